What follows belongs to an exercise in optimizing a design on an open flow for small area; a production flow would make more cautious choices. RTL that was checked went through simulation tests only; none was proved equivalent to the original. Runs are listed by start time; runs that overlapped did not see each other's results, and the first one shown may already differ from the original design. Not every run is shown, and edits may drop behaviour that the tests do not exercise. The RTL of runs 2 to 7, 15 to 18, 22, 24, 25 and 34 was laid out without a check of its function. No driver is modelled on the clock port, so clocking that relies on it looks cheaper here than on a real chip.

==> design.v <==
module FIR_low_pass_filter(
	input clk,
	input rst,
	input [7:0]FIR_IN,
	output reg [16:0]FIR_OUT
);
reg[7:0] delay_pipeline1;
reg[7:0] delay_pipeline2;
reg[7:0] delay_pipeline3;
reg[7:0] delay_pipeline4;
reg[7:0] delay_pipeline5;
reg[7:0] delay_pipeline6;
reg[7:0] delay_pipeline7;
reg[7:0] delay_pipeline8;
reg[7:0] delay_pipeline9;
wire[7:0] coeff1 = 8'd7;	 
wire[7:0] coeff2 = 8'd5;
wire[7:0] coeff3 = 8'd51;
wire[7:0] coeff4 = 8'd135;
wire[7:0] coeff5 = 8'd179;
wire[7:0] coeff6 = 8'd135;
wire[7:0] coeff7 = 8'd51;
wire[7:0] coeff8 = 8'd5;
wire[7:0] coeff9 = 8'd7;
reg signed [16:0] multi_data1 ; 
reg signed [16:0] multi_data2 ;
reg signed [16:0] multi_data3 ;
reg signed [16:0] multi_data4 ;
reg signed [16:0] multi_data5 ;
reg signed [16:0] multi_data6 ;
reg signed [16:0] multi_data7 ;
reg signed [16:0] multi_data8 ;
reg signed [16:0] multi_data9 ;
always@(posedge clk or negedge rst)
if(!rst)
begin
	delay_pipeline1 <= 8'b0 ;
	delay_pipeline2 <= 8'b0 ;
	delay_pipeline3 <= 8'b0 ;
	delay_pipeline4 <= 8'b0 ;
	delay_pipeline5 <= 8'b0 ;
	delay_pipeline6 <= 8'b0 ;
	delay_pipeline7 <= 8'b0 ;
	delay_pipeline8 <= 8'b0 ;
	delay_pipeline9 <= 8'b0 ;
end
else
begin
	delay_pipeline1 <= FIR_IN;
	delay_pipeline2 <= delay_pipeline1 ;
	delay_pipeline3 <= delay_pipeline2 ;
	delay_pipeline4 <= delay_pipeline3 ;
	delay_pipeline5 <= delay_pipeline4 ;
	delay_pipeline6 <= delay_pipeline5 ;
	delay_pipeline7 <= delay_pipeline6 ;
	delay_pipeline8 <= delay_pipeline7 ;
	delay_pipeline9 <= delay_pipeline8 ;
end
always@(posedge clk or negedge rst)  
	if(!rst)
		multi_data1 <= 17'b0 ;
	else
		multi_data1 <= delay_pipeline1*coeff1 ;
always@(posedge clk or negedge rst)  
	if(!rst)
		multi_data2 <= 17'b0 ;
	else
		multi_data2 <= delay_pipeline2*coeff2 ;
always@(posedge clk or negedge rst)  
	if(!rst)
		multi_data3 <= 17'b0 ;
	else
		multi_data3 <= delay_pipeline3*coeff3 ;
always@(posedge clk or negedge rst)  
	if(!rst)
		multi_data4 <= 17'b0 ;
	else
		multi_data4 <= delay_pipeline4*coeff4 ;
always@(posedge clk or negedge rst)  
	if(!rst)
		multi_data5 <= 17'b0 ;
	else
		multi_data5 <= delay_pipeline5*coeff5 ;
always@(posedge clk or negedge rst)  
	if(!rst)
		multi_data6 <= 17'b0 ;
	else
		multi_data6 <= delay_pipeline6*coeff6 ;
always@(posedge clk or negedge rst)  
	if(!rst)
		multi_data7 <= 17'b0 ;
	else
		multi_data7 <= delay_pipeline7*coeff7 ;
always@(posedge clk or negedge rst)  
	if(!rst)
		multi_data8 <= 17'b0 ;
	else
		multi_data8 <= delay_pipeline8*coeff8 ;
always@(posedge clk or negedge rst)  
	if(!rst)
		multi_data9 <= 17'b0 ;
	else
		multi_data9 <= delay_pipeline9*coeff9 ;
always@(posedge clk or negedge rst)
	if(!rst)
		FIR_OUT <= 16'b0 ;
	else
		FIR_OUT <= multi_data1 + multi_data2 + multi_data3 + multi_data4 +multi_data5 + multi_data6 + multi_data7 + multi_data8 + multi_data9 ;
endmodule
==> run.sh <==
#!/bin/bash
# synth_recipe.tcl (not shown) runs the flow's synth.tcl, then flattens the netlist and writes it again
# the make line also repeats each setting of config.mk as NAME=value (left out here)
make -C /OpenROAD-flow-scripts/flow DESIGN_CONFIG=/design/flow/config.mk WORK_HOME=/design/flow/orfs CLKGATE_MAP_FILE= SYNTH_SCRIPT=/design/flow/synth_recipe.tcl finish
==> config.mk <==
export PLATFORM = sky130hd
export DESIGN_NAME = FIR_low_pass_filter
export DESIGN_NICKNAME = FIR_low_pass_filter
export VERILOG_FILES = /design/flow/design.v
export SDC_FILE = /design/flow/constraint.sdc
export NUM_CORES = 4
export LEC_CHECK = 0
export CAP_MARGIN = 20
export CORE_MARGIN = 2
export CORE_UTILIZATION = 40
export SLEW_MARGIN = 20
==> constraint.sdc <==
create_clock -name core_clock -period 7.0 [get_ports {clk}]
set_input_delay 1.4000 -clock core_clock [delete_from_list [all_inputs] [get_ports {clk}]]
set_output_delay 1.4000 -clock core_clock [all_outputs]
set_load 0.01 [all_outputs]
==> flow_summary_export.csv, run 1 <==
group,metric,value,unit
clock_network,numCtsBuffers,17,
run_status,outcome,"complete, no violations",
floorplanning,io-pin-count,27,
yosys,synth_edf_count,0,
clock_network,cts.clk_slew.worst_paths,0.07,ns
worst_setup_path,cp-end-kind,"register",
min_path,hold_path_end,"delay_pipeline9[1]",
cells_and_area,mostFrequentLayoutCells,"inv_1 (308), ha_1 (239), dfrtp_1 (199), fa_1 (150), xnor2_1 (64)",
sta,period_share,64.5,%
detailed_routing,drcViolationCount,0,
worst_setup_path,slowest_delay,0.55,ns
global_route,antenna_found_initial,0,
clock_network,cts-resized-gates,0,
floorplanning,initial_core_util,40.7,%
yosys,ys_async_sr_fraction,100,%
clock_network,clock_latency,0.45,ns
clock_network,postCtsSetupBuffers,0,
floorplanning,dieWidth,195,um
sta,rsz0062_at_grt,"no",
worst_setup_path,crit_arrival,4.83,ns
detailed_routing,wirelength,28500,um
min_path,hp-class,"reg2reg",
detailed_routing,drt_iter0_markers,342,
worst_setup_path,required,7.32,ns
global_route,grt_pass1_wl,47800,um
worst_setup_path,reg2regPathDepth,17,
yosys,synthesis.instances,1265,
yosys,synth.largest_area_cell,"dfrtp_1",
yosys,ys.flop_type,"dfrtp_1",
worst_setup_path,crit_slowest_cell,"fa_1",
sta,finalSetupViolCount,0,
detailed_routing,ant_nets,0,
global_route,overflow,0,
yosys,synth_nets,1664,
cells_and_area,fillers,3338,
yosys,yosysWarnings,1,
cells_and_area,syn_to_final_growth,9.87,%
yosys,synth_seq_cells,199,
floorplanning,fp.dieH,195,um
sta,finalSetupTns,0,ns
worst_setup_path,worst-path-max-fanout,4,
sta,clock.fmax,0.222,GHz
clock_network,htree_num_levels,4,
placement,place_area,0.0154,mm^2
sta,fin_crit,4.51,ns
clock_network,cts_tree,"built",
cells_and_area,final_common_cell,"inv_1",
worst_setup_path,crit_chain,"inv_1, fa_1, inv_1, fa_1, fa_1, inv_1, fa_1, inv_1, ha_1, inv_1, fa_1, nor2b_4, o31a_1, o41ai_4, or2_4, a41o_1, xnor2_1",
clock_network,cts_root_buf,"clkbuf_16",
detailed_routing,wl_per_cell,16.0,um
detailed_routing,viasPerCell,4.71,
placement,dp_hpwl,23500,um
flow_run,max_cap_viol_count,0,
global_route,grt_max_degree,76,
yosys,ys_types,48,
yosys,ys_seq_area_share,34.3,%
clock_network,cts_buffer_depth,2,
detailed_routing,dr.pass1.iters,5,
yosys,syn_area,0.0145,mm^2
placement,gp_congestion,0.869,
sta,holdWs,0.388,ns
cells_and_area,drive_gt1_share,2.95,%
worst_setup_path,r2r-start,"multi_data1[2]",
worst_setup_path,critical_path_class,"reg2reg",
sta,worst_clock_skew,0.0130,ns
global_route,grt_pass1_vias,9130,
worst_setup_path,critical_path.top_delay_family,"adder cells",
sta,slew_violations,0,
sta,relSlewSlack,40.5,%
min_path,hold-path-cell-count,0,
sta,finalHoldViolCount,0,
yosys,synth_top_area_share,34.3,%
floorplanning,rows,69,
cells_and_area,stdcell_area,0.0160,mm^2
placement,io_buffers,26,
worst_setup_path,crit_buf_inv,5,
cells_and_area,nets,1710,
worst_setup_path,rrSetupSlack,2.49,ns
worst_setup_path,crit_cells,17,
yosys,syn_avg_cell_area,11.5,um^2
detailed_routing,vias,8402,
clock_network,cts_hold_buf,0,
yosys,synth_area_leaders,"dfrtp_1 (34%), fa_1 (21%), ha_1 (21%)",
sta,worstMarginPinSlew,0.892,ns
cells_and_area,antenna_cells,0,
min_path,min_from,"delay_pipeline8[1]",
worst_setup_path,r2r-end,"FIR_OUT[16]",
floorplanning,die_area,0.0378,mm^2
clock_network,cts_sinks,199,
worst_setup_path,worst_setup_path_start_kind,"register",
global_route,track_usage,16.4,%
floorplanning,fp.coreArea,0.0357,mm^2
cell usage after synthesis, types with 2 or more instances:
master / count
a21boi_1: 2
o21bai_1: 13
nand3_1: 4
nand4_1: 3
nor2b_1: 10
o31a_1: 2
xnor2_1: 64
a211oi_1: 6
and2_1: 2
o311ai_0: 2
fa_1: 150
o31ai_1: 3
xor2_1: 19
inv_1: 308
a21oi_1: 59
dfrtp_1: 199
ha_1: 239
or3_1: 3
nor3_1: 7
o41ai_1: 3
o21a_1: 10
nand2_1: 28
o21ai_0: 31
nor2_1: 40
nand2b_1: 7
a31o_1: 2
o21ai_1: 7
a21o_1: 22
sequential cells by signal, summed over array words and instances, names as in the netlist, 9 cells and up:
name,cells
multi_data2,9
multi_data4,15
multi_data5,15
multi_data7,13
multi_data9,11
multi_data1,10
multi_data6,15
multi_data3,13
multi_data8,9
FIR_OUT,17
worst max-delay path by stage:
| stage | startpoint | end |
|---|---|---|
| final | multi_data1[2] | FIR_OUT[16] |
| after global routing | delay_pipeline3[1] | FIR_OUT[16] |
| after CTS | multi_data1[2] | FIR_OUT[16] |
| after detailed placement | multi_data1[2] | FIR_OUT[16] |
| after global placement | multi_data1[2] | FIR_OUT[16] |
| after floorplan | multi_data1[2] | FIR_OUT[16] |
cell families after synthesis:
family                     synth area share [%]
xor gates and xnor gates                   5.01
muxes                                    0.0689
adders and majority gates                  41.3
and+or+nand+nor                            3.60
buffers and inverters                      7.99
DFF                                        34.3
AOI/OAI and AO/OA                          7.77
per-layer routing:
layer | GRT usage [%] | wire [um] | vias up
met5 | 0 | 0 | -
met4 | 4.33 | 406 | 0
met3 | 2.34 | 767 | 29
met2 | 26.8 | 13300 | 91
met1 | 23.1 | 14000 | 4200
li1 | - | - | 4082
cell type report:
| cell class | count | area [um^2] | area share (%) |
|---|---|---|---|
| Multi-Input combinational cell | 757 | 8380 | 52.5 |
| Clock inverter | 11 | 151 | 0.949 |
| Tap cell | 461 | 577 | 3.62 |
| Inverter | 308 | 1160 | 7.25 |
| Timing Repair Buffer | 28 | 279 | 1.75 |
| Clock buffer | 18 | 429 | 2.69 |
| Sequential cell | 199 | 4980 | 31.2 |
metrics by stage:
stage               worst slack, ns  utilization, %  cells
global route                   2.25            44.7   1782
detailed placement             2.49            43.1   1753
CTS                            2.48            44.7   1782
finish                         2.49            44.7   1782
global placement               2.53            43.1   1753
floorplan                      2.71               -   1265
Power of run 1 is not shown: default switching activity piles up to over one toggle a cycle in this logic, so the estimate is an artifact.
==> run 2: changes to the inputs <==
==> design.v (replaced) <==
module FIR_low_pass_filter(
	input clk,
	input rst,
	input [7:0]FIR_IN,
	output reg [16:0]FIR_OUT
);
reg [7:0] d0;
reg [7:0] d1;
reg [7:0] d2;
reg [7:0] d3;
reg [7:0] d4;
reg [7:0] d5;
reg [7:0] d6;
reg [7:0] d7;
reg [7:0] d8;
reg [7:0] d9;
always @(posedge clk or negedge rst)
	if (!rst) begin
		d0 <= 8'b0;
		d1 <= 8'b0;
		d2 <= 8'b0;
		d3 <= 8'b0;
		d4 <= 8'b0;
		d5 <= 8'b0;
		d6 <= 8'b0;
		d7 <= 8'b0;
		d8 <= 8'b0;
		d9 <= 8'b0;
	end else begin
		d0 <= FIR_IN;
		d1 <= d0;
		d2 <= d1;
		d3 <= d2;
		d4 <= d3;
		d5 <= d4;
		d6 <= d5;
		d7 <= d6;
		d8 <= d7;
		d9 <= d8;
	end
wire w1;
wire w2;
wire w4;
wire w5;
wire w7;
wire w9;
wire w11;
wire w13;
wire w15;
wire w17;
wire w19;
wire w20;
wire w22;
wire w24;
wire w26;
wire w28;
wire w30;
wire w32;
wire w34;
wire w35;
wire w37;
wire w39;
wire w41;
wire w43;
wire w45;
wire w47;
wire w49;
wire w50;
wire w52;
wire w54;
wire w56;
wire w58;
wire w59;
wire w61;
wire w62;
wire w64;
wire w66;
wire w68;
wire w70;
wire w72;
wire w74;
wire w76;
wire w77;
wire w79;
wire w81;
wire w83;
wire w85;
wire w87;
wire w89;
wire w91;
wire w92;
wire w94;
wire w96;
wire w98;
wire w100;
wire w102;
wire w104;
wire w106;
wire w107;
wire w109;
wire w111;
wire w113;
wire w115;
wire w116;
wire w118;
wire w119;
wire w121;
wire w123;
wire w125;
wire w127;
wire w129;
wire w131;
wire w133;
wire w134;
wire w136;
wire w138;
wire w140;
wire w142;
wire w144;
wire w146;
wire w148;
wire w149;
wire w151;
wire w153;
wire w155;
wire w157;
wire w159;
wire w161;
wire w163;
wire w164;
wire w166;
wire w168;
wire w170;
wire w172;
wire w173;
wire w175;
wire w176;
wire w178;
wire w180;
wire w182;
wire w184;
wire w186;
wire w188;
wire w190;
wire w191;
wire w193;
wire w195;
wire w197;
wire w199;
wire w201;
wire w203;
wire w205;
wire w206;
wire w208;
wire w210;
wire w212;
wire w214;
wire w216;
wire w218;
wire w220;
wire w221;
wire w223;
wire w225;
wire w227;
wire w229;
wire w230;
wire w232;
wire w233;
wire w235;
wire w237;
wire w239;
wire w241;
wire w243;
wire w245;
wire w247;
wire w248;
wire w250;
wire w252;
wire w254;
wire w256;
wire w258;
wire w260;
wire w262;
wire w263;
wire w265;
wire w267;
wire w269;
wire w271;
wire w273;
wire w275;
wire w277;
wire w278;
wire w280;
wire w282;
wire w284;
wire w286;
wire w288;
wire w290;
wire w292;
wire w293;
wire w295;
wire w296;
wire w298;
wire w300;
wire w302;
wire w304;
wire w306;
wire w308;
wire w310;
wire w311;
wire w313;
wire w315;
wire w317;
wire w319;
wire w321;
wire w323;
wire w325;
wire w326;
wire w328;
wire w330;
wire w332;
wire w334;
wire w336;
wire w338;
wire w340;
wire w341;
wire w343;
wire w345;
wire w347;
wire w349;
wire w351;
wire w352;
wire w354;
wire w355;
wire w357;
wire w359;
wire w361;
wire w363;
wire w365;
wire w367;
wire w369;
wire w370;
wire w372;
wire w374;
wire w376;
wire w378;
wire w380;
wire w382;
wire w384;
wire w385;
wire w387;
wire w389;
wire w391;
wire w393;
wire w395;
wire w397;
wire w399;
wire w400;
wire w402;
wire w404;
wire w406;
wire w408;
wire w410;
wire w412;
wire w414;
wire w416;
wire w418;
wire w420;
wire w421;
wire w423;
wire w424;
wire w426;
wire w427;
wire w429;
wire w430;
wire w432;
wire w433;
wire w435;
wire w436;
wire w438;
wire w439;
wire w441;
wire w442;
wire w444;
wire w445;
wire w447;
wire w448;
wire w450;
wire w451;
wire w453;
wire w454;
wire w456;
wire w457;
wire w459;
wire w460;
wire w462;
wire w463;
wire w465;
wire w466;
wire w468;
wire w469;
wire w471;
wire w472;
wire w474;
wire w475;
wire w477;
wire w478;
wire w480;
wire w481;
wire w483;
wire w484;
wire w486;
wire w487;
wire w489;
wire w490;
wire w492;
wire w493;
wire w495;
wire w496;
wire w498;
wire w499;
wire w501;
wire w502;
wire w504;
wire w505;
wire w507;
wire w508;
wire w510;
wire w511;
wire w513;
wire w514;
wire w516;
wire w517;
wire w519;
wire w520;
wire w522;
wire w523;
wire w525;
wire w526;
wire w528;
wire w529;
wire w531;
wire w532;
wire w534;
wire w535;
wire w537;
wire w538;
wire w540;
wire w541;
wire w543;
wire w544;
wire w546;
wire w547;
wire w549;
wire w550;
wire w552;
wire w553;
wire w555;
wire w556;
wire w558;
wire w559;
wire w561;
wire w562;
wire w564;
wire w565;
wire w567;
wire w568;
wire w570;
wire w571;
wire w573;
wire w574;
wire w576;
wire w577;
wire w579;
wire w580;
wire w582;
wire w583;
wire w585;
wire w586;
wire w588;
wire w589;
wire w591;
wire w592;
wire w594;
wire w595;
wire w597;
wire w598;
wire w600;
wire w601;
wire w603;
wire w604;
wire w606;
wire w607;
wire w609;
wire w610;
wire w612;
wire w613;
wire w615;
wire w617;
wire w619;
wire w621;
wire w623;
wire w624;
wire w626;
wire w628;
wire w630;
wire w632;
wire w634;
wire w636;
wire w638;
wire w639;
wire w641;
wire w643;
wire w645;
wire w647;
wire w649;
wire w651;
wire w653;
wire w655;
wire w657;
wire w659;
wire w661;
wire w663;
wire w665;
wire w667;
wire w669;
wire w671;
wire w673;
wire w674;
wire w676;
wire w678;
wire w680;
wire w682;
wire w684;
wire w685;
wire w687;
wire w689;
wire w691;
fir_ha u3 (.a(d1[0]), .b(d9[0]), .y(w1), .z(w2));
fir_ha u6 (.a(d1[1]), .b(d9[1]), .y(w4), .z(w5));
fir_xr u8 (.a(w4), .b(w2), .y(w7));
fir_aoi u10 (.a(w4), .b(w2), .c(w5), .y(w9));
fir_xn u12 (.a(d1[2]), .b(d9[2]), .y(w11));
fir_xr u14 (.a(w11), .b(w9), .y(w13));
fir_nd u16 (.a(d1[2]), .b(d9[2]), .y(w15));
fir_oai u18 (.a(w11), .b(w9), .c(w15), .y(w17));
fir_ha u21 (.a(d1[3]), .b(d9[3]), .y(w19), .z(w20));
fir_xr u23 (.a(w19), .b(w17), .y(w22));
fir_aoi u25 (.a(w19), .b(w17), .c(w20), .y(w24));
fir_xn u27 (.a(d1[4]), .b(d9[4]), .y(w26));
fir_xr u29 (.a(w26), .b(w24), .y(w28));
fir_nd u31 (.a(d1[4]), .b(d9[4]), .y(w30));
fir_oai u33 (.a(w26), .b(w24), .c(w30), .y(w32));
fir_ha u36 (.a(d1[5]), .b(d9[5]), .y(w34), .z(w35));
fir_xr u38 (.a(w34), .b(w32), .y(w37));
fir_aoi u40 (.a(w34), .b(w32), .c(w35), .y(w39));
fir_xn u42 (.a(d1[6]), .b(d9[6]), .y(w41));
fir_xr u44 (.a(w41), .b(w39), .y(w43));
fir_nd u46 (.a(d1[6]), .b(d9[6]), .y(w45));
fir_oai u48 (.a(w41), .b(w39), .c(w45), .y(w47));
fir_ha u51 (.a(d1[7]), .b(d9[7]), .y(w49), .z(w50));
fir_xr u53 (.a(w49), .b(w47), .y(w52));
fir_aoi u55 (.a(w49), .b(w47), .c(w50), .y(w54));
fir_iv u57 (.a(w54), .y(w56));
fir_ha u60 (.a(d2[0]), .b(d8[0]), .y(w58), .z(w59));
fir_ha u63 (.a(d2[1]), .b(d8[1]), .y(w61), .z(w62));
fir_xr u65 (.a(w61), .b(w59), .y(w64));
fir_aoi u67 (.a(w61), .b(w59), .c(w62), .y(w66));
fir_xn u69 (.a(d2[2]), .b(d8[2]), .y(w68));
fir_xr u71 (.a(w68), .b(w66), .y(w70));
fir_nd u73 (.a(d2[2]), .b(d8[2]), .y(w72));
fir_oai u75 (.a(w68), .b(w66), .c(w72), .y(w74));
fir_ha u78 (.a(d2[3]), .b(d8[3]), .y(w76), .z(w77));
fir_xr u80 (.a(w76), .b(w74), .y(w79));
fir_aoi u82 (.a(w76), .b(w74), .c(w77), .y(w81));
fir_xn u84 (.a(d2[4]), .b(d8[4]), .y(w83));
fir_xr u86 (.a(w83), .b(w81), .y(w85));
fir_nd u88 (.a(d2[4]), .b(d8[4]), .y(w87));
fir_oai u90 (.a(w83), .b(w81), .c(w87), .y(w89));
fir_ha u93 (.a(d2[5]), .b(d8[5]), .y(w91), .z(w92));
fir_xr u95 (.a(w91), .b(w89), .y(w94));
fir_aoi u97 (.a(w91), .b(w89), .c(w92), .y(w96));
fir_xn u99 (.a(d2[6]), .b(d8[6]), .y(w98));
fir_xr u101 (.a(w98), .b(w96), .y(w100));
fir_nd u103 (.a(d2[6]), .b(d8[6]), .y(w102));
fir_oai u105 (.a(w98), .b(w96), .c(w102), .y(w104));
fir_ha u108 (.a(d2[7]), .b(d8[7]), .y(w106), .z(w107));
fir_xr u110 (.a(w106), .b(w104), .y(w109));
fir_aoi u112 (.a(w106), .b(w104), .c(w107), .y(w111));
fir_iv u114 (.a(w111), .y(w113));
fir_ha u117 (.a(d3[0]), .b(d7[0]), .y(w115), .z(w116));
fir_ha u120 (.a(d3[1]), .b(d7[1]), .y(w118), .z(w119));
fir_xr u122 (.a(w118), .b(w116), .y(w121));
fir_aoi u124 (.a(w118), .b(w116), .c(w119), .y(w123));
fir_xn u126 (.a(d3[2]), .b(d7[2]), .y(w125));
fir_xr u128 (.a(w125), .b(w123), .y(w127));
fir_nd u130 (.a(d3[2]), .b(d7[2]), .y(w129));
fir_oai u132 (.a(w125), .b(w123), .c(w129), .y(w131));
fir_ha u135 (.a(d3[3]), .b(d7[3]), .y(w133), .z(w134));
fir_xr u137 (.a(w133), .b(w131), .y(w136));
fir_aoi u139 (.a(w133), .b(w131), .c(w134), .y(w138));
fir_xn u141 (.a(d3[4]), .b(d7[4]), .y(w140));
fir_xr u143 (.a(w140), .b(w138), .y(w142));
fir_nd u145 (.a(d3[4]), .b(d7[4]), .y(w144));
fir_oai u147 (.a(w140), .b(w138), .c(w144), .y(w146));
fir_ha u150 (.a(d3[5]), .b(d7[5]), .y(w148), .z(w149));
fir_xr u152 (.a(w148), .b(w146), .y(w151));
fir_aoi u154 (.a(w148), .b(w146), .c(w149), .y(w153));
fir_xn u156 (.a(d3[6]), .b(d7[6]), .y(w155));
fir_xr u158 (.a(w155), .b(w153), .y(w157));
fir_nd u160 (.a(d3[6]), .b(d7[6]), .y(w159));
fir_oai u162 (.a(w155), .b(w153), .c(w159), .y(w161));
fir_ha u165 (.a(d3[7]), .b(d7[7]), .y(w163), .z(w164));
fir_xr u167 (.a(w163), .b(w161), .y(w166));
fir_aoi u169 (.a(w163), .b(w161), .c(w164), .y(w168));
fir_iv u171 (.a(w168), .y(w170));
fir_ha u174 (.a(d4[0]), .b(d6[0]), .y(w172), .z(w173));
fir_ha u177 (.a(d4[1]), .b(d6[1]), .y(w175), .z(w176));
fir_xr u179 (.a(w175), .b(w173), .y(w178));
fir_aoi u181 (.a(w175), .b(w173), .c(w176), .y(w180));
fir_xn u183 (.a(d4[2]), .b(d6[2]), .y(w182));
fir_xr u185 (.a(w182), .b(w180), .y(w184));
fir_nd u187 (.a(d4[2]), .b(d6[2]), .y(w186));
fir_oai u189 (.a(w182), .b(w180), .c(w186), .y(w188));
fir_ha u192 (.a(d4[3]), .b(d6[3]), .y(w190), .z(w191));
fir_xr u194 (.a(w190), .b(w188), .y(w193));
fir_aoi u196 (.a(w190), .b(w188), .c(w191), .y(w195));
fir_xn u198 (.a(d4[4]), .b(d6[4]), .y(w197));
fir_xr u200 (.a(w197), .b(w195), .y(w199));
fir_nd u202 (.a(d4[4]), .b(d6[4]), .y(w201));
fir_oai u204 (.a(w197), .b(w195), .c(w201), .y(w203));
fir_ha u207 (.a(d4[5]), .b(d6[5]), .y(w205), .z(w206));
fir_xr u209 (.a(w205), .b(w203), .y(w208));
fir_aoi u211 (.a(w205), .b(w203), .c(w206), .y(w210));
fir_xn u213 (.a(d4[6]), .b(d6[6]), .y(w212));
fir_xr u215 (.a(w212), .b(w210), .y(w214));
fir_nd u217 (.a(d4[6]), .b(d6[6]), .y(w216));
fir_oai u219 (.a(w212), .b(w210), .c(w216), .y(w218));
fir_ha u222 (.a(d4[7]), .b(d6[7]), .y(w220), .z(w221));
fir_xr u224 (.a(w220), .b(w218), .y(w223));
fir_aoi u226 (.a(w220), .b(w218), .c(w221), .y(w225));
fir_iv u228 (.a(w225), .y(w227));
fir_ha u231 (.a(w1), .b(w172), .y(w229), .z(w230));
fir_ha u234 (.a(w7), .b(w178), .y(w232), .z(w233));
fir_xr u236 (.a(w232), .b(w230), .y(w235));
fir_aoi u238 (.a(w232), .b(w230), .c(w233), .y(w237));
fir_xn u240 (.a(w13), .b(w184), .y(w239));
fir_xr u242 (.a(w239), .b(w237), .y(w241));
fir_nd u244 (.a(w13), .b(w184), .y(w243));
fir_oai u246 (.a(w239), .b(w237), .c(w243), .y(w245));
fir_ha u249 (.a(w22), .b(w193), .y(w247), .z(w248));
fir_xr u251 (.a(w247), .b(w245), .y(w250));
fir_aoi u253 (.a(w247), .b(w245), .c(w248), .y(w252));
fir_xn u255 (.a(w28), .b(w199), .y(w254));
fir_xr u257 (.a(w254), .b(w252), .y(w256));
fir_nd u259 (.a(w28), .b(w199), .y(w258));
fir_oai u261 (.a(w254), .b(w252), .c(w258), .y(w260));
fir_ha u264 (.a(w37), .b(w208), .y(w262), .z(w263));
fir_xr u266 (.a(w262), .b(w260), .y(w265));
fir_aoi u268 (.a(w262), .b(w260), .c(w263), .y(w267));
fir_xn u270 (.a(w43), .b(w214), .y(w269));
fir_xr u272 (.a(w269), .b(w267), .y(w271));
fir_nd u274 (.a(w43), .b(w214), .y(w273));
fir_oai u276 (.a(w269), .b(w267), .c(w273), .y(w275));
fir_ha u279 (.a(w52), .b(w223), .y(w277), .z(w278));
fir_xr u281 (.a(w277), .b(w275), .y(w280));
fir_aoi u283 (.a(w277), .b(w275), .c(w278), .y(w282));
fir_xn u285 (.a(w56), .b(w227), .y(w284));
fir_xr u287 (.a(w284), .b(w282), .y(w286));
fir_nd u289 (.a(w56), .b(w227), .y(w288));
fir_oai u291 (.a(w284), .b(w282), .c(w288), .y(w290));
fir_ha u294 (.a(d5[0]), .b(w115), .y(w292), .z(w293));
fir_ha u297 (.a(d5[1]), .b(w121), .y(w295), .z(w296));
fir_xr u299 (.a(w295), .b(w293), .y(w298));
fir_aoi u301 (.a(w295), .b(w293), .c(w296), .y(w300));
fir_xn u303 (.a(w127), .b(d5[2]), .y(w302));
fir_xr u305 (.a(w302), .b(w300), .y(w304));
fir_nd u307 (.a(w127), .b(d5[2]), .y(w306));
fir_oai u309 (.a(w302), .b(w300), .c(w306), .y(w308));
fir_ha u312 (.a(d5[3]), .b(w136), .y(w310), .z(w311));
fir_xr u314 (.a(w310), .b(w308), .y(w313));
fir_aoi u316 (.a(w310), .b(w308), .c(w311), .y(w315));
fir_xn u318 (.a(w142), .b(d5[4]), .y(w317));
fir_xr u320 (.a(w317), .b(w315), .y(w319));
fir_nd u322 (.a(w142), .b(d5[4]), .y(w321));
fir_oai u324 (.a(w317), .b(w315), .c(w321), .y(w323));
fir_ha u327 (.a(d5[5]), .b(w151), .y(w325), .z(w326));
fir_xr u329 (.a(w325), .b(w323), .y(w328));
fir_aoi u331 (.a(w325), .b(w323), .c(w326), .y(w330));
fir_xn u333 (.a(w157), .b(d5[6]), .y(w332));
fir_xr u335 (.a(w332), .b(w330), .y(w334));
fir_nd u337 (.a(w157), .b(d5[6]), .y(w336));
fir_oai u339 (.a(w332), .b(w330), .c(w336), .y(w338));
fir_ha u342 (.a(d5[7]), .b(w166), .y(w340), .z(w341));
fir_xr u344 (.a(w340), .b(w338), .y(w343));
fir_aoi u346 (.a(w340), .b(w338), .c(w341), .y(w345));
fir_xn u348 (.a(w170), .b(w345), .y(w347));
fir_anb u350 (.a(w170), .b(w345), .y(w349));
fir_ha u353 (.a(w292), .b(w298), .y(w351), .z(w352));
fir_ha u356 (.a(w298), .b(w304), .y(w354), .z(w355));
fir_xr u358 (.a(w354), .b(w352), .y(w357));
fir_aoi u360 (.a(w354), .b(w352), .c(w355), .y(w359));
fir_xn u362 (.a(w313), .b(w304), .y(w361));
fir_xr u364 (.a(w361), .b(w359), .y(w363));
fir_nd u366 (.a(w313), .b(w304), .y(w365));
fir_oai u368 (.a(w361), .b(w359), .c(w365), .y(w367));
fir_ha u371 (.a(w313), .b(w319), .y(w369), .z(w370));
fir_xr u373 (.a(w369), .b(w367), .y(w372));
fir_aoi u375 (.a(w369), .b(w367), .c(w370), .y(w374));
fir_xn u377 (.a(w328), .b(w319), .y(w376));
fir_xr u379 (.a(w376), .b(w374), .y(w378));
fir_nd u381 (.a(w328), .b(w319), .y(w380));
fir_oai u383 (.a(w376), .b(w374), .c(w380), .y(w382));
fir_ha u386 (.a(w328), .b(w334), .y(w384), .z(w385));
fir_xr u388 (.a(w384), .b(w382), .y(w387));
fir_aoi u390 (.a(w384), .b(w382), .c(w385), .y(w389));
fir_xn u392 (.a(w343), .b(w334), .y(w391));
fir_xr u394 (.a(w391), .b(w389), .y(w393));
fir_nd u396 (.a(w343), .b(w334), .y(w395));
fir_oai u398 (.a(w391), .b(w389), .c(w395), .y(w397));
fir_ha u401 (.a(w343), .b(w347), .y(w399), .z(w400));
fir_xr u403 (.a(w399), .b(w397), .y(w402));
fir_aoi u405 (.a(w399), .b(w397), .c(w400), .y(w404));
fir_xn u407 (.a(w349), .b(w347), .y(w406));
fir_xr u409 (.a(w406), .b(w404), .y(w408));
fir_nd u411 (.a(w349), .b(w347), .y(w410));
fir_oai u413 (.a(w406), .b(w404), .c(w410), .y(w412));
fir_xr u415 (.a(w349), .b(w412), .y(w414));
fir_nd u417 (.a(w349), .b(w412), .y(w416));
fir_iv u419 (.a(w416), .y(w418));
fir_fa u422 (.a(w58), .b(w292), .c(w229), .y(w420), .z(w421));
fir_fa u425 (.a(w64), .b(w229), .c(w421), .y(w423), .z(w424));
fir_fa u428 (.a(w235), .b(w351), .c(w423), .y(w426), .z(w427));
fir_fa u431 (.a(w58), .b(w229), .c(w70), .y(w429), .z(w430));
fir_fa u434 (.a(w235), .b(w429), .c(w241), .y(w432), .z(w433));
fir_fa u437 (.a(w424), .b(w432), .c(w357), .y(w435), .z(w436));
fir_fa u440 (.a(w64), .b(w79), .c(w235), .y(w438), .z(w439));
fir_fa u443 (.a(w430), .b(w241), .c(w250), .y(w441), .z(w442));
fir_fa u446 (.a(w438), .b(w433), .c(w441), .y(w444), .z(w445));
fir_fa u449 (.a(w363), .b(w436), .c(w444), .y(w447), .z(w448));
fir_fa u452 (.a(w292), .b(w70), .c(w85), .y(w450), .z(w451));
fir_fa u455 (.a(w241), .b(w439), .c(w250), .y(w453), .z(w454));
fir_fa u458 (.a(w450), .b(w256), .c(w442), .y(w456), .z(w457));
fir_fa u461 (.a(w453), .b(w372), .c(w445), .y(w459), .z(w460));
fir_fa u464 (.a(w456), .b(w448), .c(w459), .y(w462), .z(w463));
fir_fa u467 (.a(w79), .b(w351), .c(w94), .y(w465), .z(w466));
fir_fa u470 (.a(w250), .b(w451), .c(w256), .y(w468), .z(w469));
fir_fa u473 (.a(w465), .b(w454), .c(w265), .y(w471), .z(w472));
fir_fa u476 (.a(w468), .b(w457), .c(w471), .y(w474), .z(w475));
fir_fa u479 (.a(w378), .b(w460), .c(w474), .y(w477), .z(w478));
fir_fa u482 (.a(w85), .b(w100), .c(w256), .y(w480), .z(w481));
fir_fa u485 (.a(w466), .b(w357), .c(w265), .y(w483), .z(w484));
fir_fa u488 (.a(w469), .b(w271), .c(w480), .y(w486), .z(w487));
fir_fa u491 (.a(w472), .b(w483), .c(w486), .y(w489), .z(w490));
fir_fa u494 (.a(w387), .b(w475), .c(w489), .y(w492), .z(w493));
fir_fa u497 (.a(d5[0]), .b(w172), .c(w94), .y(w495), .z(w496));
fir_fa u500 (.a(w109), .b(w495), .c(w265), .y(w498), .z(w499));
fir_fa u503 (.a(w363), .b(w481), .c(w271), .y(w501), .z(w502));
fir_fa u506 (.a(w484), .b(w280), .c(w498), .y(w504), .z(w505));
fir_fa u509 (.a(w487), .b(w501), .c(w504), .y(w507), .z(w508));
fir_fa u512 (.a(w393), .b(w490), .c(w507), .y(w510), .z(w511));
fir_fa u515 (.a(d5[1]), .b(w178), .c(w100), .y(w513), .z(w514));
fir_fa u518 (.a(w496), .b(w113), .c(w513), .y(w516), .z(w517));
fir_fa u521 (.a(w271), .b(w372), .c(w499), .y(w519), .z(w520));
fir_fa u524 (.a(w280), .b(w516), .c(w502), .y(w522), .z(w523));
fir_fa u527 (.a(w286), .b(w505), .c(w519), .y(w525), .z(w526));
fir_fa u530 (.a(w522), .b(w402), .c(w508), .y(w528), .z(w529));
fir_fa u533 (.a(w525), .b(w511), .c(w528), .y(w531), .z(w532));
fir_fa u536 (.a(d5[2]), .b(w184), .c(w109), .y(w534), .z(w535));
fir_fa u539 (.a(w514), .b(w534), .c(w280), .y(w537), .z(w538));
fir_fa u542 (.a(w378), .b(w517), .c(w290), .y(w540), .z(w541));
fir_fa u545 (.a(w286), .b(w520), .c(w537), .y(w543), .z(w544));
fir_fa u548 (.a(w523), .b(w540), .c(w526), .y(w546), .z(w547));
fir_fa u551 (.a(w543), .b(w408), .c(w529), .y(w549), .z(w550));
fir_fa u554 (.a(w546), .b(w549), .c(w532), .y(w552), .z(w553));
fir_fa u557 (.a(d5[3]), .b(w193), .c(w113), .y(w555), .z(w556));
fir_fa u560 (.a(w535), .b(w555), .c(w290), .y(w558), .z(w559));
fir_fa u563 (.a(w286), .b(w387), .c(w538), .y(w561), .z(w562));
fir_fa u566 (.a(w541), .b(w558), .c(w544), .y(w564), .z(w565));
fir_fa u569 (.a(w561), .b(w414), .c(w547), .y(w567), .z(w568));
fir_fa u572 (.a(w564), .b(w550), .c(w567), .y(w570), .z(w571));
fir_fa u575 (.a(d5[4]), .b(w199), .c(w556), .y(w573), .z(w574));
fir_fa u578 (.a(w290), .b(w573), .c(w393), .y(w576), .z(w577));
fir_fa u581 (.a(w559), .b(w562), .c(w576), .y(w579), .z(w580));
fir_fa u584 (.a(w418), .b(w565), .c(w579), .y(w582), .z(w583));
fir_fa u587 (.a(w568), .b(w582), .c(w571), .y(w585), .z(w586));
fir_fa u590 (.a(d5[5]), .b(w208), .c(w574), .y(w588), .z(w589));
fir_fa u593 (.a(w402), .b(w588), .c(w577), .y(w591), .z(w592));
fir_fa u596 (.a(w580), .b(w591), .c(w583), .y(w594), .z(w595));
fir_fa u599 (.a(d5[6]), .b(w214), .c(w589), .y(w597), .z(w598));
fir_fa u602 (.a(w408), .b(w597), .c(w592), .y(w600), .z(w601));
fir_fa u605 (.a(d5[7]), .b(w223), .c(w598), .y(w603), .z(w604));
fir_fa u608 (.a(w414), .b(w603), .c(w601), .y(w606), .z(w607));
fir_fa u611 (.a(w227), .b(w418), .c(w604), .y(w609), .z(w610));
fir_ha u614 (.a(w427), .b(w435), .y(w612), .z(w613));
fir_xr u616 (.a(w447), .b(w613), .y(w615));
fir_nd u618 (.a(w447), .b(w613), .y(w617));
fir_xn u620 (.a(w462), .b(w617), .y(w619));
fir_anb u622 (.a(w462), .b(w617), .y(w621));
fir_ha u625 (.a(w463), .b(w477), .y(w623), .z(w624));
fir_xr u627 (.a(w623), .b(w621), .y(w626));
fir_aoi u629 (.a(w623), .b(w621), .c(w624), .y(w628));
fir_xn u631 (.a(w478), .b(w492), .y(w630));
fir_xr u633 (.a(w630), .b(w628), .y(w632));
fir_nd u635 (.a(w478), .b(w492), .y(w634));
fir_oai u637 (.a(w630), .b(w628), .c(w634), .y(w636));
fir_ha u640 (.a(w493), .b(w510), .y(w638), .z(w639));
fir_xr u642 (.a(w638), .b(w636), .y(w641));
fir_aoi u644 (.a(w638), .b(w636), .c(w639), .y(w643));
fir_xn u646 (.a(w531), .b(w643), .y(w645));
fir_anb u648 (.a(w531), .b(w643), .y(w647));
fir_xr u650 (.a(w552), .b(w647), .y(w649));
fir_nd u652 (.a(w552), .b(w647), .y(w651));
fir_xn u654 (.a(w553), .b(w570), .y(w653));
fir_xr u656 (.a(w653), .b(w651), .y(w655));
fir_nd u658 (.a(w553), .b(w570), .y(w657));
fir_oai u660 (.a(w653), .b(w651), .c(w657), .y(w659));
fir_xr u662 (.a(w585), .b(w659), .y(w661));
fir_nd u664 (.a(w585), .b(w659), .y(w663));
fir_xn u666 (.a(w586), .b(w594), .y(w665));
fir_xr u668 (.a(w665), .b(w663), .y(w667));
fir_nd u670 (.a(w586), .b(w594), .y(w669));
fir_oai u672 (.a(w665), .b(w663), .c(w669), .y(w671));
fir_ha u675 (.a(w600), .b(w595), .y(w673), .z(w674));
fir_xr u677 (.a(w673), .b(w671), .y(w676));
fir_aoi u679 (.a(w673), .b(w671), .c(w674), .y(w678));
fir_xn u681 (.a(w606), .b(w678), .y(w680));
fir_anb u683 (.a(w606), .b(w678), .y(w682));
fir_ha u686 (.a(w609), .b(w607), .y(w684), .z(w685));
fir_xr u688 (.a(w684), .b(w682), .y(w687));
fir_aoi u690 (.a(w684), .b(w682), .c(w685), .y(w689));
fir_xn u692 (.a(w610), .b(w689), .y(w691));
wire [16:0] y = {w691, w687, w680, w676, w667, w661, w655, w649, w645, w641, w632, w626, w619, w615, w612, w426, w420};
always @(posedge clk or negedge rst)
	if (!rst)
		FIR_OUT <= 17'b0;
	else
		FIR_OUT <= y;
endmodule
module fir_anb(input a, input b, output y);
	assign y = a & ~b;
endmodule
module fir_aoi(input a, input b, input c, output y);
	assign y = ~((a & b) | c);
endmodule
module fir_fa(input a, input b, input c, output y, output z);
	assign y = a ^ b ^ c;
	assign z = (a & b) | (a & c) | (b & c);
endmodule
module fir_ha(input a, input b, output y, output z);
	assign y = a ^ b;
	assign z = a & b;
endmodule
module fir_iv(input a, output y);
	assign y = ~a;
endmodule
module fir_nd(input a, input b, output y);
	assign y = ~(a & b);
endmodule
module fir_oai(input a, input b, input c, output y);
	assign y = ~((a | b) & c);
endmodule
module fir_xn(input a, input b, output y);
	assign y = ~(a ^ b);
endmodule
module fir_xr(input a, input b, output y);
	assign y = a ^ b;
endmodule
--- a/config.mk
+++ b/config.mk
@@ -6,6 +6,9 @@
 export NUM_CORES = 4
 export LEC_CHECK = 0
+export ABC_AREA = 1
 export CAP_MARGIN = 20
 export CORE_MARGIN = 2
 export CORE_UTILIZATION = 40
 export SLEW_MARGIN = 20
+export SYNTH_HIERARCHICAL = 1
+export SYNTH_MINIMUM_KEEP_SIZE = 0
==> run 2 against run 1 <==
Compared with the run above:
- register-to-register slack worse by 1.9 ns
- core utilization up 1.6 points
- synthesized area down 55%
- sequential share of layout area up 1.7 points
- global-route usage down 1.9 points
- first-iteration DRC count down 48%
- design area down 54%
- cell count down 42%
- routed wire length down 61%
- critical path type unchanged
==> flow_summary_export.csv, run 2 <==
group,metric,value,unit
run_status,outcome,"complete, no violations",
worst_setup_path,r2r-end,"FIR_OUT[16]",
sta,period_share,91.0,%
cells_and_area,stdcell_area,0.00738,mm^2
cells_and_area,antenna_cells,0,
cells_and_area,largest_register,"FIR_OUT",
detailed_routing,ant_nets,0,
cells_and_area,drive_gt1_share,6.67,%
detailed_routing,drcViolationCount,0,
flow_run,max_cap_viol_count,0,
clock_network,postCtsSetupBuffers,0,
worst_setup_path,critical_path_class,"reg2reg",
placement,place_area,0.00707,mm^2
clock_network,htree_num_levels,3,
detailed_routing,drt_iter0_markers,177,
clock_network,cts_hold_buf,0,
global_route,grt_max_degree,63,
floorplanning,fp.dieH,132,um
detailed_routing,viasPerCell,4.18,
worst_setup_path,slowest_delay,0.53,ns
worst_setup_path,reg2regPathDepth,27,
sta,relSlewSlack,48.3,%
min_path,hold_path_end,"d1[7]",
detailed_routing,wl_per_cell,10.9,um
global_route,overflow,0,
yosys,syn_avg_cell_area,8.52,um^2
floorplanning,initial_core_util,41.0,%
clock_network,cts_root_buf,"clkbuf_16",
min_path,min_from,"d0[7]",
worst_setup_path,path_common_cell,"nand2_1",
yosys,synth_nets,881,
min_path,hold-path-cell-count,0,
sta,worst_clock_skew,0.0126,ns
min_path,hp-class,"reg2reg",
sta,finalSetupTns,0,ns
worst_setup_path,worst_setup_path_start_kind,"register",
cells_and_area,mostFrequentLayoutCells,"nand2_1 (309), inv_1 (195), dfrtp_1 (97), fa_1 (64), ha_1 (40)",
yosys,synth_seq_cells,97,
worst_setup_path,crit_buf_inv,2,
yosys,synth_edf_count,0,
floorplanning,dieWidth,132,um
yosys,ys_async_sr_fraction,100,%
yosys,synth_common_cells,"nand2_1 (309), inv_1 (195), dfrtp_1 (97), fa_1 (64), ha_1 (40)",
cells_and_area,final_common_cell,"nand2_1",
sta,finalHoldViolCount,0,
floorplanning,die_area,0.0174,mm^2
worst_setup_path,critical_path.top_delay_family,"adder cells",
placement,io_buffers,26,
worst_setup_path,rrSetupSlack,0.63,ns
sta,rsz0062_at_grt,"no",
detailed_routing,vias,4293,
clock_network,cts.clk_slew.worst_paths,0.07,ns
clock_network,cts-resized-gates,0,
clock_network,cts_tree,"built",
yosys,synthesis.instances,767,
clock_network,cts_buffer_depth,2,
placement,dp_hpwl,9090,um
clock_network,clock_latency,0.36,ns
global_route,grt_pass1_wl,19800,um
cells_and_area,final_util,46.3,%
detailed_routing,wirelength,11200,um
yosys,synth.largest_area_cell,"dfrtp_1",
yosys,yosysMostFrequentCell,"nand2_1",
clock_network,cts_sinks,97,
yosys,yosysWarnings,7,
detailed_routing,dr.pass1.iters,4,
sta,finalSetupViolCount,0,
worst_setup_path,cp-end-kind,"register",
yosys,synth_area_leaders,"dfrtp_1 (37%), fa_1 (20%), nand2_1 (18%)",
clock_network,numCtsBuffers,9,
yosys,ys_seq_area_share,37.1,%
global_route,track_usage,14.5,%
yosys,ys_types,8,
yosys,syn_area,0.00654,mm^2
yosys,ys.flop_type,"dfrtp_1",
floorplanning,io-pin-count,27,
sta,worstMarginPinSlew,0.775,ns
sta,fin_crit,6.37,ns
sta,slew_violations,0,
worst_setup_path,crit_slowest_cell,"fa_1",
sta,clock.fmax,0.157,GHz
cells_and_area,syn_to_final_growth,12.9,%
floorplanning,fp.coreArea,0.0159,mm^2
worst_setup_path,required,7.25,ns
yosys,synth_top_area_share,37.1,%
cells_and_area,nets,919,
global_route,grt_pass1_vias,4223,
placement,gp_congestion,0.800,
global_route,antenna_found_initial,0,
floorplanning,rows,46,
cells_and_area,largest_reg_flops,17,
worst_setup_path,crit_arrival,6.62,ns
worst_setup_path,worst-path-max-fanout,3,
worst_setup_path,r2r-start,"d1[1]",
[run 2: cell types whose count changed after synthesis, moves of 19 or more]
cell	previous run	this run
dfrtp_1	199	97
a21o_1	22	0
nor2_1	40	0
o21ai_1	7	26
inv_1	308	195
xnor2_1	64	0
fa_1	150	64
ha_1	239	40
a21oi_1	59	0
o21ai_0	31	0
a21oi_2	0	32
xor2_1	19	0
nand2_1	28	309
[run 2: how the worst max path moves through the flow]
stage | startpoint | endpoint | slack, ns | cells after the start
after global placement | d1[1] | FIR_OUT[16] | 0.68 | 27
after global routing | d3[1] | FIR_OUT[16] | 0.08 | 35
after floorplan | d3[1] | FIR_OUT[16] | 1.11 | 24
after CTS | d1[1] | FIR_OUT[16] | 0.59 | 27
final | d1[1] | FIR_OUT[16] | 0.63 | 27
after detailed placement | d1[1] | FIR_OUT[16] | 0.63 | 27
[run 2: layout make-up]
| cell class | count | area (um^2) |
|---|---|---|
| fillers | 1530 | 8560 |
| multi-input cells | 475 | 3380 |
| flip-flops and latches | 97 | 2430 |
| inverters | 195 | 732 |
| well taps | 216 | 270 |
| repair buffers | 27 | 265 |
| clock buffers | 9 | 225 |
| clock inverters | 7 | 85.1 |
[run 2: through the flow]
step,std cells,hold slack (ns),setup slack (ns)
3_3_place_gp,1010,0.332,0.676
2_1_floorplan,767,0.331,1.11
5_1_grt,1026,0.358,0.0780
3_5_place_dp,1010,0.335,0.632
6_report,1026,0.349,0.631
4_1_cts,1026,0.351,0.586
[run 2: kinds of logic (layout without fill, tap and decap cells)]
logic type	Yosys count	in the layout	share of synthesized area [%]
DFF	97	97	37.1
AOI/OAI and AO/OA	58	58	6.28
and+or+nand+nor	313	313	18.1
adders and majority gates	104	104	27.3
buffers and inverters	195	238	11.2
[run 2: routing by layer]
layer	routed length (um)	GRT usage, %
met1	5670	19.4
met2	5120	23.7
met3	250	3.23
met4	177	4.65
met5	0	0
[run 2: worst reg2reg max path: cells and delay by family (launching register included)]
kind / cells / cell delay, ns
buffers and inverters: 2 / 0.14
AND/OR/NAND/NOR: 9 / 0.84
AO/OA/AOI/OAI: 8 / 1.44
adder cells (fa/ha/maj): 8 / 3.45
flip-flops: 1 / 0.39
[run 2: Yosys stat by module (local to each module, per instance)]
module / flops+latches / cells / copies in the design / area (um^2)
FIR_low_pass_filter: 97 / 97 / 1 / 2430
fir_fa: 0 / 1 / 64 / 20.0
fir_xn: 0 / 5 / 31 / 18.8
fir_xr: 0 / 5 / 62 / 18.8
fir_ha: 0 / 1 / 40 / 12.5
fir_anb: 0 / 2 / 4 / 10.0
fir_aoi: 0 / 1 / 32 / 8.76
fir_oai: 0 / 1 / 26 / 5.00
fir_iv: 0 / 1 / 5 / 3.75
fir_nd: 0 / 1 / 30 / 3.75
Power of run 2 is left out for the same reason.
==> run 3: changes to the inputs <==
--- a/config.mk
+++ b/config.mk
@@ -6,5 +6,4 @@
 export NUM_CORES = 4
 export LEC_CHECK = 0
-export ABC_AREA = 1
 export CAP_MARGIN = 20
 export CORE_MARGIN = 2
==> run 3 against run 2 <==
Compared with the run above:
- die area shrank 14%
- register-to-register slack got worse by 0.13 ns
- flip-flop and latch count stayed put
- first-iteration DRC count decreased by 47%
- fmax decreased by 2.0%
- worst setup slack lost 0.13 ns
- routed wire length fell by 19%
- global-route usage fell by 0.19 points
- highest routed layer unchanged
- critical path depth decreased by 5
==> flow_summary_export.csv, run 3 <==
group,metric,value,unit
detailed_routing,viasPerCell,4.63,
worst_setup_path,startpoint,"d4[1]",
yosys,synth.largest_area_cell,"dfrtp_1",
global_route,grt_pass1_wl,16000,um
min_path,hold-path-cell-count,0,
worst_setup_path,crit_arrival,6.74,ns
placement,dp_hpwl,7430,um
yosys,ys.flop_type,"dfrtp_1",
global_route,grt_max_degree,80,
yosys,yosysMostFrequentCell,"dfrtp_1",
min_path,hp-class,"reg2reg",
detailed_routing,wl_per_cell,14.9,um
flow_run,max_cap_viol_count,0,
global_route,track_usage,14.4,%
yosys,synthesis.instances,391,
yosys,syn_avg_cell_area,14.4,um^2
worst_setup_path,r2r-start,"d4[1]",
clock_network,cts-resized-gates,0,
clock_network,cts_sinks,97,
worst_setup_path,crit_chain,"ha_1, a21oi_2, xor2_1, xnor2_1, o21ai_1, a21oi_2, o21ai_1, xor2_2, fa_1, fa_1, fa_1, fa_1, fa_1, fa_1, nand2_1, o21ai_1, nand2_1, o21ai_1, a21oi_2, nor2b_4, a21oi_2, xnor2_1",
yosys,synth_area_leaders,"dfrtp_1 (43%), fa_1 (23%), xor2_1 (9.7%)",
yosys,synthMuxAreaShare,0,%
worst_setup_path,slowest_delay,0.53,ns
sta,slew_violations,0,
worst_setup_path,cp-end-kind,"register",
yosys,syn_area,0.00562,mm^2
yosys,yosysWarnings,7,
floorplanning,dieWidth,123,um
detailed_routing,dr.pass1.iters,4,
sta,clock.fmax,0.154,GHz
sta,relSlewSlack,37.5,%
clock_network,cts_buffer_depth,2,
sta,finalHoldViolCount,0,
cells_and_area,final_common_cell,"dfrtp_1",
yosys,synth-compound-area-share,7.30,%
clock_network,cts_root_buf,"clkbuf_16",
yosys,synth_nets,505,
clock_network,postCtsSetupBuffers,0,
worst_setup_path,worst_setup_path_start_kind,"register",
clock_network,clock_latency,0.35,ns
detailed_routing,ant_nets,0,
yosys,synth_top_area_share,43.2,%
yosys,ys_types,10,
floorplanning,io-pin-count,27,
placement,gp_congestion,0.795,
floorplanning,rows,43,
global_route,antenna_found_initial,0,
sta,finalSetupTns,0,ns
placement,io_buffers,26,
floorplanning,initial_core_util,40.6,%
global_route,globalRouteMet2Util,22.8,%
sta,worst_clock_skew,0.00791,ns
worst_setup_path,critical_path_class,"reg2reg",
yosys,synthAdderAreaFrac,31.7,%
cells_and_area,largest_register,"FIR_OUT",
yosys,synth_xor_area_share,14.5,%
yosys,synth_seq_cells,97,
worst_setup_path,crit_slowest_cell,"fa_1",
sta,worstMarginPinSlew,0.937,ns
detailed_routing,vias,2842,
cells_and_area,syn_to_final_growth,14.4,%
clock_network,cts_tree,"built",
yosys,ys_async_sr_fraction,100,%
clock_network,cts_hold_buf,0,
worst_setup_path,reg2regPathDepth,22,
cells_and_area,stdcell_area,0.00643,mm^2
detailed_routing,drt_iter0_markers,93,
detailed_routing,drcViolationCount,0,
cells_and_area,largest_reg_flops,17,
placement,place_area,0.00611,mm^2
global_route,grt_pass1_vias,3261,
global_route,grt_use_met3,3.81,%
global_route,overflow,0,
sta,fin_crit,6.50,ns
clock_network,cts.clk_slew.worst_paths,0.07,ns
clock_network,htree_num_levels,3,
cells_and_area,fillers,1217,
clock_network,numCtsBuffers,9,
cells_and_area,mostFrequentLayoutCells,"dfrtp_1 (97), fa_1 (64), xor2_1 (60), ha_1 (40), a21oi_2 (32)",
yosys,synth-simple-area-share,2.98,%
cells_and_area,final_util,46.5,%
cells_and_area,drive_gt1_share,12.9,%
cells_and_area,nets,543,
cells_and_area,antenna_cells,0,
floorplanning,fp.coreArea,0.0138,mm^2
floorplanning,die_area,0.0150,mm^2
worst_setup_path,worst-path-max-fanout,3,
worst_setup_path,path_common_cell,"fa_1",
worst_setup_path,required,7.24,ns
global_route,grt_use_met1,19.2,%
run_status,outcome,"complete, no violations",
detailed_routing,wirelength,9140,um
cells_and_area,multi_input_area,0.00319,mm^2
floorplanning,fp.dieH,123,um
yosys,synth_edf_count,0,
sta,period_share,92.9,%
global_route,gr-max-usage-layer,"met2",
yosys,ys_seq_area_share,43.2,%
yosys,synth_top_family_by_area,"adder cells",
cells_and_area,ff_latch_area,0.00243,mm^2
sta,rsz0062_at_grt,"no",
yosys,synth_common_cells,"dfrtp_1 (97), fa_1 (64), xor2_1 (62), ha_1 (40), a21oi_2 (32)",
min_path,min_from,"d0[3]",
sta,finalSetupViolCount,0,
[run 3: cell count changes after synthesis, sizes merged]
cell | previous run | this run
nand2 | 309 | 30
inv | 195 | 5
xor2 | 0 | 62
xnor2 | 0 | 31
nor2 | 4 | 0
nor2b | 0 | 4
[run 3: per-layer routing]
metal	vias up	part of all wire [%]
met2	37	47
met5	-	0
met3	11	2.9
li1	1359	-
met4	0	1.6
met1	1435	48
[run 3: final cells by class]
class,count,share of cell area [%]
tap,180,3.50
multi-input combinational,289,49.6
clock buffer,10,3.72
timing repair buffer,27,4.13
sequential,97,37.8
clock inverter,6,1.01
inverter,5,0.292
[run 3: path summary, 6_finish.rpt]
path | end | slack, ns
max in group asynchronous | d9[7] | 4.86
min in group asynchronous | FIR_OUT[10] | 0.92
setup reg to reg | FIR_OUT[16] | 0.50
setup / recovery | FIR_OUT[16] | 0.50
hold reg to reg | d1[3] | 0.35
hold / removal | d1[3] | 0.35
[run 3: Yosys stat by module (local to each module, per instance), a selection]
module               cells  flops+latches  area (um^2)  times used
FIR_low_pass_filter     97             97         2430           1
fir_anb                  1              0         13.8           4
fir_ha                   1              0         12.5          40
fir_aoi                  1              0         8.76          32
fir_xn                   1              0         8.76          31
fir_nd                   1              0         3.75          30
[run 3: cells by family (layout without fill, tap and decap cells)]
group,count (synthesis),count (layout)
AO/OA/AOI/OAI,58,58
XOR/XNOR,93,93
adder cells (fa/ha/maj),104,104
buffers and inverters,5,48
flip-flops,97,97
AND/OR/NAND/NOR,34,34
[run 3: worst max-delay path, delay by kind of cell, from the launching register on]
| kind | cells | cell delay [ns] |
|---|---|---|
| AOI/OAI and AO/OA | 8 | 1.55 |
| xor gates and xnor gates | 4 | 1.00 |
| adders and majority gates | 7 | 3.11 |
| DFF | 1 | 0.39 |
| and+or+nand+nor | 3 | 0.35 |
[run 3: metrics by stage]
stage / setup slack [ns] / hold slack (ns) / std cells
final: 0.499 / 0.348 / 614
after global routing: 0.0376 / 0.356 / 614
after CTS: 0.378 / 0.350 / 614
after detailed placement: 0.395 / 0.335 / 598
after global placement: 0.429 / 0.333 / 598
after floorplan: 1.04 / 0.331 / 391
Power of run 3 is left out for the same reason.
==> run 4: changes to the inputs <==
--- a/config.mk
+++ b/config.mk
@@ -9,4 +9,5 @@
 export CORE_MARGIN = 2
 export CORE_UTILIZATION = 40
+export CTS_BUF_LIST = sky130_fd_sc_hd__clkbuf_8
 export SLEW_MARGIN = 20
 export SYNTH_HIERARCHICAL = 1
==> run 4 against run 3 <==
Compared with the run above:
- highest routed layer unchanged
- flip-flop and latch count unchanged
- still clean on timing, DRC and antenna
- via count down 0.14%
- cell count is the same
- count of clock-buffer cells in the layout is the same
- worst setup slack lost 0.0025 ns
- critical path depth unchanged
- sequential share of layout area rose by 0.60 points
- die area stayed put
- critical path type unchanged
- global-route usage grew 0.060 points
==> flow_summary_export.csv, run 4 <==
group,metric,value,unit
run_status,outcome,"complete, no violations",
placement,gp_congestion,0.795,
detailed_routing,wirelength,9110,um
global_route,grt_pass1_vias,3263,
sta,rsz0062_at_grt,"no",
yosys,syn_area,0.00562,mm^2
sta,finalSetupViolCount,0,
cells_and_area,final_common_cell,"dfrtp_1",
yosys,synth.largest_area_cell,"dfrtp_1",
detailed_routing,vias,2838,
floorplanning,initial_core_util,40.6,%
yosys,synth_area_leaders,"dfrtp_1 (43%), fa_1 (23%), xor2_1 (9.7%)",
yosys,synth_nets,505,
worst_setup_path,crit_slowest_cell,"fa_1",
global_route,globalRouteMet2Util,22.5,%
sta,clock.fmax,0.154,GHz
cells_and_area,fillers,1225,
cells_and_area,drive_gt1_share,12.9,%
cells_and_area,largest_reg_flops,17,
floorplanning,rows,43,
yosys,synthMuxAreaShare,0,%
cells_and_area,largest_register,"FIR_OUT",
yosys,ys_seq_area_share,43.2,%
detailed_routing,drcViolationCount,0,
min_path,hold-path-cell-count,0,
cells_and_area,multi_input_area,0.00319,mm^2
cells_and_area,mostFrequentLayoutCells,"dfrtp_1 (97), fa_1 (64), xor2_1 (60), ha_1 (40), a21oi_2 (32)",
global_route,track_usage,14.4,%
clock_network,cts.clk_slew.worst_paths,0.09,ns
floorplanning,fp.coreArea,0.0138,mm^2
yosys,synth_top_area_share,43.2,%
global_route,overflow,0,
clock_network,cts_tree,"built",
yosys,syn_avg_cell_area,14.4,um^2
clock_network,cts_root_buf,"clkbuf_8",
cells_and_area,final_util,45.8,%
detailed_routing,viasPerCell,4.62,
yosys,synthAdderAreaFrac,31.7,%
yosys,yosysMostFrequentCell,"dfrtp_1",
sta,fin_crit,6.50,ns
min_path,hp-class,"reg2reg",
clock_network,clock_latency,0.39,ns
detailed_routing,ant_nets,0,
placement,io_buffers,26,
worst_setup_path,crit_arrival,6.78,ns
yosys,synth_seq_cells,97,
cells_and_area,antenna_cells,0,
yosys,synth_common_cells,"dfrtp_1 (97), fa_1 (64), xor2_1 (62), ha_1 (40), a21oi_2 (32)",
sta,relSlewSlack,37.8,%
cells_and_area,ff_latch_area,0.00243,mm^2
global_route,grt_pass1_wl,16000,um
worst_setup_path,critical_path.top_delay_family,"adder cells",
worst_setup_path,worst-path-max-fanout,3,
clock_network,cts_buffer_depth,2,
worst_setup_path,slowest_delay,0.55,ns
global_route,grt_use_met3,4.51,%
sta,worstMarginPinSlew,0.934,ns
detailed_routing,dr.pass1.iters,4,
worst_setup_path,worst_setup_path_start_kind,"register",
worst_setup_path,reg2regPathDepth,22,
yosys,ys_types,10,
placement,dp_hpwl,7430,um
clock_network,numCtsBuffers,9,
yosys,synth_xor_area_share,14.5,%
sta,worst_clock_skew,0.0211,ns
floorplanning,fp.dieH,123,um
worst_setup_path,cp-end-kind,"register",
worst_setup_path,critical_path_class,"reg2reg",
yosys,synth-simple-area-share,2.98,%
clock_network,htree_num_levels,3,
flow_run,max_cap_viol_count,0,
worst_setup_path,crit_buf_inv,0,
floorplanning,io-pin-count,27,
yosys,yosysWarnings,7,
sta,period_share,92.9,%
worst_setup_path,required,7.27,ns
cells_and_area,syn_to_final_growth,12.6,%
sta,finalHoldViolCount,0,
floorplanning,die_area,0.0150,mm^2
clock_network,cts_hold_buf,0,
yosys,ys.flop_type,"dfrtp_1",
yosys,synth-compound-area-share,7.30,%
yosys,synthesis.instances,391,
yosys,ys_async_sr_fraction,100,%
yosys,synth_edf_count,0,
yosys,synth_top_family_by_area,"adder cells",
global_route,grt_use_met1,19.2,%
sta,slew_violations,0,
floorplanning,dieWidth,123,um
detailed_routing,wl_per_cell,14.8,um
worst_setup_path,crit_chain,"ha_1, a21oi_2, xor2_1, xnor2_1, o21ai_1, a21oi_2, o21ai_1, xor2_2, fa_1, fa_1, fa_1, fa_1, fa_1, fa_1, nand2_1, o21ai_1, nand2_1, o21ai_1, a21oi_2, nor2b_4, a21oi_2, xnor2_1",
detailed_routing,drt_iter0_markers,82,
global_route,gr-max-usage-layer,"met2",
sta,finalSetupTns,0,ns
worst_setup_path,crit_cells,22,
worst_setup_path,path_common_cell,"fa_1",
clock_network,cts_sinks,97,
cells_and_area,nets,543,
global_route,grt_max_degree,80,
global_route,antenna_found_initial,0,
[run 4: cell count changes in the layout (fill, tap and decap cells not counted)]
cell       change
clkbuf_8       +9
clkbuf_16      -9
[run 4: cell families (layout without fill, tap and decap cells)]
family	after synthesis	count (layout)
compound gates	58	58
xor+xnor	93	93
fa+ha+maj	104	104
buf+inv	5	48
flops	97	97
simple gates	34	34
[run 4: worst register-to-register path: stages, from the launching register on]
cell     delay [ns]
dfrtp_1        0.39
ha_1           0.34
a21oi_2        0.22
xor2_1         0.39
xnor2_1        0.18
o21ai_1        0.27
a21oi_2        0.12
o21ai_1        0.30
xor2_2         0.31
fa_1           0.49
fa_1           0.45
fa_1           0.39
fa_1           0.40
fa_1           0.47
fa_1           0.56
nand2_1        0.09
o21ai_1        0.22
nand2_1        0.12
o21ai_1        0.24
a21oi_2        0.12
nor2b_4        0.14
a21oi_2        0.07
xnor2_1        0.12
[run 4: what timing repair did]
action,4_1_cts,5_1_grt
gates resized for setup,0,2
setup buffers,0,0
endpoints found under the setup margin,0,1
endpoints found under the hold margin,0,0
[run 4: final timing paths]
path,slack [ns],to,start
worst max-delay path,0.50,FIR_OUT[16],d4[1]
worst min register to register,0.35,d1[3],d0[3]
worst max register to register,0.50,FIR_OUT[16],d4[1]
worst min-delay path,0.35,d1[3],d0[3]
max in group asynchronous,4.90,d9[7],rst
min in group asynchronous,0.87,FIR_OUT[10],rst
[run 4: cell type report]
cell class	instances	area share (%)
clock buffer	10	2.17
clock inverter	6	1.03
inverter	5	0.297
multi-input combinational	289	50.4
sequential	97	38.4
tap	180	3.56
timing repair buffer	27	4.19
[run 4: Yosys stat by module (local to each module, per instance)]
module	cell area [um^2]	flops+latches
fir_iv	3.75	0
fir_anb	13.8	0
fir_xn	8.76	0
fir_ha	12.5	0
FIR_low_pass_filter	2430	97
fir_fa	20.0	0
fir_nd	3.75	0
fir_xr	8.76	0
fir_oai	5.00	0
fir_aoi	8.76	0
[run 4: layer usage]
layer	share of wire [%]	wire, um
met5	0	0
met4	1.5	140
met3	3.4	308
met2	47	4310
met1	48	4350
[run 4: metrics by stage]
step | std cells | setup slack [ns] | hold slack (ns) | area, um^2
6_report | 614 | 0.496 | 0.353 | 6330
5_1_grt | 614 | 0.0335 | 0.363 | 6330
4_1_cts | 614 | 0.381 | 0.356 | 6310
3_5_place_dp | 598 | 0.395 | 0.335 | 6110
3_3_place_gp | 598 | 0.429 | 0.333 | 6110
2_1_floorplan | 391 | 1.04 | 0.331 | 5620
Power of run 4 is left out for the same reason.
==> run 5: changes to the inputs <==
--- a/config.mk
+++ b/config.mk
@@ -10,4 +10,6 @@
 export CORE_UTILIZATION = 40
 export CTS_BUF_LIST = sky130_fd_sc_hd__clkbuf_8
+export CTS_CLUSTER_DIAMETER = 100
+export CTS_CLUSTER_SIZE = 20
 export SLEW_MARGIN = 20
 export SYNTH_HIERARCHICAL = 1
==> run 5 against run 4 <==
Compared with the run above:
- sequential share of layout area unchanged
- hold slack unchanged
- synthesized cell count unchanged
- first-iteration DRC count unchanged
- count of clock-buffer cells in the layout unchanged
- non-clock buffer count unchanged
- synthesized area unchanged
- critical endpoint unchanged
==> flow_summary_export.csv, run 5 <==
group,metric,value,unit
cells_and_area,nets,543,
yosys,ys_async_sr_fraction,100,%
global_route,overflow,0,
clock_network,numCtsBuffers,9,
worst_setup_path,slowest_delay,0.55,ns
yosys,synth.largest_area_cell,"dfrtp_1",
detailed_routing,routed-wl-met3,308,um
floorplanning,rows,43,
clock_network,clock_latency,0.39,ns
floorplanning,dieWidth,123,um
clock_network,cts_sinks,97,
cells_and_area,multi_input_area,0.00319,mm^2
floorplanning,io-pin-count,27,
clock_network,cts.clk_slew.worst_paths,0.09,ns
min_path,hp-class,"reg2reg",
placement,dp_hpwl,7430,um
worst_setup_path,critical_path.top_delay_family,"adder cells",
cells_and_area,syn_to_final_growth,12.6,%
detailed_routing,viasPerCell,4.62,
sta,finalHoldViolCount,0,
worst_setup_path,required,7.27,ns
cells_and_area,drive_gt1_share,12.9,%
yosys,synth_seq_cells,97,
cells_and_area,fillers,1225,
cells_and_area,mostFrequentLayoutCells,"dfrtp_1 (97), fa_1 (64), xor2_1 (60), ha_1 (40), a21oi_2 (32)",
clock_network,cts_hold_buf,0,
sta,slew_violations,0,
detailed_routing,top_layer,"met4",
global_route,grt_pass1_vias,3263,
detailed_routing,dr.pass1.iters,4,
cells_and_area,antenna_cells,0,
worst_setup_path,worst-path-max-fanout,3,
global_route,track_usage,14.4,%
cells_and_area,largest_register,"FIR_OUT",
worst_setup_path,critical_path_class,"reg2reg",
global_route,grt_pass1_wl,16000,um
yosys,yosysWarnings,7,
clock_network,cts_buffer_depth,2,
floorplanning,fp.coreArea,0.0138,mm^2
flow_run,max_cap_viol_count,0,
clock_network,htree_num_levels,3,
detailed_routing,met1_length,4350,um
clock_network,cts_tree,"built",
yosys,synth_edf_count,0,
floorplanning,fp.dieH,123,um
detailed_routing,drt_iter0_markers,82,
worst_setup_path,cp-end-kind,"register",
clock_network,cts_root_buf,"clkbuf_8",
sta,worstMarginPinSlew,0.934,ns
yosys,synth_top_area_share,43.2,%
yosys,syn_avg_cell_area,14.4,um^2
yosys,yosysMostFrequentCell,"dfrtp_1",
yosys,synthesis.instances,391,
run_status,outcome,"complete, no violations",
detailed_routing,wl_per_cell,14.8,um
sta,fin_crit,6.50,ns
yosys,synth_area_leaders,"dfrtp_1 (43%), fa_1 (23%), xor2_1 (9.7%)",
floorplanning,die_area,0.0150,mm^2
cells_and_area,ff_latch_area,0.00243,mm^2
yosys,ys_types,10,
sta,worst_clock_skew,0.0211,ns
global_route,grt_max_degree,80,
detailed_routing,route.met2.wl,4310,um
sta,relSlewSlack,37.8,%
yosys,ys.flop_type,"dfrtp_1",
sta,period_share,92.9,%
worst_setup_path,crit_slowest_cell,"fa_1",
placement,gp_congestion,0.795,
detailed_routing,wirelength,9110,um
cells_and_area,largest_reg_flops,17,
yosys,synth_nets,505,
sta,finalSetupViolCount,0,
worst_setup_path,worst_setup_path_start_kind,"register",
sta,clock.fmax,0.154,GHz
sta,rsz0062_at_grt,"no",
yosys,ys_seq_area_share,43.2,%
floorplanning,initial_core_util,40.6,%
global_route,antenna_found_initial,0,
worst_setup_path,path_common_cell,"fa_1",
cells_and_area,final_common_cell,"dfrtp_1",
placement,io_buffers,26,
detailed_routing,ant_nets,0,
yosys,synth_common_cells,"dfrtp_1 (97), fa_1 (64), xor2_1 (62), ha_1 (40), a21oi_2 (32)",
worst_setup_path,crit_arrival,6.78,ns
yosys,syn_area,0.00562,mm^2
sta,finalSetupTns,0,ns
detailed_routing,drcViolationCount,0,
worst_setup_path,crit_buf_inv,0,
worst_setup_path,crit_chain,"ha_1, a21oi_2, xor2_1, xnor2_1, o21ai_1, a21oi_2, o21ai_1, xor2_2, fa_1, fa_1, fa_1, fa_1, fa_1, fa_1, nand2_1, o21ai_1, nand2_1, o21ai_1, a21oi_2, nor2b_4, a21oi_2, xnor2_1",
detailed_routing,vias,2838,
## run 5: Yosys stat by module (local to each module, per instance), a selection
module	cell area [um^2]	flops+latches
fir_xn	8.76	0
fir_fa	20.0	0
fir_nd	3.75	0
fir_aoi	8.76	0
fir_anb	13.8	0
fir_iv	3.75	0
fir_ha	12.5	0
fir_xr	8.76	0
## run 5: final timing paths
kind | to | depth (start not counted) | slack, ns | startpoint
max | FIR_OUT[16] | 22 | 0.50 | d4[1]
min | d1[3] | 0 | 0.35 | d0[3]
max reg2reg | FIR_OUT[16] | 22 | 0.50 | d4[1]
min reg2reg | d1[3] | 0 | 0.35 | d0[3]
max in group asynchronous | d9[7] | 2 | 4.90 | rst
min in group asynchronous | FIR_OUT[10] | 1 | 0.87 | rst
## run 5: layout make-up
type | instances | share of cell area, %
repair buffers | 27 | 4.19
well taps | 180 | 3.56
clock inverters | 6 | 1.03
clock buffers | 10 | 2.17
flip-flops and latches | 97 | 38.4
inverters | 5 | 0.297
multi-input cells | 289 | 50.4
## run 5: kinds of logic after synthesis
group | synth area share [%]
adders and majority gates | 31.7
xor gates and xnor gates | 14.5
AOI/OAI and AO/OA | 7.30
buffers and inverters | 0.334
DFF | 43.2
and+or+nand+nor | 2.98
## run 5: repair_timing
| action | 4_1_cts | 5_1_grt |
|---|---|---|
| setup buffers | 0 | 0 |
| resized for setup | 0 | 2 |
| endpoints found under the setup margin | 0 | 1 |
## run 5: metrics by stage
stage / worst slack (ns) / instances / instance area [um^2] / hold WS (ns) / utilization, %
after floorplan: 1.04 / 391 / 5620 / 0.331 / -
after global placement: 0.429 / 598 / 6110 / 0.333 / 44.2
after detailed placement: 0.395 / 598 / 6110 / 0.335 / 44.2
after CTS: 0.381 / 614 / 6310 / 0.356 / 45.7
after global routing: 0.0335 / 614 / 6330 / 0.363 / 45.8
final: 0.496 / 614 / 6330 / 0.353 / 45.8
## run 5: metal layers
metal | vias up | track usage [%]
li1 | 1357 | -
met1 | 1429 | 19.2
met2 | 41 | 22.5
met3 | 11 | 4.51
met4 | 0 | 4.74
met5 | - | 0
Power of run 5 is left out for the same reason.
==> run 6: changes to the inputs <==
--- a/config.mk
+++ b/config.mk
@@ -9,7 +9,5 @@
 export CORE_MARGIN = 2
 export CORE_UTILIZATION = 40
-export CTS_BUF_LIST = sky130_fd_sc_hd__clkbuf_8
-export CTS_CLUSTER_DIAMETER = 100
-export CTS_CLUSTER_SIZE = 20
+export CTS_BUF_LIST = sky130_fd_sc_hd__clkbuf_2 sky130_fd_sc_hd__clkbuf_4 sky130_fd_sc_hd__clkbuf_8
 export SLEW_MARGIN = 20
 export SYNTH_HIERARCHICAL = 1
==> run 6 against run 5 <==
Compared with the run above:
- sequential share of layout area unchanged
- flip-flop and latch count unchanged
- highest routed layer unchanged
- register-to-register slack about the same
- worst setup slack unchanged
- fmax unchanged
- global-route usage unchanged
==> flow_summary_export.csv, run 6 <==
group,metric,value,unit
run_status,outcome,"complete, no violations",
worst_setup_path,worst_setup_path_start_kind,"register",
global_route,track_usage,14.4,%
worst_setup_path,crit_chain,"ha_1, a21oi_2, xor2_1, xnor2_1, o21ai_1, a21oi_2, o21ai_1, xor2_2, fa_1, fa_1, fa_1, fa_1, fa_1, fa_1, nand2_1, o21ai_1, nand2_1, o21ai_1, a21oi_2, nor2b_4, a21oi_2, xnor2_1",
floorplanning,rows,43,
global_route,antenna_found_initial,0,
floorplanning,initial_core_util,40.6,%
sta,finalSetupTns,0,ns
global_route,grt_max_degree,80,
cells_and_area,largest_reg_flops,17,
clock_network,postCtsSetupBuffers,0,
yosys,synth_top_area_share,43.2,%
cells_and_area,syn_to_final_growth,12.6,%
worst_setup_path,critical_path_class,"reg2reg",
floorplanning,dieWidth,123,um
detailed_routing,wl_per_cell,14.8,um
yosys,synthMuxAreaShare,0,%
worst_setup_path,slowest_delay,0.55,ns
clock_network,numCtsBuffers,9,
yosys,ys.flop_type,"dfrtp_1",
cells_and_area,mostFrequentLayoutCells,"dfrtp_1 (97), fa_1 (64), xor2_1 (60), ha_1 (40), a21oi_2 (32)",
detailed_routing,drt_iter0_markers,82,
placement,io_buffers,26,
clock_network,clock_latency,0.39,ns
detailed_routing,vias,2838,
sta,finalSetupViolCount,0,
clock_network,cts_root_buf,"clkbuf_8",
yosys,synthesis.instances,391,
yosys,ys_async_sr_fraction,100,%
yosys,synth_seq_cells,97,
detailed_routing,viasPerCell,4.62,
flow_run,max_cap_viol_count,0,
clock_network,htree_num_levels,3,
sta,finalHoldViolCount,0,
worst_setup_path,cp-end-kind,"register",
cells_and_area,final_util,45.8,%
global_route,overflow,0,
yosys,syn_area,0.00562,mm^2
global_route,grt_pass1_vias,3263,
global_route,grt_pass1_wl,16000,um
floorplanning,fp.coreArea,0.0138,mm^2
worst_setup_path,crit_slowest_cell,"fa_1",
clock_network,cts_hold_buf,0,
yosys,synth_nets,505,
clock_network,cts_tree,"built",
yosys,synth_area_leaders,"dfrtp_1 (43%), fa_1 (23%), xor2_1 (9.7%)",
detailed_routing,wirelength,9110,um
yosys,synth_xor_area_share,14.5,%
yosys,yosysWarnings,7,
clock_network,cts_buffer_depth,2,
yosys,ys_types,10,
detailed_routing,dr.pass1.iters,4,
yosys,synth_edf_count,0,
sta,period_share,92.9,%
worst_setup_path,required,7.27,ns
yosys,synth-simple-area-share,2.98,%
cells_and_area,largest_register,"FIR_OUT",
sta,clock.fmax,0.154,GHz
detailed_routing,ant_nets,0,
placement,dp_hpwl,7430,um
cells_and_area,nets,543,
clock_network,cts.clk_slew.worst_paths,0.09,ns
floorplanning,fp.dieH,123,um
worst_setup_path,worst-path-max-fanout,3,
floorplanning,io-pin-count,27,
yosys,synth.largest_area_cell,"dfrtp_1",
worst_setup_path,crit_arrival,6.78,ns
min_path,hp-class,"reg2reg",
placement,gp_congestion,0.795,
yosys,synth-compound-area-share,7.30,%
detailed_routing,drcViolationCount,0,
yosys,syn_avg_cell_area,14.4,um^2
yosys,synthAdderAreaFrac,31.7,%
cells_and_area,antenna_cells,0,
sta,slew_violations,0,
cells_and_area,fillers,1225,
sta,worstMarginPinSlew,0.934,ns
sta,relSlewSlack,37.8,%
floorplanning,die_area,0.0150,mm^2
cells_and_area,drive_gt1_share,12.9,%
yosys,synth_top_family_by_area,"adder cells",
sta,worst_clock_skew,0.0211,ns
sta,fin_crit,6.50,ns
sta,rsz0062_at_grt,"no",
yosys,synth_common_cells,"dfrtp_1 (97), fa_1 (64), xor2_1 (62), ha_1 (40), a21oi_2 (32)",
worst_setup_path,path_common_cell,"fa_1",
yosys,yosysMostFrequentCell,"dfrtp_1",
cells_and_area,final_common_cell,"dfrtp_1",
yosys,ys_seq_area_share,43.2,%
clock_network,cts_sinks,97,
==> run 6: cell counts after synthesis <==
No cell type changed its count.
==> run 6: layout make-up <==
type	instances	area [um^2]	area share, %
repair buffers	27	265	4.19
clock buffers	10	138	2.17
well taps	180	225	3.56
clock inverters	6	65.1	1.03
multi-input cells	289	3190	50.4
inverters	5	18.8	0.297
flip-flops and latches	97	2430	38.4
==> run 6: repair_timing <==
action,4_1_cts,5_1_grt
endpoints found under the setup margin,0,1
resized for setup,0,2
hold endpoints to repair,0,0
==> run 6: worst max-delay path: cells and delay by family (launching register included) <==
family                   cells  cell delay [ns]
flip-flops                   1             0.39
AND/OR/NAND/NOR              3             0.35
XOR/XNOR                     4             1.00
adder cells (fa/ha/maj)      7             3.09
AO/OA/AOI/OAI                8             1.55
==> run 6: worst paths after layout <==
path	from	to	slack [ns]	cells after the start
max in group asynchronous	rst	d9[7]	4.90	2
worst min register to register	d0[3]	d1[3]	0.35	0
min in group asynchronous	rst	FIR_OUT[10]	0.87	1
worst max-delay path	d4[1]	FIR_OUT[16]	0.50	22
worst max register to register	d4[1]	FIR_OUT[16]	0.50	22
worst min-delay path	d0[3]	d1[3]	0.35	0
==> run 6: per-module statistics from Yosys (local to each module, per instance), a selection <==
| module | flops+latches | times used | cells | area, um^2 |
|---|---|---|---|---|
| fir_xr | 0 | 62 | 1 | 8.76 |
| fir_anb | 0 | 4 | 1 | 13.8 |
| fir_xn | 0 | 31 | 1 | 8.76 |
| fir_iv | 0 | 5 | 1 | 3.75 |
| fir_aoi | 0 | 32 | 1 | 8.76 |
| fir_fa | 0 | 64 | 1 | 20.0 |
| fir_oai | 0 | 26 | 1 | 5.00 |
==> run 6: through the flow <==
step / cells / worst slack, ns / hold WS, ns / instance area (um^2)
2_1_floorplan: 391 / 1.04 / 0.331 / 5620
3_3_place_gp: 598 / 0.429 / 0.333 / 6110
3_5_place_dp: 598 / 0.395 / 0.335 / 6110
4_1_cts: 614 / 0.381 / 0.356 / 6310
5_1_grt: 614 / 0.0335 / 0.363 / 6330
6_report: 614 / 0.496 / 0.353 / 6330
==> run 6: metal layers <==
metal  routed length [um]  part of all wire (%)  GRT usage, %  vias to the layer above
met5                    0                     0             0                        -
met4                  140                   1.5          4.74                        0
met2                 4310                    47          22.5                       41
met3                  308                   3.4          4.51                       11
met1                 4350                    48          19.2                     1429
li1                     -                     -             -                     1357
==> run 6: cells by family after synthesis <==
group,count (synthesis)
flip-flops,97
XOR/XNOR,93
adder cells (fa/ha/maj),104
AO/OA/AOI/OAI,58
AND/OR/NAND/NOR,34
buffers and inverters,5
Power of run 6 is left out for the same reason.
==> run 7: too many edits to list; what changed since run 6 <==
design.v: 768 -> 685 lines; modules unchanged: 8
  FIR_low_pass_filter: edited, 739 -> 656 lines, shown in part
  fir_nab: new, 3 lines
  removed: fir_anb
==> module FIR_low_pass_filter, changes in run 7, first 145 of 960 lines <==
@@ -75,10 +75,11 @@
 wire w62;
 wire w64;
-wire w66;
+wire w65;
+wire w67;
 wire w68;
 wire w70;
-wire w72;
-wire w74;
-wire w76;
+wire w71;
+wire w73;
+wire w75;
 wire w77;
 wire w79;
@@ -86,7 +87,7 @@
 wire w83;
 wire w85;
-wire w87;
-wire w89;
-wire w91;
+wire w86;
+wire w88;
+wire w90;
 wire w92;
 wire w94;
@@ -94,10 +95,12 @@
 wire w98;
 wire w100;
-wire w102;
+wire w101;
+wire w103;
 wire w104;
 wire w106;
 wire w107;
 wire w109;
-wire w111;
+wire w110;
+wire w112;
 wire w113;
 wire w115;
@@ -106,8 +109,9 @@
 wire w119;
 wire w121;
-wire w123;
-wire w125;
-wire w127;
-wire w129;
+wire w122;
+wire w124;
+wire w126;
+wire w128;
+wire w130;
 wire w131;
 wire w133;
@@ -133,17 +137,18 @@
 wire w170;
 wire w172;
-wire w173;
-wire w175;
+wire w174;
 wire w176;
 wire w178;
-wire w180;
-wire w182;
-wire w184;
-wire w186;
+wire w179;
+wire w181;
+wire w183;
+wire w185;
+wire w187;
 wire w188;
 wire w190;
 wire w191;
 wire w193;
-wire w195;
+wire w194;
+wire w196;
 wire w197;
 wire w199;
@@ -151,7 +156,7 @@
 wire w203;
 wire w205;
-wire w206;
-wire w208;
-wire w210;
+wire w207;
+wire w209;
+wire w211;
 wire w212;
 wire w214;
@@ -159,11 +164,10 @@
 wire w218;
 wire w220;
-wire w221;
-wire w223;
-wire w225;
+wire w222;
+wire w224;
+wire w226;
 wire w227;
 wire w229;
-wire w230;
-wire w232;
+wire w231;
 wire w233;
 wire w235;
@@ -171,13 +175,16 @@
 wire w239;
 wire w241;
-wire w243;
+wire w242;
+wire w244;
 wire w245;
 wire w247;
 wire w248;
 wire w250;
-wire w252;
+wire w251;
+wire w253;
 wire w254;
 wire w256;
-wire w258;
+wire w257;
+wire w259;
 wire w260;
 wire w262;
@@ -189,17 +196,18 @@
 wire w273;
 wire w275;
-wire w277;
+wire w276;
 wire w278;
-wire w280;
+wire w279;
+wire w281;
 wire w282;
 wire w284;
-wire w286;
-wire w288;
-wire w290;
-wire w292;
+wire w285;
==> module fir_nab as of run 7 <==
module fir_nab(input a, input b, output y);
	assign y = ~(~a & b);
endmodule
--- a/config.mk
+++ b/config.mk
@@ -9,5 +9,5 @@
 export CORE_MARGIN = 2
 export CORE_UTILIZATION = 40
-export CTS_BUF_LIST = sky130_fd_sc_hd__clkbuf_2 sky130_fd_sc_hd__clkbuf_4 sky130_fd_sc_hd__clkbuf_8
+export CTS_BUF_LIST = sky130_fd_sc_hd__clkbuf_8
 export SLEW_MARGIN = 20
 export SYNTH_HIERARCHICAL = 1
==> run 7 against run 6 <==
Compared with the run above:
- still clean on timing, DRC and antenna
- cell count decreased by 5.0%
- synthesized area is 5.4% lower
- die area is 5.2% lower
- sequential share of layout area grew 0.22 points
- routed wire length fell by 3.5%
- synthesized cell count decreased by 11%
- hold slack gained 0.0010 ns
- core utilization rose by 2.1 points
==> flow_summary_export.csv, run 7 <==
group,metric,value,unit
run_status,outcome,"complete, no violations",
yosys,synth_common_cells,"dfrtp_1 (97), fa_1 (70), xor2_1 (49), ha_1 (35), nand2_1 (25)",
detailed_routing,wirelength,8790,um
sta,period_share,96.1,%
yosys,ys_types,10,
clock_network,clock_latency,0.37,ns
yosys,synth_top_area_share,45.6,%
worst_setup_path,required,7.27,ns
cells_and_area,stdcell_area,0.00629,mm^2
global_route,globalRouteMet2Util,22.7,%
floorplanning,rows,42,
cells_and_area,nets,517,
clock_network,cts_buffer_depth,2,
global_route,grt_use_met1,19.1,%
yosys,yosysMostFrequentCell,"dfrtp_1",
floorplanning,die_area,0.0142,mm^2
flow_run,max_cap_viol_count,0,
worst_setup_path,crit_slowest_cell,"fa_1",
clock_network,cts_hold_buf,0,
placement,gp_congestion,0.748,
worst_setup_path,critical_path_class,"reg2reg",
floorplanning,dieWidth,119,um
global_route,overflow,0,
clock_network,cts_sinks,97,
yosys,ys_async_sr_fraction,100,%
cells_and_area,largest_reg_flops,17,
yosys,syn_area,0.00532,mm^2
yosys,ys_seq_area_share,45.6,%
detailed_routing,dr.pass1.iters,4,
detailed_routing,drcViolationCount,0,
sta,fin_crit,6.72,ns
cells_and_area,mostFrequentLayoutCells,"dfrtp_1 (97), fa_1 (68), xor2_1 (37), ha_1 (34)",
yosys,synthesis.instances,349,
worst_setup_path,crit_chain,"ha_1, fa_1, fa_1, fa_1, fa_1, fa_1, fa_1, fa_1, ha_2, a21oi_4, o21ai_2, a21oi_2, o21ai_2, xor2_2, fa_1, ha_1, a21oi_2, o21ai_2, a21oi_2, o21ai_2, nand2_1, o21ai_1, xor2_1",
yosys,yosysWarnings,7,
clock_network,cts_root_buf,"clkbuf_8",
yosys,synth_area_leaders,"dfrtp_1 (46%), fa_1 (26%), ha_1 (8.2%)",
global_route,grt_use_met3,4.26,%
detailed_routing,ant_nets,0,
sta,worstMarginPinSlew,0.703,ns
worst_setup_path,reg2regPathDepth,23,
worst_setup_path,crit_arrival,6.99,ns
placement,dp_hpwl,7040,um
global_route,track_usage,14.3,%
worst_setup_path,startpoint,"d7[0]",
placement,place_area,0.00587,mm^2
yosys,ys.flop_type,"dfrtp_1",
floorplanning,fp.dieH,119,um
cells_and_area,largest_register,"FIR_OUT",
sta,finalHoldViolCount,0,
clock_network,cts_tree,"built",
clock_network,numCtsBuffers,9,
floorplanning,initial_core_util,40.5,%
detailed_routing,wl_per_cell,15.1,um
clock_network,cts.clk_slew.worst_paths,0.10,ns
global_route,grt_max_degree,58,
cells_and_area,syn_to_final_growth,18.3,%
worst_setup_path,endpoint,"FIR_OUT[16]",
cells_and_area,final_util,47.9,%
worst_setup_path,slowest_delay,0.52,ns
sta,holdWs,0.354,ns
placement,place_inst,561,
global_route,grt_pass1_wl,15100,um
detailed_routing,viasPerCell,4.51,
sta,clock.fmax,0.149,GHz
worst_setup_path,rrSetupSlack,0.28,ns
sta,slew_violations,0,
clock_network,htree_num_levels,3,
cells_and_area,final_common_cell,"dfrtp_1",
floorplanning,fp.coreArea,0.0131,mm^2
placement,io_buffers,26,
detailed_routing,vias,2627,
yosys,synth_seq_cells,97,
worst_setup_path,cp-end-kind,"register",
yosys,synth_nets,464,
detailed_routing,drt_iter0_markers,79,
floorplanning,io-pin-count,27,
global_route,gr-max-usage-layer,"met2",
global_route,grt_pass1_vias,2989,
min_path,hp-class,"reg2reg",
sta,worst_clock_skew,0.00957,ns
min_path,hold-path-cell-count,0,
yosys,synth.largest_area_cell,"dfrtp_1",
global_route,antenna_found_initial,0,
cells_and_area,antenna_cells,0,
yosys,syn_avg_cell_area,15.2,um^2
worst_setup_path,worst_setup_path_start_kind,"register",
worst_setup_path,r2r-end,"FIR_OUT[16]",
worst_setup_path,worst-path-max-fanout,3,
sta,finalSetupViolCount,0,
worst_setup_path,path_common_cell,"fa_1",
cells_and_area,drive_gt1_share,19.7,%
yosys,synth_edf_count,0,
cells_and_area,fin_cells,583,
worst_setup_path,r2r-start,"d7[0]",
sta,relSlewSlack,53.1,%
## run 7: changes by cell type in the layout (fill, tap and decap cells not counted), sizes merged, moves of 2 or more
cell / before / now
xnor2: 31 / 22
nor2b: 4 / 0
fa: 64 / 70
nand2: 30 / 25
clkinv: 3 / 1
a21oi: 32 / 23
ha: 40 / 35
xor2: 62 / 49
o21ai: 26 / 21
buf: 2 / 17
## run 7: how the worst min path moves through the flow
stage                from  endpoint  slack, ns
floorplan           d0[0]     d1[0]       0.33
global route        d0[4]     d1[4]       0.36
global placement    d0[4]     d1[4]       0.33
detailed placement  d0[4]     d1[4]       0.33
finish              d0[0]     d1[0]       0.35
CTS                 d0[4]     d1[4]       0.36
## run 7: kinds of logic after synthesis
logic type	Yosys count	synth area share, %
xor+xnor	71	11.7
buf+inv	6	0.423
simple gates	26	1.88
compound gates	44	5.76
fa+ha+maj	105	34.6
flops	97	45.6
## run 7: stage by stage
step           setup TNS [ns]  setup WS (ns)
6_report                    0          0.276
5_1_grt               -0.0363        -0.0363
4_1_cts                     0       0.000212
3_5_place_dp                0         0.0215
3_3_place_gp                0         0.0615
2_1_floorplan               0          0.558
## run 7: layout make-up
cell class	instances	area [um^2]
multi-input combinational	246	3020
timing repair buffer	42	378
inverter	6	22.5
clock buffer	10	138
tap	176	220
clock inverter	6	88.8
sequential	97	2430
fill	1158	6850
## run 7: critical path: cells and delay by family (launching register included)
family | cells | cell delay [ns]
AOI/OAI and AO/OA | 9 | 1.27
and+or+nand+nor | 1 | 0.09
xor gates and xnor gates | 2 | 0.43
DFF | 1 | 0.41
adders and majority gates | 11 | 4.42
## run 7: metal layers
| layer | vias up | part of all wire, % | wire (um) |
|---|---|---|---|
| met5 | - | 0 | 0 |
| met4 | 0 | 1.3 | 113 |
| met3 | 8 | 2.8 | 248 |
| met2 | 29 | 49 | 4320 |
| met1 | 1361 | 47 | 4110 |
| li1 | 1229 | - | - |
## run 7: what timing repair did
action	CTS	global route
setup buffers	0	6
setup endpoints to repair	0	3
gates resized for setup	0	25
## run 7: Yosys stat by module, one instance, submodules excluded
module	times used	cell area (um^2)	flops+latches
FIR_low_pass_filter	1	2430	97
fir_fa	70	20.0	0
fir_ha	35	12.5	0
fir_aoi	23	8.76	0
fir_xn	22	8.76	0
fir_xr	49	8.76	0
fir_nab	1	6.26	0
fir_oai	21	5.00	0
fir_iv	6	3.75	0
fir_nd	25	3.75	0
Power of run 7 is left out for the same reason.
==> run 8: too many edits to list; what changed since run 7 <==
design.v: 685 -> 746 lines; modules unchanged: 9
  FIR_low_pass_filter: edited, 656 -> 717 lines, shown in part
==> module FIR_low_pass_filter, changes in run 8, first 147 of 935 lines <==
@@ -81,16 +81,17 @@
 wire w71;
 wire w73;
-wire w75;
-wire w77;
-wire w79;
-wire w81;
-wire w83;
-wire w85;
+wire w74;
+wire w76;
+wire w78;
+wire w80;
+wire w82;
+wire w84;
 wire w86;
 wire w88;
-wire w90;
-wire w92;
-wire w94;
-wire w96;
+wire w89;
+wire w91;
+wire w93;
+wire w95;
+wire w97;
 wire w98;
 wire w100;
@@ -101,10 +102,8 @@
 wire w107;
 wire w109;
-wire w110;
-wire w112;
+wire w111;
 wire w113;
 wire w115;
-wire w116;
-wire w118;
+wire w117;
 wire w119;
 wire w121;
@@ -114,12 +113,12 @@
 wire w128;
 wire w130;
-wire w131;
-wire w133;
+wire w132;
 wire w134;
 wire w136;
-wire w138;
-wire w140;
-wire w142;
-wire w144;
+wire w137;
+wire w139;
+wire w141;
+wire w143;
+wire w145;
 wire w146;
 wire w148;
@@ -145,18 +144,17 @@
 wire w185;
 wire w187;
-wire w188;
-wire w190;
+wire w189;
 wire w191;
 wire w193;
 wire w194;
 wire w196;
-wire w197;
-wire w199;
-wire w201;
+wire w198;
+wire w200;
+wire w202;
 wire w203;
 wire w205;
-wire w207;
-wire w209;
-wire w211;
+wire w206;
+wire w208;
+wire w210;
 wire w212;
 wire w214;
@@ -164,7 +162,7 @@
 wire w218;
 wire w220;
-wire w222;
-wire w224;
-wire w226;
+wire w221;
+wire w223;
+wire w225;
 wire w227;
 wire w229;
@@ -172,56 +170,55 @@
 wire w233;
 wire w235;
-wire w237;
-wire w239;
-wire w241;
+wire w236;
+wire w238;
+wire w240;
 wire w242;
 wire w244;
-wire w245;
-wire w247;
+wire w246;
 wire w248;
 wire w250;
 wire w251;
 wire w253;
-wire w254;
-wire w256;
+wire w255;
 wire w257;
 wire w259;
-wire w260;
-wire w262;
+wire w261;
 wire w263;
 wire w265;
-wire w267;
+wire w266;
+wire w268;
 wire w269;
 wire w271;
-wire w273;
+wire w272;
+wire w274;
 wire w275;
-wire w276;
-wire w278;
+wire w277;
 wire w279;
 wire w281;
-wire w282;
-wire w284;
+wire w283;
 wire w285;
 wire w287;
 wire w289;
-wire w291;
-wire w293;
==> run 8 against run 7 <==
Compared with the run above:
- hold slack about the same
- highest routed layer unchanged
- synthesized cell count increased by 9.7%
- still clean on timing, DRC and antenna
- register-to-register slack improved by 0.18 ns
- die area increased by 2.1%
- core utilization decreased by 1.6 points
- sequential share of layout area increased by 1.0 points
- design area decreased by 2.6%
- critical path depth unchanged
- worst setup slack improved by 0.18 ns
- synthesized area increased by 2.1%
==> flow_summary_export.csv, run 8 <==
group,metric,value,unit
sta,finalSetupTns,0,ns
worst_setup_path,r2r-start,"d2[0]",
detailed_routing,viasPerCell,4.49,
floorplanning,rows,42,
yosys,ys.flop_type,"dfrtp_1",
clock_network,cts_buffer_depth,2,
sta,slew_violations,0,
sta,period_share,93.5,%
sta,worstMarginPinSlew,0.750,ns
min_path,hold_path_end,"d1[2]",
yosys,yosysWarnings,7,
cells_and_area,mostFrequentLayoutCells,"dfrtp_1 (97), xor2_1 (59), fa_1 (57), ha_1 (41), nand2_1 (31)",
sta,finalSetupViolCount,0,
detailed_routing,wirelength,8870,um
yosys,synth_edf_count,0,
cells_and_area,antenna_cells,0,
min_path,hp-class,"reg2reg",
worst_setup_path,crit_arrival,6.85,ns
clock_network,cts_root_buf,"clkbuf_8",
placement,dp_hpwl,7170,um
worst_setup_path,worst_setup_path_start_kind,"register",
worst_setup_path,reg2regPathDepth,23,
clock_network,cts_hold_buf,0,
worst_setup_path,critical_path_class,"reg2reg",
floorplanning,fp.coreArea,0.0132,mm^2
clock_network,numCtsBuffers,9,
clock_network,clock_latency,0.38,ns
yosys,synth_top_area_share,44.7,%
global_route,antenna_found_initial,0,
worst_setup_path,cp-end-kind,"register",
sta,fin_crit,6.55,ns
cells_and_area,final_common_cell,"dfrtp_1",
sta,worst_clock_skew,0.00850,ns
sta,clock.fmax,0.153,GHz
floorplanning,die_area,0.0145,mm^2
yosys,yosysMostFrequentCell,"dfrtp_1",
run_status,outcome,"complete, no violations",
global_route,grt_pass1_wl,15400,um
cells_and_area,nets,530,
yosys,synth_seq_cells,97,
cells_and_area,largest_reg_flops,17,
yosys,synthesis.instances,383,
yosys,ys_seq_area_share,44.7,%
yosys,ys_async_sr_fraction,100,%
cells_and_area,syn_to_final_growth,12.9,%
floorplanning,io-pin-count,27,
worst_setup_path,rrSetupSlack,0.45,ns
floorplanning,fp.dieH,121,um
cells_and_area,drive_gt1_share,12.0,%
global_route,track_usage,14.3,%
sta,finalHoldViolCount,0,
global_route,overflow,0,
sta,rsz0062_at_grt,"no",
global_route,grt_pass1_vias,3065,
yosys,ys_types,10,
floorplanning,initial_core_util,41.0,%
detailed_routing,wl_per_cell,14.7,um
clock_network,cts_tree,"built",
worst_setup_path,required,7.30,ns
worst_setup_path,r2r-end,"FIR_OUT[16]",
floorplanning,dieWidth,121,um
detailed_routing,vias,2701,
yosys,syn_area,0.00543,mm^2
yosys,synth_nets,491,
detailed_routing,drt_iter0_markers,67,
worst_setup_path,worst-path-max-fanout,2,
clock_network,htree_num_levels,3,
clock_network,cts_sinks,97,
yosys,syn_avg_cell_area,14.2,um^2
global_route,grt_max_degree,63,
placement,io_buffers,26,
yosys,synth.largest_area_cell,"dfrtp_1",
placement,gp_congestion,0.751,
sta,relSlewSlack,50.0,%
yosys,synth_common_cells,"dfrtp_1 (97), xor2_1 (62), fa_1 (57), ha_1 (41), nand2_1 (31)",
min_path,hold-path-cell-count,0,
flow_run,max_cap_viol_count,0,
detailed_routing,ant_nets,0,
cells_and_area,largest_register,"FIR_OUT",
clock_network,cts.clk_slew.worst_paths,0.09,ns
yosys,synth_area_leaders,"dfrtp_1 (45%), fa_1 (21%), xor2_1 (10%)",
min_path,min_from,"d0[2]",
detailed_routing,dr.pass1.iters,4,
detailed_routing,drcViolationCount,0,
[run 8: layout make-up]
| class | instances | area, um^2 |
|---|---|---|
| Clock inverter | 4 | 27.5 |
| Clock buffer | 11 | 151 |
| Tap cell | 176 | 220 |
| Inverter | 7 | 26.3 |
| Timing Repair Buffer | 28 | 273 |
| Multi-Input combinational cell | 279 | 3000 |
| Sequential cell | 97 | 2430 |
| Fill cell | 1195 | 7110 |
[run 8: cell families after synthesis]
kind of cell | synth area share (%)
fa+ha+maj | 30.5
simple gates | 2.37
flops | 44.7
xor+xnor | 14.7
buf+inv | 0.484
compound gates | 7.33
[run 8: per-stage QoR]
stage | setup WS (ns) | cell area, um^2 | util, % | cells | hold WS [ns]
after detailed placement | 0.350 | 5920 | 44.7 | 587 | 0.335
after CTS | 0.329 | 6100 | 46.1 | 602 | 0.356
after global routing | 0.0169 | 6130 | 46.3 | 602 | 0.362
final | 0.452 | 6130 | 46.3 | 602 | 0.354
after global placement | 0.406 | 5920 | 44.7 | 587 | 0.332
after floorplan | 0.956 | 5430 | - | 383 | 0.331
[run 8: how the worst max path moves through the flow]
stage,from,to,slack (ns),cells past startpoint
after floorplan,d2[0],FIR_OUT[16],0.96,21
final,d2[0],FIR_OUT[16],0.45,23
after detailed placement,d2[0],FIR_OUT[16],0.35,22
after global placement,d2[0],FIR_OUT[16],0.41,22
after CTS,d2[0],FIR_OUT[16],0.33,22
after global routing,d3[0],FIR_OUT[16],0.02,25
[run 8: critical path, cell delays in order, from the launching register on]
cell,delay [ns]
dfrtp_1,0.39
ha_1,0.21
fa_1,0.39
fa_1,0.43
fa_1,0.41
fa_1,0.44
a21oi_2,0.22
o21ai_1,0.14
xor2_1,0.27
ha_1,0.33
a21oi_2,0.19
o21ai_1,0.11
xor2_1,0.20
fa_1,0.42
fa_1,0.51
fa_1,0.41
ha_1,0.33
a21oi_2,0.08
o21ai_1,0.24
a21oi_2,0.10
o21ai_1,0.20
nand2_1,0.11
o21ai_1,0.17
xor2_1,0.16
[run 8: per-layer routing]
metal	track usage, %	wire, um	vias to the layer above
met5	0	0	-
met1	19.5	4280	1337
met4	5.67	153	0
met2	22.4	4190	29
li1	-	-	1325
met3	3.11	250	10
[run 8: modules after synthesis (local to each module, per instance)]
module / copies in the design / flip-flops and latches / cells inside / area [um^2]
fir_xn: 29 / 0 / 1 / 8.76
fir_aoi: 30 / 0 / 1 / 8.76
fir_oai: 27 / 0 / 1 / 5.00
FIR_low_pass_filter: 1 / 97 / 97 / 2430
fir_nd: 31 / 0 / 1 / 3.75
fir_fa: 57 / 0 / 1 / 20.0
fir_iv: 7 / 0 / 1 / 3.75
fir_ha: 41 / 0 / 1 / 12.5
fir_nab: 2 / 0 / 1 / 6.26
fir_xr: 62 / 0 / 1 / 8.76
[run 8: what timing repair did]
action | CTS | global route
buffers inserted | 0 | 0
setup endpoints to repair | 0 | 1
gates resized for setup | 0 | 4
Power of run 8 is left out for the same reason.
==> run 9: changes to the inputs <==
==> flow/run.sh (new file) <==
#!/bin/bash
# Own layout flow: the standard flow with three changes after synthesis:
#  - ports are buffered with sky130_fd_sc_hd__buf_1 instead of the default buffer,
#  - CTS inserts no dummy loads (buffers still clkbuf_8 as in config.mk),
#  - logic cells that synthesis upsized start from drive strength 1 (downsize.tcl);
#    the usual repair steps upsize them again where timing needs it.
# Each step's full output goes to its own log file here.
set -euo pipefail
HERE=$(pwd)
bash standard.sh synth > synth.log 2>&1
bash standard.sh \
  BUFFER_PORTS_ARGS="-buffer_cell sky130_fd_sc_hd__buf_1" \
  CTS_ARGS="-sink_clustering_enable -repair_clock_nets -buf_list sky130_fd_sc_hd__clkbuf_8 -dont_use_dummy_load" \
  POST_FLOORPLAN_TCL="$HERE/flow/downsize.tcl" \
  finish > layout.log 2>&1
==> flow/downsize.tcl (new file) <==
# Runs after floorplan (before placement): put every logic cell that synthesis
# upsized back to its smallest drive strength. Later repair steps upsize again
# wherever timing needs it. Registers are not touched.
set n 0
foreach inst [get_cells *] {
  set ref [get_property $inst ref_name]
  if { [regexp {^(sky130_fd_sc_hd__(?:a21oi|o21ai|xor2|xnor2|nand2|nor2|nor2b|nand2b|inv|ha|fa))_[2-9]$} $ref -> base] } {
    set small [get_lib_cells */${base}_1]
    if { [llength $small] > 0 } {
      replace_cell $inst [lindex $small 0]
      incr n
    }
  }
}
puts "downsize.tcl: $n cells set to drive strength 1"
==> standard.sh (new file) <==
#!/bin/bash
# synth_recipe.tcl (not shown) runs the flow's synth.tcl, then flattens the netlist and writes it again
# the make line also repeats each setting of config.mk as NAME=value (left out here)
make -C /OpenROAD-flow-scripts/flow DESIGN_CONFIG=/design/flow/config.mk WORK_HOME=/design/flow/orfs CLKGATE_MAP_FILE= SYNTH_SCRIPT=/design/flow/synth_recipe.tcl "${@:-finish}"
removed: run.sh
==> run 9 against run 8 <==
Compared with the run above:
- routed wire length increased by 0.26%
- critical path depth increased by 2
- die area is the same
- still clean on timing, DRC and antenna
- largest cell class unchanged
- register-to-register slack worse by 0.07 ns
==> flow_summary_export.csv, run 9 <==
group,metric,value,unit
run_status,outcome,"complete, no violations",
cells_and_area,syn_to_final_growth,9.79,%
worst_setup_path,crit_arrival,6.87,ns
clock_network,cts_tree,"built",
placement,gp_congestion,0.778,
yosys,ys_types,10,
sta,finalHoldViolCount,0,
yosys,yosysMostFrequentCell,"dfrtp_1",
cells_and_area,final_common_cell,"dfrtp_1",
sta,clock.fmax,0.151,GHz
clock_network,postCtsSetupBuffers,0,
detailed_routing,ant_nets,0,
worst_setup_path,crit_slowest_cell,"fa_1",
yosys,synth_top_area_share,44.7,%
yosys,synthesis.instances,383,
clock_network,cts_sinks,97,
sta,finalSetupTns,0,ns
flow_run,max_cap_viol_count,0,
clock_network,clock_latency,0.37,ns
floorplanning,initial_core_util,41.0,%
global_route,grt_max_degree,66,
yosys,syn_area,0.00543,mm^2
worst_setup_path,worst-path-max-fanout,3,
global_route,grt_pass1_vias,3063,
worst_setup_path,required,7.25,ns
clock_network,cts.clk_slew.worst_paths,0.09,ns
floorplanning,fp.dieH,121,um
sta,worst_clock_skew,0.0179,ns
yosys,yosysWarnings,7,
detailed_routing,wl_per_cell,14.9,um
global_route,grt_pass1_wl,15300,um
yosys,synth_edf_count,0,
cells_and_area,antenna_cells,0,
floorplanning,rows,42,
worst_setup_path,worst_setup_path_start_kind,"register",
cells_and_area,nets,529,
detailed_routing,viasPerCell,4.61,
floorplanning,fp.coreArea,0.0132,mm^2
floorplanning,io-pin-count,27,
cells_and_area,stdcell_area,0.00596,mm^2
cells_and_area,largest_register,"FIR_OUT",
worst_setup_path,slowest_delay,0.47,ns
sta,worstMarginPinSlew,0.770,ns
clock_network,cts_root_buf,"clkbuf_8",
worst_setup_path,crit_buf_inv,0,
yosys,synth_common_cells,"dfrtp_1 (97), xor2_1 (62), fa_1 (57), ha_1 (41), nand2_1 (31)",
placement,place_area,0.00565,mm^2
cells_and_area,drive_gt1_share,10.7,%
clock_network,cts_hold_buf,0,
sta,setup_slack,0.386,ns
global_route,overflow,0,
yosys,ys_async_sr_fraction,100,%
yosys,synth.largest_area_cell,"dfrtp_1",
sta,slew_violations,0,
sta,period_share,94.5,%
placement,dp_hpwl,7110,um
clock_network,htree_num_levels,3,
yosys,synthMuxAreaShare,0,%
detailed_routing,drcViolationCount,0,
yosys,synth-simple-area-share,2.37,%
yosys,synthAdderAreaFrac,30.5,%
yosys,ys.flop_type,"dfrtp_1",
yosys,synth_top_family_by_area,"adder cells",
sta,finalSetupViolCount,0,
yosys,ys_seq_area_share,44.7,%
cells_and_area,mostFrequentLayoutCells,"dfrtp_1 (97), fa_1 (57), xor2_1 (46), ha_1 (41), nand2_1 (31)",
detailed_routing,wirelength,8890,um
yosys,synth_seq_cells,97,
yosys,synth_nets,491,
global_route,track_usage,14.0,%
sta,relSlewSlack,48.7,%
worst_setup_path,path_common_cell,"o21ai_1",
yosys,syn_avg_cell_area,14.2,um^2
yosys,synth_xor_area_share,14.7,%
min_path,hp-class,"reg2reg",
placement,io_buffers,26,
yosys,synth-compound-area-share,7.33,%
yosys,synth_area_leaders,"dfrtp_1 (45%), fa_1 (21%), xor2_1 (10%)",
floorplanning,dieWidth,121,um
placement,pre_cts_slack,0.335,ns
worst_setup_path,critical_path_class,"reg2reg",
detailed_routing,vias,2745,
cells_and_area,largest_reg_flops,17,
detailed_routing,dr.pass1.iters,4,
sta,fin_crit,6.61,ns
floorplanning,die_area,0.0145,mm^2
clock_network,numCtsBuffers,9,
clock_network,cts_buffer_depth,2,
detailed_routing,drt_iter0_markers,118,
worst_setup_path,critical_path.top_delay_family,"adder cells",
global_route,antenna_found_initial,0,
worst_setup_path,cp-end-kind,"register",
[run 9: cell counts after synthesis]
Identical to the previous run, type by type.
[run 9: metal layers]
layer / vias to the layer above / global-route usage [%] / share of wire [%]
met2: 29 / 22.1 / 49
met4: 0 / 5.45 / 1.9
met5: - / 0 / 0
met1: 1392 / 18.7 / 47
met3: 14 / 3.49 / 2.8
li1: 1310 / - / -
[run 9: layout make-up]
cell class                      count  area, um^2
Sequential cell                    97        2430
Inverter                            7        26.3
Fill cell                        1216        7280
Tap cell                          176         220
Timing Repair Buffer               27         109
Clock buffer                        9         124
Multi-Input combinational cell    279        3060
[run 9: worst reg2reg max path, stage by stage, from the launching register on]
cell and delay, ns:
dfrtp_1 0.41, ha_1 0.21, fa_1 0.39, fa_1 0.44
xor2_1 0.20, ha_1 0.34, a21oi_2 0.22, o21ai_1 0.14
a21oi_1 0.26, o21ai_1 0.15, xor2_1 0.28, ha_1 0.32
a21oi_1 0.24, o21ai_1 0.18, a21oi_2 0.23, xnor2_2 0.18
fa_1 0.47, fa_1 0.44, ha_1 0.31, a21oi_1 0.22
o21ai_1 0.13, a21oi_1 0.22, o21ai_1 0.14, nand2_1 0.11
o21ai_1 0.09, xor2_1 0.16
[run 9: Yosys stat by module (local to each module, per instance)]
module / area (um^2) / times used / flip-flops and latches
fir_oai: 5.00 / 27 / 0
fir_xr: 8.76 / 62 / 0
fir_nab: 6.26 / 2 / 0
fir_nd: 3.75 / 31 / 0
fir_ha: 12.5 / 41 / 0
fir_iv: 3.75 / 7 / 0
fir_fa: 20.0 / 57 / 0
FIR_low_pass_filter: 2430 / 1 / 97
fir_aoi: 8.76 / 30 / 0
fir_xn: 8.76 / 29 / 0
[run 9: final timing paths]
path,startpoint,to,slack (ns),cells after the start
worst max register to register,d7[0],FIR_OUT[16],0.39,25
worst max-delay path,d7[0],FIR_OUT[16],0.39,25
worst min register to register,d0[5],d1[5],0.35,0
min in group asynchronous,rst,d0[4],1.00,1
max in group asynchronous,rst,FIR_OUT[7],4.86,2
worst min-delay path,d0[5],d1[5],0.35,0
[run 9: repair_timing]
item,in CTS,in global routing
endpoints found under the hold margin,0,0
resized for setup,0,34
endpoints found under the setup margin,0,2
[run 9: metrics by stage]
stage                     hold WS, ns  std cells  util, %
after floorplan                 0.331        383        -
after global placement          0.335        586     42.6
after detailed placement        0.335        586     42.6
after CTS                       0.353        595     43.6
after global routing            0.359        595     45.0
final                           0.352        595     45.0
[run 9: cells by family (layout without fill, tap and decap cells)]
logic type	count (synthesis)	count (layout)
compound gates	57	57
xor+xnor	91	91
fa+ha+maj	98	98
buf+inv	7	43
flops	97	97
simple gates	33	33
Power of run 9 is left out for the same reason.
==> run 10: changes to the inputs <==
==> run.sh (new file) <==
#!/bin/bash
# synth_recipe.tcl (not shown) runs the flow's synth.tcl, then flattens the netlist and writes it again
# the make line also repeats each setting of config.mk as NAME=value (left out here)
make -C /OpenROAD-flow-scripts/flow DESIGN_CONFIG=/design/flow/config.mk WORK_HOME=/design/flow/orfs CLKGATE_MAP_FILE= SYNTH_SCRIPT=/design/flow/synth_recipe.tcl finish
--- a/config.mk
+++ b/config.mk
@@ -8,6 +8,7 @@
 export CAP_MARGIN = 20
 export CORE_MARGIN = 2
-export CORE_UTILIZATION = 40
+export CORE_UTILIZATION = 55
 export CTS_BUF_LIST = sky130_fd_sc_hd__clkbuf_8
+export PLACE_DENSITY = 0.65
 export SLEW_MARGIN = 20
 export SYNTH_HIERARCHICAL = 1
removed: flow/run.sh
removed: flow/downsize.tcl
removed: standard.sh
==> run 10 against run 9 <==
Compared with the run above:
- critical path depth shrank 2
- routed wire length shrank 3.2%
- global-route usage grew 5.1 points
- sequential share of layout area shrank 1.3 points
- critical endpoint unchanged
- core utilization grew 19 points
- design area grew 3.2%
- still clean
- critical path type unchanged
- fmax grew 1.4%
- die area shrank 26%
- first-iteration DRC count shrank 42%
==> flow_summary_export.csv, run 10 <==
group,metric,value,unit
detailed_routing,ant_nets,0,
detailed_routing,drt_iter0_markers,69,
yosys,synth_common_cells,"dfrtp_1 (97), xor2_1 (62), fa_1 (57), ha_1 (41), nand2_1 (31)",
worst_setup_path,critical_path.top_delay_family,"adder cells",
cells_and_area,multi_input_area,0.00306,mm^2
sta,slew_violations,0,
floorplanning,die_area,0.0107,mm^2
min_path,hold-path-cell-count,0,
detailed_routing,wirelength,8610,um
clock_network,cts_tree,"built",
clock_network,clock_latency,0.38,ns
floorplanning,dieWidth,103,um
cells_and_area,mostFrequentLayoutCells,"dfrtp_1 (97), fa_1 (57), xor2_1 (54), ha_1 (41), nand2_1 (31)",
worst_setup_path,worst_setup_path_start_kind,"register",
sta,finalHoldViolCount,0,
yosys,synth_edf_count,0,
yosys,ys_seq_area_share,44.7,%
detailed_routing,wl_per_cell,15.4,um
worst_setup_path,worst-path-max-fanout,2,
yosys,synthesis.instances,383,
worst_setup_path,path_common_cell,"fa_1",
detailed_routing,drcViolationCount,0,
yosys,ys_types,10,
clock_network,cts.clk_slew.worst_paths,0.09,ns
yosys,yosysMostFrequentCell,"dfrtp_1",
clock_network,htree_num_levels,3,
min_path,min_from,"d0[3]",
global_route,track_usage,19.1,%
clock_network,cts_sinks,97,
global_route,overflow,0,
worst_setup_path,critical_path_class,"reg2reg",
cells_and_area,ff_latch_area,0.00243,mm^2
worst_setup_path,slowest_delay,0.51,ns
worst_setup_path,r2r-start,"d2[0]",
global_route,grt_pass1_wl,14700,um
worst_setup_path,cp-end-kind,"register",
flow_run,max_cap_viol_count,0,
sta,period_share,93.2,%
floorplanning,io-pin-count,27,
global_route,antenna_found_initial,0,
sta,worstMarginPinSlew,0.722,ns
sta,finalSetupViolCount,0,
yosys,synth_nets,491,
yosys,syn_avg_cell_area,14.2,um^2
detailed_routing,vias,2735,
worst_setup_path,crit_chain,"ha_1, fa_1, fa_1, fa_1, fa_1, a21oi_2, o21ai_1, xor2_1, ha_1, a21oi_2, o21ai_1, xor2_1, fa_1, fa_1, fa_1, ha_1, a21oi_2, o21ai_1, a21oi_2, o21ai_1, nand2_1, o21ai_1, xor2_1",
worst_setup_path,crit_slowest_cell,"fa_1",
cells_and_area,final_common_cell,"dfrtp_1",
global_route,grt_max_degree,62,
min_path,hold_path_end,"d1[3]",
sta,fin_crit,6.52,ns
min_path,hp-class,"reg2reg",
yosys,syn_area,0.00543,mm^2
detailed_routing,dr.pass1.iters,4,
yosys,synth_area_leaders,"dfrtp_1 (45%), fa_1 (21%), xor2_1 (10%)",
clock_network,cts_root_buf,"clkbuf_8",
yosys,ys_async_sr_fraction,100,%
global_route,grt_pass1_vias,2990,
cells_and_area,antenna_cells,0,
yosys,synth.largest_area_cell,"dfrtp_1",
sta,holdWs,0.351,ns
worst_setup_path,crit_buf_inv,0,
placement,gp_congestion,0.811,
sta,relSlewSlack,51.8,%
floorplanning,fp.dieH,103,um
yosys,synth_seq_cells,97,
cells_and_area,largest_register,"FIR_OUT",
worst_setup_path,r2r-end,"FIR_OUT[16]",
sta,worst_clock_skew,0.0159,ns
worst_setup_path,crit_arrival,6.82,ns
floorplanning,fp.coreArea,0.00968,mm^2
sta,clock.fmax,0.153,GHz
clock_network,numCtsBuffers,9,
worst_setup_path,reg2regPathDepth,23,
cells_and_area,largest_reg_flops,17,
worst_setup_path,required,7.30,ns
detailed_routing,viasPerCell,4.88,
placement,dp_hpwl,6950,um
cells_and_area,fillers,763,
cells_and_area,syn_to_final_growth,13.3,%
clock_network,cts_buffer_depth,2,
floorplanning,initial_core_util,56.1,%
clock_network,cts_hold_buf,0,
yosys,ys.flop_type,"dfrtp_1",
run_status,outcome,"complete, no violations",
yosys,synth_top_area_share,44.7,%
yosys,yosysWarnings,7,
floorplanning,rows,36,
cells_and_area,drive_gt1_share,14.3,%
cells_and_area,nets,530,
worst_setup_path,rrSetupSlack,0.48,ns
placement,io_buffers,26,
run 10: cell counts after synthesis:
No cell type changed its count.
run 10: worst max-delay path by stage:
stage                     startpoint           to  slack (ns)  depth (start not counted)
after CTS                      d2[0]  FIR_OUT[16]        0.36                         22
after detailed placement       d2[0]  FIR_OUT[16]        0.44                         22
after floorplan                d2[0]  FIR_OUT[16]        0.96                         21
final                          d2[0]  FIR_OUT[16]        0.48                         23
after global placement         d3[0]  FIR_OUT[16]        0.43                         21
after global routing           d3[0]  FIR_OUT[16]       -0.02                         24
run 10: kinds of logic (layout without fill, tap and decap cells):
kind of cell	Yosys count	count (layout)	synth area share (%)
DFF	97	97	44.7
xor gates and xnor gates	91	91	14.7
buffers and inverters	7	51	0.484
and+or+nand+nor	33	33	2.37
adders and majority gates	98	98	30.5
AOI/OAI and AO/OA	57	57	7.33
run 10: per-layer routing:
layer | share of wire [%] | global-route usage [%] | wire [um] | vias up
met3 | 2.8 | 5.65 | 245 | 9
met4 | 1.2 | 4.86 | 103 | 0
met1 | 48 | 26.1 | 4150 | 1370
li1 | - | - | - | 1327
met5 | 0 | 0 | 0 | -
met2 | 48 | 30.5 | 4100 | 29
run 10: what timing repair did:
action,in CTS,in global routing
endpoints found under the setup margin,0,1
setup buffers,0,1
resized for setup,0,14
run 10: worst reg2reg max path, stage by stage (launching register included):
cell and delay (ns):
dfrtp_1 0.39, ha_1 0.23, fa_1 0.40, fa_1 0.43, fa_1 0.40, fa_1 0.44, a21oi_2 0.23, o21ai_1 0.14
xor2_1 0.24, ha_1 0.32, a21oi_2 0.20, o21ai_1 0.12, xor2_1 0.22, fa_1 0.41, fa_1 0.51, fa_1 0.41
ha_1 0.33, a21oi_2 0.08, o21ai_1 0.23, a21oi_2 0.10, o21ai_1 0.21, nand2_1 0.11, o21ai_1 0.17, xor2_1 0.15
run 10: Yosys stat by module, one instance, submodules excluded:
module	copies in the design	cell area, um^2	cells inside	flops+latches
fir_nd	31	3.75	1	0
fir_fa	57	20.0	1	0
fir_xr	62	8.76	1	0
fir_iv	7	3.75	1	0
FIR_low_pass_filter	1	2430	97	97
fir_xn	29	8.76	1	0
fir_nab	2	6.26	1	0
fir_aoi	30	8.76	1	0
fir_oai	27	5.00	1	0
fir_ha	41	12.5	1	0
run 10: cell type report:
cell class | instances | share of cell area [%]
Clock buffer | 10 | 2.24
Clock inverter | 6 | 0.956
Inverter | 7 | 0.427
Multi-Input combinational cell | 279 | 49.8
Sequential cell | 97 | 39.4
Tap cell | 133 | 2.70
Timing Repair Buffer | 28 | 4.43
run 10: through the flow:
stage                     util [%]  area (um^2)  std cells  setup WS [ns]  TNS (ns)
final                         63.5         6150        560          0.479         0
after global routing          63.5         6150        560        -0.0151   -0.0151
after CTS                     62.6         6060        559          0.362         0
after detailed placement      60.5         5860        543          0.439         0
after global placement        60.5         5860        543          0.429         0
after floorplan                  -         5430        383          0.956         0
Power of run 10 is left out for the same reason.
==> run 11: changes to the inputs <==
--- a/config.mk
+++ b/config.mk
@@ -8,7 +8,7 @@
 export CAP_MARGIN = 20
 export CORE_MARGIN = 2
-export CORE_UTILIZATION = 55
+export CORE_UTILIZATION = 65
 export CTS_BUF_LIST = sky130_fd_sc_hd__clkbuf_8
-export PLACE_DENSITY = 0.65
+export PLACE_DENSITY = 0.75
 export SLEW_MARGIN = 20
 export SYNTH_HIERARCHICAL = 1
==> run 11 against run 10 <==
Compared with the run above:
- via count increased by 2.4%
- synthesized area stayed put
- global-route usage is 3.9 points higher
- worst setup slack worse by 0.12 ns
- first-iteration DRC count is 43% higher
- clock skew increased by 0.0013 ns
- sequential share of layout area grew 0.66 points
- non-clock buffer count fell by 1
- design area fell by 1.6%
- fmax is 1.8% lower
- register-to-register slack worse by 0.12 ns
==> flow_summary_export.csv, run 11 <==
group,metric,value,unit
run_status,outcome,"complete, no violations",
yosys,syn_area,0.00543,mm^2
sta,rsz0062_at_grt,"no",
global_route,globalRouteMet2Util,37.7,%
yosys,synth_top_area_share,44.7,%
cells_and_area,mostFrequentLayoutCells,"dfrtp_1 (97), xor2_1 (60), fa_1 (57), ha_1 (41), nand2_1 (31)",
yosys,yosysWarnings,7,
worst_setup_path,rrSetupSlack,0.36,ns
clock_network,cts.clk_slew.worst_paths,0.11,ns
worst_setup_path,required,7.30,ns
worst_setup_path,worst-path-max-fanout,2,
floorplanning,io-pin-count,27,
detailed_routing,drt_iter0_markers,99,
sta,slew_violations,0,
global_route,grt_use_met1,31.6,%
cells_and_area,largest_register,"FIR_OUT",
clock_network,cts_root_buf,"clkbuf_8",
sta,worst_clock_skew,0.0172,ns
detailed_routing,vias,2801,
floorplanning,rows,33,
worst_setup_path,crit_arrival,6.94,ns
clock_network,cts_tree,"built",
clock_network,postCtsSetupBuffers,0,
sta,finalHoldViolCount,0,
worst_setup_path,critical_path_class,"reg2reg",
cells_and_area,largest_reg_flops,17,
detailed_routing,wl_per_cell,17.1,um
clock_network,cts_buffer_depth,2,
global_route,grt_use_met3,4.35,%
cells_and_area,syn_to_final_growth,11.4,%
worst_setup_path,r2r-start,"d2[0]",
placement,dp_hpwl,7270,um
yosys,synthesis.instances,383,
clock_network,cts_sinks,97,
sta,clock.fmax,0.151,GHz
yosys,yosysMostFrequentCell,"dfrtp_1",
yosys,ys_seq_area_share,44.7,%
cells_and_area,nets,529,
min_path,hp-class,"reg2reg",
detailed_routing,drcViolationCount,0,
clock_network,htree_num_levels,3,
global_route,antenna_found_initial,0,
cells_and_area,final_common_cell,"dfrtp_1",
placement,io_buffers,26,
sta,period_share,94.9,%
floorplanning,dieWidth,95.4,um
worst_setup_path,crit_slowest_cell,"fa_1",
global_route,grt_pass1_vias,3120,
yosys,synth_seq_cells,97,
sta,relSlewSlack,38.4,%
sta,finalSetupViolCount,0,
worst_setup_path,crit_chain,"ha_1, fa_1, fa_1, fa_1, fa_1, xor2_1, ha_1, xor2_1, fa_1, fa_1, fa_1, fa_1, nand2_1, o21ai_1, a21oi_2, o21ai_2, a21oi_2, o21ai_1, nand2_1, o21ai_1, xor2_1",
detailed_routing,viasPerCell,5.27,
yosys,syn_avg_cell_area,14.2,um^2
floorplanning,fp.dieH,95.4,um
floorplanning,die_area,0.00910,mm^2
global_route,grt_max_degree,78,
detailed_routing,wirelength,9060,um
worst_setup_path,reg2regPathDepth,21,
worst_setup_path,slowest_delay,0.55,ns
yosys,synth_common_cells,"dfrtp_1 (97), xor2_1 (62), fa_1 (57), ha_1 (41), nand2_1 (31)",
yosys,ys.flop_type,"dfrtp_1",
global_route,overflow,0,
sta,worstMarginPinSlew,0.924,ns
detailed_routing,ant_nets,0,
clock_network,clock_latency,0.37,ns
min_path,hold_path_end,"d1[6]",
global_route,track_usage,23.1,%
yosys,ys_async_sr_fraction,100,%
floorplanning,fp.coreArea,0.00818,mm^2
cells_and_area,antenna_cells,0,
yosys,synth.largest_area_cell,"dfrtp_1",
placement,gp_congestion,0.815,
yosys,ys_types,10,
sta,fin_crit,6.64,ns
yosys,synth_area_leaders,"dfrtp_1 (45%), fa_1 (21%), xor2_1 (10%)",
yosys,synth_edf_count,0,
yosys,synth_nets,491,
clock_network,numCtsBuffers,9,
global_route,grt_pass1_wl,15200,um
global_route,gr-max-usage-layer,"met2",
sta,finalSetupTns,0,ns
floorplanning,initial_core_util,66.4,%
detailed_routing,dr.pass1.iters,4,
worst_setup_path,worst_setup_path_start_kind,"register",
cells_and_area,drive_gt1_share,12.0,%
min_path,hold-path-cell-count,0,
worst_setup_path,cp-end-kind,"register",
flow_run,max_cap_viol_count,0,
min_path,min_from,"d0[6]",
worst_setup_path,path_common_cell,"fa_1",
worst_setup_path,r2r-end,"FIR_OUT[16]",
## run 11: cell counts after synthesis
No cell type changed its count.
## run 11: worst max path at each step
stage / startpoint / end / slack [ns] / cells past startpoint
5_1_grt: d2[0] / FIR_OUT[16] / 0.04 / 23
4_1_cts: d2[0] / FIR_OUT[16] / 0.32 / 21
2_1_floorplan: d2[0] / FIR_OUT[16] / 0.96 / 21
3_3_place_gp: d3[0] / FIR_OUT[16] / 0.47 / 21
3_5_place_dp: d3[0] / FIR_OUT[16] / 0.34 / 21
6_report: d2[0] / FIR_OUT[16] / 0.36 / 21
## run 11: cells by family (layout without fill, tap and decap cells)
family                     Yosys count  in the layout  synth area share (%)
and+or+nand+nor                     33             33                  2.37
adders and majority gates           98             98                  30.5
AOI/OAI and AO/OA                   57             57                  7.33
buffers and inverters                7             50                 0.484
DFF                                 97             97                  44.7
xor gates and xnor gates            91             91                  14.7
## run 11: per-module statistics from Yosys (local to each module, per instance), a selection
module / area (um^2) / cells inside / times used / flops+latches
FIR_low_pass_filter: 2430 / 97 / 1 / 97
fir_aoi: 8.76 / 1 / 30 / 0
fir_fa: 20.0 / 1 / 57 / 0
fir_ha: 12.5 / 1 / 41 / 0
fir_iv: 3.75 / 1 / 7 / 0
fir_nd: 3.75 / 1 / 31 / 0
fir_oai: 5.00 / 1 / 27 / 0
fir_xn: 8.76 / 1 / 29 / 0
fir_xr: 8.76 / 1 / 62 / 0
## run 11: cell type report
cell class / instances / area (um^2)
repair buffers: 27 / 265
flip-flops and latches: 97 / 2430
inverters: 7 / 26.3
clock buffers: 9 / 124
well taps: 105 / 131
fillers: 575 / 2120
clock inverters: 7 / 81.3
multi-input cells: 279 / 3000
## run 11: metrics by stage
step	cell area, um^2	hold WS, ns	cells	utilization [%]	setup slack, ns
2_1_floorplan	5430	0.331	383	-	0.956
3_3_place_gp	5830	0.333	515	71.3	0.474
3_5_place_dp	5830	0.335	515	71.3	0.340
4_1_cts	6030	0.359	531	73.8	0.319
5_1_grt	6050	0.368	531	74.0	0.0364
6_report	6050	0.357	531	74.0	0.358
## run 11: worst max-delay path: cells and delay by family (launching register included)
kind / cells / cell delay (ns)
compound gates: 6 / 1.01
xor+xnor: 3 / 0.78
fa+ha+maj: 10 / 4.16
flops: 1 / 0.41
simple gates: 2 / 0.20
## run 11: timing repair
action / 4_1_cts / 5_1_grt
hold buffers: 0 / 0
endpoints found under the setup margin: 0 / 1
resized for setup: 0 / 3
endpoints found under the hold margin: 0 / 0
## run 11: metal layers
layer	part of all wire [%]	routed length (um)	vias to the layer above
met1	46	4150	1414
met3	2.6	233	15
met5	0	0	-
met4	2.0	177	0
met2	50	4500	44
li1	-	-	1328
Power of run 11 is left out for the same reason.
==> run 12: changes to the inputs <==
==> flow/run.sh (new file) <==
#!/bin/bash
# Own layout flow: the standard flow (standard.sh), synthesis unchanged, with
# these layout settings changed:
#  - ports are buffered with sky130_fd_sc_hd__buf_1 instead of the default buffer,
#  - CTS inserts no dummy loads (clock buffers clkbuf_8 as in config.mk),
#  - after global-route timing repair, non-critical cells are downsized
#    (ORFS RECOVER_POWER).
# Each step's full output goes to its own log file in this folder.
set -euo pipefail
bash standard.sh synth > synth.log 2>&1
bash standard.sh \
  BUFFER_PORTS_ARGS="-buffer_cell sky130_fd_sc_hd__buf_1" \
  CTS_ARGS="-sink_clustering_enable -repair_clock_nets -buf_list sky130_fd_sc_hd__clkbuf_8 -dont_use_dummy_load" \
  RECOVER_POWER=100 \
  finish > layout.log 2>&1
==> standard.sh (new file) <==
#!/bin/bash
# synth_recipe.tcl (not shown) runs the flow's synth.tcl, then flattens the netlist and writes it again
# the make line also repeats each setting of config.mk as NAME=value (left out here)
make -C /OpenROAD-flow-scripts/flow DESIGN_CONFIG=/design/flow/config.mk WORK_HOME=/design/flow/orfs CLKGATE_MAP_FILE= SYNTH_SCRIPT=/design/flow/synth_recipe.tcl "${@:-finish}"
--- a/config.mk
+++ b/config.mk
@@ -8,7 +8,6 @@
 export CAP_MARGIN = 20
 export CORE_MARGIN = 2
-export CORE_UTILIZATION = 65
+export CORE_UTILIZATION = 40
 export CTS_BUF_LIST = sky130_fd_sc_hd__clkbuf_8
-export PLACE_DENSITY = 0.75
 export SLEW_MARGIN = 20
 export SYNTH_HIERARCHICAL = 1
removed: run.sh
==> run 12 against run 11 <==
Compared with the run above:
- count of clock-buffer cells in the layout unchanged
- register-to-register slack about the same
- critical path type unchanged
- critical path depth increased by 1
- critical endpoint unchanged
- flip-flop and latch count unchanged
- clock skew increased by 0.0049 ns
- non-clock buffer count increased by 1
- core utilization decreased by 29 points
- fmax about the same
- cell count increased by 12%
- now fails the layout checks on max-capacitance violations, max-slew violations
- highest routed layer unchanged
- sequential share of layout area increased by 0.88 points
- routed wire length decreased by 3.0%
- first-iteration DRC count decreased by 41%
- largest cell class unchanged
==> flow_summary_export.csv, run 12 <==
group,metric,value,unit
run_status,outcome,"failed layout checks",
run_status,so_faults,"max-capacitance violations, max-slew violations",
yosys,synth_common_cells,"dfrtp_1 (97), xor2_1 (62), fa_1 (57), ha_1 (41), nand2_1 (31)",
yosys,synth.largest_area_cell,"dfrtp_1",
yosys,syn_area,0.00543,mm^2
yosys,synth_top_area_share,44.7,%
cells_and_area,fillers,1209,
yosys,synthesis.instances,383,
placement,io_buffers,26,
global_route,overflow,0,
cells_and_area,ff_latch_area,0.00243,mm^2
yosys,synth_edf_count,0,
placement,gp_congestion,0.764,
sta,worst_clock_skew,0.0221,ns
detailed_routing,wl_per_cell,14.8,um
cells_and_area,syn_to_final_growth,9.03,%
sta,slew_violations,100,
cells_and_area,final_util,44.7,%
global_route,grt_pass1_vias,3092,
clock_network,cts_sinks,97,
global_route,grt_max_degree,68,
floorplanning,rows,42,
clock_network,cts_tree,"built",
yosys,syn_avg_cell_area,14.2,um^2
detailed_routing,vias,2712,
cells_and_area,nets,530,
worst_setup_path,worst_setup_path_start_kind,"register",
clock_network,clock_latency,0.38,ns
yosys,ys_async_sr_fraction,100,%
clock_network,cts_buffer_depth,2,
clock_network,htree_num_levels,3,
sta,clock.fmax,0.151,GHz
placement,pre_cts_slack,0.355,ns
worst_setup_path,cp-end-kind,"register",
detailed_routing,wirelength,8790,um
floorplanning,fp.dieH,121,um
sta,period_share,94.8,%
yosys,synth_seq_cells,97,
global_route,grt_pass1_wl,15400,um
clock_network,cts.clk_slew.worst_paths,0.09,ns
cells_and_area,largest_register,"FIR_OUT",
worst_setup_path,worst-path-max-fanout,2,
placement,place_inst,587,
yosys,ys_types,10,
yosys,yosysMostFrequentCell,"dfrtp_1",
clock_network,numCtsBuffers,9,
floorplanning,io-pin-count,27,
cells_and_area,fin_cells,596,
flow_run,max_cap_viol_count,2,
sta,rsz0062_at_grt,"no",
detailed_routing,drcViolationCount,0,
floorplanning,die_area,0.0145,mm^2
cells_and_area,antenna_cells,0,
clock_network,cts_root_buf,"clkbuf_8",
cells_and_area,drive_gt1_share,10.7,%
yosys,synth_nets,491,
clock_network,cts_hold_buf,0,
cells_and_area,final_common_cell,"dfrtp_1",
cells_and_area,mostFrequentLayoutCells,"dfrtp_1 (97), xor2_1 (58), fa_1 (57), ha_1 (41), nand2_1 (31)",
sta,worstMarginPinSlew,3.44,ns
sta,setup_slack,0.361,ns
worst_setup_path,required,7.29,ns
yosys,ys.flop_type,"dfrtp_1",
worst_setup_path,crit_arrival,6.93,ns
sta,relSlewSlack,-129,%
cells_and_area,largest_reg_flops,17,
cells_and_area,multi_input_area,0.00302,mm^2
floorplanning,dieWidth,121,um
detailed_routing,ant_nets,0,
sta,finalSetupViolCount,0,
yosys,yosysWarnings,7,
placement,dp_hpwl,7100,um
global_route,antenna_found_initial,0,
yosys,synth_area_leaders,"dfrtp_1 (45%), fa_1 (21%), xor2_1 (10%)",
sta,finalSetupTns,0,ns
floorplanning,initial_core_util,41.0,%
global_route,track_usage,14.2,%
yosys,ys_seq_area_share,44.7,%
sta,fin_crit,6.64,ns
detailed_routing,viasPerCell,4.55,
floorplanning,fp.coreArea,0.0132,mm^2
min_path,hp-class,"reg2reg",
worst_setup_path,critical_path_class,"reg2reg",
sta,finalHoldViolCount,0,
detailed_routing,dr.pass1.iters,5,
detailed_routing,drt_iter0_markers,58,
[run 12: per-layer routing]
layer,vias up,part of all wire (%),track usage [%]
li1,1327,-,-
met1,1345,49,19.0
met2,28,46,22.8
met3,12,2.5,3.40
met4,0,1.6,5.01
met5,-,0,0
[run 12: cell families after synthesis]
kind of cell,count (synthesis),share of synthesized area [%]
adders and majority gates,98,30.5
DFF,97,44.7
xor gates and xnor gates,91,14.7
AOI/OAI and AO/OA,57,7.33
and+or+nand+nor,33,2.37
buffers and inverters,7,0.484
[run 12: per-module statistics from Yosys, one instance, submodules excluded, a selection]
module               cells  copies in the design  flip-flops and latches  cell area (um^2)
fir_nd                   1                    31                       0              3.75
FIR_low_pass_filter     97                     1                      97              2430
fir_xn                   1                    29                       0              8.76
fir_ha                   1                    41                       0              12.5
fir_aoi                  1                    30                       0              8.76
fir_fa                   1                    57                       0              20.0
fir_nab                  1                     2                       0              6.26
[run 12: path summary, 6_finish.rpt]
check	endpoint	cells past startpoint	slack, ns	startpoint
worst max register to register	FIR_OUT[16]	22	0.36	d2[0]
worst min-delay path	d1[2]	0	0.35	d0[2]
min in group asynchronous	d0[5]	1	1.48	rst
worst min register to register	d1[2]	0	0.35	d0[2]
worst max-delay path	FIR_OUT[16]	22	0.36	d2[0]
max in group asynchronous	d6[5]	2	1.49	rst
[run 12: worst max-delay path, cell delays in order, from the launching register on]
cell	delay [ns]
dfrtp_1	0.40
ha_1	0.21
fa_1	0.39
fa_1	0.42
fa_1	0.42
fa_1	0.44
a21oi_2	0.23
o21ai_1	0.14
xor2_1	0.25
ha_1	0.31
xor2_1	0.32
fa_1	0.51
fa_1	0.56
fa_1	0.44
xnor2_1	0.17
o21ai_1	0.23
a21oi_2	0.10
o21ai_1	0.24
a21oi_2	0.10
o21ai_1	0.20
nand2_1	0.11
o21ai_1	0.20
xor2_1	0.15
[run 12: timing repair]
item	in CTS	in global routing
endpoints found under the setup margin	0	1
hold endpoints to repair	0	0
gates resized for setup	0	5
setup buffers	0	0
[run 12: final cells by class]
class	count	area share, %
multi-input combinational	279	50.9
sequential	97	41.0
tap	176	3.72
clock buffer	9	2.09
timing repair buffer	28	1.84
inverter	7	0.444
[run 12: metrics by stage]
stage          hold WS [ns]  cell area (um^2)
2_1_floorplan         0.331              5430
3_3_place_gp          0.334              5770
3_5_place_dp          0.336              5770
4_1_cts               0.353              5890
5_1_grt               0.360              5920
6_report              0.349              5920
Power of run 12 is left out for the same reason.
==> run 13: changes to the inputs <==
==> flow/run.sh (replaced) <==
#!/bin/bash
# Own layout flow: the standard flow (standard.sh) with synthesis unchanged and
# these layout settings changed: ports buffered with sky130_fd_sc_hd__buf_1, and
# CTS without dummy loads (-buf_list sky130_fd_sc_hd__clkbuf_8).
# Each step's full output goes to its own log file in this folder.
set -euo pipefail
bash standard.sh synth > synth.log 2>&1
bash standard.sh \
  BUFFER_PORTS_ARGS="-buffer_cell sky130_fd_sc_hd__buf_1" \
  CTS_ARGS="-sink_clustering_enable -repair_clock_nets -dont_use_dummy_load -buf_list sky130_fd_sc_hd__clkbuf_8" \
  finish > layout.log 2>&1
==> run 13 against run 12 <==
Compared with the run above:
- now clean on timing, DRC and antenna
- first-iteration DRC count unchanged
- sequential share of layout area down 0.052 points
- global-route usage unchanged
- fmax stayed put
- non-clock buffer count stayed put
- register-to-register slack hardly changed
- core utilization grew 0.057 points
- hold slack barely moved
- clock skew hardly changed
- critical path depth stayed put
- synthesized cell count did not move
- die area unchanged
- highest routed layer unchanged
==> flow_summary_export.csv, run 13 <==
group,metric,value,unit
floorplanning,initial_core_util,41.0,%
clock_network,cts_buffer_depth,2,
clock_network,cts_tree,"built",
global_route,track_usage,14.2,%
detailed_routing,drcViolationCount,0,
sta,relSlewSlack,45.9,%
detailed_routing,wirelength,8800,um
yosys,yosysMostFrequentCell,"dfrtp_1",
yosys,synth_seq_cells,97,
clock_network,clock_latency,0.38,ns
detailed_routing,dr.pass1.iters,5,
sta,fin_crit,6.64,ns
clock_network,postCtsSetupBuffers,0,
worst_setup_path,cp-end-kind,"register",
clock_network,cts.clk_slew.worst_paths,0.09,ns
yosys,synth_top_area_share,44.7,%
detailed_routing,ant_nets,0,
worst_setup_path,critical_path.top_delay_family,"adder cells",
cells_and_area,final_common_cell,"dfrtp_1",
yosys,syn_avg_cell_area,14.2,um^2
floorplanning,rows,42,
yosys,ys_types,10,
placement,io_buffers,26,
yosys,synth_edf_count,0,
min_path,hp-class,"reg2reg",
cells_and_area,syn_to_final_growth,9.17,%
worst_setup_path,crit_slowest_cell,"fa_1",
floorplanning,io-pin-count,27,
clock_network,cts_root_buf,"clkbuf_8",
clock_network,cts_hold_buf,0,
cells_and_area,largest_reg_flops,17,
yosys,synthesis.instances,383,
cells_and_area,mostFrequentLayoutCells,"dfrtp_1 (97), xor2_1 (58), fa_1 (57), ha_1 (41), nand2_1 (31)",
worst_setup_path,slowest_delay,0.56,ns
sta,worstMarginPinSlew,0.812,ns
cells_and_area,drive_gt1_share,11.2,%
global_route,overflow,0,
yosys,ys_seq_area_share,44.7,%
clock_network,cts-resized-gates,0,
detailed_routing,viasPerCell,4.56,
flow_run,max_cap_viol_count,0,
clock_network,numCtsBuffers,9,
cells_and_area,antenna_cells,0,
floorplanning,dieWidth,121,um
floorplanning,fp.coreArea,0.0132,mm^2
placement,dp_hpwl,7100,um
yosys,synth.largest_area_cell,"dfrtp_1",
global_route,grt_pass1_wl,15400,um
floorplanning,fp.dieH,121,um
clock_network,htree_num_levels,3,
worst_setup_path,crit_chain,"ha_1, fa_1, fa_1, fa_1, fa_1, a21oi_2, o21ai_1, xor2_1, ha_1, xor2_1, fa_1, fa_1, fa_1, xnor2_1, o21ai_1, a21oi_2, o21ai_1, a21oi_2, o21ai_1, nand2_1, o21ai_1, xor2_1",
sta,finalHoldViolCount,0,
clock_network,cts_sinks,97,
detailed_routing,vias,2720,
sta,finalSetupViolCount,0,
floorplanning,die_area,0.0145,mm^2
worst_setup_path,required,7.29,ns
global_route,grt_max_degree,68,
detailed_routing,wl_per_cell,14.8,um
detailed_routing,drt_iter0_markers,58,
sta,period_share,94.8,%
sta,rsz0062_at_grt,"no",
worst_setup_path,crit_buf_inv,0,
yosys,synth_nets,491,
placement,gp_congestion,0.764,
cells_and_area,final_util,44.8,%
worst_setup_path,worst-path-max-fanout,2,
yosys,syn_area,0.00543,mm^2
yosys,synth_common_cells,"dfrtp_1 (97), xor2_1 (62), fa_1 (57), ha_1 (41), nand2_1 (31)",
worst_setup_path,path_common_cell,"fa_1",
yosys,synth_area_leaders,"dfrtp_1 (45%), fa_1 (21%), xor2_1 (10%)",
sta,finalSetupTns,0,ns
global_route,grt_pass1_vias,3092,
sta,holdWs,0.349,ns
worst_setup_path,worst_setup_path_start_kind,"register",
run_status,outcome,"complete, no violations",
sta,clock.fmax,0.151,GHz
yosys,ys_async_sr_fraction,100,%
global_route,antenna_found_initial,0,
worst_setup_path,crit_arrival,6.93,ns
sta,worst_clock_skew,0.0221,ns
yosys,ys.flop_type,"dfrtp_1",
cells_and_area,largest_register,"FIR_OUT",
worst_setup_path,critical_path_class,"reg2reg",
sta,slew_violations,0,
yosys,yosysWarnings,7,
cells_and_area,nets,530,
==> run 13: metrics by stage <==
| step | setup slack [ns] | area [um^2] | std cells |
|---|---|---|---|
| 6_report | 0.361 | 5930 | 596 |
| 2_1_floorplan | 0.956 | 5430 | 383 |
| 4_1_cts | 0.305 | 5890 | 596 |
| 5_1_grt | 0.00166 | 5930 | 596 |
| 3_5_place_dp | 0.355 | 5770 | 587 |
| 3_3_place_gp | 0.407 | 5770 | 587 |
==> run 13: cell type report <==
class / count / area (um^2)
tap: 176 / 220
inverter: 7 / 26.3
clock buffer: 9 / 124
timing repair buffer: 28 / 116
fill: 1207 / 7310
sequential: 97 / 2430
multi-input combinational: 279 / 3020
==> run 13: final timing paths <==
path,start,to,slack (ns),cells after the start
setup / recovery,d2[0],FIR_OUT[16],0.36,22
hold / removal,d0[2],d1[2],0.35,0
setup reg to reg,d2[0],FIR_OUT[16],0.36,22
hold reg to reg,d0[2],d1[2],0.35,0
max in group asynchronous,rst,d6[5],4.82,2
min in group asynchronous,rst,d0[5],0.99,1
==> run 13: metal layers <==
layer / wire, um / track usage, %
met4: 142 / 5.01
met2: 4090 / 22.8
met1: 4340 / 19.0
met5: 0 / 0
met3: 230 / 3.40
==> run 13: logic make-up after synthesis <==
group	count (synthesis)	share of synthesized area (%)
adder cells (fa/ha/maj)	98	30.5
AO/OA/AOI/OAI	57	7.33
XOR/XNOR	91	14.7
buffers and inverters	7	0.484
AND/OR/NAND/NOR	33	2.37
flip-flops	97	44.7
==> run 13: per-module statistics from Yosys (local to each module, per instance) <==
module / cells inside / copies in the design / flops+latches
fir_oai: 1 / 27 / 0
fir_nd: 1 / 31 / 0
fir_aoi: 1 / 30 / 0
fir_fa: 1 / 57 / 0
fir_iv: 1 / 7 / 0
fir_xr: 1 / 62 / 0
fir_xn: 1 / 29 / 0
fir_ha: 1 / 41 / 0
fir_nab: 1 / 2 / 0
FIR_low_pass_filter: 97 / 1 / 97
Power of run 13 is left out for the same reason.
==> run 14: changes to the inputs <==
==> flow/run.sh (replaced) <==
#!/bin/bash
# Own layout flow: the standard flow (standard.sh) with synthesis unchanged and
# these layout settings changed: ports buffered with sky130_fd_sc_hd__buf_1, and
# CTS without dummy loads (-buf_list sky130_fd_sc_hd__clkbuf_4 -root_buf sky130_fd_sc_hd__clkbuf_8).
# Each step's full output goes to its own log file in this folder.
set -euo pipefail
bash standard.sh synth > synth.log 2>&1
bash standard.sh \
  BUFFER_PORTS_ARGS="-buffer_cell sky130_fd_sc_hd__buf_1" \
  CTS_ARGS="-sink_clustering_enable -repair_clock_nets -dont_use_dummy_load -buf_list sky130_fd_sc_hd__clkbuf_4 -root_buf sky130_fd_sc_hd__clkbuf_8" \
  finish > layout.log 2>&1
==> run 14 against run 13 <==
Compared with the run above:
- worst setup slack did not move
- synthesized area did not move
- synthesized cell count did not move
- sequential share of layout area did not move
==> flow_summary_export.csv, run 14 <==
group,metric,value,unit
run_status,outcome,"complete, no violations",
sta,slew_violations,0,
floorplanning,initial_core_util,41.0,%
clock_network,htree_num_levels,3,
sta,period_share,94.8,%
yosys,syn_area,0.00543,mm^2
min_path,hp-class,"reg2reg",
cells_and_area,stdcell_area,0.00593,mm^2
floorplanning,fp.coreArea,0.0132,mm^2
detailed_routing,viasPerCell,4.56,
worst_setup_path,worst-path-max-fanout,2,
sta,setup_slack,0.361,ns
floorplanning,io-pin-count,27,
yosys,ys.flop_type,"dfrtp_1",
yosys,ys_types,10,
sta,fin_crit,6.64,ns
worst_setup_path,slowest_delay,0.56,ns
sta,clock.fmax,0.151,GHz
global_route,overflow,0,
yosys,synth.largest_area_cell,"dfrtp_1",
sta,relSlewSlack,45.9,%
yosys,synth_area_leaders,"dfrtp_1 (45%), fa_1 (21%), xor2_1 (10%)",
global_route,grt_pass1_vias,3092,
global_route,grt_pass1_wl,15400,um
global_route,grt_max_degree,68,
clock_network,cts_sinks,97,
cells_and_area,largest_reg_flops,17,
placement,dp_hpwl,7100,um
clock_network,postCtsSetupBuffers,0,
yosys,synth_common_cells,"dfrtp_1 (97), xor2_1 (62), fa_1 (57), ha_1 (41), nand2_1 (31)",
yosys,ys_seq_area_share,44.7,%
floorplanning,rows,42,
cells_and_area,antenna_cells,0,
global_route,track_usage,14.2,%
cells_and_area,syn_to_final_growth,9.17,%
floorplanning,die_area,0.0145,mm^2
clock_network,cts_buffer_depth,2,
clock_network,numCtsBuffers,9,
worst_setup_path,worst_setup_path_start_kind,"register",
cells_and_area,final_common_cell,"dfrtp_1",
worst_setup_path,crit_arrival,6.93,ns
placement,pre_cts_slack,0.355,ns
detailed_routing,drcViolationCount,0,
worst_setup_path,crit_buf_inv,0,
sta,worst_clock_skew,0.0221,ns
sta,rsz0062_at_grt,"no",
yosys,yosysWarnings,7,
placement,gp_congestion,0.764,
detailed_routing,drt_iter0_markers,58,
flow_run,max_cap_viol_count,0,
yosys,synth_edf_count,0,
placement,io_buffers,26,
cells_and_area,mostFrequentLayoutCells,"dfrtp_1 (97), xor2_1 (58), fa_1 (57), ha_1 (41), nand2_1 (31)",
clock_network,clock_latency,0.38,ns
yosys,yosysMostFrequentCell,"dfrtp_1",
clock_network,cts_root_buf,"clkbuf_8",
worst_setup_path,crit_chain,"ha_1, fa_1, fa_1, fa_1, fa_1, a21oi_2, o21ai_1, xor2_1, ha_1, xor2_1, fa_1, fa_1, fa_1, xnor2_1, o21ai_1, a21oi_2, o21ai_1, a21oi_2, o21ai_1, nand2_1, o21ai_1, xor2_1",
clock_network,cts.clk_slew.worst_paths,0.09,ns
sta,worstMarginPinSlew,0.812,ns
detailed_routing,wl_per_cell,14.8,um
worst_setup_path,required,7.29,ns
worst_setup_path,critical_path_class,"reg2reg",
detailed_routing,dr.pass1.iters,5,
cells_and_area,largest_register,"FIR_OUT",
worst_setup_path,crit_slowest_cell,"fa_1",
yosys,syn_avg_cell_area,14.2,um^2
placement,place_area,0.00577,mm^2
sta,finalSetupViolCount,0,
worst_setup_path,path_common_cell,"fa_1",
floorplanning,dieWidth,121,um
floorplanning,fp.dieH,121,um
detailed_routing,wirelength,8800,um
yosys,synthesis.instances,383,
cells_and_area,final_util,44.8,%
worst_setup_path,critical_path.top_delay_family,"adder cells",
clock_network,cts_tree,"built",
yosys,synth_nets,491,
detailed_routing,ant_nets,0,
yosys,ys_async_sr_fraction,100,%
yosys,synth_top_area_share,44.7,%
worst_setup_path,rrSetupSlack,0.36,ns
global_route,antenna_found_initial,0,
sta,finalHoldViolCount,0,
worst_setup_path,cp-end-kind,"register",
cells_and_area,drive_gt1_share,11.2,%
yosys,synth_seq_cells,97,
cells_and_area,nets,530,
sta,finalSetupTns,0,ns
detailed_routing,vias,2720,
## run 14: area by class of cell
cell class / count / area (um^2)
Fill cell: 1207 / 7310
Multi-Input combinational cell: 279 / 3020
Sequential cell: 97 / 2430
Tap cell: 176 / 220
Clock buffer: 9 / 124
Timing Repair Buffer: 28 / 116
Inverter: 7 / 26.3
## run 14: cells by family after synthesis
logic type,after synthesis,synth area share [%]
adders and majority gates,98,30.5
DFF,97,44.7
xor gates and xnor gates,91,14.7
AOI/OAI and AO/OA,57,7.33
and+or+nand+nor,33,2.37
buffers and inverters,7,0.484
## run 14: per-stage QoR
stage          instances  hold slack [ns]
2_1_floorplan        383            0.331
3_3_place_gp         587            0.334
3_5_place_dp         587            0.336
4_1_cts              596            0.353
5_1_grt              596            0.360
6_report             596            0.349
## run 14: repair_timing
action	4_1_cts	5_1_grt
resized for setup	0	5
endpoints found under the setup margin	0	1
hold buffers	0	0
## run 14: layer usage
layer	global-route usage, %	up-vias	part of all wire [%]
li1	-	1327	-
met1	19.0	1349	49
met2	22.8	32	46
met3	3.40	12	2.6
met4	5.01	0	1.6
met5	0	-	0
## run 14: modules after synthesis (local to each module, per instance), excerpt
module	area (um^2)	copies in the design	cells	flip-flops and latches
FIR_low_pass_filter	2430	1	97	97
fir_fa	20.0	57	1	0
fir_ha	12.5	41	1	0
fir_iv	3.75	7	1	0
fir_nab	6.26	2	1	0
fir_xr	8.76	62	1	0
## run 14: worst paths after layout
path | to | cells past startpoint | start
max in group asynchronous | d6[5] | 2 | rst
max | FIR_OUT[16] | 22 | d2[0]
min | d1[2] | 0 | d0[2]
max reg2reg | FIR_OUT[16] | 22 | d2[0]
min reg2reg | d1[2] | 0 | d0[2]
min in group asynchronous | d0[5] | 1 | rst
Power of run 14 is left out for the same reason.
==> run 15: too many edits to list; what changed since run 14 <==
design.v: 746 -> 725 lines; modules unchanged: 9
  FIR_low_pass_filter: edited, 717 -> 696 lines, shown in part
==> module FIR_low_pass_filter, changes in run 15, first 145 of 1058 lines <==
@@ -14,5 +14,6 @@
 reg [7:0] d7;
 reg [7:0] d8;
-reg [7:0] d9;
+reg [8:0] r;
+wire [8:0] r_next;
 always @(posedge clk or negedge rst)
 	if (!rst) begin
@@ -26,5 +27,5 @@
 		d7 <= 8'b0;
 		d8 <= 8'b0;
-		d9 <= 8'b0;
+		r <= 9'b0;
 	end else begin
 		d0 <= FIR_IN;
@@ -37,5 +38,5 @@
 		d7 <= d6;
 		d8 <= d7;
-		d9 <= d8;
+		r <= r_next;
 	end
 wire w1;
@@ -44,35 +45,38 @@
 wire w5;
 wire w7;
-wire w9;
+wire w8;
+wire w10;
 wire w11;
 wire w13;
-wire w15;
+wire w14;
+wire w16;
 wire w17;
 wire w19;
 wire w20;
 wire w22;
-wire w24;
+wire w23;
+wire w25;
 wire w26;
 wire w28;
-wire w30;
+wire w29;
+wire w31;
 wire w32;
 wire w34;
 wire w35;
 wire w37;
-wire w39;
-wire w41;
-wire w43;
-wire w45;
-wire w47;
-wire w49;
+wire w38;
+wire w40;
+wire w42;
+wire w44;
+wire w46;
+wire w48;
 wire w50;
 wire w52;
-wire w54;
-wire w56;
-wire w58;
+wire w53;
+wire w55;
+wire w57;
 wire w59;
 wire w61;
-wire w62;
-wire w64;
+wire w63;
 wire w65;
 wire w67;
@@ -94,16 +98,15 @@
 wire w95;
 wire w97;
-wire w98;
-wire w100;
+wire w99;
 wire w101;
 wire w103;
 wire w104;
 wire w106;
-wire w107;
-wire w109;
-wire w111;
-wire w113;
-wire w115;
-wire w117;
+wire w108;
+wire w110;
+wire w112;
+wire w114;
+wire w116;
+wire w118;
 wire w119;
 wire w121;
@@ -121,40 +124,40 @@
 wire w143;
 wire w145;
-wire w146;
-wire w148;
+wire w147;
 wire w149;
 wire w151;
-wire w153;
-wire w155;
-wire w157;
-wire w159;
-wire w161;
-wire w163;
+wire w152;
+wire w154;
+wire w156;
+wire w158;
+wire w160;
+wire w162;
 wire w164;
 wire w166;
-wire w168;
-wire w170;
-wire w172;
-wire w174;
+wire w167;
+wire w169;
+wire w171;
+wire w173;
+wire w175;
 wire w176;
 wire w178;
 wire w179;
 wire w181;
-wire w183;
-wire w185;
-wire w187;
-wire w189;
-wire w191;
-wire w193;
+wire w182;
+wire w184;
+wire w186;
+wire w188;
==> flow/run.sh (replaced) <==
#!/bin/bash
# Own layout flow: the standard flow (standard.sh) with synthesis unchanged and
# two layout settings changed: the ports are buffered with sky130_fd_sc_hd__buf_1
# instead of the default buffer, and CTS inserts no dummy loads (clock buffers
# clkbuf_8 as in config.mk). Each step's full output goes to its own log file here.
set -euo pipefail
bash standard.sh synth > synth.log 2>&1
bash standard.sh \
  BUFFER_PORTS_ARGS="-buffer_cell sky130_fd_sc_hd__buf_1" \
  CTS_ARGS="-sink_clustering_enable -repair_clock_nets -dont_use_dummy_load -buf_list sky130_fd_sc_hd__clkbuf_8" \
  finish > layout.log 2>&1
==> run 15 against run 14 <==
Compared with the run above:
- hold slack lost 0.0041 ns
- register-to-register slack gained 0.09 ns
- count of clock-buffer cells in the layout unchanged
- still clean
- highest routed layer unchanged
- synthesized area down 0.23%
- clock skew grew 0.0059 ns
- design area hardly changed
- flip-flop and latch count is 1 higher
- largest cell class unchanged
- sequential share of layout area is 0.43 points higher
- core utilization is essentially flat
- worst setup slack better by 0.091 ns
- routed wire length rose by 5.4%
==> flow_summary_export.csv, run 15 <==
group,metric,value,unit
yosys,synth_top_area_share,45.3,%
sta,worst_clock_skew,0.0281,ns
worst_setup_path,crit_arrival,6.85,ns
cells_and_area,antenna_cells,0,
floorplanning,dieWidth,120,um
yosys,ys_async_sr_fraction,100,%
worst_setup_path,critical_path_class,"reg2reg",
detailed_routing,wl_per_cell,15.9,um
run_status,outcome,"complete, no violations",
cells_and_area,drive_gt1_share,11.5,%
detailed_routing,viasPerCell,4.66,
floorplanning,rows,42,
worst_setup_path,crit_chain,"ha_1, xor2_1, fa_1, a21oi_2, o21ai_1, a21oi_2, o21ai_1, a21oi_2, o21ai_1, xor2_1, ha_1, xor2_1, fa_1, fa_1, fa_1, xnor2_1, o21ai_1, a21oi_2, o21ai_1, a21oi_2, o21ai_1, nand2_1, o21ai_1, xor2_1",
clock_network,numCtsBuffers,9,
clock_network,clock_latency,0.37,ns
sta,relSlewSlack,53.6,%
placement,dp_hpwl,7410,um
cells_and_area,nets,520,
global_route,grt_max_degree,58,
yosys,ys.flop_type,"dfrtp_1",
yosys,synth_nets,482,
floorplanning,initial_core_util,40.9,%
yosys,synth_edf_count,0,
worst_setup_path,worst-path-max-fanout,2,
cells_and_area,largest_register,"FIR_OUT",
placement,gp_congestion,0.773,
detailed_routing,dr.pass1.iters,4,
yosys,syn_area,0.00542,mm^2
worst_setup_path,cp-end-kind,"register",
clock_network,cts_buffer_depth,2,
cells_and_area,mostFrequentLayoutCells,"dfrtp_1 (98), fa_1 (61), xor2_1 (49), ha_1 (40)",
detailed_routing,ant_nets,0,
worst_setup_path,worst_setup_path_start_kind,"register",
cells_and_area,syn_to_final_growth,9.40,%
yosys,yosysWarnings,7,
worst_setup_path,crit_slowest_cell,"fa_1",
clock_network,cts_hold_buf,0,
detailed_routing,drt_iter0_markers,107,
cells_and_area,final_common_cell,"dfrtp_1",
sta,worstMarginPinSlew,0.696,ns
sta,finalSetupViolCount,0,
flow_run,max_cap_viol_count,0,
floorplanning,io-pin-count,27,
placement,io_buffers,26,
yosys,synth.largest_area_cell,"dfrtp_1",
worst_setup_path,slowest_delay,0.51,ns
yosys,synthesis.instances,371,
global_route,overflow,0,
global_route,antenna_found_initial,0,
sta,fin_crit,6.55,ns
detailed_routing,wirelength,9270,um
clock_network,htree_num_levels,3,
floorplanning,die_area,0.0145,mm^2
sta,clock.fmax,0.153,GHz
clock_network,cts_sinks,98,
global_route,track_usage,14.8,%
cells_and_area,fin_cells,583,
floorplanning,fp.coreArea,0.0132,mm^2
yosys,synth_seq_cells,98,
clock_network,cts-resized-gates,0,
global_route,grt_pass1_wl,15900,um
worst_setup_path,crit_buf_inv,0,
placement,place_inst,574,
cells_and_area,reg_top3,"FIR_OUT (17), r (9)",
worst_setup_path,path_common_cell,"o21ai_1",
worst_setup_path,required,7.31,ns
yosys,yosysMostFrequentCell,"dfrtp_1",
yosys,ys_types,10,
worst_setup_path,critical_path.top_delay_family,"adder cells",
clock_network,cts.clk_slew.worst_paths,0.10,ns
yosys,synth_area_leaders,"dfrtp_1 (45%), fa_1 (23%), ha_1 (9.2%)",
sta,finalHoldViolCount,0,
sta,finalSetupTns,0,ns
sta,slew_violations,0,
yosys,synth_common_cells,"dfrtp_1 (98), fa_1 (61), xor2_1 (56), ha_1 (40)",
global_route,grt_pass1_vias,3122,
min_path,hp-class,"reg2reg",
detailed_routing,drcViolationCount,0,
detailed_routing,vias,2717,
sta,rsz0062_at_grt,"no",
clock_network,cts_root_buf,"clkbuf_8",
clock_network,postCtsSetupBuffers,0,
floorplanning,fp.dieH,120,um
clock_network,cts_tree,"built",
cells_and_area,largest_reg_flops,17,
sta,period_share,93.5,%
yosys,ys_seq_area_share,45.3,%
yosys,syn_avg_cell_area,14.6,um^2
[run 15: layout make-up]
cell class              count  area [um^2]
fillers                  1225         7310
multi-input cells         268         3000
flip-flops and latches     98         2450
well taps                 176          220
clock buffers               9          124
repair buffers             27          109
inverters                   5         18.8
[run 15: worst reg2reg max path, cell delays in order (launching register included)]
cell and delay [ns]:
dfrtp_1 0.39, ha_1 0.33, xor2_1 0.45, fa_1 0.36, a21oi_2 0.09, o21ai_1 0.31
a21oi_2 0.12, o21ai_1 0.32, a21oi_2 0.14, o21ai_1 0.25, xor2_1 0.29, ha_1 0.33
xor2_1 0.21, fa_1 0.42, fa_1 0.51, fa_1 0.44, xnor2_1 0.17, o21ai_1 0.23
a21oi_2 0.11, o21ai_1 0.25, a21oi_2 0.11, o21ai_1 0.21, nand2_1 0.12, o21ai_1 0.18
xor2_1 0.14
[run 15: final timing paths]
| check | cells past startpoint | startpoint | slack [ns] | end |
|---|---|---|---|---|
| max in group asynchronous | 2 | rst | 4.82 | d8[3] |
| max | 24 | d4[1] | 0.45 | FIR_OUT[16] |
| min | 0 | d1[2] | 0.34 | d2[2] |
| max reg2reg | 24 | d4[1] | 0.45 | FIR_OUT[16] |
| min in group asynchronous | 1 | rst | 1.06 | d6[1] |
| min reg2reg | 0 | d1[2] | 0.34 | d2[2] |
[run 15: logic make-up (layout without fill, tap and decap cells)]
family | Yosys count | in the layout | synth area share (%)
simple gates | 30 | 30 | 2.22
buf+inv | 5 | 41 | 0.346
compound gates | 53 | 53 | 6.83
fa+ha+maj | 101 | 101 | 31.8
flops | 98 | 98 | 45.3
xor+xnor | 84 | 84 | 13.6
[run 15: per-stage QoR]
step | util (%) | hold WS, ns | worst slack (ns) | area (um^2)
6_report | 44.8 | 0.345 | 0.452 | 5930
5_1_grt | 44.8 | 0.353 | 0.00589 | 5930
4_1_cts | 44.3 | 0.353 | 0.375 | 5870
3_5_place_dp | 43.4 | 0.336 | 0.423 | 5750
3_3_place_gp | 43.4 | 0.332 | 0.487 | 5750
2_1_floorplan | - | 0.331 | 1.18 | 5420
[run 15: layer usage]
metal | track usage (%) | share of wire [%] | vias up
met4 | 4.80 | 1.2 | 0
met2 | 23.8 | 48 | 30
met1 | 20.1 | 48 | 1402
li1 | - | - | 1277
met5 | 0 | 0 | -
met3 | 3.25 | 2.5 | 8
[run 15: Yosys stat by module, one instance, submodules excluded]
module	flops+latches	cells inside	times used	area (um^2)
FIR_low_pass_filter	98	98	1	2450
fir_fa	0	1	61	20.0
fir_ha	0	1	40	12.5
fir_aoi	0	1	28	8.76
fir_xn	0	1	28	8.76
fir_xr	0	1	56	8.76
fir_nab	0	1	3	6.26
fir_oai	0	1	25	5.00
fir_iv	0	1	5	3.75
fir_nd	0	1	27	3.75
Power of run 15 is left out for the same reason.
==> run 16: too many edits to list; what changed since run 15 <==
design.v: 725 -> 756 lines; modules unchanged: 9
  FIR_low_pass_filter: edited, 696 -> 727 lines, shown in part
==> module FIR_low_pass_filter, changes in run 16, first 147 of 1030 lines <==
@@ -14,6 +14,5 @@
 reg [7:0] d7;
 reg [7:0] d8;
-reg [8:0] r;
-wire [8:0] r_next;
+reg [7:0] d9;
 always @(posedge clk or negedge rst)
 	if (!rst) begin
@@ -27,5 +26,5 @@
 		d7 <= 8'b0;
 		d8 <= 8'b0;
-		r <= 9'b0;
+		d9 <= 8'b0;
 	end else begin
 		d0 <= FIR_IN;
@@ -38,5 +37,5 @@
 		d7 <= d6;
 		d8 <= d7;
-		r <= r_next;
+		d9 <= d8;
 	end
 wire w1;
@@ -45,38 +44,35 @@
 wire w5;
 wire w7;
-wire w8;
-wire w10;
+wire w9;
 wire w11;
 wire w13;
-wire w14;
-wire w16;
+wire w15;
 wire w17;
 wire w19;
 wire w20;
 wire w22;
-wire w23;
-wire w25;
+wire w24;
 wire w26;
 wire w28;
-wire w29;
-wire w31;
+wire w30;
 wire w32;
 wire w34;
 wire w35;
 wire w37;
-wire w38;
-wire w40;
-wire w42;
-wire w44;
-wire w46;
-wire w48;
+wire w39;
+wire w41;
+wire w43;
+wire w45;
+wire w47;
+wire w49;
 wire w50;
 wire w52;
-wire w53;
-wire w55;
-wire w57;
+wire w54;
+wire w56;
+wire w58;
 wire w59;
 wire w61;
-wire w63;
+wire w62;
+wire w64;
 wire w65;
 wire w67;
@@ -85,28 +81,28 @@
 wire w71;
 wire w73;
-wire w74;
-wire w76;
-wire w78;
-wire w80;
-wire w82;
-wire w84;
+wire w75;
+wire w77;
+wire w79;
+wire w81;
+wire w83;
+wire w85;
 wire w86;
 wire w88;
-wire w89;
-wire w91;
-wire w93;
-wire w95;
-wire w97;
-wire w99;
+wire w90;
+wire w92;
+wire w94;
+wire w96;
+wire w98;
+wire w100;
 wire w101;
 wire w103;
 wire w104;
 wire w106;
-wire w108;
-wire w110;
-wire w112;
-wire w114;
-wire w116;
-wire w118;
+wire w107;
+wire w109;
+wire w111;
+wire w113;
+wire w115;
+wire w117;
 wire w119;
 wire w121;
@@ -129,53 +125,53 @@
 wire w152;
 wire w154;
-wire w156;
-wire w158;
-wire w160;
-wire w162;
-wire w164;
-wire w166;
+wire w155;
+wire w157;
+wire w159;
+wire w161;
+wire w163;
+wire w165;
 wire w167;
 wire w169;
-wire w171;
-wire w173;
-wire w175;
+wire w170;
+wire w172;
+wire w174;
 wire w176;
==> run 16 against run 15 <==
Compared with the run above:
- count of clock-buffer cells in the layout stayed put
- sequential share of layout area is 0.34 points lower
- core utilization is 0.26 points lower
- synthesized area is 0.69% higher
- register-to-register slack better by 0.04 ns
- clock skew is 0.0045 ns lower
- critical path depth stayed put
- worst setup slack better by 0.045 ns
- largest cell class unchanged
==> flow_summary_export.csv, run 16 <==
group,metric,value,unit
run_status,outcome,"complete, no violations",
cells_and_area,antenna_cells,0,
worst_setup_path,crit_chain,"ha_1, a21oi_2, xor2_1, ha_1, a21oi_2, o21ai_1, a21oi_2, o21ai_1, xor2_1, ha_1, a21oi_2, xor2_1, fa_1, fa_1, fa_1, xnor2_1, o21ai_1, a21oi_2, o21ai_1, a21oi_2, o21ai_1, nand2_1, o21ai_1, xor2_1",
yosys,synth.largest_area_cell,"dfrtp_1",
yosys,ys_seq_area_share,44.5,%
worst_setup_path,worst-path-max-fanout,2,
worst_setup_path,crit_arrival,6.80,ns
yosys,ys_types,10,
cells_and_area,syn_to_final_growth,8.44,%
sta,setup_slack,0.497,ns
worst_setup_path,crit_buf_inv,0,
detailed_routing,wl_per_cell,15.1,um
detailed_routing,drcViolationCount,0,
sta,fin_crit,6.50,ns
global_route,antenna_found_initial,0,
yosys,yosysWarnings,7,
worst_setup_path,worst_setup_path_start_kind,"register",
clock_network,cts_sinks,97,
cells_and_area,largest_reg_flops,17,
placement,dp_hpwl,7310,um
detailed_routing,vias,2748,
worst_setup_path,critical_path_class,"reg2reg",
floorplanning,fp.coreArea,0.0133,mm^2
yosys,yosysMostFrequentCell,"dfrtp_1",
sta,finalHoldViolCount,0,
clock_network,htree_num_levels,3,
yosys,synthesis.instances,388,
worst_setup_path,slowest_delay,0.57,ns
sta,holdWs,0.350,ns
sta,relSlewSlack,54.1,%
yosys,synth_area_leaders,"dfrtp_1 (44%), fa_1 (20%), xor2_1 (10%)",
clock_network,numCtsBuffers,9,
yosys,synth_nets,496,
clock_network,cts_hold_buf,0,
yosys,ys_async_sr_fraction,100,%
placement,gp_congestion,0.764,
clock_network,cts_tree,"built",
yosys,synth_top_area_share,44.5,%
sta,period_share,92.9,%
detailed_routing,drt_iter0_markers,85,
clock_network,cts_buffer_depth,2,
cells_and_area,drive_gt1_share,10.4,%
detailed_routing,wirelength,9080,um
floorplanning,io-pin-count,27,
placement,io_buffers,26,
detailed_routing,viasPerCell,4.58,
floorplanning,dieWidth,121,um
worst_setup_path,crit_slowest_cell,"fa_1",
global_route,grt_pass1_vias,3100,
sta,slew_violations,0,
yosys,syn_area,0.00546,mm^2
sta,worstMarginPinSlew,0.689,ns
clock_network,cts_root_buf,"clkbuf_8",
yosys,syn_avg_cell_area,14.1,um^2
detailed_routing,dr.pass1.iters,4,
placement,pre_cts_slack,0.459,ns
worst_setup_path,cp-end-kind,"register",
cells_and_area,largest_register,"FIR_OUT",
floorplanning,rows,42,
flow_run,max_cap_viol_count,0,
global_route,grt_pass1_wl,15500,um
global_route,track_usage,14.4,%
min_path,hp-class,"reg2reg",
worst_setup_path,critical_path.top_delay_family,"adder cells",
sta,rsz0062_at_grt,"no",
clock_network,cts.clk_slew.worst_paths,0.09,ns
sta,finalSetupViolCount,0,
worst_setup_path,rrSetupSlack,0.50,ns
yosys,synth_edf_count,0,
cells_and_area,fillers,1212,
cells_and_area,nets,534,
global_route,overflow,0,
detailed_routing,ant_nets,0,
cells_and_area,mostFrequentLayoutCells,"dfrtp_1 (97), xor2_1 (62), fa_1 (54), ha_1 (44), a21oi_2 (32)",
sta,clock.fmax,0.154,GHz
yosys,ys.flop_type,"dfrtp_1",
yosys,synth_common_cells,"dfrtp_1 (97), xor2_1 (63), fa_1 (54), ha_1 (44), a21oi_2 (32)",
cells_and_area,final_common_cell,"dfrtp_1",
sta,worst_clock_skew,0.0236,ns
clock_network,clock_latency,0.37,ns
worst_setup_path,required,7.30,ns
yosys,synth_seq_cells,97,
floorplanning,die_area,0.0146,mm^2
floorplanning,fp.dieH,121,um
floorplanning,initial_core_util,41.0,%
global_route,grt_max_degree,50,
sta,finalSetupTns,0,ns
-- run 16: cell families after synthesis --
| logic type | count (synthesis) | share of synthesized area, % |
|---|---|---|
| AO/OA/AOI/OAI | 60 | 7.70 |
| XOR/XNOR | 94 | 15.1 |
| adder cells (fa/ha/maj) | 98 | 29.9 |
| buffers and inverters | 6 | 0.413 |
| flip-flops | 97 | 44.5 |
| AND/OR/NAND/NOR | 33 | 2.41 |
-- run 16: repair_timing --
item                                    4_1_cts  5_1_grt
resized for setup                             0        1
setup buffers                                 0        0
endpoints found under the setup margin        0        1
-- run 16: final timing paths --
check | from | to | depth (start not counted)
min in group asynchronous | rst | d0[3] | 1
hold reg to reg | d0[3] | d1[3] | 0
hold / removal | d0[3] | d1[3] | 0
setup / recovery | d4[1] | FIR_OUT[16] | 24
max in group asynchronous | rst | d8[3] | 2
setup reg to reg | d4[1] | FIR_OUT[16] | 24
-- run 16: metrics by stage --
step	area (um^2)	util [%]	std cells
after floorplan	5460	-	388
after global placement	5790	43.5	591
after detailed placement	5790	43.5	591
after CTS	5910	44.4	600
after global routing	5920	44.5	600
final	5920	44.5	600
-- run 16: metal layers --
| metal | routed length, um | share of wire (%) | vias to the layer above | global-route usage (%) |
|---|---|---|---|---|
| li1 | - | - | 1346 | - |
| met1 | 4400 | 48 | 1361 | 19.4 |
| met2 | 4300 | 47 | 33 | 22.9 |
| met3 | 243 | 2.7 | 8 | 3.54 |
| met4 | 136 | 1.5 | 0 | 4.80 |
| met5 | 0 | 0 | - | 0 |
-- run 16: layout make-up --
| class | count | area (um^2) | area share [%] |
|---|---|---|---|
| tap | 176 | 220 | 3.72 |
| clock buffer | 9 | 124 | 2.09 |
| inverter | 6 | 22.5 | 0.381 |
| sequential | 97 | 2430 | 41.0 |
| multi-input combinational | 285 | 3010 | 50.9 |
| timing repair buffer | 27 | 109 | 1.84 |
-- run 16: per-module statistics from Yosys (local to each module, per instance), a selection --
module	flops+latches	times used
fir_fa	0	54
fir_oai	0	28
FIR_low_pass_filter	97	1
fir_xn	0	31
fir_nab	0	3
fir_xr	0	63
fir_nd	0	30
Power of run 16 is left out for the same reason.
==> run 17: changes to the inputs <==
==> design.v (replaced) <==
module FIR_low_pass_filter(
	input clk,
	input rst,
	input [7:0]FIR_IN,
	output reg [16:0]FIR_OUT
);
reg [7:0] d0;
reg [7:0] d1;
reg [7:0] d2;
reg [7:0] d3;
reg [7:0] d4;
reg [7:0] d5;
reg [7:0] d6;
reg [7:0] d7;
reg [7:0] d8;
reg [8:0] r;
wire [8:0] r_next;
always @(posedge clk or negedge rst)
	if (!rst) begin
		d0 <= 8'b0;
		d1 <= 8'b0;
		d2 <= 8'b0;
		d3 <= 8'b0;
		d4 <= 8'b0;
		d5 <= 8'b0;
		d6 <= 8'b0;
		d7 <= 8'b0;
		d8 <= 8'b0;
		r <= 9'b0;
	end else begin
		d0 <= FIR_IN;
		d1 <= d0;
		d2 <= d1;
		d3 <= d2;
		d4 <= d3;
		d5 <= d4;
		d6 <= d5;
		d7 <= d6;
		d8 <= d7;
		r <= r_next;
	end
wire w1;
wire w2;
wire w4;
wire w5;
wire w7;
wire w8;
wire w10;
wire w11;
wire w13;
wire w14;
wire w16;
wire w17;
wire w19;
wire w20;
wire w22;
wire w23;
wire w25;
wire w26;
wire w28;
wire w29;
wire w31;
wire w32;
wire w34;
wire w35;
wire w37;
wire w38;
wire w40;
wire w41;
wire w43;
wire w45;
wire w47;
wire w49;
wire w51;
wire w53;
wire w55;
wire w56;
wire w58;
wire w60;
wire w62;
wire w64;
wire w65;
wire w67;
wire w68;
wire w70;
wire w71;
wire w73;
wire w74;
wire w76;
wire w77;
wire w79;
wire w81;
wire w83;
wire w85;
wire w87;
wire w89;
wire w91;
wire w92;
wire w94;
wire w96;
wire w98;
wire w100;
wire w102;
wire w104;
wire w106;
wire w107;
wire w109;
wire w110;
wire w112;
wire w113;
wire w115;
wire w117;
wire w119;
wire w121;
wire w123;
wire w125;
wire w127;
wire w128;
wire w130;
wire w132;
wire w134;
wire w136;
wire w138;
wire w140;
wire w142;
wire w143;
wire w145;
wire w147;
wire w149;
wire w151;
wire w153;
wire w155;
wire w157;
wire w158;
wire w160;
wire w161;
wire w163;
wire w164;
wire w166;
wire w168;
wire w170;
wire w172;
wire w174;
wire w176;
wire w178;
wire w179;
wire w181;
wire w183;
wire w185;
wire w187;
wire w189;
wire w191;
wire w193;
wire w194;
wire w196;
wire w198;
wire w200;
wire w202;
wire w204;
wire w206;
wire w208;
wire w209;
wire w211;
wire w213;
wire w215;
wire w217;
wire w218;
wire w220;
wire w221;
wire w223;
wire w224;
wire w226;
wire w227;
wire w229;
wire w230;
wire w232;
wire w234;
wire w236;
wire w238;
wire w240;
wire w242;
wire w244;
wire w245;
wire w247;
wire w249;
wire w251;
wire w253;
wire w255;
wire w257;
wire w259;
wire w261;
wire w263;
wire w265;
wire w266;
wire w268;
wire w269;
wire w271;
wire w272;
wire w274;
wire w275;
wire w277;
wire w279;
wire w281;
wire w283;
wire w285;
wire w287;
wire w289;
wire w290;
wire w292;
wire w294;
wire w296;
wire w298;
wire w300;
wire w302;
wire w304;
wire w305;
wire w307;
wire w309;
wire w311;
wire w313;
wire w315;
wire w317;
wire w319;
wire w321;
wire w323;
wire w325;
wire w326;
wire w328;
wire w329;
wire w331;
wire w332;
wire w334;
wire w335;
wire w337;
wire w339;
wire w341;
wire w343;
wire w345;
wire w347;
wire w349;
wire w350;
wire w352;
wire w354;
wire w356;
wire w358;
wire w360;
wire w362;
wire w364;
wire w365;
wire w367;
wire w369;
wire w371;
wire w373;
wire w375;
wire w377;
wire w379;
wire w381;
wire w383;
wire w385;
wire w386;
wire w388;
wire w389;
wire w391;
wire w392;
wire w394;
wire w395;
wire w397;
wire w398;
wire w400;
wire w401;
wire w403;
wire w404;
wire w406;
wire w407;
wire w409;
wire w410;
wire w412;
wire w413;
wire w415;
wire w416;
wire w418;
wire w419;
wire w421;
wire w422;
wire w424;
wire w425;
wire w427;
wire w428;
wire w430;
wire w431;
wire w433;
wire w434;
wire w436;
wire w437;
wire w439;
wire w440;
wire w442;
wire w443;
wire w445;
wire w446;
wire w448;
wire w449;
wire w451;
wire w452;
wire w454;
wire w455;
wire w457;
wire w458;
wire w460;
wire w461;
wire w463;
wire w464;
wire w466;
wire w467;
wire w469;
wire w470;
wire w472;
wire w473;
wire w475;
wire w476;
wire w478;
wire w479;
wire w481;
wire w482;
wire w484;
wire w485;
wire w487;
wire w488;
wire w490;
wire w491;
wire w493;
wire w494;
wire w496;
wire w497;
wire w499;
wire w500;
wire w502;
wire w503;
wire w505;
wire w506;
wire w508;
wire w509;
wire w511;
wire w512;
wire w514;
wire w515;
wire w517;
wire w518;
wire w520;
wire w521;
wire w523;
wire w524;
wire w526;
wire w527;
wire w529;
wire w530;
wire w532;
wire w533;
wire w535;
wire w536;
wire w538;
wire w539;
wire w541;
wire w543;
wire w545;
wire w547;
wire w549;
wire w551;
wire w553;
wire w555;
wire w557;
wire w559;
wire w561;
wire w563;
wire w565;
wire w566;
wire w568;
wire w570;
wire w572;
wire w574;
wire w576;
wire w578;
wire w580;
wire w581;
wire w583;
wire w585;
wire w587;
wire w589;
wire w591;
wire w593;
wire w595;
wire w597;
wire w599;
wire w601;
wire w603;
wire w605;
wire w607;
fir_ha u3 (.a(d0[0]), .b(d8[0]), .y(w1), .z(w2));
fir_fa u6 (.a(d0[1]), .b(d8[1]), .c(w2), .y(w4), .z(w5));
fir_fa u9 (.a(d0[2]), .b(d8[2]), .c(w5), .y(w7), .z(w8));
fir_fa u12 (.a(d0[3]), .b(d8[3]), .c(w8), .y(w10), .z(w11));
fir_fa u15 (.a(d0[4]), .b(d8[4]), .c(w11), .y(w13), .z(w14));
fir_fa u18 (.a(d0[5]), .b(d8[5]), .c(w14), .y(w16), .z(w17));
fir_fa u21 (.a(d0[6]), .b(d8[6]), .c(w17), .y(w19), .z(w20));
fir_fa u24 (.a(d0[7]), .b(d8[7]), .c(w20), .y(w22), .z(w23));
fir_ha u27 (.a(d2[0]), .b(d8[0]), .y(w25), .z(w26));
fir_fa u30 (.a(d2[1]), .b(d8[1]), .c(w26), .y(w28), .z(w29));
fir_fa u33 (.a(d2[2]), .b(d8[2]), .c(w29), .y(w31), .z(w32));
fir_fa u36 (.a(d2[3]), .b(d8[3]), .c(w32), .y(w34), .z(w35));
fir_fa u39 (.a(d2[4]), .b(d8[4]), .c(w35), .y(w37), .z(w38));
fir_ha u42 (.a(d2[5]), .b(d8[5]), .y(w40), .z(w41));
fir_xr u44 (.a(w40), .b(w38), .y(w43));
fir_aoi u46 (.a(w40), .b(w38), .c(w41), .y(w45));
fir_xn u48 (.a(d2[6]), .b(d8[6]), .y(w47));
fir_xr u50 (.a(w47), .b(w45), .y(w49));
fir_nd u52 (.a(d2[6]), .b(d8[6]), .y(w51));
fir_oai u54 (.a(w47), .b(w45), .c(w51), .y(w53));
fir_ha u57 (.a(d2[7]), .b(d8[7]), .y(w55), .z(w56));
fir_xr u59 (.a(w55), .b(w53), .y(w58));
fir_aoi u61 (.a(w55), .b(w53), .c(w56), .y(w60));
fir_iv u63 (.a(w60), .y(w62));
fir_ha u66 (.a(d3[0]), .b(d7[0]), .y(w64), .z(w65));
fir_fa u69 (.a(d3[1]), .b(d7[1]), .c(w65), .y(w67), .z(w68));
fir_fa u72 (.a(d3[2]), .b(d7[2]), .c(w68), .y(w70), .z(w71));
fir_fa u75 (.a(d3[3]), .b(d7[3]), .c(w71), .y(w73), .z(w74));
fir_ha u78 (.a(d3[4]), .b(d7[4]), .y(w76), .z(w77));
fir_xr u80 (.a(w76), .b(w74), .y(w79));
fir_aoi u82 (.a(w76), .b(w74), .c(w77), .y(w81));
fir_xn u84 (.a(d3[5]), .b(d7[5]), .y(w83));
fir_xr u86 (.a(w83), .b(w81), .y(w85));
fir_nd u88 (.a(d3[5]), .b(d7[5]), .y(w87));
fir_oai u90 (.a(w83), .b(w81), .c(w87), .y(w89));
fir_ha u93 (.a(d3[6]), .b(d7[6]), .y(w91), .z(w92));
fir_xr u95 (.a(w91), .b(w89), .y(w94));
fir_aoi u97 (.a(w91), .b(w89), .c(w92), .y(w96));
fir_xn u99 (.a(d3[7]), .b(d7[7]), .y(w98));
fir_xr u101 (.a(w98), .b(w96), .y(w100));
fir_nd u103 (.a(d3[7]), .b(d7[7]), .y(w102));
fir_oai u105 (.a(w98), .b(w96), .c(w102), .y(w104));
fir_ha u108 (.a(d4[0]), .b(d6[0]), .y(w106), .z(w107));
fir_fa u111 (.a(d4[1]), .b(d6[1]), .c(w107), .y(w109), .z(w110));
fir_ha u114 (.a(d4[2]), .b(d6[2]), .y(w112), .z(w113));
fir_xr u116 (.a(w112), .b(w110), .y(w115));
fir_aoi u118 (.a(w112), .b(w110), .c(w113), .y(w117));
fir_xn u120 (.a(d4[3]), .b(d6[3]), .y(w119));
fir_xr u122 (.a(w119), .b(w117), .y(w121));
fir_nd u124 (.a(d4[3]), .b(d6[3]), .y(w123));
fir_oai u126 (.a(w119), .b(w117), .c(w123), .y(w125));
fir_ha u129 (.a(d4[4]), .b(d6[4]), .y(w127), .z(w128));
fir_xr u131 (.a(w127), .b(w125), .y(w130));
fir_aoi u133 (.a(w127), .b(w125), .c(w128), .y(w132));
fir_xn u135 (.a(d4[5]), .b(d6[5]), .y(w134));
fir_xr u137 (.a(w134), .b(w132), .y(w136));
fir_nd u139 (.a(d4[5]), .b(d6[5]), .y(w138));
fir_oai u141 (.a(w134), .b(w132), .c(w138), .y(w140));
fir_ha u144 (.a(d4[6]), .b(d6[6]), .y(w142), .z(w143));
fir_xr u146 (.a(w142), .b(w140), .y(w145));
fir_aoi u148 (.a(w142), .b(w140), .c(w143), .y(w147));
fir_xn u150 (.a(d4[7]), .b(d6[7]), .y(w149));
fir_xr u152 (.a(w149), .b(w147), .y(w151));
fir_nd u154 (.a(d4[7]), .b(d6[7]), .y(w153));
fir_oai u156 (.a(w149), .b(w147), .c(w153), .y(w155));
fir_ha u159 (.a(r[0]), .b(w106), .y(w157), .z(w158));
fir_fa u162 (.a(r[1]), .b(w158), .c(w109), .y(w160), .z(w161));
fir_ha u165 (.a(r[2]), .b(w115), .y(w163), .z(w164));
fir_xr u167 (.a(w163), .b(w161), .y(w166));
fir_aoi u169 (.a(w163), .b(w161), .c(w164), .y(w168));
fir_xn u171 (.a(r[3]), .b(w121), .y(w170));
fir_xr u173 (.a(w170), .b(w168), .y(w172));
fir_nd u175 (.a(r[3]), .b(w121), .y(w174));
fir_oai u177 (.a(w170), .b(w168), .c(w174), .y(w176));
fir_ha u180 (.a(r[4]), .b(w130), .y(w178), .z(w179));
fir_xr u182 (.a(w178), .b(w176), .y(w181));
fir_aoi u184 (.a(w178), .b(w176), .c(w179), .y(w183));
fir_xn u186 (.a(r[5]), .b(w136), .y(w185));
fir_xr u188 (.a(w185), .b(w183), .y(w187));
fir_nd u190 (.a(r[5]), .b(w136), .y(w189));
fir_oai u192 (.a(w185), .b(w183), .c(w189), .y(w191));
fir_ha u195 (.a(r[6]), .b(w145), .y(w193), .z(w194));
fir_xr u197 (.a(w193), .b(w191), .y(w196));
fir_aoi u199 (.a(w193), .b(w191), .c(w194), .y(w198));
fir_xn u201 (.a(r[7]), .b(w151), .y(w200));
fir_xr u203 (.a(w200), .b(w198), .y(w202));
fir_nd u205 (.a(r[7]), .b(w151), .y(w204));
fir_oai u207 (.a(w200), .b(w198), .c(w204), .y(w206));
fir_ha u210 (.a(r[8]), .b(w155), .y(w208), .z(w209));
fir_xr u212 (.a(w208), .b(w206), .y(w211));
fir_aoi u214 (.a(w208), .b(w206), .c(w209), .y(w213));
fir_iv u216 (.a(w213), .y(w215));
fir_ha u219 (.a(d5[0]), .b(w64), .y(w217), .z(w218));
fir_fa u222 (.a(d5[1]), .b(w218), .c(w67), .y(w220), .z(w221));
fir_fa u225 (.a(d5[2]), .b(w70), .c(w221), .y(w223), .z(w224));
fir_fa u228 (.a(d5[3]), .b(w73), .c(w224), .y(w226), .z(w227));
fir_ha u231 (.a(d5[4]), .b(w79), .y(w229), .z(w230));
fir_xr u233 (.a(w229), .b(w227), .y(w232));
fir_aoi u235 (.a(w229), .b(w227), .c(w230), .y(w234));
fir_xn u237 (.a(w85), .b(d5[5]), .y(w236));
fir_xr u239 (.a(w236), .b(w234), .y(w238));
fir_nd u241 (.a(w85), .b(d5[5]), .y(w240));
fir_oai u243 (.a(w236), .b(w234), .c(w240), .y(w242));
fir_ha u246 (.a(d5[6]), .b(w94), .y(w244), .z(w245));
fir_xr u248 (.a(w244), .b(w242), .y(w247));
fir_aoi u250 (.a(w244), .b(w242), .c(w245), .y(w249));
fir_xn u252 (.a(w100), .b(d5[7]), .y(w251));
fir_xr u254 (.a(w251), .b(w249), .y(w253));
fir_nd u256 (.a(w100), .b(d5[7]), .y(w255));
fir_oai u258 (.a(w251), .b(w249), .c(w255), .y(w257));
fir_xr u260 (.a(w104), .b(w257), .y(w259));
fir_nd u262 (.a(w104), .b(w257), .y(w261));
fir_iv u264 (.a(w261), .y(w263));
fir_ha u267 (.a(w25), .b(w157), .y(w265), .z(w266));
fir_fa u270 (.a(w28), .b(w266), .c(w160), .y(w268), .z(w269));
fir_fa u273 (.a(w31), .b(w166), .c(w269), .y(w271), .z(w272));
fir_ha u276 (.a(w34), .b(w172), .y(w274), .z(w275));
fir_xr u278 (.a(w274), .b(w272), .y(w277));
fir_aoi u280 (.a(w274), .b(w272), .c(w275), .y(w279));
fir_xn u282 (.a(w181), .b(w37), .y(w281));
fir_xr u284 (.a(w281), .b(w279), .y(w283));
fir_nd u286 (.a(w181), .b(w37), .y(w285));
fir_oai u288 (.a(w281), .b(w279), .c(w285), .y(w287));
fir_ha u291 (.a(w187), .b(w43), .y(w289), .z(w290));
fir_xr u293 (.a(w289), .b(w287), .y(w292));
fir_aoi u295 (.a(w289), .b(w287), .c(w290), .y(w294));
fir_xn u297 (.a(w196), .b(w49), .y(w296));
fir_xr u299 (.a(w296), .b(w294), .y(w298));
fir_nd u301 (.a(w196), .b(w49), .y(w300));
fir_oai u303 (.a(w296), .b(w294), .c(w300), .y(w302));
fir_ha u306 (.a(w202), .b(w58), .y(w304), .z(w305));
fir_xr u308 (.a(w304), .b(w302), .y(w307));
fir_aoi u310 (.a(w304), .b(w302), .c(w305), .y(w309));
fir_xn u312 (.a(w211), .b(w62), .y(w311));
fir_xr u314 (.a(w311), .b(w309), .y(w313));
fir_nd u316 (.a(w211), .b(w62), .y(w315));
fir_oai u318 (.a(w311), .b(w309), .c(w315), .y(w317));
fir_xr u320 (.a(w215), .b(w317), .y(w319));
fir_nd u322 (.a(w215), .b(w317), .y(w321));
fir_iv u324 (.a(w321), .y(w323));
fir_ha u327 (.a(w217), .b(w220), .y(w325), .z(w326));
fir_fa u330 (.a(w220), .b(w326), .c(w223), .y(w328), .z(w329));
fir_fa u333 (.a(w223), .b(w226), .c(w329), .y(w331), .z(w332));
fir_ha u336 (.a(w226), .b(w232), .y(w334), .z(w335));
fir_xr u338 (.a(w334), .b(w332), .y(w337));
fir_aoi u340 (.a(w334), .b(w332), .c(w335), .y(w339));
fir_xn u342 (.a(w238), .b(w232), .y(w341));
fir_xr u344 (.a(w341), .b(w339), .y(w343));
fir_nd u346 (.a(w238), .b(w232), .y(w345));
fir_oai u348 (.a(w341), .b(w339), .c(w345), .y(w347));
fir_ha u351 (.a(w238), .b(w247), .y(w349), .z(w350));
fir_xr u353 (.a(w349), .b(w347), .y(w352));
fir_aoi u355 (.a(w349), .b(w347), .c(w350), .y(w354));
fir_xn u357 (.a(w253), .b(w247), .y(w356));
fir_xr u359 (.a(w356), .b(w354), .y(w358));
fir_nd u361 (.a(w253), .b(w247), .y(w360));
fir_oai u363 (.a(w356), .b(w354), .c(w360), .y(w362));
fir_ha u366 (.a(w253), .b(w259), .y(w364), .z(w365));
fir_xr u368 (.a(w364), .b(w362), .y(w367));
fir_aoi u370 (.a(w364), .b(w362), .c(w365), .y(w369));
fir_xn u372 (.a(w263), .b(w259), .y(w371));
fir_xr u374 (.a(w371), .b(w369), .y(w373));
fir_nd u376 (.a(w263), .b(w259), .y(w375));
fir_oai u378 (.a(w371), .b(w369), .c(w375), .y(w377));
fir_xr u380 (.a(w263), .b(w377), .y(w379));
fir_nd u382 (.a(w263), .b(w377), .y(w381));
fir_iv u384 (.a(w381), .y(w383));
fir_ha u387 (.a(w217), .b(w265), .y(w385), .z(w386));
fir_fa u390 (.a(w157), .b(w386), .c(w325), .y(w388), .z(w389));
fir_ha u393 (.a(w268), .b(w388), .y(w391), .z(w392));
fir_fa u396 (.a(w265), .b(w160), .c(w389), .y(w394), .z(w395));
fir_fa u399 (.a(w271), .b(w328), .c(w392), .y(w397), .z(w398));
fir_ha u402 (.a(w394), .b(w397), .y(w400), .z(w401));
fir_fa u405 (.a(w166), .b(w268), .c(w277), .y(w403), .z(w404));
fir_fa u408 (.a(w395), .b(w331), .c(w398), .y(w406), .z(w407));
fir_fa u411 (.a(w403), .b(w401), .c(w406), .y(w409), .z(w410));
fir_fa u414 (.a(w217), .b(w172), .c(w271), .y(w412), .z(w413));
fir_fa u417 (.a(w283), .b(w412), .c(w404), .y(w415), .z(w416));
fir_fa u420 (.a(w337), .b(w407), .c(w415), .y(w418), .z(w419));
fir_ha u423 (.a(w410), .b(w418), .y(w421), .z(w422));
fir_fa u426 (.a(w325), .b(w181), .c(w277), .y(w424), .z(w425));
fir_fa u429 (.a(w413), .b(w292), .c(w424), .y(w427), .z(w428));
fir_fa u432 (.a(w343), .b(w416), .c(w427), .y(w430), .z(w431));
fir_fa u435 (.a(w419), .b(w430), .c(w422), .y(w433), .z(w434));
fir_fa u438 (.a(w328), .b(w187), .c(w283), .y(w436), .z(w437));
fir_fa u441 (.a(w425), .b(w298), .c(w436), .y(w439), .z(w440));
fir_fa u444 (.a(w428), .b(w352), .c(w439), .y(w442), .z(w443));
fir_fa u447 (.a(d5[0]), .b(w106), .c(w196), .y(w445), .z(w446));
fir_fa u450 (.a(w331), .b(w292), .c(w445), .y(w448), .z(w449));
fir_fa u453 (.a(w437), .b(w307), .c(w448), .y(w451), .z(w452));
fir_fa u456 (.a(w440), .b(w358), .c(w451), .y(w454), .z(w455));
fir_fa u459 (.a(d5[1]), .b(w109), .c(w202), .y(w457), .z(w458));
fir_fa u462 (.a(w446), .b(w337), .c(w298), .y(w460), .z(w461));
fir_fa u465 (.a(w457), .b(w449), .c(w313), .y(w463), .z(w464));
fir_fa u468 (.a(w460), .b(w452), .c(w367), .y(w466), .z(w467));
fir_fa u471 (.a(w463), .b(w455), .c(w466), .y(w469), .z(w470));
fir_fa u474 (.a(d5[2]), .b(w115), .c(w211), .y(w472), .z(w473));
fir_fa u477 (.a(w458), .b(w343), .c(w307), .y(w475), .z(w476));
fir_fa u480 (.a(w472), .b(w461), .c(w319), .y(w478), .z(w479));
fir_fa u483 (.a(w475), .b(w464), .c(w373), .y(w481), .z(w482));
fir_fa u486 (.a(w478), .b(w467), .c(w481), .y(w484), .z(w485));
fir_fa u489 (.a(d5[3]), .b(w121), .c(w215), .y(w487), .z(w488));
fir_fa u492 (.a(w473), .b(w352), .c(w487), .y(w490), .z(w491));
fir_fa u495 (.a(w313), .b(w323), .c(w476), .y(w493), .z(w494));
fir_fa u498 (.a(w490), .b(w479), .c(w493), .y(w496), .z(w497));
fir_fa u501 (.a(w379), .b(w482), .c(w496), .y(w499), .z(w500));
fir_fa u504 (.a(d5[4]), .b(w130), .c(w488), .y(w502), .z(w503));
fir_fa u507 (.a(w358), .b(w319), .c(w491), .y(w505), .z(w506));
fir_fa u510 (.a(w502), .b(w494), .c(w383), .y(w508), .z(w509));
fir_fa u513 (.a(w505), .b(w497), .c(w508), .y(w511), .z(w512));
fir_fa u516 (.a(d5[5]), .b(w136), .c(w323), .y(w514), .z(w515));
fir_fa u519 (.a(w503), .b(w367), .c(w514), .y(w517), .z(w518));
fir_fa u522 (.a(w506), .b(w517), .c(w509), .y(w520), .z(w521));
fir_fa u525 (.a(d5[6]), .b(w145), .c(w373), .y(w523), .z(w524));
fir_fa u528 (.a(w515), .b(w523), .c(w518), .y(w526), .z(w527));
fir_fa u531 (.a(d5[7]), .b(w151), .c(w379), .y(w529), .z(w530));
fir_fa u534 (.a(w524), .b(w529), .c(w527), .y(w532), .z(w533));
fir_fa u537 (.a(w155), .b(w383), .c(w530), .y(w535), .z(w536));
fir_ha u540 (.a(w431), .b(w442), .y(w538), .z(w539));
fir_xr u542 (.a(w538), .b(w434), .y(w541));
fir_aoi u544 (.a(w538), .b(w434), .c(w539), .y(w543));
fir_xn u546 (.a(w443), .b(w454), .y(w545));
fir_xr u548 (.a(w545), .b(w543), .y(w547));
fir_nd u550 (.a(w443), .b(w454), .y(w549));
fir_oai u552 (.a(w545), .b(w543), .c(w549), .y(w551));
fir_xr u554 (.a(w469), .b(w551), .y(w553));
fir_nd u556 (.a(w469), .b(w551), .y(w555));
fir_xn u558 (.a(w470), .b(w484), .y(w557));
fir_xr u560 (.a(w557), .b(w555), .y(w559));
fir_nd u562 (.a(w470), .b(w484), .y(w561));
fir_oai u564 (.a(w557), .b(w555), .c(w561), .y(w563));
fir_ha u567 (.a(w485), .b(w499), .y(w565), .z(w566));
fir_xr u569 (.a(w565), .b(w563), .y(w568));
fir_aoi u571 (.a(w565), .b(w563), .c(w566), .y(w570));
fir_xn u573 (.a(w500), .b(w511), .y(w572));
fir_xr u575 (.a(w572), .b(w570), .y(w574));
fir_nd u577 (.a(w500), .b(w511), .y(w576));
fir_oai u579 (.a(w572), .b(w570), .c(w576), .y(w578));
fir_ha u582 (.a(w512), .b(w520), .y(w580), .z(w581));
fir_xr u584 (.a(w580), .b(w578), .y(w583));
fir_aoi u586 (.a(w580), .b(w578), .c(w581), .y(w585));
fir_xn u588 (.a(w521), .b(w526), .y(w587));
fir_xr u590 (.a(w587), .b(w585), .y(w589));
fir_nd u592 (.a(w521), .b(w526), .y(w591));
fir_oai u594 (.a(w587), .b(w585), .c(w591), .y(w593));
fir_xr u596 (.a(w532), .b(w593), .y(w595));
fir_nd u598 (.a(w532), .b(w593), .y(w597));
fir_xn u600 (.a(w533), .b(w535), .y(w599));
fir_xr u602 (.a(w599), .b(w597), .y(w601));
fir_nd u604 (.a(w533), .b(w535), .y(w603));
fir_oai u606 (.a(w599), .b(w597), .c(w603), .y(w605));
fir_xr u608 (.a(w536), .b(w605), .y(w607));
assign r_next = {w23, w22, w19, w16, w13, w10, w7, w4, w1};
wire [16:0] y = {w607, w601, w595, w589, w583, w574, w568, w559, w553, w547, w541, w433, w421, w409, w400, w391, w385};
always @(posedge clk or negedge rst)
	if (!rst)
		FIR_OUT <= 17'b0;
	else
		FIR_OUT <= y;
endmodule
module fir_aoi(input a, input b, input c, output y);
	assign y = ~((a & b) | c);
endmodule
module fir_fa(input a, input b, input c, output y, output z);
	assign y = a ^ b ^ c;
	assign z = (a & b) | (a & c) | (b & c);
endmodule
module fir_ha(input a, input b, output y, output z);
	assign y = a ^ b;
	assign z = a & b;
endmodule
module fir_iv(input a, output y);
	assign y = ~a;
endmodule
module fir_nd(input a, input b, output y);
	assign y = ~(a & b);
endmodule
module fir_oai(input a, input b, input c, output y);
	assign y = ~((a | b) & c);
endmodule
module fir_xn(input a, input b, output y);
	assign y = ~(a ^ b);
endmodule
module fir_xr(input a, input b, output y);
	assign y = a ^ b;
endmodule
==> run 17 against run 16 <==
Compared with the run above:
- largest cell class unchanged
- count of clock-buffer cells in the layout did not move
- critical endpoint unchanged
- core utilization rose by 0.95 points
- die area fell by 2.2%
- non-clock buffer count rose by 4
- routed wire length fell by 3.5%
- hold slack barely moved
- flip-flop and latch count rose by 1
==> flow_summary_export.csv, run 17 <==
group,metric,value,unit
cells_and_area,drive_gt1_share,15.1,%
global_route,grt_pass1_wl,15100,um
yosys,ys_async_sr_fraction,100,%
worst_setup_path,worst_setup_path_start_kind,"register",
placement,io_buffers,26,
yosys,synth_area_leaders,"dfrtp_1 (46%), fa_1 (26%), xor2_1 (8.2%)",
yosys,synth_edf_count,0,
worst_setup_path,path_common_cell,"fa_1",
detailed_routing,drcViolationCount,0,
sta,relSlewSlack,55.2,%
global_route,overflow,0,
clock_network,cts_sinks,98,
yosys,synth_nets,464,
global_route,grt_pass1_vias,3020,
cells_and_area,final_common_cell,"dfrtp_1",
floorplanning,fp.dieH,119,um
worst_setup_path,required,7.28,ns
yosys,ys_seq_area_share,46.0,%
cells_and_area,reg_top3,"FIR_OUT (17), r (9)",
floorplanning,io-pin-count,27,
sta,worst_clock_skew,0.0227,ns
worst_setup_path,worst-path-max-fanout,2,
global_route,grt_max_degree,57,
detailed_routing,wirelength,8760,um
placement,dp_hpwl,7110,um
global_route,antenna_found_initial,0,
cells_and_area,final_util,45.5,%
sta,worstMarginPinSlew,0.672,ns
sta,finalSetupViolCount,0,
floorplanning,die_area,0.0143,mm^2
worst_setup_path,crit_slowest_cell,"fa_1",
worst_setup_path,cp-end-kind,"register",
cells_and_area,largest_reg_flops,17,
floorplanning,dieWidth,119,um
floorplanning,rows,42,
yosys,synth_top_area_share,46.0,%
cells_and_area,mostFrequentLayoutCells,"dfrtp_1 (98), fa_1 (69), xor2_1 (34), ha_1 (34), nand2_1 (27)",
sta,clock.fmax,0.151,GHz
yosys,synth_common_cells,"dfrtp_1 (98), fa_1 (70), xor2_1 (50), ha_1 (34), nand2_1 (27)",
placement,gp_congestion,0.798,
yosys,yosysWarnings,7,
clock_network,cts_buffer_depth,2,
detailed_routing,drt_iter0_markers,112,
worst_setup_path,crit_arrival,6.90,ns
worst_setup_path,critical_path_class,"reg2reg",
yosys,synthesis.instances,350,
global_route,track_usage,14.2,%
floorplanning,fp.coreArea,0.0131,mm^2
flow_run,max_cap_viol_count,0,
detailed_routing,viasPerCell,4.57,
yosys,syn_avg_cell_area,15.2,um^2
yosys,ys_types,9,
yosys,ys.flop_type,"dfrtp_1",
sta,finalHoldViolCount,0,
clock_network,cts_tree,"built",
sta,period_share,94.6,%
yosys,syn_area,0.00533,mm^2
yosys,yosysMostFrequentCell,"dfrtp_1",
min_path,hp-class,"reg2reg",
cells_and_area,nets,506,
clock_network,cts_root_buf,"clkbuf_8",
detailed_routing,dr.pass1.iters,4,
yosys,synth.largest_area_cell,"dfrtp_1",
cells_and_area,syn_to_final_growth,12.0,%
detailed_routing,ant_nets,0,
worst_setup_path,slowest_delay,0.59,ns
clock_network,clock_latency,0.36,ns
clock_network,cts_hold_buf,0,
clock_network,numCtsBuffers,9,
worst_setup_path,crit_chain,"ha_1, fa_1, fa_1, fa_1, fa_1, a21oi_2, o21ai_1, a21oi_2, o21ai_1, xor2_1, fa_1, fa_1, fa_1, fa_1, ha_1, a21oi_2, o21ai_2, a21oi_2, o21ai_1, nand2_1, o21ai_1, xor2_1",
yosys,synth_seq_cells,98,
sta,finalSetupTns,0,ns
detailed_routing,vias,2584,
cells_and_area,largest_register,"FIR_OUT",
clock_network,cts.clk_slew.worst_paths,0.09,ns
sta,fin_crit,6.62,ns
sta,slew_violations,0,
floorplanning,initial_core_util,40.6,%
run_status,outcome,"complete, no violations",
detailed_routing,wl_per_cell,15.5,um
cells_and_area,antenna_cells,0,
clock_network,htree_num_levels,3,
run 17: cell count changes after synthesis, sizes merged:
cell / previous run / this run
fa: 54 / 70
xor2: 63 / 50
a21oi: 32 / 22
ha: 44 / 34
xnor2: 31 / 22
o21ai: 28 / 22
nand2: 30 / 27
nand2b: 3 / 0
dfrtp: 97 / 98
inv: 6 / 5
run 17: cell type report:
class / instances / area (um^2)
clock buffers: 9 / 124
fillers: 1216 / 7170
inverters: 5 / 18.8
multi-input cells: 247 / 3020
flip-flops and latches: 98 / 2450
well taps: 176 / 220
repair buffers: 31 / 139
run 17: critical path, delay by kind of cell (launching register included):
family                   cells  cell delay, ns
AND/OR/NAND/NOR              1            0.11
adder cells (fa/ha/maj)     10            4.24
flip-flops                   1            0.40
AO/OA/AOI/OAI                9            1.41
XOR/XNOR                     2            0.38
run 17: path summary, 6_finish.rpt:
path | startpoint | to | slack [ns] | cells after the start
setup / recovery | d4[0] | FIR_OUT[16] | 0.38 | 22
hold / removal | d1[2] | d2[2] | 0.35 | 0
setup reg to reg | d4[0] | FIR_OUT[16] | 0.38 | 22
hold reg to reg | d1[2] | d2[2] | 0.35 | 0
max in group asynchronous | rst | r[3] | 4.83 | 2
min in group asynchronous | rst | d7[1] | 1.07 | 1
run 17: modules after synthesis, one instance, submodules excluded:
| module | cells inside | flip-flops and latches | times used |
|---|---|---|---|
| fir_xr | 1 | 0 | 50 |
| FIR_low_pass_filter | 98 | 98 | 1 |
| fir_iv | 1 | 0 | 5 |
| fir_oai | 1 | 0 | 22 |
| fir_nd | 1 | 0 | 27 |
| fir_xn | 1 | 0 | 22 |
| fir_fa | 1 | 0 | 70 |
| fir_ha | 1 | 0 | 34 |
| fir_aoi | 1 | 0 | 22 |
run 17: repair_timing:
| action | in CTS | in global routing |
|---|---|---|
| resized for setup | 0 | 24 |
| buffers inserted | 0 | 2 |
| endpoints found under the setup margin | 0 | 2 |
run 17: logic make-up after synthesis:
group / count (synthesis) / share of synthesized area [%]
buf+inv: 5 / 0.352
xor+xnor: 72 / 11.8
simple gates: 27 / 1.90
flops: 98 / 46.0
compound gates: 44 / 5.68
fa+ha+maj: 104 / 34.3
run 17: through the flow:
step	std cells	worst slack [ns]	hold slack [ns]	cell area (um^2)
final	566	0.376	0.349	5970
after global routing	566	-0.0123	0.362	5970
after CTS	564	0.186	0.353	5800
after detailed placement	555	0.232	0.336	5680
after global placement	555	0.244	0.334	5680
after floorplan	350	0.774	0.331	5330
run 17: per-layer routing:
layer | wire [um] | up-vias | track usage [%]
met1 | 4160 | 1335 | 19.4
met5 | 0 | - | 0
met2 | 4210 | 35 | 22.1
li1 | - | 1203 | -
met3 | 241 | 11 | 3.69
met4 | 144 | 0 | 5.22
Power of run 17 is left out for the same reason.
==> run 18: changes to the inputs <==
==> design.v (replaced) <==
module FIR_low_pass_filter(
	input clk,
	input rst,
	input [7:0]FIR_IN,
	output reg [16:0]FIR_OUT
);
reg [7:0] d0;
reg [7:0] d1;
reg [7:0] d2;
reg [7:0] d3;
reg [7:0] d4;
reg [7:0] d5;
reg [7:0] d6;
reg [7:0] d7;
reg [7:0] d8;
reg [8:0] r;
wire [8:0] r_next;
always @(posedge clk or negedge rst)
	if (!rst) begin
		d0 <= 8'b0;
		d1 <= 8'b0;
		d2 <= 8'b0;
		d3 <= 8'b0;
		d4 <= 8'b0;
		d5 <= 8'b0;
		d6 <= 8'b0;
		d7 <= 8'b0;
		d8 <= 8'b0;
		r <= 9'b0;
	end else begin
		d0 <= FIR_IN;
		d1 <= d0;
		d2 <= d1;
		d3 <= d2;
		d4 <= d3;
		d5 <= d4;
		d6 <= d5;
		d7 <= d6;
		d8 <= d7;
		r <= r_next;
	end
wire w1;
wire w2;
wire w4;
wire w5;
wire w7;
wire w8;
wire w10;
wire w11;
wire w13;
wire w14;
wire w16;
wire w17;
wire w19;
wire w20;
wire w22;
wire w23;
wire w25;
wire w26;
wire w28;
wire w29;
wire w31;
wire w32;
wire w34;
wire w35;
wire w37;
wire w38;
wire w40;
wire w41;
wire w43;
wire w44;
wire w46;
wire w48;
wire w50;
wire w52;
wire w54;
wire w56;
wire w58;
wire w59;
wire w61;
wire w62;
wire w64;
wire w65;
wire w67;
wire w68;
wire w70;
wire w71;
wire w73;
wire w75;
wire w77;
wire w79;
wire w81;
wire w83;
wire w85;
wire w86;
wire w88;
wire w90;
wire w92;
wire w94;
wire w96;
wire w98;
wire w100;
wire w101;
wire w103;
wire w104;
wire w106;
wire w108;
wire w110;
wire w112;
wire w114;
wire w116;
wire w118;
wire w119;
wire w121;
wire w123;
wire w125;
wire w127;
wire w129;
wire w131;
wire w133;
wire w134;
wire w136;
wire w138;
wire w140;
wire w142;
wire w144;
wire w146;
wire w148;
wire w149;
wire w151;
wire w153;
wire w155;
wire w157;
wire w158;
wire w160;
wire w161;
wire w163;
wire w164;
wire w166;
wire w167;
wire w169;
wire w170;
wire w172;
wire w174;
wire w176;
wire w178;
wire w180;
wire w182;
wire w184;
wire w185;
wire w187;
wire w189;
wire w191;
wire w193;
wire w195;
wire w197;
wire w199;
wire w200;
wire w202;
wire w204;
wire w206;
wire w208;
wire w209;
wire w211;
wire w212;
wire w214;
wire w215;
wire w217;
wire w218;
wire w220;
wire w221;
wire w223;
wire w224;
wire w226;
wire w228;
wire w230;
wire w232;
wire w234;
wire w236;
wire w238;
wire w239;
wire w241;
wire w243;
wire w245;
wire w247;
wire w249;
wire w251;
wire w252;
wire w254;
wire w255;
wire w257;
wire w258;
wire w260;
wire w261;
wire w263;
wire w264;
wire w266;
wire w268;
wire w270;
wire w272;
wire w274;
wire w276;
wire w278;
wire w279;
wire w281;
wire w283;
wire w285;
wire w287;
wire w289;
wire w291;
wire w293;
wire w294;
wire w296;
wire w298;
wire w300;
wire w302;
wire w304;
wire w306;
wire w307;
wire w309;
wire w310;
wire w312;
wire w313;
wire w315;
wire w316;
wire w318;
wire w319;
wire w321;
wire w323;
wire w325;
wire w327;
wire w329;
wire w331;
wire w333;
wire w334;
wire w336;
wire w338;
wire w340;
wire w342;
wire w344;
wire w346;
wire w348;
wire w349;
wire w351;
wire w353;
wire w355;
wire w357;
wire w359;
wire w361;
wire w362;
wire w364;
wire w365;
wire w367;
wire w368;
wire w370;
wire w371;
wire w373;
wire w374;
wire w376;
wire w377;
wire w379;
wire w380;
wire w382;
wire w383;
wire w385;
wire w386;
wire w388;
wire w389;
wire w391;
wire w392;
wire w394;
wire w395;
wire w397;
wire w398;
wire w400;
wire w401;
wire w403;
wire w404;
wire w406;
wire w407;
wire w409;
wire w410;
wire w412;
wire w413;
wire w415;
wire w416;
wire w418;
wire w419;
wire w421;
wire w422;
wire w424;
wire w425;
wire w427;
wire w428;
wire w430;
wire w431;
wire w433;
wire w434;
wire w436;
wire w437;
wire w439;
wire w440;
wire w442;
wire w443;
wire w445;
wire w446;
wire w448;
wire w449;
wire w451;
wire w452;
wire w454;
wire w455;
wire w457;
wire w458;
wire w460;
wire w461;
wire w463;
wire w464;
wire w466;
wire w467;
wire w469;
wire w470;
wire w472;
wire w473;
wire w475;
wire w476;
wire w478;
wire w479;
wire w481;
wire w482;
wire w484;
wire w485;
wire w487;
wire w488;
wire w490;
wire w491;
wire w493;
wire w494;
wire w496;
wire w497;
wire w499;
wire w500;
wire w502;
wire w503;
wire w505;
wire w506;
wire w508;
wire w509;
wire w511;
wire w512;
wire w514;
wire w515;
wire w517;
wire w518;
wire w520;
wire w522;
wire w524;
wire w526;
wire w528;
wire w530;
wire w532;
wire w534;
wire w536;
wire w537;
wire w539;
wire w541;
wire w543;
wire w545;
wire w547;
wire w549;
wire w551;
wire w552;
wire w554;
wire w556;
wire w558;
wire w560;
wire w562;
wire w564;
wire w566;
wire w568;
wire w570;
wire w572;
wire w574;
wire w576;
wire w578;
fir_ha u3 (.a(d0[0]), .b(d8[0]), .y(w1), .z(w2));
fir_fa u6 (.a(d0[1]), .b(d8[1]), .c(w2), .y(w4), .z(w5));
fir_fa u9 (.a(d0[2]), .b(d8[2]), .c(w5), .y(w7), .z(w8));
fir_fa u12 (.a(d0[3]), .b(d8[3]), .c(w8), .y(w10), .z(w11));
fir_fa u15 (.a(d0[4]), .b(d8[4]), .c(w11), .y(w13), .z(w14));
fir_fa u18 (.a(d0[5]), .b(d8[5]), .c(w14), .y(w16), .z(w17));
fir_fa u21 (.a(d0[6]), .b(d8[6]), .c(w17), .y(w19), .z(w20));
fir_fa u24 (.a(d0[7]), .b(d8[7]), .c(w20), .y(w22), .z(w23));
fir_ha u27 (.a(d2[0]), .b(d8[0]), .y(w25), .z(w26));
fir_fa u30 (.a(d2[1]), .b(d8[1]), .c(w26), .y(w28), .z(w29));
fir_fa u33 (.a(d2[2]), .b(d8[2]), .c(w29), .y(w31), .z(w32));
fir_fa u36 (.a(d2[3]), .b(d8[3]), .c(w32), .y(w34), .z(w35));
fir_fa u39 (.a(d2[4]), .b(d8[4]), .c(w35), .y(w37), .z(w38));
fir_fa u42 (.a(d2[5]), .b(d8[5]), .c(w38), .y(w40), .z(w41));
fir_ha u45 (.a(d2[6]), .b(d8[6]), .y(w43), .z(w44));
fir_xr u47 (.a(w43), .b(w41), .y(w46));
fir_aoi u49 (.a(w43), .b(w41), .c(w44), .y(w48));
fir_xn u51 (.a(d2[7]), .b(d8[7]), .y(w50));
fir_xr u53 (.a(w50), .b(w48), .y(w52));
fir_nd u55 (.a(d2[7]), .b(d8[7]), .y(w54));
fir_oai u57 (.a(w50), .b(w48), .c(w54), .y(w56));
fir_ha u60 (.a(d3[0]), .b(d7[0]), .y(w58), .z(w59));
fir_fa u63 (.a(d3[1]), .b(d7[1]), .c(w59), .y(w61), .z(w62));
fir_fa u66 (.a(d3[2]), .b(d7[2]), .c(w62), .y(w64), .z(w65));
fir_fa u69 (.a(d3[3]), .b(d7[3]), .c(w65), .y(w67), .z(w68));
fir_ha u72 (.a(d3[4]), .b(d7[4]), .y(w70), .z(w71));
fir_xr u74 (.a(w70), .b(w68), .y(w73));
fir_aoi u76 (.a(w70), .b(w68), .c(w71), .y(w75));
fir_xn u78 (.a(d3[5]), .b(d7[5]), .y(w77));
fir_xr u80 (.a(w77), .b(w75), .y(w79));
fir_nd u82 (.a(d3[5]), .b(d7[5]), .y(w81));
fir_oai u84 (.a(w77), .b(w75), .c(w81), .y(w83));
fir_ha u87 (.a(d3[6]), .b(d7[6]), .y(w85), .z(w86));
fir_xr u89 (.a(w85), .b(w83), .y(w88));
fir_aoi u91 (.a(w85), .b(w83), .c(w86), .y(w90));
fir_xn u93 (.a(d3[7]), .b(d7[7]), .y(w92));
fir_xr u95 (.a(w92), .b(w90), .y(w94));
fir_nd u97 (.a(d3[7]), .b(d7[7]), .y(w96));
fir_oai u99 (.a(w92), .b(w90), .c(w96), .y(w98));
fir_ha u102 (.a(d4[0]), .b(d6[0]), .y(w100), .z(w101));
fir_ha u105 (.a(d4[1]), .b(d6[1]), .y(w103), .z(w104));
fir_xr u107 (.a(w103), .b(w101), .y(w106));
fir_aoi u109 (.a(w103), .b(w101), .c(w104), .y(w108));
fir_xn u111 (.a(d4[2]), .b(d6[2]), .y(w110));
fir_xr u113 (.a(w110), .b(w108), .y(w112));
fir_nd u115 (.a(d4[2]), .b(d6[2]), .y(w114));
fir_oai u117 (.a(w110), .b(w108), .c(w114), .y(w116));
fir_ha u120 (.a(d4[3]), .b(d6[3]), .y(w118), .z(w119));
fir_xr u122 (.a(w118), .b(w116), .y(w121));
fir_aoi u124 (.a(w118), .b(w116), .c(w119), .y(w123));
fir_xn u126 (.a(d4[4]), .b(d6[4]), .y(w125));
fir_xr u128 (.a(w125), .b(w123), .y(w127));
fir_nd u130 (.a(d4[4]), .b(d6[4]), .y(w129));
fir_oai u132 (.a(w125), .b(w123), .c(w129), .y(w131));
fir_ha u135 (.a(d4[5]), .b(d6[5]), .y(w133), .z(w134));
fir_xr u137 (.a(w133), .b(w131), .y(w136));
fir_aoi u139 (.a(w133), .b(w131), .c(w134), .y(w138));
fir_xn u141 (.a(d4[6]), .b(d6[6]), .y(w140));
fir_xr u143 (.a(w140), .b(w138), .y(w142));
fir_nd u145 (.a(d4[6]), .b(d6[6]), .y(w144));
fir_oai u147 (.a(w140), .b(w138), .c(w144), .y(w146));
fir_ha u150 (.a(d4[7]), .b(d6[7]), .y(w148), .z(w149));
fir_xr u152 (.a(w148), .b(w146), .y(w151));
fir_aoi u154 (.a(w148), .b(w146), .c(w149), .y(w153));
fir_iv u156 (.a(w153), .y(w155));
fir_ha u159 (.a(r[0]), .b(w100), .y(w157), .z(w158));
fir_fa u162 (.a(r[1]), .b(w106), .c(w158), .y(w160), .z(w161));
fir_fa u165 (.a(r[2]), .b(w112), .c(w161), .y(w163), .z(w164));
fir_fa u168 (.a(r[3]), .b(w121), .c(w164), .y(w166), .z(w167));
fir_ha u171 (.a(r[4]), .b(w127), .y(w169), .z(w170));
fir_xr u173 (.a(w169), .b(w167), .y(w172));
fir_aoi u175 (.a(w169), .b(w167), .c(w170), .y(w174));
fir_xn u177 (.a(r[5]), .b(w136), .y(w176));
fir_xr u179 (.a(w176), .b(w174), .y(w178));
fir_nd u181 (.a(r[5]), .b(w136), .y(w180));
fir_oai u183 (.a(w176), .b(w174), .c(w180), .y(w182));
fir_ha u186 (.a(r[6]), .b(w142), .y(w184), .z(w185));
fir_xr u188 (.a(w184), .b(w182), .y(w187));
fir_aoi u190 (.a(w184), .b(w182), .c(w185), .y(w189));
fir_xn u192 (.a(r[7]), .b(w151), .y(w191));
fir_xr u194 (.a(w191), .b(w189), .y(w193));
fir_nd u196 (.a(r[7]), .b(w151), .y(w195));
fir_oai u198 (.a(w191), .b(w189), .c(w195), .y(w197));
fir_ha u201 (.a(r[8]), .b(w155), .y(w199), .z(w200));
fir_xr u203 (.a(w199), .b(w197), .y(w202));
fir_aoi u205 (.a(w199), .b(w197), .c(w200), .y(w204));
fir_iv u207 (.a(w204), .y(w206));
fir_ha u210 (.a(d5[0]), .b(w58), .y(w208), .z(w209));
fir_fa u213 (.a(d5[1]), .b(w209), .c(w61), .y(w211), .z(w212));
fir_fa u216 (.a(d5[2]), .b(w64), .c(w212), .y(w214), .z(w215));
fir_fa u219 (.a(d5[3]), .b(w67), .c(w215), .y(w217), .z(w218));
fir_fa u222 (.a(d5[4]), .b(w73), .c(w218), .y(w220), .z(w221));
fir_ha u225 (.a(d5[5]), .b(w79), .y(w223), .z(w224));
fir_xr u227 (.a(w223), .b(w221), .y(w226));
fir_aoi u229 (.a(w223), .b(w221), .c(w224), .y(w228));
fir_xn u231 (.a(w88), .b(d5[6]), .y(w230));
fir_xr u233 (.a(w230), .b(w228), .y(w232));
fir_nd u235 (.a(w88), .b(d5[6]), .y(w234));
fir_oai u237 (.a(w230), .b(w228), .c(w234), .y(w236));
fir_ha u240 (.a(d5[7]), .b(w94), .y(w238), .z(w239));
fir_xr u242 (.a(w238), .b(w236), .y(w241));
fir_aoi u244 (.a(w238), .b(w236), .c(w239), .y(w243));
fir_xn u246 (.a(w98), .b(w243), .y(w245));
fir_nab u248 (.a(w243), .b(w98), .y(w247));
fir_iv u250 (.a(w247), .y(w249));
fir_ha u253 (.a(w25), .b(w157), .y(w251), .z(w252));
fir_fa u256 (.a(w28), .b(w252), .c(w160), .y(w254), .z(w255));
fir_fa u259 (.a(w31), .b(w163), .c(w255), .y(w257), .z(w258));
fir_fa u262 (.a(w34), .b(w166), .c(w258), .y(w260), .z(w261));
fir_ha u265 (.a(w37), .b(w172), .y(w263), .z(w264));
fir_xr u267 (.a(w263), .b(w261), .y(w266));
fir_aoi u269 (.a(w263), .b(w261), .c(w264), .y(w268));
fir_xn u271 (.a(w178), .b(w40), .y(w270));
fir_xr u273 (.a(w270), .b(w268), .y(w272));
fir_nd u275 (.a(w178), .b(w40), .y(w274));
fir_oai u277 (.a(w270), .b(w268), .c(w274), .y(w276));
fir_ha u280 (.a(w187), .b(w46), .y(w278), .z(w279));
fir_xr u282 (.a(w278), .b(w276), .y(w281));
fir_aoi u284 (.a(w278), .b(w276), .c(w279), .y(w283));
fir_xn u286 (.a(w193), .b(w52), .y(w285));
fir_xr u288 (.a(w285), .b(w283), .y(w287));
fir_nd u290 (.a(w193), .b(w52), .y(w289));
fir_oai u292 (.a(w285), .b(w283), .c(w289), .y(w291));
fir_ha u295 (.a(w56), .b(w202), .y(w293), .z(w294));
fir_xr u297 (.a(w293), .b(w291), .y(w296));
fir_aoi u299 (.a(w293), .b(w291), .c(w294), .y(w298));
fir_xn u301 (.a(w206), .b(w298), .y(w300));
fir_nab u303 (.a(w298), .b(w206), .y(w302));
fir_iv u305 (.a(w302), .y(w304));
fir_ha u308 (.a(w208), .b(w211), .y(w306), .z(w307));
fir_fa u311 (.a(w211), .b(w307), .c(w214), .y(w309), .z(w310));
fir_fa u314 (.a(w214), .b(w217), .c(w310), .y(w312), .z(w313));
fir_fa u317 (.a(w217), .b(w220), .c(w313), .y(w315), .z(w316));
fir_ha u320 (.a(w220), .b(w226), .y(w318), .z(w319));
fir_xr u322 (.a(w318), .b(w316), .y(w321));
fir_aoi u324 (.a(w318), .b(w316), .c(w319), .y(w323));
fir_xn u326 (.a(w232), .b(w226), .y(w325));
fir_xr u328 (.a(w325), .b(w323), .y(w327));
fir_nd u330 (.a(w232), .b(w226), .y(w329));
fir_oai u332 (.a(w325), .b(w323), .c(w329), .y(w331));
fir_ha u335 (.a(w232), .b(w241), .y(w333), .z(w334));
fir_xr u337 (.a(w333), .b(w331), .y(w336));
fir_aoi u339 (.a(w333), .b(w331), .c(w334), .y(w338));
fir_xn u341 (.a(w245), .b(w241), .y(w340));
fir_xr u343 (.a(w340), .b(w338), .y(w342));
fir_nd u345 (.a(w245), .b(w241), .y(w344));
fir_oai u347 (.a(w340), .b(w338), .c(w344), .y(w346));
fir_ha u350 (.a(w245), .b(w249), .y(w348), .z(w349));
fir_xr u352 (.a(w348), .b(w346), .y(w351));
fir_aoi u354 (.a(w348), .b(w346), .c(w349), .y(w353));
fir_xn u356 (.a(w249), .b(w353), .y(w355));
fir_nab u358 (.a(w353), .b(w249), .y(w357));
fir_iv u360 (.a(w357), .y(w359));
fir_ha u363 (.a(w208), .b(w251), .y(w361), .z(w362));
fir_fa u366 (.a(w157), .b(w362), .c(w306), .y(w364), .z(w365));
fir_ha u369 (.a(w254), .b(w364), .y(w367), .z(w368));
fir_fa u372 (.a(w251), .b(w160), .c(w365), .y(w370), .z(w371));
fir_fa u375 (.a(w257), .b(w309), .c(w368), .y(w373), .z(w374));
fir_ha u378 (.a(w370), .b(w373), .y(w376), .z(w377));
fir_fa u381 (.a(w163), .b(w254), .c(w371), .y(w379), .z(w380));
fir_fa u384 (.a(w260), .b(w312), .c(w374), .y(w382), .z(w383));
fir_fa u387 (.a(w379), .b(w377), .c(w382), .y(w385), .z(w386));
fir_fa u390 (.a(w208), .b(w166), .c(w257), .y(w388), .z(w389));
fir_fa u393 (.a(w388), .b(w266), .c(w380), .y(w391), .z(w392));
fir_fa u396 (.a(w315), .b(w383), .c(w391), .y(w394), .z(w395));
fir_ha u399 (.a(w386), .b(w394), .y(w397), .z(w398));
fir_fa u402 (.a(w306), .b(w172), .c(w260), .y(w400), .z(w401));
fir_fa u405 (.a(w389), .b(w272), .c(w400), .y(w403), .z(w404));
fir_fa u408 (.a(w392), .b(w321), .c(w403), .y(w406), .z(w407));
fir_fa u411 (.a(w395), .b(w406), .c(w398), .y(w409), .z(w410));
fir_fa u414 (.a(w309), .b(w178), .c(w266), .y(w412), .z(w413));
fir_fa u417 (.a(w401), .b(w412), .c(w281), .y(w415), .z(w416));
fir_fa u420 (.a(w404), .b(w327), .c(w415), .y(w418), .z(w419));
fir_fa u423 (.a(w407), .b(w418), .c(w410), .y(w421), .z(w422));
fir_fa u426 (.a(d5[0]), .b(w100), .c(w187), .y(w424), .z(w425));
fir_fa u429 (.a(w312), .b(w272), .c(w424), .y(w427), .z(w428));
fir_fa u432 (.a(w413), .b(w287), .c(w427), .y(w430), .z(w431));
fir_fa u435 (.a(w416), .b(w336), .c(w430), .y(w433), .z(w434));
fir_fa u438 (.a(d5[1]), .b(w106), .c(w193), .y(w436), .z(w437));
fir_fa u441 (.a(w425), .b(w315), .c(w281), .y(w439), .z(w440));
fir_fa u444 (.a(w436), .b(w428), .c(w296), .y(w442), .z(w443));
fir_fa u447 (.a(w439), .b(w342), .c(w431), .y(w445), .z(w446));
fir_fa u450 (.a(w442), .b(w434), .c(w445), .y(w448), .z(w449));
fir_fa u453 (.a(d5[2]), .b(w112), .c(w202), .y(w451), .z(w452));
fir_fa u456 (.a(w437), .b(w321), .c(w287), .y(w454), .z(w455));
fir_fa u459 (.a(w451), .b(w440), .c(w300), .y(w457), .z(w458));
fir_fa u462 (.a(w454), .b(w443), .c(w351), .y(w460), .z(w461));
fir_fa u465 (.a(w457), .b(w446), .c(w460), .y(w463), .z(w464));
fir_fa u468 (.a(d5[3]), .b(w121), .c(w206), .y(w466), .z(w467));
fir_fa u471 (.a(w452), .b(w327), .c(w466), .y(w469), .z(w470));
fir_fa u474 (.a(w296), .b(w455), .c(w304), .y(w472), .z(w473));
fir_fa u477 (.a(w469), .b(w458), .c(w355), .y(w475), .z(w476));
fir_fa u480 (.a(w472), .b(w461), .c(w475), .y(w478), .z(w479));
fir_fa u483 (.a(d5[4]), .b(w127), .c(w467), .y(w481), .z(w482));
fir_fa u486 (.a(w336), .b(w300), .c(w470), .y(w484), .z(w485));
fir_fa u489 (.a(w481), .b(w473), .c(w484), .y(w487), .z(w488));
fir_fa u492 (.a(w359), .b(w476), .c(w487), .y(w490), .z(w491));
fir_fa u495 (.a(d5[5]), .b(w136), .c(w342), .y(w493), .z(w494));
fir_fa u498 (.a(w482), .b(w304), .c(w493), .y(w496), .z(w497));
fir_fa u501 (.a(w485), .b(w496), .c(w488), .y(w499), .z(w500));
fir_fa u504 (.a(d5[6]), .b(w142), .c(w351), .y(w502), .z(w503));
fir_fa u507 (.a(w494), .b(w502), .c(w497), .y(w505), .z(w506));
fir_fa u510 (.a(d5[7]), .b(w151), .c(w355), .y(w508), .z(w509));
fir_fa u513 (.a(w503), .b(w508), .c(w506), .y(w511), .z(w512));
fir_fa u516 (.a(w155), .b(w359), .c(w509), .y(w514), .z(w515));
fir_ha u519 (.a(w419), .b(w433), .y(w517), .z(w518));
fir_xr u521 (.a(w517), .b(w422), .y(w520));
fir_aoi u523 (.a(w517), .b(w422), .c(w518), .y(w522));
fir_xn u525 (.a(w448), .b(w522), .y(w524));
fir_nab u527 (.a(w522), .b(w448), .y(w526));
fir_xn u529 (.a(w449), .b(w463), .y(w528));
fir_xr u531 (.a(w528), .b(w526), .y(w530));
fir_nd u533 (.a(w449), .b(w463), .y(w532));
fir_oai u535 (.a(w528), .b(w526), .c(w532), .y(w534));
fir_ha u538 (.a(w464), .b(w478), .y(w536), .z(w537));
fir_xr u540 (.a(w536), .b(w534), .y(w539));
fir_aoi u542 (.a(w536), .b(w534), .c(w537), .y(w541));
fir_xn u544 (.a(w479), .b(w490), .y(w543));
fir_xr u546 (.a(w543), .b(w541), .y(w545));
fir_nd u548 (.a(w479), .b(w490), .y(w547));
fir_oai u550 (.a(w543), .b(w541), .c(w547), .y(w549));
fir_ha u553 (.a(w491), .b(w499), .y(w551), .z(w552));
fir_xr u555 (.a(w551), .b(w549), .y(w554));
fir_aoi u557 (.a(w551), .b(w549), .c(w552), .y(w556));
fir_xn u559 (.a(w500), .b(w505), .y(w558));
fir_xr u561 (.a(w558), .b(w556), .y(w560));
fir_nd u563 (.a(w500), .b(w505), .y(w562));
fir_oai u565 (.a(w558), .b(w556), .c(w562), .y(w564));
fir_xr u567 (.a(w511), .b(w564), .y(w566));
fir_nd u569 (.a(w511), .b(w564), .y(w568));
fir_xn u571 (.a(w512), .b(w514), .y(w570));
fir_xr u573 (.a(w570), .b(w568), .y(w572));
fir_nd u575 (.a(w512), .b(w514), .y(w574));
fir_oai u577 (.a(w570), .b(w568), .c(w574), .y(w576));
fir_xr u579 (.a(w515), .b(w576), .y(w578));
assign r_next = {w23, w22, w19, w16, w13, w10, w7, w4, w1};
wire [16:0] y = {w578, w572, w566, w560, w554, w545, w539, w530, w524, w520, w421, w409, w397, w385, w376, w367, w361};
always @(posedge clk or negedge rst)
	if (!rst)
		FIR_OUT <= 17'b0;
	else
		FIR_OUT <= y;
endmodule
module fir_aoi(input a, input b, input c, output y);
	assign y = ~((a & b) | c);
endmodule
module fir_fa(input a, input b, input c, output y, output z);
	assign y = a ^ b ^ c;
	assign z = (a & b) | (a & c) | (b & c);
endmodule
module fir_ha(input a, input b, output y, output z);
	assign y = a ^ b;
	assign z = a & b;
endmodule
module fir_iv(input a, output y);
	assign y = ~a;
endmodule
module fir_nab(input a, input b, output y);
	assign y = ~(~a & b);
endmodule
module fir_nd(input a, input b, output y);
	assign y = ~(a & b);
endmodule
module fir_oai(input a, input b, input c, output y);
	assign y = ~((a | b) & c);
endmodule
module fir_xn(input a, input b, output y);
	assign y = ~(a ^ b);
endmodule
module fir_xr(input a, input b, output y);
	assign y = a ^ b;
endmodule
==> run 18 against run 17 <==
Compared with the run above:
- register-to-register slack got worse by 0.04 ns
- non-clock buffer count grew 3
- synthesized cell count down 4.9%
- critical path depth decreased by 1
- clock skew decreased by 0.0011 ns
- global-route usage is 0.22 points higher
- fmax decreased by 0.61%
- critical endpoint unchanged
==> flow_summary_export.csv, run 18 <==
group,metric,value,unit
cells_and_area,syn_to_final_growth,12.0,%
worst_setup_path,required,7.24,ns
worst_setup_path,r2r-end,"FIR_OUT[16]",
floorplanning,fp.dieH,119,um
detailed_routing,ant_nets,0,
floorplanning,dieWidth,119,um
placement,place_area,0.00566,mm^2
yosys,syn_area,0.00530,mm^2
worst_setup_path,critical_path_class,"reg2reg",
clock_network,htree_num_levels,3,
clock_network,cts_root_buf,"clkbuf_8",
worst_setup_path,rrSetupSlack,0.34,ns
cells_and_area,fillers,1160,
yosys,synth_seq_cells,98,
yosys,synth_common_cells,"dfrtp_1 (98), fa_1 (76), xor2_1 (40), ha_1 (33)",
cells_and_area,stdcell_area,0.00594,mm^2
yosys,synthesis.instances,333,
detailed_routing,dr.pass1.iters,4,
global_route,grt_use_met3,2.92,%
cells_and_area,largest_reg_flops,17,
yosys,synth_nets,452,
worst_setup_path,path_common_cell,"fa_1",
detailed_routing,wl_per_cell,15.9,um
sta,finalSetupTns,0,ns
run_status,outcome,"complete, no violations",
yosys,ys.flop_type,"dfrtp_1",
worst_setup_path,reg2regPathDepth,21,
yosys,synth_edf_count,0,
floorplanning,rows,42,
worst_setup_path,worst-path-max-fanout,2,
global_route,overflow,0,
yosys,syn_avg_cell_area,15.9,um^2
sta,slew_violations,0,
min_path,hold_path_end,"d2[4]",
clock_network,cts_sinks,98,
global_route,grt_pass1_wl,15200,um
detailed_routing,drt_iter0_markers,80,
floorplanning,die_area,0.0142,mm^2
cells_and_area,mostFrequentLayoutCells,"dfrtp_1 (98), fa_1 (73), ha_1 (33), xor2_1 (28), buf_1 (25)",
global_route,track_usage,14.4,%
clock_network,cts_tree,"built",
sta,fin_crit,6.66,ns
sta,finalSetupViolCount,0,
clock_network,numCtsBuffers,9,
min_path,hold-path-cell-count,0,
worst_setup_path,worst_setup_path_start_kind,"register",
worst_setup_path,crit_arrival,6.90,ns
sta,worst_clock_skew,0.0216,ns
worst_setup_path,crit_buf_inv,0,
yosys,ys_types,10,
placement,io_buffers,26,
floorplanning,initial_core_util,40.5,%
worst_setup_path,r2r-start,"d6[0]",
min_path,min_from,"d1[4]",
worst_setup_path,cp-end-kind,"register",
sta,holdWs,0.340,ns
yosys,yosysMostFrequentCell,"dfrtp_1",
cells_and_area,antenna_cells,0,
clock_network,cts_buffer_depth,2,
detailed_routing,drcViolationCount,0,
cells_and_area,drive_gt1_share,16.0,%
global_route,globalRouteMet2Util,22.8,%
placement,pre_cts_slack,0.122,ns
detailed_routing,viasPerCell,4.58,
clock_network,cts.clk_slew.worst_paths,0.09,ns
min_path,hp-class,"reg2reg",
global_route,grt_max_degree,51,
placement,gp_congestion,0.774,
detailed_routing,wirelength,8780,um
worst_setup_path,crit_slowest_cell,"fa_1",
global_route,grt_use_met1,19.3,%
worst_setup_path,slowest_delay,0.56,ns
yosys,synth_top_area_share,46.3,%
yosys,ys_async_sr_fraction,100,%
cells_and_area,reg_top3,"FIR_OUT (17), r (9)",
flow_run,max_cap_viol_count,0,
detailed_routing,vias,2528,
sta,setup_slack,0.335,ns
yosys,yosysWarnings,7,
floorplanning,io-pin-count,27,
worst_setup_path,crit_cells,21,
global_route,gr-max-usage-layer,"met2",
sta,clock.fmax,0.150,GHz
worst_setup_path,crit_chain,"ha_1, ha_1, fa_1, fa_1, fa_1, fa_1, fa_1, fa_1, fa_1, fa_1, fa_1, a21oi_2, nand2b_1, o21ai_2, a21oi_2, o21ai_2, a21oi_2, o21ai_2, nand2_1, o21ai_1, xor2_1",
global_route,grt_pass1_vias,2967,
sta,period_share,95.2,%
worst_setup_path,critical_path.top_delay_family,"adder cells",
yosys,ys_seq_area_share,46.3,%
yosys,synth_area_leaders,"dfrtp_1 (46%), fa_1 (29%), ha_1 (7.8%)",
cells_and_area,largest_register,"FIR_OUT",
sta,worstMarginPinSlew,0.686,ns
sta,finalHoldViolCount,0,
global_route,antenna_found_initial,0,
cells_and_area,nets,497,
sta,relSlewSlack,54.3,%
clock_network,clock_latency,0.37,ns
yosys,synth.largest_area_cell,"dfrtp_1",
cells_and_area,final_common_cell,"dfrtp_1",
floorplanning,fp.coreArea,0.0131,mm^2
placement,dp_hpwl,7260,um
==> run 18: final cells by class <==
cell class	instances	area (um^2)	share of cell area, %
Sequential cell	98	2450	41.3
Multi-Input combinational cell	230	2960	49.9
Clock buffer	9	124	2.09
Timing Repair Buffer	34	161	2.72
Inverter	5	18.8	0.316
Tap cell	176	220	3.71
==> run 18: timing repair <==
item,4_1_cts,5_1_grt
setup endpoints to repair,0,3
hold buffers,0,0
buffers inserted,0,3
gates resized for setup,0,22
==> run 18: worst register-to-register path: stages, from the launching register on <==
cell and delay, ns:
dfrtp_1 0.42, ha_1 0.35, ha_1 0.21, fa_1 0.39, fa_1 0.54, fa_1 0.45
fa_1 0.56, fa_1 0.45, fa_1 0.51, fa_1 0.43, fa_1 0.42, fa_1 0.42
a21oi_2 0.17, nand2b_1 0.18, o21ai_2 0.10, a21oi_2 0.19, o21ai_2 0.10, a21oi_2 0.19
o21ai_2 0.09, nand2_1 0.09, o21ai_1 0.09, xor2_1 0.16
==> run 18: cell families (layout without fill, tap and decap cells) <==
kind of cell	Yosys count	count (layout)	synth area share [%]
adder cells (fa/ha/maj)	109	109	36.5
AO/OA/AOI/OAI	38	38	5.07
XOR/XNOR	61	61	10.1
flip-flops	98	98	46.3
buffers and inverters	5	48	0.354
AND/OR/NAND/NOR	22	22	1.75
==> run 18: worst max path at each step <==
stage          start          end  slack [ns]
2_1_floorplan  d3[0]  FIR_OUT[16]        0.59
3_3_place_gp   d3[0]  FIR_OUT[16]        0.14
3_5_place_dp   d3[0]  FIR_OUT[16]        0.12
4_1_cts        d3[0]  FIR_OUT[16]        0.04
5_1_grt        d3[0]  FIR_OUT[16]      -0.005
6_report       d6[0]  FIR_OUT[16]        0.34
==> run 18: layer usage <==
layer / wire, um / vias to the layer above
li1: - / 1156
met1: 4120 / 1325
met2: 4230 / 35
met3: 241 / 12
met4: 189 / 0
met5: 0 / -
==> run 18: stage by stage <==
stage	instances	util (%)
floorplan	333	-
global placement	540	43.3
detailed placement	540	43.3
CTS	549	44.2
global route	552	45.4
finish	552	45.4
==> run 18: per-module statistics from Yosys (local to each module, per instance) <==
module	flip-flops and latches	area, um^2	cells inside
FIR_low_pass_filter	98	2450	98
fir_fa	0	20.0	1
fir_ha	0	12.5	1
fir_aoi	0	8.76	1
fir_xn	0	8.76	1
fir_xr	0	8.76	1
fir_nab	0	6.26	1
fir_oai	0	5.00	1
fir_iv	0	3.75	1
fir_nd	0	3.75	1
Power of run 18 is left out for the same reason.
## Run 19: large edit since run 18, in outline
design.v: 657 -> 706 lines; modules unchanged: 9
  FIR_low_pass_filter: edited, 628 -> 677 lines, shown in part
==> module FIR_low_pass_filter, changes in run 19, first 150 of 965 lines <==
@@ -69,14 +69,13 @@
 wire w41;
 wire w43;
-wire w44;
-wire w46;
-wire w48;
-wire w50;
-wire w52;
-wire w54;
+wire w45;
+wire w47;
+wire w49;
+wire w51;
+wire w53;
+wire w55;
 wire w56;
 wire w58;
-wire w59;
-wire w61;
+wire w60;
 wire w62;
 wire w64;
@@ -87,18 +86,18 @@
 wire w71;
 wire w73;
-wire w75;
-wire w77;
-wire w79;
-wire w81;
-wire w83;
-wire w85;
+wire w74;
+wire w76;
+wire w78;
+wire w80;
+wire w82;
+wire w84;
 wire w86;
 wire w88;
-wire w90;
-wire w92;
-wire w94;
-wire w96;
-wire w98;
-wire w100;
+wire w89;
+wire w91;
+wire w93;
+wire w95;
+wire w97;
+wire w99;
 wire w101;
 wire w103;
@@ -108,39 +107,39 @@
 wire w110;
 wire w112;
-wire w114;
+wire w113;
+wire w115;
 wire w116;
 wire w118;
-wire w119;
-wire w121;
-wire w123;
-wire w125;
-wire w127;
-wire w129;
+wire w120;
+wire w122;
+wire w124;
+wire w126;
+wire w128;
+wire w130;
 wire w131;
 wire w133;
-wire w134;
-wire w136;
-wire w138;
-wire w140;
-wire w142;
-wire w144;
+wire w135;
+wire w137;
+wire w139;
+wire w141;
+wire w143;
+wire w145;
 wire w146;
 wire w148;
-wire w149;
-wire w151;
-wire w153;
-wire w155;
-wire w157;
+wire w150;
+wire w152;
+wire w154;
+wire w156;
 wire w158;
 wire w160;
 wire w161;
 wire w163;
-wire w164;
-wire w166;
+wire w165;
 wire w167;
 wire w169;
 wire w170;
 wire w172;
-wire w174;
+wire w173;
+wire w175;
 wire w176;
 wire w178;
@@ -148,7 +147,7 @@
 wire w182;
 wire w184;
-wire w185;
-wire w187;
-wire w189;
+wire w186;
+wire w188;
+wire w190;
 wire w191;
 wire w193;
@@ -156,25 +155,24 @@
 wire w197;
 wire w199;
-wire w200;
-wire w202;
-wire w204;
+wire w201;
+wire w203;
+wire w205;
 wire w206;
 wire w208;
-wire w209;
-wire w211;
+wire w210;
 wire w212;
 wire w214;
-wire w215;
-wire w217;
+wire w216;
 wire w218;
 wire w220;
 wire w221;
 wire w223;
-wire w224;
-wire w226;
==> run 19 against run 18 <==
Compared with the run above:
- still clean on timing, DRC and antenna
- design area is 0.93% lower
- synthesized area is 1.6% higher
- count of clock-buffer cells in the layout stayed put
- global-route usage hardly changed
- non-clock buffer count is 7 lower
- critical path depth is 2 higher
- critical endpoint unchanged
- largest cell class unchanged
- highest routed layer unchanged
==> flow_summary_export.csv, run 19 <==
group,metric,value,unit
run_status,outcome,"complete, no violations",
yosys,yosysWarnings,7,
yosys,yosysMostFrequentCell,"dfrtp_1",
detailed_routing,met1_length,4190,um
yosys,synth-compound-area-share,6.27,%
sta,slew_violations,0,
yosys,ys_types,10,
worst_setup_path,worst_setup_path_start_kind,"register",
sta,clock.fmax,0.151,GHz
floorplanning,dieWidth,120,um
yosys,ys_seq_area_share,45.5,%
worst_setup_path,critical_path_class,"reg2reg",
detailed_routing,dr.pass1.iters,4,
clock_network,clock_latency,0.38,ns
yosys,ys_async_sr_fraction,100,%
global_route,grt_pass1_wl,15300,um
cells_and_area,mostFrequentLayoutCells,"dfrtp_1 (98), fa_1 (66), xor2_1 (47), ha_1 (38), a21oi_2 (26)",
placement,gp_congestion,0.810,
yosys,synth-simple-area-share,1.97,%
clock_network,cts_root_buf,"clkbuf_8",
clock_network,cts-resized-gates,0,
yosys,synth_top_area_share,45.5,%
placement,io_buffers,26,
yosys,synthesis.instances,360,
cells_and_area,largest_register,"FIR_OUT",
cells_and_area,antenna_cells,0,
placement,dp_hpwl,7250,um
detailed_routing,route.met2.wl,4320,um
worst_setup_path,cp-end-kind,"register",
cells_and_area,syn_to_final_growth,9.25,%
worst_setup_path,required,7.28,ns
detailed_routing,ant_nets,0,
detailed_routing,wl_per_cell,15.6,um
yosys,synth_seq_cells,98,
worst_setup_path,r2r-start,"d2[0]",
sta,worstMarginPinSlew,0.714,ns
sta,worst_clock_skew,0.0207,ns
yosys,synthMuxAreaShare,0,%
worst_setup_path,crit_arrival,6.90,ns
global_route,grt_max_degree,52,
min_path,hold-path-cell-count,0,
sta,period_share,94.5,%
cells_and_area,reg_top3,"FIR_OUT (17), r (9)",
cells_and_area,final_common_cell,"dfrtp_1",
floorplanning,rows,42,
sta,rsz0062_at_grt,"no",
worst_setup_path,r2r-end,"FIR_OUT[16]",
min_path,hold_path_end,"d2[3]",
clock_network,htree_num_levels,3,
global_route,antenna_found_initial,0,
clock_network,cts_tree,"built",
yosys,synth_common_cells,"dfrtp_1 (98), fa_1 (66), xor2_1 (52), ha_1 (38), a21oi_2 (26)",
detailed_routing,wirelength,8920,um
detailed_routing,top_layer,"met4",
clock_network,postCtsSetupBuffers,0,
yosys,synth_xor_area_share,12.4,%
sta,fin_crit,6.62,ns
global_route,track_usage,14.4,%
cells_and_area,drive_gt1_share,10.9,%
floorplanning,initial_core_util,40.8,%
sta,finalSetupViolCount,0,
detailed_routing,drcViolationCount,0,
sta,finalSetupTns,0,ns
yosys,synth_nets,474,
yosys,synthAdderAreaFrac,33.4,%
floorplanning,fp.coreArea,0.0132,mm^2
detailed_routing,routed-wl-met3,255,um
yosys,synth_edf_count,0,
detailed_routing,viasPerCell,4.60,
global_route,overflow,0,
min_path,hp-class,"reg2reg",
floorplanning,fp.dieH,120,um
worst_setup_path,startpoint,"d2[0]",
cells_and_area,nets,512,
yosys,ys.flop_type,"dfrtp_1",
worst_setup_path,worst-path-max-fanout,2,
detailed_routing,drt_iter0_markers,65,
flow_run,max_cap_viol_count,0,
detailed_routing,vias,2631,
clock_network,cts_sinks,98,
clock_network,numCtsBuffers,9,
cells_and_area,largest_reg_flops,17,
yosys,syn_avg_cell_area,15.0,um^2
clock_network,cts_buffer_depth,2,
yosys,synth_top_family_by_area,"adder cells",
floorplanning,die_area,0.0144,mm^2
yosys,syn_area,0.00539,mm^2
clock_network,cts_hold_buf,0,
sta,finalHoldViolCount,0,
clock_network,cts.clk_slew.worst_paths,0.09,ns
sta,relSlewSlack,52.4,%
min_path,min_from,"d1[3]",
worst_setup_path,rrSetupSlack,0.38,ns
yosys,synth_area_leaders,"dfrtp_1 (46%), fa_1 (25%), ha_1 (8.8%)",
worst_setup_path,reg2regPathDepth,23,
yosys,synth.largest_area_cell,"dfrtp_1",
floorplanning,io-pin-count,27,
global_route,grt_pass1_vias,3010,
run 19: changes by cell type after synthesis, sizes merged:
cell / before / now
xor2: 40 / 52
fa: 76 / 66
nand2: 18 / 25
a21oi: 21 / 26
ha: 33 / 38
o21ai: 17 / 22
xnor2: 21 / 24
inv: 5 / 7
nand2b: 4 / 2
run 19: how the worst max path moves through the flow:
stage,slack (ns),to
4_1_cts,0.30,FIR_OUT[16]
2_1_floorplan,0.96,FIR_OUT[16]
3_5_place_dp,0.37,FIR_OUT[16]
6_report,0.38,FIR_OUT[16]
3_3_place_gp,0.40,FIR_OUT[16]
5_1_grt,0.01,FIR_OUT[16]
run 19: per-layer routing:
layer | up-vias | global-route usage, %
li1 | 1238 | -
met1 | 1357 | 19.2
met2 | 26 | 22.9
met3 | 10 | 3.61
met4 | 0 | 5.51
met5 | - | 0
run 19: stage by stage:
step | worst slack (ns) | hold slack, ns | utilization [%] | instances | area [um^2]
3_5_place_dp | 0.366 | 0.336 | 43.3 | 563 | 5710
4_1_cts | 0.303 | 0.354 | 44.3 | 572 | 5840
6_report | 0.384 | 0.354 | 44.6 | 572 | 5880
5_1_grt | 0.0125 | 0.361 | 44.6 | 572 | 5880
2_1_floorplan | 0.956 | 0.331 | - | 360 | 5390
3_3_place_gp | 0.404 | 0.332 | 43.3 | 563 | 5710
run 19: cell families (layout without fill, tap and decap cells):
group,Yosys count,in the layout
compound gates,48,48
xor+xnor,76,76
fa+ha+maj,104,104
buf+inv,7,43
flops,98,98
simple gates,27,27
run 19: per-module statistics from Yosys (local to each module, per instance):
module | times used | cells | area, um^2 | flip-flops and latches
fir_nd | 25 | 1 | 3.75 | 0
fir_xr | 52 | 1 | 8.76 | 0
fir_oai | 22 | 1 | 5.00 | 0
fir_iv | 7 | 1 | 3.75 | 0
fir_fa | 66 | 1 | 20.0 | 0
fir_nab | 2 | 1 | 6.26 | 0
fir_xn | 24 | 1 | 8.76 | 0
fir_ha | 38 | 1 | 12.5 | 0
fir_aoi | 26 | 1 | 8.76 | 0
FIR_low_pass_filter | 1 | 98 | 2450 | 98
run 19: area by class of cell:
type,count,area (um^2)
flip-flops and latches,98,2450
fillers,1195,7310
multi-input cells,255,2950
clock buffers,9,124
well taps,176,220
inverters,7,26.3
repair buffers,27,109
run 19: critical path, cell delays in order, from the launching register on:
cell	delay (ns)
dfrtp_1	0.40
ha_1	0.22
fa_1	0.41
fa_1	0.41
fa_1	0.40
fa_1	0.43
a21oi_2	0.23
o21ai_1	0.15
xor2_1	0.29
ha_1	0.33
a21oi_2	0.20
o21ai_1	0.12
xor2_1	0.21
fa_1	0.40
fa_1	0.51
fa_1	0.41
ha_1	0.33
a21oi_2	0.08
o21ai_1	0.24
a21oi_2	0.10
o21ai_1	0.20
nand2_1	0.12
o21ai_1	0.17
xor2_1	0.16
Power of run 19 is left out for the same reason.
==> run 20: changes to the inputs <==
==> flow/run.sh (replaced) <==
#!/bin/bash
set -euo pipefail
HERE=$(pwd)
bash standard.sh synth > synth.log 2>&1
bash standard.sh \
  BUFFER_PORTS_ARGS="-buffer_cell sky130_fd_sc_hd__buf_1" \
  PRE_CTS_TCL="$HERE/flow/pre_cts.tcl" \
  CTS_ARGS="-sink_clustering_enable -repair_clock_nets -dont_use_dummy_load -buf_list sky130_fd_sc_hd__clkbuf_16" \
  finish > layout.log 2>&1
==> flow/pre_cts.tcl (new file) <==
set_max_fanout 49 [current_design]
==> run 20 against run 19 <==
Compared with the run above:
- still clean on timing, DRC and antenna
- routed wire length grew 2.0%
- die area is the same
- synthesized area is the same
- critical path depth is the same
- design area grew 2.5%
- cell count grew 0.70%
- synthesized cell count is the same
- via count grew 1.6%
- flip-flop and latch count is the same
- sequential share of layout area shrank 1.0 points
- non-clock buffer count grew 4
==> flow_summary_export.csv, run 20 <==
group,metric,value,unit
sta,finalSetupTns,0,ns
worst_setup_path,crit_cells,23,
worst_setup_path,crit_chain,"ha_1, fa_1, fa_1, fa_1, fa_1, xor2_1, ha_1, a21oi_2, o21ai_1, a21oi_2, o21ai_1, xor2_1, fa_1, fa_1, fa_1, ha_1, a21oi_2, o21ai_1, a21oi_2, o21ai_1, nand2_1, o21ai_1, xor2_1",
floorplanning,dieWidth,120,um
worst_setup_path,slowest_delay,0.51,ns
worst_setup_path,endpoint,"FIR_OUT[16]",
floorplanning,fp.dieH,120,um
global_route,grt_pass1_wl,15300,um
yosys,yosysWarnings,7,
worst_setup_path,cp-end-kind,"register",
cells_and_area,final_util,45.7,%
detailed_routing,viasPerCell,4.64,
worst_setup_path,crit_arrival,6.88,ns
sta,rsz0062_at_grt,"no",
worst_setup_path,critical_path.top_delay_family,"adder cells",
detailed_routing,wirelength,9100,um
clock_network,clock_latency,0.35,ns
worst_setup_path,startpoint,"d2[0]",
cells_and_area,nets,516,
yosys,synthesis.instances,360,
sta,holdWs,0.350,ns
cells_and_area,fillers,1175,
global_route,overflow,0,
yosys,ys_types,10,
global_route,grt_max_degree,52,
yosys,ys_seq_area_share,45.5,%
min_path,hp-class,"reg2reg",
flow_run,max_cap_viol_count,0,
cells_and_area,syn_to_final_growth,12.0,%
sta,slew_violations,0,
yosys,ys_async_sr_fraction,100,%
yosys,synth_area_leaders,"dfrtp_1 (46%), fa_1 (25%), ha_1 (8.8%)",
cells_and_area,largest_reg_flops,17,
floorplanning,die_area,0.0144,mm^2
yosys,synth_nets,474,
yosys,ys.flop_type,"dfrtp_1",
sta,worst_clock_skew,0.0119,ns
floorplanning,fp.coreArea,0.0132,mm^2
clock_network,cts.clk_slew.worst_paths,0.06,ns
worst_setup_path,worst-path-max-fanout,2,
clock_network,numCtsBuffers,9,
worst_setup_path,crit_buf_inv,0,
sta,period_share,94.6,%
detailed_routing,dr.pass1.iters,2,
sta,finalHoldViolCount,0,
detailed_routing,drt_iter0_markers,78,
sta,worstMarginPinSlew,0.595,ns
cells_and_area,final_common_cell,"dfrtp_1",
yosys,synth_common_cells,"dfrtp_1 (98), fa_1 (66), xor2_1 (52), ha_1 (38), a21oi_2 (26)",
sta,finalSetupViolCount,0,
cells_and_area,reg_top3,"FIR_OUT (17), r (9)",
yosys,yosysMostFrequentCell,"dfrtp_1",
clock_network,cts_tree,"built",
yosys,syn_avg_cell_area,15.0,um^2
detailed_routing,drcViolationCount,0,
floorplanning,io-pin-count,27,
detailed_routing,ant_nets,0,
run_status,outcome,"complete, no violations",
worst_setup_path,path_common_cell,"fa_1",
yosys,synth_top_area_share,45.5,%
yosys,syn_area,0.00539,mm^2
sta,clock.fmax,0.151,GHz
global_route,track_usage,14.4,%
worst_setup_path,crit_slowest_cell,"fa_1",
worst_setup_path,rrSetupSlack,0.38,ns
placement,dp_hpwl,7250,um
worst_setup_path,r2r-start,"d2[0]",
detailed_routing,vias,2673,
sta,fin_crit,6.62,ns
worst_setup_path,critical_path_class,"reg2reg",
global_route,antenna_found_initial,0,
cells_and_area,antenna_cells,0,
cells_and_area,drive_gt1_share,11.3,%
clock_network,cts_sinks,98,
floorplanning,rows,42,
worst_setup_path,required,7.26,ns
floorplanning,initial_core_util,40.8,%
worst_setup_path,reg2regPathDepth,23,
worst_setup_path,r2r-end,"FIR_OUT[16]",
sta,relSlewSlack,60.3,%
yosys,synth_seq_cells,98,
placement,io_buffers,26,
cells_and_area,stdcell_area,0.00603,mm^2
cells_and_area,largest_register,"FIR_OUT",
global_route,grt_pass1_vias,3019,
cells_and_area,mostFrequentLayoutCells,"dfrtp_1 (98), fa_1 (66), xor2_1 (48), ha_1 (38), a21oi_2 (26)",
yosys,synth.largest_area_cell,"dfrtp_1",
worst_setup_path,worst_setup_path_start_kind,"register",
placement,gp_congestion,0.810,
yosys,synth_edf_count,0,
placement,place_area,0.00571,mm^2
detailed_routing,wl_per_cell,15.8,um
## run 20: worst reg2reg max path, cell delays in order (launching register included)
cell,delay (ns)
dfrtp_1,0.39
ha_1,0.22
fa_1,0.43
fa_1,0.41
fa_1,0.40
fa_1,0.43
xor2_1,0.34
ha_1,0.35
a21oi_2,0.19
o21ai_1,0.16
a21oi_2,0.20
o21ai_1,0.12
xor2_1,0.21
fa_1,0.40
fa_1,0.51
fa_1,0.41
ha_1,0.33
a21oi_2,0.08
o21ai_1,0.24
a21oi_2,0.10
o21ai_1,0.20
nand2_1,0.11
o21ai_1,0.17
xor2_1,0.16
## run 20: per-stage QoR
stage	worst slack (ns)	cells
floorplan	0.956	360
global placement	0.404	563
detailed placement	0.366	563
CTS	0.319	572
finish	0.375	576
global route	0.0248	576
## run 20: what timing repair did
action	CTS	global route
hold buffers	0	0
setup endpoints to repair	0	1
resized for setup	0	5
hold endpoints to repair	0	0
buffers inserted	0	0
## run 20: cells by family (layout without fill, tap and decap cells)
kind of cell	after synthesis	in the layout	share of synthesized area (%)
buf+inv	7	47	0.488
xor+xnor	76	76	12.4
fa+ha+maj	104	104	33.4
simple gates	27	27	1.97
flops	98	98	45.5
compound gates	48	48	6.27
## run 20: cell type report
cell class | instances | area, um^2 | area share [%]
Clock buffer | 9 | 225 | 3.73
Multi-Input combinational cell | 255 | 2940 | 48.8
Tap cell | 176 | 220 | 3.65
Sequential cell | 98 | 2450 | 40.7
Inverter | 7 | 26.3 | 0.436
Timing Repair Buffer | 31 | 164 | 2.72
## run 20: worst min path at each step
stage / startpoint / endpoint / slack (ns) / cells past startpoint
after floorplan: d1[0] / d2[0] / 0.33 / 0
after global placement: d1[6] / d2[6] / 0.33 / 0
after detailed placement: d1[3] / d2[3] / 0.34 / 0
after CTS: d1[3] / d2[3] / 0.35 / 0
after global routing: d1[4] / d2[4] / 0.35 / 0
final: d1[3] / d2[3] / 0.35 / 0
## run 20: per-layer routing
metal,track usage [%],wire [um]
met3,3.61,230
met4,4.85,132
met1,19.2,4280
met5,0,0
met2,23.2,4450
## run 20: Yosys stat by module, one instance, submodules excluded
module / cell area [um^2] / times used / flops+latches
FIR_low_pass_filter: 2450 / 1 / 98
fir_fa: 20.0 / 66 / 0
fir_ha: 12.5 / 38 / 0
fir_aoi: 8.76 / 26 / 0
fir_xn: 8.76 / 24 / 0
fir_xr: 8.76 / 52 / 0
fir_nab: 6.26 / 2 / 0
fir_oai: 5.00 / 22 / 0
fir_iv: 3.75 / 7 / 0
fir_nd: 3.75 / 25 / 0
Power of run 20 is left out for the same reason.
==> run 21: changes to the inputs <==
==> flow/run.sh (replaced) <==
#!/bin/bash
set -euo pipefail
HERE=$(pwd)
bash standard.sh synth > synth.log 2>&1
bash standard.sh \
  BUFFER_PORTS_ARGS="-buffer_cell sky130_fd_sc_hd__buf_1" \
  PRE_CTS_TCL="$HERE/flow/pre_cts.tcl" \
  CTS_ARGS="-sink_clustering_enable -repair_clock_nets -dont_use_dummy_load -buf_list sky130_fd_sc_hd__clkbuf_8" \
  finish > layout.log 2>&1
==> run 21 against run 20 <==
Compared with the run above:
- still clean
- first-iteration DRC count fell by 14%
- non-clock buffer count did not move
- hold slack improved by 0.0046 ns
- via count fell by 0.15%
- cell count did not move
- synthesized cell count did not move
- flip-flop and latch count did not move
- clock skew rose by 0.0087 ns
- largest cell class unchanged
==> flow_summary_export.csv, run 21 <==
group,metric,value,unit
sta,worst_clock_skew,0.0205,ns
yosys,synthesis.instances,360,
yosys,synth.largest_area_cell,"dfrtp_1",
yosys,synthAdderAreaFrac,33.4,%
sta,finalSetupTns,0,ns
yosys,synthMuxAreaShare,0,%
detailed_routing,wl_per_cell,15.7,um
cells_and_area,syn_to_final_growth,10.3,%
placement,io_buffers,26,
cells_and_area,nets,516,
global_route,track_usage,14.4,%
floorplanning,fp.coreArea,0.0132,mm^2
floorplanning,die_area,0.0144,mm^2
flow_run,max_cap_viol_count,0,
detailed_routing,drcViolationCount,0,
sta,relSlewSlack,60.3,%
min_path,hold-path-cell-count,0,
worst_setup_path,worst-path-max-fanout,2,
yosys,yosysWarnings,7,
yosys,ys_types,10,
global_route,grt_max_degree,52,
floorplanning,rows,42,
global_route,overflow,0,
clock_network,clock_latency,0.38,ns
cells_and_area,ff_latch_area,0.00245,mm^2
min_path,hp-class,"reg2reg",
yosys,synth_xor_area_share,12.4,%
yosys,synth_nets,474,
floorplanning,fp.dieH,120,um
yosys,synth_common_cells,"dfrtp_1 (98), fa_1 (66), xor2_1 (52), ha_1 (38), a21oi_2 (26)",
yosys,ys_seq_area_share,45.5,%
detailed_routing,dr.pass1.iters,4,
clock_network,cts_hold_buf,0,
cells_and_area,mostFrequentLayoutCells,"dfrtp_1 (98), fa_1 (66), xor2_1 (47), ha_1 (38), a21oi_2 (26)",
sta,rsz0062_at_grt,"no",
clock_network,cts_sinks,98,
run_status,outcome,"complete, no violations",
worst_setup_path,crit_arrival,6.91,ns
global_route,grt_pass1_vias,3010,
placement,gp_congestion,0.810,
sta,clock.fmax,0.151,GHz
cells_and_area,reg_top3,"FIR_OUT (17), r (9)",
global_route,antenna_found_initial,0,
yosys,synth-compound-area-share,6.27,%
yosys,synth-simple-area-share,1.97,%
global_route,grt_pass1_wl,15300,um
floorplanning,io-pin-count,27,
yosys,syn_avg_cell_area,15.0,um^2
yosys,ys_async_sr_fraction,100,%
detailed_routing,viasPerCell,4.63,
cells_and_area,multi_input_area,0.00295,mm^2
worst_setup_path,critical_path_class,"reg2reg",
sta,worstMarginPinSlew,0.595,ns
cells_and_area,drive_gt1_share,11.5,%
yosys,yosysMostFrequentCell,"dfrtp_1",
sta,finalHoldViolCount,0,
cells_and_area,largest_register,"FIR_OUT",
yosys,synth_area_leaders,"dfrtp_1 (46%), fa_1 (25%), ha_1 (8.8%)",
yosys,syn_area,0.00539,mm^2
worst_setup_path,cp-end-kind,"register",
detailed_routing,ant_nets,0,
yosys,synth_seq_cells,98,
worst_setup_path,reg2regPathDepth,23,
cells_and_area,antenna_cells,0,
placement,dp_hpwl,7250,um
worst_setup_path,required,7.28,ns
worst_setup_path,worst_setup_path_start_kind,"register",
clock_network,numCtsBuffers,9,
sta,finalSetupViolCount,0,
cells_and_area,final_common_cell,"dfrtp_1",
detailed_routing,wirelength,9050,um
sta,period_share,94.6,%
yosys,synth_edf_count,0,
clock_network,cts_tree,"built",
clock_network,cts.clk_slew.worst_paths,0.09,ns
sta,fin_crit,6.63,ns
yosys,synth_top_family_by_area,"adder cells",
sta,holdWs,0.354,ns
sta,slew_violations,0,
floorplanning,dieWidth,120,um
yosys,ys.flop_type,"dfrtp_1",
detailed_routing,vias,2669,
cells_and_area,largest_reg_flops,17,
floorplanning,initial_core_util,40.8,%
yosys,synth_top_area_share,45.5,%
cells_and_area,fillers,1192,
detailed_routing,drt_iter0_markers,67,
==> run 21: cell counts after synthesis <==
No cell type changed its count.
==> run 21: worst paths after layout <==
check,startpoint,slack (ns),endpoint
max in group asynchronous,rst,4.73,d5[5]
min in group asynchronous,rst,0.84,FIR_OUT[0]
worst max-delay path,d2[0],0.37,FIR_OUT[16]
worst min-delay path,d1[3],0.35,d2[3]
worst min register to register,d1[3],0.35,d2[3]
worst max register to register,d2[0],0.37,FIR_OUT[16]
==> run 21: worst max-delay path, stage by stage, from the launching register on <==
cell	delay, ns
dfrtp_1	0.40
ha_1	0.23
fa_1	0.41
fa_1	0.41
fa_1	0.40
fa_1	0.43
a21oi_2	0.23
o21ai_1	0.15
xor2_1	0.29
ha_1	0.33
a21oi_2	0.20
o21ai_1	0.12
xor2_1	0.21
fa_1	0.40
fa_1	0.51
fa_1	0.41
ha_1	0.33
a21oi_2	0.08
o21ai_1	0.24
a21oi_2	0.10
o21ai_1	0.20
nand2_1	0.11
o21ai_1	0.17
xor2_1	0.16
==> run 21: cell families (layout without fill, tap and decap cells) <==
group,after synthesis,count (layout)
adders and majority gates,104,104
and+or+nand+nor,27,27
xor gates and xnor gates,76,76
buffers and inverters,7,47
DFF,98,98
AOI/OAI and AO/OA,48,48
==> run 21: layout make-up <==
class                           instances  share of cell area, %
Clock buffer                            9                   2.09
Inverter                                7                  0.442
Multi-Input combinational cell        255                   49.7
Sequential cell                        98                   41.3
Tap cell                              176                   3.71
Timing Repair Buffer                   31                   2.76
==> run 21: per-layer routing <==
layer	wire length (um)	share of wire, %	GRT usage, %	vias to the layer above
li1	-	-	-	1247
met1	4280	47	19.2	1384
met2	4360	48	22.9	28
met3	259	2.9	3.61	10
met4	153	1.7	5.51	0
met5	0	0	0	-
==> run 21: what timing repair did <==
item / in CTS / in global routing
gates resized for setup: 0 / 6
setup buffers: 0 / 0
setup endpoints to repair: 0 / 1
==> run 21: modules after synthesis, one instance, submodules excluded <==
module               times used  flip-flops and latches
FIR_low_pass_filter           1                      98
fir_aoi                      26                       0
fir_fa                       66                       0
fir_ha                       38                       0
fir_iv                        7                       0
fir_nab                       2                       0
fir_nd                       25                       0
fir_oai                      22                       0
fir_xn                       24                       0
fir_xr                       52                       0
==> run 21: metrics by stage <==
step	setup WS, ns	instance area (um^2)	std cells	utilization [%]
3_5_place_dp	0.366	5710	563	43.3
2_1_floorplan	0.956	5390	360	-
5_1_grt	0.0125	5940	576	45.0
4_1_cts	0.303	5840	572	44.3
3_3_place_gp	0.404	5710	563	43.3
6_report	0.375	5940	576	45.0
Power of run 21 is left out for the same reason.
==> run 22: changes to the inputs <==
==> design.v: back to that of run 17 <==
==> flow/run.sh (replaced) <==
#!/bin/bash
# Own layout flow: the standard flow (standard.sh) with synthesis unchanged and
# two layout settings changed: the ports are buffered with sky130_fd_sc_hd__buf_1
# instead of the default buffer, and CTS inserts no dummy loads (clock buffers
# clkbuf_8 as in config.mk). Each step's full output goes to its own log file here.
set -euo pipefail
bash standard.sh synth > synth.log 2>&1
bash standard.sh \
  BUFFER_PORTS_ARGS="-buffer_cell sky130_fd_sc_hd__buf_1" \
  CTS_ARGS="-sink_clustering_enable -repair_clock_nets -dont_use_dummy_load -buf_list sky130_fd_sc_hd__clkbuf_8" \
  finish > layout.log 2>&1
--- a/config.mk
+++ b/config.mk
@@ -10,4 +10,5 @@
 export CORE_UTILIZATION = 40
 export CTS_BUF_LIST = sky130_fd_sc_hd__clkbuf_8
+export SETUP_SLACK_MARGIN = -0.25
 export SLEW_MARGIN = 20
 export SYNTH_HIERARCHICAL = 1
removed: flow/pre_cts.tcl
==> run 22 against run 21 <==
Compared with the run above:
- still clean on timing, DRC and antenna
- register-to-register slack got worse by 0.15 ns
- non-clock buffer count decreased by 2
- cell count decreased by 2.1%
- critical path depth decreased by 2
- fmax decreased by 2.2%
- count of clock-buffer cells in the layout unchanged
- routed wire length decreased by 3.4%
==> flow_summary_export.csv, run 22 <==
group,metric,value,unit
detailed_routing,drt_iter0_markers,136,
worst_setup_path,critical_path_class,"reg2reg",
flow_run,max_cap_viol_count,0,
floorplanning,initial_core_util,40.6,%
cells_and_area,reg_top3,"FIR_OUT (17), r (9)",
detailed_routing,ant_nets,0,
floorplanning,dieWidth,119,um
yosys,ys_async_sr_fraction,100,%
global_route,antenna_found_initial,0,
yosys,syn_area,0.00533,mm^2
cells_and_area,ff_latch_area,0.00245,mm^2
detailed_routing,wirelength,8740,um
worst_setup_path,worst-path-max-fanout,3,
yosys,ys.flop_type,"dfrtp_1",
detailed_routing,met1_length,4190,um
worst_setup_path,slowest_delay,0.57,ns
sta,slew_violations,0,
cells_and_area,drive_gt1_share,9.02,%
cells_and_area,antenna_cells,0,
sta,worst_clock_skew,0.0224,ns
clock_network,cts_buffer_depth,2,
detailed_routing,top_layer,"met4",
detailed_routing,route.met2.wl,4150,um
floorplanning,fp.dieH,119,um
yosys,synth_edf_count,0,
worst_setup_path,crit_chain,"ha_1, fa_1, fa_1, fa_1, fa_1, xor2_1, ha_1, a21oi_2, o21ai_1, xor2_1, fa_1, fa_1, fa_1, ha_1, a21oi_2, o21ai_1, a21oi_2, o21ai_1, nand2_1, o21ai_1, xor2_1",
global_route,grt_pass1_wl,15100,um
yosys,synth_area_leaders,"dfrtp_1 (46%), fa_1 (26%), xor2_1 (8.2%)",
yosys,synthesis.instances,350,
floorplanning,io-pin-count,27,
yosys,ys_seq_area_share,46.0,%
clock_network,cts_hold_buf,0,
yosys,synth_common_cells,"dfrtp_1 (98), fa_1 (70), xor2_1 (50), ha_1 (34), nand2_1 (27)",
placement,io_buffers,26,
placement,place_inst,555,
clock_network,cts.clk_slew.worst_paths,0.09,ns
cells_and_area,syn_to_final_growth,8.78,%
floorplanning,die_area,0.0143,mm^2
yosys,syn_avg_cell_area,15.2,um^2
worst_setup_path,cp-end-kind,"register",
worst_setup_path,critical_path.top_delay_family,"adder cells",
global_route,track_usage,14.2,%
detailed_routing,routed-wl-met3,262,um
yosys,ys_types,9,
yosys,yosysWarnings,7,
sta,fin_crit,6.77,ns
sta,clock.fmax,0.148,GHz
yosys,synth_nets,464,
cells_and_area,nets,504,
cells_and_area,multi_input_area,0.00286,mm^2
sta,holdWs,0.350,ns
cells_and_area,final_common_cell,"dfrtp_1",
floorplanning,rows,42,
sta,finalSetupViolCount,0,
worst_setup_path,path_common_cell,"fa_1",
placement,dp_hpwl,7110,um
clock_network,htree_num_levels,3,
worst_setup_path,crit_arrival,7.05,ns
cells_and_area,fillers,1223,
yosys,synth.largest_area_cell,"dfrtp_1",
cells_and_area,largest_reg_flops,17,
detailed_routing,dr.pass1.iters,4,
worst_setup_path,crit_buf_inv,0,
cells_and_area,mostFrequentLayoutCells,"dfrtp_1 (98), fa_1 (70), xor2_1 (50), ha_1 (34), nand2_1 (27)",
detailed_routing,wl_per_cell,15.5,um
clock_network,cts_sinks,98,
global_route,overflow,0,
detailed_routing,drcViolationCount,0,
sta,worstMarginPinSlew,0.676,ns
min_path,hp-class,"reg2reg",
sta,finalHoldViolCount,0,
detailed_routing,viasPerCell,4.59,
clock_network,clock_latency,0.36,ns
cells_and_area,fin_cells,564,
clock_network,cts-resized-gates,0,
yosys,yosysMostFrequentCell,"dfrtp_1",
sta,finalSetupTns,0,ns
worst_setup_path,required,7.28,ns
sta,relSlewSlack,54.9,%
run_status,outcome,"complete, no violations",
detailed_routing,vias,2589,
placement,gp_congestion,0.798,
sta,period_share,96.8,%
yosys,synth_top_area_share,46.0,%
floorplanning,fp.coreArea,0.0131,mm^2
yosys,synth_seq_cells,98,
global_route,grt_pass1_vias,3020,
clock_network,numCtsBuffers,9,
global_route,grt_max_degree,57,
cells_and_area,largest_register,"FIR_OUT",
worst_setup_path,crit_slowest_cell,"fa_1",
clock_network,cts_tree,"built",
clock_network,postCtsSetupBuffers,0,
clock_network,cts_root_buf,"clkbuf_8",
worst_setup_path,worst_setup_path_start_kind,"register",
run 22: final timing paths:
path                        from           to  slack (ns)  cells past startpoint
setup / recovery           d3[0]  FIR_OUT[16]        0.23                     21
hold / removal             d1[2]        d2[2]        0.35                      0
setup reg to reg           d3[0]  FIR_OUT[16]        0.23                     21
hold reg to reg            d1[2]        d2[2]        0.35                      0
max in group asynchronous    rst        d0[4]        4.83                      2
min in group asynchronous    rst        d7[1]        1.07                      1
run 22: cell families after synthesis:
family	synth area share, %
AO/OA/AOI/OAI	5.68
XOR/XNOR	11.8
buffers and inverters	0.352
adder cells (fa/ha/maj)	34.3
flip-flops	46.0
AND/OR/NAND/NOR	1.90
run 22: worst register-to-register path, delay by kind of cell, from the launching register on:
family	cells	cell delay [ns]
fa+ha+maj	10	4.15
flops	1	0.40
simple gates	1	0.11
xor+xnor	3	0.88
compound gates	7	1.14
run 22: per-layer routing:
metal  global-route usage, %  up-vias
met5                       0        -
met4                    5.22        0
met3                    3.69       11
met2                    22.1       30
met1                    19.4     1334
li1                        -     1214
run 22: area by class of cell:
cell class / instances / area share, %
clock buffer: 9 / 2.14
multi-input combinational: 247 / 49.3
timing repair buffer: 29 / 2.14
sequential: 98 / 42.3
inverter: 5 / 0.324
tap: 176 / 3.80
run 22: metrics by stage:
stage / util [%] / instance area (um^2) / worst slack [ns]
floorplan: - / 5330 / 0.774
global placement: 43.2 / 5680 / 0.244
detailed placement: 43.2 / 5680 / 0.232
CTS: 44.2 / 5800 / 0.186
global route: 44.2 / 5800 / -0.231
finish: 44.2 / 5800 / 0.225
run 22: modules after synthesis, one instance, submodules excluded, excerpt:
module	cells	cell area, um^2	copies in the design	flip-flops and latches
fir_ha	1	12.5	34	0
fir_xr	1	8.76	50	0
fir_xn	1	8.76	22	0
FIR_low_pass_filter	98	2450	1	98
fir_iv	1	3.75	5	0
fir_fa	1	20.0	70	0
fir_nd	1	3.75	27	0
fir_aoi	1	8.76	22	0
Power of run 22 is left out for the same reason.
==> run 23: changes to the inputs <==
==> design.v: back to that of run 19 <==
==> run 23 against run 22 <==
Compared with the run above:
- still clean
- design area is 0.65% higher
- first-iteration DRC count fell by 50%
- critical path depth is the same
- non-clock buffer count decreased by 2
- fmax is 1.9% higher
- largest cell class unchanged
==> flow_summary_export.csv, run 23 <==
group,metric,value,unit
sta,finalSetupViolCount,0,
detailed_routing,viasPerCell,4.65,
cells_and_area,multi_input_area,0.00291,mm^2
floorplanning,rows,42,
cells_and_area,antenna_cells,0,
worst_setup_path,cp-end-kind,"register",
detailed_routing,routed-wl-met3,244,um
worst_setup_path,worst_setup_path_start_kind,"register",
detailed_routing,wl_per_cell,15.6,um
cells_and_area,fillers,1201,
detailed_routing,met1_length,4210,um
yosys,ys_seq_area_share,45.5,%
detailed_routing,top_layer,"met4",
global_route,antenna_found_initial,0,
floorplanning,dieWidth,120,um
worst_setup_path,worst-path-max-fanout,2,
worst_setup_path,crit_arrival,6.93,ns
yosys,ys_async_sr_fraction,100,%
detailed_routing,ant_nets,0,
clock_network,htree_num_levels,3,
cells_and_area,ff_latch_area,0.00245,mm^2
placement,gp_congestion,0.810,
clock_network,numCtsBuffers,9,
floorplanning,io-pin-count,27,
yosys,syn_area,0.00539,mm^2
sta,finalSetupTns,0,ns
clock_network,cts_root_buf,"clkbuf_8",
flow_run,max_cap_viol_count,0,
cells_and_area,largest_reg_flops,17,
global_route,grt_max_degree,52,
cells_and_area,final_common_cell,"dfrtp_1",
clock_network,cts-resized-gates,0,
yosys,synth_top_area_share,45.5,%
sta,period_share,94.9,%
sta,slew_violations,0,
yosys,syn_avg_cell_area,15.0,um^2
run_status,outcome,"complete, no violations",
cells_and_area,reg_top3,"FIR_OUT (17), r (9)",
yosys,ys.flop_type,"dfrtp_1",
global_route,track_usage,14.4,%
clock_network,cts_sinks,98,
yosys,synth_common_cells,"dfrtp_1 (98), fa_1 (66), xor2_1 (52), ha_1 (38), a21oi_2 (26)",
yosys,synth_edf_count,0,
worst_setup_path,reg2regPathDepth,21,
clock_network,cts.clk_slew.worst_paths,0.09,ns
detailed_routing,route.met2.wl,4280,um
cells_and_area,largest_register,"FIR_OUT",
yosys,synth.largest_area_cell,"dfrtp_1",
yosys,yosysMostFrequentCell,"dfrtp_1",
cells_and_area,mostFrequentLayoutCells,"dfrtp_1 (98), fa_1 (66), xor2_1 (52), ha_1 (38), a21oi_2 (26)",
yosys,synth_seq_cells,98,
clock_network,cts_hold_buf,0,
detailed_routing,vias,2662,
global_route,grt_pass1_wl,15300,um
sta,worstMarginPinSlew,0.706,ns
sta,relSlewSlack,53.0,%
floorplanning,fp.dieH,120,um
sta,clock.fmax,0.150,GHz
detailed_routing,drcViolationCount,0,
floorplanning,initial_core_util,40.8,%
yosys,synthesis.instances,360,
cells_and_area,nets,512,
worst_setup_path,critical_path_class,"reg2reg",
yosys,synth_nets,474,
detailed_routing,drt_iter0_markers,68,
floorplanning,die_area,0.0144,mm^2
min_path,hold-path-cell-count,0,
clock_network,cts_buffer_depth,2,
cells_and_area,syn_to_final_growth,8.41,%
sta,fin_crit,6.65,ns
yosys,synth_area_leaders,"dfrtp_1 (46%), fa_1 (25%), ha_1 (8.8%)",
worst_setup_path,required,7.28,ns
min_path,hp-class,"reg2reg",
yosys,yosysWarnings,7,
floorplanning,fp.coreArea,0.0132,mm^2
sta,worst_clock_skew,0.0207,ns
detailed_routing,wirelength,8900,um
yosys,ys_types,10,
cells_and_area,final_util,44.3,%
clock_network,postCtsSetupBuffers,0,
clock_network,clock_latency,0.38,ns
placement,dp_hpwl,7250,um
placement,io_buffers,26,
sta,finalHoldViolCount,0,
clock_network,cts_tree,"built",
global_route,grt_pass1_vias,3010,
detailed_routing,dr.pass1.iters,4,
global_route,overflow,0,
cells_and_area,drive_gt1_share,9.34,%
[run 23: stage by stage]
step | cell area, um^2 | instances | setup WS [ns] | hold slack, ns
floorplan | 5390 | 360 | 0.956 | 0.331
finish | 5840 | 572 | 0.354 | 0.354
global route | 5840 | 572 | -0.0848 | 0.361
global placement | 5710 | 563 | 0.404 | 0.332
detailed placement | 5710 | 563 | 0.366 | 0.336
CTS | 5840 | 572 | 0.303 | 0.354
[run 23: layout make-up]
cell class | instances | area share (%)
clock buffer | 9 | 2.12
sequential | 98 | 42.0
inverter | 7 | 0.450
multi-input combinational | 255 | 49.8
timing repair buffer | 27 | 1.86
tap | 176 | 3.77
[run 23: cell families (layout without fill, tap and decap cells)]
| family | Yosys count | in the layout | share of synthesized area (%) |
|---|---|---|---|
| AO/OA/AOI/OAI | 48 | 48 | 6.27 |
| XOR/XNOR | 76 | 76 | 12.4 |
| adder cells (fa/ha/maj) | 104 | 104 | 33.4 |
| buffers and inverters | 7 | 43 | 0.488 |
| flip-flops | 98 | 98 | 45.5 |
| AND/OR/NAND/NOR | 27 | 27 | 1.97 |
[run 23: per-module statistics from Yosys, one instance, submodules excluded]
module | cells inside | flip-flops and latches | times used
fir_xr | 1 | 0 | 52
fir_xn | 1 | 0 | 24
FIR_low_pass_filter | 98 | 98 | 1
fir_ha | 1 | 0 | 38
fir_aoi | 1 | 0 | 26
fir_iv | 1 | 0 | 7
fir_nd | 1 | 0 | 25
fir_oai | 1 | 0 | 22
fir_fa | 1 | 0 | 66
fir_nab | 1 | 0 | 2
[run 23: final timing paths]
path	slack, ns	endpoint	start
max	0.35	FIR_OUT[16]	d2[0]
min	0.35	d2[3]	d1[3]
max reg2reg	0.35	FIR_OUT[16]	d2[0]
min reg2reg	0.35	d2[3]	d1[3]
max in group asynchronous	4.83	d5[5]	rst
min in group asynchronous	1.10	d0[3]	rst
[run 23: critical path: stages (launching register included)]
cell and delay, ns:
dfrtp_1 0.40, ha_1 0.22, fa_1 0.41, fa_1 0.41
fa_1 0.40, fa_1 0.43, xor2_1 0.31, ha_1 0.32
xor2_1 0.30, fa_1 0.48, fa_1 0.47, fa_1 0.41
fa_1 0.55, nand2_1 0.09, o21ai_1 0.26, a21oi_2 0.11
o21ai_1 0.24, a21oi_2 0.10, o21ai_1 0.20, nand2_1 0.11
o21ai_1 0.17, xor2_1 0.16
[run 23: per-layer routing]
metal,up-vias,track usage (%)
met1,1382,19.2
met3,11,3.61
met4,0,5.51
met5,-,0
met2,27,22.9
li1,1242,-
Power of run 23 is left out for the same reason.
==> run 24: changes to the inputs <==
==> design.v: back to that of run 18 <==
--- a/config.mk
+++ b/config.mk
@@ -10,5 +10,5 @@
 export CORE_UTILIZATION = 40
 export CTS_BUF_LIST = sky130_fd_sc_hd__clkbuf_8
-export SETUP_SLACK_MARGIN = -0.25
+export SETUP_SLACK_MARGIN = -0.35
 export SLEW_MARGIN = 20
 export SYNTH_HIERARCHICAL = 1
==> run 24 against run 23 <==
Compared with the run above:
- clock skew is 0.00092 ns higher
- via count is 5.6% lower
- sequential share of layout area is 0.17 points higher
- core utilization is 0.17 points higher
- register-to-register slack worse by 0.21 ns
- fmax is 3.1% lower
- critical endpoint unchanged
- synthesized area is 1.6% lower
- hold slack worse by 0.014 ns
==> flow_summary_export.csv, run 24 <==
group,metric,value,unit
run_status,outcome,"complete, no violations",
clock_network,htree_num_levels,3,
detailed_routing,drt_iter0_markers,83,
worst_setup_path,crit_chain,"ha_1, fa_1, fa_1, fa_1, fa_1, fa_1, xor2_2, ha_1, a21oi_2, o21ai_1, a21oi_2, o21ai_1, a21oi_2, xnor2_2, fa_1, fa_1, ha_1, a21oi_2, o21ai_1, a21oi_2, o21ai_1, nand2_1, o21ai_1, xor2_1",
global_route,antenna_found_initial,0,
sta,clock.fmax,0.146,GHz
floorplanning,fp.coreArea,0.0131,mm^2
clock_network,cts_tree,"built",
floorplanning,die_area,0.0142,mm^2
worst_setup_path,slowest_delay,0.47,ns
yosys,synth_nets,452,
detailed_routing,wirelength,8750,um
clock_network,cts_sinks,98,
yosys,synth_area_leaders,"dfrtp_1 (46%), fa_1 (29%), ha_1 (7.8%)",
yosys,synth_edf_count,0,
cells_and_area,nets,494,
cells_and_area,fillers,1175,
floorplanning,initial_core_util,40.5,%
worst_setup_path,worst_setup_path_start_kind,"register",
cells_and_area,reg_top3,"FIR_OUT (17), r (9)",
yosys,synth_seq_cells,98,
clock_network,cts_root_buf,"clkbuf_8",
global_route,track_usage,14.4,%
detailed_routing,ant_nets,0,
detailed_routing,wl_per_cell,15.9,um
yosys,synth_top_area_share,46.3,%
cells_and_area,final_util,44.4,%
sta,fin_crit,6.86,ns
yosys,synth_common_cells,"dfrtp_1 (98), fa_1 (76), xor2_1 (40), ha_1 (33)",
yosys,synthesis.instances,333,
detailed_routing,vias,2513,
worst_setup_path,required,7.28,ns
clock_network,cts.clk_slew.worst_paths,0.09,ns
sta,worst_clock_skew,0.0217,ns
sta,finalSetupTns,0,ns
yosys,ys_async_sr_fraction,100,%
worst_setup_path,crit_buf_inv,0,
sta,relSlewSlack,54.2,%
yosys,syn_avg_cell_area,15.9,um^2
floorplanning,dieWidth,119,um
cells_and_area,stdcell_area,0.00581,mm^2
cells_and_area,ff_latch_area,0.00245,mm^2
cells_and_area,syn_to_final_growth,9.68,%
cells_and_area,antenna_cells,0,
worst_setup_path,crit_slowest_cell,"fa_1",
yosys,synth.largest_area_cell,"dfrtp_1",
yosys,yosysWarnings,7,
yosys,ys_seq_area_share,46.3,%
floorplanning,fp.dieH,119,um
detailed_routing,viasPerCell,4.58,
cells_and_area,final_common_cell,"dfrtp_1",
detailed_routing,dr.pass1.iters,4,
worst_setup_path,crit_arrival,7.14,ns
placement,dp_hpwl,7260,um
worst_setup_path,cp-end-kind,"register",
placement,place_inst,540,
floorplanning,io-pin-count,27,
clock_network,cts_buffer_depth,2,
worst_setup_path,critical_path_class,"reg2reg",
worst_setup_path,worst-path-max-fanout,3,
detailed_routing,drcViolationCount,0,
min_path,hp-class,"reg2reg",
clock_network,clock_latency,0.37,ns
placement,gp_congestion,0.774,
global_route,grt_pass1_vias,2967,
cells_and_area,mostFrequentLayoutCells,"dfrtp_1 (98), fa_1 (76), xor2_1 (37), ha_1 (33), buf_1 (25)",
global_route,overflow,0,
cells_and_area,fin_cells,549,
cells_and_area,largest_register,"FIR_OUT",
clock_network,numCtsBuffers,9,
sta,worstMarginPinSlew,0.686,ns
yosys,syn_area,0.00530,mm^2
placement,place_area,0.00566,mm^2
cells_and_area,drive_gt1_share,10.7,%
worst_setup_path,path_common_cell,"fa_1",
worst_setup_path,critical_path.top_delay_family,"adder cells",
cells_and_area,largest_reg_flops,17,
yosys,ys_types,10,
yosys,ys.flop_type,"dfrtp_1",
global_route,grt_pass1_wl,15200,um
sta,slew_violations,0,
cells_and_area,multi_input_area,0.00286,mm^2
sta,finalSetupViolCount,0,
floorplanning,rows,42,
placement,io_buffers,26,
flow_run,max_cap_viol_count,0,
yosys,yosysMostFrequentCell,"dfrtp_1",
global_route,grt_max_degree,51,
sta,finalHoldViolCount,0,
sta,period_share,98.0,%
## run 24: cell count changes after synthesis, sizes merged, moves of 5 or more
cell   previous run  this run
a21oi            26        21
xor2             52        40
nand2            25        18
o21ai            22        17
ha               38        33
fa               66        76
## run 24: path summary, 6_finish.rpt
path / from / endpoint / slack, ns / depth (start not counted)
worst max-delay path: d3[0] / FIR_OUT[16] / 0.14 / 24
worst min-delay path: d1[4] / d2[4] / 0.34 / 0
worst max register to register: d3[0] / FIR_OUT[16] / 0.14 / 24
worst min register to register: d1[4] / d2[4] / 0.34 / 0
max in group asynchronous: rst / FIR_OUT[15] / 4.83 / 2
min in group asynchronous: rst / d7[2] / 1.09 / 1
## run 24: cell families after synthesis
| kind of cell | Yosys count | synth area share, % |
|---|---|---|
| AND/OR/NAND/NOR | 22 | 1.75 |
| AO/OA/AOI/OAI | 38 | 5.07 |
| adder cells (fa/ha/maj) | 109 | 36.5 |
| XOR/XNOR | 61 | 10.1 |
| buffers and inverters | 5 | 0.354 |
| flip-flops | 98 | 46.3 |
## run 24: layer usage
layer | vias up | track usage (%) | part of all wire (%)
li1 | 1160 | - | -
met1 | 1302 | 19.3 | 47
met2 | 39 | 22.8 | 48
met3 | 12 | 2.92 | 2.9
met4 | 0 | 6.70 | 2.2
met5 | - | 0 | 0
## run 24: cell type report
class | count | share of cell area [%]
timing repair buffer | 31 | 2.39
inverter | 5 | 0.323
sequential | 98 | 42.2
multi-input combinational | 230 | 49.2
clock buffer | 9 | 2.13
tap | 176 | 3.79
## run 24: Yosys stat by module (local to each module, per instance)
module               flops+latches  times used
fir_ha                           0          33
fir_xn                           0          21
fir_fa                           0          76
FIR_low_pass_filter             98           1
fir_oai                          0          17
fir_xr                           0          40
fir_iv                           0           5
fir_nab                          0           4
fir_nd                           0          18
fir_aoi                          0          21
## run 24: per-stage QoR
stage               hold slack, ns  setup WS (ns)
finish                       0.340          0.139
global placement             0.333          0.139
floorplan                    0.331          0.589
detailed placement           0.336          0.122
CTS                          0.351         0.0420
global route                 0.367         -0.284
## run 24: repair_timing
item / CTS / global route
buffers inserted: 0 / 0
resized for setup: 0 / 4
hold buffers: 0 / 0
endpoints found under the setup margin: 0 / 1
Power of run 24 is left out for the same reason.
==> run 25: too many edits to list; what changed since run 24 <==
design.v: 657 -> 689 lines; modules unchanged: 7
  FIR_low_pass_filter: edited, 628 -> 660 lines, shown in part
  fir_an: new, 3 lines
  fir_ao: new, 3 lines
  removed: fir_iv, fir_nab
==> module FIR_low_pass_filter, changes in run 25, first 130 of 807 lines <==
@@ -71,44 +71,44 @@
 wire w44;
 wire w46;
-wire w48;
-wire w50;
-wire w52;
+wire w47;
+wire w49;
+wire w51;
+wire w53;
 wire w54;
 wire w56;
-wire w58;
+wire w57;
 wire w59;
 wire w61;
-wire w62;
-wire w64;
+wire w63;
 wire w65;
 wire w67;
-wire w68;
-wire w70;
+wire w69;
 wire w71;
-wire w73;
-wire w75;
-wire w77;
-wire w79;
-wire w81;
-wire w83;
-wire w85;
+wire w72;
+wire w74;
+wire w76;
+wire w78;
+wire w80;
+wire w82;
+wire w84;
 wire w86;
-wire w88;
-wire w90;
-wire w92;
-wire w94;
-wire w96;
-wire w98;
-wire w100;
+wire w87;
+wire w89;
+wire w91;
+wire w93;
+wire w95;
+wire w97;
+wire w99;
 wire w101;
-wire w103;
+wire w102;
 wire w104;
 wire w106;
 wire w108;
-wire w110;
+wire w109;
+wire w111;
 wire w112;
 wire w114;
-wire w116;
-wire w118;
+wire w115;
+wire w117;
 wire w119;
 wire w121;
@@ -117,6 +117,6 @@
 wire w127;
 wire w129;
-wire w131;
-wire w133;
+wire w130;
+wire w132;
 wire w134;
 wire w136;
@@ -125,6 +125,6 @@
 wire w142;
 wire w144;
-wire w146;
-wire w148;
+wire w145;
+wire w147;
 wire w149;
 wire w151;
@@ -132,12 +132,11 @@
 wire w155;
 wire w157;
-wire w158;
+wire w159;
 wire w160;
-wire w161;
+wire w162;
 wire w163;
-wire w164;
+wire w165;
 wire w166;
-wire w167;
-wire w169;
+wire w168;
 wire w170;
 wire w172;
@@ -146,6 +145,6 @@
 wire w178;
 wire w180;
-wire w182;
-wire w184;
+wire w181;
+wire w183;
 wire w185;
 wire w187;
@@ -154,6 +153,6 @@
 wire w193;
 wire w195;
-wire w197;
-wire w199;
+wire w196;
+wire w198;
 wire w200;
 wire w202;
@@ -161,8 +160,7 @@
 wire w206;
 wire w208;
-wire w209;
+wire w210;
 wire w211;
==> module fir_an as of run 25 <==
module fir_an(input a, input b, output y);
	assign y = a & b;
endmodule
==> module fir_ao as of run 25 <==
module fir_ao(input a, input b, input c, output y);
	assign y = (a & b) | c;
endmodule
==> flow/run.sh (replaced) <==
#!/bin/bash
# Own layout flow: the standard flow (standard.sh) with synthesis unchanged and
# two layout settings changed: the ports are buffered with sky130_fd_sc_hd__buf_1
# instead of the default buffer, and CTS inserts no dummy loads (clock buffers
# clkbuf_8 as in config.mk). After floorplan, flow/downsize.tcl sets the a21oi_2
# cells that synthesis chose back to a21oi_1.
# Each step's full output goes to its own log file here.
set -euo pipefail
HERE=$(pwd)
bash standard.sh synth > synth.log 2>&1
bash standard.sh \
  BUFFER_PORTS_ARGS="-buffer_cell sky130_fd_sc_hd__buf_1" \
  CTS_ARGS="-sink_clustering_enable -repair_clock_nets -dont_use_dummy_load -buf_list sky130_fd_sc_hd__clkbuf_8" \
  POST_FLOORPLAN_TCL="$HERE/flow/downsize.tcl" \
  finish > layout.log 2>&1
==> flow/downsize.tcl (new file) <==
# Runs after floorplan, before placement: synthesis maps each one-gate a21oi
# module on its own and picks sky130_fd_sc_hd__a21oi_2; put those back to
# a21oi_1 (same function). Later repair steps upsize any that timing needs.
set n 0
set small [lindex [get_lib_cells */sky130_fd_sc_hd__a21oi_1] 0]
foreach inst [get_cells *] {
  if { [get_property $inst ref_name] == "sky130_fd_sc_hd__a21oi_2" } {
    replace_cell $inst $small
    incr n
  }
}
puts "downsize.tcl: $n a21oi_2 cells set to a21oi_1"
--- a/config.mk
+++ b/config.mk
@@ -10,5 +10,5 @@
 export CORE_UTILIZATION = 40
 export CTS_BUF_LIST = sky130_fd_sc_hd__clkbuf_8
-export SETUP_SLACK_MARGIN = -0.35
+export SETUP_SLACK_MARGIN = -0.25
 export SLEW_MARGIN = 20
 export SYNTH_HIERARCHICAL = 1
==> run 25 against run 24 <==
Compared with the run above:
- non-clock buffer count shrank 3
- still clean
- design area fell by 1.0%
- worst setup slack got worse by 0.045 ns
- synthesized cell count up 5.7%
- largest cell class unchanged
==> flow_summary_export.csv, run 25 <==
group,metric,value,unit
placement,gp_congestion,0.797,
placement,io_buffers,26,
yosys,yosysMostFrequentCell,"dfrtp_1",
floorplanning,die_area,0.0143,mm^2
clock_network,cts_sinks,98,
cells_and_area,final_common_cell,"dfrtp_1",
clock_network,clock_latency,0.37,ns
global_route,antenna_found_initial,0,
yosys,synth_top_area_share,45.9,%
placement,place_inst,556,
yosys,ys_types,10,
worst_setup_path,crit_buf_inv,0,
floorplanning,dieWidth,120,um
worst_setup_path,r2r-end,"FIR_OUT[16]",
cells_and_area,drive_gt1_share,4.37,%
sta,finalSetupTns,0,ns
yosys,syn_avg_cell_area,15.2,um^2
worst_setup_path,worst-path-max-fanout,2,
yosys,ys_seq_area_share,45.9,%
global_route,grt_pass1_vias,2966,
detailed_routing,viasPerCell,4.58,
cells_and_area,fillers,1200,
yosys,synth_area_leaders,"dfrtp_1 (46%), fa_1 (25%), xor2_1 (8.7%)",
yosys,synth_nets,465,
clock_network,cts_root_buf,"clkbuf_8",
worst_setup_path,r2r-start,"d2[0]",
global_route,grt_max_degree,68,
cells_and_area,multi_input_area,0.00284,mm^2
worst_setup_path,required,7.29,ns
yosys,yosysWarnings,7,
yosys,ys_async_sr_fraction,100,%
detailed_routing,drcViolationCount,0,
floorplanning,io-pin-count,27,
yosys,synth_edf_count,0,
placement,dp_hpwl,6940,um
sta,period_share,98.7,%
sta,worstMarginPinSlew,0.830,ns
detailed_routing,drt_iter0_markers,87,
worst_setup_path,worst_setup_path_start_kind,"register",
worst_setup_path,crit_chain,"ha_1, fa_1, fa_1, fa_1, fa_1, fa_1, fa_1, xor2_1, ha_1, a21oi_1, o21ai_1, xor2_1, fa_1, fa_1, xnor2_1, o21ai_1, a21oi_1, o21ai_1, a21oi_1, o21ai_1, nand2_1, o21ai_1, xor2_1",
clock_network,cts_buffer_depth,2,
sta,worst_clock_skew,0.0299,ns
floorplanning,rows,42,
clock_network,numCtsBuffers,9,
worst_setup_path,rrSetupSlack,0.09,ns
flow_run,max_cap_viol_count,0,
cells_and_area,ff_latch_area,0.00245,mm^2
clock_network,cts_tree,"built",
min_path,hold-path-cell-count,0,
cells_and_area,fin_cells,565,
run_status,outcome,"complete, no violations",
yosys,synth_seq_cells,98,
min_path,min_from,"d1[6]",
worst_setup_path,reg2regPathDepth,23,
min_path,hp-class,"reg2reg",
floorplanning,fp.coreArea,0.0131,mm^2
global_route,track_usage,13.8,%
sta,clock.fmax,0.145,GHz
sta,finalHoldViolCount,0,
yosys,syn_area,0.00534,mm^2
detailed_routing,ant_nets,0,
cells_and_area,reg_top3,"FIR_OUT (17), r (9)",
yosys,synth.largest_area_cell,"dfrtp_1",
floorplanning,initial_core_util,40.7,%
worst_setup_path,path_common_cell,"fa_1",
global_route,overflow,0,
detailed_routing,wl_per_cell,15.2,um
cells_and_area,nets,504,
sta,relSlewSlack,44.7,%
clock_network,htree_num_levels,3,
worst_setup_path,critical_path.top_delay_family,"adder cells",
clock_network,cts_hold_buf,0,
cells_and_area,largest_reg_flops,17,
sta,fin_crit,6.91,ns
min_path,hold_path_end,"d2[6]",
yosys,synth_common_cells,"dfrtp_1 (98), fa_1 (67), xor2_1 (53), ha_1 (36), nand2_1 (25)",
floorplanning,fp.dieH,120,um
clock_network,postCtsSetupBuffers,0,
global_route,grt_pass1_wl,14800,um
detailed_routing,dr.pass1.iters,4,
worst_setup_path,cp-end-kind,"register",
worst_setup_path,slowest_delay,0.49,ns
cells_and_area,mostFrequentLayoutCells,"dfrtp_1 (98), fa_1 (67), xor2_1 (50), ha_1 (36)",
cells_and_area,syn_to_final_growth,7.70,%
sta,finalSetupViolCount,0,
cells_and_area,antenna_cells,0,
worst_setup_path,critical_path_class,"reg2reg",
yosys,synthesis.instances,352,
clock_network,cts.clk_slew.worst_paths,0.10,ns
detailed_routing,wirelength,8610,um
cells_and_area,largest_register,"FIR_OUT",
sta,holdWs,0.330,ns
clock_network,cts-resized-gates,0,
yosys,ys.flop_type,"dfrtp_1",
sta,slew_violations,0,
worst_setup_path,crit_slowest_cell,"fa_1",
worst_setup_path,crit_arrival,7.20,ns
detailed_routing,vias,2587,
==> run 25: changes by cell type in the layout (fill, tap and decap cells not counted), moves of 4 or more <==
| cell | change |
|---|---|
| o21ai_1 | +6 |
| nand2_1 | +7 |
| a21oi_1 | +19 |
| xor2_1 | +13 |
| inv_1 | -5 |
| a21oi_2 | -19 |
| nand2b_1 | -4 |
| fa_1 | -9 |
==> run 25: cell families after synthesis <==
kind of cell               after synthesis  share of synthesized area, %
DFF                                     98                          45.9
xor gates and xnor gates                76                          12.5
adders and majority gates              103                          33.5
AOI/OAI and AO/OA                       47                          6.02
and+or+nand+nor                         28                          2.11
==> run 25: per-module statistics from Yosys (local to each module, per instance) <==
module | times used | cell area, um^2
fir_an | 3 | 6.26
fir_ha | 36 | 12.5
fir_xn | 23 | 8.76
fir_xr | 53 | 8.76
fir_aoi | 21 | 8.76
fir_fa | 67 | 20.0
fir_oai | 23 | 5.00
FIR_low_pass_filter | 1 | 2450
fir_nd | 25 | 3.75
fir_ao | 3 | 7.51
==> run 25: how the worst max path moves through the flow <==
stage               startpoint          end  slack [ns]  cells past startpoint
floorplan                d2[0]  FIR_OUT[16]        0.79                     23
global placement         d4[0]  FIR_OUT[16]      -0.005                     24
detailed placement       d4[0]  FIR_OUT[16]       -0.05                     24
CTS                      d4[0]  FIR_OUT[16]       -0.08                     24
global route             d4[0]  FIR_OUT[16]       -0.24                     24
finish                   d2[0]  FIR_OUT[16]        0.09                     23
==> run 25: area by class of cell <==
type	instances	share of cell area, %
multi-input combinational	254	49.4
sequential	98	42.6
clock buffer	9	2.15
timing repair buffer	28	2.02
tap	176	3.83
==> run 25: stage by stage <==
step | area (um^2) | utilization [%] | setup slack, ns
2_1_floorplan | 5340 | - | 0.794
3_3_place_gp | 5600 | 42.6 | -0.00485
3_5_place_dp | 5600 | 42.6 | -0.0460
4_1_cts | 5730 | 43.6 | -0.0813
5_1_grt | 5760 | 43.8 | -0.245
6_report | 5760 | 43.8 | 0.0945
==> run 25: layer usage <==
metal,global-route usage (%),share of wire [%]
met5,0,0
met4,4.19,1.3
met3,3.28,2.7
met2,21.6,47
met1,19.4,49
Power of run 25 is left out for the same reason.
==> run 26: changes to the inputs <==
==> design.v (replaced) <==
module FIR_low_pass_filter(
	input clk,
	input rst,
	input [7:0]FIR_IN,
	output reg [16:0]FIR_OUT
);
reg [7:0] d0;
reg [7:0] d1;
reg [7:0] d2;
reg [7:0] d3;
reg [7:0] d4;
reg [7:0] d5;
reg [7:0] d6;
reg [7:0] d7;
reg [7:0] d8;
reg [8:0] r;
wire [8:0] r_next;
always @(posedge clk or negedge rst)
	if (!rst) begin
		d0 <= 8'b0;
		d1 <= 8'b0;
		d2 <= 8'b0;
		d3 <= 8'b0;
		d4 <= 8'b0;
		d5 <= 8'b0;
		d6 <= 8'b0;
		d7 <= 8'b0;
		d8 <= 8'b0;
		r <= 9'b0;
	end else begin
		d0 <= FIR_IN;
		d1 <= d0;
		d2 <= d1;
		d3 <= d2;
		d4 <= d3;
		d5 <= d4;
		d6 <= d5;
		d7 <= d6;
		d8 <= d7;
		r <= r_next;
	end
wire w1;
wire w2;
wire w4;
wire w5;
wire w7;
wire w8;
wire w10;
wire w11;
wire w13;
wire w14;
wire w16;
wire w17;
wire w19;
wire w20;
wire w22;
wire w23;
wire w25;
wire w26;
wire w28;
wire w29;
wire w31;
wire w32;
wire w34;
wire w35;
wire w37;
wire w38;
wire w40;
wire w41;
wire w43;
wire w45;
wire w47;
wire w49;
wire w51;
wire w53;
wire w55;
wire w56;
wire w58;
wire w60;
wire w62;
wire w63;
wire w65;
wire w66;
wire w68;
wire w69;
wire w71;
wire w72;
wire w74;
wire w75;
wire w77;
wire w79;
wire w81;
wire w83;
wire w85;
wire w87;
wire w89;
wire w90;
wire w92;
wire w94;
wire w96;
wire w98;
wire w100;
wire w102;
wire w104;
wire w105;
wire w107;
wire w108;
wire w110;
wire w112;
wire w114;
wire w116;
wire w118;
wire w120;
wire w122;
wire w123;
wire w125;
wire w127;
wire w129;
wire w131;
wire w133;
wire w135;
wire w137;
wire w138;
wire w140;
wire w142;
wire w144;
wire w146;
wire w148;
wire w150;
wire w152;
wire w153;
wire w155;
wire w157;
wire w159;
wire w160;
wire w162;
wire w163;
wire w165;
wire w166;
wire w168;
wire w169;
wire w171;
wire w173;
wire w175;
wire w177;
wire w179;
wire w181;
wire w183;
wire w184;
wire w186;
wire w188;
wire w190;
wire w192;
wire w194;
wire w196;
wire w198;
wire w199;
wire w201;
wire w203;
wire w205;
wire w207;
wire w209;
wire w211;
wire w213;
wire w214;
wire w216;
wire w217;
wire w219;
wire w220;
wire w222;
wire w223;
wire w225;
wire w226;
wire w228;
wire w230;
wire w232;
wire w234;
wire w236;
wire w238;
wire w240;
wire w241;
wire w243;
wire w245;
wire w247;
wire w249;
wire w251;
wire w253;
wire w255;
wire w257;
wire w259;
wire w260;
wire w262;
wire w263;
wire w265;
wire w266;
wire w268;
wire w269;
wire w271;
wire w273;
wire w275;
wire w277;
wire w279;
wire w281;
wire w283;
wire w284;
wire w286;
wire w288;
wire w290;
wire w292;
wire w294;
wire w296;
wire w298;
wire w299;
wire w301;
wire w303;
wire w305;
wire w307;
wire w309;
wire w311;
wire w313;
wire w315;
wire w317;
wire w318;
wire w320;
wire w321;
wire w323;
wire w324;
wire w326;
wire w327;
wire w329;
wire w331;
wire w333;
wire w335;
wire w337;
wire w339;
wire w341;
wire w342;
wire w344;
wire w346;
wire w348;
wire w350;
wire w352;
wire w354;
wire w356;
wire w357;
wire w359;
wire w361;
wire w363;
wire w365;
wire w367;
wire w369;
wire w371;
wire w373;
wire w375;
wire w376;
wire w378;
wire w379;
wire w381;
wire w382;
wire w384;
wire w385;
wire w387;
wire w388;
wire w390;
wire w391;
wire w393;
wire w394;
wire w396;
wire w397;
wire w399;
wire w400;
wire w402;
wire w403;
wire w405;
wire w406;
wire w408;
wire w409;
wire w411;
wire w412;
wire w414;
wire w415;
wire w417;
wire w418;
wire w420;
wire w421;
wire w423;
wire w424;
wire w426;
wire w427;
wire w429;
wire w430;
wire w432;
wire w433;
wire w435;
wire w436;
wire w438;
wire w439;
wire w441;
wire w442;
wire w444;
wire w445;
wire w447;
wire w448;
wire w450;
wire w451;
wire w453;
wire w454;
wire w456;
wire w457;
wire w459;
wire w460;
wire w462;
wire w463;
wire w465;
wire w466;
wire w468;
wire w469;
wire w471;
wire w472;
wire w474;
wire w475;
wire w477;
wire w478;
wire w480;
wire w481;
wire w483;
wire w484;
wire w486;
wire w487;
wire w489;
wire w490;
wire w492;
wire w493;
wire w495;
wire w496;
wire w498;
wire w499;
wire w501;
wire w502;
wire w504;
wire w505;
wire w507;
wire w508;
wire w510;
wire w511;
wire w513;
wire w514;
wire w516;
wire w517;
wire w519;
wire w520;
wire w522;
wire w523;
wire w525;
wire w526;
wire w528;
wire w529;
wire w531;
wire w532;
wire w534;
wire w536;
wire w538;
wire w540;
wire w542;
wire w544;
wire w546;
wire w548;
wire w550;
wire w551;
wire w553;
wire w555;
wire w557;
wire w559;
wire w561;
wire w563;
wire w565;
wire w566;
wire w568;
wire w570;
wire w572;
wire w574;
wire w576;
wire w578;
wire w580;
wire w582;
wire w584;
wire w586;
wire w588;
wire w590;
wire w592;
fir_ha u3 (.a(d0[0]), .b(d8[0]), .y(w1), .z(w2));
fir_fa u6 (.a(d0[1]), .b(d8[1]), .c(w2), .y(w4), .z(w5));
fir_fa u9 (.a(d0[2]), .b(d8[2]), .c(w5), .y(w7), .z(w8));
fir_fa u12 (.a(d0[3]), .b(d8[3]), .c(w8), .y(w10), .z(w11));
fir_fa u15 (.a(d0[4]), .b(d8[4]), .c(w11), .y(w13), .z(w14));
fir_fa u18 (.a(d0[5]), .b(d8[5]), .c(w14), .y(w16), .z(w17));
fir_fa u21 (.a(d0[6]), .b(d8[6]), .c(w17), .y(w19), .z(w20));
fir_fa u24 (.a(d0[7]), .b(d8[7]), .c(w20), .y(w22), .z(w23));
fir_ha u27 (.a(d2[0]), .b(d8[0]), .y(w25), .z(w26));
fir_fa u30 (.a(d2[1]), .b(d8[1]), .c(w26), .y(w28), .z(w29));
fir_fa u33 (.a(d2[2]), .b(d8[2]), .c(w29), .y(w31), .z(w32));
fir_fa u36 (.a(d2[3]), .b(d8[3]), .c(w32), .y(w34), .z(w35));
fir_fa u39 (.a(d2[4]), .b(d8[4]), .c(w35), .y(w37), .z(w38));
fir_ha u42 (.a(d2[5]), .b(d8[5]), .y(w40), .z(w41));
fir_xr u44 (.a(w40), .b(w38), .y(w43));
fir_aoi u46 (.a(w40), .b(w38), .c(w41), .y(w45));
fir_xn u48 (.a(d2[6]), .b(d8[6]), .y(w47));
fir_xr u50 (.a(w47), .b(w45), .y(w49));
fir_nd u52 (.a(d2[6]), .b(d8[6]), .y(w51));
fir_oai u54 (.a(w47), .b(w45), .c(w51), .y(w53));
fir_ha u57 (.a(d2[7]), .b(d8[7]), .y(w55), .z(w56));
fir_xr u59 (.a(w55), .b(w53), .y(w58));
fir_ao u61 (.a(w55), .b(w53), .c(w56), .y(w60));
fir_ha u64 (.a(d3[0]), .b(d7[0]), .y(w62), .z(w63));
fir_fa u67 (.a(d3[1]), .b(d7[1]), .c(w63), .y(w65), .z(w66));
fir_fa u70 (.a(d3[2]), .b(d7[2]), .c(w66), .y(w68), .z(w69));
fir_fa u73 (.a(d3[3]), .b(d7[3]), .c(w69), .y(w71), .z(w72));
fir_ha u76 (.a(d3[4]), .b(d7[4]), .y(w74), .z(w75));
fir_xr u78 (.a(w74), .b(w72), .y(w77));
fir_aoi u80 (.a(w74), .b(w72), .c(w75), .y(w79));
fir_xn u82 (.a(d3[5]), .b(d7[5]), .y(w81));
fir_xr u84 (.a(w81), .b(w79), .y(w83));
fir_nd u86 (.a(d3[5]), .b(d7[5]), .y(w85));
fir_oai u88 (.a(w81), .b(w79), .c(w85), .y(w87));
fir_ha u91 (.a(d3[6]), .b(d7[6]), .y(w89), .z(w90));
fir_xr u93 (.a(w89), .b(w87), .y(w92));
fir_aoi u95 (.a(w89), .b(w87), .c(w90), .y(w94));
fir_xn u97 (.a(d3[7]), .b(d7[7]), .y(w96));
fir_xr u99 (.a(w96), .b(w94), .y(w98));
fir_nd u101 (.a(d3[7]), .b(d7[7]), .y(w100));
fir_oai u103 (.a(w96), .b(w94), .c(w100), .y(w102));
fir_ha u106 (.a(d4[0]), .b(d6[0]), .y(w104), .z(w105));
fir_ha u109 (.a(d4[1]), .b(d6[1]), .y(w107), .z(w108));
fir_xr u111 (.a(w107), .b(w105), .y(w110));
fir_aoi u113 (.a(w107), .b(w105), .c(w108), .y(w112));
fir_xn u115 (.a(d4[2]), .b(d6[2]), .y(w114));
fir_xr u117 (.a(w114), .b(w112), .y(w116));
fir_nd u119 (.a(d4[2]), .b(d6[2]), .y(w118));
fir_oai u121 (.a(w114), .b(w112), .c(w118), .y(w120));
fir_ha u124 (.a(d4[3]), .b(d6[3]), .y(w122), .z(w123));
fir_xr u126 (.a(w122), .b(w120), .y(w125));
fir_aoi u128 (.a(w122), .b(w120), .c(w123), .y(w127));
fir_xn u130 (.a(d4[4]), .b(d6[4]), .y(w129));
fir_xr u132 (.a(w129), .b(w127), .y(w131));
fir_nd u134 (.a(d4[4]), .b(d6[4]), .y(w133));
fir_oai u136 (.a(w129), .b(w127), .c(w133), .y(w135));
fir_ha u139 (.a(d4[5]), .b(d6[5]), .y(w137), .z(w138));
fir_xr u141 (.a(w137), .b(w135), .y(w140));
fir_aoi u143 (.a(w137), .b(w135), .c(w138), .y(w142));
fir_xn u145 (.a(d4[6]), .b(d6[6]), .y(w144));
fir_xr u147 (.a(w144), .b(w142), .y(w146));
fir_nd u149 (.a(d4[6]), .b(d6[6]), .y(w148));
fir_oai u151 (.a(w144), .b(w142), .c(w148), .y(w150));
fir_ha u154 (.a(d4[7]), .b(d6[7]), .y(w152), .z(w153));
fir_xr u156 (.a(w152), .b(w150), .y(w155));
fir_ao u158 (.a(w152), .b(w150), .c(w153), .y(w157));
fir_ha u161 (.a(r[0]), .b(w104), .y(w159), .z(w160));
fir_fa u164 (.a(r[1]), .b(w110), .c(w160), .y(w162), .z(w163));
fir_fa u167 (.a(r[2]), .b(w116), .c(w163), .y(w165), .z(w166));
fir_ha u170 (.a(r[3]), .b(w125), .y(w168), .z(w169));
fir_xr u172 (.a(w168), .b(w166), .y(w171));
fir_aoi u174 (.a(w168), .b(w166), .c(w169), .y(w173));
fir_xn u176 (.a(r[4]), .b(w131), .y(w175));
fir_xr u178 (.a(w175), .b(w173), .y(w177));
fir_nd u180 (.a(r[4]), .b(w131), .y(w179));
fir_oai u182 (.a(w175), .b(w173), .c(w179), .y(w181));
fir_ha u185 (.a(r[5]), .b(w140), .y(w183), .z(w184));
fir_xr u187 (.a(w183), .b(w181), .y(w186));
fir_aoi u189 (.a(w183), .b(w181), .c(w184), .y(w188));
fir_xn u191 (.a(r[6]), .b(w146), .y(w190));
fir_xr u193 (.a(w190), .b(w188), .y(w192));
fir_nd u195 (.a(r[6]), .b(w146), .y(w194));
fir_oai u197 (.a(w190), .b(w188), .c(w194), .y(w196));
fir_ha u200 (.a(r[7]), .b(w155), .y(w198), .z(w199));
fir_xr u202 (.a(w198), .b(w196), .y(w201));
fir_aoi u204 (.a(w198), .b(w196), .c(w199), .y(w203));
fir_xn u206 (.a(r[8]), .b(w157), .y(w205));
fir_xr u208 (.a(w205), .b(w203), .y(w207));
fir_nd u210 (.a(r[8]), .b(w157), .y(w209));
fir_oai u212 (.a(w205), .b(w203), .c(w209), .y(w211));
fir_ha u215 (.a(d5[0]), .b(w62), .y(w213), .z(w214));
fir_fa u218 (.a(d5[1]), .b(w214), .c(w65), .y(w216), .z(w217));
fir_fa u221 (.a(d5[2]), .b(w68), .c(w217), .y(w219), .z(w220));
fir_fa u224 (.a(d5[3]), .b(w71), .c(w220), .y(w222), .z(w223));
fir_ha u227 (.a(d5[4]), .b(w77), .y(w225), .z(w226));
fir_xr u229 (.a(w225), .b(w223), .y(w228));
fir_aoi u231 (.a(w225), .b(w223), .c(w226), .y(w230));
fir_xn u233 (.a(w83), .b(d5[5]), .y(w232));
fir_xr u235 (.a(w232), .b(w230), .y(w234));
fir_nd u237 (.a(w83), .b(d5[5]), .y(w236));
fir_oai u239 (.a(w232), .b(w230), .c(w236), .y(w238));
fir_ha u242 (.a(d5[6]), .b(w92), .y(w240), .z(w241));
fir_xr u244 (.a(w240), .b(w238), .y(w243));
fir_aoi u246 (.a(w240), .b(w238), .c(w241), .y(w245));
fir_xn u248 (.a(w98), .b(d5[7]), .y(w247));
fir_xr u250 (.a(w247), .b(w245), .y(w249));
fir_nd u252 (.a(w98), .b(d5[7]), .y(w251));
fir_oai u254 (.a(w247), .b(w245), .c(w251), .y(w253));
fir_xr u256 (.a(w102), .b(w253), .y(w255));
fir_an u258 (.a(w102), .b(w253), .y(w257));
fir_ha u261 (.a(w25), .b(w159), .y(w259), .z(w260));
fir_fa u264 (.a(w28), .b(w260), .c(w162), .y(w262), .z(w263));
fir_fa u267 (.a(w31), .b(w165), .c(w263), .y(w265), .z(w266));
fir_ha u270 (.a(w34), .b(w171), .y(w268), .z(w269));
fir_xr u272 (.a(w268), .b(w266), .y(w271));
fir_aoi u274 (.a(w268), .b(w266), .c(w269), .y(w273));
fir_xn u276 (.a(w177), .b(w37), .y(w275));
fir_xr u278 (.a(w275), .b(w273), .y(w277));
fir_nd u280 (.a(w177), .b(w37), .y(w279));
fir_oai u282 (.a(w275), .b(w273), .c(w279), .y(w281));
fir_ha u285 (.a(w186), .b(w43), .y(w283), .z(w284));
fir_xr u287 (.a(w283), .b(w281), .y(w286));
fir_aoi u289 (.a(w283), .b(w281), .c(w284), .y(w288));
fir_xn u291 (.a(w192), .b(w49), .y(w290));
fir_xr u293 (.a(w290), .b(w288), .y(w292));
fir_nd u295 (.a(w192), .b(w49), .y(w294));
fir_oai u297 (.a(w290), .b(w288), .c(w294), .y(w296));
fir_ha u300 (.a(w201), .b(w58), .y(w298), .z(w299));
fir_xr u302 (.a(w298), .b(w296), .y(w301));
fir_aoi u304 (.a(w298), .b(w296), .c(w299), .y(w303));
fir_xn u306 (.a(w207), .b(w60), .y(w305));
fir_xr u308 (.a(w305), .b(w303), .y(w307));
fir_nd u310 (.a(w207), .b(w60), .y(w309));
fir_oai u312 (.a(w305), .b(w303), .c(w309), .y(w311));
fir_xr u314 (.a(w211), .b(w311), .y(w313));
fir_an u316 (.a(w211), .b(w311), .y(w315));
fir_ha u319 (.a(w213), .b(w216), .y(w317), .z(w318));
fir_fa u322 (.a(w216), .b(w318), .c(w219), .y(w320), .z(w321));
fir_fa u325 (.a(w219), .b(w222), .c(w321), .y(w323), .z(w324));
fir_ha u328 (.a(w222), .b(w228), .y(w326), .z(w327));
fir_xr u330 (.a(w326), .b(w324), .y(w329));
fir_aoi u332 (.a(w326), .b(w324), .c(w327), .y(w331));
fir_xn u334 (.a(w234), .b(w228), .y(w333));
fir_xr u336 (.a(w333), .b(w331), .y(w335));
fir_nd u338 (.a(w234), .b(w228), .y(w337));
fir_oai u340 (.a(w333), .b(w331), .c(w337), .y(w339));
fir_ha u343 (.a(w234), .b(w243), .y(w341), .z(w342));
fir_xr u345 (.a(w341), .b(w339), .y(w344));
fir_aoi u347 (.a(w341), .b(w339), .c(w342), .y(w346));
fir_xn u349 (.a(w249), .b(w243), .y(w348));
fir_xr u351 (.a(w348), .b(w346), .y(w350));
fir_nd u353 (.a(w249), .b(w243), .y(w352));
fir_oai u355 (.a(w348), .b(w346), .c(w352), .y(w354));
fir_ha u358 (.a(w249), .b(w255), .y(w356), .z(w357));
fir_xr u360 (.a(w356), .b(w354), .y(w359));
fir_aoi u362 (.a(w356), .b(w354), .c(w357), .y(w361));
fir_xn u364 (.a(w257), .b(w255), .y(w363));
fir_xr u366 (.a(w363), .b(w361), .y(w365));
fir_nd u368 (.a(w257), .b(w255), .y(w367));
fir_oai u370 (.a(w363), .b(w361), .c(w367), .y(w369));
fir_xr u372 (.a(w257), .b(w369), .y(w371));
fir_an u374 (.a(w257), .b(w369), .y(w373));
fir_ha u377 (.a(w213), .b(w259), .y(w375), .z(w376));
fir_fa u380 (.a(w159), .b(w376), .c(w317), .y(w378), .z(w379));
fir_ha u383 (.a(w262), .b(w378), .y(w381), .z(w382));
fir_fa u386 (.a(w259), .b(w162), .c(w379), .y(w384), .z(w385));
fir_fa u389 (.a(w265), .b(w320), .c(w382), .y(w387), .z(w388));
fir_ha u392 (.a(w384), .b(w387), .y(w390), .z(w391));
fir_fa u395 (.a(w165), .b(w262), .c(w271), .y(w393), .z(w394));
fir_fa u398 (.a(w385), .b(w323), .c(w388), .y(w396), .z(w397));
fir_fa u401 (.a(w393), .b(w391), .c(w396), .y(w399), .z(w400));
fir_fa u404 (.a(w213), .b(w171), .c(w265), .y(w402), .z(w403));
fir_fa u407 (.a(w277), .b(w402), .c(w394), .y(w405), .z(w406));
fir_fa u410 (.a(w329), .b(w397), .c(w405), .y(w408), .z(w409));
fir_ha u413 (.a(w400), .b(w408), .y(w411), .z(w412));
fir_fa u416 (.a(w317), .b(w177), .c(w271), .y(w414), .z(w415));
fir_fa u419 (.a(w403), .b(w414), .c(w286), .y(w417), .z(w418));
fir_fa u422 (.a(w406), .b(w335), .c(w417), .y(w420), .z(w421));
fir_fa u425 (.a(w409), .b(w420), .c(w412), .y(w423), .z(w424));
fir_fa u428 (.a(w186), .b(w320), .c(w277), .y(w426), .z(w427));
fir_fa u431 (.a(w415), .b(w292), .c(w426), .y(w429), .z(w430));
fir_fa u434 (.a(w418), .b(w344), .c(w429), .y(w432), .z(w433));
fir_fa u437 (.a(w421), .b(w432), .c(w424), .y(w435), .z(w436));
fir_fa u440 (.a(d5[0]), .b(w104), .c(w192), .y(w438), .z(w439));
fir_fa u443 (.a(w323), .b(w286), .c(w438), .y(w441), .z(w442));
fir_fa u446 (.a(w427), .b(w301), .c(w441), .y(w444), .z(w445));
fir_fa u449 (.a(w430), .b(w350), .c(w444), .y(w447), .z(w448));
fir_fa u452 (.a(d5[1]), .b(w110), .c(w201), .y(w450), .z(w451));
fir_fa u455 (.a(w439), .b(w329), .c(w292), .y(w453), .z(w454));
fir_fa u458 (.a(w450), .b(w442), .c(w307), .y(w456), .z(w457));
fir_fa u461 (.a(w453), .b(w445), .c(w359), .y(w459), .z(w460));
fir_fa u464 (.a(w456), .b(w448), .c(w459), .y(w462), .z(w463));
fir_fa u467 (.a(d5[2]), .b(w116), .c(w207), .y(w465), .z(w466));
fir_fa u470 (.a(w451), .b(w335), .c(w301), .y(w468), .z(w469));
fir_fa u473 (.a(w465), .b(w454), .c(w313), .y(w471), .z(w472));
fir_fa u476 (.a(w468), .b(w457), .c(w365), .y(w474), .z(w475));
fir_fa u479 (.a(w471), .b(w460), .c(w474), .y(w477), .z(w478));
fir_fa u482 (.a(d5[3]), .b(w125), .c(w211), .y(w480), .z(w481));
fir_fa u485 (.a(w466), .b(w480), .c(w344), .y(w483), .z(w484));
fir_fa u488 (.a(w307), .b(w469), .c(w315), .y(w486), .z(w487));
fir_fa u491 (.a(w483), .b(w472), .c(w486), .y(w489), .z(w490));
fir_fa u494 (.a(w371), .b(w475), .c(w489), .y(w492), .z(w493));
fir_fa u497 (.a(d5[4]), .b(w131), .c(w481), .y(w495), .z(w496));
fir_fa u500 (.a(w350), .b(w313), .c(w495), .y(w498), .z(w499));
fir_fa u503 (.a(w484), .b(w487), .c(w498), .y(w501), .z(w502));
fir_fa u506 (.a(w373), .b(w490), .c(w501), .y(w504), .z(w505));
fir_fa u509 (.a(d5[5]), .b(w140), .c(w315), .y(w507), .z(w508));
fir_fa u512 (.a(w496), .b(w359), .c(w507), .y(w510), .z(w511));
fir_fa u515 (.a(w499), .b(w510), .c(w502), .y(w513), .z(w514));
fir_fa u518 (.a(d5[6]), .b(w146), .c(w365), .y(w516), .z(w517));
fir_fa u521 (.a(w508), .b(w516), .c(w511), .y(w519), .z(w520));
fir_fa u524 (.a(d5[7]), .b(w155), .c(w371), .y(w522), .z(w523));
fir_fa u527 (.a(w517), .b(w522), .c(w520), .y(w525), .z(w526));
fir_fa u530 (.a(w157), .b(w373), .c(w523), .y(w528), .z(w529));
fir_ha u533 (.a(w433), .b(w447), .y(w531), .z(w532));
fir_xr u535 (.a(w531), .b(w436), .y(w534));
fir_aoi u537 (.a(w531), .b(w436), .c(w532), .y(w536));
fir_xn u539 (.a(w462), .b(w536), .y(w538));
fir_nab u541 (.a(w536), .b(w462), .y(w540));
fir_xn u543 (.a(w463), .b(w477), .y(w542));
fir_xr u545 (.a(w542), .b(w540), .y(w544));
fir_nd u547 (.a(w463), .b(w477), .y(w546));
fir_oai u549 (.a(w542), .b(w540), .c(w546), .y(w548));
fir_ha u552 (.a(w478), .b(w492), .y(w550), .z(w551));
fir_xr u554 (.a(w550), .b(w548), .y(w553));
fir_aoi u556 (.a(w550), .b(w548), .c(w551), .y(w555));
fir_xn u558 (.a(w493), .b(w504), .y(w557));
fir_xr u560 (.a(w557), .b(w555), .y(w559));
fir_nd u562 (.a(w493), .b(w504), .y(w561));
fir_oai u564 (.a(w557), .b(w555), .c(w561), .y(w563));
fir_ha u567 (.a(w505), .b(w513), .y(w565), .z(w566));
fir_xr u569 (.a(w565), .b(w563), .y(w568));
fir_aoi u571 (.a(w565), .b(w563), .c(w566), .y(w570));
fir_xn u573 (.a(w514), .b(w519), .y(w572));
fir_xr u575 (.a(w572), .b(w570), .y(w574));
fir_nd u577 (.a(w514), .b(w519), .y(w576));
fir_oai u579 (.a(w572), .b(w570), .c(w576), .y(w578));
fir_xr u581 (.a(w525), .b(w578), .y(w580));
fir_nd u583 (.a(w525), .b(w578), .y(w582));
fir_xn u585 (.a(w526), .b(w528), .y(w584));
fir_xr u587 (.a(w584), .b(w582), .y(w586));
fir_nd u589 (.a(w526), .b(w528), .y(w588));
fir_oai u591 (.a(w584), .b(w582), .c(w588), .y(w590));
fir_xr u593 (.a(w529), .b(w590), .y(w592));
assign r_next = {w23, w22, w19, w16, w13, w10, w7, w4, w1};
wire [16:0] y = {w592, w586, w580, w574, w568, w559, w553, w544, w538, w534, w435, w423, w411, w399, w390, w381, w375};
always @(posedge clk or negedge rst)
	if (!rst)
		FIR_OUT <= 17'b0;
	else
		FIR_OUT <= y;
endmodule
module fir_an(input a, input b, output y);
	assign y = a & b;
endmodule
module fir_ao(input a, input b, input c, output y);
	assign y = (a & b) | c;
endmodule
module fir_aoi(input a, input b, input c, output y);
	assign y = ~((a & b) | c);
endmodule
module fir_fa(input a, input b, input c, output y, output z);
	assign y = a ^ b ^ c;
	assign z = (a & b) | (a & c) | (b & c);
endmodule
module fir_ha(input a, input b, output y, output z);
	assign y = a ^ b;
	assign z = a & b;
endmodule
module fir_nab(input a, input b, output y);
	assign y = ~(~a & b);
endmodule
module fir_nd(input a, input b, output y);
	assign y = ~(a & b);
endmodule
module fir_oai(input a, input b, input c, output y);
	assign y = ~((a | b) & c);
endmodule
module fir_xn(input a, input b, output y);
	assign y = ~(a ^ b);
endmodule
module fir_xr(input a, input b, output y);
	assign y = a ^ b;
endmodule
==> flow/run.sh (replaced) <==
#!/bin/bash
# Own layout flow: the standard flow (standard.sh) with synthesis unchanged and
# two layout settings changed: the ports are buffered with sky130_fd_sc_hd__buf_1
# instead of the default buffer, and CTS inserts no dummy loads (clock buffers
# clkbuf_8 as in config.mk). Each step's full output goes to its own log file here.
set -euo pipefail
bash standard.sh synth > synth.log 2>&1
bash standard.sh \
  BUFFER_PORTS_ARGS="-buffer_cell sky130_fd_sc_hd__buf_1" \
  CTS_ARGS="-sink_clustering_enable -repair_clock_nets -dont_use_dummy_load -buf_list sky130_fd_sc_hd__clkbuf_8" \
  finish > layout.log 2>&1
removed: flow/downsize.tcl
==> run 26 against run 25 <==
Compared with the run above:
- first-iteration DRC count is 17% higher
- worst setup slack better by 0.16 ns
- flip-flop and latch count stayed put
- synthesized area is 0.54% lower
- via count is 1.5% lower
- count of clock-buffer cells in the layout stayed put
- critical path type unchanged
- critical endpoint unchanged
==> flow_summary_export.csv, run 26 <==
group,metric,value,unit
detailed_routing,wl_per_cell,15.4,um
sta,relSlewSlack,53.3,%
sta,worstMarginPinSlew,0.700,ns
cells_and_area,nets,495,
yosys,ys_async_sr_fraction,100,%
yosys,synth_seq_cells,98,
yosys,ys_types,11,
floorplanning,fp.dieH,119,um
cells_and_area,fillers,1187,
cells_and_area,antenna_cells,0,
detailed_routing,drt_iter0_markers,102,
cells_and_area,final_util,44.1,%
worst_setup_path,crit_arrival,7.04,ns
clock_network,cts_buffer_depth,2,
clock_network,cts.clk_slew.worst_paths,0.09,ns
yosys,synth_nets,457,
yosys,synthesis.instances,342,
yosys,synth_top_area_share,46.1,%
yosys,yosysWarnings,7,
global_route,track_usage,13.7,%
sta,slew_violations,0,
clock_network,numCtsBuffers,9,
yosys,syn_area,0.00532,mm^2
sta,period_share,96.3,%
worst_setup_path,cp-end-kind,"register",
yosys,synth_edf_count,0,
global_route,grt_pass1_wl,14500,um
clock_network,cts-resized-gates,0,
detailed_routing,ant_nets,0,
sta,finalHoldViolCount,0,
clock_network,cts_root_buf,"clkbuf_8",
clock_network,postCtsSetupBuffers,0,
detailed_routing,viasPerCell,4.60,
yosys,syn_avg_cell_area,15.5,um^2
worst_setup_path,required,7.30,ns
placement,dp_hpwl,7040,um
yosys,ys_seq_area_share,46.1,%
sta,finalSetupViolCount,0,
floorplanning,initial_core_util,40.6,%
clock_network,cts_hold_buf,0,
yosys,ys.flop_type,"dfrtp_1",
floorplanning,io-pin-count,27,
placement,gp_congestion,0.785,
flow_run,max_cap_viol_count,0,
placement,io_buffers,26,
clock_network,cts_sinks,98,
global_route,antenna_found_initial,0,
cells_and_area,mostFrequentLayoutCells,"dfrtp_1 (98), fa_1 (71), xor2_1 (48), ha_1 (34), buf_1 (25)",
global_route,grt_max_degree,59,
clock_network,cts_tree,"built",
detailed_routing,wirelength,8520,um
clock_network,clock_latency,0.37,ns
sta,fin_crit,6.74,ns
cells_and_area,largest_reg_flops,17,
run_status,outcome,"complete, no violations",
sta,worst_clock_skew,0.0154,ns
worst_setup_path,worst-path-max-fanout,2,
worst_setup_path,critical_path_class,"reg2reg",
cells_and_area,final_common_cell,"dfrtp_1",
yosys,synth.largest_area_cell,"dfrtp_1",
cells_and_area,largest_register,"FIR_OUT",
floorplanning,dieWidth,119,um
floorplanning,rows,42,
cells_and_area,reg_top3,"FIR_OUT (17), r (9)",
detailed_routing,vias,2548,
floorplanning,fp.coreArea,0.0131,mm^2
cells_and_area,drive_gt1_share,8.20,%
global_route,grt_pass1_vias,2864,
global_route,overflow,0,
yosys,synth_area_leaders,"dfrtp_1 (46%), fa_1 (27%), ha_1 (8.0%)",
floorplanning,die_area,0.0142,mm^2
min_path,hp-class,"reg2reg",
sta,clock.fmax,0.148,GHz
yosys,synth_common_cells,"dfrtp_1 (98), fa_1 (71), xor2_1 (48), ha_1 (34)",
cells_and_area,syn_to_final_growth,8.52,%
worst_setup_path,worst_setup_path_start_kind,"register",
sta,holdWs,0.345,ns
yosys,yosysMostFrequentCell,"dfrtp_1",
detailed_routing,drcViolationCount,0,
clock_network,htree_num_levels,3,
detailed_routing,dr.pass1.iters,4,
-- run 26: critical path, stage by stage (launching register included) --
cell	delay (ns)
dfrtp_1	0.42
ha_1	0.22
fa_1	0.41
fa_1	0.41
fa_1	0.40
fa_1	0.44
xor2_1	0.30
ha_1	0.32
a21oi_2	0.18
o21ai_1	0.13
xor2_1	0.22
fa_1	0.41
fa_1	0.48
fa_1	0.51
fa_1	0.41
ha_1	0.33
a21oi_2	0.08
o21ai_1	0.24
a21oi_2	0.10
o21ai_1	0.21
nand2_1	0.11
o21ai_1	0.18
xor2_1	0.15
-- run 26: per-stage QoR --
stage          cell area, um^2  cells  setup TNS, ns  setup slack (ns)
5_1_grt                   5770    554        -0.0419           -0.0419
4_1_cts                   5770    554              0             0.208
3_5_place_dp              5640    545              0             0.248
3_3_place_gp              5640    545              0             0.237
2_1_floorplan             5320    342              0             0.764
6_report                  5770    554              0             0.259
-- run 26: cell families after synthesis --
group	Yosys count	share of synthesized area, %
AND/OR/NAND/NOR	26	2.02
flip-flops	98	46.1
XOR/XNOR	70	11.5
AO/OA/AOI/OAI	43	5.56
adder cells (fa/ha/maj)	105	34.7
-- run 26: worst paths after layout --
path / end / from / depth (start not counted) / slack [ns]
worst max-delay path: FIR_OUT[16] / d2[0] / 22 / 0.26
worst min-delay path: d2[3] / d1[3] / 0 / 0.34
worst max register to register: FIR_OUT[16] / d2[0] / 22 / 0.26
worst min register to register: d2[3] / d1[3] / 0 / 0.34
max in group asynchronous: d0[3] / rst / 2 / 4.81
min in group asynchronous: d8[2] / rst / 1 / 1.05
-- run 26: layout make-up --
| class | count | area [um^2] | area share [%] |
|---|---|---|---|
| multi-input combinational | 244 | 2860 | 49.6 |
| sequential | 98 | 2450 | 42.5 |
| tap | 176 | 220 | 3.82 |
| clock buffer | 9 | 124 | 2.15 |
| timing repair buffer | 27 | 109 | 1.89 |
-- run 26: routing by layer --
metal	part of all wire [%]	vias to the layer above	wire length [um]	track usage (%)
met3	2.9	18	246	3.35
met2	46	39	3950	20.9
met1	48	1302	4110	18.6
met4	2.4	0	208	6.55
li1	-	1189	-	-
met5	0	-	0	0
-- run 26: Yosys stat by module (local to each module, per instance) --
| module | cells | times used |
|---|---|---|
| fir_xn | 1 | 22 |
| fir_fa | 1 | 71 |
| fir_ha | 1 | 34 |
| FIR_low_pass_filter | 98 | 1 |
| fir_aoi | 1 | 20 |
| fir_nd | 1 | 22 |
| fir_ao | 1 | 2 |
| fir_xr | 1 | 48 |
| fir_nab | 1 | 1 |
| fir_oai | 1 | 21 |
| fir_an | 1 | 3 |
Power of run 26 is left out for the same reason.
==> run 27: changes to the inputs <==
--- a/flow/run.sh
+++ b/flow/run.sh
@@ -8,4 +8,4 @@
 bash standard.sh \
   BUFFER_PORTS_ARGS="-buffer_cell sky130_fd_sc_hd__buf_1" \
-  CTS_ARGS="-sink_clustering_enable -repair_clock_nets -dont_use_dummy_load -buf_list sky130_fd_sc_hd__clkbuf_8" \
+  CTS_ARGS="-sink_clustering_enable -sink_clustering_size 30 -sink_clustering_max_diameter 100 -repair_clock_nets -dont_use_dummy_load -buf_list sky130_fd_sc_hd__clkbuf_16" \
   finish > layout.log 2>&1
==> run 27 against run 26 <==
Compared with the run above:
- fmax hardly changed
- critical path depth unchanged
- first-iteration DRC count is 9.8% lower
- critical endpoint unchanged
- largest cell class unchanged
- still clean
- synthesized cell count unchanged
==> flow_summary_export.csv, run 27 <==
group,metric,value,unit
yosys,synth_seq_cells,98,
run_status,outcome,"complete, no violations",
clock_network,cts_tree,"built",
global_route,overflow,0,
yosys,ys_seq_area_share,46.1,%
cells_and_area,nets,495,
yosys,synth_area_leaders,"dfrtp_1 (46%), fa_1 (27%), ha_1 (8.0%)",
global_route,track_usage,13.8,%
min_path,hp-class,"reg2reg",
cells_and_area,reg_top3,"FIR_OUT (17), r (9)",
clock_network,cts.clk_slew.worst_paths,0.06,ns
sta,finalSetupViolCount,0,
worst_setup_path,slowest_delay,0.51,ns
sta,holdWs,0.343,ns
worst_setup_path,critical_path_class,"reg2reg",
sta,slew_violations,0,
worst_setup_path,worst-path-max-fanout,2,
worst_setup_path,worst_setup_path_start_kind,"register",
sta,fin_crit,6.74,ns
floorplanning,fp.dieH,119,um
cells_and_area,antenna_cells,0,
yosys,ys_types,11,
sta,finalHoldViolCount,0,
global_route,grt_pass1_wl,14500,um
placement,io_buffers,26,
yosys,synth_nets,457,
clock_network,cts_sinks,98,
clock_network,numCtsBuffers,9,
worst_setup_path,crit_chain,"ha_1, fa_1, fa_1, fa_1, fa_1, xor2_1, ha_1, a21oi_2, o21ai_1, xor2_1, fa_1, fa_1, fa_1, fa_1, ha_1, a21oi_2, o21ai_1, a21oi_2, o21ai_1, nand2_1, o21ai_1, xor2_1",
sta,period_share,96.2,%
clock_network,htree_num_levels,3,
yosys,synth_top_area_share,46.1,%
sta,clock.fmax,0.148,GHz
clock_network,clock_latency,0.34,ns
placement,place_area,0.00564,mm^2
yosys,yosysMostFrequentCell,"dfrtp_1",
flow_run,max_cap_viol_count,0,
placement,dp_hpwl,7040,um
yosys,syn_area,0.00532,mm^2
placement,gp_congestion,0.785,
sta,relSlewSlack,53.3,%
worst_setup_path,required,7.27,ns
worst_setup_path,path_common_cell,"fa_1",
yosys,synth_edf_count,0,
detailed_routing,drt_iter0_markers,92,
detailed_routing,ant_nets,0,
clock_network,postCtsSetupBuffers,0,
clock_network,cts_buffer_depth,2,
detailed_routing,dr.pass1.iters,4,
cells_and_area,largest_reg_flops,17,
yosys,synth_common_cells,"dfrtp_1 (98), fa_1 (71), xor2_1 (48), ha_1 (34)",
yosys,yosysWarnings,7,
cells_and_area,largest_register,"FIR_OUT",
cells_and_area,drive_gt1_share,8.20,%
cells_and_area,final_util,44.9,%
detailed_routing,vias,2540,
sta,worst_clock_skew,0.00941,ns
global_route,grt_max_degree,59,
cells_and_area,final_common_cell,"dfrtp_1",
clock_network,cts-resized-gates,0,
detailed_routing,viasPerCell,4.58,
sta,worstMarginPinSlew,0.701,ns
placement,place_inst,545,
yosys,synthesis.instances,342,
cells_and_area,fin_cells,554,
floorplanning,dieWidth,119,um
global_route,antenna_found_initial,0,
clock_network,cts_root_buf,"clkbuf_16",
worst_setup_path,crit_slowest_cell,"fa_1",
global_route,grt_pass1_vias,2875,
cells_and_area,syn_to_final_growth,10.4,%
floorplanning,io-pin-count,27,
detailed_routing,drcViolationCount,0,
detailed_routing,wl_per_cell,15.5,um
worst_setup_path,cp-end-kind,"register",
floorplanning,fp.coreArea,0.0131,mm^2
yosys,ys_async_sr_fraction,100,%
floorplanning,rows,42,
yosys,syn_avg_cell_area,15.5,um^2
worst_setup_path,crit_arrival,7.00,ns
floorplanning,die_area,0.0142,mm^2
yosys,synth.largest_area_cell,"dfrtp_1",
floorplanning,initial_core_util,40.6,%
cells_and_area,mostFrequentLayoutCells,"dfrtp_1 (98), fa_1 (71), xor2_1 (48), ha_1 (34), buf_1 (25)",
cells_and_area,stdcell_area,0.00587,mm^2
clock_network,cts_hold_buf,0,
detailed_routing,wirelength,8570,um
yosys,ys.flop_type,"dfrtp_1",
-- run 27: changes by cell type in the layout (fill, tap and decap cells not counted) --
cell,before,now
clkbuf_8,9,0
clkbuf_16,0,9
-- run 27: through the flow --
step	setup WS, ns	setup TNS, ns
global placement	0.237	0
CTS	0.214	0
finish	0.263	0
floorplan	0.764	0
global route	-0.0363	-0.0363
detailed placement	0.248	0
-- run 27: logic make-up after synthesis --
kind of cell               after synthesis  synth area share [%]
DFF                                     98                  46.1
and+or+nand+nor                         26                  2.02
adders and majority gates              105                  34.7
xor gates and xnor gates                70                  11.5
AOI/OAI and AO/OA                       43                  5.56
-- run 27: worst paths after layout --
| kind | start | end | slack [ns] | cells after the start |
|---|---|---|---|---|
| max in group asynchronous | rst | d0[3] | 4.77 | 2 |
| min reg2reg | d1[3] | d2[3] | 0.34 | 0 |
| min in group asynchronous | rst | d0[2] | 1.08 | 1 |
| max reg2reg | d2[0] | FIR_OUT[16] | 0.26 | 22 |
| max | d2[0] | FIR_OUT[16] | 0.26 | 22 |
| min | d1[3] | d2[3] | 0.34 | 0 |
-- run 27: Yosys stat by module (local to each module, per instance) --
module               flip-flops and latches  area (um^2)  times used
fir_ao                                    0         7.51           2
fir_an                                    0         6.26           3
fir_fa                                    0         20.0          71
fir_oai                                   0         5.00          21
fir_xn                                    0         8.76          22
FIR_low_pass_filter                      98         2450           1
fir_nd                                    0         3.75          22
fir_ha                                    0         12.5          34
fir_xr                                    0         8.76          48
fir_nab                                   0         6.26           1
fir_aoi                                   0         8.76          20
-- run 27: area by class of cell --
class,count,area [um^2]
clock buffer,9,225
fill,1172,7220
multi-input combinational,244,2860
sequential,98,2450
tap,176,220
timing repair buffer,27,109
-- run 27: critical path: cells and delay by family (launching register included) --
family / cells / cell delay [ns]
AOI/OAI and AO/OA: 7 / 1.12
xor gates and xnor gates: 3 / 0.67
adders and majority gates: 11 / 4.33
DFF: 1 / 0.42
and+or+nand+nor: 1 / 0.11
-- run 27: routing by layer --
layer | vias up | part of all wire [%] | global-route usage (%)
met5 | - | 0 | 0
li1 | 1188 | - | -
met3 | 10 | 2.5 | 3.35
met2 | 33 | 47 | 21.0
met4 | 0 | 2.1 | 6.77
met1 | 1309 | 48 | 18.7
Power of run 27 is left out for the same reason.
==> run 28: changes to the inputs <==
--- a/flow/run.sh
+++ b/flow/run.sh
@@ -8,4 +8,4 @@
 bash standard.sh \
   BUFFER_PORTS_ARGS="-buffer_cell sky130_fd_sc_hd__buf_1" \
-  CTS_ARGS="-sink_clustering_enable -sink_clustering_size 30 -sink_clustering_max_diameter 100 -repair_clock_nets -dont_use_dummy_load -buf_list sky130_fd_sc_hd__clkbuf_16" \
+  CTS_ARGS="-repair_clock_nets -dont_use_dummy_load -buf_list sky130_fd_sc_hd__clkbuf_8" \
   finish > layout.log 2>&1
==> run 28 against run 27 <==
Compared with the run above:
- cell count did not move
- design area fell by 1.7%
- count of clock-buffer cells in the layout did not move
- critical path depth did not move
- sequential share of layout area rose by 0.73 points
- core utilization fell by 0.77 points
- still clean
- hold slack improved by 0.0022 ns
- synthesized cell count did not move
- flip-flop and latch count did not move
- critical path type unchanged
==> flow_summary_export.csv, run 28 <==
group,metric,value,unit
sta,holdWs,0.345,ns
clock_network,cts_buffer_depth,2,
yosys,synth.largest_area_cell,"dfrtp_1",
global_route,antenna_found_initial,0,
floorplanning,io-pin-count,27,
floorplanning,rows,42,
yosys,syn_avg_cell_area,15.5,um^2
cells_and_area,reg_top3,"FIR_OUT (17), r (9)",
cells_and_area,fillers,1187,
yosys,yosysMostFrequentCell,"dfrtp_1",
detailed_routing,ant_nets,0,
cells_and_area,nets,495,
floorplanning,die_area,0.0142,mm^2
global_route,grt_max_degree,59,
floorplanning,initial_core_util,40.6,%
clock_network,cts.clk_slew.worst_paths,0.09,ns
yosys,synth_area_leaders,"dfrtp_1 (46%), fa_1 (27%), ha_1 (8.0%)",
cells_and_area,stdcell_area,0.00577,mm^2
global_route,track_usage,13.7,%
yosys,yosysWarnings,7,
cells_and_area,mostFrequentLayoutCells,"dfrtp_1 (98), fa_1 (71), xor2_1 (48), ha_1 (34), buf_1 (25)",
clock_network,postCtsSetupBuffers,0,
sta,finalHoldViolCount,0,
yosys,ys_seq_area_share,46.1,%
worst_setup_path,worst_setup_path_start_kind,"register",
clock_network,cts_hold_buf,0,
sta,fin_crit,6.74,ns
yosys,ys.flop_type,"dfrtp_1",
detailed_routing,wl_per_cell,15.4,um
sta,worst_clock_skew,0.0154,ns
global_route,grt_pass1_vias,2864,
global_route,overflow,0,
cells_and_area,largest_register,"FIR_OUT",
floorplanning,fp.dieH,119,um
placement,gp_congestion,0.785,
sta,period_share,96.3,%
detailed_routing,drt_iter0_markers,102,
detailed_routing,dr.pass1.iters,4,
cells_and_area,antenna_cells,0,
yosys,syn_area,0.00532,mm^2
placement,io_buffers,26,
min_path,hold-path-cell-count,0,
worst_setup_path,crit_arrival,7.04,ns
sta,finalSetupTns,0,ns
detailed_routing,wirelength,8520,um
run_status,outcome,"complete, no violations",
sta,finalSetupViolCount,0,
flow_run,max_cap_viol_count,0,
clock_network,cts_tree,"built",
yosys,synthesis.instances,342,
clock_network,htree_num_levels,3,
yosys,ys_types,11,
floorplanning,dieWidth,119,um
placement,place_area,0.00564,mm^2
clock_network,numCtsBuffers,9,
clock_network,cts-resized-gates,0,
cells_and_area,largest_reg_flops,17,
sta,worstMarginPinSlew,0.700,ns
clock_network,cts_root_buf,"clkbuf_8",
cells_and_area,drive_gt1_share,8.20,%
yosys,synth_nets,457,
sta,relSlewSlack,53.3,%
worst_setup_path,required,7.30,ns
detailed_routing,drcViolationCount,0,
yosys,ys_async_sr_fraction,100,%
cells_and_area,final_util,44.1,%
yosys,synth_top_area_share,46.1,%
worst_setup_path,critical_path_class,"reg2reg",
cells_and_area,final_common_cell,"dfrtp_1",
yosys,synth_edf_count,0,
floorplanning,fp.coreArea,0.0131,mm^2
worst_setup_path,reg2regPathDepth,22,
yosys,synth_seq_cells,98,
sta,clock.fmax,0.148,GHz
detailed_routing,viasPerCell,4.60,
worst_setup_path,cp-end-kind,"register",
worst_setup_path,worst-path-max-fanout,2,
detailed_routing,vias,2548,
cells_and_area,syn_to_final_growth,8.52,%
sta,slew_violations,0,
clock_network,cts_sinks,98,
placement,dp_hpwl,7040,um
min_path,hp-class,"reg2reg",
global_route,grt_pass1_wl,14500,um
yosys,synth_common_cells,"dfrtp_1 (98), fa_1 (71), xor2_1 (48), ha_1 (34)",
clock_network,clock_latency,0.37,ns
==> run 28: final timing paths <==
path / startpoint / to / slack, ns
setup / recovery: d2[0] / FIR_OUT[16] / 0.26
hold / removal: d1[3] / d2[3] / 0.34
setup reg to reg: d2[0] / FIR_OUT[16] / 0.26
hold reg to reg: d1[3] / d2[3] / 0.34
max in group asynchronous: rst / d0[3] / 4.81
min in group asynchronous: rst / d8[2] / 1.05
==> run 28: worst max-delay path, cell delays in order (launching register included) <==
cell     delay [ns]
dfrtp_1        0.42
ha_1           0.22
fa_1           0.41
fa_1           0.41
fa_1           0.40
fa_1           0.44
xor2_1         0.30
ha_1           0.32
a21oi_2        0.18
o21ai_1        0.13
xor2_1         0.22
fa_1           0.41
fa_1           0.48
fa_1           0.51
fa_1           0.41
ha_1           0.33
a21oi_2        0.08
o21ai_1        0.24
a21oi_2        0.10
o21ai_1        0.21
nand2_1        0.11
o21ai_1        0.18
xor2_1         0.15
==> run 28: layout make-up <==
cell class | instances | area (um^2) | area share, %
Timing Repair Buffer | 27 | 109 | 1.89
Multi-Input combinational cell | 244 | 2860 | 49.6
Tap cell | 176 | 220 | 3.82
Sequential cell | 98 | 2450 | 42.5
Clock buffer | 9 | 124 | 2.15
==> run 28: logic make-up after synthesis <==
| family | count (synthesis) | share of synthesized area (%) |
|---|---|---|
| compound gates | 43 | 5.56 |
| fa+ha+maj | 105 | 34.7 |
| simple gates | 26 | 2.02 |
| flops | 98 | 46.1 |
| xor+xnor | 70 | 11.5 |
==> run 28: Yosys stat by module (local to each module, per instance), a selection <==
module,area [um^2],times used,cells inside,flops+latches
fir_ao,7.51,2,1,0
fir_aoi,8.76,20,1,0
fir_ha,12.5,34,1,0
fir_nd,3.75,22,1,0
fir_an,6.26,3,1,0
fir_oai,5.00,21,1,0
fir_xr,8.76,48,1,0
FIR_low_pass_filter,2450,1,98,98
==> run 28: through the flow <==
stage | instances | setup slack [ns]
2_1_floorplan | 342 | 0.764
5_1_grt | 554 | -0.0419
3_5_place_dp | 545 | 0.248
3_3_place_gp | 545 | 0.237
6_report | 554 | 0.259
4_1_cts | 554 | 0.208
==> run 28: per-layer routing <==
layer / up-vias / global-route usage, % / part of all wire (%)
li1: 1189 / - / -
met3: 18 / 3.35 / 2.9
met2: 39 / 20.9 / 46
met1: 1302 / 18.6 / 48
met5: - / 0 / 0
met4: 0 / 6.55 / 2.4
Power of run 28 is left out for the same reason.
==> run 29: changes to the inputs <==
==> design.v (replaced) <==
module FIR_low_pass_filter(
	input clk,
	input rst,
	input [7:0]FIR_IN,
	output reg [16:0]FIR_OUT
);
reg [7:0] d0;
reg [7:0] d1;
reg [7:0] d2;
reg [7:0] d3;
reg [7:0] d4;
reg [7:0] d5;
reg [7:0] d6;
reg [7:0] d7;
reg [7:0] d8;
reg [8:0] r;
wire [8:0] r_next;
always @(posedge clk or negedge rst)
	if (!rst) begin
		d0 <= 8'b0;
		d1 <= 8'b0;
		d2 <= 8'b0;
		d3 <= 8'b0;
		d4 <= 8'b0;
		d5 <= 8'b0;
		d6 <= 8'b0;
		d7 <= 8'b0;
		d8 <= 8'b0;
		r <= 9'b0;
	end else begin
		d0 <= FIR_IN;
		d1 <= d0;
		d2 <= d1;
		d3 <= d2;
		d4 <= d3;
		d5 <= d4;
		d6 <= d5;
		d7 <= d6;
		d8 <= d7;
		r <= r_next;
	end
wire w1;
wire w2;
wire w4;
wire w5;
wire w7;
wire w8;
wire w10;
wire w11;
wire w13;
wire w14;
wire w16;
wire w17;
wire w19;
wire w20;
wire w22;
wire w23;
wire w25;
wire w26;
wire w28;
wire w29;
wire w31;
wire w33;
wire w35;
wire w37;
wire w39;
wire w41;
wire w43;
wire w44;
wire w46;
wire w48;
wire w50;
wire w52;
wire w54;
wire w56;
wire w58;
wire w59;
wire w61;
wire w63;
wire w65;
wire w67;
wire w69;
wire w71;
wire w73;
wire w74;
wire w76;
wire w78;
wire w80;
wire w81;
wire w83;
wire w84;
wire w86;
wire w87;
wire w89;
wire w90;
wire w92;
wire w94;
wire w96;
wire w98;
wire w100;
wire w102;
wire w104;
wire w105;
wire w107;
wire w109;
wire w111;
wire w113;
wire w115;
wire w117;
wire w119;
wire w120;
wire w122;
wire w124;
wire w126;
wire w128;
wire w130;
wire w132;
wire w134;
wire w135;
wire w137;
wire w138;
wire w140;
wire w141;
wire w143;
wire w144;
wire w146;
wire w147;
wire w149;
wire w150;
wire w152;
wire w153;
wire w155;
wire w156;
wire w158;
wire w159;
wire w161;
wire w162;
wire w164;
wire w166;
wire w168;
wire w170;
wire w172;
wire w174;
wire w176;
wire w177;
wire w179;
wire w181;
wire w183;
wire w185;
wire w187;
wire w189;
wire w191;
wire w192;
wire w194;
wire w196;
wire w198;
wire w200;
wire w202;
wire w204;
wire w206;
wire w208;
wire w210;
wire w211;
wire w213;
wire w214;
wire w216;
wire w217;
wire w219;
wire w220;
wire w222;
wire w223;
wire w225;
wire w226;
wire w228;
wire w229;
wire w231;
wire w232;
wire w234;
wire w235;
wire w237;
wire w238;
wire w240;
wire w241;
wire w243;
wire w245;
wire w247;
wire w249;
wire w251;
wire w253;
wire w255;
wire w256;
wire w258;
wire w260;
wire w262;
wire w264;
wire w266;
wire w268;
wire w270;
wire w271;
wire w273;
wire w275;
wire w277;
wire w279;
wire w281;
wire w283;
wire w285;
wire w287;
wire w289;
wire w290;
wire w292;
wire w293;
wire w295;
wire w296;
wire w298;
wire w300;
wire w302;
wire w304;
wire w306;
wire w308;
wire w310;
wire w311;
wire w313;
wire w315;
wire w317;
wire w319;
wire w321;
wire w323;
wire w325;
wire w326;
wire w328;
wire w330;
wire w332;
wire w334;
wire w336;
wire w338;
wire w340;
wire w341;
wire w343;
wire w345;
wire w347;
wire w349;
wire w351;
wire w353;
wire w354;
wire w356;
wire w357;
wire w359;
wire w360;
wire w362;
wire w363;
wire w365;
wire w366;
wire w368;
wire w369;
wire w371;
wire w372;
wire w374;
wire w375;
wire w377;
wire w378;
wire w380;
wire w381;
wire w383;
wire w384;
wire w386;
wire w387;
wire w389;
wire w390;
wire w392;
wire w393;
wire w395;
wire w396;
wire w398;
wire w399;
wire w401;
wire w402;
wire w404;
wire w405;
wire w407;
wire w408;
wire w410;
wire w411;
wire w413;
wire w414;
wire w416;
wire w417;
wire w419;
wire w420;
wire w422;
wire w423;
wire w425;
wire w426;
wire w428;
wire w429;
wire w431;
wire w432;
wire w434;
wire w435;
wire w437;
wire w438;
wire w440;
wire w441;
wire w443;
wire w444;
wire w446;
wire w447;
wire w449;
wire w450;
wire w452;
wire w453;
wire w455;
wire w456;
wire w458;
wire w459;
wire w461;
wire w462;
wire w464;
wire w465;
wire w467;
wire w468;
wire w470;
wire w471;
wire w473;
wire w474;
wire w476;
wire w477;
wire w479;
wire w480;
wire w482;
wire w483;
wire w485;
wire w486;
wire w488;
wire w489;
wire w491;
wire w492;
wire w494;
wire w495;
wire w497;
wire w498;
wire w500;
wire w501;
wire w503;
wire w504;
wire w506;
wire w507;
wire w509;
wire w510;
wire w512;
wire w514;
wire w516;
wire w518;
wire w520;
wire w522;
wire w524;
wire w526;
wire w528;
wire w529;
wire w531;
wire w533;
wire w535;
wire w537;
wire w539;
wire w541;
wire w543;
wire w544;
wire w546;
wire w548;
wire w550;
wire w552;
wire w554;
wire w556;
wire w558;
wire w560;
wire w562;
wire w564;
wire w566;
wire w568;
wire w570;
fir_ha u3 (.a(d0[0]), .b(d8[0]), .y(w1), .z(w2));
fir_fa u6 (.a(d0[1]), .b(d8[1]), .c(w2), .y(w4), .z(w5));
fir_fa u9 (.a(d0[2]), .b(d8[2]), .c(w5), .y(w7), .z(w8));
fir_fa u12 (.a(d0[3]), .b(d8[3]), .c(w8), .y(w10), .z(w11));
fir_fa u15 (.a(d0[4]), .b(d8[4]), .c(w11), .y(w13), .z(w14));
fir_fa u18 (.a(d0[5]), .b(d8[5]), .c(w14), .y(w16), .z(w17));
fir_fa u21 (.a(d0[6]), .b(d8[6]), .c(w17), .y(w19), .z(w20));
fir_fa u24 (.a(d0[7]), .b(d8[7]), .c(w20), .y(w22), .z(w23));
fir_ha u27 (.a(d4[0]), .b(d6[0]), .y(w25), .z(w26));
fir_ha u30 (.a(d4[1]), .b(d6[1]), .y(w28), .z(w29));
fir_xr u32 (.a(w28), .b(w26), .y(w31));
fir_aoi u34 (.a(w28), .b(w26), .c(w29), .y(w33));
fir_xn u36 (.a(d4[2]), .b(d6[2]), .y(w35));
fir_xr u38 (.a(w35), .b(w33), .y(w37));
fir_nd u40 (.a(d4[2]), .b(d6[2]), .y(w39));
fir_oai u42 (.a(w35), .b(w33), .c(w39), .y(w41));
fir_ha u45 (.a(d4[3]), .b(d6[3]), .y(w43), .z(w44));
fir_xr u47 (.a(w43), .b(w41), .y(w46));
fir_aoi u49 (.a(w43), .b(w41), .c(w44), .y(w48));
fir_xn u51 (.a(d4[4]), .b(d6[4]), .y(w50));
fir_xr u53 (.a(w50), .b(w48), .y(w52));
fir_nd u55 (.a(d4[4]), .b(d6[4]), .y(w54));
fir_oai u57 (.a(w50), .b(w48), .c(w54), .y(w56));
fir_ha u60 (.a(d4[5]), .b(d6[5]), .y(w58), .z(w59));
fir_xr u62 (.a(w58), .b(w56), .y(w61));
fir_aoi u64 (.a(w58), .b(w56), .c(w59), .y(w63));
fir_xn u66 (.a(d4[6]), .b(d6[6]), .y(w65));
fir_xr u68 (.a(w65), .b(w63), .y(w67));
fir_nd u70 (.a(d4[6]), .b(d6[6]), .y(w69));
fir_oai u72 (.a(w65), .b(w63), .c(w69), .y(w71));
fir_ha u75 (.a(d4[7]), .b(d6[7]), .y(w73), .z(w74));
fir_xr u77 (.a(w73), .b(w71), .y(w76));
fir_ao u79 (.a(w73), .b(w71), .c(w74), .y(w78));
fir_ha u82 (.a(r[0]), .b(w25), .y(w80), .z(w81));
fir_fa u85 (.a(r[1]), .b(w31), .c(w81), .y(w83), .z(w84));
fir_fa u88 (.a(r[2]), .b(w37), .c(w84), .y(w86), .z(w87));
fir_ha u91 (.a(r[3]), .b(w46), .y(w89), .z(w90));
fir_xr u93 (.a(w89), .b(w87), .y(w92));
fir_aoi u95 (.a(w89), .b(w87), .c(w90), .y(w94));
fir_xn u97 (.a(r[4]), .b(w52), .y(w96));
fir_xr u99 (.a(w96), .b(w94), .y(w98));
fir_nd u101 (.a(r[4]), .b(w52), .y(w100));
fir_oai u103 (.a(w96), .b(w94), .c(w100), .y(w102));
fir_ha u106 (.a(r[5]), .b(w61), .y(w104), .z(w105));
fir_xr u108 (.a(w104), .b(w102), .y(w107));
fir_aoi u110 (.a(w104), .b(w102), .c(w105), .y(w109));
fir_xn u112 (.a(r[6]), .b(w67), .y(w111));
fir_xr u114 (.a(w111), .b(w109), .y(w113));
fir_nd u116 (.a(r[6]), .b(w67), .y(w115));
fir_oai u118 (.a(w111), .b(w109), .c(w115), .y(w117));
fir_ha u121 (.a(r[7]), .b(w76), .y(w119), .z(w120));
fir_xr u123 (.a(w119), .b(w117), .y(w122));
fir_aoi u125 (.a(w119), .b(w117), .c(w120), .y(w124));
fir_xn u127 (.a(r[8]), .b(w78), .y(w126));
fir_xr u129 (.a(w126), .b(w124), .y(w128));
fir_nd u131 (.a(r[8]), .b(w78), .y(w130));
fir_oai u133 (.a(w126), .b(w124), .c(w130), .y(w132));
fir_fa u136 (.a(d3[0]), .b(d7[0]), .c(d5[0]), .y(w134), .z(w135));
fir_fa u139 (.a(d3[1]), .b(d7[1]), .c(d5[1]), .y(w137), .z(w138));
fir_fa u142 (.a(d3[2]), .b(d7[2]), .c(d5[2]), .y(w140), .z(w141));
fir_fa u145 (.a(d3[3]), .b(d7[3]), .c(d5[3]), .y(w143), .z(w144));
fir_fa u148 (.a(d3[4]), .b(d7[4]), .c(d5[4]), .y(w146), .z(w147));
fir_fa u151 (.a(d3[5]), .b(d7[5]), .c(d5[5]), .y(w149), .z(w150));
fir_fa u154 (.a(d3[6]), .b(d7[6]), .c(d5[6]), .y(w152), .z(w153));
fir_fa u157 (.a(d3[7]), .b(d7[7]), .c(d5[7]), .y(w155), .z(w156));
fir_ha u160 (.a(w135), .b(w137), .y(w158), .z(w159));
fir_ha u163 (.a(w138), .b(w140), .y(w161), .z(w162));
fir_xr u165 (.a(w161), .b(w159), .y(w164));
fir_aoi u167 (.a(w161), .b(w159), .c(w162), .y(w166));
fir_xn u169 (.a(w141), .b(w143), .y(w168));
fir_xr u171 (.a(w168), .b(w166), .y(w170));
fir_nd u173 (.a(w141), .b(w143), .y(w172));
fir_oai u175 (.a(w168), .b(w166), .c(w172), .y(w174));
fir_ha u178 (.a(w144), .b(w146), .y(w176), .z(w177));
fir_xr u180 (.a(w176), .b(w174), .y(w179));
fir_aoi u182 (.a(w176), .b(w174), .c(w177), .y(w181));
fir_xn u184 (.a(w147), .b(w149), .y(w183));
fir_xr u186 (.a(w183), .b(w181), .y(w185));
fir_nd u188 (.a(w147), .b(w149), .y(w187));
fir_oai u190 (.a(w183), .b(w181), .c(w187), .y(w189));
fir_ha u193 (.a(w150), .b(w152), .y(w191), .z(w192));
fir_xr u195 (.a(w191), .b(w189), .y(w194));
fir_aoi u197 (.a(w191), .b(w189), .c(w192), .y(w196));
fir_xn u199 (.a(w153), .b(w155), .y(w198));
fir_xr u201 (.a(w198), .b(w196), .y(w200));
fir_nd u203 (.a(w153), .b(w155), .y(w202));
fir_oai u205 (.a(w198), .b(w196), .c(w202), .y(w204));
fir_xr u207 (.a(w156), .b(w204), .y(w206));
fir_an u209 (.a(w156), .b(w204), .y(w208));
fir_fa u212 (.a(d2[0]), .b(d8[0]), .c(w80), .y(w210), .z(w211));
fir_fa u215 (.a(d2[1]), .b(d8[1]), .c(w83), .y(w213), .z(w214));
fir_ha u218 (.a(w211), .b(w213), .y(w216), .z(w217));
fir_fa u221 (.a(d2[2]), .b(d8[2]), .c(w86), .y(w219), .z(w220));
fir_fa u224 (.a(w214), .b(w217), .c(w219), .y(w222), .z(w223));
fir_fa u227 (.a(d2[3]), .b(d8[3]), .c(w92), .y(w225), .z(w226));
fir_fa u230 (.a(d2[4]), .b(d8[4]), .c(w98), .y(w228), .z(w229));
fir_fa u233 (.a(d2[5]), .b(d8[5]), .c(w107), .y(w231), .z(w232));
fir_fa u236 (.a(d2[6]), .b(d8[6]), .c(w113), .y(w234), .z(w235));
fir_fa u239 (.a(d2[7]), .b(d8[7]), .c(w122), .y(w237), .z(w238));
fir_ha u242 (.a(w220), .b(w225), .y(w240), .z(w241));
fir_xr u244 (.a(w240), .b(w223), .y(w243));
fir_aoi u246 (.a(w240), .b(w223), .c(w241), .y(w245));
fir_xn u248 (.a(w226), .b(w228), .y(w247));
fir_xr u250 (.a(w247), .b(w245), .y(w249));
fir_nd u252 (.a(w226), .b(w228), .y(w251));
fir_oai u254 (.a(w247), .b(w245), .c(w251), .y(w253));
fir_ha u257 (.a(w229), .b(w231), .y(w255), .z(w256));
fir_xr u259 (.a(w255), .b(w253), .y(w258));
fir_aoi u261 (.a(w255), .b(w253), .c(w256), .y(w260));
fir_xn u263 (.a(w232), .b(w234), .y(w262));
fir_xr u265 (.a(w262), .b(w260), .y(w264));
fir_nd u267 (.a(w232), .b(w234), .y(w266));
fir_oai u269 (.a(w262), .b(w260), .c(w266), .y(w268));
fir_ha u272 (.a(w235), .b(w237), .y(w270), .z(w271));
fir_xr u274 (.a(w270), .b(w268), .y(w273));
fir_aoi u276 (.a(w270), .b(w268), .c(w271), .y(w275));
fir_xn u278 (.a(w128), .b(w238), .y(w277));
fir_xr u280 (.a(w277), .b(w275), .y(w279));
fir_nd u282 (.a(w128), .b(w238), .y(w281));
fir_oai u284 (.a(w277), .b(w275), .c(w281), .y(w283));
fir_xr u286 (.a(w132), .b(w283), .y(w285));
fir_an u288 (.a(w132), .b(w283), .y(w287));
fir_ha u291 (.a(w134), .b(w158), .y(w289), .z(w290));
fir_fa u294 (.a(w158), .b(w164), .c(w290), .y(w292), .z(w293));
fir_ha u297 (.a(w164), .b(w170), .y(w295), .z(w296));
fir_xr u299 (.a(w295), .b(w293), .y(w298));
fir_aoi u301 (.a(w295), .b(w293), .c(w296), .y(w300));
fir_xn u303 (.a(w179), .b(w170), .y(w302));
fir_xr u305 (.a(w302), .b(w300), .y(w304));
fir_nd u307 (.a(w179), .b(w170), .y(w306));
fir_oai u309 (.a(w302), .b(w300), .c(w306), .y(w308));
fir_ha u312 (.a(w179), .b(w185), .y(w310), .z(w311));
fir_xr u314 (.a(w310), .b(w308), .y(w313));
fir_aoi u316 (.a(w310), .b(w308), .c(w311), .y(w315));
fir_xn u318 (.a(w194), .b(w185), .y(w317));
fir_xr u320 (.a(w317), .b(w315), .y(w319));
fir_nd u322 (.a(w194), .b(w185), .y(w321));
fir_oai u324 (.a(w317), .b(w315), .c(w321), .y(w323));
fir_ha u327 (.a(w194), .b(w200), .y(w325), .z(w326));
fir_xr u329 (.a(w325), .b(w323), .y(w328));
fir_aoi u331 (.a(w325), .b(w323), .c(w326), .y(w330));
fir_xn u333 (.a(w206), .b(w200), .y(w332));
fir_xr u335 (.a(w332), .b(w330), .y(w334));
fir_nd u337 (.a(w206), .b(w200), .y(w336));
fir_oai u339 (.a(w332), .b(w330), .c(w336), .y(w338));
fir_ha u342 (.a(w208), .b(w206), .y(w340), .z(w341));
fir_xr u344 (.a(w340), .b(w338), .y(w343));
fir_aoi u346 (.a(w340), .b(w338), .c(w341), .y(w345));
fir_xn u348 (.a(w208), .b(w345), .y(w347));
fir_nab u350 (.a(w345), .b(w208), .y(w349));
fir_iv u352 (.a(w349), .y(w351));
fir_ha u355 (.a(w134), .b(w210), .y(w353), .z(w354));
fir_fa u358 (.a(w80), .b(w289), .c(w354), .y(w356), .z(w357));
fir_ha u361 (.a(w356), .b(w216), .y(w359), .z(w360));
fir_fa u364 (.a(w83), .b(w210), .c(w292), .y(w362), .z(w363));
fir_fa u367 (.a(w357), .b(w362), .c(w360), .y(w365), .z(w366));
fir_ha u370 (.a(w222), .b(w365), .y(w368), .z(w369));
fir_fa u373 (.a(w86), .b(w298), .c(w216), .y(w371), .z(w372));
fir_fa u376 (.a(w363), .b(w371), .c(w366), .y(w374), .z(w375));
fir_fa u379 (.a(w243), .b(w369), .c(w374), .y(w377), .z(w378));
fir_fa u382 (.a(w134), .b(w92), .c(w304), .y(w380), .z(w381));
fir_fa u385 (.a(w372), .b(w222), .c(w380), .y(w383), .z(w384));
fir_fa u388 (.a(w249), .b(w375), .c(w383), .y(w386), .z(w387));
fir_ha u391 (.a(w378), .b(w386), .y(w389), .z(w390));
fir_fa u394 (.a(w289), .b(w98), .c(w313), .y(w392), .z(w393));
fir_fa u397 (.a(w381), .b(w243), .c(w392), .y(w395), .z(w396));
fir_fa u400 (.a(w384), .b(w258), .c(w395), .y(w398), .z(w399));
fir_fa u403 (.a(w387), .b(w390), .c(w398), .y(w401), .z(w402));
fir_fa u406 (.a(w292), .b(w107), .c(w319), .y(w404), .z(w405));
fir_fa u409 (.a(w393), .b(w249), .c(w404), .y(w407), .z(w408));
fir_fa u412 (.a(w396), .b(w264), .c(w407), .y(w410), .z(w411));
fir_fa u415 (.a(w399), .b(w410), .c(w402), .y(w413), .z(w414));
fir_fa u418 (.a(d5[0]), .b(w25), .c(w298), .y(w416), .z(w417));
fir_fa u421 (.a(w113), .b(w416), .c(w328), .y(w419), .z(w420));
fir_fa u424 (.a(w405), .b(w258), .c(w419), .y(w422), .z(w423));
fir_fa u427 (.a(w408), .b(w273), .c(w422), .y(w425), .z(w426));
fir_fa u430 (.a(d5[1]), .b(w31), .c(w304), .y(w428), .z(w429));
fir_fa u433 (.a(w417), .b(w428), .c(w122), .y(w431), .z(w432));
fir_fa u436 (.a(w334), .b(w431), .c(w420), .y(w434), .z(w435));
fir_fa u439 (.a(w264), .b(w423), .c(w434), .y(w437), .z(w438));
fir_fa u442 (.a(w279), .b(w426), .c(w437), .y(w440), .z(w441));
fir_fa u445 (.a(d5[2]), .b(w37), .c(w313), .y(w443), .z(w444));
fir_fa u448 (.a(w429), .b(w128), .c(w443), .y(w446), .z(w447));
fir_fa u451 (.a(w432), .b(w343), .c(w446), .y(w449), .z(w450));
fir_fa u454 (.a(w273), .b(w435), .c(w449), .y(w452), .z(w453));
fir_fa u457 (.a(w285), .b(w438), .c(w452), .y(w455), .z(w456));
fir_fa u460 (.a(d5[3]), .b(w46), .c(w319), .y(w458), .z(w459));
fir_fa u463 (.a(w444), .b(w132), .c(w458), .y(w461), .z(w462));
fir_fa u466 (.a(w447), .b(w347), .c(w461), .y(w464), .z(w465));
fir_fa u469 (.a(w450), .b(w279), .c(w464), .y(w467), .z(w468));
fir_fa u472 (.a(w287), .b(w453), .c(w467), .y(w470), .z(w471));
fir_fa u475 (.a(d5[4]), .b(w52), .c(w328), .y(w473), .z(w474));
fir_fa u478 (.a(w459), .b(w473), .c(w462), .y(w476), .z(w477));
fir_fa u481 (.a(w351), .b(w465), .c(w476), .y(w479), .z(w480));
fir_fa u484 (.a(w285), .b(w468), .c(w479), .y(w482), .z(w483));
fir_fa u487 (.a(d5[5]), .b(w61), .c(w334), .y(w485), .z(w486));
fir_fa u490 (.a(w474), .b(w485), .c(w477), .y(w488), .z(w489));
fir_fa u493 (.a(w287), .b(w488), .c(w480), .y(w491), .z(w492));
fir_fa u496 (.a(d5[6]), .b(w67), .c(w343), .y(w494), .z(w495));
fir_fa u499 (.a(w486), .b(w494), .c(w489), .y(w497), .z(w498));
fir_fa u502 (.a(d5[7]), .b(w76), .c(w347), .y(w500), .z(w501));
fir_fa u505 (.a(w495), .b(w500), .c(w498), .y(w503), .z(w504));
fir_fa u508 (.a(w78), .b(w351), .c(w501), .y(w506), .z(w507));
fir_ha u511 (.a(w411), .b(w425), .y(w509), .z(w510));
fir_xr u513 (.a(w509), .b(w414), .y(w512));
fir_aoi u515 (.a(w509), .b(w414), .c(w510), .y(w514));
fir_xn u517 (.a(w440), .b(w514), .y(w516));
fir_nab u519 (.a(w514), .b(w440), .y(w518));
fir_xn u521 (.a(w441), .b(w455), .y(w520));
fir_xr u523 (.a(w520), .b(w518), .y(w522));
fir_nd u525 (.a(w441), .b(w455), .y(w524));
fir_oai u527 (.a(w520), .b(w518), .c(w524), .y(w526));
fir_ha u530 (.a(w456), .b(w470), .y(w528), .z(w529));
fir_xr u532 (.a(w528), .b(w526), .y(w531));
fir_aoi u534 (.a(w528), .b(w526), .c(w529), .y(w533));
fir_xn u536 (.a(w471), .b(w482), .y(w535));
fir_xr u538 (.a(w535), .b(w533), .y(w537));
fir_nd u540 (.a(w471), .b(w482), .y(w539));
fir_oai u542 (.a(w535), .b(w533), .c(w539), .y(w541));
fir_ha u545 (.a(w483), .b(w491), .y(w543), .z(w544));
fir_xr u547 (.a(w543), .b(w541), .y(w546));
fir_aoi u549 (.a(w543), .b(w541), .c(w544), .y(w548));
fir_xn u551 (.a(w492), .b(w497), .y(w550));
fir_xr u553 (.a(w550), .b(w548), .y(w552));
fir_nd u555 (.a(w492), .b(w497), .y(w554));
fir_oai u557 (.a(w550), .b(w548), .c(w554), .y(w556));
fir_xr u559 (.a(w503), .b(w556), .y(w558));
fir_nd u561 (.a(w503), .b(w556), .y(w560));
fir_xn u563 (.a(w504), .b(w506), .y(w562));
fir_xr u565 (.a(w562), .b(w560), .y(w564));
fir_nd u567 (.a(w504), .b(w506), .y(w566));
fir_oai u569 (.a(w562), .b(w560), .c(w566), .y(w568));
fir_xr u571 (.a(w507), .b(w568), .y(w570));
assign r_next = {w23, w22, w19, w16, w13, w10, w7, w4, w1};
wire [16:0] y = {w570, w564, w558, w552, w546, w537, w531, w522, w516, w512, w413, w401, w389, w377, w368, w359, w353};
always @(posedge clk or negedge rst)
	if (!rst)
		FIR_OUT <= 17'b0;
	else
		FIR_OUT <= y;
endmodule
module fir_an(input a, input b, output y);
	assign y = a & b;
endmodule
module fir_ao(input a, input b, input c, output y);
	assign y = (a & b) | c;
endmodule
module fir_aoi(input a, input b, input c, output y);
	assign y = ~((a & b) | c);
endmodule
module fir_fa(input a, input b, input c, output y, output z);
	assign y = a ^ b ^ c;
	assign z = (a & b) | (a & c) | (b & c);
endmodule
module fir_ha(input a, input b, output y, output z);
	assign y = a ^ b;
	assign z = a & b;
endmodule
module fir_iv(input a, output y);
	assign y = ~a;
endmodule
module fir_nab(input a, input b, output y);
	assign y = ~(~a & b);
endmodule
module fir_nd(input a, input b, output y);
	assign y = ~(a & b);
endmodule
module fir_oai(input a, input b, input c, output y);
	assign y = ~((a | b) & c);
endmodule
module fir_xn(input a, input b, output y);
	assign y = ~(a ^ b);
endmodule
module fir_xr(input a, input b, output y);
	assign y = a ^ b;
endmodule
--- a/flow/run.sh
+++ b/flow/run.sh
@@ -8,4 +8,4 @@
 bash standard.sh \
   BUFFER_PORTS_ARGS="-buffer_cell sky130_fd_sc_hd__buf_1" \
-  CTS_ARGS="-repair_clock_nets -dont_use_dummy_load -buf_list sky130_fd_sc_hd__clkbuf_8" \
+  CTS_ARGS="-sink_clustering_enable -repair_clock_nets -dont_use_dummy_load -buf_list sky130_fd_sc_hd__clkbuf_8" \
   finish > layout.log 2>&1
==> run 29 against run 28 <==
Compared with the run above:
- largest cell class unchanged
- synthesized area fell by 0.99%
- still clean on timing, DRC and antenna
- critical path depth did not move
- sequential share of layout area rose by 0.20 points
- register-to-register slack barely moved
- cell count fell by 2.0%
- non-clock buffer count rose by 4
- global-route usage rose by 0.36 points
==> flow_summary_export.csv, run 29 <==
group,metric,value,unit
cells_and_area,fin_cells,543,
yosys,yosysMostFrequentCell,"dfrtp_1",
placement,gp_congestion,0.788,
cells_and_area,multi_input_area,0.00281,mm^2
clock_network,cts_root_buf,"clkbuf_8",
yosys,ys_types,12,
yosys,syn_avg_cell_area,15.9,um^2
global_route,grt_pass1_wl,14900,um
global_route,grt_max_degree,76,
yosys,synthesis.instances,331,
sta,period_share,96.4,%
clock_network,cts_hold_buf,0,
cells_and_area,syn_to_final_growth,9.08,%
yosys,synth.largest_area_cell,"dfrtp_1",
clock_network,htree_num_levels,3,
worst_setup_path,crit_arrival,7.04,ns
detailed_routing,drt_iter0_markers,119,
cells_and_area,mostFrequentLayoutCells,"dfrtp_1 (98), fa_1 (75), xor2_1 (43), ha_1 (30), buf_1 (25)",
flow_run,max_cap_viol_count,0,
cells_and_area,drive_gt1_share,9.16,%
detailed_routing,dr.pass1.iters,4,
clock_network,cts-resized-gates,0,
sta,finalSetupViolCount,0,
detailed_routing,ant_nets,0,
cells_and_area,antenna_cells,0,
worst_setup_path,reg2regPathDepth,22,
sta,clock.fmax,0.148,GHz
global_route,track_usage,14.1,%
yosys,syn_area,0.00526,mm^2
worst_setup_path,cp-end-kind,"register",
cells_and_area,nets,488,
floorplanning,initial_core_util,41.4,%
placement,io_buffers,26,
floorplanning,rows,41,
floorplanning,io-pin-count,27,
cells_and_area,ff_latch_area,0.00245,mm^2
worst_setup_path,rrSetupSlack,0.25,ns
worst_setup_path,r2r-end,"FIR_OUT[16]",
sta,fin_crit,6.75,ns
floorplanning,die_area,0.0141,mm^2
global_route,grt_pass1_vias,2892,
sta,relSlewSlack,40.0,%
sta,worst_clock_skew,0.0159,ns
clock_network,postCtsSetupBuffers,0,
min_path,hold-path-cell-count,0,
clock_network,cts_tree,"built",
sta,worstMarginPinSlew,0.900,ns
worst_setup_path,r2r-start,"d5[2]",
clock_network,cts.clk_slew.worst_paths,0.08,ns
detailed_routing,drcViolationCount,0,
min_path,hp-class,"reg2reg",
yosys,yosysWarnings,7,
placement,dp_hpwl,7010,um
yosys,synth_top_area_share,46.6,%
yosys,ys_seq_area_share,46.6,%
clock_network,cts_sinks,98,
yosys,synth_common_cells,"dfrtp_1 (98), fa_1 (75), xor2_1 (43), ha_1 (30), xnor2_1 (21)",
worst_setup_path,startpoint,"d5[2]",
global_route,antenna_found_initial,0,
cells_and_area,largest_register,"FIR_OUT",
yosys,synth_area_leaders,"dfrtp_1 (47%), fa_1 (29%), xor2_1 (7.2%)",
detailed_routing,wl_per_cell,15.4,um
clock_network,numCtsBuffers,9,
detailed_routing,vias,2465,
min_path,min_from,"d1[2]",
floorplanning,dieWidth,119,um
worst_setup_path,required,7.29,ns
yosys,synth_seq_cells,98,
worst_setup_path,worst-path-max-fanout,3,
floorplanning,fp.dieH,119,um
min_path,hold_path_end,"d2[2]",
placement,place_inst,534,
yosys,synth_nets,446,
worst_setup_path,critical_path_class,"reg2reg",
sta,slew_violations,0,
cells_and_area,largest_reg_flops,17,
detailed_routing,viasPerCell,4.54,
cells_and_area,final_common_cell,"dfrtp_1",
detailed_routing,wirelength,8390,um
clock_network,clock_latency,0.38,ns
yosys,ys.flop_type,"dfrtp_1",
cells_and_area,reg_top3,"FIR_OUT (17), r (9)",
floorplanning,fp.coreArea,0.0127,mm^2
sta,finalHoldViolCount,0,
yosys,synth_edf_count,0,
cells_and_area,fillers,1149,
run_status,outcome,"complete, no violations",
worst_setup_path,worst_setup_path_start_kind,"register",
clock_network,cts_buffer_depth,2,
yosys,ys_async_sr_fraction,100,%
global_route,overflow,0,
## run 29: cell count changes in the layout (fill, tap and decap cells not counted)
cell and change:
a21o_1 -1, a21oi_2 -1, and2_1 -1, buf_4 +4
fa_1 +4, ha_1 -4, inv_1 +1, nand2_1 -2
nand2b_1 +1, o21ai_1 -2, xnor2_1 -1, xor2_1 -5
## run 29: area by class of cell
cell class | count | share of cell area (%)
multi-input combinational | 232 | 48.9
sequential | 98 | 42.7
tap | 172 | 3.75
timing repair buffer | 31 | 2.42
clock buffer | 9 | 2.16
inverter | 1 | 0.0654
## run 29: cell families (layout without fill, tap and decap cells)
kind of cell / count (synthesis) / after routing / synth area share [%]
AO/OA/AOI/OAI: 39 / 39 / 5.11
XOR/XNOR: 64 / 64 / 10.7
adder cells (fa/ha/maj): 105 / 105 / 35.7
buffers and inverters: 1 / 41 / 0.0713
flip-flops: 98 / 98 / 46.6
AND/OR/NAND/NOR: 24 / 24 / 1.90
## run 29: worst max-delay path by stage
stage	end	slack, ns
after floorplan	FIR_OUT[16]	0.79
after global placement	FIR_OUT[16]	0.23
after detailed placement	FIR_OUT[16]	0.21
after CTS	FIR_OUT[16]	0.19
after global routing	FIR_OUT[16]	-0.19
final	FIR_OUT[16]	0.25
## run 29: per-module statistics from Yosys (local to each module, per instance)
module               cells  area [um^2]
FIR_low_pass_filter     98         2450
fir_an                   1         6.26
fir_ao                   1         7.51
fir_aoi                  1         8.76
fir_fa                   1         20.0
fir_ha                   1         12.5
fir_iv                   1         3.75
fir_nab                  1         6.26
fir_nd                   1         3.75
fir_oai                  1         5.00
fir_xn                   1         8.76
fir_xr                   1         8.76
## run 29: critical path, stage by stage, from the launching register on
cell,delay (ns)
dfrtp_1,0.45
fa_1,0.47
ha_1,0.33
a21oi_2,0.19
o21ai_1,0.15
a21oi_2,0.20
xor2_1,0.30
ha_1,0.33
a21oi_2,0.19
xor2_1,0.29
fa_1,0.48
fa_1,0.54
fa_1,0.44
fa_1,0.51
fa_1,0.42
ha_1,0.34
a21oi_2,0.08
o21ai_1,0.25
a21oi_2,0.10
o21ai_1,0.20
nand2_1,0.11
o21ai_1,0.17
xor2_1,0.15
## run 29: layer usage
layer	track usage (%)	wire (um)	vias to the layer above
met2	21.1	3820	30
met4	5.80	173	0
li1	-	-	1155
met1	19.7	4140	1267
met3	3.52	248	13
met5	0	0	-
## run 29: stage by stage
step,util (%),hold WS [ns],TNS (ns),cell area [um^2],setup slack (ns)
5_1_grt,45.1,0.364,-0.287,5740,-0.194
4_1_cts,45.1,0.352,0,5740,0.189
6_report,45.1,0.350,0,5740,0.251
3_5_place_dp,44.1,0.335,0,5620,0.214
2_1_floorplan,-,0.331,0,5260,0.791
3_3_place_gp,44.1,0.334,0,5620,0.230
Power of run 29 is left out for the same reason.
==> run 30: changes to the inputs <==
--- a/flow/run.sh
+++ b/flow/run.sh
@@ -5,7 +5,9 @@
 # clkbuf_8 as in config.mk). Each step's full output goes to its own log file here.
 set -euo pipefail
+HERE=$(pwd)
 bash standard.sh synth > synth.log 2>&1
 bash standard.sh \
   BUFFER_PORTS_ARGS="-buffer_cell sky130_fd_sc_hd__buf_1" \
-  CTS_ARGS="-sink_clustering_enable -repair_clock_nets -dont_use_dummy_load -buf_list sky130_fd_sc_hd__clkbuf_8" \
+  CTS_ARGS="-sink_clustering_enable -repair_clock_nets -dont_use_dummy_load -buf_list sky130_fd_sc_hd__clkbuf_8 -root_buf sky130_fd_sc_hd__clkbuf_4" \
+  POST_CTS_TCL="$HERE/flow/clk_fix.tcl" \
   finish > layout.log 2>&1
==> flow/clk_fix.tcl (new file) <==
# Runs after CTS (whose clock buffers are all clkbuf_4 here): any clock buffer
# whose flip-flop clock pins would see a slow edge is upsized to clkbuf_8, then
# the placement is legalized again.
estimate_parasitics -placement
set big [lindex [get_lib_cells */sky130_fd_sc_hd__clkbuf_8] 0]
set n 0
foreach inst [get_cells *] {
  set ref [get_property $inst ref_name]
  if { $ref != "sky130_fd_sc_hd__clkbuf_4" } { continue }
  set out [get_pins -of_objects $inst -filter "direction == output"]
  set net [get_nets -of_objects $out]
  if { $net == "" } { continue }
  if { ![string match "clknet*" [get_full_name $net]] } { continue }
  set worst 0.0
  foreach pin [get_pins -of_objects $net -filter "direction == input"] {
    foreach rf {rise fall} {
      set s [get_property $pin slew_max_$rf]
      if { [string is double -strict $s] && $s > $worst } { set worst $s }
    }
  }
  if { $worst > 0.095 } {
    replace_cell $inst $big
    incr n
    puts "clk_fix.tcl: [get_full_name $inst] worst sink slew $worst -> clkbuf_8"
  }
}
puts "clk_fix.tcl: $n clock buffers upsized"
detailed_placement
check_placement -verbose
==> run 30 against run 29 <==
Compared with the run above:
- still clean on timing, DRC and antenna
- non-clock buffer count did not move
- sequential share of layout area did not move
- core utilization did not move
- register-to-register slack got worse by 0.02 ns
- hold slack barely moved
- worst setup slack got worse by 0.017 ns
- flip-flop and latch count did not move
- fmax fell by 0.24%
- first-iteration DRC count rose by 0.84%
==> flow_summary_export.csv, run 30 <==
group,metric,value,unit
clock_network,cts_sinks,98,
detailed_routing,wl_per_cell,15.4,um
cells_and_area,multi_input_area,0.00281,mm^2
cells_and_area,antenna_cells,0,
sta,relSlewSlack,40.5,%
yosys,synth_top_area_share,46.6,%
worst_setup_path,crit_buf_inv,0,
sta,period_share,96.6,%
min_path,hp-class,"reg2reg",
cells_and_area,mostFrequentLayoutCells,"dfrtp_1 (98), fa_1 (75), xor2_1 (43), ha_1 (30), buf_1 (25)",
yosys,syn_area,0.00526,mm^2
clock_network,cts.clk_slew.worst_paths,0.08,ns
global_route,antenna_found_initial,0,
flow_run,max_cap_viol_count,0,
sta,clock.fmax,0.148,GHz
sta,finalHoldViolCount,0,
floorplanning,fp.coreArea,0.0127,mm^2
detailed_routing,drcViolationCount,0,
global_route,overflow,0,
cells_and_area,final_common_cell,"dfrtp_1",
yosys,synth_area_leaders,"dfrtp_1 (47%), fa_1 (29%), xor2_1 (7.2%)",
floorplanning,io-pin-count,27,
floorplanning,die_area,0.0141,mm^2
sta,slew_violations,0,
placement,gp_congestion,0.788,
sta,fin_crit,6.77,ns
yosys,ys_types,12,
yosys,synth_seq_cells,98,
worst_setup_path,crit_cells,22,
yosys,ys_async_sr_fraction,100,%
yosys,ys_seq_area_share,46.6,%
clock_network,clock_latency,0.37,ns
sta,worst_clock_skew,0.0158,ns
floorplanning,fp.dieH,119,um
worst_setup_path,worst-path-max-fanout,3,
clock_network,cts_tree,"built",
worst_setup_path,critical_path.top_delay_family,"adder cells",
detailed_routing,ant_nets,0,
global_route,grt_pass1_vias,2895,
sta,finalSetupViolCount,0,
placement,dp_hpwl,7010,um
worst_setup_path,crit_slowest_cell,"fa_1",
cells_and_area,stdcell_area,0.00574,mm^2
worst_setup_path,crit_chain,"fa_1, ha_1, a21oi_2, o21ai_1, a21oi_2, xor2_1, ha_1, a21oi_2, xor2_1, fa_1, fa_1, fa_1, fa_1, fa_1, ha_1, a21oi_2, o21ai_1, a21oi_2, o21ai_1, nand2_1, o21ai_1, xor2_1",
yosys,synth_common_cells,"dfrtp_1 (98), fa_1 (75), xor2_1 (43), ha_1 (30), xnor2_1 (21)",
cells_and_area,fillers,1153,
placement,io_buffers,26,
worst_setup_path,reg2regPathDepth,22,
yosys,yosysMostFrequentCell,"dfrtp_1",
placement,place_area,0.00562,mm^2
worst_setup_path,crit_arrival,7.06,ns
cells_and_area,drive_gt1_share,9.16,%
yosys,ys.flop_type,"dfrtp_1",
cells_and_area,syn_to_final_growth,9.08,%
detailed_routing,dr.pass1.iters,4,
worst_setup_path,required,7.29,ns
worst_setup_path,critical_path_class,"reg2reg",
worst_setup_path,path_common_cell,"fa_1",
yosys,synth.largest_area_cell,"dfrtp_1",
floorplanning,initial_core_util,41.4,%
worst_setup_path,cp-end-kind,"register",
global_route,track_usage,14.0,%
run_status,outcome,"complete, no violations",
yosys,synth_edf_count,0,
sta,worstMarginPinSlew,0.892,ns
detailed_routing,vias,2470,
yosys,syn_avg_cell_area,15.9,um^2
global_route,grt_pass1_wl,14900,um
cells_and_area,ff_latch_area,0.00245,mm^2
floorplanning,dieWidth,119,um
detailed_routing,viasPerCell,4.55,
yosys,synth_nets,446,
yosys,yosysWarnings,7,
floorplanning,rows,41,
detailed_routing,wirelength,8360,um
global_route,grt_max_degree,76,
worst_setup_path,worst_setup_path_start_kind,"register",
cells_and_area,reg_top3,"FIR_OUT (17), r (9)",
cells_and_area,largest_reg_flops,17,
worst_setup_path,slowest_delay,0.54,ns
cells_and_area,nets,488,
detailed_routing,drt_iter0_markers,120,
yosys,synthesis.instances,331,
cells_and_area,largest_register,"FIR_OUT",
min_path,hold-path-cell-count,0,
## run 30: routing by layer
| metal | wire (um) | up-vias | global-route usage [%] |
|---|---|---|---|
| li1 | - | 1155 | - |
| met1 | 4130 | 1272 | 19.7 |
| met2 | 3830 | 30 | 21.2 |
| met3 | 249 | 13 | 3.52 |
| met4 | 149 | 0 | 5.13 |
| met5 | 0 | - | 0 |
## run 30: final timing paths
path                            startpoint          end  slack [ns]
worst max register to register       d5[2]  FIR_OUT[16]        0.23
min in group asynchronous              rst        d3[0]        0.95
worst max-delay path                 d5[2]  FIR_OUT[16]        0.23
max in group asynchronous              rst        d5[7]        4.85
worst min register to register       d1[2]        d2[2]        0.35
worst min-delay path                 d1[2]        d2[2]        0.35
## run 30: kinds of logic (layout without fill, tap and decap cells)
family,after synthesis,in the layout,share of synthesized area [%]
XOR/XNOR,64,64,10.7
AO/OA/AOI/OAI,39,39,5.11
AND/OR/NAND/NOR,24,24,1.90
adder cells (fa/ha/maj),105,105,35.7
flip-flops,98,98,46.6
buffers and inverters,1,41,0.0713
## run 30: modules after synthesis (local to each module, per instance), excerpt
module   copies in the design  area [um^2]  cells  flops+latches
fir_ha                     30         12.5      1              0
fir_aoi                    19         8.76      1              0
fir_nab                     2         6.26      1              0
fir_nd                     20         3.75      1              0
fir_oai                    19         5.00      1              0
fir_an                      2         6.26      1              0
fir_xr                     43         8.76      1              0
## run 30: layout make-up
class / count / area share (%)
Multi-Input combinational cell: 232 / 48.9
Inverter: 1 / 0.0654
Sequential cell: 98 / 42.7
Timing Repair Buffer: 31 / 2.42
Clock buffer: 9 / 2.16
Tap cell: 172 / 3.75
## run 30: stage by stage
stage	cells	utilization (%)	TNS [ns]	hold slack, ns	setup WS [ns]
global placement	534	44.1	0	0.334	0.230
floorplan	331	-	0	0.331	0.791
global route	543	45.1	-0.301	0.363	-0.201
finish	543	45.1	0	0.350	0.235
detailed placement	534	44.1	0	0.335	0.214
## run 30: worst reg2reg max path: cells and delay by family (launching register included)
family / cells / cell delay, ns
xor gates and xnor gates: 3 / 0.75
adders and majority gates: 9 / 3.86
DFF: 1 / 0.45
AOI/OAI and AO/OA: 9 / 1.54
and+or+nand+nor: 1 / 0.11
Power of run 30 is left out for the same reason.
==> run 31: changes to the inputs <==
==> flow/run.sh (replaced) <==
#!/bin/bash
# Own layout flow: the standard flow (standard.sh) with synthesis unchanged and
# two layout settings changed: the ports are buffered with sky130_fd_sc_hd__buf_1
# instead of the default buffer, and CTS inserts no dummy loads (clock buffers
# clkbuf_8 as in config.mk). Each step's full output goes to its own log file here.
set -euo pipefail
bash standard.sh synth > synth.log 2>&1
bash standard.sh \
  BUFFER_PORTS_ARGS="-buffer_cell sky130_fd_sc_hd__buf_1" \
  CTS_ARGS="-sink_clustering_enable -repair_clock_nets -dont_use_dummy_load -buf_list sky130_fd_sc_hd__clkbuf_8" \
  finish > layout.log 2>&1
--- a/config.mk
+++ b/config.mk
@@ -10,4 +10,5 @@
 export CORE_UTILIZATION = 40
 export CTS_BUF_LIST = sky130_fd_sc_hd__clkbuf_8
+export GPL_TIMING_DRIVEN = 0
 export SETUP_SLACK_MARGIN = -0.25
 export SLEW_MARGIN = 20
removed: flow/clk_fix.tcl
==> run 31 against run 30 <==
Compared with the run above:
- routed wire length rose by 0.47%
- worst setup slack better by 0.069 ns
- synthesized area stayed put
- core utilization rose by 0.22 points
- flip-flop and latch count did not move
- register-to-register slack improved by 0.07 ns
- clock skew grew 0.012 ns
- via count down 0.81%
- largest cell class unchanged
==> flow_summary_export.csv, run 31 <==
group,metric,value,unit
detailed_routing,drt_iter0_markers,114,
worst_setup_path,r2r-start,"d5[2]",
sta,fin_crit,6.70,ns
run_status,outcome,"complete, no violations",
yosys,ys_async_sr_fraction,100,%
clock_network,htree_num_levels,3,
detailed_routing,dr.pass1.iters,4,
worst_setup_path,reg2regPathDepth,22,
detailed_routing,wirelength,8400,um
sta,period_share,95.7,%
sta,finalSetupTns,0,ns
floorplanning,fp.coreArea,0.0127,mm^2
clock_network,cts_buffer_depth,2,
worst_setup_path,cp-end-kind,"register",
worst_setup_path,crit_slowest_cell,"fa_1",
sta,slew_violations,0,
global_route,grt_pass1_vias,2791,
yosys,yosysMostFrequentCell,"dfrtp_1",
floorplanning,dieWidth,119,um
min_path,hold_path_end,"d2[3]",
yosys,synthesis.instances,331,
cells_and_area,final_util,45.3,%
detailed_routing,wl_per_cell,15.5,um
worst_setup_path,rrSetupSlack,0.30,ns
clock_network,numCtsBuffers,9,
worst_setup_path,required,7.30,ns
global_route,antenna_found_initial,0,
cells_and_area,largest_reg_flops,17,
min_path,hp-class,"reg2reg",
sta,clock.fmax,0.149,GHz
sta,relSlewSlack,62.8,%
yosys,ys_seq_area_share,46.6,%
cells_and_area,ff_latch_area,0.00245,mm^2
worst_setup_path,startpoint,"d5[2]",
yosys,synth_area_leaders,"dfrtp_1 (47%), fa_1 (29%), xor2_1 (7.2%)",
worst_setup_path,crit_buf_inv,0,
worst_setup_path,worst-path-max-fanout,3,
cells_and_area,reg_top3,"FIR_OUT (17), r (9)",
min_path,hold-path-cell-count,0,
global_route,track_usage,13.9,%
detailed_routing,vias,2450,
yosys,synth_common_cells,"dfrtp_1 (98), fa_1 (75), xor2_1 (43), ha_1 (30), xnor2_1 (21)",
placement,io_buffers,26,
yosys,yosysWarnings,7,
clock_network,clock_latency,0.38,ns
yosys,synth_edf_count,0,
worst_setup_path,critical_path_class,"reg2reg",
cells_and_area,final_common_cell,"dfrtp_1",
worst_setup_path,worst_setup_path_start_kind,"register",
cells_and_area,largest_register,"FIR_OUT",
worst_setup_path,slowest_delay,0.53,ns
clock_network,cts_root_buf,"clkbuf_8",
yosys,ys.flop_type,"dfrtp_1",
global_route,overflow,0,
sta,worstMarginPinSlew,0.558,ns
floorplanning,rows,41,
yosys,synth_top_area_share,46.6,%
cells_and_area,fillers,1153,
sta,finalSetupViolCount,0,
cells_and_area,antenna_cells,0,
yosys,syn_avg_cell_area,15.9,um^2
yosys,synth.largest_area_cell,"dfrtp_1",
detailed_routing,drcViolationCount,0,
placement,dp_hpwl,7010,um
cells_and_area,nets,486,
floorplanning,die_area,0.0141,mm^2
yosys,synth_seq_cells,98,
clock_network,postCtsSetupBuffers,0,
sta,holdWs,0.353,ns
clock_network,cts.clk_slew.worst_paths,0.08,ns
worst_setup_path,critical_path.top_delay_family,"adder cells",
yosys,synth_nets,446,
clock_network,cts-resized-gates,0,
floorplanning,fp.dieH,119,um
worst_setup_path,crit_arrival,7.00,ns
global_route,grt_pass1_wl,14400,um
cells_and_area,multi_input_area,0.00281,mm^2
flow_run,max_cap_viol_count,0,
yosys,syn_area,0.00526,mm^2
worst_setup_path,crit_cells,22,
sta,finalHoldViolCount,0,
cells_and_area,mostFrequentLayoutCells,"dfrtp_1 (98), fa_1 (75), xor2_1 (43), ha_1 (30), buf_1 (25)",
worst_setup_path,path_common_cell,"fa_1",
sta,worst_clock_skew,0.0280,ns
placement,gp_congestion,0.747,
floorplanning,initial_core_util,41.4,%
clock_network,cts_hold_buf,0,
clock_network,cts_sinks,98,
floorplanning,io-pin-count,27,
detailed_routing,ant_nets,0,
worst_setup_path,r2r-end,"FIR_OUT[16]",
global_route,grt_max_degree,33,
worst_setup_path,crit_chain,"fa_1, ha_1, a21oi_2, o21ai_1, a21oi_2, xor2_1, ha_1, a21oi_2, xor2_1, fa_1, fa_1, fa_1, fa_1, fa_1, ha_1, a21oi_2, o21ai_1, a21oi_2, o21ai_1, nand2_1, o21ai_1, xor2_1",
min_path,min_from,"d1[3]",
detailed_routing,viasPerCell,4.53,
yosys,ys_types,12,
cells_and_area,drive_gt1_share,8.67,%
clock_network,cts_tree,"built",
cells_and_area,syn_to_final_growth,9.61,%
## run 31: cell counts after synthesis
Identical to the previous run, type by type.
## run 31: how the worst max path moves through the flow
stage                     slack, ns           to
after detailed placement       0.26  FIR_OUT[16]
after CTS                      0.25  FIR_OUT[16]
after global placement         0.25  FIR_OUT[16]
final                          0.30  FIR_OUT[16]
after floorplan                0.79  FIR_OUT[16]
after global routing          -0.16  FIR_OUT[16]
## run 31: worst register-to-register path: stages, from the launching register on
cell and delay [ns]:
dfrtp_1 0.45, fa_1 0.46, ha_1 0.32, a21oi_2 0.19
o21ai_1 0.14, a21oi_2 0.19, xor2_1 0.31, ha_1 0.33
a21oi_2 0.18, xor2_1 0.28, fa_1 0.48, fa_1 0.53
fa_1 0.44, fa_1 0.51, fa_1 0.41, ha_1 0.33
a21oi_2 0.08, o21ai_1 0.25, a21oi_2 0.11, o21ai_1 0.21
nand2_1 0.12, o21ai_1 0.17, xor2_1 0.15
## run 31: per-module statistics from Yosys (local to each module, per instance), a selection
module	area, um^2	flops+latches	times used
fir_ao	7.51	0	1
fir_aoi	8.76	0	19
fir_fa	20.0	0	75
fir_iv	3.75	0	1
fir_nab	6.26	0	2
fir_oai	5.00	0	19
## run 31: kinds of logic (layout without fill, tap and decap cells)
family          after synthesis  count (layout)  synth area share, %
flops                        98              98                 46.6
compound gates               39              39                 5.11
xor+xnor                     64              64                 10.7
fa+ha+maj                   105             105                 35.7
buf+inv                       1              39               0.0713
simple gates                 24              24                 1.90
## run 31: layer usage
metal  wire [um]  track usage [%]  up-vias  part of all wire (%)
met4         100             4.69        0                   1.2
li1            -                -     1151                     -
met3         267             4.20        9                   3.2
met2        3780             20.3       32                    45
met5           0                0        -                     0
met1        4250             19.7     1258                    51
## run 31: stage by stage
stage | instance area (um^2) | cells | setup WS (ns)
floorplan | 5260 | 331 | 0.791
global placement | 5580 | 529 | 0.247
detailed placement | 5640 | 532 | 0.260
CTS | 5770 | 541 | 0.248
global route | 5770 | 541 | -0.157
finish | 5770 | 541 | 0.304
## run 31: final cells by class
type / count / area share (%)
clock buffer: 9 / 2.15
sequential: 98 / 42.5
inverter: 1 / 0.0651
multi-input combinational: 232 / 48.7
timing repair buffer: 29 / 2.89
tap: 172 / 3.73
Power of run 31 is left out for the same reason.
==> run 32: changes to the inputs <==
--- a/config.mk
+++ b/config.mk
@@ -6,11 +6,10 @@
 export NUM_CORES = 4
 export LEC_CHECK = 0
-export CAP_MARGIN = 20
+export CAP_MARGIN = 5
 export CORE_MARGIN = 2
 export CORE_UTILIZATION = 40
 export CTS_BUF_LIST = sky130_fd_sc_hd__clkbuf_8
-export GPL_TIMING_DRIVEN = 0
 export SETUP_SLACK_MARGIN = -0.25
-export SLEW_MARGIN = 20
+export SLEW_MARGIN = 5
 export SYNTH_HIERARCHICAL = 1
 export SYNTH_MINIMUM_KEEP_SIZE = 0
==> run 32 against run 31 <==
Compared with the run above:
- still clean
- sequential share of layout area grew 0.20 points
- fmax fell by 0.78%
- non-clock buffer count grew 2
- via count grew 0.61%
- core utilization fell by 0.22 points
- hold slack worse by 0.0025 ns
- synthesized cell count stayed put
- critical path type unchanged
- routed wire length decreased by 0.17%
==> flow_summary_export.csv, run 32 <==
group,metric,value,unit
detailed_routing,dr.pass1.iters,4,
clock_network,numCtsBuffers,9,
cells_and_area,final_common_cell,"dfrtp_1",
floorplanning,fp.dieH,119,um
yosys,synth.largest_area_cell,"dfrtp_1",
worst_setup_path,critical_path_class,"reg2reg",
yosys,syn_avg_cell_area,15.9,um^2
yosys,synth_area_leaders,"dfrtp_1 (47%), fa_1 (29%), xor2_1 (7.2%)",
yosys,synth_edf_count,0,
global_route,grt_pass1_vias,2892,
clock_network,postCtsSetupBuffers,0,
worst_setup_path,r2r-start,"d5[2]",
detailed_routing,met1_length,4140,um
yosys,synthesis.instances,331,
flow_run,max_cap_viol_count,0,
sta,clock.fmax,0.148,GHz
sta,finalHoldViolCount,0,
cells_and_area,reg_top3,"FIR_OUT (17), r (9)",
cells_and_area,fin_cells,543,
sta,slew_violations,0,
run_status,outcome,"complete, no violations",
detailed_routing,top_layer,"met4",
sta,finalSetupViolCount,0,
global_route,grt_max_degree,76,
sta,holdWs,0.350,ns
clock_network,cts_sinks,98,
detailed_routing,wl_per_cell,15.4,um
placement,gp_congestion,0.788,
worst_setup_path,reg2regPathDepth,22,
sta,fin_crit,6.75,ns
cells_and_area,largest_register,"FIR_OUT",
placement,dp_hpwl,7010,um
yosys,ys_types,12,
min_path,min_from,"d1[2]",
cells_and_area,syn_to_final_growth,9.08,%
floorplanning,fp.coreArea,0.0127,mm^2
yosys,synth_common_cells,"dfrtp_1 (98), fa_1 (75), xor2_1 (43), ha_1 (30), xnor2_1 (21)",
worst_setup_path,worst_setup_path_start_kind,"register",
yosys,ys_async_sr_fraction,100,%
yosys,synth_top_area_share,46.6,%
floorplanning,initial_core_util,41.4,%
clock_network,cts.clk_slew.worst_paths,0.08,ns
detailed_routing,routed-wl-met3,248,um
cells_and_area,nets,488,
yosys,yosysMostFrequentCell,"dfrtp_1",
yosys,synth_seq_cells,98,
clock_network,cts_buffer_depth,2,
clock_network,htree_num_levels,3,
sta,finalSetupTns,0,ns
clock_network,cts_hold_buf,0,
detailed_routing,vias,2465,
sta,relSlewSlack,40.0,%
worst_setup_path,cp-end-kind,"register",
worst_setup_path,worst-path-max-fanout,3,
detailed_routing,drcViolationCount,0,
global_route,grt_pass1_wl,14900,um
yosys,ys_seq_area_share,46.6,%
worst_setup_path,rrSetupSlack,0.25,ns
clock_network,clock_latency,0.38,ns
placement,place_inst,534,
yosys,ys.flop_type,"dfrtp_1",
detailed_routing,ant_nets,0,
detailed_routing,drt_iter0_markers,119,
yosys,syn_area,0.00526,mm^2
sta,period_share,96.4,%
global_route,overflow,0,
yosys,synth_nets,446,
global_route,antenna_found_initial,0,
sta,worstMarginPinSlew,0.900,ns
detailed_routing,viasPerCell,4.54,
cells_and_area,drive_gt1_share,9.16,%
min_path,hold-path-cell-count,0,
worst_setup_path,crit_arrival,7.04,ns
min_path,hp-class,"reg2reg",
cells_and_area,mostFrequentLayoutCells,"dfrtp_1 (98), fa_1 (75), xor2_1 (43), ha_1 (30), buf_1 (25)",
detailed_routing,route.met2.wl,3820,um
detailed_routing,wirelength,8390,um
clock_network,cts_tree,"built",
global_route,track_usage,14.1,%
min_path,hold_path_end,"d2[2]",
floorplanning,dieWidth,119,um
clock_network,cts_root_buf,"clkbuf_8",
clock_network,cts-resized-gates,0,
worst_setup_path,required,7.29,ns
worst_setup_path,r2r-end,"FIR_OUT[16]",
floorplanning,rows,41,
cells_and_area,largest_reg_flops,17,
yosys,yosysWarnings,7,
sta,worst_clock_skew,0.0159,ns
cells_and_area,antenna_cells,0,
floorplanning,die_area,0.0141,mm^2
floorplanning,io-pin-count,27,
placement,io_buffers,26,
-- run 32: cell types whose count changed in the layout (fill, tap and decap cells not counted) --
cell      before  now
buf_12         2    0
buf_16         1    0
buf_2          1    0
buf_4          0    5
clkbuf_4       0    1
-- run 32: per-module statistics from Yosys, one instance, submodules excluded, a selection --
module | cells inside | area, um^2
fir_an | 1 | 6.26
fir_iv | 1 | 3.75
FIR_low_pass_filter | 98 | 2450
fir_ao | 1 | 7.51
fir_xn | 1 | 8.76
fir_xr | 1 | 8.76
fir_nd | 1 | 3.75
fir_nab | 1 | 6.26
fir_oai | 1 | 5.00
fir_aoi | 1 | 8.76
fir_fa | 1 | 20.0
-- run 32: how the worst max path moves through the flow --
| stage | cells after the start | from | slack, ns | end |
|---|---|---|---|---|
| global placement | 22 | d5[2] | 0.23 | FIR_OUT[16] |
| detailed placement | 22 | d5[2] | 0.21 | FIR_OUT[16] |
| finish | 22 | d5[2] | 0.25 | FIR_OUT[16] |
| CTS | 22 | d5[2] | 0.19 | FIR_OUT[16] |
| global route | 22 | d5[2] | -0.19 | FIR_OUT[16] |
| floorplan | 22 | d3[2] | 0.79 | FIR_OUT[16] |
-- run 32: worst max-delay path, stage by stage (launching register included) --
cell     delay (ns)
dfrtp_1        0.45
fa_1           0.47
ha_1           0.33
a21oi_2        0.19
o21ai_1        0.15
a21oi_2        0.20
xor2_1         0.30
ha_1           0.33
a21oi_2        0.19
xor2_1         0.29
fa_1           0.48
fa_1           0.54
fa_1           0.44
fa_1           0.51
fa_1           0.42
ha_1           0.34
a21oi_2        0.08
o21ai_1        0.25
a21oi_2        0.10
o21ai_1        0.20
nand2_1        0.11
o21ai_1        0.17
xor2_1         0.15
-- run 32: kinds of logic (layout without fill, tap and decap cells) --
logic type	after synthesis	in the layout	synth area share (%)
AOI/OAI and AO/OA	39	39	5.11
DFF	98	98	46.6
adders and majority gates	105	105	35.7
and+or+nand+nor	24	24	1.90
xor gates and xnor gates	64	64	10.7
buffers and inverters	1	41	0.0713
-- run 32: layout make-up --
cell class / instances / area (um^2)
flip-flops and latches: 98 / 2450
well taps: 172 / 215
repair buffers: 31 / 139
clock buffers: 9 / 124
multi-input cells: 232 / 2810
fillers: 1149 / 6980
inverters: 1 / 3.75
-- run 32: through the flow --
stage	worst slack [ns]	instance area, um^2	utilization, %
floorplan	0.791	5260	-
global placement	0.230	5620	44.1
detailed placement	0.214	5620	44.1
CTS	0.189	5740	45.1
global route	-0.194	5740	45.1
finish	0.251	5740	45.1
-- run 32: layer usage --
layer / up-vias / global-route usage [%]
met5: - / 0
met4: 0 / 5.80
met1: 1267 / 19.7
met3: 13 / 3.52
li1: 1155 / -
met2: 30 / 21.1
Power of run 32 is left out for the same reason.
==> run 33: changes to the inputs <==
==> design.v (replaced) <==
module FIR_low_pass_filter(
	input clk,
	input rst,
	input [7:0]FIR_IN,
	output reg [16:0]FIR_OUT
);
reg [7:0] d0;
reg [7:0] d1;
reg [7:0] d2;
reg [7:0] d3;
reg [7:0] d4;
reg [7:0] d5;
reg [7:0] d6;
reg [7:0] d7;
reg [7:0] d8;
reg [8:0] r;
wire [8:0] r_next;
always @(posedge clk or negedge rst)
	if (!rst) begin
		d0 <= 8'b0;
		d1 <= 8'b0;
		d2 <= 8'b0;
		d3 <= 8'b0;
		d4 <= 8'b0;
		d5 <= 8'b0;
		d6 <= 8'b0;
		d7 <= 8'b0;
		d8 <= 8'b0;
		r <= 9'b0;
	end else begin
		d0 <= FIR_IN;
		d1 <= d0;
		d2 <= d1;
		d3 <= d2;
		d4 <= d3;
		d5 <= d4;
		d6 <= d5;
		d7 <= d6;
		d8 <= d7;
		r <= r_next;
	end
wire w1;
wire w2;
wire w4;
wire w5;
wire w7;
wire w8;
wire w10;
wire w11;
wire w13;
wire w14;
wire w16;
wire w17;
wire w19;
wire w20;
wire w22;
wire w23;
wire w25;
wire w26;
wire w28;
wire w29;
wire w31;
wire w33;
wire w35;
wire w37;
wire w39;
wire w41;
wire w43;
wire w44;
wire w46;
wire w48;
wire w50;
wire w52;
wire w54;
wire w56;
wire w58;
wire w59;
wire w61;
wire w63;
wire w65;
wire w67;
wire w69;
wire w71;
wire w73;
wire w74;
wire w76;
wire w78;
wire w80;
wire w81;
wire w83;
wire w84;
wire w86;
wire w87;
wire w89;
wire w90;
wire w92;
wire w94;
wire w96;
wire w98;
wire w100;
wire w102;
wire w104;
wire w105;
wire w107;
wire w109;
wire w111;
wire w113;
wire w115;
wire w117;
wire w119;
wire w120;
wire w122;
wire w124;
wire w126;
wire w128;
wire w130;
wire w132;
wire w134;
wire w135;
wire w137;
wire w138;
wire w140;
wire w141;
wire w143;
wire w144;
wire w146;
wire w147;
wire w149;
wire w150;
wire w152;
wire w153;
wire w155;
wire w156;
wire w158;
wire w159;
wire w161;
wire w162;
wire w164;
wire w166;
wire w168;
wire w170;
wire w172;
wire w174;
wire w176;
wire w177;
wire w179;
wire w181;
wire w183;
wire w185;
wire w187;
wire w189;
wire w191;
wire w192;
wire w194;
wire w196;
wire w198;
wire w200;
wire w202;
wire w204;
wire w206;
wire w207;
wire w209;
wire w210;
wire w212;
wire w213;
wire w215;
wire w216;
wire w218;
wire w219;
wire w221;
wire w222;
wire w224;
wire w225;
wire w227;
wire w228;
wire w230;
wire w231;
wire w233;
wire w234;
wire w236;
wire w237;
wire w239;
wire w240;
wire w242;
wire w244;
wire w246;
wire w248;
wire w250;
wire w252;
wire w254;
wire w255;
wire w257;
wire w259;
wire w261;
wire w263;
wire w265;
wire w267;
wire w269;
wire w270;
wire w272;
wire w274;
wire w276;
wire w278;
wire w279;
wire w281;
wire w282;
wire w284;
wire w285;
wire w287;
wire w288;
wire w290;
wire w291;
wire w293;
wire w295;
wire w297;
wire w299;
wire w301;
wire w303;
wire w305;
wire w306;
wire w308;
wire w310;
wire w312;
wire w314;
wire w316;
wire w318;
wire w320;
wire w321;
wire w323;
wire w325;
wire w327;
wire w329;
wire w331;
wire w333;
wire w335;
wire w336;
wire w338;
wire w340;
wire w342;
wire w344;
wire w346;
wire w348;
wire w349;
wire w351;
wire w352;
wire w354;
wire w355;
wire w357;
wire w358;
wire w360;
wire w361;
wire w363;
wire w364;
wire w366;
wire w367;
wire w369;
wire w370;
wire w372;
wire w373;
wire w375;
wire w376;
wire w378;
wire w379;
wire w381;
wire w382;
wire w384;
wire w385;
wire w387;
wire w388;
wire w390;
wire w391;
wire w393;
wire w394;
wire w396;
wire w397;
wire w399;
wire w400;
wire w402;
wire w403;
wire w405;
wire w406;
wire w408;
wire w409;
wire w411;
wire w412;
wire w414;
wire w415;
wire w417;
wire w418;
wire w420;
wire w421;
wire w423;
wire w424;
wire w426;
wire w427;
wire w429;
wire w430;
wire w432;
wire w433;
wire w435;
wire w436;
wire w438;
wire w439;
wire w441;
wire w442;
wire w444;
wire w445;
wire w447;
wire w448;
wire w450;
wire w451;
wire w453;
wire w454;
wire w456;
wire w457;
wire w459;
wire w460;
wire w462;
wire w463;
wire w465;
wire w466;
wire w468;
wire w469;
wire w471;
wire w472;
wire w474;
wire w475;
wire w477;
wire w478;
wire w480;
wire w481;
wire w483;
wire w484;
wire w486;
wire w487;
wire w489;
wire w490;
wire w492;
wire w493;
wire w495;
wire w496;
wire w498;
wire w499;
wire w501;
wire w502;
wire w504;
wire w505;
wire w507;
wire w509;
wire w511;
wire w513;
wire w515;
wire w517;
wire w519;
wire w521;
wire w523;
wire w524;
wire w526;
wire w528;
wire w530;
wire w532;
wire w534;
wire w536;
wire w538;
wire w539;
wire w541;
wire w543;
wire w545;
wire w547;
wire w549;
wire w551;
wire w553;
wire w555;
wire w557;
wire w559;
wire w561;
wire w563;
wire w565;
fir_ha u3 (.a(d0[0]), .b(d8[0]), .y(w1), .z(w2));
fir_fa u6 (.a(d0[1]), .b(d8[1]), .c(w2), .y(w4), .z(w5));
fir_fa u9 (.a(d0[2]), .b(d8[2]), .c(w5), .y(w7), .z(w8));
fir_fa u12 (.a(d0[3]), .b(d8[3]), .c(w8), .y(w10), .z(w11));
fir_fa u15 (.a(d0[4]), .b(d8[4]), .c(w11), .y(w13), .z(w14));
fir_fa u18 (.a(d0[5]), .b(d8[5]), .c(w14), .y(w16), .z(w17));
fir_fa u21 (.a(d0[6]), .b(d8[6]), .c(w17), .y(w19), .z(w20));
fir_fa u24 (.a(d0[7]), .b(d8[7]), .c(w20), .y(w22), .z(w23));
fir_ha u27 (.a(d4[0]), .b(d6[0]), .y(w25), .z(w26));
fir_ha u30 (.a(d4[1]), .b(d6[1]), .y(w28), .z(w29));
fir_xr u32 (.a(w28), .b(w26), .y(w31));
fir_aoi u34 (.a(w28), .b(w26), .c(w29), .y(w33));
fir_xn u36 (.a(d4[2]), .b(d6[2]), .y(w35));
fir_xr u38 (.a(w35), .b(w33), .y(w37));
fir_nd u40 (.a(d4[2]), .b(d6[2]), .y(w39));
fir_oai u42 (.a(w35), .b(w33), .c(w39), .y(w41));
fir_ha u45 (.a(d4[3]), .b(d6[3]), .y(w43), .z(w44));
fir_xr u47 (.a(w43), .b(w41), .y(w46));
fir_aoi u49 (.a(w43), .b(w41), .c(w44), .y(w48));
fir_xn u51 (.a(d4[4]), .b(d6[4]), .y(w50));
fir_xr u53 (.a(w50), .b(w48), .y(w52));
fir_nd u55 (.a(d4[4]), .b(d6[4]), .y(w54));
fir_oai u57 (.a(w50), .b(w48), .c(w54), .y(w56));
fir_ha u60 (.a(d4[5]), .b(d6[5]), .y(w58), .z(w59));
fir_xr u62 (.a(w58), .b(w56), .y(w61));
fir_aoi u64 (.a(w58), .b(w56), .c(w59), .y(w63));
fir_xn u66 (.a(d4[6]), .b(d6[6]), .y(w65));
fir_xr u68 (.a(w65), .b(w63), .y(w67));
fir_nd u70 (.a(d4[6]), .b(d6[6]), .y(w69));
fir_oai u72 (.a(w65), .b(w63), .c(w69), .y(w71));
fir_ha u75 (.a(d4[7]), .b(d6[7]), .y(w73), .z(w74));
fir_xr u77 (.a(w73), .b(w71), .y(w76));
fir_ao u79 (.a(w73), .b(w71), .c(w74), .y(w78));
fir_ha u82 (.a(r[0]), .b(w25), .y(w80), .z(w81));
fir_fa u85 (.a(r[1]), .b(w31), .c(w81), .y(w83), .z(w84));
fir_fa u88 (.a(r[2]), .b(w37), .c(w84), .y(w86), .z(w87));
fir_ha u91 (.a(r[3]), .b(w46), .y(w89), .z(w90));
fir_xr u93 (.a(w89), .b(w87), .y(w92));
fir_aoi u95 (.a(w89), .b(w87), .c(w90), .y(w94));
fir_xn u97 (.a(r[4]), .b(w52), .y(w96));
fir_xr u99 (.a(w96), .b(w94), .y(w98));
fir_nd u101 (.a(r[4]), .b(w52), .y(w100));
fir_oai u103 (.a(w96), .b(w94), .c(w100), .y(w102));
fir_ha u106 (.a(r[5]), .b(w61), .y(w104), .z(w105));
fir_xr u108 (.a(w104), .b(w102), .y(w107));
fir_aoi u110 (.a(w104), .b(w102), .c(w105), .y(w109));
fir_xn u112 (.a(r[6]), .b(w67), .y(w111));
fir_xr u114 (.a(w111), .b(w109), .y(w113));
fir_nd u116 (.a(r[6]), .b(w67), .y(w115));
fir_oai u118 (.a(w111), .b(w109), .c(w115), .y(w117));
fir_ha u121 (.a(r[7]), .b(w76), .y(w119), .z(w120));
fir_xr u123 (.a(w119), .b(w117), .y(w122));
fir_aoi u125 (.a(w119), .b(w117), .c(w120), .y(w124));
fir_xn u127 (.a(r[8]), .b(w78), .y(w126));
fir_xr u129 (.a(w126), .b(w124), .y(w128));
fir_nd u131 (.a(r[8]), .b(w78), .y(w130));
fir_oai u133 (.a(w126), .b(w124), .c(w130), .y(w132));
fir_fa u136 (.a(d3[0]), .b(d7[0]), .c(d5[0]), .y(w134), .z(w135));
fir_fa u139 (.a(d3[1]), .b(d7[1]), .c(d5[1]), .y(w137), .z(w138));
fir_fa u142 (.a(d3[2]), .b(d7[2]), .c(d5[2]), .y(w140), .z(w141));
fir_fa u145 (.a(d3[3]), .b(d7[3]), .c(d5[3]), .y(w143), .z(w144));
fir_fa u148 (.a(d3[4]), .b(d7[4]), .c(d5[4]), .y(w146), .z(w147));
fir_fa u151 (.a(d3[5]), .b(d7[5]), .c(d5[5]), .y(w149), .z(w150));
fir_fa u154 (.a(d3[6]), .b(d7[6]), .c(d5[6]), .y(w152), .z(w153));
fir_fa u157 (.a(d3[7]), .b(d7[7]), .c(d5[7]), .y(w155), .z(w156));
fir_ha u160 (.a(w135), .b(w137), .y(w158), .z(w159));
fir_ha u163 (.a(w138), .b(w140), .y(w161), .z(w162));
fir_xr u165 (.a(w161), .b(w159), .y(w164));
fir_aoi u167 (.a(w161), .b(w159), .c(w162), .y(w166));
fir_xn u169 (.a(w141), .b(w143), .y(w168));
fir_xr u171 (.a(w168), .b(w166), .y(w170));
fir_nd u173 (.a(w141), .b(w143), .y(w172));
fir_oai u175 (.a(w168), .b(w166), .c(w172), .y(w174));
fir_ha u178 (.a(w144), .b(w146), .y(w176), .z(w177));
fir_xr u180 (.a(w176), .b(w174), .y(w179));
fir_aoi u182 (.a(w176), .b(w174), .c(w177), .y(w181));
fir_xn u184 (.a(w147), .b(w149), .y(w183));
fir_xr u186 (.a(w183), .b(w181), .y(w185));
fir_nd u188 (.a(w147), .b(w149), .y(w187));
fir_oai u190 (.a(w183), .b(w181), .c(w187), .y(w189));
fir_ha u193 (.a(w150), .b(w152), .y(w191), .z(w192));
fir_xr u195 (.a(w191), .b(w189), .y(w194));
fir_aoi u197 (.a(w191), .b(w189), .c(w192), .y(w196));
fir_xn u199 (.a(w153), .b(w155), .y(w198));
fir_xr u201 (.a(w198), .b(w196), .y(w200));
fir_nd u203 (.a(w153), .b(w155), .y(w202));
fir_oai u205 (.a(w198), .b(w196), .c(w202), .y(w204));
fir_ha u208 (.a(w156), .b(w204), .y(w206), .z(w207));
fir_fa u211 (.a(d2[0]), .b(d8[0]), .c(w80), .y(w209), .z(w210));
fir_fa u214 (.a(d2[1]), .b(d8[1]), .c(w83), .y(w212), .z(w213));
fir_ha u217 (.a(w210), .b(w212), .y(w215), .z(w216));
fir_fa u220 (.a(d2[2]), .b(d8[2]), .c(w86), .y(w218), .z(w219));
fir_fa u223 (.a(w213), .b(w216), .c(w218), .y(w221), .z(w222));
fir_fa u226 (.a(d2[3]), .b(d8[3]), .c(w92), .y(w224), .z(w225));
fir_fa u229 (.a(d2[4]), .b(d8[4]), .c(w98), .y(w227), .z(w228));
fir_fa u232 (.a(d2[5]), .b(d8[5]), .c(w107), .y(w230), .z(w231));
fir_fa u235 (.a(d2[6]), .b(d8[6]), .c(w113), .y(w233), .z(w234));
fir_fa u238 (.a(d2[7]), .b(d8[7]), .c(w122), .y(w236), .z(w237));
fir_ha u241 (.a(w219), .b(w224), .y(w239), .z(w240));
fir_xr u243 (.a(w239), .b(w222), .y(w242));
fir_aoi u245 (.a(w239), .b(w222), .c(w240), .y(w244));
fir_xn u247 (.a(w225), .b(w227), .y(w246));
fir_xr u249 (.a(w246), .b(w244), .y(w248));
fir_nd u251 (.a(w225), .b(w227), .y(w250));
fir_oai u253 (.a(w246), .b(w244), .c(w250), .y(w252));
fir_ha u256 (.a(w228), .b(w230), .y(w254), .z(w255));
fir_xr u258 (.a(w254), .b(w252), .y(w257));
fir_aoi u260 (.a(w254), .b(w252), .c(w255), .y(w259));
fir_xn u262 (.a(w231), .b(w233), .y(w261));
fir_xr u264 (.a(w261), .b(w259), .y(w263));
fir_nd u266 (.a(w231), .b(w233), .y(w265));
fir_oai u268 (.a(w261), .b(w259), .c(w265), .y(w267));
fir_ha u271 (.a(w234), .b(w236), .y(w269), .z(w270));
fir_xr u273 (.a(w269), .b(w267), .y(w272));
fir_aoi u275 (.a(w269), .b(w267), .c(w270), .y(w274));
fir_iv u277 (.a(w274), .y(w276));
fir_fa u280 (.a(w128), .b(w237), .c(w276), .y(w278), .z(w279));
fir_ha u283 (.a(w132), .b(w279), .y(w281), .z(w282));
fir_ha u286 (.a(w134), .b(w158), .y(w284), .z(w285));
fir_fa u289 (.a(w158), .b(w164), .c(w285), .y(w287), .z(w288));
fir_ha u292 (.a(w164), .b(w170), .y(w290), .z(w291));
fir_xr u294 (.a(w290), .b(w288), .y(w293));
fir_aoi u296 (.a(w290), .b(w288), .c(w291), .y(w295));
fir_xn u298 (.a(w179), .b(w170), .y(w297));
fir_xr u300 (.a(w297), .b(w295), .y(w299));
fir_nd u302 (.a(w179), .b(w170), .y(w301));
fir_oai u304 (.a(w297), .b(w295), .c(w301), .y(w303));
fir_ha u307 (.a(w179), .b(w185), .y(w305), .z(w306));
fir_xr u309 (.a(w305), .b(w303), .y(w308));
fir_aoi u311 (.a(w305), .b(w303), .c(w306), .y(w310));
fir_xn u313 (.a(w194), .b(w185), .y(w312));
fir_xr u315 (.a(w312), .b(w310), .y(w314));
fir_nd u317 (.a(w194), .b(w185), .y(w316));
fir_oai u319 (.a(w312), .b(w310), .c(w316), .y(w318));
fir_ha u322 (.a(w194), .b(w200), .y(w320), .z(w321));
fir_xr u324 (.a(w320), .b(w318), .y(w323));
fir_aoi u326 (.a(w320), .b(w318), .c(w321), .y(w325));
fir_xn u328 (.a(w206), .b(w200), .y(w327));
fir_xr u330 (.a(w327), .b(w325), .y(w329));
fir_nd u332 (.a(w206), .b(w200), .y(w331));
fir_oai u334 (.a(w327), .b(w325), .c(w331), .y(w333));
fir_ha u337 (.a(w207), .b(w206), .y(w335), .z(w336));
fir_xr u339 (.a(w335), .b(w333), .y(w338));
fir_aoi u341 (.a(w335), .b(w333), .c(w336), .y(w340));
fir_xn u343 (.a(w207), .b(w340), .y(w342));
fir_nab u345 (.a(w340), .b(w207), .y(w344));
fir_iv u347 (.a(w344), .y(w346));
fir_ha u350 (.a(w134), .b(w209), .y(w348), .z(w349));
fir_fa u353 (.a(w80), .b(w284), .c(w349), .y(w351), .z(w352));
fir_ha u356 (.a(w351), .b(w215), .y(w354), .z(w355));
fir_fa u359 (.a(w83), .b(w209), .c(w287), .y(w357), .z(w358));
fir_fa u362 (.a(w352), .b(w357), .c(w355), .y(w360), .z(w361));
fir_ha u365 (.a(w221), .b(w360), .y(w363), .z(w364));
fir_fa u368 (.a(w86), .b(w293), .c(w215), .y(w366), .z(w367));
fir_fa u371 (.a(w358), .b(w366), .c(w361), .y(w369), .z(w370));
fir_fa u374 (.a(w242), .b(w364), .c(w369), .y(w372), .z(w373));
fir_fa u377 (.a(w134), .b(w92), .c(w299), .y(w375), .z(w376));
fir_fa u380 (.a(w367), .b(w221), .c(w375), .y(w378), .z(w379));
fir_fa u383 (.a(w248), .b(w370), .c(w378), .y(w381), .z(w382));
fir_ha u386 (.a(w373), .b(w381), .y(w384), .z(w385));
fir_fa u389 (.a(w284), .b(w98), .c(w308), .y(w387), .z(w388));
fir_fa u392 (.a(w376), .b(w242), .c(w387), .y(w390), .z(w391));
fir_fa u395 (.a(w379), .b(w257), .c(w390), .y(w393), .z(w394));
fir_fa u398 (.a(w382), .b(w385), .c(w393), .y(w396), .z(w397));
fir_fa u401 (.a(w287), .b(w107), .c(w314), .y(w399), .z(w400));
fir_fa u404 (.a(w388), .b(w248), .c(w399), .y(w402), .z(w403));
fir_fa u407 (.a(w391), .b(w263), .c(w402), .y(w405), .z(w406));
fir_fa u410 (.a(w394), .b(w405), .c(w397), .y(w408), .z(w409));
fir_fa u413 (.a(d5[0]), .b(w25), .c(w293), .y(w411), .z(w412));
fir_fa u416 (.a(w113), .b(w411), .c(w323), .y(w414), .z(w415));
fir_fa u419 (.a(w400), .b(w257), .c(w414), .y(w417), .z(w418));
fir_fa u422 (.a(w403), .b(w272), .c(w417), .y(w420), .z(w421));
fir_fa u425 (.a(d5[1]), .b(w31), .c(w299), .y(w423), .z(w424));
fir_fa u428 (.a(w412), .b(w423), .c(w122), .y(w426), .z(w427));
fir_fa u431 (.a(w329), .b(w426), .c(w415), .y(w429), .z(w430));
fir_fa u434 (.a(w263), .b(w418), .c(w429), .y(w432), .z(w433));
fir_fa u437 (.a(w278), .b(w421), .c(w432), .y(w435), .z(w436));
fir_fa u440 (.a(d5[2]), .b(w37), .c(w308), .y(w438), .z(w439));
fir_fa u443 (.a(w424), .b(w128), .c(w438), .y(w441), .z(w442));
fir_fa u446 (.a(w427), .b(w338), .c(w441), .y(w444), .z(w445));
fir_fa u449 (.a(w272), .b(w430), .c(w444), .y(w447), .z(w448));
fir_fa u452 (.a(w433), .b(w447), .c(w281), .y(w450), .z(w451));
fir_fa u455 (.a(d5[3]), .b(w46), .c(w314), .y(w453), .z(w454));
fir_fa u458 (.a(w439), .b(w132), .c(w453), .y(w456), .z(w457));
fir_fa u461 (.a(w442), .b(w342), .c(w456), .y(w459), .z(w460));
fir_fa u464 (.a(w445), .b(w459), .c(w278), .y(w462), .z(w463));
fir_fa u467 (.a(w448), .b(w282), .c(w462), .y(w465), .z(w466));
fir_fa u470 (.a(d5[4]), .b(w52), .c(w323), .y(w468), .z(w469));
fir_fa u473 (.a(w454), .b(w468), .c(w457), .y(w471), .z(w472));
fir_fa u476 (.a(w346), .b(w471), .c(w460), .y(w474), .z(w475));
fir_fa u479 (.a(w281), .b(w474), .c(w463), .y(w477), .z(w478));
fir_fa u482 (.a(d5[5]), .b(w61), .c(w329), .y(w480), .z(w481));
fir_fa u485 (.a(w469), .b(w480), .c(w472), .y(w483), .z(w484));
fir_fa u488 (.a(w282), .b(w483), .c(w475), .y(w486), .z(w487));
fir_fa u491 (.a(d5[6]), .b(w67), .c(w338), .y(w489), .z(w490));
fir_fa u494 (.a(w481), .b(w489), .c(w484), .y(w492), .z(w493));
fir_fa u497 (.a(d5[7]), .b(w76), .c(w342), .y(w495), .z(w496));
fir_fa u500 (.a(w490), .b(w495), .c(w493), .y(w498), .z(w499));
fir_fa u503 (.a(w78), .b(w346), .c(w496), .y(w501), .z(w502));
fir_ha u506 (.a(w406), .b(w420), .y(w504), .z(w505));
fir_xr u508 (.a(w504), .b(w409), .y(w507));
fir_aoi u510 (.a(w504), .b(w409), .c(w505), .y(w509));
fir_xn u512 (.a(w435), .b(w509), .y(w511));
fir_nab u514 (.a(w509), .b(w435), .y(w513));
fir_xn u516 (.a(w436), .b(w450), .y(w515));
fir_xr u518 (.a(w515), .b(w513), .y(w517));
fir_nd u520 (.a(w436), .b(w450), .y(w519));
fir_oai u522 (.a(w515), .b(w513), .c(w519), .y(w521));
fir_ha u525 (.a(w451), .b(w465), .y(w523), .z(w524));
fir_xr u527 (.a(w523), .b(w521), .y(w526));
fir_aoi u529 (.a(w523), .b(w521), .c(w524), .y(w528));
fir_xn u531 (.a(w466), .b(w477), .y(w530));
fir_xr u533 (.a(w530), .b(w528), .y(w532));
fir_nd u535 (.a(w466), .b(w477), .y(w534));
fir_oai u537 (.a(w530), .b(w528), .c(w534), .y(w536));
fir_ha u540 (.a(w486), .b(w478), .y(w538), .z(w539));
fir_xr u542 (.a(w538), .b(w536), .y(w541));
fir_aoi u544 (.a(w538), .b(w536), .c(w539), .y(w543));
fir_xn u546 (.a(w487), .b(w492), .y(w545));
fir_xr u548 (.a(w545), .b(w543), .y(w547));
fir_nd u550 (.a(w487), .b(w492), .y(w549));
fir_oai u552 (.a(w545), .b(w543), .c(w549), .y(w551));
fir_xr u554 (.a(w498), .b(w551), .y(w553));
fir_nd u556 (.a(w498), .b(w551), .y(w555));
fir_xn u558 (.a(w499), .b(w501), .y(w557));
fir_xr u560 (.a(w557), .b(w555), .y(w559));
fir_nd u562 (.a(w499), .b(w501), .y(w561));
fir_oai u564 (.a(w557), .b(w555), .c(w561), .y(w563));
fir_xr u566 (.a(w502), .b(w563), .y(w565));
assign r_next = {w23, w22, w19, w16, w13, w10, w7, w4, w1};
wire [16:0] y = {w565, w559, w553, w547, w541, w532, w526, w517, w511, w507, w408, w396, w384, w372, w363, w354, w348};
always @(posedge clk or negedge rst)
	if (!rst)
		FIR_OUT <= 17'b0;
	else
		FIR_OUT <= y;
endmodule
module fir_ao(input a, input b, input c, output y);
	assign y = (a & b) | c;
endmodule
module fir_aoi(input a, input b, input c, output y);
	assign y = ~((a & b) | c);
endmodule
module fir_fa(input a, input b, input c, output y, output z);
	assign y = a ^ b ^ c;
	assign z = (a & b) | (a & c) | (b & c);
endmodule
module fir_ha(input a, input b, output y, output z);
	assign y = a ^ b;
	assign z = a & b;
endmodule
module fir_iv(input a, output y);
	assign y = ~a;
endmodule
module fir_nab(input a, input b, output y);
	assign y = ~(~a & b);
endmodule
module fir_nd(input a, input b, output y);
	assign y = ~(a & b);
endmodule
module fir_oai(input a, input b, input c, output y);
	assign y = ~((a | b) & c);
endmodule
module fir_xn(input a, input b, output y);
	assign y = ~(a ^ b);
endmodule
module fir_xr(input a, input b, output y);
	assign y = a ^ b;
endmodule
--- a/config.mk
+++ b/config.mk
@@ -6,10 +6,10 @@
 export NUM_CORES = 4
 export LEC_CHECK = 0
-export CAP_MARGIN = 5
+export CAP_MARGIN = 20
 export CORE_MARGIN = 2
 export CORE_UTILIZATION = 40
 export CTS_BUF_LIST = sky130_fd_sc_hd__clkbuf_8
 export SETUP_SLACK_MARGIN = -0.25
-export SLEW_MARGIN = 5
+export SLEW_MARGIN = 20
 export SYNTH_HIERARCHICAL = 1
 export SYNTH_MINIMUM_KEEP_SIZE = 0
==> run 33 against run 32 <==
Compared with the run above:
- global-route usage shrank 0.41 points
- largest cell class unchanged
- hold slack lost 0.00073 ns
- highest routed layer unchanged
- synthesized cell count shrank 1.2%
==> flow_summary_export.csv, run 33 <==
group,metric,value,unit
clock_network,cts_sinks,98,
clock_network,htree_num_levels,3,
cells_and_area,antenna_cells,0,
cells_and_area,fillers,1156,
floorplanning,fp.dieH,119,um
sta,slew_violations,0,
worst_setup_path,cp-end-kind,"register",
flow_run,max_cap_viol_count,0,
yosys,ys_types,11,
detailed_routing,viasPerCell,4.57,
yosys,synth_edf_count,0,
placement,io_buffers,26,
sta,clock.fmax,0.148,GHz
detailed_routing,vias,2446,
cells_and_area,largest_register,"FIR_OUT",
sta,finalHoldViolCount,0,
clock_network,clock_latency,0.38,ns
detailed_routing,drcViolationCount,0,
sta,finalSetupViolCount,0,
sta,fin_crit,6.75,ns
yosys,yosysMostFrequentCell,"dfrtp_1",
global_route,grt_pass1_vias,2769,
clock_network,cts_buffer_depth,2,
placement,gp_congestion,0.819,
cells_and_area,syn_to_final_growth,8.81,%
yosys,yosysWarnings,7,
yosys,synth_seq_cells,98,
clock_network,cts_root_buf,"clkbuf_8",
cells_and_area,nets,483,
worst_setup_path,worst-path-max-fanout,3,
detailed_routing,wl_per_cell,15.6,um
yosys,syn_area,0.00526,mm^2
yosys,synth_common_cells,"dfrtp_1 (98), fa_1 (76), xor2_1 (40), ha_1 (32), xnor2_1 (20)",
sta,period_share,96.5,%
detailed_routing,dr.pass1.iters,4,
placement,place_area,0.00558,mm^2
yosys,synth_nets,445,
cells_and_area,reg_top3,"FIR_OUT (17), r (9)",
placement,dp_hpwl,6870,um
worst_setup_path,crit_arrival,7.03,ns
floorplanning,rows,41,
yosys,ys_async_sr_fraction,100,%
global_route,grt_pass1_wl,14500,um
cells_and_area,drive_gt1_share,8.82,%
global_route,overflow,0,
clock_network,numCtsBuffers,9,
clock_network,cts_hold_buf,0,
floorplanning,die_area,0.0141,mm^2
cells_and_area,final_common_cell,"dfrtp_1",
global_route,antenna_found_initial,0,
floorplanning,dieWidth,119,um
global_route,track_usage,13.7,%
detailed_routing,drt_iter0_markers,80,
sta,finalSetupTns,0,ns
floorplanning,fp.coreArea,0.0127,mm^2
floorplanning,initial_core_util,41.3,%
yosys,synth.largest_area_cell,"dfrtp_1",
yosys,synth_area_leaders,"dfrtp_1 (47%), fa_1 (29%), ha_1 (7.6%)",
cells_and_area,stdcell_area,0.00572,mm^2
detailed_routing,wirelength,8350,um
clock_network,cts_tree,"built",
worst_setup_path,required,7.28,ns
run_status,outcome,"complete, no violations",
floorplanning,io-pin-count,27,
clock_network,cts.clk_slew.worst_paths,0.09,ns
yosys,ys.flop_type,"dfrtp_1",
worst_setup_path,worst_setup_path_start_kind,"register",
sta,relSlewSlack,49.1,%
yosys,synth_top_area_share,46.7,%
sta,worst_clock_skew,0.0254,ns
sta,worstMarginPinSlew,0.763,ns
global_route,grt_max_degree,64,
detailed_routing,ant_nets,0,
min_path,hp-class,"reg2reg",
cells_and_area,largest_reg_flops,17,
yosys,synthesis.instances,327,
worst_setup_path,critical_path_class,"reg2reg",
cells_and_area,mostFrequentLayoutCells,"dfrtp_1 (98), fa_1 (76), xor2_1 (38), ha_1 (32), buf_1 (25)",
yosys,ys_seq_area_share,46.7,%
yosys,syn_avg_cell_area,16.1,um^2
run 33: timing repair:
| action | CTS | global route |
|---|---|---|
| resized for setup | 0 | 2 |
| setup buffers | 0 | 0 |
| endpoints found under the setup margin | 0 | 1 |
run 33: worst paths after layout:
| path | cells after the start | slack, ns | from | endpoint |
|---|---|---|---|---|
| hold reg to reg | 0 | 0.35 | d1[4] | d2[4] |
| setup reg to reg | 22 | 0.25 | d5[2] | FIR_OUT[16] |
| setup / recovery | 22 | 0.25 | d5[2] | FIR_OUT[16] |
| hold / removal | 0 | 0.35 | d1[4] | d2[4] |
| max in group asynchronous | 2 | 4.84 | rst | d7[4] |
| min in group asynchronous | 1 | 1.01 | rst | d2[1] |
run 33: kinds of logic (layout without fill, tap and decap cells):
logic type | after synthesis | count (layout) | share of synthesized area, %
AOI/OAI and AO/OA | 38 | 38 | 5.02
DFF | 98 | 98 | 46.7
buffers and inverters | 2 | 38 | 0.143
adders and majority gates | 108 | 108 | 36.6
and+or+nand+nor | 21 | 21 | 1.60
xor gates and xnor gates | 60 | 60 | 10.0
run 33: layer usage:
metal  up-vias  share of wire [%]  GRT usage [%]
li1       1138                  -              -
met1      1267                 50           19.9
met2        30                 45           19.6
met3        11                2.6           3.19
met4         0                1.9           5.80
met5         -                  0              0
run 33: Yosys stat by module, one instance, submodules excluded:
module | flip-flops and latches | copies in the design | area [um^2]
fir_ha | 0 | 32 | 12.5
fir_nd | 0 | 19 | 3.75
fir_fa | 0 | 76 | 20.0
fir_xr | 0 | 40 | 8.76
fir_aoi | 0 | 19 | 8.76
fir_ao | 0 | 1 | 7.51
fir_nab | 0 | 2 | 6.26
FIR_low_pass_filter | 98 | 1 | 2450
fir_xn | 0 | 20 | 8.76
fir_iv | 0 | 2 | 3.75
fir_oai | 0 | 18 | 5.00
run 33: stage by stage:
step / hold slack (ns) / setup WS (ns) / std cells / utilization, %
finish: 0.350 / 0.248 / 535 / 44.9
global route: 0.367 / -0.197 / 535 / 44.9
CTS: 0.354 / 0.0478 / 535 / 44.8
detailed placement: 0.336 / 0.0845 / 526 / 43.9
global placement: 0.335 / 0.145 / 526 / 43.9
floorplan: 0.331 / 0.757 / 327 / -
run 33: worst max-delay path, stage by stage, from the launching register on:
cell     delay (ns)
dfrtp_1        0.44
fa_1           0.46
ha_1           0.33
a21oi_2        0.19
o21ai_1        0.16
a21oi_2        0.24
xor2_2         0.24
ha_1           0.31
a21oi_2        0.25
xor2_2         0.26
fa_1           0.47
fa_1           0.53
fa_1           0.44
fa_1           0.54
fa_1           0.42
ha_1           0.33
a21oi_2        0.08
o21ai_1        0.25
a21oi_2        0.11
o21ai_1        0.20
nand2_1        0.11
o21ai_1        0.16
xor2_1         0.15
run 33: layout make-up:
cell class                 count  area, um^2  area share (%)
sequential                    98        2450            42.9
inverter                       2        7.51           0.131
multi-input combinational    227        2810            49.1
clock buffer                   9         124            2.17
tap                          172         215            3.76
timing repair buffer          27         109            1.90
Power of run 33 is left out for the same reason.
==> run 34: changes to the inputs <==
==> design.v (replaced) <==
module FIR_low_pass_filter(
	input clk,
	input rst,
	input [7:0]FIR_IN,
	output reg [16:0]FIR_OUT
);
reg [7:0] d0;
reg [7:0] d1;
reg [7:0] d2;
reg [7:0] d3;
reg [7:0] d4;
reg [7:0] d5;
reg [7:0] d6;
reg [7:0] d7;
reg [7:0] d8;
reg [8:0] r;
wire [8:0] r_next;
always @(posedge clk or negedge rst)
	if (!rst) begin
		d0 <= 8'b0;
		d1 <= 8'b0;
		d2 <= 8'b0;
		d3 <= 8'b0;
		d4 <= 8'b0;
		d5 <= 8'b0;
		d6 <= 8'b0;
		d7 <= 8'b0;
		d8 <= 8'b0;
		r <= 9'b0;
	end else begin
		d0 <= FIR_IN;
		d1 <= d0;
		d2 <= d1;
		d3 <= d2;
		d4 <= d3;
		d5 <= d4;
		d6 <= d5;
		d7 <= d6;
		d8 <= d7;
		r <= r_next;
	end
wire w1;
wire w2;
wire w4;
wire w5;
wire w7;
wire w8;
wire w10;
wire w11;
wire w13;
wire w14;
wire w16;
wire w17;
wire w19;
wire w20;
wire w22;
wire w23;
wire w25;
wire w26;
wire w28;
wire w29;
wire w31;
wire w33;
wire w35;
wire w37;
wire w39;
wire w41;
wire w43;
wire w44;
wire w46;
wire w48;
wire w50;
wire w52;
wire w54;
wire w56;
wire w58;
wire w59;
wire w61;
wire w63;
wire w65;
wire w67;
wire w69;
wire w71;
wire w73;
wire w74;
wire w76;
wire w78;
wire w80;
wire w81;
wire w83;
wire w84;
wire w86;
wire w87;
wire w89;
wire w91;
wire w93;
wire w95;
wire w97;
wire w99;
wire w101;
wire w102;
wire w104;
wire w106;
wire w108;
wire w110;
wire w112;
wire w114;
wire w116;
wire w117;
wire w119;
wire w121;
wire w123;
wire w125;
wire w127;
wire w129;
wire w131;
wire w132;
wire w134;
wire w136;
wire w138;
wire w139;
wire w141;
wire w142;
wire w144;
wire w145;
wire w147;
wire w148;
wire w150;
wire w151;
wire w153;
wire w154;
wire w156;
wire w157;
wire w159;
wire w160;
wire w162;
wire w164;
wire w166;
wire w168;
wire w170;
wire w172;
wire w174;
wire w175;
wire w177;
wire w179;
wire w181;
wire w183;
wire w185;
wire w187;
wire w189;
wire w190;
wire w192;
wire w194;
wire w196;
wire w198;
wire w200;
wire w202;
wire w204;
wire w205;
wire w207;
wire w209;
wire w211;
wire w213;
wire w214;
wire w216;
wire w217;
wire w219;
wire w220;
wire w222;
wire w223;
wire w225;
wire w226;
wire w228;
wire w229;
wire w231;
wire w232;
wire w234;
wire w235;
wire w237;
wire w238;
wire w240;
wire w241;
wire w243;
wire w244;
wire w246;
wire w247;
wire w249;
wire w251;
wire w253;
wire w255;
wire w257;
wire w259;
wire w261;
wire w262;
wire w264;
wire w266;
wire w268;
wire w270;
wire w272;
wire w274;
wire w276;
wire w277;
wire w279;
wire w281;
wire w283;
wire w285;
wire w287;
wire w289;
wire w291;
wire w292;
wire w294;
wire w295;
wire w297;
wire w298;
wire w300;
wire w301;
wire w303;
wire w305;
wire w307;
wire w309;
wire w311;
wire w313;
wire w315;
wire w316;
wire w318;
wire w320;
wire w322;
wire w324;
wire w326;
wire w328;
wire w330;
wire w331;
wire w333;
wire w335;
wire w337;
wire w339;
wire w341;
wire w343;
wire w345;
wire w346;
wire w348;
wire w349;
wire w351;
wire w352;
wire w354;
wire w355;
wire w357;
wire w358;
wire w360;
wire w361;
wire w363;
wire w364;
wire w366;
wire w367;
wire w369;
wire w370;
wire w372;
wire w373;
wire w375;
wire w376;
wire w378;
wire w379;
wire w381;
wire w382;
wire w384;
wire w385;
wire w387;
wire w388;
wire w390;
wire w391;
wire w393;
wire w394;
wire w396;
wire w397;
wire w399;
wire w400;
wire w402;
wire w403;
wire w405;
wire w406;
wire w408;
wire w409;
wire w411;
wire w412;
wire w414;
wire w415;
wire w417;
wire w418;
wire w420;
wire w421;
wire w423;
wire w424;
wire w426;
wire w427;
wire w429;
wire w430;
wire w432;
wire w433;
wire w435;
wire w436;
wire w438;
wire w439;
wire w441;
wire w442;
wire w444;
wire w445;
wire w447;
wire w448;
wire w450;
wire w451;
wire w453;
wire w454;
wire w456;
wire w457;
wire w459;
wire w460;
wire w462;
wire w463;
wire w465;
wire w466;
wire w468;
wire w469;
wire w471;
wire w472;
wire w474;
wire w475;
wire w477;
wire w478;
wire w480;
wire w481;
wire w483;
wire w484;
wire w486;
wire w487;
wire w489;
wire w490;
wire w492;
wire w493;
wire w495;
wire w496;
wire w498;
wire w499;
wire w501;
wire w502;
wire w504;
wire w505;
wire w507;
wire w509;
wire w511;
wire w513;
wire w515;
wire w517;
wire w519;
wire w521;
wire w523;
wire w525;
wire w527;
wire w529;
wire w531;
wire w532;
wire w534;
wire w536;
wire w538;
wire w540;
wire w542;
wire w544;
wire w546;
wire w547;
wire w549;
wire w551;
wire w553;
wire w555;
wire w557;
wire w559;
wire w561;
wire w563;
wire w565;
wire w567;
wire w569;
wire w571;
wire w573;
fir_ha u3 (.a(d0[0]), .b(d8[0]), .y(w1), .z(w2));
fir_fa u6 (.a(d0[1]), .b(d8[1]), .c(w2), .y(w4), .z(w5));
fir_fa u9 (.a(d0[2]), .b(d8[2]), .c(w5), .y(w7), .z(w8));
fir_fa u12 (.a(d0[3]), .b(d8[3]), .c(w8), .y(w10), .z(w11));
fir_fa u15 (.a(d0[4]), .b(d8[4]), .c(w11), .y(w13), .z(w14));
fir_fa u18 (.a(d0[5]), .b(d8[5]), .c(w14), .y(w16), .z(w17));
fir_fa u21 (.a(d0[6]), .b(d8[6]), .c(w17), .y(w19), .z(w20));
fir_fa u24 (.a(d0[7]), .b(d8[7]), .c(w20), .y(w22), .z(w23));
fir_ha u27 (.a(d4[0]), .b(d6[0]), .y(w25), .z(w26));
fir_ha u30 (.a(d4[1]), .b(d6[1]), .y(w28), .z(w29));
fir_xr u32 (.a(w28), .b(w26), .y(w31));
fir_aoi u34 (.a(w28), .b(w26), .c(w29), .y(w33));
fir_xn u36 (.a(d4[2]), .b(d6[2]), .y(w35));
fir_xr u38 (.a(w35), .b(w33), .y(w37));
fir_nd u40 (.a(d4[2]), .b(d6[2]), .y(w39));
fir_oai u42 (.a(w35), .b(w33), .c(w39), .y(w41));
fir_ha u45 (.a(d4[3]), .b(d6[3]), .y(w43), .z(w44));
fir_xr u47 (.a(w43), .b(w41), .y(w46));
fir_aoi u49 (.a(w43), .b(w41), .c(w44), .y(w48));
fir_xn u51 (.a(d4[4]), .b(d6[4]), .y(w50));
fir_xr u53 (.a(w50), .b(w48), .y(w52));
fir_nd u55 (.a(d4[4]), .b(d6[4]), .y(w54));
fir_oai u57 (.a(w50), .b(w48), .c(w54), .y(w56));
fir_ha u60 (.a(d4[5]), .b(d6[5]), .y(w58), .z(w59));
fir_xr u62 (.a(w58), .b(w56), .y(w61));
fir_aoi u64 (.a(w58), .b(w56), .c(w59), .y(w63));
fir_xn u66 (.a(d4[6]), .b(d6[6]), .y(w65));
fir_xr u68 (.a(w65), .b(w63), .y(w67));
fir_nd u70 (.a(d4[6]), .b(d6[6]), .y(w69));
fir_oai u72 (.a(w65), .b(w63), .c(w69), .y(w71));
fir_ha u75 (.a(d4[7]), .b(d6[7]), .y(w73), .z(w74));
fir_xr u77 (.a(w73), .b(w71), .y(w76));
fir_ao u79 (.a(w73), .b(w71), .c(w74), .y(w78));
fir_ha u82 (.a(r[0]), .b(w25), .y(w80), .z(w81));
fir_fa u85 (.a(r[1]), .b(w31), .c(w81), .y(w83), .z(w84));
fir_ha u88 (.a(r[2]), .b(w37), .y(w86), .z(w87));
fir_xr u90 (.a(w86), .b(w84), .y(w89));
fir_aoi u92 (.a(w86), .b(w84), .c(w87), .y(w91));
fir_xn u94 (.a(r[3]), .b(w46), .y(w93));
fir_xr u96 (.a(w93), .b(w91), .y(w95));
fir_nd u98 (.a(r[3]), .b(w46), .y(w97));
fir_oai u100 (.a(w93), .b(w91), .c(w97), .y(w99));
fir_ha u103 (.a(r[4]), .b(w52), .y(w101), .z(w102));
fir_xr u105 (.a(w101), .b(w99), .y(w104));
fir_aoi u107 (.a(w101), .b(w99), .c(w102), .y(w106));
fir_xn u109 (.a(r[5]), .b(w61), .y(w108));
fir_xr u111 (.a(w108), .b(w106), .y(w110));
fir_nd u113 (.a(r[5]), .b(w61), .y(w112));
fir_oai u115 (.a(w108), .b(w106), .c(w112), .y(w114));
fir_ha u118 (.a(r[6]), .b(w67), .y(w116), .z(w117));
fir_xr u120 (.a(w116), .b(w114), .y(w119));
fir_aoi u122 (.a(w116), .b(w114), .c(w117), .y(w121));
fir_xn u124 (.a(r[7]), .b(w76), .y(w123));
fir_xr u126 (.a(w123), .b(w121), .y(w125));
fir_nd u128 (.a(r[7]), .b(w76), .y(w127));
fir_oai u130 (.a(w123), .b(w121), .c(w127), .y(w129));
fir_ha u133 (.a(r[8]), .b(w78), .y(w131), .z(w132));
fir_xr u135 (.a(w131), .b(w129), .y(w134));
fir_ao u137 (.a(w131), .b(w129), .c(w132), .y(w136));
fir_fa u140 (.a(d3[0]), .b(d7[0]), .c(d5[0]), .y(w138), .z(w139));
fir_fa u143 (.a(d3[1]), .b(d7[1]), .c(d5[1]), .y(w141), .z(w142));
fir_fa u146 (.a(d3[2]), .b(d7[2]), .c(d5[2]), .y(w144), .z(w145));
fir_fa u149 (.a(d3[3]), .b(d7[3]), .c(d5[3]), .y(w147), .z(w148));
fir_fa u152 (.a(d3[4]), .b(d7[4]), .c(d5[4]), .y(w150), .z(w151));
fir_fa u155 (.a(d3[5]), .b(d7[5]), .c(d5[5]), .y(w153), .z(w154));
fir_fa u158 (.a(d3[6]), .b(d7[6]), .c(d5[6]), .y(w156), .z(w157));
fir_fa u161 (.a(d3[7]), .b(d7[7]), .c(d5[7]), .y(w159), .z(w160));
fir_xr u163 (.a(w141), .b(w139), .y(w162));
fir_nd u165 (.a(w141), .b(w139), .y(w164));
fir_xn u167 (.a(w142), .b(w144), .y(w166));
fir_xr u169 (.a(w166), .b(w164), .y(w168));
fir_nd u171 (.a(w142), .b(w144), .y(w170));
fir_oai u173 (.a(w166), .b(w164), .c(w170), .y(w172));
fir_ha u176 (.a(w145), .b(w147), .y(w174), .z(w175));
fir_xr u178 (.a(w174), .b(w172), .y(w177));
fir_aoi u180 (.a(w174), .b(w172), .c(w175), .y(w179));
fir_xn u182 (.a(w148), .b(w150), .y(w181));
fir_xr u184 (.a(w181), .b(w179), .y(w183));
fir_nd u186 (.a(w148), .b(w150), .y(w185));
fir_oai u188 (.a(w181), .b(w179), .c(w185), .y(w187));
fir_ha u191 (.a(w151), .b(w153), .y(w189), .z(w190));
fir_xr u193 (.a(w189), .b(w187), .y(w192));
fir_aoi u195 (.a(w189), .b(w187), .c(w190), .y(w194));
fir_xn u197 (.a(w154), .b(w156), .y(w196));
fir_xr u199 (.a(w196), .b(w194), .y(w198));
fir_nd u201 (.a(w154), .b(w156), .y(w200));
fir_oai u203 (.a(w196), .b(w194), .c(w200), .y(w202));
fir_ha u206 (.a(w157), .b(w159), .y(w204), .z(w205));
fir_xr u208 (.a(w204), .b(w202), .y(w207));
fir_aoi u210 (.a(w204), .b(w202), .c(w205), .y(w209));
fir_iv u212 (.a(w209), .y(w211));
fir_ha u215 (.a(w160), .b(w211), .y(w213), .z(w214));
fir_fa u218 (.a(d2[0]), .b(d8[0]), .c(w80), .y(w216), .z(w217));
fir_fa u221 (.a(d2[1]), .b(d8[1]), .c(w83), .y(w219), .z(w220));
fir_ha u224 (.a(w217), .b(w219), .y(w222), .z(w223));
fir_fa u227 (.a(d2[2]), .b(d8[2]), .c(w89), .y(w225), .z(w226));
fir_fa u230 (.a(w220), .b(w223), .c(w225), .y(w228), .z(w229));
fir_fa u233 (.a(d2[3]), .b(d8[3]), .c(w95), .y(w231), .z(w232));
fir_fa u236 (.a(d2[4]), .b(d8[4]), .c(w104), .y(w234), .z(w235));
fir_fa u239 (.a(d2[5]), .b(d8[5]), .c(w110), .y(w237), .z(w238));
fir_fa u242 (.a(d2[6]), .b(d8[6]), .c(w119), .y(w240), .z(w241));
fir_fa u245 (.a(d2[7]), .b(d8[7]), .c(w125), .y(w243), .z(w244));
fir_ha u248 (.a(w226), .b(w231), .y(w246), .z(w247));
fir_xr u250 (.a(w246), .b(w229), .y(w249));
fir_aoi u252 (.a(w246), .b(w229), .c(w247), .y(w251));
fir_xn u254 (.a(w232), .b(w234), .y(w253));
fir_xr u256 (.a(w253), .b(w251), .y(w255));
fir_nd u258 (.a(w232), .b(w234), .y(w257));
fir_oai u260 (.a(w253), .b(w251), .c(w257), .y(w259));
fir_ha u263 (.a(w235), .b(w237), .y(w261), .z(w262));
fir_xr u265 (.a(w261), .b(w259), .y(w264));
fir_aoi u267 (.a(w261), .b(w259), .c(w262), .y(w266));
fir_xn u269 (.a(w238), .b(w240), .y(w268));
fir_xr u271 (.a(w268), .b(w266), .y(w270));
fir_nd u273 (.a(w238), .b(w240), .y(w272));
fir_oai u275 (.a(w268), .b(w266), .c(w272), .y(w274));
fir_ha u278 (.a(w241), .b(w243), .y(w276), .z(w277));
fir_xr u280 (.a(w276), .b(w274), .y(w279));
fir_aoi u282 (.a(w276), .b(w274), .c(w277), .y(w281));
fir_xn u284 (.a(w134), .b(w244), .y(w283));
fir_xr u286 (.a(w283), .b(w281), .y(w285));
fir_nd u288 (.a(w134), .b(w244), .y(w287));
fir_oai u290 (.a(w283), .b(w281), .c(w287), .y(w289));
fir_ha u293 (.a(w136), .b(w289), .y(w291), .z(w292));
fir_ha u296 (.a(w138), .b(w162), .y(w294), .z(w295));
fir_fa u299 (.a(w162), .b(w168), .c(w295), .y(w297), .z(w298));
fir_ha u302 (.a(w168), .b(w177), .y(w300), .z(w301));
fir_xr u304 (.a(w300), .b(w298), .y(w303));
fir_aoi u306 (.a(w300), .b(w298), .c(w301), .y(w305));
fir_xn u308 (.a(w183), .b(w177), .y(w307));
fir_xr u310 (.a(w307), .b(w305), .y(w309));
fir_nd u312 (.a(w183), .b(w177), .y(w311));
fir_oai u314 (.a(w307), .b(w305), .c(w311), .y(w313));
fir_ha u317 (.a(w183), .b(w192), .y(w315), .z(w316));
fir_xr u319 (.a(w315), .b(w313), .y(w318));
fir_aoi u321 (.a(w315), .b(w313), .c(w316), .y(w320));
fir_xn u323 (.a(w198), .b(w192), .y(w322));
fir_xr u325 (.a(w322), .b(w320), .y(w324));
fir_nd u327 (.a(w198), .b(w192), .y(w326));
fir_oai u329 (.a(w322), .b(w320), .c(w326), .y(w328));
fir_ha u332 (.a(w198), .b(w207), .y(w330), .z(w331));
fir_xr u334 (.a(w330), .b(w328), .y(w333));
fir_aoi u336 (.a(w330), .b(w328), .c(w331), .y(w335));
fir_xn u338 (.a(w213), .b(w207), .y(w337));
fir_xr u340 (.a(w337), .b(w335), .y(w339));
fir_nd u342 (.a(w213), .b(w207), .y(w341));
fir_oai u344 (.a(w337), .b(w335), .c(w341), .y(w343));
fir_fa u347 (.a(w214), .b(w213), .c(w343), .y(w345), .z(w346));
fir_ha u350 (.a(w214), .b(w346), .y(w348), .z(w349));
fir_ha u353 (.a(w138), .b(w216), .y(w351), .z(w352));
fir_fa u356 (.a(w80), .b(w294), .c(w352), .y(w354), .z(w355));
fir_ha u359 (.a(w354), .b(w222), .y(w357), .z(w358));
fir_fa u362 (.a(w83), .b(w216), .c(w297), .y(w360), .z(w361));
fir_fa u365 (.a(w355), .b(w360), .c(w358), .y(w363), .z(w364));
fir_ha u368 (.a(w228), .b(w363), .y(w366), .z(w367));
fir_fa u371 (.a(w89), .b(w303), .c(w222), .y(w369), .z(w370));
fir_fa u374 (.a(w361), .b(w369), .c(w364), .y(w372), .z(w373));
fir_fa u377 (.a(w249), .b(w367), .c(w372), .y(w375), .z(w376));
fir_fa u380 (.a(w138), .b(w95), .c(w309), .y(w378), .z(w379));
fir_fa u383 (.a(w370), .b(w228), .c(w378), .y(w381), .z(w382));
fir_fa u386 (.a(w255), .b(w373), .c(w381), .y(w384), .z(w385));
fir_ha u389 (.a(w376), .b(w384), .y(w387), .z(w388));
fir_fa u392 (.a(w294), .b(w104), .c(w318), .y(w390), .z(w391));
fir_fa u395 (.a(w379), .b(w249), .c(w390), .y(w393), .z(w394));
fir_fa u398 (.a(w382), .b(w264), .c(w393), .y(w396), .z(w397));
fir_fa u401 (.a(w385), .b(w388), .c(w396), .y(w399), .z(w400));
fir_fa u404 (.a(w297), .b(w110), .c(w324), .y(w402), .z(w403));
fir_fa u407 (.a(w391), .b(w255), .c(w402), .y(w405), .z(w406));
fir_fa u410 (.a(w394), .b(w270), .c(w405), .y(w408), .z(w409));
fir_fa u413 (.a(d5[0]), .b(w25), .c(w303), .y(w411), .z(w412));
fir_fa u416 (.a(w119), .b(w411), .c(w333), .y(w414), .z(w415));
fir_fa u419 (.a(w403), .b(w264), .c(w414), .y(w417), .z(w418));
fir_fa u422 (.a(w406), .b(w279), .c(w417), .y(w420), .z(w421));
fir_fa u425 (.a(d5[1]), .b(w31), .c(w309), .y(w423), .z(w424));
fir_fa u428 (.a(w412), .b(w125), .c(w423), .y(w426), .z(w427));
fir_fa u431 (.a(w426), .b(w339), .c(w415), .y(w429), .z(w430));
fir_fa u434 (.a(w270), .b(w418), .c(w429), .y(w432), .z(w433));
fir_fa u437 (.a(w285), .b(w421), .c(w432), .y(w435), .z(w436));
fir_fa u440 (.a(d5[2]), .b(w37), .c(w318), .y(w438), .z(w439));
fir_fa u443 (.a(w424), .b(w134), .c(w438), .y(w441), .z(w442));
fir_fa u446 (.a(w427), .b(w441), .c(w345), .y(w444), .z(w445));
fir_fa u449 (.a(w279), .b(w430), .c(w444), .y(w447), .z(w448));
fir_fa u452 (.a(w433), .b(w291), .c(w447), .y(w450), .z(w451));
fir_fa u455 (.a(d5[3]), .b(w46), .c(w324), .y(w453), .z(w454));
fir_fa u458 (.a(w439), .b(w136), .c(w453), .y(w456), .z(w457));
fir_fa u461 (.a(w442), .b(w456), .c(w285), .y(w459), .z(w460));
fir_fa u464 (.a(w348), .b(w445), .c(w292), .y(w462), .z(w463));
fir_fa u467 (.a(w459), .b(w448), .c(w462), .y(w465), .z(w466));
fir_fa u470 (.a(d5[4]), .b(w52), .c(w333), .y(w468), .z(w469));
fir_fa u473 (.a(w454), .b(w468), .c(w457), .y(w471), .z(w472));
fir_fa u476 (.a(w349), .b(w471), .c(w291), .y(w474), .z(w475));
fir_fa u479 (.a(w460), .b(w463), .c(w474), .y(w477), .z(w478));
fir_fa u482 (.a(d5[5]), .b(w61), .c(w339), .y(w480), .z(w481));
fir_fa u485 (.a(w469), .b(w480), .c(w472), .y(w483), .z(w484));
fir_fa u488 (.a(w292), .b(w483), .c(w475), .y(w486), .z(w487));
fir_fa u491 (.a(d5[6]), .b(w67), .c(w481), .y(w489), .z(w490));
fir_fa u494 (.a(w345), .b(w489), .c(w484), .y(w492), .z(w493));
fir_fa u497 (.a(d5[7]), .b(w76), .c(w348), .y(w495), .z(w496));
fir_fa u500 (.a(w490), .b(w495), .c(w493), .y(w498), .z(w499));
fir_fa u503 (.a(w78), .b(w349), .c(w496), .y(w501), .z(w502));
fir_ha u506 (.a(w397), .b(w408), .y(w504), .z(w505));
fir_xr u508 (.a(w504), .b(w400), .y(w507));
fir_aoi u510 (.a(w504), .b(w400), .c(w505), .y(w509));
fir_xn u512 (.a(w409), .b(w420), .y(w511));
fir_xr u514 (.a(w511), .b(w509), .y(w513));
fir_nd u516 (.a(w409), .b(w420), .y(w515));
fir_oai u518 (.a(w511), .b(w509), .c(w515), .y(w517));
fir_xr u520 (.a(w435), .b(w517), .y(w519));
fir_nd u522 (.a(w435), .b(w517), .y(w521));
fir_xn u524 (.a(w436), .b(w450), .y(w523));
fir_xr u526 (.a(w523), .b(w521), .y(w525));
fir_nd u528 (.a(w436), .b(w450), .y(w527));
fir_oai u530 (.a(w523), .b(w521), .c(w527), .y(w529));
fir_ha u533 (.a(w451), .b(w465), .y(w531), .z(w532));
fir_xr u535 (.a(w531), .b(w529), .y(w534));
fir_aoi u537 (.a(w531), .b(w529), .c(w532), .y(w536));
fir_xn u539 (.a(w466), .b(w477), .y(w538));
fir_xr u541 (.a(w538), .b(w536), .y(w540));
fir_nd u543 (.a(w466), .b(w477), .y(w542));
fir_oai u545 (.a(w538), .b(w536), .c(w542), .y(w544));
fir_ha u548 (.a(w478), .b(w486), .y(w546), .z(w547));
fir_xr u550 (.a(w546), .b(w544), .y(w549));
fir_aoi u552 (.a(w546), .b(w544), .c(w547), .y(w551));
fir_xn u554 (.a(w487), .b(w492), .y(w553));
fir_xr u556 (.a(w553), .b(w551), .y(w555));
fir_nd u558 (.a(w487), .b(w492), .y(w557));
fir_oai u560 (.a(w553), .b(w551), .c(w557), .y(w559));
fir_xr u562 (.a(w498), .b(w559), .y(w561));
fir_nd u564 (.a(w498), .b(w559), .y(w563));
fir_xn u566 (.a(w499), .b(w501), .y(w565));
fir_xr u568 (.a(w565), .b(w563), .y(w567));
fir_nd u570 (.a(w499), .b(w501), .y(w569));
fir_oai u572 (.a(w565), .b(w563), .c(w569), .y(w571));
fir_xr u574 (.a(w502), .b(w571), .y(w573));
assign r_next = {w23, w22, w19, w16, w13, w10, w7, w4, w1};
wire [16:0] y = {w573, w567, w561, w555, w549, w540, w534, w525, w519, w513, w507, w399, w387, w375, w366, w357, w351};
always @(posedge clk or negedge rst)
	if (!rst)
		FIR_OUT <= 17'b0;
	else
		FIR_OUT <= y;
endmodule
module fir_ao(input a, input b, input c, output y);
	assign y = (a & b) | c;
endmodule
module fir_aoi(input a, input b, input c, output y);
	assign y = ~((a & b) | c);
endmodule
module fir_fa(input a, input b, input c, output y, output z);
	assign y = a ^ b ^ c;
	assign z = (a & b) | (a & c) | (b & c);
endmodule
module fir_ha(input a, input b, output y, output z);
	assign y = a ^ b;
	assign z = a & b;
endmodule
module fir_iv(input a, output y);
	assign y = ~a;
endmodule
module fir_nd(input a, input b, output y);
	assign y = ~(a & b);
endmodule
module fir_oai(input a, input b, input c, output y);
	assign y = ~((a | b) & c);
endmodule
module fir_xn(input a, input b, output y);
	assign y = ~(a ^ b);
endmodule
module fir_xr(input a, input b, output y);
	assign y = a ^ b;
endmodule
==> flow/run.sh (replaced) <==
#!/bin/bash
# Own layout flow: the standard flow (standard.sh) with synthesis unchanged and
# two layout settings changed: the ports are buffered with sky130_fd_sc_hd__buf_1
# instead of the default buffer, and CTS inserts no dummy loads (clock buffers
# clkbuf_8 as in config.mk). After floorplan, flow/downsize.tcl sets the a21oi_2
# cells that synthesis chose back to a21oi_1.
# Each step's full output goes to its own log file here.
set -euo pipefail
HERE=$(pwd)
bash standard.sh synth > synth.log 2>&1
bash standard.sh \
  BUFFER_PORTS_ARGS="-buffer_cell sky130_fd_sc_hd__buf_1" \
  CTS_ARGS="-sink_clustering_enable -repair_clock_nets -dont_use_dummy_load -buf_list sky130_fd_sc_hd__clkbuf_8" \
  POST_FLOORPLAN_TCL="$HERE/flow/downsize.tcl" \
  finish > layout.log 2>&1
==> flow/downsize.tcl (new file) <==
# Runs after floorplan, before placement: synthesis maps each one-gate a21oi
# module on its own and picks sky130_fd_sc_hd__a21oi_2; put those back to
# a21oi_1 (same function). Later repair steps upsize any that timing needs.
set n 0
set small [lindex [get_lib_cells */sky130_fd_sc_hd__a21oi_1] 0]
foreach inst [get_cells *] {
  if { [get_property $inst ref_name] == "sky130_fd_sc_hd__a21oi_2" } {
    replace_cell $inst $small
    incr n
  }
}
puts "downsize.tcl: $n a21oi_2 cells set to a21oi_1"
==> run 34 against run 33 <==
Compared with the run above:
- still clean
- non-clock buffer count rose by 1
- worst setup slack improved by 0.036 ns
- core utilization barely moved
- flip-flop and latch count stayed put
- highest routed layer unchanged
==> flow_summary_export.csv, run 34 <==
group,metric,value,unit
yosys,synth_top_area_share,46.6,%
floorplanning,initial_core_util,41.3,%
floorplanning,rows,41,
worst_setup_path,r2r-start,"d6[1]",
detailed_routing,dr.pass1.iters,4,
worst_setup_path,crit_arrival,6.97,ns
yosys,synth_area_leaders,"dfrtp_1 (47%), fa_1 (28%), ha_1 (7.6%)",
cells_and_area,final_common_cell,"dfrtp_1",
worst_setup_path,cp-end-kind,"register",
worst_setup_path,crit_slowest_cell,"fa_1",
flow_run,max_cap_viol_count,0,
clock_network,numCtsBuffers,9,
detailed_routing,drt_iter0_markers,106,
worst_setup_path,path_common_cell,"o21ai_1",
global_route,grt_pass1_wl,14500,um
yosys,synth_seq_cells,98,
sta,finalSetupTns,0,ns
sta,worst_clock_skew,0.0288,ns
yosys,ys_async_sr_fraction,100,%
worst_setup_path,critical_path_class,"reg2reg",
cells_and_area,reg_top3,"FIR_OUT (17), r (9)",
yosys,synthesis.instances,332,
worst_setup_path,reg2regPathDepth,25,
clock_network,cts_hold_buf,0,
global_route,grt_pass1_vias,2801,
sta,slew_violations,0,
sta,period_share,95.9,%
worst_setup_path,r2r-end,"FIR_OUT[16]",
worst_setup_path,rrSetupSlack,0.28,ns
sta,finalHoldViolCount,0,
global_route,overflow,0,
cells_and_area,largest_reg_flops,17,
run_status,outcome,"complete, no violations",
yosys,yosysMostFrequentCell,"dfrtp_1",
sta,setup_slack,0.284,ns
detailed_routing,wl_per_cell,15.5,um
sta,fin_crit,6.72,ns
yosys,syn_area,0.00526,mm^2
global_route,track_usage,13.7,%
clock_network,cts_root_buf,"clkbuf_8",
placement,gp_congestion,0.805,
detailed_routing,vias,2453,
yosys,synth_nets,448,
yosys,ys_types,10,
clock_network,clock_latency,0.38,ns
worst_setup_path,required,7.25,ns
min_path,hp-class,"reg2reg",
floorplanning,die_area,0.0141,mm^2
placement,pre_cts_slack,0.0395,ns
floorplanning,fp.dieH,119,um
min_path,hold_path_end,"d2[2]",
min_path,hold-path-cell-count,0,
cells_and_area,antenna_cells,0,
placement,dp_hpwl,6860,um
clock_network,cts_buffer_depth,2,
cells_and_area,nets,487,
worst_setup_path,crit_buf_inv,0,
sta,finalSetupViolCount,0,
sta,worstMarginPinSlew,0.661,ns
detailed_routing,drcViolationCount,0,
yosys,synth_edf_count,0,
detailed_routing,ant_nets,0,
yosys,syn_avg_cell_area,15.8,um^2
detailed_routing,wirelength,8410,um
cells_and_area,syn_to_final_growth,8.66,%
cells_and_area,fillers,1159,
yosys,ys_seq_area_share,46.6,%
sta,relSlewSlack,55.9,%
clock_network,htree_num_levels,3,
cells_and_area,drive_gt1_share,6.23,%
worst_setup_path,worst-path-max-fanout,2,
worst_setup_path,critical_path.top_delay_family,"adder cells",
floorplanning,io-pin-count,27,
yosys,yosysWarnings,7,
global_route,antenna_found_initial,0,
min_path,min_from,"d1[2]",
yosys,synth_common_cells,"dfrtp_1 (98), fa_1 (74), xor2_1 (44), ha_1 (32), nand2_1 (23)",
global_route,grt_max_degree,53,
sta,clock.fmax,0.149,GHz
clock_network,cts.clk_slew.worst_paths,0.10,ns
clock_network,cts_tree,"built",
worst_setup_path,slowest_delay,0.51,ns
placement,io_buffers,26,
floorplanning,dieWidth,119,um
detailed_routing,viasPerCell,4.53,
floorplanning,fp.coreArea,0.0127,mm^2
cells_and_area,largest_register,"FIR_OUT",
worst_setup_path,worst_setup_path_start_kind,"register",
clock_network,cts_sinks,98,
yosys,ys.flop_type,"dfrtp_1",
cells_and_area,mostFrequentLayoutCells,"dfrtp_1 (98), fa_1 (74), xor2_1 (37), ha_1 (32), buf_1 (25)",
yosys,synth.largest_area_cell,"dfrtp_1",
==> run 34: layer usage <==
layer  GRT usage [%]  wire length (um)
met3            4.01               276
met4            5.06               158
met1            19.7              4230
met5               0                 0
met2            19.8              3740
==> run 34: metrics by stage <==
step                      area, um^2  instances  util [%]  hold WS [ns]
final                           5710        541      44.9         0.349
after floorplan                 5260        332         -         0.331
after global routing            5710        541      44.9         0.357
after global placement          5510        531      43.3         0.334
after detailed placement        5510        531      43.3         0.335
after CTS                       5640        540      44.3         0.351
==> run 34: logic make-up (layout without fill, tap and decap cells) <==
group	Yosys count	in the layout	share of synthesized area (%)
fa+ha+maj	106	106	35.8
flops	98	98	46.6
xor+xnor	64	64	10.7
compound gates	40	40	5.19
simple gates	23	23	1.64
buf+inv	1	38	0.0713
==> run 34: layout make-up <==
type | instances | area (um^2) | share of cell area [%]
Inverter | 1 | 3.75 | 0.0657
Tap cell | 172 | 215 | 3.77
Sequential cell | 98 | 2450 | 42.9
Timing Repair Buffer | 28 | 116 | 2.04
Multi-Input combinational cell | 233 | 2800 | 49.0
Clock buffer | 9 | 124 | 2.17
==> run 34: worst max-delay path by stage <==
| stage | startpoint | endpoint | cells after the start |
|---|---|---|---|
| floorplan | d3[2] | FIR_OUT[16] | 22 |
| global placement | d4[1] | FIR_OUT[16] | 24 |
| detailed placement | d4[1] | FIR_OUT[16] | 24 |
| CTS | d6[1] | FIR_OUT[16] | 24 |
| global route | d6[1] | FIR_OUT[16] | 25 |
| finish | d6[1] | FIR_OUT[16] | 25 |
==> run 34: per-module statistics from Yosys, one instance, submodules excluded, a selection <==
| module | area, um^2 | flops+latches |
|---|---|---|
| fir_xr | 8.76 | 0 |
| fir_xn | 8.76 | 0 |
| fir_oai | 5.00 | 0 |
| fir_fa | 20.0 | 0 |
| fir_ha | 12.5 | 0 |
| fir_aoi | 8.76 | 0 |
| fir_iv | 3.75 | 0 |
| fir_nd | 3.75 | 0 |
==> run 34: worst reg2reg max path: stages, from the launching register on <==
cell     delay [ns]
dfrtp_1        0.40
ha_1           0.32
a21oi_2        0.24
o21ai_1        0.19
a21oi_2        0.26
xor2_2         0.23
ha_1           0.29
a21oi_1        0.29
o21ai_1        0.21
a21oi_2        0.23
xor2_2         0.26
fa_1           0.46
ha_1           0.31
a21oi_1        0.22
o21ai_1        0.11
ha_1           0.24
fa_1           0.51
fa_1           0.41
ha_1           0.31
a21oi_1        0.22
o21ai_1        0.13
a21oi_1        0.24
o21ai_1        0.14
nand2_1        0.11
o21ai_1        0.08
xor2_1         0.16
==> run 34: repair_timing <==
action | 4_1_cts | 5_1_grt
endpoints found under the setup margin | 0 | 3
buffers inserted | 0 | 1
endpoints found under the hold margin | 0 | 0
resized for setup | 0 | 11
Power of run 34 is left out for the same reason.

==> what the ideal ports hide <==
In the flow no input, the clock included, has a driving cell. The finished layouts below were timed again as built, in two steps.
Step 1, drivers: a clkbuf_16 drives clk and a buf_2 each remaining input, both assumed.
Step 2 adds t to the input delays and takes it off the output delays; t is the mean of the earliest and latest rising clock arrival at the registers after step 1. Input paths then give back, and output paths get back, about the clock's delay inside the block.
Three values: ideal ports, drivers, drivers and shift; two values: the first two.
run	t (ns)	setup WS [ns]	worst hold slack (ns)	latest minus earliest clock arrival (ns)	pins driven straight from the clock port
run 1	0.495	2.488 / 2.488 / 2.488	0.388 / 0.388 / 0.388	0.013 / 0.013	1
run 2	0.391	0.631 / 0.631 / 0.631	0.349 / 0.349 / 0.349	0.013 / 0.012	1
run 3	0.385	0.499 / 0.499 / 0.499	0.348 / 0.348 / 0.348	0.008 / 0.008	1
run 4	0.413	0.496 / 0.496 / 0.496	0.353 / 0.353 / 0.353	0.021 / 0.021	1
run 5	0.413	0.496 / 0.496 / 0.496	0.353 / 0.353 / 0.353	0.021 / 0.021	1
run 6	0.413	0.496 / 0.496 / 0.496	0.353 / 0.353 / 0.353	0.021 / 0.021	1
run 7	0.402	0.276 / 0.276 / 0.276	0.354 / 0.354 / 0.354	0.009 / 0.009	1
run 8	0.406	0.452 / 0.452 / 0.452	0.354 / 0.354 / 0.354	0.008 / 0.009	1
run 9	0.397	0.386 / 0.386 / 0.386	0.352 / 0.352 / 0.352	0.018 / 0.019	1
run 10	0.404	0.479 / 0.479 / 0.479	0.351 / 0.351 / 0.351	0.016 / 0.017	1
run 11	0.396	0.358 / 0.358 / 0.358	0.357 / 0.357 / 0.357	0.018 / 0.017	1
run 12	0.397	0.361 / 0.361 / 0.361	0.349 / 0.349 / 0.349	0.022 / 0.022	1
run 13	0.397	0.361 / 0.361 / 0.361	0.349 / 0.349 / 0.349	0.022 / 0.022	1
run 14	0.397	0.361 / 0.361 / 0.361	0.349 / 0.349 / 0.349	0.022 / 0.022	1
run 15	0.393	0.452 / 0.452 / 0.452	0.345 / 0.345 / 0.345	0.028 / 0.028	1
run 16	0.394	0.497 / 0.497 / 0.497	0.350 / 0.350 / 0.350	0.025 / 0.024	1
run 17	0.388	0.376 / 0.376 / 0.376	0.349 / 0.349 / 0.349	0.024 / 0.024	1
run 18	0.396	0.335 / 0.335 / 0.335	0.340 / 0.340 / 0.340	0.022 / 0.022	1
run 19	0.402	0.384 / 0.384 / 0.384	0.354 / 0.354 / 0.354	0.020 / 0.021	1
run 20	0.379	0.375 / 0.375 / 0.375	0.350 / 0.350 / 0.350	0.013 / 0.012	1
run 21	0.404	0.375 / 0.375 / 0.375	0.354 / 0.354 / 0.354	0.020 / 0.020	1
run 22	0.388	0.225 / 0.225 / 0.225	0.350 / 0.350 / 0.350	0.024 / 0.023	1
run 23	0.403	0.354 / 0.354 / 0.354	0.354 / 0.354 / 0.354	0.021 / 0.021	1
run 24	0.396	0.139 / 0.139 / 0.139	0.340 / 0.340 / 0.340	0.022 / 0.022	1
run 25	0.393	0.094 / 0.094 / 0.094	0.330 / 0.330 / 0.330	0.030 / 0.030	1
run 26	0.394	0.259 / 0.259 / 0.259	0.345 / 0.345 / 0.345	0.015 / 0.016	1
run 27	0.372	0.263 / 0.263 / 0.263	0.343 / 0.343 / 0.343	0.010 / 0.010	1
run 28	0.394	0.259 / 0.259 / 0.259	0.345 / 0.345 / 0.345	0.015 / 0.016	1
run 29	0.404	0.251 / 0.251 / 0.251	0.350 / 0.350 / 0.350	0.016 / 0.016	1
run 30	0.397	0.235 / 0.235 / 0.235	0.350 / 0.350 / 0.350	0.017 / 0.016	1
run 31	0.400	0.304 / 0.304 / 0.304	0.353 / 0.353 / 0.353	0.034 / 0.034	1
run 32	0.404	0.251 / 0.251 / 0.251	0.350 / 0.350 / 0.350	0.016 / 0.016	1
run 33	0.398	0.248 / 0.248 / 0.248	0.350 / 0.350 / 0.350	0.026 / 0.025	1
run 34	0.399	0.284 / 0.284 / 0.284	0.349 / 0.349 / 0.349	0.029 / 0.029	1
